Context: an optimization exercise on an open-source flow, tuned for small area, a short achievable clock period and few clock cycles. The choices shown serve that exercise and are no tape-out recipe.
RTL that was checked went through simulation tests only; none was proved equivalent to the original.
The runs stand in the order in which they began. Some may have run side by side, so a run need not build on the results above it, and the first need not be the original design.
Some runs may be left out. An edit can pass the tests and still lose a function that they never use.
For runs 2 to 6, 8 to 10 and 24, only the layout was checked, not whether the RTL still works.
Power and IR drop assume default switching activity.

==> design.v <==
module CONVCOR(clk, rst_n, in_valid, in_a, in_b, in_mode, out_valid, out);
input clk, rst_n, in_valid, in_mode;
input [15:0] in_a, in_b;
output reg out_valid;
output reg signed [35:0] out;
reg [15:0] A1, A2, A3, B1, B2, B3;
always @(posedge clk) begin
  if (in_valid) begin
    A1 <= in_a; A2 <= A1; A3 <= A2;
    B1 <= in_b; B2 <= B1; B3 <= B2;
  end
end
reg m;
reg [3:0] cnt;
reg acc;
wire mm = (cnt == 4'd0) ? in_mode : m;
wire last = m ? (cnt == 4'd4) : (cnt == 4'd10);
wire [3:0] ncnt = (cnt == 4'd0) ? {3'd0, in_valid} : (last ? 4'd0 : cnt + 4'd1);
reg [1:0] sx, sy;
reg nacc, nvalid;
always @(*) begin
  sx = 2'd0; sy = 2'd0; nacc = 1'b0; nvalid = 1'b0;
  if (mm) begin
    nacc = (cnt == 4'd1) || (cnt == 4'd2);
    nvalid = (cnt == 4'd3);
  end else begin
    case (cnt)
      4'd1: begin sx = 2'd1; sy = 2'd0; end
      4'd2: begin sx = 2'd1; sy = 2'd2; nacc = 1'b1; end
      4'd3: begin sx = 2'd3; sy = 2'd1; end
      4'd4: begin sx = 2'd2; sy = 2'd2; nacc = 1'b1; end
      4'd5: begin sx = 2'd1; sy = 2'd3; nacc = 1'b1; end
      4'd6: begin sx = 2'd2; sy = 2'd1; end
      4'd7: begin sx = 2'd1; sy = 2'd2; nacc = 1'b1; end
      4'd8: begin sx = 2'd1; sy = 2'd1; end
      default: ;
    endcase
    nvalid = (cnt == 4'd1) || (cnt == 4'd3) || (cnt == 4'd6) || (cnt == 4'd8) || (cnt == 4'd9);
  end
end
wire [15:0] nx = (sx == 2'd0) ? in_a : (sx == 2'd1) ? A1 : (sx == 2'd2) ? A2 : A3;
wire [15:0] ny = (sy == 2'd0) ? in_b : (sy == 2'd1) ? B1 : (sy == 2'd2) ? B2 : B3;
reg [3:0] n_r_one, n_r_two, n_r_neg, n_i_one, n_i_two, n_i_neg;
integer k;
always @(*) begin
  for (k = 0; k < 4; k = k + 1) begin
    n_r_one[k] = ny[8+2*k] ^ ((k == 0) ? 1'b0 : ny[8+2*k-1]);
    n_r_two[k] = (ny[8+2*k+1] & ~ny[8+2*k] & ~((k == 0) ? 1'b0 : ny[8+2*k-1])) |
                 (~ny[8+2*k+1] & ny[8+2*k] & ((k == 0) ? 1'b0 : ny[8+2*k-1]));
    n_r_neg[k] = ny[8+2*k+1];
    n_i_one[k] = ny[2*k] ^ ((k == 0) ? 1'b0 : ny[2*k-1]);
    n_i_two[k] = (ny[2*k+1] & ~ny[2*k] & ~((k == 0) ? 1'b0 : ny[2*k-1])) |
                 (~ny[2*k+1] & ny[2*k] & ((k == 0) ? 1'b0 : ny[2*k-1]));
    n_i_neg[k] = ny[2*k+1];
  end
end
reg [7:0] xr, xi;
reg [3:0] r_one, r_two, r_neg, i_one, i_two, i_nre, i_nim;
always @(posedge clk) begin
  xr <= nx[15:8]; xi <= nx[7:0];
  r_one <= n_r_one; r_two <= n_r_two; r_neg <= n_r_neg;
  i_one <= n_i_one; i_two <= n_i_two;
  i_nre <= n_i_neg ^ {4{~mm}};
  i_nim <= n_i_neg ^ {4{mm}};
end
always @(posedge clk) begin
  if (!rst_n) begin
    cnt <= 4'd0;
    out_valid <= 1'b0;
    acc <= 1'b0;
  end else begin
    cnt <= ncnt;
    m <= mm;
    out_valid <= nvalid;
    acc <= nacc;
  end
end
wire [17:0] sre, sim;
wire prr_p0_0 = (r_one[0] & xr[0]) ^ r_neg[0];
wire prr_p0_1 = ((r_one[0] & xr[1]) | (r_two[0] & xr[0])) ^ r_neg[0];
wire prr_p0_2 = ((r_one[0] & xr[2]) | (r_two[0] & xr[1])) ^ r_neg[0];
wire prr_p0_3 = ((r_one[0] & xr[3]) | (r_two[0] & xr[2])) ^ r_neg[0];
wire prr_p0_4 = ((r_one[0] & xr[4]) | (r_two[0] & xr[3])) ^ r_neg[0];
wire prr_p0_5 = ((r_one[0] & xr[5]) | (r_two[0] & xr[4])) ^ r_neg[0];
wire prr_p0_6 = ((r_one[0] & xr[6]) | (r_two[0] & xr[5])) ^ r_neg[0];
wire prr_p0_7 = ((r_one[0] & xr[7]) | (r_two[0] & xr[6])) ^ r_neg[0];
wire prr_p0_8 = ((r_one[0] & xr[7]) | (r_two[0] & xr[7])) ^ r_neg[0];
wire prr_p1_0 = (r_one[1] & xr[0]) ^ r_neg[1];
wire prr_p1_1 = ((r_one[1] & xr[1]) | (r_two[1] & xr[0])) ^ r_neg[1];
wire prr_p1_2 = ((r_one[1] & xr[2]) | (r_two[1] & xr[1])) ^ r_neg[1];
wire prr_p1_3 = ((r_one[1] & xr[3]) | (r_two[1] & xr[2])) ^ r_neg[1];
wire prr_p1_4 = ((r_one[1] & xr[4]) | (r_two[1] & xr[3])) ^ r_neg[1];
wire prr_p1_5 = ((r_one[1] & xr[5]) | (r_two[1] & xr[4])) ^ r_neg[1];
wire prr_p1_6 = ((r_one[1] & xr[6]) | (r_two[1] & xr[5])) ^ r_neg[1];
wire prr_p1_7 = ((r_one[1] & xr[7]) | (r_two[1] & xr[6])) ^ r_neg[1];
wire prr_p1_8 = ((r_one[1] & xr[7]) | (r_two[1] & xr[7])) ^ r_neg[1];
wire prr_p2_0 = (r_one[2] & xr[0]) ^ r_neg[2];
wire prr_p2_1 = ((r_one[2] & xr[1]) | (r_two[2] & xr[0])) ^ r_neg[2];
wire prr_p2_2 = ((r_one[2] & xr[2]) | (r_two[2] & xr[1])) ^ r_neg[2];
wire prr_p2_3 = ((r_one[2] & xr[3]) | (r_two[2] & xr[2])) ^ r_neg[2];
wire prr_p2_4 = ((r_one[2] & xr[4]) | (r_two[2] & xr[3])) ^ r_neg[2];
wire prr_p2_5 = ((r_one[2] & xr[5]) | (r_two[2] & xr[4])) ^ r_neg[2];
wire prr_p2_6 = ((r_one[2] & xr[6]) | (r_two[2] & xr[5])) ^ r_neg[2];
wire prr_p2_7 = ((r_one[2] & xr[7]) | (r_two[2] & xr[6])) ^ r_neg[2];
wire prr_p2_8 = ((r_one[2] & xr[7]) | (r_two[2] & xr[7])) ^ r_neg[2];
wire prr_p3_0 = (r_one[3] & xr[0]) ^ r_neg[3];
wire prr_p3_1 = ((r_one[3] & xr[1]) | (r_two[3] & xr[0])) ^ r_neg[3];
wire prr_p3_2 = ((r_one[3] & xr[2]) | (r_two[3] & xr[1])) ^ r_neg[3];
wire prr_p3_3 = ((r_one[3] & xr[3]) | (r_two[3] & xr[2])) ^ r_neg[3];
wire prr_p3_4 = ((r_one[3] & xr[4]) | (r_two[3] & xr[3])) ^ r_neg[3];
wire prr_p3_5 = ((r_one[3] & xr[5]) | (r_two[3] & xr[4])) ^ r_neg[3];
wire prr_p3_6 = ((r_one[3] & xr[6]) | (r_two[3] & xr[5])) ^ r_neg[3];
wire prr_p3_7 = ((r_one[3] & xr[7]) | (r_two[3] & xr[6])) ^ r_neg[3];
wire prr_p3_8 = ((r_one[3] & xr[7]) | (r_two[3] & xr[7])) ^ r_neg[3];
wire pii_p0_0 = (i_one[0] & xi[0]) ^ i_nre[0];
wire pii_p0_1 = ((i_one[0] & xi[1]) | (i_two[0] & xi[0])) ^ i_nre[0];
wire pii_p0_2 = ((i_one[0] & xi[2]) | (i_two[0] & xi[1])) ^ i_nre[0];
wire pii_p0_3 = ((i_one[0] & xi[3]) | (i_two[0] & xi[2])) ^ i_nre[0];
wire pii_p0_4 = ((i_one[0] & xi[4]) | (i_two[0] & xi[3])) ^ i_nre[0];
wire pii_p0_5 = ((i_one[0] & xi[5]) | (i_two[0] & xi[4])) ^ i_nre[0];
wire pii_p0_6 = ((i_one[0] & xi[6]) | (i_two[0] & xi[5])) ^ i_nre[0];
wire pii_p0_7 = ((i_one[0] & xi[7]) | (i_two[0] & xi[6])) ^ i_nre[0];
wire pii_p0_8 = ((i_one[0] & xi[7]) | (i_two[0] & xi[7])) ^ i_nre[0];
wire pii_p1_0 = (i_one[1] & xi[0]) ^ i_nre[1];
wire pii_p1_1 = ((i_one[1] & xi[1]) | (i_two[1] & xi[0])) ^ i_nre[1];
wire pii_p1_2 = ((i_one[1] & xi[2]) | (i_two[1] & xi[1])) ^ i_nre[1];
wire pii_p1_3 = ((i_one[1] & xi[3]) | (i_two[1] & xi[2])) ^ i_nre[1];
wire pii_p1_4 = ((i_one[1] & xi[4]) | (i_two[1] & xi[3])) ^ i_nre[1];
wire pii_p1_5 = ((i_one[1] & xi[5]) | (i_two[1] & xi[4])) ^ i_nre[1];
wire pii_p1_6 = ((i_one[1] & xi[6]) | (i_two[1] & xi[5])) ^ i_nre[1];
wire pii_p1_7 = ((i_one[1] & xi[7]) | (i_two[1] & xi[6])) ^ i_nre[1];
wire pii_p1_8 = ((i_one[1] & xi[7]) | (i_two[1] & xi[7])) ^ i_nre[1];
wire pii_p2_0 = (i_one[2] & xi[0]) ^ i_nre[2];
wire pii_p2_1 = ((i_one[2] & xi[1]) | (i_two[2] & xi[0])) ^ i_nre[2];
wire pii_p2_2 = ((i_one[2] & xi[2]) | (i_two[2] & xi[1])) ^ i_nre[2];
wire pii_p2_3 = ((i_one[2] & xi[3]) | (i_two[2] & xi[2])) ^ i_nre[2];
wire pii_p2_4 = ((i_one[2] & xi[4]) | (i_two[2] & xi[3])) ^ i_nre[2];
wire pii_p2_5 = ((i_one[2] & xi[5]) | (i_two[2] & xi[4])) ^ i_nre[2];
wire pii_p2_6 = ((i_one[2] & xi[6]) | (i_two[2] & xi[5])) ^ i_nre[2];
wire pii_p2_7 = ((i_one[2] & xi[7]) | (i_two[2] & xi[6])) ^ i_nre[2];
wire pii_p2_8 = ((i_one[2] & xi[7]) | (i_two[2] & xi[7])) ^ i_nre[2];
wire pii_p3_0 = (i_one[3] & xi[0]) ^ i_nre[3];
wire pii_p3_1 = ((i_one[3] & xi[1]) | (i_two[3] & xi[0])) ^ i_nre[3];
wire pii_p3_2 = ((i_one[3] & xi[2]) | (i_two[3] & xi[1])) ^ i_nre[3];
wire pii_p3_3 = ((i_one[3] & xi[3]) | (i_two[3] & xi[2])) ^ i_nre[3];
wire pii_p3_4 = ((i_one[3] & xi[4]) | (i_two[3] & xi[3])) ^ i_nre[3];
wire pii_p3_5 = ((i_one[3] & xi[5]) | (i_two[3] & xi[4])) ^ i_nre[3];
wire pii_p3_6 = ((i_one[3] & xi[6]) | (i_two[3] & xi[5])) ^ i_nre[3];
wire pii_p3_7 = ((i_one[3] & xi[7]) | (i_two[3] & xi[6])) ^ i_nre[3];
wire pii_p3_8 = ((i_one[3] & xi[7]) | (i_two[3] & xi[7])) ^ i_nre[3];
wire pri_p0_0 = (i_one[0] & xr[0]) ^ i_nim[0];
wire pri_p0_1 = ((i_one[0] & xr[1]) | (i_two[0] & xr[0])) ^ i_nim[0];
wire pri_p0_2 = ((i_one[0] & xr[2]) | (i_two[0] & xr[1])) ^ i_nim[0];
wire pri_p0_3 = ((i_one[0] & xr[3]) | (i_two[0] & xr[2])) ^ i_nim[0];
wire pri_p0_4 = ((i_one[0] & xr[4]) | (i_two[0] & xr[3])) ^ i_nim[0];
wire pri_p0_5 = ((i_one[0] & xr[5]) | (i_two[0] & xr[4])) ^ i_nim[0];
wire pri_p0_6 = ((i_one[0] & xr[6]) | (i_two[0] & xr[5])) ^ i_nim[0];
wire pri_p0_7 = ((i_one[0] & xr[7]) | (i_two[0] & xr[6])) ^ i_nim[0];
wire pri_p0_8 = ((i_one[0] & xr[7]) | (i_two[0] & xr[7])) ^ i_nim[0];
wire pri_p1_0 = (i_one[1] & xr[0]) ^ i_nim[1];
wire pri_p1_1 = ((i_one[1] & xr[1]) | (i_two[1] & xr[0])) ^ i_nim[1];
wire pri_p1_2 = ((i_one[1] & xr[2]) | (i_two[1] & xr[1])) ^ i_nim[1];
wire pri_p1_3 = ((i_one[1] & xr[3]) | (i_two[1] & xr[2])) ^ i_nim[1];
wire pri_p1_4 = ((i_one[1] & xr[4]) | (i_two[1] & xr[3])) ^ i_nim[1];
wire pri_p1_5 = ((i_one[1] & xr[5]) | (i_two[1] & xr[4])) ^ i_nim[1];
wire pri_p1_6 = ((i_one[1] & xr[6]) | (i_two[1] & xr[5])) ^ i_nim[1];
wire pri_p1_7 = ((i_one[1] & xr[7]) | (i_two[1] & xr[6])) ^ i_nim[1];
wire pri_p1_8 = ((i_one[1] & xr[7]) | (i_two[1] & xr[7])) ^ i_nim[1];
wire pri_p2_0 = (i_one[2] & xr[0]) ^ i_nim[2];
wire pri_p2_1 = ((i_one[2] & xr[1]) | (i_two[2] & xr[0])) ^ i_nim[2];
wire pri_p2_2 = ((i_one[2] & xr[2]) | (i_two[2] & xr[1])) ^ i_nim[2];
wire pri_p2_3 = ((i_one[2] & xr[3]) | (i_two[2] & xr[2])) ^ i_nim[2];
wire pri_p2_4 = ((i_one[2] & xr[4]) | (i_two[2] & xr[3])) ^ i_nim[2];
wire pri_p2_5 = ((i_one[2] & xr[5]) | (i_two[2] & xr[4])) ^ i_nim[2];
wire pri_p2_6 = ((i_one[2] & xr[6]) | (i_two[2] & xr[5])) ^ i_nim[2];
wire pri_p2_7 = ((i_one[2] & xr[7]) | (i_two[2] & xr[6])) ^ i_nim[2];
wire pri_p2_8 = ((i_one[2] & xr[7]) | (i_two[2] & xr[7])) ^ i_nim[2];
wire pri_p3_0 = (i_one[3] & xr[0]) ^ i_nim[3];
wire pri_p3_1 = ((i_one[3] & xr[1]) | (i_two[3] & xr[0])) ^ i_nim[3];
wire pri_p3_2 = ((i_one[3] & xr[2]) | (i_two[3] & xr[1])) ^ i_nim[3];
wire pri_p3_3 = ((i_one[3] & xr[3]) | (i_two[3] & xr[2])) ^ i_nim[3];
wire pri_p3_4 = ((i_one[3] & xr[4]) | (i_two[3] & xr[3])) ^ i_nim[3];
wire pri_p3_5 = ((i_one[3] & xr[5]) | (i_two[3] & xr[4])) ^ i_nim[3];
wire pri_p3_6 = ((i_one[3] & xr[6]) | (i_two[3] & xr[5])) ^ i_nim[3];
wire pri_p3_7 = ((i_one[3] & xr[7]) | (i_two[3] & xr[6])) ^ i_nim[3];
wire pri_p3_8 = ((i_one[3] & xr[7]) | (i_two[3] & xr[7])) ^ i_nim[3];
wire pir_p0_0 = (r_one[0] & xi[0]) ^ r_neg[0];
wire pir_p0_1 = ((r_one[0] & xi[1]) | (r_two[0] & xi[0])) ^ r_neg[0];
wire pir_p0_2 = ((r_one[0] & xi[2]) | (r_two[0] & xi[1])) ^ r_neg[0];
wire pir_p0_3 = ((r_one[0] & xi[3]) | (r_two[0] & xi[2])) ^ r_neg[0];
wire pir_p0_4 = ((r_one[0] & xi[4]) | (r_two[0] & xi[3])) ^ r_neg[0];
wire pir_p0_5 = ((r_one[0] & xi[5]) | (r_two[0] & xi[4])) ^ r_neg[0];
wire pir_p0_6 = ((r_one[0] & xi[6]) | (r_two[0] & xi[5])) ^ r_neg[0];
wire pir_p0_7 = ((r_one[0] & xi[7]) | (r_two[0] & xi[6])) ^ r_neg[0];
wire pir_p0_8 = ((r_one[0] & xi[7]) | (r_two[0] & xi[7])) ^ r_neg[0];
wire pir_p1_0 = (r_one[1] & xi[0]) ^ r_neg[1];
wire pir_p1_1 = ((r_one[1] & xi[1]) | (r_two[1] & xi[0])) ^ r_neg[1];
wire pir_p1_2 = ((r_one[1] & xi[2]) | (r_two[1] & xi[1])) ^ r_neg[1];
wire pir_p1_3 = ((r_one[1] & xi[3]) | (r_two[1] & xi[2])) ^ r_neg[1];
wire pir_p1_4 = ((r_one[1] & xi[4]) | (r_two[1] & xi[3])) ^ r_neg[1];
wire pir_p1_5 = ((r_one[1] & xi[5]) | (r_two[1] & xi[4])) ^ r_neg[1];
wire pir_p1_6 = ((r_one[1] & xi[6]) | (r_two[1] & xi[5])) ^ r_neg[1];
wire pir_p1_7 = ((r_one[1] & xi[7]) | (r_two[1] & xi[6])) ^ r_neg[1];
wire pir_p1_8 = ((r_one[1] & xi[7]) | (r_two[1] & xi[7])) ^ r_neg[1];
wire pir_p2_0 = (r_one[2] & xi[0]) ^ r_neg[2];
wire pir_p2_1 = ((r_one[2] & xi[1]) | (r_two[2] & xi[0])) ^ r_neg[2];
wire pir_p2_2 = ((r_one[2] & xi[2]) | (r_two[2] & xi[1])) ^ r_neg[2];
wire pir_p2_3 = ((r_one[2] & xi[3]) | (r_two[2] & xi[2])) ^ r_neg[2];
wire pir_p2_4 = ((r_one[2] & xi[4]) | (r_two[2] & xi[3])) ^ r_neg[2];
wire pir_p2_5 = ((r_one[2] & xi[5]) | (r_two[2] & xi[4])) ^ r_neg[2];
wire pir_p2_6 = ((r_one[2] & xi[6]) | (r_two[2] & xi[5])) ^ r_neg[2];
wire pir_p2_7 = ((r_one[2] & xi[7]) | (r_two[2] & xi[6])) ^ r_neg[2];
wire pir_p2_8 = ((r_one[2] & xi[7]) | (r_two[2] & xi[7])) ^ r_neg[2];
wire pir_p3_0 = (r_one[3] & xi[0]) ^ r_neg[3];
wire pir_p3_1 = ((r_one[3] & xi[1]) | (r_two[3] & xi[0])) ^ r_neg[3];
wire pir_p3_2 = ((r_one[3] & xi[2]) | (r_two[3] & xi[1])) ^ r_neg[3];
wire pir_p3_3 = ((r_one[3] & xi[3]) | (r_two[3] & xi[2])) ^ r_neg[3];
wire pir_p3_4 = ((r_one[3] & xi[4]) | (r_two[3] & xi[3])) ^ r_neg[3];
wire pir_p3_5 = ((r_one[3] & xi[5]) | (r_two[3] & xi[4])) ^ r_neg[3];
wire pir_p3_6 = ((r_one[3] & xi[6]) | (r_two[3] & xi[5])) ^ r_neg[3];
wire pir_p3_7 = ((r_one[3] & xi[7]) | (r_two[3] & xi[6])) ^ r_neg[3];
wire pir_p3_8 = ((r_one[3] & xi[7]) | (r_two[3] & xi[7])) ^ r_neg[3];
wire tre_w1 = prr_p0_6 ^ prr_p1_4 ^ prr_p2_2;
wire tre_w2 = (prr_p0_6 & prr_p1_4) | (prr_p0_6 & prr_p2_2) | (prr_p1_4 & prr_p2_2);
wire tre_w3 = prr_p0_7 ^ prr_p1_5;
wire tre_w4 = prr_p0_7 & prr_p1_5;
wire tre_w5 = ~(prr_p0_8) ^ prr_p1_6;
wire tre_w6 = ~(prr_p0_8) & prr_p1_6;
wire tre_w7 = prr_p0_2 ^ prr_p1_0;
wire tre_w8 = prr_p0_2 & prr_p1_0;
wire tre_w9 = prr_p0_4 ^ prr_p1_2 ^ prr_p2_0;
wire tre_w10 = (prr_p0_4 & prr_p1_2) | (prr_p0_4 & prr_p2_0) | (prr_p1_2 & prr_p2_0);
wire tre_w11 = r_neg[2] ^ pii_p0_4;
wire tre_w12 = r_neg[2] & pii_p0_4;
wire tre_w13 = prr_p0_5 ^ prr_p1_3 ^ prr_p2_1;
wire tre_w14 = (prr_p0_5 & prr_p1_3) | (prr_p0_5 & prr_p2_1) | (prr_p1_3 & prr_p2_1);
wire tre_w15 = pii_p0_5 ^ pii_p1_3;
wire tre_w16 = pii_p0_5 & pii_p1_3;
wire tre_w17 = tre_w1 ^ prr_p3_0 ^ r_neg[3];
wire tre_w18 = (tre_w1 & prr_p3_0) | (tre_w1 & r_neg[3]) | (prr_p3_0 & r_neg[3]);
wire tre_w19 = pii_p0_6 ^ pii_p1_4 ^ pii_p2_2;
wire tre_w20 = (pii_p0_6 & pii_p1_4) | (pii_p0_6 & pii_p2_2) | (pii_p1_4 & pii_p2_2);
wire tre_w21 = pii_p3_0 ^ i_nre[3];
wire tre_w22 = pii_p3_0 & i_nre[3];
wire tre_w23 = tre_w2 ^ tre_w3 ^ prr_p2_3;
wire tre_w24 = (tre_w2 & tre_w3) | (tre_w2 & prr_p2_3) | (tre_w3 & prr_p2_3);
wire tre_w25 = prr_p3_1 ^ pii_p0_7 ^ pii_p1_5;
wire tre_w26 = (prr_p3_1 & pii_p0_7) | (prr_p3_1 & pii_p1_5) | (pii_p0_7 & pii_p1_5);
wire tre_w27 = pii_p2_3 ^ pii_p3_1 ^ out[25] & acc;
wire tre_w28 = (pii_p2_3 & pii_p3_1) | (pii_p2_3 & out[25] & acc) | (pii_p3_1 & out[25] & acc);
wire tre_w29 = tre_w4 ^ tre_w5 ^ prr_p2_4;
wire tre_w30 = (tre_w4 & tre_w5) | (tre_w4 & prr_p2_4) | (tre_w5 & prr_p2_4);
wire tre_w31 = prr_p3_2 ^ ~(pii_p0_8) ^ pii_p1_6;
wire tre_w32 = (prr_p3_2 & ~(pii_p0_8)) | (prr_p3_2 & pii_p1_6) | (~(pii_p0_8) & pii_p1_6);
wire tre_w33 = pii_p2_4 ^ pii_p3_2 ^ out[26] & acc;
wire tre_w34 = (pii_p2_4 & pii_p3_2) | (pii_p2_4 & out[26] & acc) | (pii_p3_2 & out[26] & acc);
wire tre_w35 = tre_w6 ^ prr_p1_7 ^ prr_p2_5;
wire tre_w36 = (tre_w6 & prr_p1_7) | (tre_w6 & prr_p2_5) | (prr_p1_7 & prr_p2_5);
wire tre_w37 = prr_p3_3 ^ pii_p1_7 ^ pii_p2_5;
wire tre_w38 = (prr_p3_3 & pii_p1_7) | (prr_p3_3 & pii_p2_5) | (pii_p1_7 & pii_p2_5);
wire tre_w39 = pii_p3_3 ^ out[27] & acc ^ 1'b1;
wire tre_w40 = (pii_p3_3 & out[27] & acc) | (pii_p3_3 & 1'b1) | (out[27] & acc & 1'b1);
wire tre_w41 = ~(prr_p1_8) ^ prr_p2_6 ^ prr_p3_4;
wire tre_w42 = (~(prr_p1_8) & prr_p2_6) | (~(prr_p1_8) & prr_p3_4) | (prr_p2_6 & prr_p3_4);
wire tre_w43 = ~(pii_p1_8) ^ pii_p2_6 ^ pii_p3_4;
wire tre_w44 = (~(pii_p1_8) & pii_p2_6) | (~(pii_p1_8) & pii_p3_4) | (pii_p2_6 & pii_p3_4);
wire tre_w45 = out[28] & acc ^ 1'b1;
wire tre_w46 = out[28] & acc & 1'b1;
wire tre_w47 = prr_p2_7 ^ prr_p3_5 ^ pii_p2_7;
wire tre_w48 = (prr_p2_7 & prr_p3_5) | (prr_p2_7 & pii_p2_7) | (prr_p3_5 & pii_p2_7);
wire tre_w49 = ~(prr_p2_8) ^ prr_p3_6;
wire tre_w50 = ~(prr_p2_8) & prr_p3_6;
wire tre_w51 = prr_p0_0 ^ r_neg[0];
wire tre_w52 = prr_p0_0 & r_neg[0];
wire tre_w53 = tre_w7 ^ r_neg[1] ^ pii_p0_2;
wire tre_w54 = (tre_w7 & r_neg[1]) | (tre_w7 & pii_p0_2) | (r_neg[1] & pii_p0_2);
wire tre_w55 = tre_w8 ^ prr_p0_3 ^ prr_p1_1;
wire tre_w56 = (tre_w8 & prr_p0_3) | (tre_w8 & prr_p1_1) | (prr_p0_3 & prr_p1_1);
wire tre_w57 = pii_p0_3 ^ pii_p1_1;
wire tre_w58 = pii_p0_3 & pii_p1_1;
wire tre_w59 = tre_w9 ^ tre_w11 ^ pii_p1_2;
wire tre_w60 = (tre_w9 & tre_w11) | (tre_w9 & pii_p1_2) | (tre_w11 & pii_p1_2);
wire tre_w61 = pii_p2_0 ^ i_nre[2] ^ out[22] & acc;
wire tre_w62 = (pii_p2_0 & i_nre[2]) | (pii_p2_0 & out[22] & acc) | (i_nre[2] & out[22] & acc);
wire tre_w63 = tre_w10 ^ tre_w12 ^ tre_w13;
wire tre_w64 = (tre_w10 & tre_w12) | (tre_w10 & tre_w13) | (tre_w12 & tre_w13);
wire tre_w65 = tre_w15 ^ pii_p2_1 ^ out[23] & acc;
wire tre_w66 = (tre_w15 & pii_p2_1) | (tre_w15 & out[23] & acc) | (pii_p2_1 & out[23] & acc);
wire tre_w67 = tre_w14 ^ tre_w16 ^ tre_w17;
wire tre_w68 = (tre_w14 & tre_w16) | (tre_w14 & tre_w17) | (tre_w16 & tre_w17);
wire tre_w69 = tre_w19 ^ tre_w21 ^ out[24] & acc;
wire tre_w70 = (tre_w19 & tre_w21) | (tre_w19 & out[24] & acc) | (tre_w21 & out[24] & acc);
wire tre_w71 = tre_w18 ^ tre_w20 ^ tre_w22;
wire tre_w72 = (tre_w18 & tre_w20) | (tre_w18 & tre_w22) | (tre_w20 & tre_w22);
wire tre_w73 = tre_w23 ^ tre_w25 ^ tre_w27;
wire tre_w74 = (tre_w23 & tre_w25) | (tre_w23 & tre_w27) | (tre_w25 & tre_w27);
wire tre_w75 = tre_w24 ^ tre_w26 ^ tre_w28;
wire tre_w76 = (tre_w24 & tre_w26) | (tre_w24 & tre_w28) | (tre_w26 & tre_w28);
wire tre_w77 = tre_w29 ^ tre_w31 ^ tre_w33;
wire tre_w78 = (tre_w29 & tre_w31) | (tre_w29 & tre_w33) | (tre_w31 & tre_w33);
wire tre_w79 = tre_w30 ^ tre_w32 ^ tre_w34;
wire tre_w80 = (tre_w30 & tre_w32) | (tre_w30 & tre_w34) | (tre_w32 & tre_w34);
wire tre_w81 = tre_w35 ^ tre_w37 ^ tre_w39;
wire tre_w82 = (tre_w35 & tre_w37) | (tre_w35 & tre_w39) | (tre_w37 & tre_w39);
wire tre_w83 = tre_w36 ^ tre_w38 ^ tre_w40;
wire tre_w84 = (tre_w36 & tre_w38) | (tre_w36 & tre_w40) | (tre_w38 & tre_w40);
wire tre_w85 = tre_w41 ^ tre_w43 ^ tre_w45;
wire tre_w86 = (tre_w41 & tre_w43) | (tre_w41 & tre_w45) | (tre_w43 & tre_w45);
wire tre_w87 = tre_w42 ^ tre_w44 ^ tre_w46;
wire tre_w88 = (tre_w42 & tre_w44) | (tre_w42 & tre_w46) | (tre_w44 & tre_w46);
wire tre_w89 = tre_w47 ^ pii_p3_5 ^ out[29] & acc;
wire tre_w90 = (tre_w47 & pii_p3_5) | (tre_w47 & out[29] & acc) | (pii_p3_5 & out[29] & acc);
wire tre_w91 = tre_w48 ^ tre_w49 ^ ~(pii_p2_8);
wire tre_w92 = (tre_w48 & tre_w49) | (tre_w48 & ~(pii_p2_8)) | (tre_w49 & ~(pii_p2_8));
wire tre_w93 = pii_p3_6 ^ out[30] & acc ^ 1'b1;
wire tre_w94 = (pii_p3_6 & out[30] & acc) | (pii_p3_6 & 1'b1) | (out[30] & acc & 1'b1);
wire tre_w95 = tre_w50 ^ prr_p3_7 ^ pii_p3_7;
wire tre_w96 = (tre_w50 & prr_p3_7) | (tre_w50 & pii_p3_7) | (prr_p3_7 & pii_p3_7);
wire tre_w97 = ~(prr_p3_8) ^ ~(pii_p3_8);
wire tre_w98 = ~(prr_p3_8) & ~(pii_p3_8);
wire tre_w99 = tre_w51 ^ pii_p0_0;
wire tre_w100 = tre_w51 & pii_p0_0;
wire tre_w101 = tre_w52 ^ prr_p0_1 ^ pii_p0_1;
wire tre_w102 = (tre_w52 & prr_p0_1) | (tre_w52 & pii_p0_1) | (prr_p0_1 & pii_p0_1);
wire tre_w103 = tre_w53 ^ pii_p1_0 ^ i_nre[1];
wire tre_w104 = (tre_w53 & pii_p1_0) | (tre_w53 & i_nre[1]) | (pii_p1_0 & i_nre[1]);
wire tre_w105 = tre_w54 ^ tre_w55 ^ tre_w57;
wire tre_w106 = (tre_w54 & tre_w55) | (tre_w54 & tre_w57) | (tre_w55 & tre_w57);
wire tre_w107 = tre_w56 ^ tre_w58 ^ tre_w59;
wire tre_w108 = (tre_w56 & tre_w58) | (tre_w56 & tre_w59) | (tre_w58 & tre_w59);
wire tre_w109 = tre_w60 ^ tre_w62 ^ tre_w63;
wire tre_w110 = (tre_w60 & tre_w62) | (tre_w60 & tre_w63) | (tre_w62 & tre_w63);
wire tre_w111 = tre_w64 ^ tre_w66 ^ tre_w67;
wire tre_w112 = (tre_w64 & tre_w66) | (tre_w64 & tre_w67) | (tre_w66 & tre_w67);
wire tre_w113 = tre_w68 ^ tre_w70 ^ tre_w71;
wire tre_w114 = (tre_w68 & tre_w70) | (tre_w68 & tre_w71) | (tre_w70 & tre_w71);
wire tre_w115 = tre_w72 ^ tre_w74 ^ tre_w75;
wire tre_w116 = (tre_w72 & tre_w74) | (tre_w72 & tre_w75) | (tre_w74 & tre_w75);
wire tre_w117 = tre_w76 ^ tre_w78 ^ tre_w79;
wire tre_w118 = (tre_w76 & tre_w78) | (tre_w76 & tre_w79) | (tre_w78 & tre_w79);
wire tre_w119 = tre_w80 ^ tre_w82 ^ tre_w83;
wire tre_w120 = (tre_w80 & tre_w82) | (tre_w80 & tre_w83) | (tre_w82 & tre_w83);
wire tre_w121 = tre_w84 ^ tre_w86 ^ tre_w87;
wire tre_w122 = (tre_w84 & tre_w86) | (tre_w84 & tre_w87) | (tre_w86 & tre_w87);
wire tre_w123 = tre_w88 ^ tre_w90 ^ tre_w91;
wire tre_w124 = (tre_w88 & tre_w90) | (tre_w88 & tre_w91) | (tre_w90 & tre_w91);
wire tre_w125 = tre_w92 ^ tre_w94 ^ tre_w95;
wire tre_w126 = (tre_w92 & tre_w94) | (tre_w92 & tre_w95) | (tre_w94 & tre_w95);
wire tre_w127 = tre_w96 ^ tre_w97 ^ out[32] & acc;
wire tre_w128 = (tre_w96 & tre_w97) | (tre_w96 & out[32] & acc) | (tre_w97 & out[32] & acc);
wire tre_w129 = tre_w99 ^ i_nre[0];
wire tre_w130 = tre_w99 & i_nre[0];
wire tre_w131 = tre_w100 ^ tre_w101 ^ out[19] & acc;
wire tre_w132 = (tre_w100 & tre_w101) | (tre_w100 & out[19] & acc) | (tre_w101 & out[19] & acc);
wire tre_w133 = tre_w102 ^ tre_w103 ^ out[20] & acc;
wire tre_w134 = (tre_w102 & tre_w103) | (tre_w102 & out[20] & acc) | (tre_w103 & out[20] & acc);
wire tre_w135 = tre_w104 ^ tre_w105 ^ out[21] & acc;
wire tre_w136 = (tre_w104 & tre_w105) | (tre_w104 & out[21] & acc) | (tre_w105 & out[21] & acc);
wire tre_w137 = tre_w106 ^ tre_w107 ^ tre_w61;
wire tre_w138 = (tre_w106 & tre_w107) | (tre_w106 & tre_w61) | (tre_w107 & tre_w61);
wire tre_w139 = tre_w108 ^ tre_w109 ^ tre_w65;
wire tre_w140 = (tre_w108 & tre_w109) | (tre_w108 & tre_w65) | (tre_w109 & tre_w65);
wire tre_w141 = tre_w110 ^ tre_w111 ^ tre_w69;
wire tre_w142 = (tre_w110 & tre_w111) | (tre_w110 & tre_w69) | (tre_w111 & tre_w69);
wire tre_w143 = tre_w112 ^ tre_w113 ^ tre_w73;
wire tre_w144 = (tre_w112 & tre_w113) | (tre_w112 & tre_w73) | (tre_w113 & tre_w73);
wire tre_w145 = tre_w114 ^ tre_w115 ^ tre_w77;
wire tre_w146 = (tre_w114 & tre_w115) | (tre_w114 & tre_w77) | (tre_w115 & tre_w77);
wire tre_w147 = tre_w116 ^ tre_w117 ^ tre_w81;
wire tre_w148 = (tre_w116 & tre_w117) | (tre_w116 & tre_w81) | (tre_w117 & tre_w81);
wire tre_w149 = tre_w118 ^ tre_w119 ^ tre_w85;
wire tre_w150 = (tre_w118 & tre_w119) | (tre_w118 & tre_w85) | (tre_w119 & tre_w85);
wire tre_w151 = tre_w120 ^ tre_w121 ^ tre_w89;
wire tre_w152 = (tre_w120 & tre_w121) | (tre_w120 & tre_w89) | (tre_w121 & tre_w89);
wire tre_w153 = tre_w122 ^ tre_w123 ^ tre_w93;
wire tre_w154 = (tre_w122 & tre_w123) | (tre_w122 & tre_w93) | (tre_w123 & tre_w93);
wire tre_w155 = tre_w124 ^ tre_w125 ^ out[31] & acc;
wire tre_w156 = (tre_w124 & tre_w125) | (tre_w124 & out[31] & acc) | (tre_w125 & out[31] & acc);
wire tre_w157 = tre_w126 ^ tre_w127 ^ 1'b1;
wire tre_w158 = (tre_w126 & tre_w127) | (tre_w126 & 1'b1) | (tre_w127 & 1'b1);
wire tre_w159 = tre_w128 ^ tre_w98 ^ out[33] & acc;
wire tre_w160 = (tre_w128 & tre_w98) | (tre_w128 & out[33] & acc) | (tre_w98 & out[33] & acc);
wire tre_w161 = out[34] & acc ^ 1'b1;
wire tre_w162 = out[34] & acc & 1'b1;
wire tre_w163 = out[35] & acc ^ 1'b1;
wire tre_w164 = out[35] & acc & 1'b1;
wire [17:0] tre_r0 = {tre_w162, tre_w160, tre_w158, tre_w156, tre_w154, tre_w152, tre_w150, tre_w148, tre_w146, tre_w144, tre_w142, tre_w140, tre_w138, tre_w136, tre_w134, tre_w132, tre_w130, tre_w129};
wire [17:0] tre_r1 = {tre_w163, tre_w161, tre_w159, tre_w157, tre_w155, tre_w153, tre_w151, tre_w149, tre_w147, tre_w145, tre_w143, tre_w141, tre_w139, tre_w137, tre_w135, tre_w133, tre_w131, out[18] & acc};
assign sre = tre_r0 + tre_r1;
wire tim_w1 = pri_p0_6 ^ pri_p1_4 ^ pri_p2_2;
wire tim_w2 = (pri_p0_6 & pri_p1_4) | (pri_p0_6 & pri_p2_2) | (pri_p1_4 & pri_p2_2);
wire tim_w3 = pri_p0_7 ^ pri_p1_5;
wire tim_w4 = pri_p0_7 & pri_p1_5;
wire tim_w5 = ~(pri_p0_8) ^ pri_p1_6;
wire tim_w6 = ~(pri_p0_8) & pri_p1_6;
wire tim_w7 = pri_p0_2 ^ pri_p1_0;
wire tim_w8 = pri_p0_2 & pri_p1_0;
wire tim_w9 = pri_p0_4 ^ pri_p1_2 ^ pri_p2_0;
wire tim_w10 = (pri_p0_4 & pri_p1_2) | (pri_p0_4 & pri_p2_0) | (pri_p1_2 & pri_p2_0);
wire tim_w11 = i_nim[2] ^ pir_p0_4;
wire tim_w12 = i_nim[2] & pir_p0_4;
wire tim_w13 = pri_p0_5 ^ pri_p1_3 ^ pri_p2_1;
wire tim_w14 = (pri_p0_5 & pri_p1_3) | (pri_p0_5 & pri_p2_1) | (pri_p1_3 & pri_p2_1);
wire tim_w15 = pir_p0_5 ^ pir_p1_3;
wire tim_w16 = pir_p0_5 & pir_p1_3;
wire tim_w17 = tim_w1 ^ pri_p3_0 ^ i_nim[3];
wire tim_w18 = (tim_w1 & pri_p3_0) | (tim_w1 & i_nim[3]) | (pri_p3_0 & i_nim[3]);
wire tim_w19 = pir_p0_6 ^ pir_p1_4 ^ pir_p2_2;
wire tim_w20 = (pir_p0_6 & pir_p1_4) | (pir_p0_6 & pir_p2_2) | (pir_p1_4 & pir_p2_2);
wire tim_w21 = pir_p3_0 ^ r_neg[3];
wire tim_w22 = pir_p3_0 & r_neg[3];
wire tim_w23 = tim_w2 ^ tim_w3 ^ pri_p2_3;
wire tim_w24 = (tim_w2 & tim_w3) | (tim_w2 & pri_p2_3) | (tim_w3 & pri_p2_3);
wire tim_w25 = pri_p3_1 ^ pir_p0_7 ^ pir_p1_5;
wire tim_w26 = (pri_p3_1 & pir_p0_7) | (pri_p3_1 & pir_p1_5) | (pir_p0_7 & pir_p1_5);
wire tim_w27 = pir_p2_3 ^ pir_p3_1 ^ out[7] & acc;
wire tim_w28 = (pir_p2_3 & pir_p3_1) | (pir_p2_3 & out[7] & acc) | (pir_p3_1 & out[7] & acc);
wire tim_w29 = tim_w4 ^ tim_w5 ^ pri_p2_4;
wire tim_w30 = (tim_w4 & tim_w5) | (tim_w4 & pri_p2_4) | (tim_w5 & pri_p2_4);
wire tim_w31 = pri_p3_2 ^ ~(pir_p0_8) ^ pir_p1_6;
wire tim_w32 = (pri_p3_2 & ~(pir_p0_8)) | (pri_p3_2 & pir_p1_6) | (~(pir_p0_8) & pir_p1_6);
wire tim_w33 = pir_p2_4 ^ pir_p3_2 ^ out[8] & acc;
wire tim_w34 = (pir_p2_4 & pir_p3_2) | (pir_p2_4 & out[8] & acc) | (pir_p3_2 & out[8] & acc);
wire tim_w35 = tim_w6 ^ pri_p1_7 ^ pri_p2_5;
wire tim_w36 = (tim_w6 & pri_p1_7) | (tim_w6 & pri_p2_5) | (pri_p1_7 & pri_p2_5);
wire tim_w37 = pri_p3_3 ^ pir_p1_7 ^ pir_p2_5;
wire tim_w38 = (pri_p3_3 & pir_p1_7) | (pri_p3_3 & pir_p2_5) | (pir_p1_7 & pir_p2_5);
wire tim_w39 = pir_p3_3 ^ out[9] & acc ^ 1'b1;
wire tim_w40 = (pir_p3_3 & out[9] & acc) | (pir_p3_3 & 1'b1) | (out[9] & acc & 1'b1);
wire tim_w41 = ~(pri_p1_8) ^ pri_p2_6 ^ pri_p3_4;
wire tim_w42 = (~(pri_p1_8) & pri_p2_6) | (~(pri_p1_8) & pri_p3_4) | (pri_p2_6 & pri_p3_4);
wire tim_w43 = ~(pir_p1_8) ^ pir_p2_6 ^ pir_p3_4;
wire tim_w44 = (~(pir_p1_8) & pir_p2_6) | (~(pir_p1_8) & pir_p3_4) | (pir_p2_6 & pir_p3_4);
wire tim_w45 = out[10] & acc ^ 1'b1;
wire tim_w46 = out[10] & acc & 1'b1;
wire tim_w47 = pri_p2_7 ^ pri_p3_5 ^ pir_p2_7;
wire tim_w48 = (pri_p2_7 & pri_p3_5) | (pri_p2_7 & pir_p2_7) | (pri_p3_5 & pir_p2_7);
wire tim_w49 = ~(pri_p2_8) ^ pri_p3_6;
wire tim_w50 = ~(pri_p2_8) & pri_p3_6;
wire tim_w51 = pri_p0_0 ^ i_nim[0];
wire tim_w52 = pri_p0_0 & i_nim[0];
wire tim_w53 = tim_w7 ^ i_nim[1] ^ pir_p0_2;
wire tim_w54 = (tim_w7 & i_nim[1]) | (tim_w7 & pir_p0_2) | (i_nim[1] & pir_p0_2);
wire tim_w55 = tim_w8 ^ pri_p0_3 ^ pri_p1_1;
wire tim_w56 = (tim_w8 & pri_p0_3) | (tim_w8 & pri_p1_1) | (pri_p0_3 & pri_p1_1);
wire tim_w57 = pir_p0_3 ^ pir_p1_1;
wire tim_w58 = pir_p0_3 & pir_p1_1;
wire tim_w59 = tim_w9 ^ tim_w11 ^ pir_p1_2;
wire tim_w60 = (tim_w9 & tim_w11) | (tim_w9 & pir_p1_2) | (tim_w11 & pir_p1_2);
wire tim_w61 = pir_p2_0 ^ r_neg[2] ^ out[4] & acc;
wire tim_w62 = (pir_p2_0 & r_neg[2]) | (pir_p2_0 & out[4] & acc) | (r_neg[2] & out[4] & acc);
wire tim_w63 = tim_w10 ^ tim_w12 ^ tim_w13;
wire tim_w64 = (tim_w10 & tim_w12) | (tim_w10 & tim_w13) | (tim_w12 & tim_w13);
wire tim_w65 = tim_w15 ^ pir_p2_1 ^ out[5] & acc;
wire tim_w66 = (tim_w15 & pir_p2_1) | (tim_w15 & out[5] & acc) | (pir_p2_1 & out[5] & acc);
wire tim_w67 = tim_w14 ^ tim_w16 ^ tim_w17;
wire tim_w68 = (tim_w14 & tim_w16) | (tim_w14 & tim_w17) | (tim_w16 & tim_w17);
wire tim_w69 = tim_w19 ^ tim_w21 ^ out[6] & acc;
wire tim_w70 = (tim_w19 & tim_w21) | (tim_w19 & out[6] & acc) | (tim_w21 & out[6] & acc);
wire tim_w71 = tim_w18 ^ tim_w20 ^ tim_w22;
wire tim_w72 = (tim_w18 & tim_w20) | (tim_w18 & tim_w22) | (tim_w20 & tim_w22);
wire tim_w73 = tim_w23 ^ tim_w25 ^ tim_w27;
wire tim_w74 = (tim_w23 & tim_w25) | (tim_w23 & tim_w27) | (tim_w25 & tim_w27);
wire tim_w75 = tim_w24 ^ tim_w26 ^ tim_w28;
wire tim_w76 = (tim_w24 & tim_w26) | (tim_w24 & tim_w28) | (tim_w26 & tim_w28);
wire tim_w77 = tim_w29 ^ tim_w31 ^ tim_w33;
wire tim_w78 = (tim_w29 & tim_w31) | (tim_w29 & tim_w33) | (tim_w31 & tim_w33);
wire tim_w79 = tim_w30 ^ tim_w32 ^ tim_w34;
wire tim_w80 = (tim_w30 & tim_w32) | (tim_w30 & tim_w34) | (tim_w32 & tim_w34);
wire tim_w81 = tim_w35 ^ tim_w37 ^ tim_w39;
wire tim_w82 = (tim_w35 & tim_w37) | (tim_w35 & tim_w39) | (tim_w37 & tim_w39);
wire tim_w83 = tim_w36 ^ tim_w38 ^ tim_w40;
wire tim_w84 = (tim_w36 & tim_w38) | (tim_w36 & tim_w40) | (tim_w38 & tim_w40);
wire tim_w85 = tim_w41 ^ tim_w43 ^ tim_w45;
wire tim_w86 = (tim_w41 & tim_w43) | (tim_w41 & tim_w45) | (tim_w43 & tim_w45);
wire tim_w87 = tim_w42 ^ tim_w44 ^ tim_w46;
wire tim_w88 = (tim_w42 & tim_w44) | (tim_w42 & tim_w46) | (tim_w44 & tim_w46);
wire tim_w89 = tim_w47 ^ pir_p3_5 ^ out[11] & acc;
wire tim_w90 = (tim_w47 & pir_p3_5) | (tim_w47 & out[11] & acc) | (pir_p3_5 & out[11] & acc);
wire tim_w91 = tim_w48 ^ tim_w49 ^ ~(pir_p2_8);
wire tim_w92 = (tim_w48 & tim_w49) | (tim_w48 & ~(pir_p2_8)) | (tim_w49 & ~(pir_p2_8));
wire tim_w93 = pir_p3_6 ^ out[12] & acc ^ 1'b1;
wire tim_w94 = (pir_p3_6 & out[12] & acc) | (pir_p3_6 & 1'b1) | (out[12] & acc & 1'b1);
wire tim_w95 = tim_w50 ^ pri_p3_7 ^ pir_p3_7;
wire tim_w96 = (tim_w50 & pri_p3_7) | (tim_w50 & pir_p3_7) | (pri_p3_7 & pir_p3_7);
wire tim_w97 = ~(pri_p3_8) ^ ~(pir_p3_8);
wire tim_w98 = ~(pri_p3_8) & ~(pir_p3_8);
wire tim_w99 = tim_w51 ^ pir_p0_0;
wire tim_w100 = tim_w51 & pir_p0_0;
wire tim_w101 = tim_w52 ^ pri_p0_1 ^ pir_p0_1;
wire tim_w102 = (tim_w52 & pri_p0_1) | (tim_w52 & pir_p0_1) | (pri_p0_1 & pir_p0_1);
wire tim_w103 = tim_w53 ^ pir_p1_0 ^ r_neg[1];
wire tim_w104 = (tim_w53 & pir_p1_0) | (tim_w53 & r_neg[1]) | (pir_p1_0 & r_neg[1]);
wire tim_w105 = tim_w54 ^ tim_w55 ^ tim_w57;
wire tim_w106 = (tim_w54 & tim_w55) | (tim_w54 & tim_w57) | (tim_w55 & tim_w57);
wire tim_w107 = tim_w56 ^ tim_w58 ^ tim_w59;
wire tim_w108 = (tim_w56 & tim_w58) | (tim_w56 & tim_w59) | (tim_w58 & tim_w59);
wire tim_w109 = tim_w60 ^ tim_w62 ^ tim_w63;
wire tim_w110 = (tim_w60 & tim_w62) | (tim_w60 & tim_w63) | (tim_w62 & tim_w63);
wire tim_w111 = tim_w64 ^ tim_w66 ^ tim_w67;
wire tim_w112 = (tim_w64 & tim_w66) | (tim_w64 & tim_w67) | (tim_w66 & tim_w67);
wire tim_w113 = tim_w68 ^ tim_w70 ^ tim_w71;
wire tim_w114 = (tim_w68 & tim_w70) | (tim_w68 & tim_w71) | (tim_w70 & tim_w71);
wire tim_w115 = tim_w72 ^ tim_w74 ^ tim_w75;
wire tim_w116 = (tim_w72 & tim_w74) | (tim_w72 & tim_w75) | (tim_w74 & tim_w75);
wire tim_w117 = tim_w76 ^ tim_w78 ^ tim_w79;
wire tim_w118 = (tim_w76 & tim_w78) | (tim_w76 & tim_w79) | (tim_w78 & tim_w79);
wire tim_w119 = tim_w80 ^ tim_w82 ^ tim_w83;
wire tim_w120 = (tim_w80 & tim_w82) | (tim_w80 & tim_w83) | (tim_w82 & tim_w83);
wire tim_w121 = tim_w84 ^ tim_w86 ^ tim_w87;
wire tim_w122 = (tim_w84 & tim_w86) | (tim_w84 & tim_w87) | (tim_w86 & tim_w87);
wire tim_w123 = tim_w88 ^ tim_w90 ^ tim_w91;
wire tim_w124 = (tim_w88 & tim_w90) | (tim_w88 & tim_w91) | (tim_w90 & tim_w91);
wire tim_w125 = tim_w92 ^ tim_w94 ^ tim_w95;
wire tim_w126 = (tim_w92 & tim_w94) | (tim_w92 & tim_w95) | (tim_w94 & tim_w95);
wire tim_w127 = tim_w96 ^ tim_w97 ^ out[14] & acc;
wire tim_w128 = (tim_w96 & tim_w97) | (tim_w96 & out[14] & acc) | (tim_w97 & out[14] & acc);
wire tim_w129 = tim_w99 ^ r_neg[0];
wire tim_w130 = tim_w99 & r_neg[0];
wire tim_w131 = tim_w100 ^ tim_w101 ^ out[1] & acc;
wire tim_w132 = (tim_w100 & tim_w101) | (tim_w100 & out[1] & acc) | (tim_w101 & out[1] & acc);
wire tim_w133 = tim_w102 ^ tim_w103 ^ out[2] & acc;
wire tim_w134 = (tim_w102 & tim_w103) | (tim_w102 & out[2] & acc) | (tim_w103 & out[2] & acc);
wire tim_w135 = tim_w104 ^ tim_w105 ^ out[3] & acc;
wire tim_w136 = (tim_w104 & tim_w105) | (tim_w104 & out[3] & acc) | (tim_w105 & out[3] & acc);
wire tim_w137 = tim_w106 ^ tim_w107 ^ tim_w61;
wire tim_w138 = (tim_w106 & tim_w107) | (tim_w106 & tim_w61) | (tim_w107 & tim_w61);
wire tim_w139 = tim_w108 ^ tim_w109 ^ tim_w65;
wire tim_w140 = (tim_w108 & tim_w109) | (tim_w108 & tim_w65) | (tim_w109 & tim_w65);
wire tim_w141 = tim_w110 ^ tim_w111 ^ tim_w69;
wire tim_w142 = (tim_w110 & tim_w111) | (tim_w110 & tim_w69) | (tim_w111 & tim_w69);
wire tim_w143 = tim_w112 ^ tim_w113 ^ tim_w73;
wire tim_w144 = (tim_w112 & tim_w113) | (tim_w112 & tim_w73) | (tim_w113 & tim_w73);
wire tim_w145 = tim_w114 ^ tim_w115 ^ tim_w77;
wire tim_w146 = (tim_w114 & tim_w115) | (tim_w114 & tim_w77) | (tim_w115 & tim_w77);
wire tim_w147 = tim_w116 ^ tim_w117 ^ tim_w81;
wire tim_w148 = (tim_w116 & tim_w117) | (tim_w116 & tim_w81) | (tim_w117 & tim_w81);
wire tim_w149 = tim_w118 ^ tim_w119 ^ tim_w85;
wire tim_w150 = (tim_w118 & tim_w119) | (tim_w118 & tim_w85) | (tim_w119 & tim_w85);
wire tim_w151 = tim_w120 ^ tim_w121 ^ tim_w89;
wire tim_w152 = (tim_w120 & tim_w121) | (tim_w120 & tim_w89) | (tim_w121 & tim_w89);
wire tim_w153 = tim_w122 ^ tim_w123 ^ tim_w93;
wire tim_w154 = (tim_w122 & tim_w123) | (tim_w122 & tim_w93) | (tim_w123 & tim_w93);
wire tim_w155 = tim_w124 ^ tim_w125 ^ out[13] & acc;
wire tim_w156 = (tim_w124 & tim_w125) | (tim_w124 & out[13] & acc) | (tim_w125 & out[13] & acc);
wire tim_w157 = tim_w126 ^ tim_w127 ^ 1'b1;
wire tim_w158 = (tim_w126 & tim_w127) | (tim_w126 & 1'b1) | (tim_w127 & 1'b1);
wire tim_w159 = tim_w128 ^ tim_w98 ^ out[15] & acc;
wire tim_w160 = (tim_w128 & tim_w98) | (tim_w128 & out[15] & acc) | (tim_w98 & out[15] & acc);
wire tim_w161 = out[16] & acc ^ 1'b1;
wire tim_w162 = out[16] & acc & 1'b1;
wire tim_w163 = out[17] & acc ^ 1'b1;
wire tim_w164 = out[17] & acc & 1'b1;
wire [17:0] tim_r0 = {tim_w162, tim_w160, tim_w158, tim_w156, tim_w154, tim_w152, tim_w150, tim_w148, tim_w146, tim_w144, tim_w142, tim_w140, tim_w138, tim_w136, tim_w134, tim_w132, tim_w130, tim_w129};
wire [17:0] tim_r1 = {tim_w163, tim_w161, tim_w159, tim_w157, tim_w155, tim_w153, tim_w151, tim_w149, tim_w147, tim_w145, tim_w143, tim_w141, tim_w139, tim_w137, tim_w135, tim_w133, tim_w131, out[0] & acc};
assign sim = tim_r0 + tim_r1;
always @(posedge clk) out <= {sre, sim};
endmodule
==> run.sh <==
#!/bin/bash
# synth_recipe.tcl (not shown) runs the flow's synth.tcl, then flattens the netlist and writes it again
# the make line also repeats each setting of config.mk as NAME=value (left out here)
make -C /OpenROAD-flow-scripts/flow DESIGN_CONFIG=/design/flow/config.mk WORK_HOME=/design/flow/orfs CLKGATE_MAP_FILE= SYNTH_SCRIPT=/design/flow/synth_recipe.tcl finish
==> config.mk <==
export PLATFORM = sky130hd
export DESIGN_NAME = CONVCOR
export DESIGN_NICKNAME = CONVCOR
export VERILOG_FILES = /design/flow/design.v
export SDC_FILE = /design/flow/constraint.sdc
export NUM_CORES = 4
export LEC_CHECK = 0
export CAP_MARGIN = 20
export CORE_MARGIN = 2
export CORE_UTILIZATION = 40
export SLEW_MARGIN = 20
==> constraint.sdc <==
create_clock -name core_clock -period 12.5 [get_ports {clk}]
set_input_delay 2.5000 -clock core_clock [delete_from_list [all_inputs] [get_ports {clk}]]
set_output_delay 2.5000 -clock core_clock [all_outputs]
set_load 0.01 [all_outputs]
==> results of run 1 <==
-- stage by stage --
stage                     hold WS, ns  cell area [µm²]  worst slack [ns]  instances  util [%]
after global placement         0.4246            14960             7.117       1749     43.41
after CTS                      0.4390            15590             7.014       1782     45.24
after floorplan                0.4166            13960             7.240       1301         -
final                          0.4375            15590             7.006       1782     45.25
after detailed placement       0.4291            14970             7.030       1750     43.44
after global routing           0.4507            15590             6.692       1782     45.25
-- worst paths after layout --
path	start	end	slack (ns)	depth (start not counted)
hold reg to reg	B2[1]	B3[1]	0.44	0
setup / recovery	i_one[2]	out[15]	7.01	15
setup reg to reg	i_one[2]	out[15]	7.01	15
hold / removal	B2[1]	B3[1]	0.44	0
-- routing by layer --
| metal | track usage (%) | share of wire, % | vias to the layer above |
|---|---|---|---|
| li1 | - | - | 4532 |
| met1 | 25.63 | 45 | 4798 |
| met2 | 29.91 | 47 | 313 |
| met3 | 3.239 | 6.5 | 28 |
| met4 | 4.353 | 1.3 | 0 |
| met5 | 0 | 0 | - |
-- worst reg2reg max path: stages, from the launching register on --
cell and delay, ns:
dfxtp_1 0.71, a22oi_1 0.21, xnor2_1 0.19, fa_1 0.54
xnor2_1 0.17, fa_1 0.54, inv_1 0.06, fa_1 0.53
inv_1 0.05, fa_1 0.45, ha_1 0.34, a2111oi_0 0.53
a21oi_1 0.21, o22ai_1 0.49, o21ai_0 0.16, a32o_1 0.22
-- registers in the layout, summed over array words and instances, names as in the netlist, 8 cells and up --
signal / cells
A1: 16
A2: 16
A3: 16
B1: 16
B2: 16
B3: 16
out: 36
xi: 8
xr: 8
-- layout make-up --
| type | count | area, µm² | share of cell area [%] |
|---|---|---|---|
| tap | 455 | 569.3 | 3.651 |
| sequential | 183 | 4637 | 29.74 |
| inverter | 124 | 465.4 | 2.985 |
| clock inverter | 11 | 127.6 | 0.8184 |
| multi-input combinational | 908 | 8516 | 54.61 |
| clock buffer | 21 | 493.0 | 3.161 |
| timing repair buffer | 80 | 785.8 | 5.039 |
-- cell usage in the layout (no fill, tap or decap), types with 4 or more instances in the layout --
cell type        synthesis  layout
a21oi_1                 42      42
clkdlybuf4s50_1          0      71
nor3_1                   6       6
buf_4                    0       7
mux4_2                  16      16
ha_1                    85      85
clkbuf_16                0      19
fa_1                   102     102
xnor2_1                146     146
a22oi_1                121     121
and2_1                   7       7
nand2b_1                17      17
nor2_1                  37      36
xor2_1                  61      61
mux2i_1                 15      15
a21o_1                  14      14
nand2_1                 67      67
o21ai_0                 38      38
nor2b_1                 10      10
o21a_1                   7       7
a211oi_1                 4       4
dfxtp_1                 86      84
edfxtp_1                97      97
mux2_2                  12      12
or2_2                   12      12
nor4_1                   4       4
a31oi_1                 11      11
o21bai_1                14      14
a222oi_1                 7       7
inv_1                  121     121
-- cells by family (layout without fill, tap and decap cells) --
logic type	after synthesis	count (layout)	synth area share [%]
multiplexers	43	43	4.625
AO/OA/AOI/OAI	287	287	14.48
adder cells (fa/ha/maj)	187	187	22.25
AND/OR/NAND/NOR	184	184	6.561
flip-flops	183	183	33.20
buffers and inverters	210	236	5.907
XOR/XNOR	207	207	12.99
==> impl_metrics.env, run 1 <==
export IMPL_outcome="timing/DRC/antenna clean"
export IMPL_syn_area_um2=13960
export IMPL_cts_htree_levels=4
export IMPL_num_antenna_cells=0
export IMPL_drv_slew=0
export IMPL_grt_max_degree=89
export IMPL_synth_seq_cells=183
export IMPL_cts_made_buffers=17
export IMPL_drt_iter0_markers=730
export IMPL_path_clk_slew_ns=0.08
export IMPL_vias=9671
export IMPL_startpoint_type="register"
export IMPL_place_gp_congestion=0.8254
export IMPL_maxCapViolCount=0
export IMPL_ys_flop_type="edfxtp_1"
export IMPL_worstPathMaxFanout=18
export IMPL_ctsResizeCount=0
export IMPL_synth_most_common_cell="xnor2_1"
export IMPL_synth_nets=1524
export IMPL_yosysSeqAreaShare_pct=33.20
export IMPL_fill_cells=3235
export IMPL_tightest_slew_ns=1.023
export IMPL_wl_per_cell_um=18.01
export IMPL_hold_viol=0
export IMPL_ctsHoldBuffers=0
export IMPL_grt_pass1_vias=9718
export IMPL_yosysWarnings=1
export IMPL_root_buffer="clkbuf_16"
export IMPL_clockBufferDepth=2
export IMPL_fin_crit_sh_pct=43.95
export IMPL_post_cts_buffers=0
export IMPL_viasPerCell=5.427
export IMPL_core_area_um2=34460
export IMPL_cp_top_family="adder cells"
export IMPL_ys_types=68
export IMPL_portBuffers=72
export IMPL_critPathMostFrequentCell="fa_1"
export IMPL_timing_setup_tns_ns=0
export IMPL_synth_common_cells="xnor2_1 (146), a22oi_1 (121), inv_1 (121)"
export IMPL_area_delta_synth_final_pct=11.71
export IMPL_worstSetupEndpointType="register"
export IMPL_finalWirelength_mm=32.10
export IMPL_die_area_um2=36410
export IMPL_antenna_found_initial=0
export IMPL_finalSetupViolations=0
export IMPL_clock_sinks=183
export IMPL_layout_drive_gt1_share_pct=7.234
export IMPL_grt_pass1_wl_mm=52.37
export IMPL_crit_path_max_incr_delay_ns=0.71
export IMPL_finalCriticalPeriod_ns=5.494
export IMPL_die_x_um=190.8
export IMPL_place_hpwl_mm=23.56
export IMPL_critPathSlowestCell="dfxtp_1"
export IMPL_worstPathArrival_ns=5.84
export IMPL_postSynthCellCount=1301
export IMPL_relSlewSlack_pct=31.79
export IMPL_synthArstFlopShare_pct=0
export IMPL_firstDrtPassIters=6
export IMPL_rsz0062_at_grt="false"
export IMPL_hp_class="register to register"
export IMPL_avgSynthCellArea_um2=10.73
export IMPL_fmax_mhz=182.0
export IMPL_overflow=0
export IMPL_synthTopCellsByArea="edfxtp_1 (21%), fa_1 (15%), dfxtp_1 (12%)"
export IMPL_required_ns=12.85
export IMPL_worst_skew_pair_late_latency_ns=0.45
export IMPL_crit_chain="a22oi_1, xnor2_1, fa_1, xnor2_1, fa_1, inv_1, fa_1, inv_1, fa_1, ha_1, a2111oi_0, a21oi_1, o22ai_1, o21ai_0, a32o_1"
export IMPL_nets=1537
export IMPL_rows=68
export IMPL_cts_tree="done"
export IMPL_ios=73
export IMPL_ant_nets=0
export IMPL_initial_core_util_pct=40.51
export IMPL_path_buf_inv=2
export IMPL_drcViolationCount=0
export IMPL_die_h_um=190.8
export IMPL_synth_edff_count=97
export IMPL_finClkSkew_ns=0.01242
export IMPL_yosys_area_top_type="edfxtp_1"
export IMPL_criticalPathCategory="register to register"
export IMPL_synth_top_area_share_pct=20.87
export IMPL_grt_usage_pct=18.44
Testbench counts, summed over its fixed seeds: cycles 12,944.
Power of run 1 is left out: the tool's default activity adds up to more than one toggle a clock period on the data nets, which glitch-free logic cannot reach.
==> run 2: changes to the inputs <==
--- a/design.v
+++ b/design.v
@@ -3,65 +3,86 @@
 input [15:0] in_a, in_b;
 output reg out_valid;
 output reg signed [35:0] out;
+reg m;
+reg [3:0] cnt;
+reg acc;
+wire idle = (cnt == 4'd0);
+wire mm = idle ? in_mode : m;
+wire last = m ? (cnt == 4'd4) : (cnt == 4'd10);
+wire [3:0] ncnt = idle ? {3'd0, in_valid} : (last ? 4'd0 : cnt + 4'd1);
 reg [15:0] A1, A2, A3, B1, B2, B3;
+wire shift = (cnt[3:2] == 2'b00) && (cnt[1:0] != 2'b11);
 always @(posedge clk) begin
-  if (in_valid) begin
+  if (shift) begin
     A1 <= in_a; A2 <= A1; A3 <= A2;
     B1 <= in_b; B2 <= B1; B3 <= B2;
   end
 end
-reg m;
-reg [3:0] cnt;
-reg acc;
-wire mm = (cnt == 4'd0) ? in_mode : m;
-wire last = m ? (cnt == 4'd4) : (cnt == 4'd10);
-wire [3:0] ncnt = (cnt == 4'd0) ? {3'd0, in_valid} : (last ? 4'd0 : cnt + 4'd1);
-reg [1:0] sx, sy;
-reg nacc, nvalid;
+reg [2:0] nax, nay;
+reg npx, npy, nacc, nvalid;
 always @(*) begin
-  sx = 2'd0; sy = 2'd0; nacc = 1'b0; nvalid = 1'b0;
-  if (mm) begin
+  nax = 3'b000; nay = 3'b000; npx = 1'b1; npy = 1'b1; nacc = 1'b0; nvalid = 1'b0;
+  if (m) begin
     nacc = (cnt == 4'd1) || (cnt == 4'd2);
     nvalid = (cnt == 4'd3);
   end else begin
     case (cnt)
-      4'd1: begin sx = 2'd1; sy = 2'd0; end
-      4'd2: begin sx = 2'd1; sy = 2'd2; nacc = 1'b1; end
-      4'd3: begin sx = 2'd3; sy = 2'd1; end
-      4'd4: begin sx = 2'd2; sy = 2'd2; nacc = 1'b1; end
-      4'd5: begin sx = 2'd1; sy = 2'd3; nacc = 1'b1; end
-      4'd6: begin sx = 2'd2; sy = 2'd1; end
-      4'd7: begin sx = 2'd1; sy = 2'd2; nacc = 1'b1; end
-      4'd8: begin sx = 2'd1; sy = 2'd1; end
+      4'd0: begin npx = 1'b0; nax = 3'b001; end
+      4'd1: begin npx = 1'b0; npy = 1'b0; nax = 3'b001; nay = 3'b010; end
+      4'd2: begin npx = 1'b0; npy = 1'b0; nax = 3'b100; nay = 3'b001; end
+      4'd3: begin npx = 1'b0; npy = 1'b0; nax = 3'b010; nay = 3'b010; end
+      4'd4: begin npx = 1'b0; npy = 1'b0; nax = 3'b001; nay = 3'b100; end
+      4'd5: begin npx = 1'b0; npy = 1'b0; nax = 3'b010; nay = 3'b001; end
+      4'd6: begin npx = 1'b0; npy = 1'b0; nax = 3'b001; nay = 3'b010; end
+      4'd7: begin npx = 1'b0; npy = 1'b0; nax = 3'b001; nay = 3'b001; end
       default: ;
     endcase
+    nacc = (cnt == 4'd2) || (cnt == 4'd4) || (cnt == 4'd5) || (cnt == 4'd7);
     nvalid = (cnt == 4'd1) || (cnt == 4'd3) || (cnt == 4'd6) || (cnt == 4'd8) || (cnt == 4'd9);
   end
+  if (idle) begin
+    nax = 3'b000; nay = 3'b000; npx = 1'b1; npy = 1'b1; nacc = 1'b0; nvalid = 1'b0;
+  end
 end
-wire [15:0] nx = (sx == 2'd0) ? in_a : (sx == 2'd1) ? A1 : (sx == 2'd2) ? A2 : A3;
-wire [15:0] ny = (sy == 2'd0) ? in_b : (sy == 2'd1) ? B1 : (sy == 2'd2) ? B2 : B3;
-reg [3:0] n_r_one, n_r_two, n_r_neg, n_i_one, n_i_two, n_i_neg;
-integer k;
-always @(*) begin
-  for (k = 0; k < 4; k = k + 1) begin
-    n_r_one[k] = ny[8+2*k] ^ ((k == 0) ? 1'b0 : ny[8+2*k-1]);
-    n_r_two[k] = (ny[8+2*k+1] & ~ny[8+2*k] & ~((k == 0) ? 1'b0 : ny[8+2*k-1])) |
-                 (~ny[8+2*k+1] & ny[8+2*k] & ((k == 0) ? 1'b0 : ny[8+2*k-1]));
-    n_r_neg[k] = ny[8+2*k+1];
-    n_i_one[k] = ny[2*k] ^ ((k == 0) ? 1'b0 : ny[2*k-1]);
-    n_i_two[k] = (ny[2*k+1] & ~ny[2*k] & ~((k == 0) ? 1'b0 : ny[2*k-1])) |
-                 (~ny[2*k+1] & ny[2*k] & ((k == 0) ? 1'b0 : ny[2*k-1]));
-    n_i_neg[k] = ny[2*k+1];
+reg [2:0] ax, ay;
+reg px, py;
+always @(posedge clk) begin
+  if (!rst_n) begin
+    px <= 1'b1; py <= 1'b1; ax <= 3'b000; ay <= 3'b000;
+  end else if (idle) begin
+    px <= 1'b1; py <= 1'b1; ax <= 3'b000; ay <= 3'b000;
+    if (in_valid && !in_mode) begin px <= 1'b0; ax <= 3'b001; end
+  end else begin
+    px <= npx; py <= npy; ax <= nax; ay <= nay;
   end
 end
+wire [15:0] sx = ({16{ax[0]}} & A1) | ({16{ax[1]}} & A2) | ({16{ax[2]}} & A3);
+wire [15:0] sy = ({16{ay[0]}} & B1) | ({16{ay[1]}} & B2) | ({16{ay[2]}} & B3);
+function [11:0] benc(input [7:0] y);    
+  integer k;
+  reg ym;
+  begin
+    for (k = 0; k < 4; k = k + 1) begin
+      ym = (k == 0) ? 1'b0 : y[2*k-1];
+      benc[k] = y[2*k] ^ ym;
+      benc[4+k] = (y[2*k+1] & ~y[2*k] & ~ym) | (~y[2*k+1] & y[2*k] & ym);
+      benc[8+k] = y[2*k+1];
+    end
+  end
+endfunction
+wire [11:0] er_pin = benc(in_b[15:8]), ei_pin = benc(in_b[7:0]);
+wire [11:0] er_st = benc(sy[15:8]), ei_st = benc(sy[7:0]);
+wire [11:0] ner = py ? er_pin : er_st;
+wire [11:0] nei = py ? ei_pin : ei_st;
+wire [15:0] nx = px ? in_a : sx;
 reg [7:0] xr, xi;
 reg [3:0] r_one, r_two, r_neg, i_one, i_two, i_nre, i_nim;
 always @(posedge clk) begin
   xr <= nx[15:8]; xi <= nx[7:0];
-  r_one <= n_r_one; r_two <= n_r_two; r_neg <= n_r_neg;
-  i_one <= n_i_one; i_two <= n_i_two;
-  i_nre <= n_i_neg ^ {4{~mm}};
-  i_nim <= n_i_neg ^ {4{mm}};
+  r_one <= ner[3:0]; r_two <= ner[7:4]; r_neg <= ner[11:8];
+  i_one <= nei[3:0]; i_two <= nei[7:4];
+  i_nre <= nei[11:8] ^ {4{~mm}};
+  i_nim <= nei[11:8] ^ {4{mm}};
 end
 always @(posedge clk) begin
   if (!rst_n) begin
==> flow/run.sh (new file) <==
#!/bin/bash
set -euo pipefail
bash standard.sh SETUP_SLACK_MARGIN=8.5 finish > standard_flow.log 2>&1
==> standard.sh (new file) <==
#!/bin/bash
# synth_recipe.tcl (not shown) runs the flow's synth.tcl, then flattens the netlist and writes it again
# the make line also repeats each setting of config.mk as NAME=value (left out here)
make -C /OpenROAD-flow-scripts/flow DESIGN_CONFIG=/design/flow/config.mk WORK_HOME=/design/flow/orfs CLKGATE_MAP_FILE= SYNTH_SCRIPT=/design/flow/synth_recipe.tcl "${@:-finish}"
removed: run.sh
==> run 2 against run 1 <==
Count of clock-buffer cells in the layout is 1 lower. Highest routed layer unchanged. Non-clock buffer count increased by 102. Hold slack better by 0.015 ns. Utilization up 4.7 points. Critical path type unchanged. Critical path depth increased by 2. Register-to-register slack gained 0.96 ns. Worst setup slack better by 0.96 ns. Synthesized area rose by 2.3%. Routed wire length is 17% higher. Cell area grew 13%.
==> impl_metrics.env, run 2 <==
export IMPL_relSlewSlack_pct=30.65
export IMPL_regMostFlops="out"
export IMPL_cp_depth=17
export IMPL_nets=1737
export IMPL_timing_setup_tns_ns=0
export IMPL_core_area_um2=35400
export IMPL_grt_pass1_vias=10770
export IMPL_critPathMostFrequentCell="fa_1"
export IMPL_synthArstFlopShare_pct=0
export IMPL_antenna_found_initial=0
export IMPL_cts_htree_levels=4
export IMPL_r2r_cells=17
export IMPL_initial_core_util_pct=40.36
export IMPL_worstPathArrival_ns=4.92
export IMPL_ys_flop_type="edfxtp_1"
export IMPL_tightest_slew_ns=1.039
export IMPL_die_area_um2=37250
export IMPL_synth_most_common_cell="inv_1"
export IMPL_yosysWarnings=1
export IMPL_startpoint_type="register"
export IMPL_synth_top_area_share_pct=20.39
export IMPL_finClkSkew_ns=0.01096
export IMPL_path_buf_inv=3
export IMPL_ctsHoldBuffers=0
export IMPL_required_ns=12.89
export IMPL_worst_skew_pair_late_latency_ns=0.45
export IMPL_largest_reg_flops=36
export IMPL_yosys_area_top_type="edfxtp_1"
export IMPL_syn_area_um2=14290
export IMPL_maxCapViolCount=0
export IMPL_layout_drive_gt1_share_pct=22.25
export IMPL_worstPathMaxFanout=8
export IMPL_wl_met3_mm=1.942
export IMPL_synth_edff_count=97
export IMPL_synth_seq_cells=191
export IMPL_vias=10900
export IMPL_crit_chain="buf_6, a22oi_2, xnor2_1, ha_1, fa_1, inv_1, fa_1, inv_1, fa_1, fa_1, ha_4, a21oi_2, nor2_1, nor2_1, a31oi_4, a41oi_2, a21boi_2"
export IMPL_path_clk_slew_ns=0.08
export IMPL_cts_made_buffers=17
export IMPL_area_delta_synth_final_pct=23.79
export IMPL_firstDrtPassIters=7
export IMPL_final_common_cell="inv_1"
export IMPL_crit_path_max_incr_delay_ns=0.58
export IMPL_grt_usage_pct=20.47
export IMPL_critPathSlowestCell="fa_1"
export IMPL_utilization_pct=49.97
export IMPL_viasPerCell=5.478
export IMPL_die_h_um=193.0
export IMPL_fmax_mhz=220.5
export IMPL_finalCriticalPeriod_ns=4.535
export IMPL_avgSynthCellArea_um2=10.08
export IMPL_place_gp_congestion=0.8228
export IMPL_drt_iter0_markers=958
export IMPL_worstHoldPathCells=0
export IMPL_portBuffers=72
export IMPL_instances_no_fill=1989
export IMPL_fin_crit_sh_pct=36.28
export IMPL_overflow=0
export IMPL_finalSetupViolations=0
export IMPL_rows=69
export IMPL_routed_wl_met2_mm=17.61
export IMPL_worstSetupEndpointType="register"
export IMPL_drv_slew=0
export IMPL_drcViolationCount=0
export IMPL_cts_tree="done"
export IMPL_place_hpwl_mm=25.02
export IMPL_postSynthCellCount=1417
export IMPL_rsz0062_at_grt="true"
export IMPL_topRoutingLayerUsed="met4"
export IMPL_clockBufferDepth=2
export IMPL_wl_per_cell_um=18.83
export IMPL_finalWirelength_mm=37.44
export IMPL_synth_common_cells="inv_1 (148), xnor2_1 (143), a22oi_1 (117)"
export IMPL_ys_types=59
export IMPL_synth_nets=1639
export IMPL_clock_sinks=191
export IMPL_hp_class="register to register"
export IMPL_die_x_um=193.0
export IMPL_yosysSeqAreaShare_pct=33.56
export IMPL_num_antenna_cells=0
export IMPL_outcome="timing/DRC/antenna clean"
export IMPL_ant_nets=0
export IMPL_met1Wirelength_mm=16.93
export IMPL_criticalPathCategory="register to register"
export IMPL_place_inst=1852
export IMPL_grt_pass1_wl_mm=58.94
export IMPL_ios=73
export IMPL_hold_ws_ns=0.4525
export IMPL_hold_viol=0
export IMPL_final_cell_mix="inv_1 (137), xnor2_1 (132), edfxtp_1 (97), nand2_1 (96), a22oi_1 (95)"
export IMPL_grt_max_degree=54
export IMPL_root_buffer="clkbuf_16"
export IMPL_cp_top_family="adder cells"
export IMPL_synthTopCellsByArea="edfxtp_1 (20%), fa_1 (14%), dfxtp_1 (13%)"
==> run 2: kinds of logic after synthesis <==
group | after synthesis | share of synthesized area, %
adders and majority gates | 186 | 21.65
buffers and inverters | 253 | 6.655
muxes | 30 | 2.137
DFF | 191 | 33.56
and+or+nand+nor | 223 | 6.901
AOI/OAI and AO/OA | 322 | 16.10
xor gates and xnor gates | 212 | 13.00
==> run 2: area by class of cell <==
type,count,area (µm²)
Multi-Input combinational cell,973,9346
Sequential cell,191,4933
Inverter,150,564.3
Fill cell,3151,17710
Tap cell,461,576.8
Timing Repair Buffer,182,1649
Clock buffer,20,478.0
Clock inverter,12,138.9
==> run 2: per-stage QoR <==
| stage | worst slack, ns | area, µm² |
|---|---|---|
| detailed placement | 7.204 | 15440 |
| global route | 7.833 | 17690 |
| CTS | 8.039 | 17190 |
| finish | 7.965 | 17690 |
| floorplan | 7.888 | 14700 |
| global placement | 7.311 | 15440 |
==> run 2: timing repair <==
action / in CTS / in global routing
gates resized for setup: 158 / 71
buffers inserted: 78 / 27
pin swaps: 63 / 47
setup endpoints to repair: 27 / 25
==> run 2: final timing paths <==
check             endpoint   from  slack, ns
setup reg to reg   out[35]  xr[5]       7.97
setup / recovery   out[35]  xr[5]       7.97
hold reg to reg      A2[2]  A1[2]       0.45
hold / removal       A2[2]  A1[2]       0.45
==> run 2: layer usage <==
layer / global-route usage [%] / up-vias
li1: - / 5076
met3: 3.204 / 65
met1: 28.61 / 5414
met2: 32.37 / 341
met4: 7.139 / 0
met5: 0 / -
Power of run 2 is left out for the same reason.
==> run 3: changes to the inputs <==
==> flow/run.sh (replaced) <==
#!/bin/bash
set -euo pipefail
bash standard.sh SETUP_SLACK_MARGIN=10 finish > standard_flow.log 2>&1
==> run 3 against run 2 <==
Hold slack got worse by 0.0023 ns. Register-to-register slack about the same. Worst setup slack improved by 0.0071 ns. Die area unchanged. Flip-flop and latch count unchanged. Routed wire length increased by 3.9%. Clock skew increased by 0.0029 ns. Synthesized area unchanged. Critical path depth decreased by 1. Cell count increased by 2.9%. Critical path type unchanged. Largest cell class unchanged.
==> impl_metrics.env, run 3 <==
export IMPL_clock_sinks=191
export IMPL_hp_class="register to register"
export IMPL_worstPathMaxFanout=13
export IMPL_yosysWarnings=1
export IMPL_drt_iter0_markers=1006
export IMPL_rsz0062_at_grt="true"
export IMPL_finalSetupViolations=0
export IMPL_maxCapViolCount=0
export IMPL_wl_per_cell_um=19.01
export IMPL_synthArstFlopShare_pct=0
export IMPL_num_antenna_cells=0
export IMPL_grt_pass1_vias=11160
export IMPL_ctsHoldBuffers=0
export IMPL_outcome="timing/DRC/antenna clean"
export IMPL_synth_most_common_cell="inv_1"
export IMPL_overflow=0
export IMPL_cp_top_family="adder cells"
export IMPL_rows=69
export IMPL_cts_made_buffers=17
export IMPL_avgSynthCellArea_um2=10.08
export IMPL_tightest_slew_ns=1.003
export IMPL_nets=1794
export IMPL_synth_nets=1639
export IMPL_startpoint_type="register"
export IMPL_finClkSkew_ns=0.01390
export IMPL_ys_types=59
export IMPL_fmax_mhz=220.9
export IMPL_crit_path_max_incr_delay_ns=0.52
export IMPL_syn_area_um2=14290
export IMPL_firstDrtPassIters=8
export IMPL_die_x_um=193.0
export IMPL_worstPathArrival_ns=4.88
export IMPL_portBuffers=72
export IMPL_root_buffer="clkbuf_16"
export IMPL_finalWirelength_mm=38.90
export IMPL_synth_seq_cells=191
export IMPL_criticalPathCategory="register to register"
export IMPL_hold_ws_ns=0.4503
export IMPL_core_area_um2=35400
export IMPL_worstSetupEndpointType="register"
export IMPL_finalCriticalPeriod_ns=4.528
export IMPL_relSlewSlack_pct=33.15
export IMPL_path_buf_inv=3
export IMPL_grt_usage_pct=20.77
export IMPL_drcViolationCount=0
export IMPL_regMostFlops="out"
export IMPL_drv_slew=0
export IMPL_cts_htree_levels=4
export IMPL_synth_common_cells="inv_1 (148), xnor2_1 (143), a22oi_1 (117)"
export IMPL_critPathMostFrequentCell="fa_1"
export IMPL_setup_slack_ns=7.972
export IMPL_place_inst=1851
export IMPL_yosys_area_top_type="edfxtp_1"
export IMPL_ys_flop_type="edfxtp_1"
export IMPL_initial_core_util_pct=40.36
export IMPL_die_h_um=193.0
export IMPL_final_cell_mix="xnor2_1 (126), buf_4 (126), inv_1 (111), edfxtp_1 (97), nand2_1 (90)"
export IMPL_place_hpwl_mm=25.39
export IMPL_yosysSeqAreaShare_pct=33.56
export IMPL_dpl_worst_slack_ns=7.216
export IMPL_die_area_um2=37250
export IMPL_layout_drive_gt1_share_pct=38.42
export IMPL_fin_crit_sh_pct=36.22
export IMPL_timing_setup_tns_ns=0
export IMPL_synth_top_area_share_pct=20.39
export IMPL_instances_no_fill=2046
export IMPL_required_ns=12.86
export IMPL_area_delta_synth_final_pct=33.71
export IMPL_cts_tree="done"
export IMPL_viasPerCell=5.532
export IMPL_grt_max_degree=79
export IMPL_worst_skew_pair_late_latency_ns=0.46
export IMPL_path_clk_slew_ns=0.08
export IMPL_critPathSlowestCell="fa_1"
export IMPL_synthTopCellsByArea="edfxtp_1 (20%), fa_1 (14%), dfxtp_1 (13%)"
export IMPL_clockBufferDepth=2
export IMPL_crit_chain="buf_4, a22oi_1, xnor2_1, fa_1, fa_1, inv_1, fa_1, fa_1, inv_1, ha_1, nand2_1, o2111ai_1, nand2_1, a31oi_4, a41oi_2, a21boi_2"
export IMPL_antenna_found_initial=0
export IMPL_largest_reg_flops=36
export IMPL_place_gp_congestion=0.8447
export IMPL_postSynthCellCount=1417
export IMPL_hold_viol=0
export IMPL_grt_pass1_wl_mm=60.06
export IMPL_ios=73
export IMPL_synth_edff_count=97
export IMPL_vias=11320
export IMPL_ant_nets=0
## run 3: layer usage
layer	track usage (%)	routed length, µm	up-vias
li1	-	-	5193
met1	28.40	16980	5609
met2	33.80	18410	428
met3	2.896	2333	88
met4	7.372	1174	0
met5	0	0	-
## run 3: metrics by stage
stage / cell area, µm² / utilization, %
2_1_floorplan: 15030 / -
3_3_place_gp: 15770 / 44.54
3_5_place_dp: 15770 / 44.54
4_1_cts: 18120 / 51.21
5_1_grt: 19100 / 53.97
6_report: 19100 / 53.97
## run 3: area by class of cell
type | instances | area, µm²
Fill cell | 3078 | 16290
Clock inverter | 15 | 187.7
Multi-Input combinational cell | 973 | 9962
Clock buffer | 17 | 425.4
Tap cell | 461 | 576.8
Sequential cell | 191 | 4994
Inverter | 150 | 716.9
Timing Repair Buffer | 239 | 2241
## run 3: cell families (layout without fill, tap and decap cells)
logic type | count (synthesis) | after routing | synth area share (%)
compound gates | 322 | 322 | 16.10
simple gates | 223 | 223 | 6.901
mux | 30 | 30 | 2.137
fa+ha+maj | 186 | 186 | 21.65
buf+inv | 253 | 421 | 6.655
flops | 191 | 191 | 33.56
xor+xnor | 212 | 212 | 13.00
## run 3: repair_timing
item / 4_1_cts / 5_1_grt
buffers inserted: 109 / 53
resized for setup: 614 / 126
gates cloned: 1 / 0
pin swaps: 84 / 125
endpoints found under the setup margin: 241 / 147
## run 3: path summary, 6_finish.rpt
path,from,endpoint,slack [ns],cells past startpoint
setup / recovery,r_one[2],out[35],7.97,16
hold / removal,B2[4],B3[4],0.45,0
setup reg to reg,r_one[2],out[35],7.97,16
hold reg to reg,B2[4],B3[4],0.45,0
Power of run 3 is left out for the same reason.
==> run 4: changes to the inputs <==
==> design.v (replaced) <==
module CONVCOR(clk, rst_n, in_valid, in_a, in_b, in_mode, out_valid, out);
input clk, rst_n, in_valid, in_mode;
input [15:0] in_a, in_b;
output reg out_valid;
output reg signed [35:0] out;
reg m;
reg [3:0] cnt;
reg acc;
wire idle = (cnt == 4'd0);
wire mm = idle ? in_mode : m;
wire last = m ? (cnt == 4'd4) : (cnt == 4'd10);
wire [3:0] ncnt = idle ? {3'd0, in_valid} : (last ? 4'd0 : cnt + 4'd1);
reg [15:0] A1, A2, A3, B1, B2, B3;
wire shift = (cnt[3:2] == 2'b00) && (cnt[1:0] != 2'b11);
always @(posedge clk) begin
  if (shift) begin
    A1 <= in_a; A2 <= A1; A3 <= A2;
    B1 <= in_b; B2 <= B1; B3 <= B2;
  end
end
reg [2:0] nax, nay;
reg npx, npy, nacc, nvalid;
always @(*) begin
  nax = 3'b000; nay = 3'b000; npx = 1'b1; npy = 1'b1; nacc = 1'b0; nvalid = 1'b0;
  if (m) begin
    nacc = (cnt == 4'd1) || (cnt == 4'd2);
    nvalid = (cnt == 4'd3);
  end else begin
    case (cnt)
      4'd0: begin npx = 1'b0; nax = 3'b001; end
      4'd1: begin npx = 1'b0; npy = 1'b0; nax = 3'b001; nay = 3'b010; end
      4'd2: begin npx = 1'b0; npy = 1'b0; nax = 3'b100; nay = 3'b001; end
      4'd3: begin npx = 1'b0; npy = 1'b0; nax = 3'b010; nay = 3'b010; end
      4'd4: begin npx = 1'b0; npy = 1'b0; nax = 3'b001; nay = 3'b100; end
      4'd5: begin npx = 1'b0; npy = 1'b0; nax = 3'b010; nay = 3'b001; end
      4'd6: begin npx = 1'b0; npy = 1'b0; nax = 3'b001; nay = 3'b010; end
      4'd7: begin npx = 1'b0; npy = 1'b0; nax = 3'b001; nay = 3'b001; end
      default: ;
    endcase
    nacc = (cnt == 4'd2) || (cnt == 4'd4) || (cnt == 4'd5) || (cnt == 4'd7);
    nvalid = (cnt == 4'd1) || (cnt == 4'd3) || (cnt == 4'd6) || (cnt == 4'd8) || (cnt == 4'd9);
  end
  if (idle) begin
    nax = 3'b000; nay = 3'b000; npx = 1'b1; npy = 1'b1; nacc = 1'b0; nvalid = 1'b0;
  end
end
reg [2:0] ax, ay;
reg px, py;
always @(posedge clk) begin
  if (!rst_n) begin
    px <= 1'b1; py <= 1'b1; ax <= 3'b000; ay <= 3'b000;
  end else if (idle) begin
    px <= 1'b1; py <= 1'b1; ax <= 3'b000; ay <= 3'b000;
    if (in_valid && !in_mode) begin px <= 1'b0; ax <= 3'b001; end
  end else begin
    px <= npx; py <= npy; ax <= nax; ay <= nay;
  end
end
wire [15:0] sx = ({16{ax[0]}} & A1) | ({16{ax[1]}} & A2) | ({16{ax[2]}} & A3);
wire [15:0] sy = ({16{ay[0]}} & B1) | ({16{ay[1]}} & B2) | ({16{ay[2]}} & B3);
function [16:0] benc(input [7:0] y);    
  integer k;
  reg ym, z;
  begin
    for (k = 0; k < 3; k = k + 1) begin
      ym = (k == 0) ? 1'b0 : y[2*k-1];
      benc[k] = y[2*k] ^ ym;
      benc[3+k] = (y[2*k+1] & ~y[2*k] & ~ym) | (~y[2*k+1] & y[2*k] & ym);
      benc[6+k] = y[2*k+1];
    end
    z = y[6] ^ y[5];
    benc[9]  = ~y[7] & z;                    
    benc[10] = y[7] & z;                     
    benc[11] = ~y[7] & y[6] & y[5];          
    benc[12] = y[7] & ~y[6] & ~y[5];         
    benc[16:13] = {benc[11], benc[12], benc[9], benc[10]};
  end
endfunction
wire [16:0] er_pin = benc(in_b[15:8]), ei_pin = benc(in_b[7:0]);
wire [16:0] er_st = benc(sy[15:8]), ei_st = benc(sy[7:0]);
wire [16:0] ner = py ? er_pin : er_st;
wire [16:0] nei = py ? ei_pin : ei_st;
wire [15:0] nx = px ? in_a : sx;
wire [8:0] nnxr = -{nx[15], nx[15:8]};
wire [8:0] nnxi = -{nx[7], nx[7:0]};
reg [7:0] xr, xi;
reg [8:0] nxr, nxi;
reg [2:0] r_one, r_two, r_neg, i_one, i_two, i_nre, i_nim;
reg [3:0] r_top, i_tre, i_tim;
always @(posedge clk) begin
  xr <= nx[15:8]; xi <= nx[7:0];
  nxr <= nnxr; nxi <= nnxi;
  r_one <= ner[2:0]; r_two <= ner[5:3]; r_neg <= ner[8:6]; r_top <= ner[12:9];
  i_one <= nei[2:0]; i_two <= nei[5:3];
  i_nre <= nei[8:6] ^ {3{~mm}};
  i_nim <= nei[8:6] ^ {3{mm}};
  i_tre <= mm ? nei[12:9] : nei[16:13];
  i_tim <= mm ? nei[16:13] : nei[12:9];
end
always @(posedge clk) begin
  if (!rst_n) begin
    cnt <= 4'd0;
    out_valid <= 1'b0;
    acc <= 1'b0;
  end else begin
    cnt <= ncnt;
    m <= mm;
    out_valid <= nvalid;
    acc <= nacc;
  end
end
wire [17:0] sre, sim;
wire prr_p0_0 = (r_one[0] & xr[0]) ^ r_neg[0];
wire prr_p0_1 = ((r_one[0] & xr[1]) | (r_two[0] & xr[0])) ^ r_neg[0];
wire prr_p0_2 = ((r_one[0] & xr[2]) | (r_two[0] & xr[1])) ^ r_neg[0];
wire prr_p0_3 = ((r_one[0] & xr[3]) | (r_two[0] & xr[2])) ^ r_neg[0];
wire prr_p0_4 = ((r_one[0] & xr[4]) | (r_two[0] & xr[3])) ^ r_neg[0];
wire prr_p0_5 = ((r_one[0] & xr[5]) | (r_two[0] & xr[4])) ^ r_neg[0];
wire prr_p0_6 = ((r_one[0] & xr[6]) | (r_two[0] & xr[5])) ^ r_neg[0];
wire prr_p0_7 = ((r_one[0] & xr[7]) | (r_two[0] & xr[6])) ^ r_neg[0];
wire prr_p0_8 = ((r_one[0] & xr[7]) | (r_two[0] & xr[7])) ^ r_neg[0];
wire prr_p1_0 = (r_one[1] & xr[0]) ^ r_neg[1];
wire prr_p1_1 = ((r_one[1] & xr[1]) | (r_two[1] & xr[0])) ^ r_neg[1];
wire prr_p1_2 = ((r_one[1] & xr[2]) | (r_two[1] & xr[1])) ^ r_neg[1];
wire prr_p1_3 = ((r_one[1] & xr[3]) | (r_two[1] & xr[2])) ^ r_neg[1];
wire prr_p1_4 = ((r_one[1] & xr[4]) | (r_two[1] & xr[3])) ^ r_neg[1];
wire prr_p1_5 = ((r_one[1] & xr[5]) | (r_two[1] & xr[4])) ^ r_neg[1];
wire prr_p1_6 = ((r_one[1] & xr[6]) | (r_two[1] & xr[5])) ^ r_neg[1];
wire prr_p1_7 = ((r_one[1] & xr[7]) | (r_two[1] & xr[6])) ^ r_neg[1];
wire prr_p1_8 = ((r_one[1] & xr[7]) | (r_two[1] & xr[7])) ^ r_neg[1];
wire prr_p2_0 = (r_one[2] & xr[0]) ^ r_neg[2];
wire prr_p2_1 = ((r_one[2] & xr[1]) | (r_two[2] & xr[0])) ^ r_neg[2];
wire prr_p2_2 = ((r_one[2] & xr[2]) | (r_two[2] & xr[1])) ^ r_neg[2];
wire prr_p2_3 = ((r_one[2] & xr[3]) | (r_two[2] & xr[2])) ^ r_neg[2];
wire prr_p2_4 = ((r_one[2] & xr[4]) | (r_two[2] & xr[3])) ^ r_neg[2];
wire prr_p2_5 = ((r_one[2] & xr[5]) | (r_two[2] & xr[4])) ^ r_neg[2];
wire prr_p2_6 = ((r_one[2] & xr[6]) | (r_two[2] & xr[5])) ^ r_neg[2];
wire prr_p2_7 = ((r_one[2] & xr[7]) | (r_two[2] & xr[6])) ^ r_neg[2];
wire prr_p2_8 = ((r_one[2] & xr[7]) | (r_two[2] & xr[7])) ^ r_neg[2];
wire prr_p3_0 = (r_top[0] & xr[0]) | (r_top[1] & nxr[0]);
wire prr_p3_1 = (r_top[0] & xr[1]) | (r_top[1] & nxr[1]) | (r_top[2] & xr[0]) | (r_top[3] & nxr[0]);
wire prr_p3_2 = (r_top[0] & xr[2]) | (r_top[1] & nxr[2]) | (r_top[2] & xr[1]) | (r_top[3] & nxr[1]);
wire prr_p3_3 = (r_top[0] & xr[3]) | (r_top[1] & nxr[3]) | (r_top[2] & xr[2]) | (r_top[3] & nxr[2]);
wire prr_p3_4 = (r_top[0] & xr[4]) | (r_top[1] & nxr[4]) | (r_top[2] & xr[3]) | (r_top[3] & nxr[3]);
wire prr_p3_5 = (r_top[0] & xr[5]) | (r_top[1] & nxr[5]) | (r_top[2] & xr[4]) | (r_top[3] & nxr[4]);
wire prr_p3_6 = (r_top[0] & xr[6]) | (r_top[1] & nxr[6]) | (r_top[2] & xr[5]) | (r_top[3] & nxr[5]);
wire prr_p3_7 = (r_top[0] & xr[7]) | (r_top[1] & nxr[7]) | (r_top[2] & xr[6]) | (r_top[3] & nxr[6]);
wire prr_p3_8 = (r_top[0] & xr[7]) | (r_top[1] & nxr[8]) | (r_top[2] & xr[7]) | (r_top[3] & nxr[7]);
wire prr_p3_9 = (r_top[0] & xr[7]) | (r_top[1] & nxr[8]) | (r_top[2] & xr[7]) | (r_top[3] & nxr[8]);
wire pii_p0_0 = (i_one[0] & xi[0]) ^ i_nre[0];
wire pii_p0_1 = ((i_one[0] & xi[1]) | (i_two[0] & xi[0])) ^ i_nre[0];
wire pii_p0_2 = ((i_one[0] & xi[2]) | (i_two[0] & xi[1])) ^ i_nre[0];
wire pii_p0_3 = ((i_one[0] & xi[3]) | (i_two[0] & xi[2])) ^ i_nre[0];
wire pii_p0_4 = ((i_one[0] & xi[4]) | (i_two[0] & xi[3])) ^ i_nre[0];
wire pii_p0_5 = ((i_one[0] & xi[5]) | (i_two[0] & xi[4])) ^ i_nre[0];
wire pii_p0_6 = ((i_one[0] & xi[6]) | (i_two[0] & xi[5])) ^ i_nre[0];
wire pii_p0_7 = ((i_one[0] & xi[7]) | (i_two[0] & xi[6])) ^ i_nre[0];
wire pii_p0_8 = ((i_one[0] & xi[7]) | (i_two[0] & xi[7])) ^ i_nre[0];
wire pii_p1_0 = (i_one[1] & xi[0]) ^ i_nre[1];
wire pii_p1_1 = ((i_one[1] & xi[1]) | (i_two[1] & xi[0])) ^ i_nre[1];
wire pii_p1_2 = ((i_one[1] & xi[2]) | (i_two[1] & xi[1])) ^ i_nre[1];
wire pii_p1_3 = ((i_one[1] & xi[3]) | (i_two[1] & xi[2])) ^ i_nre[1];
wire pii_p1_4 = ((i_one[1] & xi[4]) | (i_two[1] & xi[3])) ^ i_nre[1];
wire pii_p1_5 = ((i_one[1] & xi[5]) | (i_two[1] & xi[4])) ^ i_nre[1];
wire pii_p1_6 = ((i_one[1] & xi[6]) | (i_two[1] & xi[5])) ^ i_nre[1];
wire pii_p1_7 = ((i_one[1] & xi[7]) | (i_two[1] & xi[6])) ^ i_nre[1];
wire pii_p1_8 = ((i_one[1] & xi[7]) | (i_two[1] & xi[7])) ^ i_nre[1];
wire pii_p2_0 = (i_one[2] & xi[0]) ^ i_nre[2];
wire pii_p2_1 = ((i_one[2] & xi[1]) | (i_two[2] & xi[0])) ^ i_nre[2];
wire pii_p2_2 = ((i_one[2] & xi[2]) | (i_two[2] & xi[1])) ^ i_nre[2];
wire pii_p2_3 = ((i_one[2] & xi[3]) | (i_two[2] & xi[2])) ^ i_nre[2];
wire pii_p2_4 = ((i_one[2] & xi[4]) | (i_two[2] & xi[3])) ^ i_nre[2];
wire pii_p2_5 = ((i_one[2] & xi[5]) | (i_two[2] & xi[4])) ^ i_nre[2];
wire pii_p2_6 = ((i_one[2] & xi[6]) | (i_two[2] & xi[5])) ^ i_nre[2];
wire pii_p2_7 = ((i_one[2] & xi[7]) | (i_two[2] & xi[6])) ^ i_nre[2];
wire pii_p2_8 = ((i_one[2] & xi[7]) | (i_two[2] & xi[7])) ^ i_nre[2];
wire pii_p3_0 = (i_tre[0] & xi[0]) | (i_tre[1] & nxi[0]);
wire pii_p3_1 = (i_tre[0] & xi[1]) | (i_tre[1] & nxi[1]) | (i_tre[2] & xi[0]) | (i_tre[3] & nxi[0]);
wire pii_p3_2 = (i_tre[0] & xi[2]) | (i_tre[1] & nxi[2]) | (i_tre[2] & xi[1]) | (i_tre[3] & nxi[1]);
wire pii_p3_3 = (i_tre[0] & xi[3]) | (i_tre[1] & nxi[3]) | (i_tre[2] & xi[2]) | (i_tre[3] & nxi[2]);
wire pii_p3_4 = (i_tre[0] & xi[4]) | (i_tre[1] & nxi[4]) | (i_tre[2] & xi[3]) | (i_tre[3] & nxi[3]);
wire pii_p3_5 = (i_tre[0] & xi[5]) | (i_tre[1] & nxi[5]) | (i_tre[2] & xi[4]) | (i_tre[3] & nxi[4]);
wire pii_p3_6 = (i_tre[0] & xi[6]) | (i_tre[1] & nxi[6]) | (i_tre[2] & xi[5]) | (i_tre[3] & nxi[5]);
wire pii_p3_7 = (i_tre[0] & xi[7]) | (i_tre[1] & nxi[7]) | (i_tre[2] & xi[6]) | (i_tre[3] & nxi[6]);
wire pii_p3_8 = (i_tre[0] & xi[7]) | (i_tre[1] & nxi[8]) | (i_tre[2] & xi[7]) | (i_tre[3] & nxi[7]);
wire pii_p3_9 = (i_tre[0] & xi[7]) | (i_tre[1] & nxi[8]) | (i_tre[2] & xi[7]) | (i_tre[3] & nxi[8]);
wire pri_p0_0 = (i_one[0] & xr[0]) ^ i_nim[0];
wire pri_p0_1 = ((i_one[0] & xr[1]) | (i_two[0] & xr[0])) ^ i_nim[0];
wire pri_p0_2 = ((i_one[0] & xr[2]) | (i_two[0] & xr[1])) ^ i_nim[0];
wire pri_p0_3 = ((i_one[0] & xr[3]) | (i_two[0] & xr[2])) ^ i_nim[0];
wire pri_p0_4 = ((i_one[0] & xr[4]) | (i_two[0] & xr[3])) ^ i_nim[0];
wire pri_p0_5 = ((i_one[0] & xr[5]) | (i_two[0] & xr[4])) ^ i_nim[0];
wire pri_p0_6 = ((i_one[0] & xr[6]) | (i_two[0] & xr[5])) ^ i_nim[0];
wire pri_p0_7 = ((i_one[0] & xr[7]) | (i_two[0] & xr[6])) ^ i_nim[0];
wire pri_p0_8 = ((i_one[0] & xr[7]) | (i_two[0] & xr[7])) ^ i_nim[0];
wire pri_p1_0 = (i_one[1] & xr[0]) ^ i_nim[1];
wire pri_p1_1 = ((i_one[1] & xr[1]) | (i_two[1] & xr[0])) ^ i_nim[1];
wire pri_p1_2 = ((i_one[1] & xr[2]) | (i_two[1] & xr[1])) ^ i_nim[1];
wire pri_p1_3 = ((i_one[1] & xr[3]) | (i_two[1] & xr[2])) ^ i_nim[1];
wire pri_p1_4 = ((i_one[1] & xr[4]) | (i_two[1] & xr[3])) ^ i_nim[1];
wire pri_p1_5 = ((i_one[1] & xr[5]) | (i_two[1] & xr[4])) ^ i_nim[1];
wire pri_p1_6 = ((i_one[1] & xr[6]) | (i_two[1] & xr[5])) ^ i_nim[1];
wire pri_p1_7 = ((i_one[1] & xr[7]) | (i_two[1] & xr[6])) ^ i_nim[1];
wire pri_p1_8 = ((i_one[1] & xr[7]) | (i_two[1] & xr[7])) ^ i_nim[1];
wire pri_p2_0 = (i_one[2] & xr[0]) ^ i_nim[2];
wire pri_p2_1 = ((i_one[2] & xr[1]) | (i_two[2] & xr[0])) ^ i_nim[2];
wire pri_p2_2 = ((i_one[2] & xr[2]) | (i_two[2] & xr[1])) ^ i_nim[2];
wire pri_p2_3 = ((i_one[2] & xr[3]) | (i_two[2] & xr[2])) ^ i_nim[2];
wire pri_p2_4 = ((i_one[2] & xr[4]) | (i_two[2] & xr[3])) ^ i_nim[2];
wire pri_p2_5 = ((i_one[2] & xr[5]) | (i_two[2] & xr[4])) ^ i_nim[2];
wire pri_p2_6 = ((i_one[2] & xr[6]) | (i_two[2] & xr[5])) ^ i_nim[2];
wire pri_p2_7 = ((i_one[2] & xr[7]) | (i_two[2] & xr[6])) ^ i_nim[2];
wire pri_p2_8 = ((i_one[2] & xr[7]) | (i_two[2] & xr[7])) ^ i_nim[2];
wire pri_p3_0 = (i_tim[0] & xr[0]) | (i_tim[1] & nxr[0]);
wire pri_p3_1 = (i_tim[0] & xr[1]) | (i_tim[1] & nxr[1]) | (i_tim[2] & xr[0]) | (i_tim[3] & nxr[0]);
wire pri_p3_2 = (i_tim[0] & xr[2]) | (i_tim[1] & nxr[2]) | (i_tim[2] & xr[1]) | (i_tim[3] & nxr[1]);
wire pri_p3_3 = (i_tim[0] & xr[3]) | (i_tim[1] & nxr[3]) | (i_tim[2] & xr[2]) | (i_tim[3] & nxr[2]);
wire pri_p3_4 = (i_tim[0] & xr[4]) | (i_tim[1] & nxr[4]) | (i_tim[2] & xr[3]) | (i_tim[3] & nxr[3]);
wire pri_p3_5 = (i_tim[0] & xr[5]) | (i_tim[1] & nxr[5]) | (i_tim[2] & xr[4]) | (i_tim[3] & nxr[4]);
wire pri_p3_6 = (i_tim[0] & xr[6]) | (i_tim[1] & nxr[6]) | (i_tim[2] & xr[5]) | (i_tim[3] & nxr[5]);
wire pri_p3_7 = (i_tim[0] & xr[7]) | (i_tim[1] & nxr[7]) | (i_tim[2] & xr[6]) | (i_tim[3] & nxr[6]);
wire pri_p3_8 = (i_tim[0] & xr[7]) | (i_tim[1] & nxr[8]) | (i_tim[2] & xr[7]) | (i_tim[3] & nxr[7]);
wire pri_p3_9 = (i_tim[0] & xr[7]) | (i_tim[1] & nxr[8]) | (i_tim[2] & xr[7]) | (i_tim[3] & nxr[8]);
wire pir_p0_0 = (r_one[0] & xi[0]) ^ r_neg[0];
wire pir_p0_1 = ((r_one[0] & xi[1]) | (r_two[0] & xi[0])) ^ r_neg[0];
wire pir_p0_2 = ((r_one[0] & xi[2]) | (r_two[0] & xi[1])) ^ r_neg[0];
wire pir_p0_3 = ((r_one[0] & xi[3]) | (r_two[0] & xi[2])) ^ r_neg[0];
wire pir_p0_4 = ((r_one[0] & xi[4]) | (r_two[0] & xi[3])) ^ r_neg[0];
wire pir_p0_5 = ((r_one[0] & xi[5]) | (r_two[0] & xi[4])) ^ r_neg[0];
wire pir_p0_6 = ((r_one[0] & xi[6]) | (r_two[0] & xi[5])) ^ r_neg[0];
wire pir_p0_7 = ((r_one[0] & xi[7]) | (r_two[0] & xi[6])) ^ r_neg[0];
wire pir_p0_8 = ((r_one[0] & xi[7]) | (r_two[0] & xi[7])) ^ r_neg[0];
wire pir_p1_0 = (r_one[1] & xi[0]) ^ r_neg[1];
wire pir_p1_1 = ((r_one[1] & xi[1]) | (r_two[1] & xi[0])) ^ r_neg[1];
wire pir_p1_2 = ((r_one[1] & xi[2]) | (r_two[1] & xi[1])) ^ r_neg[1];
wire pir_p1_3 = ((r_one[1] & xi[3]) | (r_two[1] & xi[2])) ^ r_neg[1];
wire pir_p1_4 = ((r_one[1] & xi[4]) | (r_two[1] & xi[3])) ^ r_neg[1];
wire pir_p1_5 = ((r_one[1] & xi[5]) | (r_two[1] & xi[4])) ^ r_neg[1];
wire pir_p1_6 = ((r_one[1] & xi[6]) | (r_two[1] & xi[5])) ^ r_neg[1];
wire pir_p1_7 = ((r_one[1] & xi[7]) | (r_two[1] & xi[6])) ^ r_neg[1];
wire pir_p1_8 = ((r_one[1] & xi[7]) | (r_two[1] & xi[7])) ^ r_neg[1];
wire pir_p2_0 = (r_one[2] & xi[0]) ^ r_neg[2];
wire pir_p2_1 = ((r_one[2] & xi[1]) | (r_two[2] & xi[0])) ^ r_neg[2];
wire pir_p2_2 = ((r_one[2] & xi[2]) | (r_two[2] & xi[1])) ^ r_neg[2];
wire pir_p2_3 = ((r_one[2] & xi[3]) | (r_two[2] & xi[2])) ^ r_neg[2];
wire pir_p2_4 = ((r_one[2] & xi[4]) | (r_two[2] & xi[3])) ^ r_neg[2];
wire pir_p2_5 = ((r_one[2] & xi[5]) | (r_two[2] & xi[4])) ^ r_neg[2];
wire pir_p2_6 = ((r_one[2] & xi[6]) | (r_two[2] & xi[5])) ^ r_neg[2];
wire pir_p2_7 = ((r_one[2] & xi[7]) | (r_two[2] & xi[6])) ^ r_neg[2];
wire pir_p2_8 = ((r_one[2] & xi[7]) | (r_two[2] & xi[7])) ^ r_neg[2];
wire pir_p3_0 = (r_top[0] & xi[0]) | (r_top[1] & nxi[0]);
wire pir_p3_1 = (r_top[0] & xi[1]) | (r_top[1] & nxi[1]) | (r_top[2] & xi[0]) | (r_top[3] & nxi[0]);
wire pir_p3_2 = (r_top[0] & xi[2]) | (r_top[1] & nxi[2]) | (r_top[2] & xi[1]) | (r_top[3] & nxi[1]);
wire pir_p3_3 = (r_top[0] & xi[3]) | (r_top[1] & nxi[3]) | (r_top[2] & xi[2]) | (r_top[3] & nxi[2]);
wire pir_p3_4 = (r_top[0] & xi[4]) | (r_top[1] & nxi[4]) | (r_top[2] & xi[3]) | (r_top[3] & nxi[3]);
wire pir_p3_5 = (r_top[0] & xi[5]) | (r_top[1] & nxi[5]) | (r_top[2] & xi[4]) | (r_top[3] & nxi[4]);
wire pir_p3_6 = (r_top[0] & xi[6]) | (r_top[1] & nxi[6]) | (r_top[2] & xi[5]) | (r_top[3] & nxi[5]);
wire pir_p3_7 = (r_top[0] & xi[7]) | (r_top[1] & nxi[7]) | (r_top[2] & xi[6]) | (r_top[3] & nxi[6]);
wire pir_p3_8 = (r_top[0] & xi[7]) | (r_top[1] & nxi[8]) | (r_top[2] & xi[7]) | (r_top[3] & nxi[7]);
wire pir_p3_9 = (r_top[0] & xi[7]) | (r_top[1] & nxi[8]) | (r_top[2] & xi[7]) | (r_top[3] & nxi[8]);
wire tre_w1 = prr_p0_2 ^ prr_p1_0;
wire tre_w2 = prr_p0_2 & prr_p1_0;
wire tre_w3 = prr_p0_4 ^ prr_p1_2 ^ prr_p2_0;
wire tre_w4 = (prr_p0_4 & prr_p1_2) | (prr_p0_4 & prr_p2_0) | (prr_p1_2 & prr_p2_0);
wire tre_w5 = r_neg[2] ^ pii_p0_4;
wire tre_w6 = r_neg[2] & pii_p0_4;
wire tre_w7 = prr_p0_5 ^ prr_p1_3 ^ prr_p2_1;
wire tre_w8 = (prr_p0_5 & prr_p1_3) | (prr_p0_5 & prr_p2_1) | (prr_p1_3 & prr_p2_1);
wire tre_w9 = pii_p0_5 ^ pii_p1_3;
wire tre_w10 = pii_p0_5 & pii_p1_3;
wire tre_w11 = prr_p0_6 ^ prr_p1_4 ^ prr_p2_2;
wire tre_w12 = (prr_p0_6 & prr_p1_4) | (prr_p0_6 & prr_p2_2) | (prr_p1_4 & prr_p2_2);
wire tre_w13 = prr_p3_0 ^ pii_p0_6 ^ pii_p1_4;
wire tre_w14 = (prr_p3_0 & pii_p0_6) | (prr_p3_0 & pii_p1_4) | (pii_p0_6 & pii_p1_4);
wire tre_w15 = pii_p2_2 ^ pii_p3_0;
wire tre_w16 = pii_p2_2 & pii_p3_0;
wire tre_w17 = prr_p0_7 ^ prr_p1_5 ^ prr_p2_3;
wire tre_w18 = (prr_p0_7 & prr_p1_5) | (prr_p0_7 & prr_p2_3) | (prr_p1_5 & prr_p2_3);
wire tre_w19 = prr_p3_1 ^ pii_p0_7 ^ pii_p1_5;
wire tre_w20 = (prr_p3_1 & pii_p0_7) | (prr_p3_1 & pii_p1_5) | (pii_p0_7 & pii_p1_5);
wire tre_w21 = pii_p2_3 ^ pii_p3_1 ^ out[25] & acc;
wire tre_w22 = (pii_p2_3 & pii_p3_1) | (pii_p2_3 & out[25] & acc) | (pii_p3_1 & out[25] & acc);
wire tre_w23 = ~(prr_p0_8) ^ prr_p1_6 ^ prr_p2_4;
wire tre_w24 = (~(prr_p0_8) & prr_p1_6) | (~(prr_p0_8) & prr_p2_4) | (prr_p1_6 & prr_p2_4);
wire tre_w25 = prr_p3_2 ^ ~(pii_p0_8) ^ pii_p1_6;
wire tre_w26 = (prr_p3_2 & ~(pii_p0_8)) | (prr_p3_2 & pii_p1_6) | (~(pii_p0_8) & pii_p1_6);
wire tre_w27 = pii_p2_4 ^ pii_p3_2 ^ out[26] & acc;
wire tre_w28 = (pii_p2_4 & pii_p3_2) | (pii_p2_4 & out[26] & acc) | (pii_p3_2 & out[26] & acc);
wire tre_w29 = prr_p1_7 ^ prr_p2_5 ^ prr_p3_3;
wire tre_w30 = (prr_p1_7 & prr_p2_5) | (prr_p1_7 & prr_p3_3) | (prr_p2_5 & prr_p3_3);
wire tre_w31 = pii_p1_7 ^ pii_p2_5 ^ pii_p3_3;
wire tre_w32 = (pii_p1_7 & pii_p2_5) | (pii_p1_7 & pii_p3_3) | (pii_p2_5 & pii_p3_3);
wire tre_w33 = out[27] & acc ^ 1'b1;
wire tre_w34 = out[27] & acc & 1'b1;
wire tre_w35 = ~(prr_p1_8) ^ prr_p2_6 ^ prr_p3_4;
wire tre_w36 = (~(prr_p1_8) & prr_p2_6) | (~(prr_p1_8) & prr_p3_4) | (prr_p2_6 & prr_p3_4);
wire tre_w37 = ~(pii_p1_8) ^ pii_p2_6 ^ pii_p3_4;
wire tre_w38 = (~(pii_p1_8) & pii_p2_6) | (~(pii_p1_8) & pii_p3_4) | (pii_p2_6 & pii_p3_4);
wire tre_w39 = out[28] & acc ^ 1'b1;
wire tre_w40 = out[28] & acc & 1'b1;
wire tre_w41 = prr_p2_7 ^ prr_p3_5 ^ pii_p2_7;
wire tre_w42 = (prr_p2_7 & prr_p3_5) | (prr_p2_7 & pii_p2_7) | (prr_p3_5 & pii_p2_7);
wire tre_w43 = ~(prr_p2_8) ^ prr_p3_6;
wire tre_w44 = ~(prr_p2_8) & prr_p3_6;
wire tre_w45 = prr_p0_0 ^ r_neg[0];
wire tre_w46 = prr_p0_0 & r_neg[0];
wire tre_w47 = tre_w1 ^ r_neg[1] ^ pii_p0_2;
wire tre_w48 = (tre_w1 & r_neg[1]) | (tre_w1 & pii_p0_2) | (r_neg[1] & pii_p0_2);
wire tre_w49 = tre_w2 ^ prr_p0_3 ^ prr_p1_1;
wire tre_w50 = (tre_w2 & prr_p0_3) | (tre_w2 & prr_p1_1) | (prr_p0_3 & prr_p1_1);
wire tre_w51 = pii_p0_3 ^ pii_p1_1;
wire tre_w52 = pii_p0_3 & pii_p1_1;
wire tre_w53 = tre_w3 ^ tre_w5 ^ pii_p1_2;
wire tre_w54 = (tre_w3 & tre_w5) | (tre_w3 & pii_p1_2) | (tre_w5 & pii_p1_2);
wire tre_w55 = pii_p2_0 ^ i_nre[2] ^ out[22] & acc;
wire tre_w56 = (pii_p2_0 & i_nre[2]) | (pii_p2_0 & out[22] & acc) | (i_nre[2] & out[22] & acc);
wire tre_w57 = tre_w4 ^ tre_w6 ^ tre_w7;
wire tre_w58 = (tre_w4 & tre_w6) | (tre_w4 & tre_w7) | (tre_w6 & tre_w7);
wire tre_w59 = tre_w9 ^ pii_p2_1 ^ out[23] & acc;
wire tre_w60 = (tre_w9 & pii_p2_1) | (tre_w9 & out[23] & acc) | (pii_p2_1 & out[23] & acc);
wire tre_w61 = tre_w8 ^ tre_w10 ^ tre_w11;
wire tre_w62 = (tre_w8 & tre_w10) | (tre_w8 & tre_w11) | (tre_w10 & tre_w11);
wire tre_w63 = tre_w13 ^ tre_w15 ^ out[24] & acc;
wire tre_w64 = (tre_w13 & tre_w15) | (tre_w13 & out[24] & acc) | (tre_w15 & out[24] & acc);
wire tre_w65 = tre_w12 ^ tre_w14 ^ tre_w16;
wire tre_w66 = (tre_w12 & tre_w14) | (tre_w12 & tre_w16) | (tre_w14 & tre_w16);
wire tre_w67 = tre_w17 ^ tre_w19 ^ tre_w21;
wire tre_w68 = (tre_w17 & tre_w19) | (tre_w17 & tre_w21) | (tre_w19 & tre_w21);
wire tre_w69 = tre_w18 ^ tre_w20 ^ tre_w22;
wire tre_w70 = (tre_w18 & tre_w20) | (tre_w18 & tre_w22) | (tre_w20 & tre_w22);
wire tre_w71 = tre_w23 ^ tre_w25 ^ tre_w27;
wire tre_w72 = (tre_w23 & tre_w25) | (tre_w23 & tre_w27) | (tre_w25 & tre_w27);
wire tre_w73 = tre_w24 ^ tre_w26 ^ tre_w28;
wire tre_w74 = (tre_w24 & tre_w26) | (tre_w24 & tre_w28) | (tre_w26 & tre_w28);
wire tre_w75 = tre_w29 ^ tre_w31 ^ tre_w33;
wire tre_w76 = (tre_w29 & tre_w31) | (tre_w29 & tre_w33) | (tre_w31 & tre_w33);
wire tre_w77 = tre_w30 ^ tre_w32 ^ tre_w34;
wire tre_w78 = (tre_w30 & tre_w32) | (tre_w30 & tre_w34) | (tre_w32 & tre_w34);
wire tre_w79 = tre_w35 ^ tre_w37 ^ tre_w39;
wire tre_w80 = (tre_w35 & tre_w37) | (tre_w35 & tre_w39) | (tre_w37 & tre_w39);
wire tre_w81 = tre_w36 ^ tre_w38 ^ tre_w40;
wire tre_w82 = (tre_w36 & tre_w38) | (tre_w36 & tre_w40) | (tre_w38 & tre_w40);
wire tre_w83 = tre_w41 ^ pii_p3_5 ^ out[29] & acc;
wire tre_w84 = (tre_w41 & pii_p3_5) | (tre_w41 & out[29] & acc) | (pii_p3_5 & out[29] & acc);
wire tre_w85 = tre_w42 ^ tre_w43 ^ ~(pii_p2_8);
wire tre_w86 = (tre_w42 & tre_w43) | (tre_w42 & ~(pii_p2_8)) | (tre_w43 & ~(pii_p2_8));
wire tre_w87 = pii_p3_6 ^ out[30] & acc ^ 1'b1;
wire tre_w88 = (pii_p3_6 & out[30] & acc) | (pii_p3_6 & 1'b1) | (out[30] & acc & 1'b1);
wire tre_w89 = tre_w44 ^ prr_p3_7 ^ pii_p3_7;
wire tre_w90 = (tre_w44 & prr_p3_7) | (tre_w44 & pii_p3_7) | (prr_p3_7 & pii_p3_7);
wire tre_w91 = prr_p3_8 ^ pii_p3_8;
wire tre_w92 = prr_p3_8 & pii_p3_8;
wire tre_w93 = ~(prr_p3_9) ^ ~(pii_p3_9);
wire tre_w94 = ~(prr_p3_9) & ~(pii_p3_9);
wire tre_w95 = tre_w45 ^ pii_p0_0;
wire tre_w96 = tre_w45 & pii_p0_0;
wire tre_w97 = tre_w46 ^ prr_p0_1 ^ pii_p0_1;
wire tre_w98 = (tre_w46 & prr_p0_1) | (tre_w46 & pii_p0_1) | (prr_p0_1 & pii_p0_1);
wire tre_w99 = tre_w47 ^ pii_p1_0 ^ i_nre[1];
wire tre_w100 = (tre_w47 & pii_p1_0) | (tre_w47 & i_nre[1]) | (pii_p1_0 & i_nre[1]);
wire tre_w101 = tre_w48 ^ tre_w49 ^ tre_w51;
wire tre_w102 = (tre_w48 & tre_w49) | (tre_w48 & tre_w51) | (tre_w49 & tre_w51);
wire tre_w103 = tre_w50 ^ tre_w52 ^ tre_w53;
wire tre_w104 = (tre_w50 & tre_w52) | (tre_w50 & tre_w53) | (tre_w52 & tre_w53);
wire tre_w105 = tre_w54 ^ tre_w56 ^ tre_w57;
wire tre_w106 = (tre_w54 & tre_w56) | (tre_w54 & tre_w57) | (tre_w56 & tre_w57);
wire tre_w107 = tre_w58 ^ tre_w60 ^ tre_w61;
wire tre_w108 = (tre_w58 & tre_w60) | (tre_w58 & tre_w61) | (tre_w60 & tre_w61);
wire tre_w109 = tre_w62 ^ tre_w64 ^ tre_w65;
wire tre_w110 = (tre_w62 & tre_w64) | (tre_w62 & tre_w65) | (tre_w64 & tre_w65);
wire tre_w111 = tre_w66 ^ tre_w68 ^ tre_w69;
wire tre_w112 = (tre_w66 & tre_w68) | (tre_w66 & tre_w69) | (tre_w68 & tre_w69);
wire tre_w113 = tre_w70 ^ tre_w72 ^ tre_w73;
wire tre_w114 = (tre_w70 & tre_w72) | (tre_w70 & tre_w73) | (tre_w72 & tre_w73);
wire tre_w115 = tre_w74 ^ tre_w76 ^ tre_w77;
wire tre_w116 = (tre_w74 & tre_w76) | (tre_w74 & tre_w77) | (tre_w76 & tre_w77);
wire tre_w117 = tre_w78 ^ tre_w80 ^ tre_w81;
wire tre_w118 = (tre_w78 & tre_w80) | (tre_w78 & tre_w81) | (tre_w80 & tre_w81);
wire tre_w119 = tre_w82 ^ tre_w84 ^ tre_w85;
wire tre_w120 = (tre_w82 & tre_w84) | (tre_w82 & tre_w85) | (tre_w84 & tre_w85);
wire tre_w121 = tre_w86 ^ tre_w88 ^ tre_w89;
wire tre_w122 = (tre_w86 & tre_w88) | (tre_w86 & tre_w89) | (tre_w88 & tre_w89);
wire tre_w123 = tre_w90 ^ tre_w91 ^ out[32] & acc;
wire tre_w124 = (tre_w90 & tre_w91) | (tre_w90 & out[32] & acc) | (tre_w91 & out[32] & acc);
wire tre_w125 = tre_w92 ^ tre_w93 ^ out[33] & acc;
wire tre_w126 = (tre_w92 & tre_w93) | (tre_w92 & out[33] & acc) | (tre_w93 & out[33] & acc);
wire tre_w127 = tre_w95 ^ i_nre[0];
wire tre_w128 = tre_w95 & i_nre[0];
wire tre_w129 = tre_w96 ^ tre_w97 ^ out[19] & acc;
wire tre_w130 = (tre_w96 & tre_w97) | (tre_w96 & out[19] & acc) | (tre_w97 & out[19] & acc);
wire tre_w131 = tre_w98 ^ tre_w99 ^ out[20] & acc;
wire tre_w132 = (tre_w98 & tre_w99) | (tre_w98 & out[20] & acc) | (tre_w99 & out[20] & acc);
wire tre_w133 = tre_w100 ^ tre_w101 ^ out[21] & acc;
wire tre_w134 = (tre_w100 & tre_w101) | (tre_w100 & out[21] & acc) | (tre_w101 & out[21] & acc);
wire tre_w135 = tre_w102 ^ tre_w103 ^ tre_w55;
wire tre_w136 = (tre_w102 & tre_w103) | (tre_w102 & tre_w55) | (tre_w103 & tre_w55);
wire tre_w137 = tre_w104 ^ tre_w105 ^ tre_w59;
wire tre_w138 = (tre_w104 & tre_w105) | (tre_w104 & tre_w59) | (tre_w105 & tre_w59);
wire tre_w139 = tre_w106 ^ tre_w107 ^ tre_w63;
wire tre_w140 = (tre_w106 & tre_w107) | (tre_w106 & tre_w63) | (tre_w107 & tre_w63);
wire tre_w141 = tre_w108 ^ tre_w109 ^ tre_w67;
wire tre_w142 = (tre_w108 & tre_w109) | (tre_w108 & tre_w67) | (tre_w109 & tre_w67);
wire tre_w143 = tre_w110 ^ tre_w111 ^ tre_w71;
wire tre_w144 = (tre_w110 & tre_w111) | (tre_w110 & tre_w71) | (tre_w111 & tre_w71);
wire tre_w145 = tre_w112 ^ tre_w113 ^ tre_w75;
wire tre_w146 = (tre_w112 & tre_w113) | (tre_w112 & tre_w75) | (tre_w113 & tre_w75);
wire tre_w147 = tre_w114 ^ tre_w115 ^ tre_w79;
wire tre_w148 = (tre_w114 & tre_w115) | (tre_w114 & tre_w79) | (tre_w115 & tre_w79);
wire tre_w149 = tre_w116 ^ tre_w117 ^ tre_w83;
wire tre_w150 = (tre_w116 & tre_w117) | (tre_w116 & tre_w83) | (tre_w117 & tre_w83);
wire tre_w151 = tre_w118 ^ tre_w119 ^ tre_w87;
wire tre_w152 = (tre_w118 & tre_w119) | (tre_w118 & tre_w87) | (tre_w119 & tre_w87);
wire tre_w153 = tre_w120 ^ tre_w121 ^ out[31] & acc;
wire tre_w154 = (tre_w120 & tre_w121) | (tre_w120 & out[31] & acc) | (tre_w121 & out[31] & acc);
wire tre_w155 = tre_w122 ^ tre_w123 ^ 1'b1;
wire tre_w156 = (tre_w122 & tre_w123) | (tre_w122 & 1'b1) | (tre_w123 & 1'b1);
wire tre_w157 = tre_w124 ^ tre_w125 ^ 1'b1;
wire tre_w158 = (tre_w124 & tre_w125) | (tre_w124 & 1'b1) | (tre_w125 & 1'b1);
wire tre_w159 = tre_w126 ^ tre_w94 ^ out[34] & acc;
wire tre_w160 = (tre_w126 & tre_w94) | (tre_w126 & out[34] & acc) | (tre_w94 & out[34] & acc);
wire tre_w161 = out[35] & acc ^ 1'b1;
wire tre_w162 = out[35] & acc & 1'b1;
wire [17:0] tre_r0 = {tre_w160, tre_w158, tre_w156, tre_w154, tre_w152, tre_w150, tre_w148, tre_w146, tre_w144, tre_w142, tre_w140, tre_w138, tre_w136, tre_w134, tre_w132, tre_w130, tre_w128, tre_w127};
wire [17:0] tre_r1 = {tre_w161, tre_w159, tre_w157, tre_w155, tre_w153, tre_w151, tre_w149, tre_w147, tre_w145, tre_w143, tre_w141, tre_w139, tre_w137, tre_w135, tre_w133, tre_w131, tre_w129, out[18] & acc};
assign sre = tre_r0 + tre_r1;
wire tim_w1 = pri_p0_2 ^ pri_p1_0;
wire tim_w2 = pri_p0_2 & pri_p1_0;
wire tim_w3 = pri_p0_4 ^ pri_p1_2 ^ pri_p2_0;
wire tim_w4 = (pri_p0_4 & pri_p1_2) | (pri_p0_4 & pri_p2_0) | (pri_p1_2 & pri_p2_0);
wire tim_w5 = i_nim[2] ^ pir_p0_4;
wire tim_w6 = i_nim[2] & pir_p0_4;
wire tim_w7 = pri_p0_5 ^ pri_p1_3 ^ pri_p2_1;
wire tim_w8 = (pri_p0_5 & pri_p1_3) | (pri_p0_5 & pri_p2_1) | (pri_p1_3 & pri_p2_1);
wire tim_w9 = pir_p0_5 ^ pir_p1_3;
wire tim_w10 = pir_p0_5 & pir_p1_3;
wire tim_w11 = pri_p0_6 ^ pri_p1_4 ^ pri_p2_2;
wire tim_w12 = (pri_p0_6 & pri_p1_4) | (pri_p0_6 & pri_p2_2) | (pri_p1_4 & pri_p2_2);
wire tim_w13 = pri_p3_0 ^ pir_p0_6 ^ pir_p1_4;
wire tim_w14 = (pri_p3_0 & pir_p0_6) | (pri_p3_0 & pir_p1_4) | (pir_p0_6 & pir_p1_4);
wire tim_w15 = pir_p2_2 ^ pir_p3_0;
wire tim_w16 = pir_p2_2 & pir_p3_0;
wire tim_w17 = pri_p0_7 ^ pri_p1_5 ^ pri_p2_3;
wire tim_w18 = (pri_p0_7 & pri_p1_5) | (pri_p0_7 & pri_p2_3) | (pri_p1_5 & pri_p2_3);
wire tim_w19 = pri_p3_1 ^ pir_p0_7 ^ pir_p1_5;
wire tim_w20 = (pri_p3_1 & pir_p0_7) | (pri_p3_1 & pir_p1_5) | (pir_p0_7 & pir_p1_5);
wire tim_w21 = pir_p2_3 ^ pir_p3_1 ^ out[7] & acc;
wire tim_w22 = (pir_p2_3 & pir_p3_1) | (pir_p2_3 & out[7] & acc) | (pir_p3_1 & out[7] & acc);
wire tim_w23 = ~(pri_p0_8) ^ pri_p1_6 ^ pri_p2_4;
wire tim_w24 = (~(pri_p0_8) & pri_p1_6) | (~(pri_p0_8) & pri_p2_4) | (pri_p1_6 & pri_p2_4);
wire tim_w25 = pri_p3_2 ^ ~(pir_p0_8) ^ pir_p1_6;
wire tim_w26 = (pri_p3_2 & ~(pir_p0_8)) | (pri_p3_2 & pir_p1_6) | (~(pir_p0_8) & pir_p1_6);
wire tim_w27 = pir_p2_4 ^ pir_p3_2 ^ out[8] & acc;
wire tim_w28 = (pir_p2_4 & pir_p3_2) | (pir_p2_4 & out[8] & acc) | (pir_p3_2 & out[8] & acc);
wire tim_w29 = pri_p1_7 ^ pri_p2_5 ^ pri_p3_3;
wire tim_w30 = (pri_p1_7 & pri_p2_5) | (pri_p1_7 & pri_p3_3) | (pri_p2_5 & pri_p3_3);
wire tim_w31 = pir_p1_7 ^ pir_p2_5 ^ pir_p3_3;
wire tim_w32 = (pir_p1_7 & pir_p2_5) | (pir_p1_7 & pir_p3_3) | (pir_p2_5 & pir_p3_3);
wire tim_w33 = out[9] & acc ^ 1'b1;
wire tim_w34 = out[9] & acc & 1'b1;
wire tim_w35 = ~(pri_p1_8) ^ pri_p2_6 ^ pri_p3_4;
wire tim_w36 = (~(pri_p1_8) & pri_p2_6) | (~(pri_p1_8) & pri_p3_4) | (pri_p2_6 & pri_p3_4);
wire tim_w37 = ~(pir_p1_8) ^ pir_p2_6 ^ pir_p3_4;
wire tim_w38 = (~(pir_p1_8) & pir_p2_6) | (~(pir_p1_8) & pir_p3_4) | (pir_p2_6 & pir_p3_4);
wire tim_w39 = out[10] & acc ^ 1'b1;
wire tim_w40 = out[10] & acc & 1'b1;
wire tim_w41 = pri_p2_7 ^ pri_p3_5 ^ pir_p2_7;
wire tim_w42 = (pri_p2_7 & pri_p3_5) | (pri_p2_7 & pir_p2_7) | (pri_p3_5 & pir_p2_7);
wire tim_w43 = ~(pri_p2_8) ^ pri_p3_6;
wire tim_w44 = ~(pri_p2_8) & pri_p3_6;
wire tim_w45 = pri_p0_0 ^ i_nim[0];
wire tim_w46 = pri_p0_0 & i_nim[0];
wire tim_w47 = tim_w1 ^ i_nim[1] ^ pir_p0_2;
wire tim_w48 = (tim_w1 & i_nim[1]) | (tim_w1 & pir_p0_2) | (i_nim[1] & pir_p0_2);
wire tim_w49 = tim_w2 ^ pri_p0_3 ^ pri_p1_1;
wire tim_w50 = (tim_w2 & pri_p0_3) | (tim_w2 & pri_p1_1) | (pri_p0_3 & pri_p1_1);
wire tim_w51 = pir_p0_3 ^ pir_p1_1;
wire tim_w52 = pir_p0_3 & pir_p1_1;
wire tim_w53 = tim_w3 ^ tim_w5 ^ pir_p1_2;
wire tim_w54 = (tim_w3 & tim_w5) | (tim_w3 & pir_p1_2) | (tim_w5 & pir_p1_2);
wire tim_w55 = pir_p2_0 ^ r_neg[2] ^ out[4] & acc;
wire tim_w56 = (pir_p2_0 & r_neg[2]) | (pir_p2_0 & out[4] & acc) | (r_neg[2] & out[4] & acc);
wire tim_w57 = tim_w4 ^ tim_w6 ^ tim_w7;
wire tim_w58 = (tim_w4 & tim_w6) | (tim_w4 & tim_w7) | (tim_w6 & tim_w7);
wire tim_w59 = tim_w9 ^ pir_p2_1 ^ out[5] & acc;
wire tim_w60 = (tim_w9 & pir_p2_1) | (tim_w9 & out[5] & acc) | (pir_p2_1 & out[5] & acc);
wire tim_w61 = tim_w8 ^ tim_w10 ^ tim_w11;
wire tim_w62 = (tim_w8 & tim_w10) | (tim_w8 & tim_w11) | (tim_w10 & tim_w11);
wire tim_w63 = tim_w13 ^ tim_w15 ^ out[6] & acc;
wire tim_w64 = (tim_w13 & tim_w15) | (tim_w13 & out[6] & acc) | (tim_w15 & out[6] & acc);
wire tim_w65 = tim_w12 ^ tim_w14 ^ tim_w16;
wire tim_w66 = (tim_w12 & tim_w14) | (tim_w12 & tim_w16) | (tim_w14 & tim_w16);
wire tim_w67 = tim_w17 ^ tim_w19 ^ tim_w21;
wire tim_w68 = (tim_w17 & tim_w19) | (tim_w17 & tim_w21) | (tim_w19 & tim_w21);
wire tim_w69 = tim_w18 ^ tim_w20 ^ tim_w22;
wire tim_w70 = (tim_w18 & tim_w20) | (tim_w18 & tim_w22) | (tim_w20 & tim_w22);
wire tim_w71 = tim_w23 ^ tim_w25 ^ tim_w27;
wire tim_w72 = (tim_w23 & tim_w25) | (tim_w23 & tim_w27) | (tim_w25 & tim_w27);
wire tim_w73 = tim_w24 ^ tim_w26 ^ tim_w28;
wire tim_w74 = (tim_w24 & tim_w26) | (tim_w24 & tim_w28) | (tim_w26 & tim_w28);
wire tim_w75 = tim_w29 ^ tim_w31 ^ tim_w33;
wire tim_w76 = (tim_w29 & tim_w31) | (tim_w29 & tim_w33) | (tim_w31 & tim_w33);
wire tim_w77 = tim_w30 ^ tim_w32 ^ tim_w34;
wire tim_w78 = (tim_w30 & tim_w32) | (tim_w30 & tim_w34) | (tim_w32 & tim_w34);
wire tim_w79 = tim_w35 ^ tim_w37 ^ tim_w39;
wire tim_w80 = (tim_w35 & tim_w37) | (tim_w35 & tim_w39) | (tim_w37 & tim_w39);
wire tim_w81 = tim_w36 ^ tim_w38 ^ tim_w40;
wire tim_w82 = (tim_w36 & tim_w38) | (tim_w36 & tim_w40) | (tim_w38 & tim_w40);
wire tim_w83 = tim_w41 ^ pir_p3_5 ^ out[11] & acc;
wire tim_w84 = (tim_w41 & pir_p3_5) | (tim_w41 & out[11] & acc) | (pir_p3_5 & out[11] & acc);
wire tim_w85 = tim_w42 ^ tim_w43 ^ ~(pir_p2_8);
wire tim_w86 = (tim_w42 & tim_w43) | (tim_w42 & ~(pir_p2_8)) | (tim_w43 & ~(pir_p2_8));
wire tim_w87 = pir_p3_6 ^ out[12] & acc ^ 1'b1;
wire tim_w88 = (pir_p3_6 & out[12] & acc) | (pir_p3_6 & 1'b1) | (out[12] & acc & 1'b1);
wire tim_w89 = tim_w44 ^ pri_p3_7 ^ pir_p3_7;
wire tim_w90 = (tim_w44 & pri_p3_7) | (tim_w44 & pir_p3_7) | (pri_p3_7 & pir_p3_7);
wire tim_w91 = pri_p3_8 ^ pir_p3_8;
wire tim_w92 = pri_p3_8 & pir_p3_8;
wire tim_w93 = ~(pri_p3_9) ^ ~(pir_p3_9);
wire tim_w94 = ~(pri_p3_9) & ~(pir_p3_9);
wire tim_w95 = tim_w45 ^ pir_p0_0;
wire tim_w96 = tim_w45 & pir_p0_0;
wire tim_w97 = tim_w46 ^ pri_p0_1 ^ pir_p0_1;
wire tim_w98 = (tim_w46 & pri_p0_1) | (tim_w46 & pir_p0_1) | (pri_p0_1 & pir_p0_1);
wire tim_w99 = tim_w47 ^ pir_p1_0 ^ r_neg[1];
wire tim_w100 = (tim_w47 & pir_p1_0) | (tim_w47 & r_neg[1]) | (pir_p1_0 & r_neg[1]);
wire tim_w101 = tim_w48 ^ tim_w49 ^ tim_w51;
wire tim_w102 = (tim_w48 & tim_w49) | (tim_w48 & tim_w51) | (tim_w49 & tim_w51);
wire tim_w103 = tim_w50 ^ tim_w52 ^ tim_w53;
wire tim_w104 = (tim_w50 & tim_w52) | (tim_w50 & tim_w53) | (tim_w52 & tim_w53);
wire tim_w105 = tim_w54 ^ tim_w56 ^ tim_w57;
wire tim_w106 = (tim_w54 & tim_w56) | (tim_w54 & tim_w57) | (tim_w56 & tim_w57);
wire tim_w107 = tim_w58 ^ tim_w60 ^ tim_w61;
wire tim_w108 = (tim_w58 & tim_w60) | (tim_w58 & tim_w61) | (tim_w60 & tim_w61);
wire tim_w109 = tim_w62 ^ tim_w64 ^ tim_w65;
wire tim_w110 = (tim_w62 & tim_w64) | (tim_w62 & tim_w65) | (tim_w64 & tim_w65);
wire tim_w111 = tim_w66 ^ tim_w68 ^ tim_w69;
wire tim_w112 = (tim_w66 & tim_w68) | (tim_w66 & tim_w69) | (tim_w68 & tim_w69);
wire tim_w113 = tim_w70 ^ tim_w72 ^ tim_w73;
wire tim_w114 = (tim_w70 & tim_w72) | (tim_w70 & tim_w73) | (tim_w72 & tim_w73);
wire tim_w115 = tim_w74 ^ tim_w76 ^ tim_w77;
wire tim_w116 = (tim_w74 & tim_w76) | (tim_w74 & tim_w77) | (tim_w76 & tim_w77);
wire tim_w117 = tim_w78 ^ tim_w80 ^ tim_w81;
wire tim_w118 = (tim_w78 & tim_w80) | (tim_w78 & tim_w81) | (tim_w80 & tim_w81);
wire tim_w119 = tim_w82 ^ tim_w84 ^ tim_w85;
wire tim_w120 = (tim_w82 & tim_w84) | (tim_w82 & tim_w85) | (tim_w84 & tim_w85);
wire tim_w121 = tim_w86 ^ tim_w88 ^ tim_w89;
wire tim_w122 = (tim_w86 & tim_w88) | (tim_w86 & tim_w89) | (tim_w88 & tim_w89);
wire tim_w123 = tim_w90 ^ tim_w91 ^ out[14] & acc;
wire tim_w124 = (tim_w90 & tim_w91) | (tim_w90 & out[14] & acc) | (tim_w91 & out[14] & acc);
wire tim_w125 = tim_w92 ^ tim_w93 ^ out[15] & acc;
wire tim_w126 = (tim_w92 & tim_w93) | (tim_w92 & out[15] & acc) | (tim_w93 & out[15] & acc);
wire tim_w127 = tim_w95 ^ r_neg[0];
wire tim_w128 = tim_w95 & r_neg[0];
wire tim_w129 = tim_w96 ^ tim_w97 ^ out[1] & acc;
wire tim_w130 = (tim_w96 & tim_w97) | (tim_w96 & out[1] & acc) | (tim_w97 & out[1] & acc);
wire tim_w131 = tim_w98 ^ tim_w99 ^ out[2] & acc;
wire tim_w132 = (tim_w98 & tim_w99) | (tim_w98 & out[2] & acc) | (tim_w99 & out[2] & acc);
wire tim_w133 = tim_w100 ^ tim_w101 ^ out[3] & acc;
wire tim_w134 = (tim_w100 & tim_w101) | (tim_w100 & out[3] & acc) | (tim_w101 & out[3] & acc);
wire tim_w135 = tim_w102 ^ tim_w103 ^ tim_w55;
wire tim_w136 = (tim_w102 & tim_w103) | (tim_w102 & tim_w55) | (tim_w103 & tim_w55);
wire tim_w137 = tim_w104 ^ tim_w105 ^ tim_w59;
wire tim_w138 = (tim_w104 & tim_w105) | (tim_w104 & tim_w59) | (tim_w105 & tim_w59);
wire tim_w139 = tim_w106 ^ tim_w107 ^ tim_w63;
wire tim_w140 = (tim_w106 & tim_w107) | (tim_w106 & tim_w63) | (tim_w107 & tim_w63);
wire tim_w141 = tim_w108 ^ tim_w109 ^ tim_w67;
wire tim_w142 = (tim_w108 & tim_w109) | (tim_w108 & tim_w67) | (tim_w109 & tim_w67);
wire tim_w143 = tim_w110 ^ tim_w111 ^ tim_w71;
wire tim_w144 = (tim_w110 & tim_w111) | (tim_w110 & tim_w71) | (tim_w111 & tim_w71);
wire tim_w145 = tim_w112 ^ tim_w113 ^ tim_w75;
wire tim_w146 = (tim_w112 & tim_w113) | (tim_w112 & tim_w75) | (tim_w113 & tim_w75);
wire tim_w147 = tim_w114 ^ tim_w115 ^ tim_w79;
wire tim_w148 = (tim_w114 & tim_w115) | (tim_w114 & tim_w79) | (tim_w115 & tim_w79);
wire tim_w149 = tim_w116 ^ tim_w117 ^ tim_w83;
wire tim_w150 = (tim_w116 & tim_w117) | (tim_w116 & tim_w83) | (tim_w117 & tim_w83);
wire tim_w151 = tim_w118 ^ tim_w119 ^ tim_w87;
wire tim_w152 = (tim_w118 & tim_w119) | (tim_w118 & tim_w87) | (tim_w119 & tim_w87);
wire tim_w153 = tim_w120 ^ tim_w121 ^ out[13] & acc;
wire tim_w154 = (tim_w120 & tim_w121) | (tim_w120 & out[13] & acc) | (tim_w121 & out[13] & acc);
wire tim_w155 = tim_w122 ^ tim_w123 ^ 1'b1;
wire tim_w156 = (tim_w122 & tim_w123) | (tim_w122 & 1'b1) | (tim_w123 & 1'b1);
wire tim_w157 = tim_w124 ^ tim_w125 ^ 1'b1;
wire tim_w158 = (tim_w124 & tim_w125) | (tim_w124 & 1'b1) | (tim_w125 & 1'b1);
wire tim_w159 = tim_w126 ^ tim_w94 ^ out[16] & acc;
wire tim_w160 = (tim_w126 & tim_w94) | (tim_w126 & out[16] & acc) | (tim_w94 & out[16] & acc);
wire tim_w161 = out[17] & acc ^ 1'b1;
wire tim_w162 = out[17] & acc & 1'b1;
wire [17:0] tim_r0 = {tim_w160, tim_w158, tim_w156, tim_w154, tim_w152, tim_w150, tim_w148, tim_w146, tim_w144, tim_w142, tim_w140, tim_w138, tim_w136, tim_w134, tim_w132, tim_w130, tim_w128, tim_w127};
wire [17:0] tim_r1 = {tim_w161, tim_w159, tim_w157, tim_w155, tim_w153, tim_w151, tim_w149, tim_w147, tim_w145, tim_w143, tim_w141, tim_w139, tim_w137, tim_w135, tim_w133, tim_w131, tim_w129, out[0] & acc};
assign sim = tim_r0 + tim_r1;
always @(posedge clk) out <= {sre, sim};
endmodule
==> flow/run.sh (replaced) <==
#!/bin/bash
set -euo pipefail
bash standard.sh SETUP_SLACK_MARGIN=7 finish > standard_flow.log 2>&1
==> run 4 against run 3 <==
Count of clock-buffer cells in the layout up 14. Synthesized cell count grew 5.2%. Utilization shrank 8.3 points. First-iteration DRC count unchanged. Clock skew decreased by 0.0055 ns. Sequential share of layout area is 4.5 points higher. Cell count is 3.0% lower. Via count fell by 2.8%.
==> impl_metrics.env, run 4 <==
export IMPL_ys_flop_type="dfxtp_1"
export IMPL_required_ns=12.98
export IMPL_initial_core_util_pct=40.72
export IMPL_finClkSkew_ns=0.008441
export IMPL_place_gp_congestion=0.8635
export IMPL_synth_top_family_by_area="adder cells"
export IMPL_synth_compound_area_share_pct=17.36
export IMPL_synth_edff_count=97
export IMPL_largest_reg_flops=36
export IMPL_overflow=0
export IMPL_ctsHoldBuffers=0
export IMPL_yosysWarnings=1
export IMPL_ys_types=66
export IMPL_ant_nets=0
export IMPL_multi_input_area_um2=8925
export IMPL_worstPathMaxFanout=11
export IMPL_rsz0062_at_grt="false"
export IMPL_path_buf_inv=2
export IMPL_syn_area_um2=14940
export IMPL_drcViolationCount=0
export IMPL_grt_pass1_wl_mm=61.72
export IMPL_startpoint_type="register"
export IMPL_portBuffers=72
export IMPL_grt_max_degree=97
export IMPL_finalCriticalPeriod_ns=5.243
export IMPL_num_antenna_cells=0
export IMPL_clockBufferDepth=3
export IMPL_nets=1727
export IMPL_path_clk_slew_ns=0.06
export IMPL_clock_sinks=208
export IMPL_finalWirelength_mm=37.16
export IMPL_synthArstFlopShare_pct=0
export IMPL_synth_top_area_share_pct=19.49
export IMPL_synth_nets=1718
export IMPL_r2r_start="r_neg[2]"
export IMPL_r2r_end="out[34]"
export IMPL_core_area_um2=36700
export IMPL_layout_drive_gt1_share_pct=5.409
export IMPL_vias=11000
export IMPL_synth_common_cells="inv_1 (135), a22oi_1 (127), nand2_1 (126)"
export IMPL_cts_made_buffers=24
export IMPL_antenna_found_initial=0
export IMPL_wl_per_cell_um=18.73
export IMPL_viasPerCell=5.545
export IMPL_timing_setup_tns_ns=0
export IMPL_relSlewSlack_pct=40.74
export IMPL_die_area_um2=38920
export IMPL_dpl_worst_slack_ns=7.090
export IMPL_grt_usage_pct=19.90
export IMPL_area_delta_synth_final_pct=12.12
export IMPL_final_common_cell="inv_1"
export IMPL_root_buffer="clkbuf_16"
export IMPL_hold_viol=0
export IMPL_worst_skew_pair_late_latency_ns=0.55
export IMPL_fmax_mhz=190.7
export IMPL_place_hpwl_mm=26.82
export IMPL_cts_tree="done"
export IMPL_crit_path_max_incr_delay_ns=0.78
export IMPL_r2r_cells=14
export IMPL_rrSetupSlack_ns=7.26
export IMPL_avgSynthCellArea_um2=10.03
export IMPL_synthSimpleGateAreaFrac_pct=8.749
export IMPL_maxCapViolCount=0
export IMPL_firstDrtPassIters=5
export IMPL_critPathMostFrequentCell="fa_1"
export IMPL_criticalPathCategory="register to register"
export IMPL_cts_htree_levels=1
export IMPL_synthAdderAreaFrac_pct=21.20
export IMPL_worstSetupEndpointType="register"
export IMPL_die_x_um=197.3
export IMPL_synth_mux_area_share_pct=1.381
export IMPL_final_cell_mix="inv_1 (135), a22oi_1 (127), nand2_1 (126), xnor2_1 (120), dfxtp_1 (110)"
export IMPL_die_h_um=197.3
export IMPL_fin_crit_sh_pct=41.95
export IMPL_cp_top_family="adder cells"
export IMPL_outcome="timing/DRC/antenna clean"
export IMPL_min_to="A3[4]"
export IMPL_drv_slew=0
export IMPL_worstHoldPathCells=0
export IMPL_setup_slack_ns=7.257
export IMPL_tightest_slew_ns=0.8889
export IMPL_synthXorXnorAreaFrac_pct=10.96
export IMPL_yosysSeqAreaShare_pct=34.36
export IMPL_critPathSlowestCell="dfxtp_1"
export IMPL_crit_chain="inv_2, xnor2_1, fa_1, fa_1, fa_1, inv_1, fa_1, ha_1, a21o_1, a2111oi_2, a21oi_1, a221oi_1, o21ba_2, xnor2_1"
export IMPL_rows=70
export IMPL_drt_iter0_markers=1006
export IMPL_ios=73
export IMPL_postSynthCellCount=1490
export IMPL_hold_ws_ns=0.4458
export IMPL_synth_seq_cells=208
export IMPL_yosys_area_top_type="edfxtp_1"
export IMPL_fill_cells=3422
export IMPL_synth_most_common_cell="inv_1"
export IMPL_worstPathArrival_ns=5.72
export IMPL_hold_start="A2[4]"
export IMPL_finalSetupViolations=0
export IMPL_grt_pass1_vias=11220
export IMPL_regMostFlops="out"
export IMPL_regArea_um2=5136
export IMPL_synthTopCellsByArea="edfxtp_1 (19%), dfxtp_1 (15%), fa_1 (14%)"
export IMPL_hp_class="register to register"
run 4: cell types whose count changed after synthesis, sizes merged, moves of 13 or more:
cell / change
xnor2: -23
mux2i: -19
inv: -13
a22o: +13
dfxtp: +17
nand2: +27
run 4: worst max path at each step:
| stage | startpoint | slack [ns] | endpoint | depth (start not counted) |
|---|---|---|---|---|
| after global routing | r_neg[2] | 7.00 | out[17] | 15 |
| after detailed placement | r_neg[1] | 7.09 | out[34] | 14 |
| after CTS | r_neg[1] | 7.08 | out[34] | 14 |
| final | r_neg[2] | 7.26 | out[34] | 14 |
| after global placement | r_neg[1] | 7.25 | out[17] | 15 |
| after floorplan | cnt[2] | 7.68 | A1[0] | 2 |
run 4: cell families (layout without fill, tap and decap cells):
group | Yosys count | count (layout)
AO/OA/AOI/OAI | 360 | 360
XOR/XNOR | 187 | 187
adder cells (fa/ha/maj) | 192 | 192
buffers and inverters | 235 | 261
flip-flops | 208 | 208
multiplexers | 18 | 18
AND/OR/NAND/NOR | 290 | 290
run 4: layer usage:
| layer | track usage (%) | vias up | share of wire (%) | wire length (µm) |
|---|---|---|---|---|
| met5 | 0 | - | 0 | 0 |
| met4 | 5.124 | 0 | 2.3 | 856 |
| met3 | 2.783 | 55 | 8.0 | 2959 |
| met2 | 31.95 | 439 | 46 | 16940 |
| met1 | 28.27 | 5307 | 44 | 16410 |
| li1 | - | 5200 | - | - |
run 4: metrics by stage:
stage / instances / util [%] / area, µm²
floorplan: 1490 / - / 14950
global placement: 1937 / 43.37 / 15920
detailed placement: 1937 / 43.37 / 15920
CTS: 1980 / 45.56 / 16720
global route: 1984 / 45.66 / 16760
finish: 1984 / 45.66 / 16760
run 4: repair_timing:
item	in CTS	in global routing
endpoints found under the setup margin	0	6
resized for setup	0	1
buffers inserted	0	4
run 4: final cells by class:
cell class,count,share of cell area (%)
multi-input combinational,1047,53.26
sequential,208,30.65
clock inverter,12,0.9483
inverter,138,3.114
timing repair buffer,80,4.682
tap,468,3.495
clock buffer,31,3.846
Power of run 4 is left out for the same reason.
==> run 5: changes to the inputs <==
==> flow/run.sh (replaced) <==
#!/bin/bash
set -euo pipefail
bash standard.sh SETUP_SLACK_MARGIN=8 finish > standard_flow.log 2>&1
==> run 5 against run 4 <==
Still clean on timing, DRC and antenna. Sequential share of layout area fell by 1.2 points. Utilization grew 3.3 points. Clock skew up 0.0024 ns. Cell area rose by 7.2%. Synthesized area unchanged. First-iteration DRC count fell by 14%. Non-clock buffer count rose by 66. Critical path type unchanged. Critical endpoint unchanged.
==> impl_metrics.env, run 5 <==
export IMPL_rrSetupSlack_ns=7.92
export IMPL_synthTopCellsByArea="edfxtp_1 (19%), dfxtp_1 (15%), fa_1 (14%)"
export IMPL_r2r_end="out[34]"
export IMPL_grt_usage_pct=20.09
export IMPL_hold_viol=0
export IMPL_grt_met2_usage_pct=32.94
export IMPL_fin_crit_sh_pct=36.61
export IMPL_place_gp_congestion=0.9019
export IMPL_yosys_area_top_type="edfxtp_1"
export IMPL_tightest_slew_ns=0.8900
export IMPL_die_x_um=197.3
export IMPL_largest_reg_flops=36
export IMPL_crit_chain="or2_4, a222oi_1, fa_1, fa_2, fa_1, inv_2, fa_1, ha_4, a21o_4, a2111oi_4, a21oi_2, a221oi_2, o21ba_2, xnor2_1"
export IMPL_use_met3_pct=3.073
export IMPL_final_common_cell="inv_1"
export IMPL_worstSetupEndpointType="register"
export IMPL_die_area_um2=38920
export IMPL_nets=1793
export IMPL_ios=73
export IMPL_crit_path_max_incr_delay_ns=0.55
export IMPL_cp_top_family="adder cells"
export IMPL_fill_cells=3331
export IMPL_place_hpwl_mm=27.16
export IMPL_rows=70
export IMPL_synth_edff_count=97
export IMPL_wl_per_cell_um=18.90
export IMPL_worst_skew_pair_late_latency_ns=0.56
export IMPL_die_h_um=197.3
export IMPL_ant_nets=0
export IMPL_regMostFlops="out"
export IMPL_rsz0062_at_grt="true"
export IMPL_startpoint="r_top[2]"
export IMPL_yosysSeqAreaShare_pct=34.36
export IMPL_worstPathArrival_ns=5.06
export IMPL_required_ns=12.99
export IMPL_grt_use_met1_pct=27.39
export IMPL_cts_htree_levels=1
export IMPL_root_buffer="clkbuf_16"
export IMPL_synth_common_cells="inv_1 (135), a22oi_1 (127), nand2_1 (126)"
export IMPL_cp_depth=14
export IMPL_drcViolationCount=0
export IMPL_maxCapViolCount=0
export IMPL_relSlewSlack_pct=40.67
export IMPL_clock_sinks=208
export IMPL_synth_seq_cells=208
export IMPL_vias=11360
export IMPL_hp_class="register to register"
export IMPL_avgSynthCellArea_um2=10.03
export IMPL_initial_core_util_pct=40.72
export IMPL_grt_max_degree=49
export IMPL_num_antenna_cells=0
export IMPL_finalWirelength_mm=38.77
export IMPL_criticalPathCategory="register to register"
export IMPL_synth_top_area_share_pct=19.49
export IMPL_layout_drive_gt1_share_pct=16.93
export IMPL_syn_area_um2=14940
export IMPL_worstPathMaxFanout=3
export IMPL_ctsHoldBuffers=0
export IMPL_hold_start="A2[8]"
export IMPL_firstDrtPassIters=6
export IMPL_path_clk_slew_ns=0.06
export IMPL_drt_iter0_markers=864
export IMPL_fmax_mhz=218.5
export IMPL_r2r_cells=14
export IMPL_synth_most_common_cell="inv_1"
export IMPL_ys_types=66
export IMPL_grt_pass1_wl_mm=61.67
export IMPL_ys_flop_type="dfxtp_1"
export IMPL_overflow=0
export IMPL_yosysWarnings=1
export IMPL_cts_tree="done"
export IMPL_synth_nets=1718
export IMPL_critPathSlowestCell="fa_1"
export IMPL_postSynthCellCount=1490
export IMPL_top_usage_layer="met2"
export IMPL_grt_pass1_vias=11380
export IMPL_portBuffers=72
export IMPL_antenna_found_initial=1
export IMPL_timing_setup_tns_ns=0
export IMPL_finalSetupViolations=0
export IMPL_cts_made_buffers=24
export IMPL_startpoint_type="register"
export IMPL_clockBufferDepth=3
export IMPL_endpoint="out[34]"
export IMPL_path_buf_inv=1
export IMPL_final_cell_mix="inv_1 (133), nand2_1 (126), xnor2_1 (118), a22oi_1 (113), edfxtp_1 (97)"
export IMPL_area_delta_synth_final_pct=20.18
export IMPL_viasPerCell=5.539
export IMPL_critPathMostFrequentCell="fa_1"
export IMPL_drv_slew=0
export IMPL_finClkSkew_ns=0.01079
export IMPL_synthArstFlopShare_pct=0
export IMPL_core_area_um2=36700
export IMPL_r2r_start="r_top[2]"
export IMPL_finalCriticalPeriod_ns=4.576
export IMPL_outcome="timing/DRC/antenna clean"
[run 5: cell counts after synthesis]
No cell type changed its count.
[run 5: how the worst min path moves through the flow]
| stage | to | slack, ns | cells past startpoint |
|---|---|---|---|
| after global placement | B2[9] | 0.43 | 0 |
| after floorplan | A2[15] | 0.43 | 0 |
| final | A3[8] | 0.45 | 0 |
| after detailed placement | A3[12] | 0.43 | 0 |
| after global routing | A3[8] | 0.45 | 0 |
| after CTS | A3[8] | 0.44 | 0 |
[run 5: logic make-up (layout without fill, tap and decap cells)]
kind of cell	after synthesis	count (layout)	synth area share, %
xor+xnor	187	187	10.96
buf+inv	235	328	5.995
compound gates	360	360	17.36
flops	208	208	34.36
fa+ha+maj	192	192	21.20
simple gates	290	290	8.749
mux	18	18	1.381
[run 5: routing by layer]
metal  vias up  share of wire, %  wire (µm)
met1      5445                44      17020
met4         2               3.5       1338
met2       459                46      17650
met3        97               7.1       2744
met5         -             0.046         18
li1       5358                 -          -
[run 5: timing repair]
action                     4_1_cts  5_1_grt
buffers inserted                28       39
gates resized for setup        113       53
pin swaps                       21       33
setup endpoints to repair       22       14
gates cloned                     0        1
[run 5: metrics by stage]
step / util, % / cell area, µm² / setup slack [ns] / instances / hold slack [ns]
final: 48.94 / 17960 / 7.924 / 2051 / 0.4451
after global routing: 48.94 / 17960 / 7.801 / 2051 / 0.4519
after CTS: 47.40 / 17400 / 7.996 / 2011 / 0.4436
after detailed placement: 43.56 / 15980 / 7.152 / 1939 / 0.4324
after global placement: 43.56 / 15980 / 7.153 / 1939 / 0.4272
after floorplan: - / 15090 / 7.987 / 1490 / 0.4252
[run 5: cell type report]
type                    count  area (µm²)  share of cell area (%)
flip-flops and latches    208        5281                   29.41
inverters                 138       536.8                   2.989
well taps                 468       585.6                   3.260
clock inverters            12       116.4                  0.6479
clock buffers              32       734.5                   4.089
multi-input cells        1047        9385                   52.26
repair buffers            146        1320                   7.350
Power of run 5 is left out for the same reason.
--- run 6: outline of the changes from run 5 ---
design.v: 592 -> 748 lines; modules unchanged: 0
  CONVCOR: edited, 592 -> 748 lines, shown in part
==> module CONVCOR as of run 6, first 47 of 748 lines <==
module CONVCOR(clk, rst_n, in_valid, in_a, in_b, in_mode, out_valid, out);
input clk, rst_n, in_valid, in_mode;
input [15:0] in_a, in_b;
output reg out_valid;
output reg signed [35:0] out;
reg m;
reg [3:0] cnt;
reg acc;
wire idle = (cnt == 4'd0);
wire mm = idle ? in_mode : m;
wire last = m ? (cnt == 4'd4) : (cnt == 4'd10);
wire [3:0] ncnt = idle ? {3'd0, in_valid} : (last ? 4'd0 : cnt + 4'd1);
reg [15:0] A1, A2, A3, B1, B2, B3;
wire shift = (cnt[3:2] == 2'b00) && (cnt[1:0] != 2'b11);
always @(posedge clk) begin
  if (shift) begin
    A1 <= in_a; A2 <= A1; A3 <= A2;
    B1 <= in_b; B2 <= B1; B3 <= B2;
  end
end
reg [2:0] nax, nay;
reg npx, npy, nacc, nvalid;
always @(*) begin
  nax = 3'b000; nay = 3'b000; npx = 1'b1; npy = 1'b1; nacc = 1'b0; nvalid = 1'b0;
  if (m) begin
    nacc = (cnt == 4'd1) || (cnt == 4'd2);
    nvalid = (cnt == 4'd3);
  end else begin
    case (cnt)
      4'd0: begin npx = 1'b0; nax = 3'b001; end
      4'd1: begin npx = 1'b0; npy = 1'b0; nax = 3'b001; nay = 3'b010; end
      4'd2: begin npx = 1'b0; npy = 1'b0; nax = 3'b100; nay = 3'b001; end
      4'd3: begin npx = 1'b0; npy = 1'b0; nax = 3'b010; nay = 3'b010; end
      4'd4: begin npx = 1'b0; npy = 1'b0; nax = 3'b001; nay = 3'b100; end
      4'd5: begin npx = 1'b0; npy = 1'b0; nax = 3'b010; nay = 3'b001; end
      4'd6: begin npx = 1'b0; npy = 1'b0; nax = 3'b001; nay = 3'b010; end
      4'd7: begin npx = 1'b0; npy = 1'b0; nax = 3'b001; nay = 3'b001; end
      default: ;
    endcase
    nacc = (cnt == 4'd2) || (cnt == 4'd4) || (cnt == 4'd5) || (cnt == 4'd7);
    nvalid = (cnt == 4'd1) || (cnt == 4'd3) || (cnt == 4'd6) || (cnt == 4'd8) || (cnt == 4'd9);
  end
  if (idle) begin
    nax = 3'b000; nay = 3'b000; npx = 1'b1; npy = 1'b1; nacc = 1'b0; nvalid = 1'b0;
  end
end
reg [2:0] ax, ay;
==> run 6 against run 5 <==
Cell count grew 7.0%. Routed wire length grew 2.5%. Via count is 5.0% higher. Worst setup slack got worse by 0.53 ns. Critical path type unchanged. Highest routed layer is now met4.
==> impl_metrics.env, run 6 <==
export IMPL_grt_usage_pct=19.98
export IMPL_instances_no_fill=2194
export IMPL_rows=71
export IMPL_die_area_um2=39420
export IMPL_portBuffers=72
export IMPL_hold_viol=0
export IMPL_criticalPathCategory="register to register"
export IMPL_worstSetupEndpointType="register"
export IMPL_synth_seq_cells=208
export IMPL_drt_iter0_markers=1301
export IMPL_cts_htree_levels=1
export IMPL_synth_common_cells="xnor2_1 (265), nand2_1 (151), a22oi_1 (125)"
export IMPL_relSlewSlack_pct=31.66
export IMPL_path_buf_inv=3
export IMPL_die_h_um=198.6
export IMPL_place_gp_congestion=0.8999
export IMPL_firstDrtPassIters=9
export IMPL_synthTopCellsByArea="edfxtp_1 (19%), xnor2_1 (15%), dfxtp_1 (15%)"
export IMPL_fmax_mhz=195.9
export IMPL_hold_ws_ns=0.4469
export IMPL_required_ns=12.97
export IMPL_num_antenna_cells=0
export IMPL_cts_tree="done"
export IMPL_met1Wirelength_mm=18.37
export IMPL_clock_sinks=208
export IMPL_hp_class="register to register"
export IMPL_tightest_slew_ns=1.024
export IMPL_grt_pass1_vias=11360
export IMPL_root_buffer="clkbuf_16"
export IMPL_synth_edff_count=97
export IMPL_ys_flop_type="dfxtp_1"
export IMPL_postSynthCellCount=1587
export IMPL_finalSetupViolations=0
export IMPL_vias=11930
export IMPL_synthArstFlopShare_pct=0
export IMPL_critPathSlowestCell="xnor3_2"
export IMPL_final_cell_mix="xnor2_1 (237), nand2_1 (149), a22oi_1 (114), xor2_1 (102), edfxtp_1 (97)"
export IMPL_avgSynthCellArea_um2=9.540
export IMPL_yosysSeqAreaShare_pct=33.91
export IMPL_cts_made_buffers=24
export IMPL_wl_met3_mm=2.561
export IMPL_core_area_um2=37490
export IMPL_viasPerCell=5.436
export IMPL_timing_setup_tns_ns=0
export IMPL_path_clk_slew_ns=0.06
export IMPL_worst_skew_pair_late_latency_ns=0.55
export IMPL_worstPathMaxFanout=5
export IMPL_finClkSkew_ns=0.01575
export IMPL_yosys_area_top_type="edfxtp_1"
export IMPL_ys_types=66
export IMPL_cp_top_family="XOR/XNOR gates"
export IMPL_ant_nets=0
export IMPL_dpl_worst_slack_ns=6.770
export IMPL_overflow=0
export IMPL_largest_reg_flops=36
export IMPL_syn_area_um2=15140
export IMPL_place_hpwl_mm=28.14
export IMPL_finalWirelength_mm=39.75
export IMPL_rsz0062_at_grt="true"
export IMPL_maxCapViolCount=0
export IMPL_setup_slack_ns=7.396
export IMPL_initial_core_util_pct=40.39
export IMPL_ios=73
export IMPL_outcome="timing/DRC/antenna clean"
export IMPL_drv_slew=0
export IMPL_topRoutingLayerUsed="met4"
export IMPL_fin_crit_sh_pct=40.83
export IMPL_crit_path_max_incr_delay_ns=0.47
export IMPL_synth_top_area_share_pct=19.24
export IMPL_antenna_found_initial=0
export IMPL_synth_nets=1689
export IMPL_finalCriticalPeriod_ns=5.104
export IMPL_crit_chain="buf_6, buf_6, a22oi_2, xnor2_2, xnor2_1, xnor2_1, xor2_1, xnor2_1, xor2_1, buf_4, xnor3_2, nor2_4, xnor2_2, nor2b_4, fa_2, ha_4, o211a_1, o21a_1, o21a_1, o21ai_2, a21oi_2, o21a_1, o21ai_1, xnor2_1"
export IMPL_worstPathArrival_ns=5.57
export IMPL_layout_drive_gt1_share_pct=16.52
export IMPL_synth_most_common_cell="xnor2_1"
export IMPL_die_x_um=198.6
export IMPL_place_inst=2078
export IMPL_yosysWarnings=1
export IMPL_grt_max_degree=49
export IMPL_routed_wl_met2_mm=17.78
export IMPL_nets=1767
export IMPL_area_delta_synth_final_pct=20.17
export IMPL_clockBufferDepth=3
export IMPL_wl_per_cell_um=18.12
export IMPL_final_common_cell="xnor2_1"
export IMPL_drcViolationCount=0
export IMPL_critPathMostFrequentCell="xnor2_1"
export IMPL_regMostFlops="out"
export IMPL_grt_pass1_wl_mm=62.78
export IMPL_startpoint_type="register"
[run 6: routing by layer]
metal	vias up	GRT usage, %
met3	75	3.018
met5	-	0
met2	435	31.76
li1	5681	-
met4	0	5.141
met1	5736	28.39
[run 6: final cells by class]
cell class                 instances  area (µm²)
sequential                       208        5234
inverter                          89       335.3
tap                              511       639.4
clock buffer                      37       710.7
timing repair buffer             153        1366
clock inverter                     7       110.1
multi-input combinational       1189        9799
fill                            3515       19290
[run 6: metrics by stage]
stage | area [µm²] | util, %
final | 18200 | 48.53
after global routing | 18200 | 48.53
after CTS | 17730 | 47.29
after detailed placement | 16280 | 43.43
after global placement | 16280 | 43.43
after floorplan | 15300 | -
[run 6: timing repair]
item / 4_1_cts / 5_1_grt
hold buffers: 0 / 0
setup buffers: 45 / 27
pin swaps: 56 / 58
setup endpoints to repair: 22 / 16
gates resized for setup: 94 / 53
[run 6: kinds of logic after synthesis]
family	after synthesis	share of synthesized area, %
simple gates	298	8.503
compound gates	333	15.68
fa+ha+maj	138	11.23
xor+xnor	383	23.07
buf+inv	190	5.066
mux	37	2.537
flops	208	33.91
[run 6: path summary, 6_finish.rpt]
check                            from      end  slack (ns)  cells past startpoint
worst max-delay path            xr[3]  out[34]        7.40                     24
worst min-delay path            B2[5]    B3[5]        0.45                      0
worst max register to register  xr[3]  out[34]        7.40                     24
worst min register to register  B2[5]    B3[5]        0.45                      0
Power of run 6 is left out for the same reason.
==> run 7: changes to the inputs <==
==> design.v: back to that of run 1 <==
==> run 7 against run 6 <==
Cell area is 6.2% lower. Fmax grew 9.4%. Synthesized area fell by 7.8%. Sequential share of layout area decreased by 0.80 points. Critical endpoint is now out[35]. Hold slack worse by 0.0067 ns. Worst setup slack gained 0.44 ns.
==> impl_metrics.env, run 7 <==
export IMPL_drcViolationCount=0
export IMPL_ys_flop_type="edfxtp_1"
export IMPL_synth_most_common_cell="xnor2_1"
export IMPL_startpoint_type="register"
export IMPL_overflow=0
export IMPL_worstPathArrival_ns=5.03
export IMPL_die_h_um=190.8
export IMPL_yosysWarnings=1
export IMPL_hold_viol=0
export IMPL_required_ns=12.86
export IMPL_layout_drive_gt1_share_pct=23.09
export IMPL_timing_setup_tns_ns=0
export IMPL_postSynthCellCount=1301
export IMPL_worstPathMaxFanout=6
export IMPL_area_delta_synth_final_pct=22.26
export IMPL_fill_cells=3125
export IMPL_yosys_area_top_type="edfxtp_1"
export IMPL_die_x_um=190.8
export IMPL_path_buf_inv=2
export IMPL_critPathMostFrequentCell="fa_2"
export IMPL_worst_skew_pair_late_latency_ns=0.47
export IMPL_worstSetupEndpointType="register"
export IMPL_rsz0062_at_grt="true"
export IMPL_rows=68
export IMPL_critPathSlowestCell="fa_2"
export IMPL_grt_usage_pct=20.02
export IMPL_outcome="timing/DRC/antenna clean"
export IMPL_finClkSkew_ns=0.02035
export IMPL_fin_crit_sh_pct=37.33
export IMPL_viasPerCell=5.457
export IMPL_tightest_slew_ns=1.084
export IMPL_ys_types=68
export IMPL_cts_htree_levels=4
export IMPL_multi_input_area_um2=9146
export IMPL_final_cell_mix="xnor2_1 (134), inv_1 (112), a22oi_1 (100), edfxtp_1 (97), fa_1 (95)"
export IMPL_hp_class="register to register"
export IMPL_drv_slew=0
export IMPL_synth_top_area_share_pct=20.87
export IMPL_clock_sinks=183
export IMPL_yosysSeqAreaShare_pct=33.20
export IMPL_finalWirelength_mm=35.10
export IMPL_cts_made_buffers=17
export IMPL_synth_nets=1524
export IMPL_syn_area_um2=13960
export IMPL_drt_iter0_markers=866
export IMPL_crit_chain="a22oi_2, xnor2_2, fa_2, fa_2, inv_1, fa_2, fa_1, fa_1, inv_2, ha_4, or3_4, o21ba_4, o21ai_0, a21o_1, or4_1, and4_1"
export IMPL_grt_pass1_vias=10420
export IMPL_cp_top_family="adder cells"
export IMPL_clockBufferDepth=2
export IMPL_place_hpwl_mm=23.71
export IMPL_regMostFlops="out"
export IMPL_grt_max_degree=86
export IMPL_initial_core_util_pct=40.51
export IMPL_core_area_um2=34460
export IMPL_cts_tree="done"
export IMPL_num_antenna_cells=0
export IMPL_wl_per_cell_um=18.76
export IMPL_avgSynthCellArea_um2=10.73
export IMPL_finalSetupViolations=0
export IMPL_crit_path_max_incr_delay_ns=0.52
export IMPL_nets=1626
export IMPL_finalCriticalPeriod_ns=4.667
export IMPL_die_area_um2=36410
export IMPL_firstDrtPassIters=5
export IMPL_path_clk_slew_ns=0.09
export IMPL_synth_common_cells="xnor2_1 (146), a22oi_1 (121), inv_1 (121)"
export IMPL_fmax_mhz=214.3
export IMPL_place_gp_congestion=0.8035
export IMPL_regArea_um2=4772
export IMPL_grt_pass1_wl_mm=56.29
export IMPL_ctsHoldBuffers=0
export IMPL_ios=73
export IMPL_largest_reg_flops=36
export IMPL_final_common_cell="xnor2_1"
export IMPL_vias=10210
export IMPL_synthArstFlopShare_pct=0
export IMPL_criticalPathCategory="register to register"
export IMPL_ant_nets=0
export IMPL_synth_edff_count=97
export IMPL_relSlewSlack_pct=27.73
export IMPL_portBuffers=72
export IMPL_synth_seq_cells=183
export IMPL_maxCapViolCount=0
export IMPL_root_buffer="clkbuf_16"
export IMPL_antenna_found_initial=0
export IMPL_synthTopCellsByArea="edfxtp_1 (21%), fa_1 (15%), dfxtp_1 (12%)"
run 7: cell families (layout without fill, tap and decap cells):
family,count (synthesis),count (layout),share of synthesized area (%)
fa+ha+maj,187,187,22.25
simple gates,184,184,6.561
compound gates,287,287,14.48
mux,43,43,4.625
flops,183,183,33.20
buf+inv,210,325,5.907
xor+xnor,207,207,12.99
run 7: repair_timing:
action,CTS,global route
gates resized for setup,106,85
buffers inserted,65,25
setup endpoints to repair,23,23
cloned,0,0
pin swaps,13,74
run 7: layer usage:
layer / GRT usage, % / wire length [µm] / vias to the layer above
li1: - / - / 4722
met1: 27.16 / 15690 / 5096
met2: 32.07 / 16540 / 323
met3: 3.589 / 1975 / 69
met4: 7.096 / 904 / 0
met5: 0.4121 / 0 / -
run 7: worst paths after layout:
| kind | startpoint | end | slack [ns] | depth (start not counted) |
|---|---|---|---|---|
| worst max-delay path | xr[6] | out[35] | 7.83 | 16 |
| worst min-delay path | A2[6] | A3[6] | 0.44 | 0 |
| worst max register to register | xr[6] | out[35] | 7.83 | 16 |
| worst min register to register | A2[6] | A3[6] | 0.44 | 0 |
run 7: stage by stage:
step | setup slack [ns] | hold WS (ns) | cell area, µm² | util, % | instances
final | 7.833 | 0.4403 | 17070 | 49.53 | 1871
after detailed placement | 7.028 | 0.4274 | 15100 | 43.82 | 1749
after CTS | 7.836 | 0.4404 | 16500 | 47.87 | 1846
after global placement | 7.125 | 0.4227 | 15100 | 43.82 | 1749
after global routing | 7.639 | 0.4491 | 17070 | 49.53 | 1871
after floorplan | 7.780 | 0.4166 | 14240 | - | 1301
run 7: cell type report:
type,instances,area share (%)
clock buffer,18,2.639
clock inverter,14,0.8798
inverter,124,2.742
multi-input combinational,908,53.59
sequential,183,27.96
tap,455,3.336
timing repair buffer,169,8.849
Testbench counts for the RTL of run 7, summed over its fixed seeds: cycles 12,944.
Power of run 7 is left out for the same reason.
==> run 8: too many edits to list; what changed since run 7 <==
design.v: 558 -> 589 lines; modules unchanged: 0
  CONVCOR: edited, 558 -> 589 lines, shown in part
==> module CONVCOR, changes in run 8, first 49 of 902 lines <==
@@ -3,65 +3,96 @@
 input [15:0] in_a, in_b;
 output reg out_valid;
 output reg signed [35:0] out;
-reg [15:0] A1, A2, A3, B1, B2, B3;
-always @(posedge clk) begin
-  if (in_valid) begin
-    A1 <= in_a; A2 <= A1; A3 <= A2;
-    B1 <= in_b; B2 <= B1; B3 <= B2;
-  end
-end
 reg m;
 reg [3:0] cnt;
 reg acc;
-wire mm = (cnt == 4'd0) ? in_mode : m;
+wire idle = (cnt == 4'd0);
+wire mm = idle ? in_mode : m;
 wire last = m ? (cnt == 4'd4) : (cnt == 4'd10);
-wire [3:0] ncnt = (cnt == 4'd0) ? {3'd0, in_valid} : (last ? 4'd0 : cnt + 4'd1);
-reg [1:0] sx, sy;
-reg nacc, nvalid;
+wire [3:0] ncnt = idle ? {3'd0, in_valid} : (last ? 4'd0 : cnt + 4'd1);
+reg [15:0] A1, A2, A3, B1, B2, B3;
+wire shift = (cnt[3:2] == 2'b00) && (cnt[1:0] != 2'b11);
+always @(posedge clk) begin
+  A1 <= shift ? in_a : A3; A2 <= A1; A3 <= A2;
+  B1 <= shift ? in_b : B3; B2 <= B1; B3 <= B2;
+end
+reg [2:0] nax, nay;
+reg npx, npy, nacc, nvalid;
 always @(*) begin
-  sx = 2'd0; sy = 2'd0; nacc = 1'b0; nvalid = 1'b0;
-  if (mm) begin
+  nax = 3'b000; nay = 3'b000; npx = 1'b1; npy = 1'b1; nacc = 1'b0; nvalid = 1'b0;
+  if (m) begin
     nacc = (cnt == 4'd1) || (cnt == 4'd2);
     nvalid = (cnt == 4'd3);
   end else begin
     case (cnt)
-      4'd1: begin sx = 2'd1; sy = 2'd0; end
-      4'd2: begin sx = 2'd1; sy = 2'd2; nacc = 1'b1; end
-      4'd3: begin sx = 2'd3; sy = 2'd1; end
-      4'd4: begin sx = 2'd2; sy = 2'd2; nacc = 1'b1; end
-      4'd5: begin sx = 2'd1; sy = 2'd3; nacc = 1'b1; end
-      4'd6: begin sx = 2'd2; sy = 2'd1; end
-      4'd7: begin sx = 2'd1; sy = 2'd2; nacc = 1'b1; end
-      4'd8: begin sx = 2'd1; sy = 2'd1; end
+      4'd1: begin npx = 1'b0; npy = 1'b0; nax = 3'b001; nay = 3'b010; end
+      4'd2: begin npx = 1'b0; npy = 1'b0; nax = 3'b100; nay = 3'b001; end
==> run 8 against run 7 <==
Critical path type unchanged. Largest cell class unchanged. Highest routed layer unchanged. Count of clock-buffer cells in the layout increased by 11. Flip-flop and latch count grew 25. Cell count increased by 13%. Via count grew 11%. Still clean. Non-clock buffer count is 6 higher. Fmax is 3.0% higher. Routed wire length is 11% higher.
==> impl_metrics.env, run 8 <==
export IMPL_outcome="timing/DRC/antenna clean"
export IMPL_cp_top_family="adder cells"
export IMPL_syn_area_um2=14410
export IMPL_worstPathArrival_ns=4.97
export IMPL_worstSetupEndpointType="register"
export IMPL_wl_per_cell_um=18.53
export IMPL_synth_top_area_share_pct=28.76
export IMPL_postSynthCellCount=1530
export IMPL_yosys_area_top_type="dfxtp_1"
export IMPL_utilization_pct=49.84
export IMPL_critPathSlowestCell="fa_1"
export IMPL_overflow=0
export IMPL_tightest_slew_ns=0.8894
export IMPL_fmax_mhz=220.6
export IMPL_crit_path_max_incr_delay_ns=0.55
export IMPL_die_x_um=193.8
export IMPL_required_ns=12.94
export IMPL_ys_types=63
export IMPL_vias=11350
export IMPL_ios=73
export IMPL_synthArstFlopShare_pct=0
export IMPL_place_gp_congestion=0.8822
export IMPL_hp_class="register to register"
export IMPL_synth_common_cells="dfxtp_1 (207), inv_1 (148), a22oi_1 (125)"
export IMPL_worstHoldPathCells=0
export IMPL_antenna_found_initial=0
export IMPL_viasPerCell=5.390
export IMPL_synth_edff_count=1
export IMPL_hold_ws_ns=0.3383
export IMPL_drv_slew=0
export IMPL_clockBufferDepth=3
export IMPL_num_antenna_cells=0
export IMPL_area_delta_synth_final_pct=22.76
export IMPL_ys_flop_type="dfxtp_1"
export IMPL_grt_pass1_vias=11420
export IMPL_regMostFlops="out"
export IMPL_crit_chain="a22oi_1, xor2_1, fa_1, fa_1, fa_1, inv_1, fa_1, ha_4, a21o_1, nor2b_2, o21ai_2, a311oi_4, buf_6, o21bai_1, a21o_1, xor2_1"
export IMPL_maxCapViolCount=0
export IMPL_firstDrtPassIters=6
export IMPL_synth_nets=1758
export IMPL_rsz0062_at_grt="true"
export IMPL_finClkSkew_ns=0.01673
export IMPL_path_buf_inv=2
export IMPL_avgSynthCellArea_um2=9.416
export IMPL_relSlewSlack_pct=40.71
export IMPL_r2r_cells=16
export IMPL_die_h_um=193.8
export IMPL_core_area_um2=35480
export IMPL_synth_seq_cells=208
export IMPL_die_area_um2=37550
export IMPL_ant_nets=0
export IMPL_fin_area_um2=17680
export IMPL_clock_sinks=208
export IMPL_layout_drive_gt1_share_pct=20.61
export IMPL_final_common_cell="dfxtp_1"
export IMPL_finalSetupViolations=0
export IMPL_grt_pass1_wl_mm=61.56
export IMPL_root_buffer="clkbuf_16"
export IMPL_worst_skew_pair_late_latency_ns=0.55
export IMPL_criticalPathCategory="register to register"
export IMPL_hold_viol=0
export IMPL_drcViolationCount=0
export IMPL_synth_most_common_cell="dfxtp_1"
export IMPL_path_clk_slew_ns=0.06
export IMPL_cts_htree_levels=1
export IMPL_dpl_cell_area_um2=15370
export IMPL_portBuffers=72
export IMPL_drt_iter0_markers=896
export IMPL_timing_setup_tns_ns=0
export IMPL_worstPathMaxFanout=9
export IMPL_cp_depth=16
export IMPL_initial_core_util_pct=40.60
export IMPL_final_cell_mix="dfxtp_1 (162), inv_1 (146), nand2_1 (120), xnor2_1 (119), a22oi_1 (101)"
export IMPL_nets=1854
export IMPL_critPathMostFrequentCell="fa_1"
export IMPL_largest_reg_flops=36
export IMPL_fin_crit_sh_pct=36.26
export IMPL_rows=69
export IMPL_cts_tree="done"
export IMPL_finalWirelength_mm=39.02
export IMPL_synthTopCellsByArea="dfxtp_1 (29%), fa_1 (14%), ha_1 (7.8%)"
export IMPL_place_hpwl_mm=26.74
export IMPL_yosysSeqAreaShare_pct=28.97
export IMPL_grt_max_degree=51
export IMPL_grt_usage_pct=20.19
export IMPL_yosysWarnings=1
export IMPL_startpoint_type="register"
export IMPL_cts_made_buffers=25
export IMPL_finalCriticalPeriod_ns=4.532
==> run 8: changes by cell type after synthesis, moves of 16 or more <==
cell      before  now
clkbuf_1      71   88
dfxtp_1       86  207
edfxtp_1      97    1
inv_1        121  148
mux2_2        12   38
mux4_2        16    0
nand2_1       67  121
nor2_1        37   62
xnor2_1      146  121
==> run 8: layout make-up <==
| type | count | area (µm²) |
|---|---|---|
| clock buffers | 29 | 660.6 |
| repair buffers | 175 | 1549 |
| inverters | 150 | 570.5 |
| well taps | 461 | 576.8 |
| flip-flops and latches | 208 | 4318 |
| multi-input cells | 1066 | 9798 |
| clock inverters | 17 | 211.5 |
| fillers | 3193 | 17800 |
==> run 8: logic make-up (layout without fill, tap and decap cells) <==
kind of cell,after synthesis,after routing,share of synthesized area (%)
buf+inv,256,371,6.852
simple gates,268,268,8.424
mux,58,58,4.395
fa+ha+maj,192,192,21.99
xor+xnor,189,189,11.49
compound gates,359,359,17.87
flops,208,208,28.97
==> run 8: through the flow <==
| step | instances | setup WS [ns] |
|---|---|---|
| 6_report | 2106 | 7.968 |
| 4_1_cts | 2074 | 7.997 |
| 3_5_place_dp | 1963 | 7.122 |
| 5_1_grt | 2106 | 7.837 |
| 3_3_place_gp | 1963 | 7.171 |
| 2_1_floorplan | 1530 | 8.001 |
==> run 8: timing repair <==
action | 4_1_cts | 5_1_grt
endpoints found under the setup margin | 21 | 12
pin swaps | 16 | 40
resized for setup | 126 | 57
hold buffers | 0 | 0
buffers inserted | 65 | 32
==> run 8: path summary, 6_finish.rpt <==
path,startpoint,to,slack (ns)
max,xr[6],out[32],7.97
min reg2reg,A1[8],A2[8],0.34
max reg2reg,xr[6],out[32],7.97
min,A1[8],A2[8],0.34
==> run 8: routing by layer <==
layer	vias up	global-route usage, %	share of wire, %
li1	5434	-	-
met1	5494	27.15	44
met2	356	32.26	46
met3	67	4.053	7.0
met4	0	7.181	3.0
met5	-	0	0
Power of run 8 is left out for the same reason.
--- run 9: outline of the changes from run 8 ---
design.v: 589 -> 576 lines; modules unchanged: 0
  CONVCOR: edited, 589 -> 576 lines, shown in part
==> module CONVCOR, changes in run 9, first 46 of 824 lines <==
@@ -55,44 +55,31 @@
 end
 wire [15:0] sx = ({16{ax[0]}} & A1) | ({16{ax[1]}} & A2) | ({16{ax[2]}} & A3);
 wire [15:0] sy = ({16{ay[0]}} & B1) | ({16{ay[1]}} & B2) | ({16{ay[2]}} & B3);
-function [16:0] benc(input [7:0] y);    
+function [11:0] benc(input [7:0] y);    
   integer k;
-  reg ym, z;
+  reg ym;
   begin
-    for (k = 0; k < 3; k = k + 1) begin
+    for (k = 0; k < 4; k = k + 1) begin
       ym = (k == 0) ? 1'b0 : y[2*k-1];
       benc[k] = y[2*k] ^ ym;
-      benc[3+k] = (y[2*k+1] & ~y[2*k] & ~ym) | (~y[2*k+1] & y[2*k] & ym);
-      benc[6+k] = y[2*k+1];
+      benc[4+k] = (y[2*k+1] & ~y[2*k] & ~ym) | (~y[2*k+1] & y[2*k] & ym);
+      benc[8+k] = y[2*k+1];
     end
-    z = y[6] ^ y[5];
-    benc[9]  = ~y[7] & z;                    
-    benc[10] = y[7] & z;                     
-    benc[11] = ~y[7] & y[6] & y[5];          
-    benc[12] = y[7] & ~y[6] & ~y[5];         
-    benc[16:13] = {benc[11], benc[12], benc[9], benc[10]};
   end
 endfunction
-wire [16:0] er_pin = benc(in_b[15:8]), ei_pin = benc(in_b[7:0]);
-wire [16:0] er_st = benc(sy[15:8]), ei_st = benc(sy[7:0]);
-wire [16:0] ner = py ? er_pin : er_st;
-wire [16:0] nei = py ? ei_pin : ei_st;
+wire [11:0] er_pin = benc(in_b[15:8]), ei_pin = benc(in_b[7:0]);
+wire [11:0] er_st = benc(sy[15:8]), ei_st = benc(sy[7:0]);
+wire [11:0] ner = py ? er_pin : er_st;
+wire [11:0] nei = py ? ei_pin : ei_st;
 wire [15:0] nx = px ? in_a : sx;
-wire [8:0] nnxr = -{nx[15], nx[15:8]};
-wire [8:0] nnxi = -{nx[7], nx[7:0]};
 reg [7:0] xr, xi;
-reg [8:0] nxr, nxi;
-reg [2:0] r_one, r_two, r_neg, i_one, i_two, i_nre, i_nim;
-reg [3:0] r_top, i_tre, i_tim;
+reg [3:0] r_one, r_two, r_neg, i_one, i_two, i_nre, i_nim;
 always @(posedge clk) begin
   xr <= nx[15:8]; xi <= nx[7:0];
-  nxr <= nnxr; nxi <= nnxi;
==> run 9 against run 8 <==
Routed wire length is 9.6% lower. Worst setup slack worse by 0.0019 ns. Critical path depth stayed put. Cell count is 7.3% lower. Die area is 5.7% lower. Critical endpoint is now out[16]. Largest cell class unchanged.
==> impl_metrics.env, run 9 <==
export IMPL_drv_slew=0
export IMPL_critPathSlowestCell="fa_1"
export IMPL_root_buffer="clkbuf_16"
export IMPL_rrSetupSlack_ns=7.97
export IMPL_hp_class="register to register"
export IMPL_layout_drive_gt1_share_pct=20.28
export IMPL_ios=73
export IMPL_tightest_slew_ns=0.9834
export IMPL_largest_reg_flops=36
export IMPL_synthAdderAreaFrac_pct=22.80
export IMPL_synthTopCellsByArea="dfxtp_1 (28%), fa_1 (15%), xnor2_1 (9.3%)"
export IMPL_yosys_area_top_type="dfxtp_1"
export IMPL_synth_compound_area_share_pct=16.44
export IMPL_fmax_mhz=220.5
export IMPL_avgSynthCellArea_um2=9.560
export IMPL_crit_chain="o21ai_1, xor2_1, ha_1, fa_1, inv_1, fa_1, fa_1, inv_1, fa_1, ha_4, a21o_1, a21o_1, a21oi_2, o31ai_4, nor3b_2, a2111oi_2"
export IMPL_cts_made_buffers=17
export IMPL_synth_nets=1641
export IMPL_r2r_cells=16
export IMPL_fill_cells=3106
export IMPL_maxCapViolCount=0
export IMPL_postSynthCellCount=1419
export IMPL_finalSetupViolations=0
export IMPL_drt_iter0_markers=995
export IMPL_place_hpwl_mm=23.51
export IMPL_synthArstFlopShare_pct=0
export IMPL_dpl_cell_area_um2=14650
export IMPL_ys_types=58
export IMPL_worstPathArrival_ns=4.86
export IMPL_cts_htree_levels=4
export IMPL_nets=1713
export IMPL_crit_path_max_incr_delay_ns=0.55
export IMPL_critPathMostFrequentCell="fa_1"
export IMPL_place_gp_congestion=0.8125
export IMPL_final_cell_mix="dfxtp_1 (151), inv_1 (138), xnor2_1 (135), a22oi_1 (92), fa_1 (92)"
export IMPL_regArea_um2=3955
export IMPL_yosysWarnings=1
export IMPL_final_common_cell="dfxtp_1"
export IMPL_syn_area_um2=13570
export IMPL_wl_per_cell_um=18.08
export IMPL_min_to="B2[4]"
export IMPL_criticalPathCategory="register to register"
export IMPL_finalCriticalPeriod_ns=4.534
export IMPL_die_area_um2=35400
export IMPL_synth_seq_cells=191
export IMPL_drcViolationCount=0
export IMPL_ctsHoldBuffers=0
export IMPL_yosysSeqAreaShare_pct=28.26
export IMPL_clock_sinks=191
export IMPL_finalWirelength_mm=35.29
export IMPL_grt_pass1_vias=10770
export IMPL_ant_nets=0
export IMPL_cts_tree="done"
export IMPL_area_delta_synth_final_pct=21.60
export IMPL_worstHoldPathCells=0
export IMPL_core_area_um2=33450
export IMPL_grt_max_degree=48
export IMPL_hold_viol=0
export IMPL_overflow=0
export IMPL_rsz0062_at_grt="true"
export IMPL_antenna_found_initial=1
export IMPL_ys_flop_type="dfxtp_1"
export IMPL_synthXorXnorAreaFrac_pct=13.95
export IMPL_worst_skew_pair_late_latency_ns=0.46
export IMPL_fin_crit_sh_pct=36.27
export IMPL_grt_usage_pct=20.02
export IMPL_synth_top_family_by_area="adder cells"
export IMPL_fin_area_um2=16500
export IMPL_portBuffers=72
export IMPL_num_antenna_cells=0
export IMPL_path_clk_slew_ns=0.09
export IMPL_rows=67
export IMPL_multi_input_area_um2=9465
export IMPL_place_inst=1845
export IMPL_initial_core_util_pct=40.56
export IMPL_synth_common_cells="dfxtp_1 (190), inv_1 (145), xnor2_1 (144)"
export IMPL_clockBufferDepth=2
export IMPL_firstDrtPassIters=8
export IMPL_die_x_um=188.2
export IMPL_worstSetupEndpointType="register"
export IMPL_relSlewSlack_pct=34.35
export IMPL_regMostFlops="out"
export IMPL_timing_setup_tns_ns=0
export IMPL_r2r_start="i_two[0]"
export IMPL_finClkSkew_ns=0.01389
export IMPL_viasPerCell=5.419
export IMPL_synth_edff_count=1
export IMPL_synth_most_common_cell="dfxtp_1"
export IMPL_die_h_um=188.2
export IMPL_worstPathMaxFanout=8
export IMPL_instances_no_fill=1952
export IMPL_synth_mux_area_share_pct=4.907
export IMPL_vias=10580
export IMPL_r2r_end="out[16]"
export IMPL_grt_pass1_wl_mm=56.51
export IMPL_synth_top_area_share_pct=28.04
export IMPL_required_ns=12.83
export IMPL_hold_start="B1[4]"
export IMPL_startpoint_type="register"
export IMPL_synthSimpleGateAreaFrac_pct=6.779
export IMPL_outcome="timing/DRC/antenna clean"
[run 9: cells by family after synthesis]
family	count (synthesis)
AND/OR/NAND/NOR	208
flip-flops	191
AO/OA/AOI/OAI	309
adder cells (fa/ha/maj)	186
multiplexers	62
buffers and inverters	247
XOR/XNOR	216
[run 9: layout make-up]
class	count	share of cell area, %
Clock buffer	17	2.579
Clock inverter	15	1.100
Inverter	147	3.353
Multi-Input combinational cell	981	57.38
Sequential cell	191	23.98
Tap cell	448	3.398
Timing Repair Buffer	153	8.215
[run 9: repair_timing]
item | 4_1_cts | 5_1_grt
setup endpoints to repair | 24 | 15
setup buffers | 53 | 22
pin swaps | 25 | 58
resized for setup | 102 | 81
[run 9: how the worst max path moves through the flow]
stage / cells after the start / endpoint / start
after global placement: 14 / out[33] / r_neg[1]
after detailed placement: 14 / out[16] / r_neg[2]
final: 16 / out[16] / i_two[0]
after CTS: 16 / out[33] / xr[4]
after floorplan: 15 / out[17] / i_nim[2]
after global routing: 16 / out[16] / i_two[1]
[run 9: metrics by stage]
| step | setup slack [ns] | hold WS (ns) | utilization [%] |
|---|---|---|---|
| floorplan | 7.972 | 0.3298 | - |
| global placement | 7.245 | 0.3325 | 43.80 |
| detailed placement | 7.173 | 0.3353 | 43.80 |
| CTS | 7.988 | 0.3486 | 47.72 |
| global route | 7.802 | 0.3552 | 49.32 |
| finish | 7.966 | 0.3451 | 49.32 |
[run 9: metal layers]
metal | GRT usage (%) | share of wire (%) | wire (µm) | vias to the layer above
li1 | - | - | - | 4963
met1 | 26.76 | 43 | 15350 | 5220
met2 | 32.76 | 48 | 16890 | 322
met3 | 3.313 | 6.0 | 2132 | 70
met4 | 6.996 | 2.6 | 906 | 2
met5 | 0 | 0.031 | 11 | -
[run 9: critical path, delay by kind of cell (launching register included)]
| family | cells | cell delay [ns] |
|---|---|---|
| flip-flops | 1 | 0.39 |
| AND/OR/NAND/NOR | 1 | 0.24 |
| XOR/XNOR | 1 | 0.23 |
| AO/OA/AOI/OAI | 6 | 0.95 |
| adder cells (fa/ha/maj) | 6 | 2.47 |
| buffers and inverters | 2 | 0.13 |
Power of run 9 is left out for the same reason.
==> run 10: changes to the inputs <==
==> design.v (replaced) <==
module CONVCOR(clk, rst_n, in_valid, in_a, in_b, in_mode, out_valid, out);
input clk, rst_n, in_valid, in_mode;
input [15:0] in_a, in_b;
output reg out_valid;
output reg signed [35:0] out;
reg m;
reg [3:0] cnt;
reg acc;
wire idle = (cnt == 4'd0);
wire mm = idle ? in_mode : m;
wire last = m ? (cnt == 4'd5) : (cnt == 4'd11);
wire [3:0] ncnt = idle ? {3'd0, in_valid} : (last ? 4'd0 : cnt + 4'd1);
reg [15:0] A1, A2, A3, B1, B2, B3;
wire shift = (cnt[3:2] == 2'b00) && (cnt[1:0] != 2'b11);
always @(posedge clk) begin
  A1 <= shift ? in_a : A3; A2 <= A1; A3 <= A2;
  B1 <= shift ? in_b : B3; B2 <= B1; B3 <= B2;
end
reg [2:0] nax, nay;
reg npx, npy, nacc, nvalid;
always @(*) begin
  nax = 3'b000; nay = 3'b000; npx = 1'b1; npy = 1'b1; nacc = 1'b0; nvalid = 1'b0;
  if (m) begin
    nacc = (cnt == 4'd1) || (cnt == 4'd2);
    nvalid = (cnt == 4'd4);
  end else begin
    case (cnt)
      4'd1: begin npx = 1'b0; npy = 1'b0; nax = 3'b001; nay = 3'b010; end
      4'd2: begin npx = 1'b0; npy = 1'b0; nax = 3'b100; nay = 3'b001; end
      4'd3: begin npx = 1'b0; npy = 1'b0; nax = 3'b100; nay = 3'b100; end
      4'd4: begin npx = 1'b0; npy = 1'b0; nax = 3'b100; nay = 3'b010; end
      4'd5: begin npx = 1'b0; npy = 1'b0; nax = 3'b010; nay = 3'b001; end
      4'd6: begin npx = 1'b0; npy = 1'b0; nax = 3'b010; nay = 3'b100; end
      4'd7: begin npx = 1'b0; npy = 1'b0; nax = 3'b100; nay = 3'b100; end
      default: ;
    endcase
    nacc = (cnt == 4'd2) || (cnt == 4'd4) || (cnt == 4'd5) || (cnt == 4'd7);
    nvalid = (cnt == 4'd2) || (cnt == 4'd4) || (cnt == 4'd7) || (cnt == 4'd9) || (cnt == 4'd10);
  end
  if (idle) begin
    nax = 3'b000; nay = 3'b000; npx = 1'b1; npy = 1'b1; nacc = 1'b0; nvalid = 1'b0;
  end
end
reg [2:0] ax, ay;
reg px, py;
always @(posedge clk) begin
  if (!rst_n) begin
    px <= 1'b1; py <= 1'b1; ax <= 3'b000; ay <= 3'b000;
  end else if (idle) begin
    px <= 1'b1; py <= 1'b1; ax <= 3'b000; ay <= 3'b000;
    if (in_valid && !in_mode) begin px <= 1'b0; ax <= 3'b001; end
  end else begin
    px <= npx; py <= npy; ax <= nax; ay <= nay;
  end
end
wire [15:0] sx = ({16{ax[0]}} & A1) | ({16{ax[1]}} & A2) | ({16{ax[2]}} & A3);
wire [15:0] sy = ({16{ay[0]}} & B1) | ({16{ay[1]}} & B2) | ({16{ay[2]}} & B3);
function [16:0] benc(input [7:0] y);    
  integer k;
  reg ym, z;
  begin
    for (k = 0; k < 3; k = k + 1) begin
      ym = (k == 0) ? 1'b0 : y[2*k-1];
      benc[k] = y[2*k] ^ ym;
      benc[3+k] = (y[2*k+1] & ~y[2*k] & ~ym) | (~y[2*k+1] & y[2*k] & ym);
      benc[6+k] = y[2*k+1];
    end
    z = y[6] ^ y[5];
    benc[9]  = ~y[7] & z;                    
    benc[10] = y[7] & z;                     
    benc[11] = ~y[7] & y[6] & y[5];          
    benc[12] = y[7] & ~y[6] & ~y[5];         
    benc[16:13] = {benc[11], benc[12], benc[9], benc[10]};
  end
endfunction
wire [16:0] er_pin = benc(in_b[15:8]), ei_pin = benc(in_b[7:0]);
wire [16:0] er_st = benc(sy[15:8]), ei_st = benc(sy[7:0]);
wire [16:0] ner = py ? er_pin : er_st;
wire [16:0] nei = py ? ei_pin : ei_st;
wire [15:0] nx = px ? in_a : sx;
wire [8:0] nnxr = -{nx[15], nx[15:8]};
wire [8:0] nnxi = -{nx[7], nx[7:0]};
reg [7:0] xr, xi;
reg [8:0] nxr, nxi;
reg [2:0] r_one, r_two, r_neg, i_one, i_two, i_nre, i_nim;
reg [3:0] r_top, i_tre, i_tim;
always @(posedge clk) begin
  xr <= nx[15:8]; xi <= nx[7:0];
  nxr <= nnxr; nxi <= nnxi;
  r_one <= ner[2:0]; r_two <= ner[5:3]; r_neg <= ner[8:6]; r_top <= ner[12:9];
  i_one <= nei[2:0]; i_two <= nei[5:3];
  i_nre <= nei[8:6] ^ {3{~mm}};
  i_nim <= nei[8:6] ^ {3{mm}};
  i_tre <= mm ? nei[12:9] : nei[16:13];
  i_tim <= mm ? nei[16:13] : nei[12:9];
end
always @(posedge clk) begin
  if (!rst_n) begin
    cnt <= 4'd0;
    out_valid <= 1'b0;
    acc <= 1'b0;
  end else begin
    cnt <= ncnt;
    m <= mm;
    out_valid <= nvalid;
    acc <= nacc;
  end
end
reg [17:0] cre0, cre1, cim0, cim1;
reg acc2;
wire prr_p0_0 = (r_one[0] & xr[0]) ^ r_neg[0];
wire prr_p0_1 = ((r_one[0] & xr[1]) | (r_two[0] & xr[0])) ^ r_neg[0];
wire prr_p0_2 = ((r_one[0] & xr[2]) | (r_two[0] & xr[1])) ^ r_neg[0];
wire prr_p0_3 = ((r_one[0] & xr[3]) | (r_two[0] & xr[2])) ^ r_neg[0];
wire prr_p0_4 = ((r_one[0] & xr[4]) | (r_two[0] & xr[3])) ^ r_neg[0];
wire prr_p0_5 = ((r_one[0] & xr[5]) | (r_two[0] & xr[4])) ^ r_neg[0];
wire prr_p0_6 = ((r_one[0] & xr[6]) | (r_two[0] & xr[5])) ^ r_neg[0];
wire prr_p0_7 = ((r_one[0] & xr[7]) | (r_two[0] & xr[6])) ^ r_neg[0];
wire prr_p0_8 = ((r_one[0] & xr[7]) | (r_two[0] & xr[7])) ^ r_neg[0];
wire prr_p1_0 = (r_one[1] & xr[0]) ^ r_neg[1];
wire prr_p1_1 = ((r_one[1] & xr[1]) | (r_two[1] & xr[0])) ^ r_neg[1];
wire prr_p1_2 = ((r_one[1] & xr[2]) | (r_two[1] & xr[1])) ^ r_neg[1];
wire prr_p1_3 = ((r_one[1] & xr[3]) | (r_two[1] & xr[2])) ^ r_neg[1];
wire prr_p1_4 = ((r_one[1] & xr[4]) | (r_two[1] & xr[3])) ^ r_neg[1];
wire prr_p1_5 = ((r_one[1] & xr[5]) | (r_two[1] & xr[4])) ^ r_neg[1];
wire prr_p1_6 = ((r_one[1] & xr[6]) | (r_two[1] & xr[5])) ^ r_neg[1];
wire prr_p1_7 = ((r_one[1] & xr[7]) | (r_two[1] & xr[6])) ^ r_neg[1];
wire prr_p1_8 = ((r_one[1] & xr[7]) | (r_two[1] & xr[7])) ^ r_neg[1];
wire prr_p2_0 = (r_one[2] & xr[0]) ^ r_neg[2];
wire prr_p2_1 = ((r_one[2] & xr[1]) | (r_two[2] & xr[0])) ^ r_neg[2];
wire prr_p2_2 = ((r_one[2] & xr[2]) | (r_two[2] & xr[1])) ^ r_neg[2];
wire prr_p2_3 = ((r_one[2] & xr[3]) | (r_two[2] & xr[2])) ^ r_neg[2];
wire prr_p2_4 = ((r_one[2] & xr[4]) | (r_two[2] & xr[3])) ^ r_neg[2];
wire prr_p2_5 = ((r_one[2] & xr[5]) | (r_two[2] & xr[4])) ^ r_neg[2];
wire prr_p2_6 = ((r_one[2] & xr[6]) | (r_two[2] & xr[5])) ^ r_neg[2];
wire prr_p2_7 = ((r_one[2] & xr[7]) | (r_two[2] & xr[6])) ^ r_neg[2];
wire prr_p2_8 = ((r_one[2] & xr[7]) | (r_two[2] & xr[7])) ^ r_neg[2];
wire prr_p3_0 = (r_top[0] & xr[0]) | (r_top[1] & nxr[0]);
wire prr_p3_1 = (r_top[0] & xr[1]) | (r_top[1] & nxr[1]) | (r_top[2] & xr[0]) | (r_top[3] & nxr[0]);
wire prr_p3_2 = (r_top[0] & xr[2]) | (r_top[1] & nxr[2]) | (r_top[2] & xr[1]) | (r_top[3] & nxr[1]);
wire prr_p3_3 = (r_top[0] & xr[3]) | (r_top[1] & nxr[3]) | (r_top[2] & xr[2]) | (r_top[3] & nxr[2]);
wire prr_p3_4 = (r_top[0] & xr[4]) | (r_top[1] & nxr[4]) | (r_top[2] & xr[3]) | (r_top[3] & nxr[3]);
wire prr_p3_5 = (r_top[0] & xr[5]) | (r_top[1] & nxr[5]) | (r_top[2] & xr[4]) | (r_top[3] & nxr[4]);
wire prr_p3_6 = (r_top[0] & xr[6]) | (r_top[1] & nxr[6]) | (r_top[2] & xr[5]) | (r_top[3] & nxr[5]);
wire prr_p3_7 = (r_top[0] & xr[7]) | (r_top[1] & nxr[7]) | (r_top[2] & xr[6]) | (r_top[3] & nxr[6]);
wire prr_p3_8 = (r_top[0] & xr[7]) | (r_top[1] & nxr[8]) | (r_top[2] & xr[7]) | (r_top[3] & nxr[7]);
wire prr_p3_9 = (r_top[0] & xr[7]) | (r_top[1] & nxr[8]) | (r_top[2] & xr[7]) | (r_top[3] & nxr[8]);
wire pii_p0_0 = (i_one[0] & xi[0]) ^ i_nre[0];
wire pii_p0_1 = ((i_one[0] & xi[1]) | (i_two[0] & xi[0])) ^ i_nre[0];
wire pii_p0_2 = ((i_one[0] & xi[2]) | (i_two[0] & xi[1])) ^ i_nre[0];
wire pii_p0_3 = ((i_one[0] & xi[3]) | (i_two[0] & xi[2])) ^ i_nre[0];
wire pii_p0_4 = ((i_one[0] & xi[4]) | (i_two[0] & xi[3])) ^ i_nre[0];
wire pii_p0_5 = ((i_one[0] & xi[5]) | (i_two[0] & xi[4])) ^ i_nre[0];
wire pii_p0_6 = ((i_one[0] & xi[6]) | (i_two[0] & xi[5])) ^ i_nre[0];
wire pii_p0_7 = ((i_one[0] & xi[7]) | (i_two[0] & xi[6])) ^ i_nre[0];
wire pii_p0_8 = ((i_one[0] & xi[7]) | (i_two[0] & xi[7])) ^ i_nre[0];
wire pii_p1_0 = (i_one[1] & xi[0]) ^ i_nre[1];
wire pii_p1_1 = ((i_one[1] & xi[1]) | (i_two[1] & xi[0])) ^ i_nre[1];
wire pii_p1_2 = ((i_one[1] & xi[2]) | (i_two[1] & xi[1])) ^ i_nre[1];
wire pii_p1_3 = ((i_one[1] & xi[3]) | (i_two[1] & xi[2])) ^ i_nre[1];
wire pii_p1_4 = ((i_one[1] & xi[4]) | (i_two[1] & xi[3])) ^ i_nre[1];
wire pii_p1_5 = ((i_one[1] & xi[5]) | (i_two[1] & xi[4])) ^ i_nre[1];
wire pii_p1_6 = ((i_one[1] & xi[6]) | (i_two[1] & xi[5])) ^ i_nre[1];
wire pii_p1_7 = ((i_one[1] & xi[7]) | (i_two[1] & xi[6])) ^ i_nre[1];
wire pii_p1_8 = ((i_one[1] & xi[7]) | (i_two[1] & xi[7])) ^ i_nre[1];
wire pii_p2_0 = (i_one[2] & xi[0]) ^ i_nre[2];
wire pii_p2_1 = ((i_one[2] & xi[1]) | (i_two[2] & xi[0])) ^ i_nre[2];
wire pii_p2_2 = ((i_one[2] & xi[2]) | (i_two[2] & xi[1])) ^ i_nre[2];
wire pii_p2_3 = ((i_one[2] & xi[3]) | (i_two[2] & xi[2])) ^ i_nre[2];
wire pii_p2_4 = ((i_one[2] & xi[4]) | (i_two[2] & xi[3])) ^ i_nre[2];
wire pii_p2_5 = ((i_one[2] & xi[5]) | (i_two[2] & xi[4])) ^ i_nre[2];
wire pii_p2_6 = ((i_one[2] & xi[6]) | (i_two[2] & xi[5])) ^ i_nre[2];
wire pii_p2_7 = ((i_one[2] & xi[7]) | (i_two[2] & xi[6])) ^ i_nre[2];
wire pii_p2_8 = ((i_one[2] & xi[7]) | (i_two[2] & xi[7])) ^ i_nre[2];
wire pii_p3_0 = (i_tre[0] & xi[0]) | (i_tre[1] & nxi[0]);
wire pii_p3_1 = (i_tre[0] & xi[1]) | (i_tre[1] & nxi[1]) | (i_tre[2] & xi[0]) | (i_tre[3] & nxi[0]);
wire pii_p3_2 = (i_tre[0] & xi[2]) | (i_tre[1] & nxi[2]) | (i_tre[2] & xi[1]) | (i_tre[3] & nxi[1]);
wire pii_p3_3 = (i_tre[0] & xi[3]) | (i_tre[1] & nxi[3]) | (i_tre[2] & xi[2]) | (i_tre[3] & nxi[2]);
wire pii_p3_4 = (i_tre[0] & xi[4]) | (i_tre[1] & nxi[4]) | (i_tre[2] & xi[3]) | (i_tre[3] & nxi[3]);
wire pii_p3_5 = (i_tre[0] & xi[5]) | (i_tre[1] & nxi[5]) | (i_tre[2] & xi[4]) | (i_tre[3] & nxi[4]);
wire pii_p3_6 = (i_tre[0] & xi[6]) | (i_tre[1] & nxi[6]) | (i_tre[2] & xi[5]) | (i_tre[3] & nxi[5]);
wire pii_p3_7 = (i_tre[0] & xi[7]) | (i_tre[1] & nxi[7]) | (i_tre[2] & xi[6]) | (i_tre[3] & nxi[6]);
wire pii_p3_8 = (i_tre[0] & xi[7]) | (i_tre[1] & nxi[8]) | (i_tre[2] & xi[7]) | (i_tre[3] & nxi[7]);
wire pii_p3_9 = (i_tre[0] & xi[7]) | (i_tre[1] & nxi[8]) | (i_tre[2] & xi[7]) | (i_tre[3] & nxi[8]);
wire pri_p0_0 = (i_one[0] & xr[0]) ^ i_nim[0];
wire pri_p0_1 = ((i_one[0] & xr[1]) | (i_two[0] & xr[0])) ^ i_nim[0];
wire pri_p0_2 = ((i_one[0] & xr[2]) | (i_two[0] & xr[1])) ^ i_nim[0];
wire pri_p0_3 = ((i_one[0] & xr[3]) | (i_two[0] & xr[2])) ^ i_nim[0];
wire pri_p0_4 = ((i_one[0] & xr[4]) | (i_two[0] & xr[3])) ^ i_nim[0];
wire pri_p0_5 = ((i_one[0] & xr[5]) | (i_two[0] & xr[4])) ^ i_nim[0];
wire pri_p0_6 = ((i_one[0] & xr[6]) | (i_two[0] & xr[5])) ^ i_nim[0];
wire pri_p0_7 = ((i_one[0] & xr[7]) | (i_two[0] & xr[6])) ^ i_nim[0];
wire pri_p0_8 = ((i_one[0] & xr[7]) | (i_two[0] & xr[7])) ^ i_nim[0];
wire pri_p1_0 = (i_one[1] & xr[0]) ^ i_nim[1];
wire pri_p1_1 = ((i_one[1] & xr[1]) | (i_two[1] & xr[0])) ^ i_nim[1];
wire pri_p1_2 = ((i_one[1] & xr[2]) | (i_two[1] & xr[1])) ^ i_nim[1];
wire pri_p1_3 = ((i_one[1] & xr[3]) | (i_two[1] & xr[2])) ^ i_nim[1];
wire pri_p1_4 = ((i_one[1] & xr[4]) | (i_two[1] & xr[3])) ^ i_nim[1];
wire pri_p1_5 = ((i_one[1] & xr[5]) | (i_two[1] & xr[4])) ^ i_nim[1];
wire pri_p1_6 = ((i_one[1] & xr[6]) | (i_two[1] & xr[5])) ^ i_nim[1];
wire pri_p1_7 = ((i_one[1] & xr[7]) | (i_two[1] & xr[6])) ^ i_nim[1];
wire pri_p1_8 = ((i_one[1] & xr[7]) | (i_two[1] & xr[7])) ^ i_nim[1];
wire pri_p2_0 = (i_one[2] & xr[0]) ^ i_nim[2];
wire pri_p2_1 = ((i_one[2] & xr[1]) | (i_two[2] & xr[0])) ^ i_nim[2];
wire pri_p2_2 = ((i_one[2] & xr[2]) | (i_two[2] & xr[1])) ^ i_nim[2];
wire pri_p2_3 = ((i_one[2] & xr[3]) | (i_two[2] & xr[2])) ^ i_nim[2];
wire pri_p2_4 = ((i_one[2] & xr[4]) | (i_two[2] & xr[3])) ^ i_nim[2];
wire pri_p2_5 = ((i_one[2] & xr[5]) | (i_two[2] & xr[4])) ^ i_nim[2];
wire pri_p2_6 = ((i_one[2] & xr[6]) | (i_two[2] & xr[5])) ^ i_nim[2];
wire pri_p2_7 = ((i_one[2] & xr[7]) | (i_two[2] & xr[6])) ^ i_nim[2];
wire pri_p2_8 = ((i_one[2] & xr[7]) | (i_two[2] & xr[7])) ^ i_nim[2];
wire pri_p3_0 = (i_tim[0] & xr[0]) | (i_tim[1] & nxr[0]);
wire pri_p3_1 = (i_tim[0] & xr[1]) | (i_tim[1] & nxr[1]) | (i_tim[2] & xr[0]) | (i_tim[3] & nxr[0]);
wire pri_p3_2 = (i_tim[0] & xr[2]) | (i_tim[1] & nxr[2]) | (i_tim[2] & xr[1]) | (i_tim[3] & nxr[1]);
wire pri_p3_3 = (i_tim[0] & xr[3]) | (i_tim[1] & nxr[3]) | (i_tim[2] & xr[2]) | (i_tim[3] & nxr[2]);
wire pri_p3_4 = (i_tim[0] & xr[4]) | (i_tim[1] & nxr[4]) | (i_tim[2] & xr[3]) | (i_tim[3] & nxr[3]);
wire pri_p3_5 = (i_tim[0] & xr[5]) | (i_tim[1] & nxr[5]) | (i_tim[2] & xr[4]) | (i_tim[3] & nxr[4]);
wire pri_p3_6 = (i_tim[0] & xr[6]) | (i_tim[1] & nxr[6]) | (i_tim[2] & xr[5]) | (i_tim[3] & nxr[5]);
wire pri_p3_7 = (i_tim[0] & xr[7]) | (i_tim[1] & nxr[7]) | (i_tim[2] & xr[6]) | (i_tim[3] & nxr[6]);
wire pri_p3_8 = (i_tim[0] & xr[7]) | (i_tim[1] & nxr[8]) | (i_tim[2] & xr[7]) | (i_tim[3] & nxr[7]);
wire pri_p3_9 = (i_tim[0] & xr[7]) | (i_tim[1] & nxr[8]) | (i_tim[2] & xr[7]) | (i_tim[3] & nxr[8]);
wire pir_p0_0 = (r_one[0] & xi[0]) ^ r_neg[0];
wire pir_p0_1 = ((r_one[0] & xi[1]) | (r_two[0] & xi[0])) ^ r_neg[0];
wire pir_p0_2 = ((r_one[0] & xi[2]) | (r_two[0] & xi[1])) ^ r_neg[0];
wire pir_p0_3 = ((r_one[0] & xi[3]) | (r_two[0] & xi[2])) ^ r_neg[0];
wire pir_p0_4 = ((r_one[0] & xi[4]) | (r_two[0] & xi[3])) ^ r_neg[0];
wire pir_p0_5 = ((r_one[0] & xi[5]) | (r_two[0] & xi[4])) ^ r_neg[0];
wire pir_p0_6 = ((r_one[0] & xi[6]) | (r_two[0] & xi[5])) ^ r_neg[0];
wire pir_p0_7 = ((r_one[0] & xi[7]) | (r_two[0] & xi[6])) ^ r_neg[0];
wire pir_p0_8 = ((r_one[0] & xi[7]) | (r_two[0] & xi[7])) ^ r_neg[0];
wire pir_p1_0 = (r_one[1] & xi[0]) ^ r_neg[1];
wire pir_p1_1 = ((r_one[1] & xi[1]) | (r_two[1] & xi[0])) ^ r_neg[1];
wire pir_p1_2 = ((r_one[1] & xi[2]) | (r_two[1] & xi[1])) ^ r_neg[1];
wire pir_p1_3 = ((r_one[1] & xi[3]) | (r_two[1] & xi[2])) ^ r_neg[1];
wire pir_p1_4 = ((r_one[1] & xi[4]) | (r_two[1] & xi[3])) ^ r_neg[1];
wire pir_p1_5 = ((r_one[1] & xi[5]) | (r_two[1] & xi[4])) ^ r_neg[1];
wire pir_p1_6 = ((r_one[1] & xi[6]) | (r_two[1] & xi[5])) ^ r_neg[1];
wire pir_p1_7 = ((r_one[1] & xi[7]) | (r_two[1] & xi[6])) ^ r_neg[1];
wire pir_p1_8 = ((r_one[1] & xi[7]) | (r_two[1] & xi[7])) ^ r_neg[1];
wire pir_p2_0 = (r_one[2] & xi[0]) ^ r_neg[2];
wire pir_p2_1 = ((r_one[2] & xi[1]) | (r_two[2] & xi[0])) ^ r_neg[2];
wire pir_p2_2 = ((r_one[2] & xi[2]) | (r_two[2] & xi[1])) ^ r_neg[2];
wire pir_p2_3 = ((r_one[2] & xi[3]) | (r_two[2] & xi[2])) ^ r_neg[2];
wire pir_p2_4 = ((r_one[2] & xi[4]) | (r_two[2] & xi[3])) ^ r_neg[2];
wire pir_p2_5 = ((r_one[2] & xi[5]) | (r_two[2] & xi[4])) ^ r_neg[2];
wire pir_p2_6 = ((r_one[2] & xi[6]) | (r_two[2] & xi[5])) ^ r_neg[2];
wire pir_p2_7 = ((r_one[2] & xi[7]) | (r_two[2] & xi[6])) ^ r_neg[2];
wire pir_p2_8 = ((r_one[2] & xi[7]) | (r_two[2] & xi[7])) ^ r_neg[2];
wire pir_p3_0 = (r_top[0] & xi[0]) | (r_top[1] & nxi[0]);
wire pir_p3_1 = (r_top[0] & xi[1]) | (r_top[1] & nxi[1]) | (r_top[2] & xi[0]) | (r_top[3] & nxi[0]);
wire pir_p3_2 = (r_top[0] & xi[2]) | (r_top[1] & nxi[2]) | (r_top[2] & xi[1]) | (r_top[3] & nxi[1]);
wire pir_p3_3 = (r_top[0] & xi[3]) | (r_top[1] & nxi[3]) | (r_top[2] & xi[2]) | (r_top[3] & nxi[2]);
wire pir_p3_4 = (r_top[0] & xi[4]) | (r_top[1] & nxi[4]) | (r_top[2] & xi[3]) | (r_top[3] & nxi[3]);
wire pir_p3_5 = (r_top[0] & xi[5]) | (r_top[1] & nxi[5]) | (r_top[2] & xi[4]) | (r_top[3] & nxi[4]);
wire pir_p3_6 = (r_top[0] & xi[6]) | (r_top[1] & nxi[6]) | (r_top[2] & xi[5]) | (r_top[3] & nxi[5]);
wire pir_p3_7 = (r_top[0] & xi[7]) | (r_top[1] & nxi[7]) | (r_top[2] & xi[6]) | (r_top[3] & nxi[6]);
wire pir_p3_8 = (r_top[0] & xi[7]) | (r_top[1] & nxi[8]) | (r_top[2] & xi[7]) | (r_top[3] & nxi[7]);
wire pir_p3_9 = (r_top[0] & xi[7]) | (r_top[1] & nxi[8]) | (r_top[2] & xi[7]) | (r_top[3] & nxi[8]);
wire tre_w1 = prr_p0_4 ^ prr_p1_2 ^ prr_p2_0;
wire tre_w2 = (prr_p0_4 & prr_p1_2) | (prr_p0_4 & prr_p2_0) | (prr_p1_2 & prr_p2_0);
wire tre_w3 = prr_p0_5 ^ prr_p1_3;
wire tre_w4 = prr_p0_5 & prr_p1_3;
wire tre_w5 = prr_p0_6 ^ prr_p1_4 ^ prr_p2_2;
wire tre_w6 = (prr_p0_6 & prr_p1_4) | (prr_p0_6 & prr_p2_2) | (prr_p1_4 & prr_p2_2);
wire tre_w7 = prr_p3_0 ^ pii_p0_6;
wire tre_w8 = prr_p3_0 & pii_p0_6;
wire tre_w9 = prr_p0_7 ^ prr_p1_5 ^ prr_p2_3;
wire tre_w10 = (prr_p0_7 & prr_p1_5) | (prr_p0_7 & prr_p2_3) | (prr_p1_5 & prr_p2_3);
wire tre_w11 = prr_p3_1 ^ pii_p0_7 ^ pii_p1_5;
wire tre_w12 = (prr_p3_1 & pii_p0_7) | (prr_p3_1 & pii_p1_5) | (pii_p0_7 & pii_p1_5);
wire tre_w13 = ~(prr_p0_8) ^ prr_p1_6 ^ prr_p2_4;
wire tre_w14 = (~(prr_p0_8) & prr_p1_6) | (~(prr_p0_8) & prr_p2_4) | (prr_p1_6 & prr_p2_4);
wire tre_w15 = prr_p3_2 ^ ~(pii_p0_8) ^ pii_p1_6;
wire tre_w16 = (prr_p3_2 & ~(pii_p0_8)) | (prr_p3_2 & pii_p1_6) | (~(pii_p0_8) & pii_p1_6);
wire tre_w17 = prr_p1_7 ^ prr_p2_5 ^ prr_p3_3;
wire tre_w18 = (prr_p1_7 & prr_p2_5) | (prr_p1_7 & prr_p3_3) | (prr_p2_5 & prr_p3_3);
wire tre_w19 = pii_p1_7 ^ pii_p2_5;
wire tre_w20 = pii_p1_7 & pii_p2_5;
wire tre_w21 = ~(prr_p1_8) ^ prr_p2_6 ^ prr_p3_4;
wire tre_w22 = (~(prr_p1_8) & prr_p2_6) | (~(prr_p1_8) & prr_p3_4) | (prr_p2_6 & prr_p3_4);
wire tre_w23 = ~(pii_p1_8) ^ pii_p2_6;
wire tre_w24 = ~(pii_p1_8) & pii_p2_6;
wire tre_w25 = prr_p0_2 ^ prr_p1_0 ^ r_neg[1];
wire tre_w26 = (prr_p0_2 & prr_p1_0) | (prr_p0_2 & r_neg[1]) | (prr_p1_0 & r_neg[1]);
wire tre_w27 = prr_p0_3 ^ prr_p1_1;
wire tre_w28 = prr_p0_3 & prr_p1_1;
wire tre_w29 = tre_w1 ^ r_neg[2] ^ pii_p0_4;
wire tre_w30 = (tre_w1 & r_neg[2]) | (tre_w1 & pii_p0_4) | (r_neg[2] & pii_p0_4);
wire tre_w31 = pii_p1_2 ^ pii_p2_0;
wire tre_w32 = pii_p1_2 & pii_p2_0;
wire tre_w33 = tre_w2 ^ tre_w3 ^ prr_p2_1;
wire tre_w34 = (tre_w2 & tre_w3) | (tre_w2 & prr_p2_1) | (tre_w3 & prr_p2_1);
wire tre_w35 = pii_p0_5 ^ pii_p1_3 ^ pii_p2_1;
wire tre_w36 = (pii_p0_5 & pii_p1_3) | (pii_p0_5 & pii_p2_1) | (pii_p1_3 & pii_p2_1);
wire tre_w37 = tre_w4 ^ tre_w5 ^ tre_w7;
wire tre_w38 = (tre_w4 & tre_w5) | (tre_w4 & tre_w7) | (tre_w5 & tre_w7);
wire tre_w39 = pii_p1_4 ^ pii_p2_2 ^ pii_p3_0;
wire tre_w40 = (pii_p1_4 & pii_p2_2) | (pii_p1_4 & pii_p3_0) | (pii_p2_2 & pii_p3_0);
wire tre_w41 = tre_w6 ^ tre_w8 ^ tre_w9;
wire tre_w42 = (tre_w6 & tre_w8) | (tre_w6 & tre_w9) | (tre_w8 & tre_w9);
wire tre_w43 = tre_w11 ^ pii_p2_3 ^ pii_p3_1;
wire tre_w44 = (tre_w11 & pii_p2_3) | (tre_w11 & pii_p3_1) | (pii_p2_3 & pii_p3_1);
wire tre_w45 = tre_w10 ^ tre_w12 ^ tre_w13;
wire tre_w46 = (tre_w10 & tre_w12) | (tre_w10 & tre_w13) | (tre_w12 & tre_w13);
wire tre_w47 = tre_w15 ^ pii_p2_4 ^ pii_p3_2;
wire tre_w48 = (tre_w15 & pii_p2_4) | (tre_w15 & pii_p3_2) | (pii_p2_4 & pii_p3_2);
wire tre_w49 = tre_w14 ^ tre_w16 ^ tre_w17;
wire tre_w50 = (tre_w14 & tre_w16) | (tre_w14 & tre_w17) | (tre_w16 & tre_w17);
wire tre_w51 = tre_w19 ^ pii_p3_3 ^ 1'b1;
wire tre_w52 = (tre_w19 & pii_p3_3) | (tre_w19 & 1'b1) | (pii_p3_3 & 1'b1);
wire tre_w53 = tre_w18 ^ tre_w20 ^ tre_w21;
wire tre_w54 = (tre_w18 & tre_w20) | (tre_w18 & tre_w21) | (tre_w20 & tre_w21);
wire tre_w55 = tre_w23 ^ pii_p3_4 ^ 1'b1;
wire tre_w56 = (tre_w23 & pii_p3_4) | (tre_w23 & 1'b1) | (pii_p3_4 & 1'b1);
wire tre_w57 = tre_w22 ^ tre_w24 ^ prr_p2_7;
wire tre_w58 = (tre_w22 & tre_w24) | (tre_w22 & prr_p2_7) | (tre_w24 & prr_p2_7);
wire tre_w59 = prr_p3_5 ^ pii_p2_7 ^ pii_p3_5;
wire tre_w60 = (prr_p3_5 & pii_p2_7) | (prr_p3_5 & pii_p3_5) | (pii_p2_7 & pii_p3_5);
wire tre_w61 = ~(prr_p2_8) ^ prr_p3_6 ^ ~(pii_p2_8);
wire tre_w62 = (~(prr_p2_8) & prr_p3_6) | (~(prr_p2_8) & ~(pii_p2_8)) | (prr_p3_6 & ~(pii_p2_8));
wire tre_w63 = pii_p3_6 ^ 1'b1;
wire tre_w64 = pii_p3_6 & 1'b1;
wire tre_w65 = prr_p0_0 ^ r_neg[0];
wire tre_w66 = prr_p0_0 & r_neg[0];
wire tre_w67 = tre_w25 ^ pii_p0_2;
wire tre_w68 = tre_w25 & pii_p0_2;
wire tre_w69 = tre_w26 ^ tre_w27 ^ pii_p0_3;
wire tre_w70 = (tre_w26 & tre_w27) | (tre_w26 & pii_p0_3) | (tre_w27 & pii_p0_3);
wire tre_w71 = tre_w28 ^ tre_w29 ^ tre_w31;
wire tre_w72 = (tre_w28 & tre_w29) | (tre_w28 & tre_w31) | (tre_w29 & tre_w31);
wire tre_w73 = tre_w30 ^ tre_w32 ^ tre_w33;
wire tre_w74 = (tre_w30 & tre_w32) | (tre_w30 & tre_w33) | (tre_w32 & tre_w33);
wire tre_w75 = tre_w34 ^ tre_w36 ^ tre_w37;
wire tre_w76 = (tre_w34 & tre_w36) | (tre_w34 & tre_w37) | (tre_w36 & tre_w37);
wire tre_w77 = tre_w38 ^ tre_w40 ^ tre_w41;
wire tre_w78 = (tre_w38 & tre_w40) | (tre_w38 & tre_w41) | (tre_w40 & tre_w41);
wire tre_w79 = tre_w42 ^ tre_w44 ^ tre_w45;
wire tre_w80 = (tre_w42 & tre_w44) | (tre_w42 & tre_w45) | (tre_w44 & tre_w45);
wire tre_w81 = tre_w46 ^ tre_w48 ^ tre_w49;
wire tre_w82 = (tre_w46 & tre_w48) | (tre_w46 & tre_w49) | (tre_w48 & tre_w49);
wire tre_w83 = tre_w50 ^ tre_w52 ^ tre_w53;
wire tre_w84 = (tre_w50 & tre_w52) | (tre_w50 & tre_w53) | (tre_w52 & tre_w53);
wire tre_w85 = tre_w54 ^ tre_w56 ^ tre_w57;
wire tre_w86 = (tre_w54 & tre_w56) | (tre_w54 & tre_w57) | (tre_w56 & tre_w57);
wire tre_w87 = tre_w58 ^ tre_w60 ^ tre_w61;
wire tre_w88 = (tre_w58 & tre_w60) | (tre_w58 & tre_w61) | (tre_w60 & tre_w61);
wire tre_w89 = tre_w62 ^ tre_w64 ^ prr_p3_7;
wire tre_w90 = (tre_w62 & tre_w64) | (tre_w62 & prr_p3_7) | (tre_w64 & prr_p3_7);
wire tre_w91 = prr_p3_8 ^ pii_p3_8;
wire tre_w92 = prr_p3_8 & pii_p3_8;
wire tre_w93 = ~(prr_p3_9) ^ ~(pii_p3_9);
wire tre_w94 = ~(prr_p3_9) & ~(pii_p3_9);
wire tre_w95 = tre_w65 ^ pii_p0_0;
wire tre_w96 = tre_w65 & pii_p0_0;
wire tre_w97 = tre_w66 ^ prr_p0_1 ^ pii_p0_1;
wire tre_w98 = (tre_w66 & prr_p0_1) | (tre_w66 & pii_p0_1) | (prr_p0_1 & pii_p0_1);
wire tre_w99 = tre_w67 ^ pii_p1_0 ^ i_nre[1];
wire tre_w100 = (tre_w67 & pii_p1_0) | (tre_w67 & i_nre[1]) | (pii_p1_0 & i_nre[1]);
wire tre_w101 = tre_w68 ^ tre_w69 ^ pii_p1_1;
wire tre_w102 = (tre_w68 & tre_w69) | (tre_w68 & pii_p1_1) | (tre_w69 & pii_p1_1);
wire tre_w103 = tre_w70 ^ tre_w71 ^ i_nre[2];
wire tre_w104 = (tre_w70 & tre_w71) | (tre_w70 & i_nre[2]) | (tre_w71 & i_nre[2]);
wire tre_w105 = tre_w72 ^ tre_w73 ^ tre_w35;
wire tre_w106 = (tre_w72 & tre_w73) | (tre_w72 & tre_w35) | (tre_w73 & tre_w35);
wire tre_w107 = tre_w74 ^ tre_w75 ^ tre_w39;
wire tre_w108 = (tre_w74 & tre_w75) | (tre_w74 & tre_w39) | (tre_w75 & tre_w39);
wire tre_w109 = tre_w76 ^ tre_w77 ^ tre_w43;
wire tre_w110 = (tre_w76 & tre_w77) | (tre_w76 & tre_w43) | (tre_w77 & tre_w43);
wire tre_w111 = tre_w78 ^ tre_w79 ^ tre_w47;
wire tre_w112 = (tre_w78 & tre_w79) | (tre_w78 & tre_w47) | (tre_w79 & tre_w47);
wire tre_w113 = tre_w80 ^ tre_w81 ^ tre_w51;
wire tre_w114 = (tre_w80 & tre_w81) | (tre_w80 & tre_w51) | (tre_w81 & tre_w51);
wire tre_w115 = tre_w82 ^ tre_w83 ^ tre_w55;
wire tre_w116 = (tre_w82 & tre_w83) | (tre_w82 & tre_w55) | (tre_w83 & tre_w55);
wire tre_w117 = tre_w84 ^ tre_w85 ^ tre_w59;
wire tre_w118 = (tre_w84 & tre_w85) | (tre_w84 & tre_w59) | (tre_w85 & tre_w59);
wire tre_w119 = tre_w86 ^ tre_w87 ^ tre_w63;
wire tre_w120 = (tre_w86 & tre_w87) | (tre_w86 & tre_w63) | (tre_w87 & tre_w63);
wire tre_w121 = tre_w88 ^ tre_w89 ^ pii_p3_7;
wire tre_w122 = (tre_w88 & tre_w89) | (tre_w88 & pii_p3_7) | (tre_w89 & pii_p3_7);
wire tre_w123 = tre_w90 ^ tre_w91 ^ 1'b1;
wire tre_w124 = (tre_w90 & tre_w91) | (tre_w90 & 1'b1) | (tre_w91 & 1'b1);
wire tre_w125 = tre_w92 ^ tre_w93 ^ 1'b1;
wire tre_w126 = (tre_w92 & tre_w93) | (tre_w92 & 1'b1) | (tre_w93 & 1'b1);
wire [17:0] tre_r0 = {1'b1, tre_w126, tre_w124, tre_w122, tre_w120, tre_w118, tre_w116, tre_w114, tre_w112, tre_w110, tre_w108, tre_w106, tre_w104, tre_w102, tre_w100, tre_w98, tre_w96, tre_w95};
wire [17:0] tre_r1 = {1'b0, tre_w94, tre_w125, tre_w123, tre_w121, tre_w119, tre_w117, tre_w115, tre_w113, tre_w111, tre_w109, tre_w107, tre_w105, tre_w103, tre_w101, tre_w99, tre_w97, i_nre[0]};
wire tim_w1 = pri_p0_4 ^ pri_p1_2 ^ pri_p2_0;
wire tim_w2 = (pri_p0_4 & pri_p1_2) | (pri_p0_4 & pri_p2_0) | (pri_p1_2 & pri_p2_0);
wire tim_w3 = pri_p0_5 ^ pri_p1_3;
wire tim_w4 = pri_p0_5 & pri_p1_3;
wire tim_w5 = pri_p0_6 ^ pri_p1_4 ^ pri_p2_2;
wire tim_w6 = (pri_p0_6 & pri_p1_4) | (pri_p0_6 & pri_p2_2) | (pri_p1_4 & pri_p2_2);
wire tim_w7 = pri_p3_0 ^ pir_p0_6;
wire tim_w8 = pri_p3_0 & pir_p0_6;
wire tim_w9 = pri_p0_7 ^ pri_p1_5 ^ pri_p2_3;
wire tim_w10 = (pri_p0_7 & pri_p1_5) | (pri_p0_7 & pri_p2_3) | (pri_p1_5 & pri_p2_3);
wire tim_w11 = pri_p3_1 ^ pir_p0_7 ^ pir_p1_5;
wire tim_w12 = (pri_p3_1 & pir_p0_7) | (pri_p3_1 & pir_p1_5) | (pir_p0_7 & pir_p1_5);
wire tim_w13 = ~(pri_p0_8) ^ pri_p1_6 ^ pri_p2_4;
wire tim_w14 = (~(pri_p0_8) & pri_p1_6) | (~(pri_p0_8) & pri_p2_4) | (pri_p1_6 & pri_p2_4);
wire tim_w15 = pri_p3_2 ^ ~(pir_p0_8) ^ pir_p1_6;
wire tim_w16 = (pri_p3_2 & ~(pir_p0_8)) | (pri_p3_2 & pir_p1_6) | (~(pir_p0_8) & pir_p1_6);
wire tim_w17 = pri_p1_7 ^ pri_p2_5 ^ pri_p3_3;
wire tim_w18 = (pri_p1_7 & pri_p2_5) | (pri_p1_7 & pri_p3_3) | (pri_p2_5 & pri_p3_3);
wire tim_w19 = pir_p1_7 ^ pir_p2_5;
wire tim_w20 = pir_p1_7 & pir_p2_5;
wire tim_w21 = ~(pri_p1_8) ^ pri_p2_6 ^ pri_p3_4;
wire tim_w22 = (~(pri_p1_8) & pri_p2_6) | (~(pri_p1_8) & pri_p3_4) | (pri_p2_6 & pri_p3_4);
wire tim_w23 = ~(pir_p1_8) ^ pir_p2_6;
wire tim_w24 = ~(pir_p1_8) & pir_p2_6;
wire tim_w25 = pri_p0_2 ^ pri_p1_0 ^ i_nim[1];
wire tim_w26 = (pri_p0_2 & pri_p1_0) | (pri_p0_2 & i_nim[1]) | (pri_p1_0 & i_nim[1]);
wire tim_w27 = pri_p0_3 ^ pri_p1_1;
wire tim_w28 = pri_p0_3 & pri_p1_1;
wire tim_w29 = tim_w1 ^ i_nim[2] ^ pir_p0_4;
wire tim_w30 = (tim_w1 & i_nim[2]) | (tim_w1 & pir_p0_4) | (i_nim[2] & pir_p0_4);
wire tim_w31 = pir_p1_2 ^ pir_p2_0;
wire tim_w32 = pir_p1_2 & pir_p2_0;
wire tim_w33 = tim_w2 ^ tim_w3 ^ pri_p2_1;
wire tim_w34 = (tim_w2 & tim_w3) | (tim_w2 & pri_p2_1) | (tim_w3 & pri_p2_1);
wire tim_w35 = pir_p0_5 ^ pir_p1_3 ^ pir_p2_1;
wire tim_w36 = (pir_p0_5 & pir_p1_3) | (pir_p0_5 & pir_p2_1) | (pir_p1_3 & pir_p2_1);
wire tim_w37 = tim_w4 ^ tim_w5 ^ tim_w7;
wire tim_w38 = (tim_w4 & tim_w5) | (tim_w4 & tim_w7) | (tim_w5 & tim_w7);
wire tim_w39 = pir_p1_4 ^ pir_p2_2 ^ pir_p3_0;
wire tim_w40 = (pir_p1_4 & pir_p2_2) | (pir_p1_4 & pir_p3_0) | (pir_p2_2 & pir_p3_0);
wire tim_w41 = tim_w6 ^ tim_w8 ^ tim_w9;
wire tim_w42 = (tim_w6 & tim_w8) | (tim_w6 & tim_w9) | (tim_w8 & tim_w9);
wire tim_w43 = tim_w11 ^ pir_p2_3 ^ pir_p3_1;
wire tim_w44 = (tim_w11 & pir_p2_3) | (tim_w11 & pir_p3_1) | (pir_p2_3 & pir_p3_1);
wire tim_w45 = tim_w10 ^ tim_w12 ^ tim_w13;
wire tim_w46 = (tim_w10 & tim_w12) | (tim_w10 & tim_w13) | (tim_w12 & tim_w13);
wire tim_w47 = tim_w15 ^ pir_p2_4 ^ pir_p3_2;
wire tim_w48 = (tim_w15 & pir_p2_4) | (tim_w15 & pir_p3_2) | (pir_p2_4 & pir_p3_2);
wire tim_w49 = tim_w14 ^ tim_w16 ^ tim_w17;
wire tim_w50 = (tim_w14 & tim_w16) | (tim_w14 & tim_w17) | (tim_w16 & tim_w17);
wire tim_w51 = tim_w19 ^ pir_p3_3 ^ 1'b1;
wire tim_w52 = (tim_w19 & pir_p3_3) | (tim_w19 & 1'b1) | (pir_p3_3 & 1'b1);
wire tim_w53 = tim_w18 ^ tim_w20 ^ tim_w21;
wire tim_w54 = (tim_w18 & tim_w20) | (tim_w18 & tim_w21) | (tim_w20 & tim_w21);
wire tim_w55 = tim_w23 ^ pir_p3_4 ^ 1'b1;
wire tim_w56 = (tim_w23 & pir_p3_4) | (tim_w23 & 1'b1) | (pir_p3_4 & 1'b1);
wire tim_w57 = tim_w22 ^ tim_w24 ^ pri_p2_7;
wire tim_w58 = (tim_w22 & tim_w24) | (tim_w22 & pri_p2_7) | (tim_w24 & pri_p2_7);
wire tim_w59 = pri_p3_5 ^ pir_p2_7 ^ pir_p3_5;
wire tim_w60 = (pri_p3_5 & pir_p2_7) | (pri_p3_5 & pir_p3_5) | (pir_p2_7 & pir_p3_5);
wire tim_w61 = ~(pri_p2_8) ^ pri_p3_6 ^ ~(pir_p2_8);
wire tim_w62 = (~(pri_p2_8) & pri_p3_6) | (~(pri_p2_8) & ~(pir_p2_8)) | (pri_p3_6 & ~(pir_p2_8));
wire tim_w63 = pir_p3_6 ^ 1'b1;
wire tim_w64 = pir_p3_6 & 1'b1;
wire tim_w65 = pri_p0_0 ^ i_nim[0];
wire tim_w66 = pri_p0_0 & i_nim[0];
wire tim_w67 = tim_w25 ^ pir_p0_2;
wire tim_w68 = tim_w25 & pir_p0_2;
wire tim_w69 = tim_w26 ^ tim_w27 ^ pir_p0_3;
wire tim_w70 = (tim_w26 & tim_w27) | (tim_w26 & pir_p0_3) | (tim_w27 & pir_p0_3);
wire tim_w71 = tim_w28 ^ tim_w29 ^ tim_w31;
wire tim_w72 = (tim_w28 & tim_w29) | (tim_w28 & tim_w31) | (tim_w29 & tim_w31);
wire tim_w73 = tim_w30 ^ tim_w32 ^ tim_w33;
wire tim_w74 = (tim_w30 & tim_w32) | (tim_w30 & tim_w33) | (tim_w32 & tim_w33);
wire tim_w75 = tim_w34 ^ tim_w36 ^ tim_w37;
wire tim_w76 = (tim_w34 & tim_w36) | (tim_w34 & tim_w37) | (tim_w36 & tim_w37);
wire tim_w77 = tim_w38 ^ tim_w40 ^ tim_w41;
wire tim_w78 = (tim_w38 & tim_w40) | (tim_w38 & tim_w41) | (tim_w40 & tim_w41);
wire tim_w79 = tim_w42 ^ tim_w44 ^ tim_w45;
wire tim_w80 = (tim_w42 & tim_w44) | (tim_w42 & tim_w45) | (tim_w44 & tim_w45);
wire tim_w81 = tim_w46 ^ tim_w48 ^ tim_w49;
wire tim_w82 = (tim_w46 & tim_w48) | (tim_w46 & tim_w49) | (tim_w48 & tim_w49);
wire tim_w83 = tim_w50 ^ tim_w52 ^ tim_w53;
wire tim_w84 = (tim_w50 & tim_w52) | (tim_w50 & tim_w53) | (tim_w52 & tim_w53);
wire tim_w85 = tim_w54 ^ tim_w56 ^ tim_w57;
wire tim_w86 = (tim_w54 & tim_w56) | (tim_w54 & tim_w57) | (tim_w56 & tim_w57);
wire tim_w87 = tim_w58 ^ tim_w60 ^ tim_w61;
wire tim_w88 = (tim_w58 & tim_w60) | (tim_w58 & tim_w61) | (tim_w60 & tim_w61);
wire tim_w89 = tim_w62 ^ tim_w64 ^ pri_p3_7;
wire tim_w90 = (tim_w62 & tim_w64) | (tim_w62 & pri_p3_7) | (tim_w64 & pri_p3_7);
wire tim_w91 = pri_p3_8 ^ pir_p3_8;
wire tim_w92 = pri_p3_8 & pir_p3_8;
wire tim_w93 = ~(pri_p3_9) ^ ~(pir_p3_9);
wire tim_w94 = ~(pri_p3_9) & ~(pir_p3_9);
wire tim_w95 = tim_w65 ^ pir_p0_0;
wire tim_w96 = tim_w65 & pir_p0_0;
wire tim_w97 = tim_w66 ^ pri_p0_1 ^ pir_p0_1;
wire tim_w98 = (tim_w66 & pri_p0_1) | (tim_w66 & pir_p0_1) | (pri_p0_1 & pir_p0_1);
wire tim_w99 = tim_w67 ^ pir_p1_0 ^ r_neg[1];
wire tim_w100 = (tim_w67 & pir_p1_0) | (tim_w67 & r_neg[1]) | (pir_p1_0 & r_neg[1]);
wire tim_w101 = tim_w68 ^ tim_w69 ^ pir_p1_1;
wire tim_w102 = (tim_w68 & tim_w69) | (tim_w68 & pir_p1_1) | (tim_w69 & pir_p1_1);
wire tim_w103 = tim_w70 ^ tim_w71 ^ r_neg[2];
wire tim_w104 = (tim_w70 & tim_w71) | (tim_w70 & r_neg[2]) | (tim_w71 & r_neg[2]);
wire tim_w105 = tim_w72 ^ tim_w73 ^ tim_w35;
wire tim_w106 = (tim_w72 & tim_w73) | (tim_w72 & tim_w35) | (tim_w73 & tim_w35);
wire tim_w107 = tim_w74 ^ tim_w75 ^ tim_w39;
wire tim_w108 = (tim_w74 & tim_w75) | (tim_w74 & tim_w39) | (tim_w75 & tim_w39);
wire tim_w109 = tim_w76 ^ tim_w77 ^ tim_w43;
wire tim_w110 = (tim_w76 & tim_w77) | (tim_w76 & tim_w43) | (tim_w77 & tim_w43);
wire tim_w111 = tim_w78 ^ tim_w79 ^ tim_w47;
wire tim_w112 = (tim_w78 & tim_w79) | (tim_w78 & tim_w47) | (tim_w79 & tim_w47);
wire tim_w113 = tim_w80 ^ tim_w81 ^ tim_w51;
wire tim_w114 = (tim_w80 & tim_w81) | (tim_w80 & tim_w51) | (tim_w81 & tim_w51);
wire tim_w115 = tim_w82 ^ tim_w83 ^ tim_w55;
wire tim_w116 = (tim_w82 & tim_w83) | (tim_w82 & tim_w55) | (tim_w83 & tim_w55);
wire tim_w117 = tim_w84 ^ tim_w85 ^ tim_w59;
wire tim_w118 = (tim_w84 & tim_w85) | (tim_w84 & tim_w59) | (tim_w85 & tim_w59);
wire tim_w119 = tim_w86 ^ tim_w87 ^ tim_w63;
wire tim_w120 = (tim_w86 & tim_w87) | (tim_w86 & tim_w63) | (tim_w87 & tim_w63);
wire tim_w121 = tim_w88 ^ tim_w89 ^ pir_p3_7;
wire tim_w122 = (tim_w88 & tim_w89) | (tim_w88 & pir_p3_7) | (tim_w89 & pir_p3_7);
wire tim_w123 = tim_w90 ^ tim_w91 ^ 1'b1;
wire tim_w124 = (tim_w90 & tim_w91) | (tim_w90 & 1'b1) | (tim_w91 & 1'b1);
wire tim_w125 = tim_w92 ^ tim_w93 ^ 1'b1;
wire tim_w126 = (tim_w92 & tim_w93) | (tim_w92 & 1'b1) | (tim_w93 & 1'b1);
wire [17:0] tim_r0 = {1'b1, tim_w126, tim_w124, tim_w122, tim_w120, tim_w118, tim_w116, tim_w114, tim_w112, tim_w110, tim_w108, tim_w106, tim_w104, tim_w102, tim_w100, tim_w98, tim_w96, tim_w95};
wire [17:0] tim_r1 = {1'b0, tim_w94, tim_w125, tim_w123, tim_w121, tim_w119, tim_w117, tim_w115, tim_w113, tim_w111, tim_w109, tim_w107, tim_w105, tim_w103, tim_w101, tim_w99, tim_w97, r_neg[0]};
always @(posedge clk) begin
  cre0 <= tre_r0; cre1 <= tre_r1;
  cim0 <= tim_r0; cim1 <= tim_r1;
  acc2 <= acc;
end
wire [17:0] are = acc2 ? out[35:18] : 18'd0;
wire [17:0] aim = acc2 ? out[17:0] : 18'd0;
wire [17:0] sre = cre0 + cre1 + are;
wire [17:0] sim = cim0 + cim1 + aim;
always @(posedge clk) out <= {sre, sim};
endmodule
==> flow/run.sh (replaced) <==
#!/bin/bash
set -euo pipefail
bash standard.sh SETUP_SLACK_MARGIN=9 finish > standard_flow.log 2>&1
==> run 10 against run 9 <==
Synthesized cell count increased by 6.8%. Fmax increased by 29%. Critical path depth decreased by 15. Utilization decreased by 2.5 points. Cell count increased by 5.8%. Sequential share of layout area increased by 7.8 points. Cell area increased by 7.4%. Non-clock buffer count decreased by 61.
==> impl_metrics.env, run 10 <==
export IMPL_outcome="timing/DRC/antenna clean"
export IMPL_worstHoldPathCells=0
export IMPL_timing_setup_tns_ns=0
export IMPL_grt_max_degree=44
export IMPL_synth_top_area_share_pct=35.78
export IMPL_die_h_um=200.5
export IMPL_nets=1763
export IMPL_layout_drive_gt1_share_pct=14.41
export IMPL_cts_tree="done"
export IMPL_yosysWarnings=1
export IMPL_final_cell_mix="dfxtp_1 (215), inv_1 (129), a22oi_1 (126), fa_1 (126), xnor2_1 (107)"
export IMPL_grt_pass1_vias=11100
export IMPL_finalSetupViolations=0
export IMPL_yosysSeqAreaShare_pct=35.97
export IMPL_synth_seq_cells=277
export IMPL_worstPathArrival_ns=1.03
export IMPL_postSynthCellCount=1516
export IMPL_drt_iter0_markers=710
export IMPL_place_gp_congestion=0.8330
export IMPL_syn_area_um2=15440
export IMPL_maxCapViolCount=0
export IMPL_ant_nets=0
export IMPL_ys_types=64
export IMPL_r2r_start="i_tim[1]"
export IMPL_yosys_area_top_type="dfxtp_1"
export IMPL_vias=10920
export IMPL_clockBufferDepth=3
export IMPL_worst_skew_pair_late_latency_ns=0.56
export IMPL_cp_depth=1
export IMPL_utilization_pct=46.83
export IMPL_rsz0062_at_grt="true"
export IMPL_fin_crit_sh_pct=28.22
export IMPL_relSlewSlack_pct=37.24
export IMPL_startpoint="out[7]"
export IMPL_regMostFlops="out"
export IMPL_area_delta_synth_final_pct=14.76
export IMPL_hold_start="A2[10]"
export IMPL_synth_mux_area_share_pct=3.727
export IMPL_synthTopCellsByArea="dfxtp_1 (36%), fa_1 (16%), a22oi_1 (6.2%)"
export IMPL_firstDrtPassIters=5
export IMPL_avgSynthCellArea_um2=10.19
export IMPL_wl_per_cell_um=17.88
export IMPL_portBuffers=72
export IMPL_required_ns=10.00
export IMPL_synthXorXnorAreaFrac_pct=9.131
export IMPL_finalWirelength_mm=36.93
export IMPL_place_hpwl_mm=26.14
export IMPL_fill_cells=3575
export IMPL_ios=73
export IMPL_grt_usage_pct=18.01
export IMPL_antenna_found_initial=0
export IMPL_r2r_cells=7
export IMPL_worstSetupEndpointType="primary output"
export IMPL_crit_chain="buf_6"
export IMPL_ctsHoldBuffers=0
export IMPL_path_clk_slew_ns=0.06
export IMPL_regArea_um2=5637
export IMPL_worstPathMaxFanout=2
export IMPL_fmax_mhz=283.4
export IMPL_cts_made_buffers=30
export IMPL_multi_input_area_um2=9041
export IMPL_finClkSkew_ns=0.009900
export IMPL_cts_htree_levels=1
export IMPL_clock_sinks=277
export IMPL_cp_top_family="flip-flops"
export IMPL_ys_flop_type="dfxtp_1"
export IMPL_synth_top_family_by_area="adder cells"
export IMPL_die_area_um2=40200
export IMPL_finalCriticalPeriod_ns=3.528
export IMPL_startpoint_type="register"
export IMPL_synth_edff_count=1
export IMPL_vdd_drop_max_mv=0.1058
export IMPL_hold_viol=0
export IMPL_initial_core_util_pct=40.81
export IMPL_die_x_um=200.5
export IMPL_synthAdderAreaFrac_pct=21.68
export IMPL_critPathSlowestCell="dfxtp_4"
export IMPL_drv_slew=0
export IMPL_crit_path_max_incr_delay_ns=0.35
export IMPL_synthSimpleGateAreaFrac_pct=7.867
export IMPL_synth_common_cells="dfxtp_1 (276), inv_1 (129), a22oi_1 (127)"
export IMPL_criticalPathCategory="register to primary output"
export IMPL_final_common_cell="dfxtp_1"
export IMPL_core_area_um2=37840
export IMPL_drcViolationCount=0
export IMPL_rows=71
export IMPL_largest_reg_flops=36
export IMPL_power_density_nw_per_um2=259.5
export IMPL_grt_pass1_wl_mm=59.26
export IMPL_synthArstFlopShare_pct=0
export IMPL_root_buffer="clkbuf_16"
export IMPL_synth_most_common_cell="dfxtp_1"
export IMPL_hp_class="register to register"
export IMPL_viasPerCell=5.287
export IMPL_tightest_slew_ns=0.9403
export IMPL_path_buf_inv=1
export IMPL_num_antenna_cells=0
export IMPL_synth_nets=1744
export IMPL_synth_compound_area_share_pct=15.78
export IMPL_p_leak_nw=7.513
export IMPL_overflow=0
==> run 10: cell count changes in the layout (fill, tap and decap cells not counted), moves of 16 or more <==
cell,before,now
clkdlybuf4s50_1,72,35
xnor2_1,135,107
and2_1,5,40
fa_1,92,126
buf_4,74,18
a22oi_1,92,126
a22oi_2,24,1
mux2i_1,26,10
a21oi_1,40,61
dfxtp_1,151,215
xor2_1,71,54
buf_6,7,36
dfxtp_2,10,59
dfxtp_4,29,2
==> run 10: layer usage <==
metal | part of all wire (%) | wire (µm) | GRT usage, %
met5 | 0 | 0 | 0
met4 | 3.0 | 1097 | 6.058
met3 | 6.2 | 2273 | 3.117
met2 | 46 | 17000 | 29.45
met1 | 45 | 16570 | 24.19
==> run 10: final timing paths <==
kind / endpoint / slack (ns)
worst max-delay path: out[7] / 8.97
worst min-delay path: A3[10] / 0.34
worst max register to register: cim1[9] / 9.12
worst min register to register: A3[10] / 0.34
==> run 10: area by class of cell <==
cell class,count,area share [%]
Multi-Input combinational cell,1004,51.01
Sequential cell,277,31.80
Timing Repair Buffer,92,5.309
Clock buffer,44,4.991
Tap cell,511,3.607
Inverter,130,2.753
Clock inverter,8,0.5224
==> run 10: metrics by stage <==
| step | setup WS [ns] | cells | total power, mW | hold WS (ns) | instance area (µm²) |
|---|---|---|---|---|---|
| global route | 8.940 | 2066 | 5.051 | 0.3526 | 17720 |
| CTS | 8.930 | 2061 | 4.634 | 0.3475 | 17600 |
| detailed placement | 8.377 | 2002 | 3.679 | 0.3365 | 16450 |
| finish | 8.972 | 2066 | 4.599 | 0.3438 | 17720 |
| global placement | 8.373 | 2002 | 3.620 | 0.3256 | 16450 |
| floorplan | 9.014 | 1516 | 2.989 | 0.3096 | 15440 |
==> run 10: report_power, final <==
group / internal, mW / switching, mW
Clock: 0.525 / 0.345
Sequential: 1.17 / 0.214
Combinational: 1.10 / 1.24
Total: 2.80 / 1.80
==> run 10: kinds of logic after synthesis <==
family | Yosys count
AOI/OAI and AO/OA | 342
DFF | 277
and+or+nand+nor | 257
buffers and inverters | 235
adders and majority gates | 192
xor gates and xnor gates | 161
muxes | 52
==> run 10: what timing repair did <==
action                                  4_1_cts  5_1_grt
pin swaps                                     1        3
buffers inserted                              7        4
endpoints found under the setup margin       46       65
resized for setup                           237       33
cloned                                        0        1
==> run 11: changes to the inputs <==
==> design.v (replaced) <==
module CONVCOR(clk, rst_n, in_valid, in_a, in_b, in_mode, out_valid, out);
input clk, rst_n, in_valid, in_mode;
input [15:0] in_a, in_b;
output reg out_valid;
output reg signed [35:0] out;
reg m;
reg [3:0] cnt;
reg acc;
wire idle = (cnt == 4'd0);
wire mm = idle ? in_mode : m;
wire last = m ? (cnt == 4'd5) : (cnt == 4'd11);
wire [3:0] ncnt = idle ? {3'd0, in_valid} : (last ? 4'd0 : cnt + 4'd1);
reg [15:0] A1, A2, A3, B1, B2, B3;
wire shift = (cnt[3:2] == 2'b00) && (cnt[1:0] != 2'b11);
always @(posedge clk) begin
  A1 <= shift ? in_a : A3; A2 <= A1; A3 <= A2;
  B1 <= shift ? in_b : B3; B2 <= B1; B3 <= B2;
end
reg [2:0] nax, nay;
reg npx, npy, nacc, nvalid;
always @(*) begin
  nax = 3'b000; nay = 3'b000; npx = 1'b1; npy = 1'b1; nacc = 1'b0; nvalid = 1'b0;
  if (m) begin
    nacc = (cnt == 4'd1) || (cnt == 4'd2);
    nvalid = (cnt == 4'd4);
  end else begin
    case (cnt)
      4'd1: begin npx = 1'b0; npy = 1'b0; nax = 3'b001; nay = 3'b010; end
      4'd2: begin npx = 1'b0; npy = 1'b0; nax = 3'b100; nay = 3'b001; end
      4'd3: begin npx = 1'b0; npy = 1'b0; nax = 3'b100; nay = 3'b100; end
      4'd4: begin npx = 1'b0; npy = 1'b0; nax = 3'b100; nay = 3'b010; end
      4'd5: begin npx = 1'b0; npy = 1'b0; nax = 3'b010; nay = 3'b001; end
      4'd6: begin npx = 1'b0; npy = 1'b0; nax = 3'b010; nay = 3'b100; end
      4'd7: begin npx = 1'b0; npy = 1'b0; nax = 3'b100; nay = 3'b100; end
      default: ;
    endcase
    nacc = (cnt == 4'd2) || (cnt == 4'd4) || (cnt == 4'd5) || (cnt == 4'd7);
    nvalid = (cnt == 4'd2) || (cnt == 4'd4) || (cnt == 4'd7) || (cnt == 4'd9) || (cnt == 4'd10);
  end
  if (idle) begin
    nax = 3'b000; nay = 3'b000; npx = 1'b1; npy = 1'b1; nacc = 1'b0; nvalid = 1'b0;
  end
end
reg [2:0] ax, ay;
reg px, py;
always @(posedge clk) begin
  if (!rst_n) begin
    px <= 1'b1; py <= 1'b1; ax <= 3'b000; ay <= 3'b000;
  end else if (idle) begin
    px <= 1'b1; py <= 1'b1; ax <= 3'b000; ay <= 3'b000;
    if (in_valid && !in_mode) begin px <= 1'b0; ax <= 3'b001; end
  end else begin
    px <= npx; py <= npy; ax <= nax; ay <= nay;
  end
end
wire [15:0] sx = ({16{ax[0]}} & A1) | ({16{ax[1]}} & A2) | ({16{ax[2]}} & A3);
wire [15:0] sy = ({16{ay[0]}} & B1) | ({16{ay[1]}} & B2) | ({16{ay[2]}} & B3);
function [11:0] benc(input [7:0] y);    
  integer k;
  reg ym;
  begin
    for (k = 0; k < 4; k = k + 1) begin
      ym = (k == 0) ? 1'b0 : y[2*k-1];
      benc[k] = y[2*k] ^ ym;
      benc[4+k] = (y[2*k+1] & ~y[2*k] & ~ym) | (~y[2*k+1] & y[2*k] & ym);
      benc[8+k] = y[2*k+1];
    end
  end
endfunction
wire [11:0] er_pin = benc(in_b[15:8]), ei_pin = benc(in_b[7:0]);
wire [11:0] er_st = benc(sy[15:8]), ei_st = benc(sy[7:0]);
wire [11:0] ner = py ? er_pin : er_st;
wire [11:0] nei = py ? ei_pin : ei_st;
wire [15:0] nx = px ? in_a : sx;
reg [7:0] xr, xi;
reg [3:0] r_one, r_two, r_neg, i_one, i_two, i_nre, i_nim;
always @(posedge clk) begin
  xr <= nx[15:8]; xi <= nx[7:0];
  r_one <= ner[3:0]; r_two <= ner[7:4]; r_neg <= ner[11:8];
  i_one <= nei[3:0]; i_two <= nei[7:4];
  i_nre <= nei[11:8] ^ {4{~mm}};
  i_nim <= nei[11:8] ^ {4{mm}};
end
always @(posedge clk) begin
  if (!rst_n) begin
    cnt <= 4'd0;
    out_valid <= 1'b0;
    acc <= 1'b0;
  end else begin
    cnt <= ncnt;
    m <= mm;
    out_valid <= nvalid;
    acc <= nacc;
  end
end
reg [17:0] cre0, cre1, cim0, cim1;
reg acc2;
wire prr_p0_0 = (r_one[0] & xr[0]) ^ r_neg[0];
wire prr_p0_1 = ((r_one[0] & xr[1]) | (r_two[0] & xr[0])) ^ r_neg[0];
wire prr_p0_2 = ((r_one[0] & xr[2]) | (r_two[0] & xr[1])) ^ r_neg[0];
wire prr_p0_3 = ((r_one[0] & xr[3]) | (r_two[0] & xr[2])) ^ r_neg[0];
wire prr_p0_4 = ((r_one[0] & xr[4]) | (r_two[0] & xr[3])) ^ r_neg[0];
wire prr_p0_5 = ((r_one[0] & xr[5]) | (r_two[0] & xr[4])) ^ r_neg[0];
wire prr_p0_6 = ((r_one[0] & xr[6]) | (r_two[0] & xr[5])) ^ r_neg[0];
wire prr_p0_7 = ((r_one[0] & xr[7]) | (r_two[0] & xr[6])) ^ r_neg[0];
wire prr_p0_8 = ((r_one[0] & xr[7]) | (r_two[0] & xr[7])) ^ r_neg[0];
wire prr_p1_0 = (r_one[1] & xr[0]) ^ r_neg[1];
wire prr_p1_1 = ((r_one[1] & xr[1]) | (r_two[1] & xr[0])) ^ r_neg[1];
wire prr_p1_2 = ((r_one[1] & xr[2]) | (r_two[1] & xr[1])) ^ r_neg[1];
wire prr_p1_3 = ((r_one[1] & xr[3]) | (r_two[1] & xr[2])) ^ r_neg[1];
wire prr_p1_4 = ((r_one[1] & xr[4]) | (r_two[1] & xr[3])) ^ r_neg[1];
wire prr_p1_5 = ((r_one[1] & xr[5]) | (r_two[1] & xr[4])) ^ r_neg[1];
wire prr_p1_6 = ((r_one[1] & xr[6]) | (r_two[1] & xr[5])) ^ r_neg[1];
wire prr_p1_7 = ((r_one[1] & xr[7]) | (r_two[1] & xr[6])) ^ r_neg[1];
wire prr_p1_8 = ((r_one[1] & xr[7]) | (r_two[1] & xr[7])) ^ r_neg[1];
wire prr_p2_0 = (r_one[2] & xr[0]) ^ r_neg[2];
wire prr_p2_1 = ((r_one[2] & xr[1]) | (r_two[2] & xr[0])) ^ r_neg[2];
wire prr_p2_2 = ((r_one[2] & xr[2]) | (r_two[2] & xr[1])) ^ r_neg[2];
wire prr_p2_3 = ((r_one[2] & xr[3]) | (r_two[2] & xr[2])) ^ r_neg[2];
wire prr_p2_4 = ((r_one[2] & xr[4]) | (r_two[2] & xr[3])) ^ r_neg[2];
wire prr_p2_5 = ((r_one[2] & xr[5]) | (r_two[2] & xr[4])) ^ r_neg[2];
wire prr_p2_6 = ((r_one[2] & xr[6]) | (r_two[2] & xr[5])) ^ r_neg[2];
wire prr_p2_7 = ((r_one[2] & xr[7]) | (r_two[2] & xr[6])) ^ r_neg[2];
wire prr_p2_8 = ((r_one[2] & xr[7]) | (r_two[2] & xr[7])) ^ r_neg[2];
wire prr_p3_0 = (r_one[3] & xr[0]) ^ r_neg[3];
wire prr_p3_1 = ((r_one[3] & xr[1]) | (r_two[3] & xr[0])) ^ r_neg[3];
wire prr_p3_2 = ((r_one[3] & xr[2]) | (r_two[3] & xr[1])) ^ r_neg[3];
wire prr_p3_3 = ((r_one[3] & xr[3]) | (r_two[3] & xr[2])) ^ r_neg[3];
wire prr_p3_4 = ((r_one[3] & xr[4]) | (r_two[3] & xr[3])) ^ r_neg[3];
wire prr_p3_5 = ((r_one[3] & xr[5]) | (r_two[3] & xr[4])) ^ r_neg[3];
wire prr_p3_6 = ((r_one[3] & xr[6]) | (r_two[3] & xr[5])) ^ r_neg[3];
wire prr_p3_7 = ((r_one[3] & xr[7]) | (r_two[3] & xr[6])) ^ r_neg[3];
wire prr_p3_8 = ((r_one[3] & xr[7]) | (r_two[3] & xr[7])) ^ r_neg[3];
wire pii_p0_0 = (i_one[0] & xi[0]) ^ i_nre[0];
wire pii_p0_1 = ((i_one[0] & xi[1]) | (i_two[0] & xi[0])) ^ i_nre[0];
wire pii_p0_2 = ((i_one[0] & xi[2]) | (i_two[0] & xi[1])) ^ i_nre[0];
wire pii_p0_3 = ((i_one[0] & xi[3]) | (i_two[0] & xi[2])) ^ i_nre[0];
wire pii_p0_4 = ((i_one[0] & xi[4]) | (i_two[0] & xi[3])) ^ i_nre[0];
wire pii_p0_5 = ((i_one[0] & xi[5]) | (i_two[0] & xi[4])) ^ i_nre[0];
wire pii_p0_6 = ((i_one[0] & xi[6]) | (i_two[0] & xi[5])) ^ i_nre[0];
wire pii_p0_7 = ((i_one[0] & xi[7]) | (i_two[0] & xi[6])) ^ i_nre[0];
wire pii_p0_8 = ((i_one[0] & xi[7]) | (i_two[0] & xi[7])) ^ i_nre[0];
wire pii_p1_0 = (i_one[1] & xi[0]) ^ i_nre[1];
wire pii_p1_1 = ((i_one[1] & xi[1]) | (i_two[1] & xi[0])) ^ i_nre[1];
wire pii_p1_2 = ((i_one[1] & xi[2]) | (i_two[1] & xi[1])) ^ i_nre[1];
wire pii_p1_3 = ((i_one[1] & xi[3]) | (i_two[1] & xi[2])) ^ i_nre[1];
wire pii_p1_4 = ((i_one[1] & xi[4]) | (i_two[1] & xi[3])) ^ i_nre[1];
wire pii_p1_5 = ((i_one[1] & xi[5]) | (i_two[1] & xi[4])) ^ i_nre[1];
wire pii_p1_6 = ((i_one[1] & xi[6]) | (i_two[1] & xi[5])) ^ i_nre[1];
wire pii_p1_7 = ((i_one[1] & xi[7]) | (i_two[1] & xi[6])) ^ i_nre[1];
wire pii_p1_8 = ((i_one[1] & xi[7]) | (i_two[1] & xi[7])) ^ i_nre[1];
wire pii_p2_0 = (i_one[2] & xi[0]) ^ i_nre[2];
wire pii_p2_1 = ((i_one[2] & xi[1]) | (i_two[2] & xi[0])) ^ i_nre[2];
wire pii_p2_2 = ((i_one[2] & xi[2]) | (i_two[2] & xi[1])) ^ i_nre[2];
wire pii_p2_3 = ((i_one[2] & xi[3]) | (i_two[2] & xi[2])) ^ i_nre[2];
wire pii_p2_4 = ((i_one[2] & xi[4]) | (i_two[2] & xi[3])) ^ i_nre[2];
wire pii_p2_5 = ((i_one[2] & xi[5]) | (i_two[2] & xi[4])) ^ i_nre[2];
wire pii_p2_6 = ((i_one[2] & xi[6]) | (i_two[2] & xi[5])) ^ i_nre[2];
wire pii_p2_7 = ((i_one[2] & xi[7]) | (i_two[2] & xi[6])) ^ i_nre[2];
wire pii_p2_8 = ((i_one[2] & xi[7]) | (i_two[2] & xi[7])) ^ i_nre[2];
wire pii_p3_0 = (i_one[3] & xi[0]) ^ i_nre[3];
wire pii_p3_1 = ((i_one[3] & xi[1]) | (i_two[3] & xi[0])) ^ i_nre[3];
wire pii_p3_2 = ((i_one[3] & xi[2]) | (i_two[3] & xi[1])) ^ i_nre[3];
wire pii_p3_3 = ((i_one[3] & xi[3]) | (i_two[3] & xi[2])) ^ i_nre[3];
wire pii_p3_4 = ((i_one[3] & xi[4]) | (i_two[3] & xi[3])) ^ i_nre[3];
wire pii_p3_5 = ((i_one[3] & xi[5]) | (i_two[3] & xi[4])) ^ i_nre[3];
wire pii_p3_6 = ((i_one[3] & xi[6]) | (i_two[3] & xi[5])) ^ i_nre[3];
wire pii_p3_7 = ((i_one[3] & xi[7]) | (i_two[3] & xi[6])) ^ i_nre[3];
wire pii_p3_8 = ((i_one[3] & xi[7]) | (i_two[3] & xi[7])) ^ i_nre[3];
wire pri_p0_0 = (i_one[0] & xr[0]) ^ i_nim[0];
wire pri_p0_1 = ((i_one[0] & xr[1]) | (i_two[0] & xr[0])) ^ i_nim[0];
wire pri_p0_2 = ((i_one[0] & xr[2]) | (i_two[0] & xr[1])) ^ i_nim[0];
wire pri_p0_3 = ((i_one[0] & xr[3]) | (i_two[0] & xr[2])) ^ i_nim[0];
wire pri_p0_4 = ((i_one[0] & xr[4]) | (i_two[0] & xr[3])) ^ i_nim[0];
wire pri_p0_5 = ((i_one[0] & xr[5]) | (i_two[0] & xr[4])) ^ i_nim[0];
wire pri_p0_6 = ((i_one[0] & xr[6]) | (i_two[0] & xr[5])) ^ i_nim[0];
wire pri_p0_7 = ((i_one[0] & xr[7]) | (i_two[0] & xr[6])) ^ i_nim[0];
wire pri_p0_8 = ((i_one[0] & xr[7]) | (i_two[0] & xr[7])) ^ i_nim[0];
wire pri_p1_0 = (i_one[1] & xr[0]) ^ i_nim[1];
wire pri_p1_1 = ((i_one[1] & xr[1]) | (i_two[1] & xr[0])) ^ i_nim[1];
wire pri_p1_2 = ((i_one[1] & xr[2]) | (i_two[1] & xr[1])) ^ i_nim[1];
wire pri_p1_3 = ((i_one[1] & xr[3]) | (i_two[1] & xr[2])) ^ i_nim[1];
wire pri_p1_4 = ((i_one[1] & xr[4]) | (i_two[1] & xr[3])) ^ i_nim[1];
wire pri_p1_5 = ((i_one[1] & xr[5]) | (i_two[1] & xr[4])) ^ i_nim[1];
wire pri_p1_6 = ((i_one[1] & xr[6]) | (i_two[1] & xr[5])) ^ i_nim[1];
wire pri_p1_7 = ((i_one[1] & xr[7]) | (i_two[1] & xr[6])) ^ i_nim[1];
wire pri_p1_8 = ((i_one[1] & xr[7]) | (i_two[1] & xr[7])) ^ i_nim[1];
wire pri_p2_0 = (i_one[2] & xr[0]) ^ i_nim[2];
wire pri_p2_1 = ((i_one[2] & xr[1]) | (i_two[2] & xr[0])) ^ i_nim[2];
wire pri_p2_2 = ((i_one[2] & xr[2]) | (i_two[2] & xr[1])) ^ i_nim[2];
wire pri_p2_3 = ((i_one[2] & xr[3]) | (i_two[2] & xr[2])) ^ i_nim[2];
wire pri_p2_4 = ((i_one[2] & xr[4]) | (i_two[2] & xr[3])) ^ i_nim[2];
wire pri_p2_5 = ((i_one[2] & xr[5]) | (i_two[2] & xr[4])) ^ i_nim[2];
wire pri_p2_6 = ((i_one[2] & xr[6]) | (i_two[2] & xr[5])) ^ i_nim[2];
wire pri_p2_7 = ((i_one[2] & xr[7]) | (i_two[2] & xr[6])) ^ i_nim[2];
wire pri_p2_8 = ((i_one[2] & xr[7]) | (i_two[2] & xr[7])) ^ i_nim[2];
wire pri_p3_0 = (i_one[3] & xr[0]) ^ i_nim[3];
wire pri_p3_1 = ((i_one[3] & xr[1]) | (i_two[3] & xr[0])) ^ i_nim[3];
wire pri_p3_2 = ((i_one[3] & xr[2]) | (i_two[3] & xr[1])) ^ i_nim[3];
wire pri_p3_3 = ((i_one[3] & xr[3]) | (i_two[3] & xr[2])) ^ i_nim[3];
wire pri_p3_4 = ((i_one[3] & xr[4]) | (i_two[3] & xr[3])) ^ i_nim[3];
wire pri_p3_5 = ((i_one[3] & xr[5]) | (i_two[3] & xr[4])) ^ i_nim[3];
wire pri_p3_6 = ((i_one[3] & xr[6]) | (i_two[3] & xr[5])) ^ i_nim[3];
wire pri_p3_7 = ((i_one[3] & xr[7]) | (i_two[3] & xr[6])) ^ i_nim[3];
wire pri_p3_8 = ((i_one[3] & xr[7]) | (i_two[3] & xr[7])) ^ i_nim[3];
wire pir_p0_0 = (r_one[0] & xi[0]) ^ r_neg[0];
wire pir_p0_1 = ((r_one[0] & xi[1]) | (r_two[0] & xi[0])) ^ r_neg[0];
wire pir_p0_2 = ((r_one[0] & xi[2]) | (r_two[0] & xi[1])) ^ r_neg[0];
wire pir_p0_3 = ((r_one[0] & xi[3]) | (r_two[0] & xi[2])) ^ r_neg[0];
wire pir_p0_4 = ((r_one[0] & xi[4]) | (r_two[0] & xi[3])) ^ r_neg[0];
wire pir_p0_5 = ((r_one[0] & xi[5]) | (r_two[0] & xi[4])) ^ r_neg[0];
wire pir_p0_6 = ((r_one[0] & xi[6]) | (r_two[0] & xi[5])) ^ r_neg[0];
wire pir_p0_7 = ((r_one[0] & xi[7]) | (r_two[0] & xi[6])) ^ r_neg[0];
wire pir_p0_8 = ((r_one[0] & xi[7]) | (r_two[0] & xi[7])) ^ r_neg[0];
wire pir_p1_0 = (r_one[1] & xi[0]) ^ r_neg[1];
wire pir_p1_1 = ((r_one[1] & xi[1]) | (r_two[1] & xi[0])) ^ r_neg[1];
wire pir_p1_2 = ((r_one[1] & xi[2]) | (r_two[1] & xi[1])) ^ r_neg[1];
wire pir_p1_3 = ((r_one[1] & xi[3]) | (r_two[1] & xi[2])) ^ r_neg[1];
wire pir_p1_4 = ((r_one[1] & xi[4]) | (r_two[1] & xi[3])) ^ r_neg[1];
wire pir_p1_5 = ((r_one[1] & xi[5]) | (r_two[1] & xi[4])) ^ r_neg[1];
wire pir_p1_6 = ((r_one[1] & xi[6]) | (r_two[1] & xi[5])) ^ r_neg[1];
wire pir_p1_7 = ((r_one[1] & xi[7]) | (r_two[1] & xi[6])) ^ r_neg[1];
wire pir_p1_8 = ((r_one[1] & xi[7]) | (r_two[1] & xi[7])) ^ r_neg[1];
wire pir_p2_0 = (r_one[2] & xi[0]) ^ r_neg[2];
wire pir_p2_1 = ((r_one[2] & xi[1]) | (r_two[2] & xi[0])) ^ r_neg[2];
wire pir_p2_2 = ((r_one[2] & xi[2]) | (r_two[2] & xi[1])) ^ r_neg[2];
wire pir_p2_3 = ((r_one[2] & xi[3]) | (r_two[2] & xi[2])) ^ r_neg[2];
wire pir_p2_4 = ((r_one[2] & xi[4]) | (r_two[2] & xi[3])) ^ r_neg[2];
wire pir_p2_5 = ((r_one[2] & xi[5]) | (r_two[2] & xi[4])) ^ r_neg[2];
wire pir_p2_6 = ((r_one[2] & xi[6]) | (r_two[2] & xi[5])) ^ r_neg[2];
wire pir_p2_7 = ((r_one[2] & xi[7]) | (r_two[2] & xi[6])) ^ r_neg[2];
wire pir_p2_8 = ((r_one[2] & xi[7]) | (r_two[2] & xi[7])) ^ r_neg[2];
wire pir_p3_0 = (r_one[3] & xi[0]) ^ r_neg[3];
wire pir_p3_1 = ((r_one[3] & xi[1]) | (r_two[3] & xi[0])) ^ r_neg[3];
wire pir_p3_2 = ((r_one[3] & xi[2]) | (r_two[3] & xi[1])) ^ r_neg[3];
wire pir_p3_3 = ((r_one[3] & xi[3]) | (r_two[3] & xi[2])) ^ r_neg[3];
wire pir_p3_4 = ((r_one[3] & xi[4]) | (r_two[3] & xi[3])) ^ r_neg[3];
wire pir_p3_5 = ((r_one[3] & xi[5]) | (r_two[3] & xi[4])) ^ r_neg[3];
wire pir_p3_6 = ((r_one[3] & xi[6]) | (r_two[3] & xi[5])) ^ r_neg[3];
wire pir_p3_7 = ((r_one[3] & xi[7]) | (r_two[3] & xi[6])) ^ r_neg[3];
wire pir_p3_8 = ((r_one[3] & xi[7]) | (r_two[3] & xi[7])) ^ r_neg[3];
wire tre_w1 = prr_p0_6 ^ prr_p1_4;
wire tre_w2 = prr_p0_6 & prr_p1_4;
wire tre_w3 = prr_p0_4 ^ prr_p1_2 ^ prr_p2_0;
wire tre_w4 = (prr_p0_4 & prr_p1_2) | (prr_p0_4 & prr_p2_0) | (prr_p1_2 & prr_p2_0);
wire tre_w5 = prr_p0_5 ^ prr_p1_3;
wire tre_w6 = prr_p0_5 & prr_p1_3;
wire tre_w7 = tre_w1 ^ prr_p2_2 ^ prr_p3_0;
wire tre_w8 = (tre_w1 & prr_p2_2) | (tre_w1 & prr_p3_0) | (prr_p2_2 & prr_p3_0);
wire tre_w9 = r_neg[3] ^ pii_p0_6 ^ pii_p1_4;
wire tre_w10 = (r_neg[3] & pii_p0_6) | (r_neg[3] & pii_p1_4) | (pii_p0_6 & pii_p1_4);
wire tre_w11 = tre_w2 ^ prr_p0_7 ^ prr_p1_5;
wire tre_w12 = (tre_w2 & prr_p0_7) | (tre_w2 & prr_p1_5) | (prr_p0_7 & prr_p1_5);
wire tre_w13 = prr_p2_3 ^ prr_p3_1 ^ pii_p0_7;
wire tre_w14 = (prr_p2_3 & prr_p3_1) | (prr_p2_3 & pii_p0_7) | (prr_p3_1 & pii_p0_7);
wire tre_w15 = pii_p1_5 ^ pii_p2_3;
wire tre_w16 = pii_p1_5 & pii_p2_3;
wire tre_w17 = ~(prr_p0_8) ^ prr_p1_6 ^ prr_p2_4;
wire tre_w18 = (~(prr_p0_8) & prr_p1_6) | (~(prr_p0_8) & prr_p2_4) | (prr_p1_6 & prr_p2_4);
wire tre_w19 = prr_p3_2 ^ ~(pii_p0_8) ^ pii_p1_6;
wire tre_w20 = (prr_p3_2 & ~(pii_p0_8)) | (prr_p3_2 & pii_p1_6) | (~(pii_p0_8) & pii_p1_6);
wire tre_w21 = pii_p2_4 ^ pii_p3_2;
wire tre_w22 = pii_p2_4 & pii_p3_2;
wire tre_w23 = prr_p1_7 ^ prr_p2_5 ^ prr_p3_3;
wire tre_w24 = (prr_p1_7 & prr_p2_5) | (prr_p1_7 & prr_p3_3) | (prr_p2_5 & prr_p3_3);
wire tre_w25 = pii_p1_7 ^ pii_p2_5 ^ pii_p3_3;
wire tre_w26 = (pii_p1_7 & pii_p2_5) | (pii_p1_7 & pii_p3_3) | (pii_p2_5 & pii_p3_3);
wire tre_w27 = ~(prr_p1_8) ^ prr_p2_6 ^ prr_p3_4;
wire tre_w28 = (~(prr_p1_8) & prr_p2_6) | (~(prr_p1_8) & prr_p3_4) | (prr_p2_6 & prr_p3_4);
wire tre_w29 = ~(pii_p1_8) ^ pii_p2_6;
wire tre_w30 = ~(pii_p1_8) & pii_p2_6;
wire tre_w31 = prr_p0_2 ^ prr_p1_0 ^ r_neg[1];
wire tre_w32 = (prr_p0_2 & prr_p1_0) | (prr_p0_2 & r_neg[1]) | (prr_p1_0 & r_neg[1]);
wire tre_w33 = prr_p0_3 ^ prr_p1_1;
wire tre_w34 = prr_p0_3 & prr_p1_1;
wire tre_w35 = tre_w3 ^ r_neg[2] ^ pii_p0_4;
wire tre_w36 = (tre_w3 & r_neg[2]) | (tre_w3 & pii_p0_4) | (r_neg[2] & pii_p0_4);
wire tre_w37 = pii_p1_2 ^ pii_p2_0;
wire tre_w38 = pii_p1_2 & pii_p2_0;
wire tre_w39 = tre_w4 ^ tre_w5 ^ prr_p2_1;
wire tre_w40 = (tre_w4 & tre_w5) | (tre_w4 & prr_p2_1) | (tre_w5 & prr_p2_1);
wire tre_w41 = pii_p0_5 ^ pii_p1_3 ^ pii_p2_1;
wire tre_w42 = (pii_p0_5 & pii_p1_3) | (pii_p0_5 & pii_p2_1) | (pii_p1_3 & pii_p2_1);
wire tre_w43 = tre_w6 ^ tre_w7 ^ tre_w9;
wire tre_w44 = (tre_w6 & tre_w7) | (tre_w6 & tre_w9) | (tre_w7 & tre_w9);
wire tre_w45 = pii_p2_2 ^ pii_p3_0 ^ i_nre[3];
wire tre_w46 = (pii_p2_2 & pii_p3_0) | (pii_p2_2 & i_nre[3]) | (pii_p3_0 & i_nre[3]);
wire tre_w47 = tre_w8 ^ tre_w10 ^ tre_w11;
wire tre_w48 = (tre_w8 & tre_w10) | (tre_w8 & tre_w11) | (tre_w10 & tre_w11);
wire tre_w49 = tre_w13 ^ tre_w15 ^ pii_p3_1;
wire tre_w50 = (tre_w13 & tre_w15) | (tre_w13 & pii_p3_1) | (tre_w15 & pii_p3_1);
wire tre_w51 = tre_w12 ^ tre_w14 ^ tre_w16;
wire tre_w52 = (tre_w12 & tre_w14) | (tre_w12 & tre_w16) | (tre_w14 & tre_w16);
wire tre_w53 = tre_w17 ^ tre_w19 ^ tre_w21;
wire tre_w54 = (tre_w17 & tre_w19) | (tre_w17 & tre_w21) | (tre_w19 & tre_w21);
wire tre_w55 = tre_w18 ^ tre_w20 ^ tre_w22;
wire tre_w56 = (tre_w18 & tre_w20) | (tre_w18 & tre_w22) | (tre_w20 & tre_w22);
wire tre_w57 = tre_w23 ^ tre_w25 ^ 1'b1;
wire tre_w58 = (tre_w23 & tre_w25) | (tre_w23 & 1'b1) | (tre_w25 & 1'b1);
wire tre_w59 = tre_w24 ^ tre_w26 ^ tre_w27;
wire tre_w60 = (tre_w24 & tre_w26) | (tre_w24 & tre_w27) | (tre_w26 & tre_w27);
wire tre_w61 = tre_w29 ^ pii_p3_4 ^ 1'b1;
wire tre_w62 = (tre_w29 & pii_p3_4) | (tre_w29 & 1'b1) | (pii_p3_4 & 1'b1);
wire tre_w63 = tre_w28 ^ tre_w30 ^ prr_p2_7;
wire tre_w64 = (tre_w28 & tre_w30) | (tre_w28 & prr_p2_7) | (tre_w30 & prr_p2_7);
wire tre_w65 = prr_p3_5 ^ pii_p2_7 ^ pii_p3_5;
wire tre_w66 = (prr_p3_5 & pii_p2_7) | (prr_p3_5 & pii_p3_5) | (pii_p2_7 & pii_p3_5);
wire tre_w67 = ~(prr_p2_8) ^ prr_p3_6 ^ ~(pii_p2_8);
wire tre_w68 = (~(prr_p2_8) & prr_p3_6) | (~(prr_p2_8) & ~(pii_p2_8)) | (prr_p3_6 & ~(pii_p2_8));
wire tre_w69 = pii_p3_6 ^ 1'b1;
wire tre_w70 = pii_p3_6 & 1'b1;
wire tre_w71 = prr_p0_0 ^ r_neg[0];
wire tre_w72 = prr_p0_0 & r_neg[0];
wire tre_w73 = tre_w31 ^ pii_p0_2;
wire tre_w74 = tre_w31 & pii_p0_2;
wire tre_w75 = tre_w32 ^ tre_w33 ^ pii_p0_3;
wire tre_w76 = (tre_w32 & tre_w33) | (tre_w32 & pii_p0_3) | (tre_w33 & pii_p0_3);
wire tre_w77 = tre_w34 ^ tre_w35 ^ tre_w37;
wire tre_w78 = (tre_w34 & tre_w35) | (tre_w34 & tre_w37) | (tre_w35 & tre_w37);
wire tre_w79 = tre_w36 ^ tre_w38 ^ tre_w39;
wire tre_w80 = (tre_w36 & tre_w38) | (tre_w36 & tre_w39) | (tre_w38 & tre_w39);
wire tre_w81 = tre_w40 ^ tre_w42 ^ tre_w43;
wire tre_w82 = (tre_w40 & tre_w42) | (tre_w40 & tre_w43) | (tre_w42 & tre_w43);
wire tre_w83 = tre_w44 ^ tre_w46 ^ tre_w47;
wire tre_w84 = (tre_w44 & tre_w46) | (tre_w44 & tre_w47) | (tre_w46 & tre_w47);
wire tre_w85 = tre_w48 ^ tre_w50 ^ tre_w51;
wire tre_w86 = (tre_w48 & tre_w50) | (tre_w48 & tre_w51) | (tre_w50 & tre_w51);
wire tre_w87 = tre_w52 ^ tre_w54 ^ tre_w55;
wire tre_w88 = (tre_w52 & tre_w54) | (tre_w52 & tre_w55) | (tre_w54 & tre_w55);
wire tre_w89 = tre_w56 ^ tre_w58 ^ tre_w59;
wire tre_w90 = (tre_w56 & tre_w58) | (tre_w56 & tre_w59) | (tre_w58 & tre_w59);
wire tre_w91 = tre_w60 ^ tre_w62 ^ tre_w63;
wire tre_w92 = (tre_w60 & tre_w62) | (tre_w60 & tre_w63) | (tre_w62 & tre_w63);
wire tre_w93 = tre_w64 ^ tre_w66 ^ tre_w67;
wire tre_w94 = (tre_w64 & tre_w66) | (tre_w64 & tre_w67) | (tre_w66 & tre_w67);
wire tre_w95 = tre_w68 ^ tre_w70 ^ prr_p3_7;
wire tre_w96 = (tre_w68 & tre_w70) | (tre_w68 & prr_p3_7) | (tre_w70 & prr_p3_7);
wire tre_w97 = ~(prr_p3_8) ^ ~(pii_p3_8);
wire tre_w98 = ~(prr_p3_8) & ~(pii_p3_8);
wire tre_w99 = tre_w71 ^ pii_p0_0;
wire tre_w100 = tre_w71 & pii_p0_0;
wire tre_w101 = tre_w72 ^ prr_p0_1 ^ pii_p0_1;
wire tre_w102 = (tre_w72 & prr_p0_1) | (tre_w72 & pii_p0_1) | (prr_p0_1 & pii_p0_1);
wire tre_w103 = tre_w73 ^ pii_p1_0 ^ i_nre[1];
wire tre_w104 = (tre_w73 & pii_p1_0) | (tre_w73 & i_nre[1]) | (pii_p1_0 & i_nre[1]);
wire tre_w105 = tre_w74 ^ tre_w75 ^ pii_p1_1;
wire tre_w106 = (tre_w74 & tre_w75) | (tre_w74 & pii_p1_1) | (tre_w75 & pii_p1_1);
wire tre_w107 = tre_w76 ^ tre_w77 ^ i_nre[2];
wire tre_w108 = (tre_w76 & tre_w77) | (tre_w76 & i_nre[2]) | (tre_w77 & i_nre[2]);
wire tre_w109 = tre_w78 ^ tre_w79 ^ tre_w41;
wire tre_w110 = (tre_w78 & tre_w79) | (tre_w78 & tre_w41) | (tre_w79 & tre_w41);
wire tre_w111 = tre_w80 ^ tre_w81 ^ tre_w45;
wire tre_w112 = (tre_w80 & tre_w81) | (tre_w80 & tre_w45) | (tre_w81 & tre_w45);
wire tre_w113 = tre_w82 ^ tre_w83 ^ tre_w49;
wire tre_w114 = (tre_w82 & tre_w83) | (tre_w82 & tre_w49) | (tre_w83 & tre_w49);
wire tre_w115 = tre_w84 ^ tre_w85 ^ tre_w53;
wire tre_w116 = (tre_w84 & tre_w85) | (tre_w84 & tre_w53) | (tre_w85 & tre_w53);
wire tre_w117 = tre_w86 ^ tre_w87 ^ tre_w57;
wire tre_w118 = (tre_w86 & tre_w87) | (tre_w86 & tre_w57) | (tre_w87 & tre_w57);
wire tre_w119 = tre_w88 ^ tre_w89 ^ tre_w61;
wire tre_w120 = (tre_w88 & tre_w89) | (tre_w88 & tre_w61) | (tre_w89 & tre_w61);
wire tre_w121 = tre_w90 ^ tre_w91 ^ tre_w65;
wire tre_w122 = (tre_w90 & tre_w91) | (tre_w90 & tre_w65) | (tre_w91 & tre_w65);
wire tre_w123 = tre_w92 ^ tre_w93 ^ tre_w69;
wire tre_w124 = (tre_w92 & tre_w93) | (tre_w92 & tre_w69) | (tre_w93 & tre_w69);
wire tre_w125 = tre_w94 ^ tre_w95 ^ pii_p3_7;
wire tre_w126 = (tre_w94 & tre_w95) | (tre_w94 & pii_p3_7) | (tre_w95 & pii_p3_7);
wire tre_w127 = tre_w96 ^ tre_w97 ^ 1'b1;
wire tre_w128 = (tre_w96 & tre_w97) | (tre_w96 & 1'b1) | (tre_w97 & 1'b1);
wire [17:0] tre_r0 = {1'b1, 1'b1, tre_w128, tre_w126, tre_w124, tre_w122, tre_w120, tre_w118, tre_w116, tre_w114, tre_w112, tre_w110, tre_w108, tre_w106, tre_w104, tre_w102, tre_w100, tre_w99};
wire [17:0] tre_r1 = {1'b0, 1'b0, tre_w98, tre_w127, tre_w125, tre_w123, tre_w121, tre_w119, tre_w117, tre_w115, tre_w113, tre_w111, tre_w109, tre_w107, tre_w105, tre_w103, tre_w101, i_nre[0]};
wire tim_w1 = pri_p0_6 ^ pri_p1_4;
wire tim_w2 = pri_p0_6 & pri_p1_4;
wire tim_w3 = pri_p0_4 ^ pri_p1_2 ^ pri_p2_0;
wire tim_w4 = (pri_p0_4 & pri_p1_2) | (pri_p0_4 & pri_p2_0) | (pri_p1_2 & pri_p2_0);
wire tim_w5 = pri_p0_5 ^ pri_p1_3;
wire tim_w6 = pri_p0_5 & pri_p1_3;
wire tim_w7 = tim_w1 ^ pri_p2_2 ^ pri_p3_0;
wire tim_w8 = (tim_w1 & pri_p2_2) | (tim_w1 & pri_p3_0) | (pri_p2_2 & pri_p3_0);
wire tim_w9 = i_nim[3] ^ pir_p0_6 ^ pir_p1_4;
wire tim_w10 = (i_nim[3] & pir_p0_6) | (i_nim[3] & pir_p1_4) | (pir_p0_6 & pir_p1_4);
wire tim_w11 = tim_w2 ^ pri_p0_7 ^ pri_p1_5;
wire tim_w12 = (tim_w2 & pri_p0_7) | (tim_w2 & pri_p1_5) | (pri_p0_7 & pri_p1_5);
wire tim_w13 = pri_p2_3 ^ pri_p3_1 ^ pir_p0_7;
wire tim_w14 = (pri_p2_3 & pri_p3_1) | (pri_p2_3 & pir_p0_7) | (pri_p3_1 & pir_p0_7);
wire tim_w15 = pir_p1_5 ^ pir_p2_3;
wire tim_w16 = pir_p1_5 & pir_p2_3;
wire tim_w17 = ~(pri_p0_8) ^ pri_p1_6 ^ pri_p2_4;
wire tim_w18 = (~(pri_p0_8) & pri_p1_6) | (~(pri_p0_8) & pri_p2_4) | (pri_p1_6 & pri_p2_4);
wire tim_w19 = pri_p3_2 ^ ~(pir_p0_8) ^ pir_p1_6;
wire tim_w20 = (pri_p3_2 & ~(pir_p0_8)) | (pri_p3_2 & pir_p1_6) | (~(pir_p0_8) & pir_p1_6);
wire tim_w21 = pir_p2_4 ^ pir_p3_2;
wire tim_w22 = pir_p2_4 & pir_p3_2;
wire tim_w23 = pri_p1_7 ^ pri_p2_5 ^ pri_p3_3;
wire tim_w24 = (pri_p1_7 & pri_p2_5) | (pri_p1_7 & pri_p3_3) | (pri_p2_5 & pri_p3_3);
wire tim_w25 = pir_p1_7 ^ pir_p2_5 ^ pir_p3_3;
wire tim_w26 = (pir_p1_7 & pir_p2_5) | (pir_p1_7 & pir_p3_3) | (pir_p2_5 & pir_p3_3);
wire tim_w27 = ~(pri_p1_8) ^ pri_p2_6 ^ pri_p3_4;
wire tim_w28 = (~(pri_p1_8) & pri_p2_6) | (~(pri_p1_8) & pri_p3_4) | (pri_p2_6 & pri_p3_4);
wire tim_w29 = ~(pir_p1_8) ^ pir_p2_6;
wire tim_w30 = ~(pir_p1_8) & pir_p2_6;
wire tim_w31 = pri_p0_2 ^ pri_p1_0 ^ i_nim[1];
wire tim_w32 = (pri_p0_2 & pri_p1_0) | (pri_p0_2 & i_nim[1]) | (pri_p1_0 & i_nim[1]);
wire tim_w33 = pri_p0_3 ^ pri_p1_1;
wire tim_w34 = pri_p0_3 & pri_p1_1;
wire tim_w35 = tim_w3 ^ i_nim[2] ^ pir_p0_4;
wire tim_w36 = (tim_w3 & i_nim[2]) | (tim_w3 & pir_p0_4) | (i_nim[2] & pir_p0_4);
wire tim_w37 = pir_p1_2 ^ pir_p2_0;
wire tim_w38 = pir_p1_2 & pir_p2_0;
wire tim_w39 = tim_w4 ^ tim_w5 ^ pri_p2_1;
wire tim_w40 = (tim_w4 & tim_w5) | (tim_w4 & pri_p2_1) | (tim_w5 & pri_p2_1);
wire tim_w41 = pir_p0_5 ^ pir_p1_3 ^ pir_p2_1;
wire tim_w42 = (pir_p0_5 & pir_p1_3) | (pir_p0_5 & pir_p2_1) | (pir_p1_3 & pir_p2_1);
wire tim_w43 = tim_w6 ^ tim_w7 ^ tim_w9;
wire tim_w44 = (tim_w6 & tim_w7) | (tim_w6 & tim_w9) | (tim_w7 & tim_w9);
wire tim_w45 = pir_p2_2 ^ pir_p3_0 ^ r_neg[3];
wire tim_w46 = (pir_p2_2 & pir_p3_0) | (pir_p2_2 & r_neg[3]) | (pir_p3_0 & r_neg[3]);
wire tim_w47 = tim_w8 ^ tim_w10 ^ tim_w11;
wire tim_w48 = (tim_w8 & tim_w10) | (tim_w8 & tim_w11) | (tim_w10 & tim_w11);
wire tim_w49 = tim_w13 ^ tim_w15 ^ pir_p3_1;
wire tim_w50 = (tim_w13 & tim_w15) | (tim_w13 & pir_p3_1) | (tim_w15 & pir_p3_1);
wire tim_w51 = tim_w12 ^ tim_w14 ^ tim_w16;
wire tim_w52 = (tim_w12 & tim_w14) | (tim_w12 & tim_w16) | (tim_w14 & tim_w16);
wire tim_w53 = tim_w17 ^ tim_w19 ^ tim_w21;
wire tim_w54 = (tim_w17 & tim_w19) | (tim_w17 & tim_w21) | (tim_w19 & tim_w21);
wire tim_w55 = tim_w18 ^ tim_w20 ^ tim_w22;
wire tim_w56 = (tim_w18 & tim_w20) | (tim_w18 & tim_w22) | (tim_w20 & tim_w22);
wire tim_w57 = tim_w23 ^ tim_w25 ^ 1'b1;
wire tim_w58 = (tim_w23 & tim_w25) | (tim_w23 & 1'b1) | (tim_w25 & 1'b1);
wire tim_w59 = tim_w24 ^ tim_w26 ^ tim_w27;
wire tim_w60 = (tim_w24 & tim_w26) | (tim_w24 & tim_w27) | (tim_w26 & tim_w27);
wire tim_w61 = tim_w29 ^ pir_p3_4 ^ 1'b1;
wire tim_w62 = (tim_w29 & pir_p3_4) | (tim_w29 & 1'b1) | (pir_p3_4 & 1'b1);
wire tim_w63 = tim_w28 ^ tim_w30 ^ pri_p2_7;
wire tim_w64 = (tim_w28 & tim_w30) | (tim_w28 & pri_p2_7) | (tim_w30 & pri_p2_7);
wire tim_w65 = pri_p3_5 ^ pir_p2_7 ^ pir_p3_5;
wire tim_w66 = (pri_p3_5 & pir_p2_7) | (pri_p3_5 & pir_p3_5) | (pir_p2_7 & pir_p3_5);
wire tim_w67 = ~(pri_p2_8) ^ pri_p3_6 ^ ~(pir_p2_8);
wire tim_w68 = (~(pri_p2_8) & pri_p3_6) | (~(pri_p2_8) & ~(pir_p2_8)) | (pri_p3_6 & ~(pir_p2_8));
wire tim_w69 = pir_p3_6 ^ 1'b1;
wire tim_w70 = pir_p3_6 & 1'b1;
wire tim_w71 = pri_p0_0 ^ i_nim[0];
wire tim_w72 = pri_p0_0 & i_nim[0];
wire tim_w73 = tim_w31 ^ pir_p0_2;
wire tim_w74 = tim_w31 & pir_p0_2;
wire tim_w75 = tim_w32 ^ tim_w33 ^ pir_p0_3;
wire tim_w76 = (tim_w32 & tim_w33) | (tim_w32 & pir_p0_3) | (tim_w33 & pir_p0_3);
wire tim_w77 = tim_w34 ^ tim_w35 ^ tim_w37;
wire tim_w78 = (tim_w34 & tim_w35) | (tim_w34 & tim_w37) | (tim_w35 & tim_w37);
wire tim_w79 = tim_w36 ^ tim_w38 ^ tim_w39;
wire tim_w80 = (tim_w36 & tim_w38) | (tim_w36 & tim_w39) | (tim_w38 & tim_w39);
wire tim_w81 = tim_w40 ^ tim_w42 ^ tim_w43;
wire tim_w82 = (tim_w40 & tim_w42) | (tim_w40 & tim_w43) | (tim_w42 & tim_w43);
wire tim_w83 = tim_w44 ^ tim_w46 ^ tim_w47;
wire tim_w84 = (tim_w44 & tim_w46) | (tim_w44 & tim_w47) | (tim_w46 & tim_w47);
wire tim_w85 = tim_w48 ^ tim_w50 ^ tim_w51;
wire tim_w86 = (tim_w48 & tim_w50) | (tim_w48 & tim_w51) | (tim_w50 & tim_w51);
wire tim_w87 = tim_w52 ^ tim_w54 ^ tim_w55;
wire tim_w88 = (tim_w52 & tim_w54) | (tim_w52 & tim_w55) | (tim_w54 & tim_w55);
wire tim_w89 = tim_w56 ^ tim_w58 ^ tim_w59;
wire tim_w90 = (tim_w56 & tim_w58) | (tim_w56 & tim_w59) | (tim_w58 & tim_w59);
wire tim_w91 = tim_w60 ^ tim_w62 ^ tim_w63;
wire tim_w92 = (tim_w60 & tim_w62) | (tim_w60 & tim_w63) | (tim_w62 & tim_w63);
wire tim_w93 = tim_w64 ^ tim_w66 ^ tim_w67;
wire tim_w94 = (tim_w64 & tim_w66) | (tim_w64 & tim_w67) | (tim_w66 & tim_w67);
wire tim_w95 = tim_w68 ^ tim_w70 ^ pri_p3_7;
wire tim_w96 = (tim_w68 & tim_w70) | (tim_w68 & pri_p3_7) | (tim_w70 & pri_p3_7);
wire tim_w97 = ~(pri_p3_8) ^ ~(pir_p3_8);
wire tim_w98 = ~(pri_p3_8) & ~(pir_p3_8);
wire tim_w99 = tim_w71 ^ pir_p0_0;
wire tim_w100 = tim_w71 & pir_p0_0;
wire tim_w101 = tim_w72 ^ pri_p0_1 ^ pir_p0_1;
wire tim_w102 = (tim_w72 & pri_p0_1) | (tim_w72 & pir_p0_1) | (pri_p0_1 & pir_p0_1);
wire tim_w103 = tim_w73 ^ pir_p1_0 ^ r_neg[1];
wire tim_w104 = (tim_w73 & pir_p1_0) | (tim_w73 & r_neg[1]) | (pir_p1_0 & r_neg[1]);
wire tim_w105 = tim_w74 ^ tim_w75 ^ pir_p1_1;
wire tim_w106 = (tim_w74 & tim_w75) | (tim_w74 & pir_p1_1) | (tim_w75 & pir_p1_1);
wire tim_w107 = tim_w76 ^ tim_w77 ^ r_neg[2];
wire tim_w108 = (tim_w76 & tim_w77) | (tim_w76 & r_neg[2]) | (tim_w77 & r_neg[2]);
wire tim_w109 = tim_w78 ^ tim_w79 ^ tim_w41;
wire tim_w110 = (tim_w78 & tim_w79) | (tim_w78 & tim_w41) | (tim_w79 & tim_w41);
wire tim_w111 = tim_w80 ^ tim_w81 ^ tim_w45;
wire tim_w112 = (tim_w80 & tim_w81) | (tim_w80 & tim_w45) | (tim_w81 & tim_w45);
wire tim_w113 = tim_w82 ^ tim_w83 ^ tim_w49;
wire tim_w114 = (tim_w82 & tim_w83) | (tim_w82 & tim_w49) | (tim_w83 & tim_w49);
wire tim_w115 = tim_w84 ^ tim_w85 ^ tim_w53;
wire tim_w116 = (tim_w84 & tim_w85) | (tim_w84 & tim_w53) | (tim_w85 & tim_w53);
wire tim_w117 = tim_w86 ^ tim_w87 ^ tim_w57;
wire tim_w118 = (tim_w86 & tim_w87) | (tim_w86 & tim_w57) | (tim_w87 & tim_w57);
wire tim_w119 = tim_w88 ^ tim_w89 ^ tim_w61;
wire tim_w120 = (tim_w88 & tim_w89) | (tim_w88 & tim_w61) | (tim_w89 & tim_w61);
wire tim_w121 = tim_w90 ^ tim_w91 ^ tim_w65;
wire tim_w122 = (tim_w90 & tim_w91) | (tim_w90 & tim_w65) | (tim_w91 & tim_w65);
wire tim_w123 = tim_w92 ^ tim_w93 ^ tim_w69;
wire tim_w124 = (tim_w92 & tim_w93) | (tim_w92 & tim_w69) | (tim_w93 & tim_w69);
wire tim_w125 = tim_w94 ^ tim_w95 ^ pir_p3_7;
wire tim_w126 = (tim_w94 & tim_w95) | (tim_w94 & pir_p3_7) | (tim_w95 & pir_p3_7);
wire tim_w127 = tim_w96 ^ tim_w97 ^ 1'b1;
wire tim_w128 = (tim_w96 & tim_w97) | (tim_w96 & 1'b1) | (tim_w97 & 1'b1);
wire [17:0] tim_r0 = {1'b1, 1'b1, tim_w128, tim_w126, tim_w124, tim_w122, tim_w120, tim_w118, tim_w116, tim_w114, tim_w112, tim_w110, tim_w108, tim_w106, tim_w104, tim_w102, tim_w100, tim_w99};
wire [17:0] tim_r1 = {1'b0, 1'b0, tim_w98, tim_w127, tim_w125, tim_w123, tim_w121, tim_w119, tim_w117, tim_w115, tim_w113, tim_w111, tim_w109, tim_w107, tim_w105, tim_w103, tim_w101, r_neg[0]};
always @(posedge clk) begin
  cre0 <= tre_r0; cre1 <= tre_r1;
  cim0 <= tim_r0; cim1 <= tim_r1;
  acc2 <= acc;
end
wire [17:0] are = acc2 ? out[35:18] : 18'd0;
wire [17:0] aim = acc2 ? out[17:0] : 18'd0;
wire [17:0] sre = cre0 + cre1 + are;
wire [17:0] sim = cim0 + cim1 + aim;
always @(posedge clk) out <= {sre, sim};
endmodule
--- a/config.mk
+++ b/config.mk
@@ -8,4 +8,6 @@
 export CAP_MARGIN = 20
 export CORE_MARGIN = 2
 export CORE_UTILIZATION = 40
+export CTS_BUF_LIST = sky130_fd_sc_hd__clkbuf_8
+export CTS_CLUSTER_SIZE = 30
 export SLEW_MARGIN = 20
==> run 11 against run 10 <==
Critical path depth is the same. Cell area is 3.2% lower. Largest cell class unchanged. First-iteration DRC count fell by 2.5%. Fmax down 0.42%. Flip-flop and latch count fell by 21. Sequential share of layout area shrank 1.2 points. Count of clock-buffer cells in the layout up 15. Routed wire length fell by 9.5%. Hold slack worse by 0.020 ns. Register-to-register slack is essentially flat. Utilization grew 0.46 points. Clock skew is 0.033 ns higher.
==> impl_metrics.env, run 11 <==
export IMPL_r2r_start="acc2"
export IMPL_viasPerCell=5.152
export IMPL_root_buffer="clkbuf_8"
export IMPL_finalWirelength_mm=33.42
export IMPL_cp_depth=1
export IMPL_clockBufferDepth=3
export IMPL_rows=70
export IMPL_worstSetupEndpointType="primary output"
export IMPL_ys_types=58
export IMPL_avgSynthCellArea_um2=10.35
export IMPL_vdd_drop_max_mv=0.1067
export IMPL_num_antenna_cells=0
export IMPL_hold_viol=0
export IMPL_rsz0062_at_grt="true"
export IMPL_place_inst=1866
export IMPL_grt_pass1_vias=10480
export IMPL_swShare_pct=39.28
export IMPL_place_gp_congestion=0.8078
export IMPL_fmax_mhz=282.3
export IMPL_endpoint="out[16]"
export IMPL_core_area_um2=36260
export IMPL_grt_max_degree=39
export IMPL_r2r_cells=11
export IMPL_crit_chain="buf_6"
export IMPL_regMostFlops="out"
export IMPL_path_buf_inv=1
export IMPL_power_density_nw_per_um2=257.8
export IMPL_yosys_area_top_type="dfxtp_1"
export IMPL_power_frac_seq_pct=28.7
export IMPL_rrSetupSlack_ns=9.12
export IMPL_synthTopCellsByArea="dfxtp_1 (35%), fa_1 (17%), xnor2_1 (7.1%)"
export IMPL_instances_no_fill=1980
export IMPL_die_area_um2=38100
export IMPL_grt_usage_pct=17.95
export IMPL_final_common_cell="dfxtp_1"
export IMPL_initial_core_util_pct=40.32
export IMPL_outcome="timing/DRC/antenna clean"
export IMPL_drt_iter0_markers=692
export IMPL_synth_common_cells="dfxtp_1 (255), inv_1 (148), fa_1 (126)"
export IMPL_synth_top_area_share_pct=34.92
export IMPL_worstPathMaxFanout=3
export IMPL_startpoint_type="register"
export IMPL_clock_sinks=256
export IMPL_finClkSkew_ns=0.04273
export IMPL_drv_slew=0
export IMPL_yosysSeqAreaShare_pct=35.12
export IMPL_vias=10200
export IMPL_grt_pass1_wl_mm=55.08
export IMPL_syn_area_um2=14620
export IMPL_tightest_slew_ns=1.007
export IMPL_worst_skew_pair_late_latency_ns=0.59
export IMPL_cp_top_family="flip-flops"
export IMPL_path_clk_slew_ns=0.06
export IMPL_cts_htree_levels=2
export IMPL_cts_tree="done"
export IMPL_largest_reg_flops=36
export IMPL_worstPathArrival_ns=1.04
export IMPL_layout_drive_gt1_share_pct=17.72
export IMPL_p_leak_nw=7.503
export IMPL_die_x_um=195.2
export IMPL_ys_flop_type="dfxtp_1"
export IMPL_crit_path_max_incr_delay_ns=0.35
export IMPL_ios=73
export IMPL_die_h_um=195.2
export IMPL_pwr_share_comb_pct=51.4
export IMPL_final_cell_mix="dfxtp_1 (189), inv_1 (157), fa_1 (124), xnor2_1 (119), a22oi_1 (116)"
export IMPL_maxCapViolCount=0
export IMPL_portBuffers=72
export IMPL_synth_most_common_cell="dfxtp_1"
export IMPL_nets=1698
export IMPL_synth_edff_count=1
export IMPL_power_switching_mw=1.736
export IMPL_synth_seq_cells=256
export IMPL_required_ns=10.00
export IMPL_ant_nets=0
export IMPL_overflow=0
export IMPL_drcViolationCount=0
export IMPL_internal_power_mw=2.684
export IMPL_finalSetupViolations=0
export IMPL_p_clk_share_pct=20.0
export IMPL_synthArstFlopShare_pct=0
export IMPL_area_delta_synth_final_pct=17.29
export IMPL_relSlewSlack_pct=32.79
export IMPL_yosysWarnings=1
export IMPL_timing_setup_tns_ns=0
export IMPL_criticalPathCategory="register to primary output"
export IMPL_antenna_found_initial=0
export IMPL_fin_crit_sh_pct=28.34
export IMPL_hp_class="register to register"
export IMPL_synth_nets=1637
export IMPL_finalCriticalPeriod_ns=3.543
export IMPL_postSynthCellCount=1413
export IMPL_startpoint="out[16]"
export IMPL_critPathSlowestCell="dfxtp_2"
export IMPL_r2r_end="out[34]"
export IMPL_wl_per_cell_um=16.88
export IMPL_hold_start="acc"
export IMPL_place_hpwl_mm=22.97
export IMPL_firstDrtPassIters=5
export IMPL_hold_ws_ns=0.3233
export IMPL_cts_made_buffers=46
[run 11: cell count changes in the layout (fill, tap and decap cells not counted), sizes merged, moves of 13 or more]
cell	delta
mux2i	+16
clkbuf	+14
inv	+29
nand2	-30
nor2	-21
a21oi	-16
a221oi	-13
dfxtp	-21
buf	+18
[run 11: per-layer routing]
metal | share of wire (%) | track usage [%] | vias up | wire (µm)
met5 | 0 | 0 | - | 0
met4 | 2.5 | 6.079 | 0 | 820
met3 | 5.5 | 3.178 | 63 | 1845
met2 | 46 | 29.30 | 302 | 15370
met1 | 46 | 24.10 | 4958 | 15390
li1 | - | - | 4878 | -
[run 11: per-stage QoR]
step / cell area (µm²) / total power [mW] / worst slack, ns / utilization [%]
after floorplan: 14630 / 2.869 / 8.939 / -
after global placement: 15640 / 3.434 / 8.656 / 43.13
after detailed placement: 15640 / 3.481 / 8.607 / 43.13
after CTS: 17000 / 4.462 / 8.913 / 46.88
after global routing: 17150 / 4.906 / 8.907 / 47.29
final: 17150 / 4.420 / 8.957 / 47.29
[run 11: cell type report]
| type | instances | area (µm²) |
|---|---|---|
| fill | 3414 | 19110 |
| multi-input combinational | 912 | 8593 |
| sequential | 256 | 5250 |
| timing repair buffer | 110 | 1094 |
| clock buffer | 59 | 812.0 |
| tap | 468 | 585.6 |
| inverter | 148 | 555.5 |
| clock inverter | 27 | 257.7 |
[run 11: cells by family after synthesis]
group                    Yosys count  synth area share [%]
AO/OA/AOI/OAI                    281                 13.56
XOR/XNOR                         185                 11.08
adder cells (fa/ha/maj)          188                 22.56
buffers and inverters            245                 6.316
flip-flops                       256                 35.12
multiplexers                      65                 4.775
AND/OR/NAND/NOR                  193                 6.581
[run 11: power by group through the flow]
stage          Sequential [mW]  Combinational [mW]  Clock, mW
5_1_grt                   1.30                2.66      0.949
6_report                  1.27                2.27      0.882
4_1_cts                   1.27                2.28      0.907
2_1_floorplan             1.21                1.66          0
3_3_place_gp              1.26                2.17          0
3_5_place_dp              1.27                2.21          0
[run 11: worst min-delay path by stage]
stage | endpoint | slack [ns] | depth (start not counted)
5_1_grt | B2[0] | 0.33 | 0
6_report | acc2 | 0.32 | 0
2_1_floorplan | acc2 | 0.31 | 0
3_3_place_gp | acc2 | 0.31 | 0
3_5_place_dp | acc2 | 0.31 | 0
4_1_cts | acc2 | 0.32 | 0
[run 11: what timing repair did]
| item | CTS | global route |
|---|---|---|
| pin swaps | 4 | 6 |
| resized for setup | 249 | 27 |
| setup endpoints to repair | 52 | 55 |
| hold endpoints to repair | 0 | 0 |
| setup buffers | 17 | 10 |
| hold buffers | 0 | 0 |
| gates cloned | 1 | 0 |
Testbench counts for the RTL of run 11, summed over its fixed seeds: cycles 14,544.
==> run 12: changes to the inputs <==
--- a/config.mk
+++ b/config.mk
@@ -7,7 +7,7 @@
 export LEC_CHECK = 0
 export CAP_MARGIN = 20
 export CORE_MARGIN = 2
-export CORE_UTILIZATION = 40
+export CORE_UTILIZATION = 60
 export CTS_BUF_LIST = sky130_fd_sc_hd__clkbuf_8
 export CTS_CLUSTER_SIZE = 30
 export SLEW_MARGIN = 20
==> run 12 against run 11 <==
Clock skew shrank 0.016 ns. Synthesized cell count unchanged. Non-clock buffer count shrank 20. Routed wire length is 3.4% lower. Count of clock-buffer cells in the layout is 10 lower. Die area shrank 33%. Still clean. Fmax up 1.1%.
==> impl_metrics.env, run 12 <==
export IMPL_grt_max_degree=39
export IMPL_rows=57
export IMPL_clockBufferDepth=3
export IMPL_die_x_um=160.1
export IMPL_yosysSeqAreaShare_pct=35.12
export IMPL_ys_types=58
export IMPL_hp_class="register to register"
export IMPL_vias=10210
export IMPL_startpoint_type="register"
export IMPL_synthArstFlopShare_pct=0
export IMPL_grt_usage_pct=25.43
export IMPL_final_common_cell="dfxtp_1"
export IMPL_firstDrtPassIters=6
export IMPL_viasPerCell=5.680
export IMPL_worstSetupEndpointType="primary output"
export IMPL_avgSynthCellArea_um2=10.35
export IMPL_dpl_cell_area_um2=15440
export IMPL_finClkSkew_ns=0.02633
export IMPL_regMostFlops="out"
export IMPL_largest_reg_flops=36
export IMPL_outcome="timing/DRC/antenna clean"
export IMPL_area_delta_synth_final_pct=13.55
export IMPL_final_cell_mix="dfxtp_1 (189), inv_1 (158), fa_1 (125), xnor2_1 (119), a22oi_1 (117)"
export IMPL_place_hpwl_mm=22.40
export IMPL_fmax_mhz=285.2
export IMPL_cts_made_buffers=43
export IMPL_die_area_um2=25630
export IMPL_syn_area_um2=14620
export IMPL_worstPathMaxFanout=2
export IMPL_ctsHoldBuffers=0
export IMPL_maxCapViolCount=0
export IMPL_instances_no_fill=1798
export IMPL_path_buf_inv=1
export IMPL_num_antenna_cells=0
export IMPL_regArea_um2=5245
export IMPL_synth_top_area_share_pct=34.92
export IMPL_synthTopCellsByArea="dfxtp_1 (35%), fa_1 (17%), xnor2_1 (7.1%)"
export IMPL_crit_chain="buf_6"
export IMPL_fin_crit_sh_pct=28.05
export IMPL_core_area_um2=24110
export IMPL_r2r_cells=11
export IMPL_vdd_drop_max_mv=0.1566
export IMPL_postSynthCellCount=1413
export IMPL_crit_path_max_incr_delay_ns=0.33
export IMPL_grt_pass1_wl_mm=52.54
export IMPL_path_clk_slew_ns=0.06
export IMPL_drcViolationCount=0
export IMPL_layout_drive_gt1_share_pct=15.33
export IMPL_initial_core_util_pct=60.65
export IMPL_overflow=0
export IMPL_worstHoldPathCells=0
export IMPL_drt_iter0_markers=833
export IMPL_finalWirelength_mm=32.29
export IMPL_hold_start="acc"
export IMPL_rrSetupSlack_ns=9.14
export IMPL_synth_nets=1637
export IMPL_grt_pass1_vias=10480
export IMPL_worstPathArrival_ns=1.01
export IMPL_cp_top_family="flip-flops"
export IMPL_p_leak_nw=7.308
export IMPL_timing_setup_tns_ns=0
export IMPL_rsz0062_at_grt="true"
export IMPL_wl_per_cell_um=17.96
export IMPL_tightest_slew_ns=0.9752
export IMPL_min_to="acc2"
export IMPL_yosys_area_top_type="dfxtp_1"
export IMPL_criticalPathCategory="register to primary output"
export IMPL_hold_viol=0
export IMPL_synth_most_common_cell="dfxtp_1"
export IMPL_synth_edff_count=1
export IMPL_drv_slew=0
export IMPL_die_h_um=160.1
export IMPL_critPathSlowestCell="dfxtp_2"
export IMPL_worst_skew_pair_late_latency_ns=0.56
export IMPL_hold_ws_ns=0.3243
export IMPL_antenna_found_initial=0
export IMPL_yosysWarnings=1
export IMPL_root_buffer="clkbuf_8"
export IMPL_ant_nets=0
export IMPL_ios=73
export IMPL_r2r_end="cim1[6]"
export IMPL_place_inst=1720
export IMPL_fill_cells=1962
export IMPL_ys_flop_type="dfxtp_1"
export IMPL_power_density_nw_per_um2=258.0
export IMPL_finalSetupViolations=0
export IMPL_synth_common_cells="dfxtp_1 (255), inv_1 (148), fa_1 (126)"
export IMPL_required_ns=10.00
export IMPL_place_gp_congestion=0.8401
export IMPL_relSlewSlack_pct=34.90
export IMPL_portBuffers=72
export IMPL_synth_seq_cells=256
export IMPL_multi_input_area_um2=8573
export IMPL_cts_tree="done"
export IMPL_cts_htree_levels=2
export IMPL_r2r_start="i_two[1]"
export IMPL_finalCriticalPeriod_ns=3.506
export IMPL_nets=1675
export IMPL_fin_area_um2=16600
export IMPL_clock_sinks=256
## run 12: worst max-delay path by stage
stage	startpoint	end	slack, ns	cells after the start
6_report	out[12]	out[12]	8.99	1
4_1_cts	out[34]	out[34]	8.94	1
3_3_place_gp	in_mode	i_nim[0]	8.67	4
3_5_place_dp	in_mode	i_nim[2]	8.65	4
5_1_grt	acc2	out[17]	8.96	13
2_1_floorplan	r_neg[1]	cre1[6]	8.94	12
## run 12: cell type report
type / instances / share of cell area, %
timing repair buffer: 90 / 5.615
tap: 324 / 2.442
clock buffer: 49 / 4.062
multi-input combinational: 912 / 51.64
clock inverter: 19 / 1.296
sequential: 256 / 31.59
inverter: 148 / 3.346
## run 12: what timing repair did
item | 4_1_cts | 5_1_grt
cloned | 0 | 1
setup buffers | 6 | 3
endpoints found under the setup margin | 49 | 54
pin swaps | 0 | 1
gates resized for setup | 236 | 32
## run 12: metrics by stage
| stage | worst slack, ns | util (%) | power, mW |
|---|---|---|---|
| 6_report | 8.994 | 68.87 | 4.283 |
| 5_1_grt | 8.958 | 68.87 | 4.747 |
| 4_1_cts | 8.937 | 68.35 | 4.330 |
| 3_5_place_dp | 8.652 | 64.07 | 3.483 |
| 3_3_place_gp | 8.674 | 64.07 | 3.417 |
| 2_1_floorplan | 8.939 | - | 2.869 |
## run 12: per-layer routing
layer	global-route usage (%)	vias up	routed length, µm
met4	7.862	0	937
met5	0	-	0
met2	42.11	379	14930
met3	4.286	77	2297
li1	-	4822	-
met1	34.40	4935	14130
## run 12: kinds of logic (layout without fill, tap and decap cells)
family | count (synthesis) | after routing | share of synthesized area [%]
compound gates | 281 | 281 | 13.56
fa+ha+maj | 188 | 188 | 22.56
simple gates | 193 | 193 | 6.581
flops | 256 | 256 | 35.12
mux | 65 | 65 | 4.775
xor+xnor | 185 | 185 | 11.08
buf+inv | 245 | 306 | 6.316
## run 12: power by group
| part | switching (mW) | leakage (nW) | total, mW | internal (mW) |
|---|---|---|---|---|
| logic | 1.17 | 4.65 | 2.22 | 1.06 |
| clock network | 0.325 | 0.493 | 0.783 | 0.458 |
| registers | 0.189 | 2.16 | 1.28 | 1.09 |
| total | 1.68 | 7.31 | 4.28 | 2.60 |
==> run 13: changes to the inputs <==
--- a/config.mk
+++ b/config.mk
@@ -7,7 +7,5 @@
 export LEC_CHECK = 0
 export CAP_MARGIN = 20
 export CORE_MARGIN = 2
-export CORE_UTILIZATION = 60
-export CTS_BUF_LIST = sky130_fd_sc_hd__clkbuf_8
-export CTS_CLUSTER_SIZE = 30
+export CORE_UTILIZATION = 40
 export SLEW_MARGIN = 20
==> run 13 against run 12 <==
Still clean on timing, DRC and antenna. Cell count is 8.1% higher. Flip-flop and latch count unchanged. Synthesized area unchanged. Clock power up 11%. Sequential share of layout area is 0.81 points lower. Sequential power about the same. Register-to-register slack barely moved. Critical path depth unchanged. Total power is 2.8% higher. Synthesized cell count unchanged. Highest routed layer unchanged.
==> impl_metrics.env, run 13 <==
export IMPL_outcome="timing/DRC/antenna clean"
export IMPL_grt_max_degree=39
export IMPL_final_cell_mix="dfxtp_1 (189), inv_1 (148), fa_1 (124), xnor2_1 (119), a22oi_1 (117)"
export IMPL_cts_made_buffers=28
export IMPL_rows=70
export IMPL_finalWirelength_mm=33.13
export IMPL_required_ns=10.00
export IMPL_wl_met3_mm=1.706
export IMPL_final_common_cell="dfxtp_1"
export IMPL_core_area_um2=36260
export IMPL_topRoutingLayerUsed="met4"
export IMPL_synth_seq_cells=256
export IMPL_finalCriticalPeriod_ns=3.522
export IMPL_internal_power_mw=2.687
export IMPL_rsz0062_at_grt="true"
export IMPL_grt_pass1_wl_mm=54.86
export IMPL_drcViolationCount=0
export IMPL_yosys_area_top_type="dfxtp_1"
export IMPL_ctsHoldBuffers=0
export IMPL_setup_slack_ns=8.978
export IMPL_tightest_slew_ns=1.012
export IMPL_path_clk_slew_ns=0.06
export IMPL_fin_area_um2=17050
export IMPL_num_antenna_cells=0
export IMPL_worstPathMaxFanout=3
export IMPL_finClkSkew_ns=0.009547
export IMPL_drv_slew=0
export IMPL_cts_tree="done"
export IMPL_hold_viol=0
export IMPL_root_buffer="clkbuf_16"
export IMPL_synthTopCellsByArea="dfxtp_1 (35%), fa_1 (17%), xnor2_1 (7.1%)"
export IMPL_hp_class="register to register"
export IMPL_cts_htree_levels=1
export IMPL_cp_top_family="flip-flops"
export IMPL_power_switching_mw=1.717
export IMPL_antenna_found_initial=0
export IMPL_ios=73
export IMPL_dpl_cell_area_um2=15640
export IMPL_yosysWarnings=1
export IMPL_nets=1678
export IMPL_clock_sinks=256
export IMPL_wl_per_cell_um=17.04
export IMPL_synth_top_area_share_pct=34.92
export IMPL_vias=10080
export IMPL_routed_wl_met2_mm=15.31
export IMPL_die_h_um=195.2
export IMPL_worst_skew_pair_late_latency_ns=0.56
export IMPL_synthArstFlopShare_pct=0
export IMPL_worstPathArrival_ns=1.02
export IMPL_relSlewSlack_pct=32.45
export IMPL_die_area_um2=38100
export IMPL_startpoint_type="register"
export IMPL_viasPerCell=5.184
export IMPL_clockBufferDepth=3
export IMPL_p_leak_nw=7.382
export IMPL_vdd_drop_max_mv=0.1271
export IMPL_yosysSeqAreaShare_pct=35.12
export IMPL_p_clk_share_pct=19.8
export IMPL_die_x_um=195.2
export IMPL_fin_crit_sh_pct=28.17
export IMPL_place_gp_congestion=0.8078
export IMPL_timing_setup_tns_ns=0
export IMPL_layout_drive_gt1_share_pct=16.19
export IMPL_postSynthCellCount=1413
export IMPL_synth_edff_count=1
export IMPL_pwr_share_comb_pct=51.4
export IMPL_criticalPathCategory="register to primary output"
export IMPL_crit_path_max_incr_delay_ns=0.35
export IMPL_power_frac_seq_pct=28.8
export IMPL_ys_flop_type="dfxtp_1"
export IMPL_fmax_mhz=284.0
export IMPL_regMostFlops="out"
export IMPL_area_delta_synth_final_pct=16.65
export IMPL_synth_most_common_cell="dfxtp_1"
export IMPL_path_buf_inv=1
export IMPL_portBuffers=72
export IMPL_avgSynthCellArea_um2=10.35
export IMPL_ys_types=58
export IMPL_overflow=0
export IMPL_place_hpwl_mm=22.97
export IMPL_drt_iter0_markers=648
export IMPL_initial_core_util_pct=40.32
export IMPL_dpl_worst_slack_ns=8.607
export IMPL_synth_nets=1637
export IMPL_ant_nets=0
export IMPL_maxCapViolCount=0
export IMPL_power_density_nw_per_um2=258.3
export IMPL_largest_reg_flops=36
export IMPL_swShare_pct=38.98
export IMPL_firstDrtPassIters=5
export IMPL_synth_common_cells="dfxtp_1 (255), inv_1 (148), fa_1 (126)"
export IMPL_grt_pass1_vias=10360
export IMPL_critPathSlowestCell="dfxtp_2"
export IMPL_met1Wirelength_mm=15.22
export IMPL_finalSetupViolations=0
export IMPL_grt_usage_pct=17.79
export IMPL_crit_chain="buf_6"
export IMPL_syn_area_um2=14620
export IMPL_worstSetupEndpointType="primary output"
==> run 13: cell count changes in the layout (fill, tap and decap cells not counted), sizes merged <==
cell / before / now
clkbuf: 50 / 33
clkinv: 2 / 8
inv: 160 / 149
bufinv: 5 / 4
bufbuf: 0 / 1
clkinvlp: 0 / 6
buf: 54 / 72
==> run 13: power by group through the flow <==
stage               sequential [mW]  clock, mW  combinational, mW
finish                         1.27      0.872               2.27
floorplan                      1.21          0               1.66
CTS                            1.27      0.895               2.28
global route                   1.30      0.928               2.66
global placement               1.26          0               2.17
detailed placement             1.27          0               2.21
==> run 13: cell type report <==
cell class	instances	area, µm²
Multi-Input combinational cell	912	8588
Inverter	148	555.5
Tap cell	468	585.6
Sequential cell	256	5250
Clock inverter	19	240.2
Fill cell	3410	19210
Timing Repair Buffer	108	1075
Clock buffer	33	759.5
==> run 13: cell families (layout without fill, tap and decap cells) <==
family / after synthesis / count (layout) / share of synthesized area (%)
xor+xnor: 185 / 185 / 11.08
fa+ha+maj: 188 / 188 / 22.56
compound gates: 281 / 281 / 13.56
simple gates: 193 / 193 / 6.581
mux: 65 / 65 / 4.775
flops: 256 / 256 / 35.12
buf+inv: 245 / 308 / 6.316
==> run 13: path summary, 6_finish.rpt <==
kind,start,slack [ns],endpoint,depth (start not counted)
max,out[16],8.98,out[16],1
min,acc,0.32,acc2,0
max reg2reg,acc2,9.13,out[35],12
min reg2reg,acc,0.32,acc2,0
==> run 13: repair_timing <==
item | 4_1_cts | 5_1_grt
pin swaps | 2 | 5
setup endpoints to repair | 46 | 51
cloned | 1 | 0
setup buffers | 16 | 9
gates resized for setup | 247 | 27
==> run 13: per-stage QoR <==
step,hold slack (ns),utilization [%],instances,power (mW)
final,0.3246,47.03,1944,4.404
after global routing,0.3391,47.03,1944,4.883
after CTS,0.3308,46.66,1935,4.445
after detailed placement,0.3136,43.13,1866,3.481
after global placement,0.3124,43.13,1866,3.434
after floorplan,0.3096,-,1413,2.869
==> run 13: layer usage <==
metal  track usage (%)  up-vias
li1                  -     4827
met1             24.12     4930
met2             29.55      257
met3             2.366       63
met4             5.626        0
met5                 0        -
==> run 14: changes to the inputs <==
--- a/config.mk
+++ b/config.mk
@@ -7,5 +7,6 @@
 export LEC_CHECK = 0
 export CAP_MARGIN = 20
 export CORE_MARGIN = 2
-export CORE_UTILIZATION = 40
+export CORE_UTILIZATION = 70
+export CTS_CLUSTER_SIZE = 30
 export SLEW_MARGIN = 20
==> run 14 against run 13 <==
Total power shrank 2.5%. Utilization grew 34 points. Hold slack gained 0.012 ns. Cell count shrank 12%. Worst setup slack gained 0.037 ns. Critical path depth is the same. Via count grew 3.2%. Critical path type unchanged.
==> impl_metrics.env, run 14 <==
export IMPL_postSynthCellCount=1413
export IMPL_avgSynthCellArea_um2=10.35
export IMPL_portBuffers=72
export IMPL_synth_seq_cells=256
export IMPL_cts_htree_levels=1
export IMPL_final_cell_mix="dfxtp_1 (190), inv_1 (148), fa_1 (125), xnor2_1 (119), a22oi_1 (117)"
export IMPL_startpoint_type="register"
export IMPL_synthTopCellsByArea="dfxtp_1 (35%), fa_1 (17%), xnor2_1 (7.1%)"
export IMPL_min_to="acc2"
export IMPL_crit_chain="buf_6"
export IMPL_grt_usage_pct=29.86
export IMPL_drcViolationCount=0
export IMPL_vdd_drop_max_mv=0.1200
export IMPL_rows=52
export IMPL_synth_common_cells="dfxtp_1 (255), inv_1 (148), fa_1 (126)"
export IMPL_criticalPathCategory="register to primary output"
export IMPL_initial_core_util_pct=71.79
export IMPL_worstHoldPathCells=0
export IMPL_nets=1652
export IMPL_hold_start="acc"
export IMPL_ios=73
export IMPL_die_x_um=148.5
export IMPL_ys_flop_type="dfxtp_1"
export IMPL_regMostFlops="out"
export IMPL_required_ns=10.00
export IMPL_num_antenna_cells=0
export IMPL_area_delta_synth_final_pct=12.42
export IMPL_yosys_area_top_type="dfxtp_1"
export IMPL_finalSetupViolations=0
export IMPL_cts_tree="done"
export IMPL_synth_most_common_cell="dfxtp_1"
export IMPL_finClkSkew_ns=0.02028
export IMPL_layout_drive_gt1_share_pct=14.03
export IMPL_place_hpwl_mm=21.85
export IMPL_grt_pass1_vias=10570
export IMPL_clockBufferDepth=3
export IMPL_worstSetupEndpointType="primary output"
export IMPL_tightest_slew_ns=0.9893
export IMPL_finalWirelength_mm=32.76
export IMPL_place_gp_congestion=0.8711
export IMPL_utilization_pct=80.71
export IMPL_relSlewSlack_pct=33.96
export IMPL_rsz0062_at_grt="true"
export IMPL_worst_skew_pair_late_latency_ns=0.54
export IMPL_power_density_nw_per_um2=261.3
export IMPL_ant_nets=0
export IMPL_p_leak_nw=7.202
export IMPL_dpl_worst_slack_ns=8.644
export IMPL_core_area_um2=20360
export IMPL_yosysWarnings=1
export IMPL_setup_slack_ns=9.015
export IMPL_largest_reg_flops=36
export IMPL_grt_max_degree=39
export IMPL_synth_edff_count=1
export IMPL_die_h_um=148.5
export IMPL_root_buffer="clkbuf_16"
export IMPL_antenna_found_initial=1
export IMPL_r2r_end="cim1[6]"
export IMPL_drt_iter0_markers=881
export IMPL_r2r_cells=11
export IMPL_grt_pass1_wl_mm=53.19
export IMPL_ys_types=58
export IMPL_fin_crit_sh_pct=27.88
export IMPL_clock_sinks=256
export IMPL_overflow=0
export IMPL_synthArstFlopShare_pct=0
export IMPL_syn_area_um2=14620
export IMPL_path_clk_slew_ns=0.06
export IMPL_vias=10400
export IMPL_r2r_start="i_two[0]"
export IMPL_worstPathMaxFanout=2
export IMPL_wl_per_cell_um=19.08
export IMPL_synth_nets=1637
export IMPL_maxCapViolCount=0
export IMPL_hold_viol=0
export IMPL_finalCriticalPeriod_ns=3.485
export IMPL_viasPerCell=6.054
export IMPL_yosysSeqAreaShare_pct=35.12
export IMPL_die_area_um2=22060
export IMPL_path_buf_inv=1
export IMPL_critPathSlowestCell="dfxtp_2"
export IMPL_final_common_cell="dfxtp_1"
export IMPL_worstPathArrival_ns=0.98
export IMPL_rrSetupSlack_ns=9.09
export IMPL_hp_class="register to register"
export IMPL_timing_setup_tns_ns=0
export IMPL_cts_made_buffers=25
export IMPL_drv_slew=0
export IMPL_cp_top_family="flip-flops"
export IMPL_crit_path_max_incr_delay_ns=0.33
export IMPL_fmax_mhz=287.0
export IMPL_outcome="timing/DRC/antenna clean"
export IMPL_synth_top_area_share_pct=34.92
export IMPL_firstDrtPassIters=7
[run 14: cell count changes in the layout (fill, tap and decap cells not counted), moves of 2 or more]
| cell | previous run | this run |
|---|---|---|
| buf_2 | 0 | 2 |
| buf_4 | 34 | 11 |
| buf_6 | 37 | 35 |
| bufinv_16 | 4 | 2 |
| clkbuf_1 | 1 | 5 |
| clkbuf_16 | 28 | 26 |
| clkbuf_8 | 4 | 6 |
| clkinv_2 | 6 | 4 |
| clkinvlp_4 | 6 | 2 |
| dfxtp_2 | 53 | 57 |
| dfxtp_4 | 13 | 8 |
[run 14: timing repair]
item,in CTS,in global routing
hold buffers,0,0
cloned,0,1
pin swaps,0,2
setup endpoints to repair,49,50
setup buffers,1,3
resized for setup,196,65
[run 14: worst max-delay path by stage]
stage / from / endpoint / depth (start not counted)
after global placement: in_mode / i_nim[2] / 4
after CTS: out[34] / out[34] / 1
after global routing: i_nim[0] / cim1[6] / 10
after detailed placement: in_mode / i_nim[2] / 4
final: out[28] / out[28] / 1
after floorplan: r_neg[1] / cre1[6] / 12
[run 14: cells by family (layout without fill, tap and decap cells)]
logic type	after synthesis	count (layout)	synth area share (%)
AO/OA/AOI/OAI	281	281	13.56
adder cells (fa/ha/maj)	188	188	22.56
multiplexers	65	65	4.775
XOR/XNOR	185	185	11.08
buffers and inverters	245	279	6.316
AND/OR/NAND/NOR	193	193	6.581
flip-flops	256	256	35.12
[run 14: through the flow]
stage	cells	power (mW)	cell area (µm²)	hold slack [ns]
after floorplan	1413	2.869	14630	0.3096
after global placement	1666	3.380	15380	0.3106
after detailed placement	1666	3.468	15380	0.3121
after CTS	1713	4.242	16160	0.3485
after global routing	1717	4.701	16440	0.3448
final	1717	4.295	16440	0.3368
[run 14: layer usage]
| metal | vias to the layer above | track usage [%] | share of wire [%] |
|---|---|---|---|
| met5 | - | 0 | 0.046 |
| met4 | 2 | 9.190 | 2.9 |
| met3 | 78 | 4.540 | 7.6 |
| met2 | 454 | 49.75 | 48 |
| met1 | 5081 | 40.63 | 42 |
| li1 | 4780 | - | - |
[run 14: cell type report]
class | instances | area, µm²
clock buffer | 36 | 726.9
clock inverter | 10 | 123.9
fill | 1253 | 3929
inverter | 148 | 555.5
multi-input combinational | 912 | 8573
sequential | 256 | 5236
tap | 270 | 337.8
timing repair buffer | 85 | 882.1
[run 14: report_power, final]
part | total (mW) | switching [mW] | leakage, nW | internal (mW)
logic | 2.25 | 1.20 | 4.63 | 1.05
registers | 1.28 | 0.195 | 2.16 | 1.09
clock network | 0.767 | 0.319 | 0.415 | 0.449
total | 4.30 | 1.71 | 7.20 | 2.58
==> run 15: changes to the inputs <==
--- a/config.mk
+++ b/config.mk
@@ -7,6 +7,8 @@
 export LEC_CHECK = 0
 export CAP_MARGIN = 20
 export CORE_MARGIN = 2
-export CORE_UTILIZATION = 70
+export CORE_UTILIZATION = 75
+export CTS_BUF_LIST = sky130_fd_sc_hd__clkbuf_16
+export CTS_CLUSTER_DIAMETER = 100
 export CTS_CLUSTER_SIZE = 30
 export SLEW_MARGIN = 20
==> run 15 against run 14 <==
Sequential share of layout area up 1.6 points. Routed wire length down 2.4%. Hold slack better by 0.0068 ns. Largest cell class unchanged. Utilization up 0.88 points. Cell count down 1.9%. Die area down 6.5%. Synthesized area unchanged.
==> impl_metrics.env, run 15 <==
export IMPL_power_density_nw_per_um2=247.9
export IMPL_required_ns=10.00
export IMPL_portBuffers=72
export IMPL_setup_slack_ns=9.029
export IMPL_path_buf_inv=1
export IMPL_synth_most_common_cell="dfxtp_1"
export IMPL_synth_edff_count=1
export IMPL_postSynthCellCount=1413
export IMPL_finClkSkew_ns=0.02744
export IMPL_grt_usage_pct=31.27
export IMPL_rsz0062_at_grt="true"
export IMPL_place_gp_congestion=0.9060
export IMPL_synth_top_area_share_pct=34.92
export IMPL_worstSetupEndpointType="primary output"
export IMPL_p_leak_nw=6.889
export IMPL_tightest_slew_ns=1.024
export IMPL_synthTopCellsByArea="dfxtp_1 (35%), fa_1 (17%), xnor2_1 (7.1%)"
export IMPL_final_common_cell="dfxtp_1"
export IMPL_finalWirelength_mm=31.99
export IMPL_place_hpwl_mm=22.31
export IMPL_grt_max_degree=39
export IMPL_ys_flop_type="dfxtp_1"
export IMPL_fin_area_um2=15720
export IMPL_die_h_um=143.6
export IMPL_worst_skew_pair_late_latency_ns=0.50
export IMPL_syn_area_um2=14620
export IMPL_finalCriticalPeriod_ns=3.471
export IMPL_grt_pass1_wl_mm=50.94
export IMPL_power_frac_seq_pct=32.5
export IMPL_firstDrtPassIters=6
export IMPL_grt_pass1_vias=10370
export IMPL_cts_tree="done"
export IMPL_core_area_um2=19270
export IMPL_fmax_mhz=288.1
export IMPL_yosys_area_top_type="dfxtp_1"
export IMPL_nets=1640
export IMPL_ios=73
export IMPL_rows=51
export IMPL_crit_path_max_incr_delay_ns=0.35
export IMPL_finalSetupViolations=0
export IMPL_worstPathMaxFanout=2
export IMPL_relSlewSlack_pct=31.66
export IMPL_critPathSlowestCell="dfxtp_2"
export IMPL_synthArstFlopShare_pct=0
export IMPL_fill_cells=1231
export IMPL_clock_sinks=256
export IMPL_synth_common_cells="dfxtp_1 (255), inv_1 (148), fa_1 (126)"
export IMPL_pwr_share_comb_pct=56.5
export IMPL_outcome="timing/DRC/antenna clean"
export IMPL_r2r_start="xi[7]"
export IMPL_maxCapViolCount=0
export IMPL_p_clk_share_pct=11.1
export IMPL_final_cell_mix="dfxtp_1 (186), inv_1 (149), fa_1 (126), xnor2_1 (119), a22oi_1 (117)"
export IMPL_swShare_pct=41.94
export IMPL_startpoint_type="register"
export IMPL_root_buffer="clkbuf_16"
export IMPL_initial_core_util_pct=75.87
export IMPL_largest_reg_flops=36
export IMPL_criticalPathCategory="register to primary output"
export IMPL_layout_drive_gt1_share_pct=12.68
export IMPL_synth_nets=1637
export IMPL_num_antenna_cells=0
export IMPL_fin_crit_sh_pct=27.77
export IMPL_dpl_worst_slack_ns=8.655
export IMPL_drcViolationCount=0
export IMPL_synth_seq_cells=256
export IMPL_hp_class="register to register"
export IMPL_worstPathArrival_ns=0.97
export IMPL_vdd_drop_max_mv=0.1447
export IMPL_cp_top_family="flip-flops"
export IMPL_die_area_um2=20630
export IMPL_vias=10280
export IMPL_crit_chain="buf_2"
export IMPL_cts_htree_levels=1
export IMPL_dpl_cell_area_um2=15360
export IMPL_regMostFlops="out"
export IMPL_viasPerCell=6.107
export IMPL_hold_viol=0
export IMPL_hold_start="acc"
export IMPL_timing_setup_tns_ns=0
export IMPL_die_x_um=143.6
export IMPL_drv_slew=0
export IMPL_drt_iter0_markers=931
export IMPL_overflow=0
export IMPL_avgSynthCellArea_um2=10.35
export IMPL_path_clk_slew_ns=0.11
export IMPL_wl_per_cell_um=18.99
export IMPL_cts_made_buffers=12
export IMPL_ant_nets=0
export IMPL_clockBufferDepth=3
export IMPL_startpoint="out[16]"
export IMPL_yosysSeqAreaShare_pct=35.12
export IMPL_antenna_found_initial=0
export IMPL_area_delta_synth_final_pct=7.540
export IMPL_power_switching_mw=1.634
export IMPL_yosysWarnings=1
export IMPL_total_power_mw=3.897
export IMPL_ys_types=58
export IMPL_internal_power_mw=2.263
[run 15: repair_timing]
action	in CTS	in global routing
cloned	0	1
buffers inserted	5	1
gates resized for setup	206	29
pin swaps	0	2
hold buffers	0	0
endpoints found under the setup margin	50	17
[run 15: power groups by stage]
stage | clock network [mW] | registers, mW | logic, mW
global placement | 0 | 1.26 | 2.11
global route | 0.466 | 1.29 | 2.52
CTS | 0.441 | 1.26 | 2.21
floorplan | 0 | 1.21 | 1.66
detailed placement | 0 | 1.27 | 2.24
finish | 0.432 | 1.26 | 2.20
[run 15: worst paths after layout]
kind                                end  slack [ns]  cells after the start
worst min-delay path               acc2        0.34                      0
worst max register to register  cim1[9]        9.08                      7
worst min register to register     acc2        0.34                      0
worst max-delay path            out[16]        9.03                      1
[run 15: kinds of logic after synthesis]
logic type                 count (synthesis)  synth area share, %
xor gates and xnor gates                 185                11.08
AOI/OAI and AO/OA                        281                13.56
muxes                                     65                4.775
adders and majority gates                188                22.56
DFF                                      256                35.12
buffers and inverters                    245                6.316
and+or+nand+nor                          193                6.581
[run 15: cell type report]
cell class	instances	area, µm²	area share [%]
Tap cell	265	331.6	2.109
Clock buffer	12	300.3	1.910
Clock inverter	5	37.54	0.2387
Multi-Input combinational cell	912	8567	54.49
Sequential cell	256	5254	33.42
Inverter	148	555.5	3.533
Timing Repair Buffer	86	676.9	4.305
[run 15: stage by stage]
step                instances  hold WS, ns  utilization, %
floorplan                1413       0.3096               -
global placement         1660       0.3102           79.72
detailed placement       1660       0.3185           79.72
CTS                      1682       0.3502           81.09
global route             1684       0.3502           81.59
finish                   1684       0.3436           81.59
[run 15: metal layers]
metal | up-vias | track usage [%] | wire, µm
met2 | 466 | 53.88 | 15620
met4 | 0 | 9.288 | 922
met5 | - | 0 | 0
met3 | 84 | 4.565 | 2432
li1 | 4726 | - | -
met1 | 5008 | 41.25 | 13010
==> run 16: changes to the inputs <==
--- a/config.mk
+++ b/config.mk
@@ -7,8 +7,8 @@
 export LEC_CHECK = 0
 export CAP_MARGIN = 20
 export CORE_MARGIN = 2
-export CORE_UTILIZATION = 75
+export CORE_UTILIZATION = 70
 export CTS_BUF_LIST = sky130_fd_sc_hd__clkbuf_16
-export CTS_CLUSTER_DIAMETER = 100
-export CTS_CLUSTER_SIZE = 30
+export CTS_CLUSTER_DIAMETER = 120
+export CTS_CLUSTER_SIZE = 25
 export SLEW_MARGIN = 20
==> run 16 against run 15 <==
Still clean on timing, DRC and antenna. Count of clock-buffer cells in the layout up 2. Cell count is 0.53% higher. Fmax shrank 0.19%. Worst setup slack lost 0.0066 ns. Utilization is 4.0 points lower. Sequential share of layout area shrank 0.33 points. Cell area rose by 0.51%. Routed wire length decreased by 0.89%. Global-route usage shrank 2.2 points. Largest cell class unchanged. Highest routed layer is now met5.
==> impl_metrics.env, run 16 <==
export IMPL_rsz0062_at_grt="true"
export IMPL_finalSetupViolations=0
export IMPL_worstSetupEndpointType="primary output"
export IMPL_wl_per_cell_um=18.72
export IMPL_finalCriticalPeriod_ns=3.478
export IMPL_rows=52
export IMPL_crit_path_max_incr_delay_ns=0.33
export IMPL_yosys_area_top_type="dfxtp_1"
export IMPL_power_density_nw_per_um2=247.5
export IMPL_hold_viol=0
export IMPL_clock_sinks=256
export IMPL_vias=10150
export IMPL_path_buf_inv=1
export IMPL_place_gp_congestion=0.8711
export IMPL_timing_setup_tns_ns=0
export IMPL_hold_ws_ns=0.3324
export IMPL_final_cell_mix="dfxtp_1 (190), inv_1 (149), fa_1 (126), xnor2_1 (119), a22oi_1 (117)"
export IMPL_synth_top_area_share_pct=34.92
export IMPL_drt_iter0_markers=834
export IMPL_hp_class="register to register"
export IMPL_ant_nets=0
export IMPL_grt_pass1_wl_mm=51.83
export IMPL_core_area_um2=20360
export IMPL_ys_types=58
export IMPL_vdd_drop_max_mv=0.1326
export IMPL_fmax_mhz=287.5
export IMPL_critPathSlowestCell="dfxtp_2"
export IMPL_drv_slew=0
export IMPL_fin_crit_sh_pct=27.82
export IMPL_overflow=0
export IMPL_cts_made_buffers=14
export IMPL_num_antenna_cells=0
export IMPL_synthTopCellsByArea="dfxtp_1 (35%), fa_1 (17%), xnor2_1 (7.1%)"
export IMPL_initial_core_util_pct=71.79
export IMPL_criticalPathCategory="register to primary output"
export IMPL_required_ns=10.00
export IMPL_grt_max_degree=39
export IMPL_worst_skew_pair_late_latency_ns=0.51
export IMPL_min_to="acc2"
export IMPL_die_x_um=148.5
export IMPL_ios=73
export IMPL_worstPathArrival_ns=0.98
export IMPL_rrSetupSlack_ns=9.07
export IMPL_finClkSkew_ns=0.02002
export IMPL_yosysSeqAreaShare_pct=35.12
export IMPL_r2r_cells=10
export IMPL_die_h_um=148.5
export IMPL_portBuffers=72
export IMPL_worstHoldPathCells=0
export IMPL_r2r_start="i_nim[1]"
export IMPL_viasPerCell=5.994
export IMPL_yosysWarnings=1
export IMPL_firstDrtPassIters=8
export IMPL_synth_nets=1637
export IMPL_syn_area_um2=14620
export IMPL_synthArstFlopShare_pct=0
export IMPL_nets=1646
export IMPL_root_buffer="clkbuf_16"
export IMPL_r2r_end="cim1[6]"
export IMPL_layout_drive_gt1_share_pct=12.79
export IMPL_fill_cells=1390
export IMPL_startpoint_type="register"
export IMPL_antenna_found_initial=1
export IMPL_worstPathMaxFanout=2
export IMPL_synth_edff_count=1
export IMPL_maxCapViolCount=0
export IMPL_cts_tree="done"
export IMPL_avgSynthCellArea_um2=10.35
export IMPL_crit_chain="buf_2"
export IMPL_cp_top_family="flip-flops"
export IMPL_regMostFlops="out"
export IMPL_grt_pass1_vias=10300
export IMPL_cts_htree_levels=1
export IMPL_area_delta_synth_final_pct=8.088
export IMPL_synth_most_common_cell="dfxtp_1"
export IMPL_drcViolationCount=0
export IMPL_relSlewSlack_pct=35.84
export IMPL_final_common_cell="dfxtp_1"
export IMPL_clockBufferDepth=3
export IMPL_grt_usage_pct=29.12
export IMPL_outcome="timing/DRC/antenna clean"
export IMPL_tightest_slew_ns=0.9610
export IMPL_largest_reg_flops=36
export IMPL_finalWirelength_mm=31.70
export IMPL_place_hpwl_mm=21.85
export IMPL_die_area_um2=22060
export IMPL_hold_start="acc"
export IMPL_postSynthCellCount=1413
export IMPL_synth_seq_cells=256
export IMPL_path_clk_slew_ns=0.11
export IMPL_ys_flop_type="dfxtp_1"
export IMPL_synth_common_cells="dfxtp_1 (255), inv_1 (148), fa_1 (126)"
export IMPL_p_leak_nw=6.935
## run 16: cell counts after synthesis
Identical to the previous run, type by type.
## run 16: worst max path at each step
| stage | end | slack [ns] | cells past startpoint | from |
|---|---|---|---|---|
| global placement | i_nim[2] | 8.69 | 4 | in_mode |
| global route | cim1[6] | 8.93 | 11 | i_one[0] |
| floorplan | cre1[6] | 8.94 | 12 | r_neg[1] |
| finish | out[34] | 9.02 | 1 | out[34] |
| detailed placement | i_nim[2] | 8.64 | 4 | in_mode |
| CTS | out[34] | 8.93 | 1 | out[34] |
## run 16: report_power, final
group	total [mW]	switching, mW	leakage (nW)	internal, mW
combinational	2.17	1.18	4.58	0.995
sequential	1.26	0.179	2.16	1.08
clock	0.477	0.267	0.195	0.209
total	3.91	1.62	6.93	2.29
## run 16: stage by stage
step / utilization, % / cell area [µm²] / std cells / total power, mW / worst slack, ns
2_1_floorplan: - / 14630 / 1413 / 2.869 / 8.939
6_report: 77.60 / 15800 / 1693 / 3.911 / 9.022
5_1_grt: 77.60 / 15800 / 1693 / 4.323 / 8.932
4_1_cts: 77.09 / 15700 / 1688 / 3.918 / 8.931
3_3_place_gp: 75.50 / 15380 / 1666 / 3.380 / 8.693
3_5_place_dp: 75.50 / 15380 / 1666 / 3.468 / 8.644
## run 16: logic make-up (layout without fill, tap and decap cells)
group / after synthesis / in the layout / share of synthesized area [%]
AOI/OAI and AO/OA: 281 / 281 / 13.56
xor gates and xnor gates: 185 / 185 / 11.08
adders and majority gates: 188 / 188 / 22.56
buffers and inverters: 245 / 255 / 6.316
DFF: 256 / 256 / 35.12
muxes: 65 / 65 / 4.775
and+or+nand+nor: 193 / 193 / 6.581
## run 16: metal layers
layer  share of wire, %  track usage, %  vias to the layer above  wire [µm]
met5              0.044               0                        -         14
met4                3.1           9.476                        2        992
met3                7.6           4.018                       76       2415
met2                 47           48.29                      442      14990
met1                 42           39.90                     4885      13290
li1                   -               -                     4743          -
## run 16: cell type report
type	count	area, µm²	share of cell area, %
multi-input cells	912	8571	54.24
repair buffers	90	719.4	4.553
inverters	148	555.5	3.515
well taps	270	337.8	2.138
clock buffers	14	350.3	2.217
flip-flops and latches	256	5229	33.09
clock inverters	3	40.04	0.2534
## run 16: timing repair
action | 4_1_cts | 5_1_grt
gates cloned | 0 | 1
buffers inserted | 5 | 4
pin swaps | 0 | 2
gates resized for setup | 202 | 23
endpoints found under the setup margin | 47 | 21
hold buffers | 0 | 0
==> run 17: changes to the inputs <==
==> flow/run.sh (replaced) <==
#!/bin/bash
set -euo pipefail
bash standard.sh SETUP_SLACK_MARGIN=9.2 finish > standard_flow.log 2>&1
--- a/config.mk
+++ b/config.mk
@@ -7,7 +7,7 @@
 export LEC_CHECK = 0
 export CAP_MARGIN = 20
 export CORE_MARGIN = 2
-export CORE_UTILIZATION = 70
+export CORE_UTILIZATION = 60
 export CTS_BUF_LIST = sky130_fd_sc_hd__clkbuf_16
 export CTS_CLUSTER_DIAMETER = 120
 export CTS_CLUSTER_SIZE = 25
==> run 17 against run 16 <==
Critical path depth unchanged. Global-route usage is 3.8 points lower. Clock power is 0.8% lower. Largest power group unchanged. Combinational power is 6% higher. Largest cell class unchanged.
==> impl_metrics.env, run 17 <==
export IMPL_fmax_mhz=289.2
export IMPL_utilization_pct=68.43
export IMPL_viasPerCell=5.703
export IMPL_synth_edff_count=1
export IMPL_power_switching_mw=1.651
export IMPL_power_density_nw_per_um2=245.2
export IMPL_place_gp_congestion=0.8105
export IMPL_power_frac_seq_pct=31.3
export IMPL_synthArstFlopShare_pct=0
export IMPL_cts_made_buffers=14
export IMPL_hold_ws_ns=0.3298
export IMPL_required_ns=10.00
export IMPL_cts_htree_levels=1
export IMPL_cp_depth=1
export IMPL_synth_top_area_share_pct=34.92
export IMPL_synth_nets=1637
export IMPL_regMostFlops="out"
export IMPL_avgSynthCellArea_um2=10.35
export IMPL_place_hpwl_mm=21.90
export IMPL_synthTopCellsByArea="dfxtp_1 (35%), fa_1 (17%), xnor2_1 (7.1%)"
export IMPL_root_buffer="clkbuf_16"
export IMPL_cts_tree="done"
export IMPL_largest_reg_flops=36
export IMPL_vias=10150
export IMPL_firstDrtPassIters=6
export IMPL_final_cell_mix="dfxtp_1 (185), inv_1 (148), fa_1 (124), xnor2_1 (119), a22oi_1 (113)"
export IMPL_yosysWarnings=1
export IMPL_final_common_cell="dfxtp_1"
export IMPL_maxCapViolCount=0
export IMPL_crit_chain="buf_6"
export IMPL_die_h_um=160.1
export IMPL_postSynthCellCount=1413
export IMPL_timing_setup_tns_ns=0
export IMPL_grt_max_degree=39
export IMPL_swShare_pct=40.83
export IMPL_nets=1678
export IMPL_yosys_area_top_type="dfxtp_1"
export IMPL_synth_most_common_cell="dfxtp_1"
export IMPL_die_area_um2=25630
export IMPL_r2r_cells=11
export IMPL_ios=73
export IMPL_overflow=0
export IMPL_yosysSeqAreaShare_pct=35.12
export IMPL_ant_nets=0
export IMPL_rows=57
export IMPL_num_antenna_cells=0
export IMPL_p_leak_nw=7.205
export IMPL_worstPathMaxFanout=2
export IMPL_internal_power_mw=2.393
export IMPL_worst_skew_pair_late_latency_ns=0.50
export IMPL_fin_crit_sh_pct=27.66
export IMPL_drt_iter0_markers=841
export IMPL_die_x_um=160.1
export IMPL_place_inst=1720
export IMPL_path_buf_inv=1
export IMPL_antenna_found_initial=0
export IMPL_instances_no_fill=1779
export IMPL_tightest_slew_ns=1.028
export IMPL_critPathSlowestCell="dfxtp_2"
export IMPL_fill_cells=1969
export IMPL_worstPathArrival_ns=0.96
export IMPL_grt_pass1_vias=10230
export IMPL_relSlewSlack_pct=31.39
export IMPL_core_area_um2=24110
export IMPL_clock_sinks=256
export IMPL_cp_top_family="flip-flops"
export IMPL_path_clk_slew_ns=0.09
export IMPL_grt_pass1_wl_mm=52.85
export IMPL_vdd_drop_max_mv=0.1314
export IMPL_pwr_share_comb_pct=57.0
export IMPL_ys_types=58
export IMPL_crit_path_max_incr_delay_ns=0.34
export IMPL_initial_core_util_pct=60.65
export IMPL_wl_per_cell_um=18.02
export IMPL_startpoint_type="register"
export IMPL_worstHoldPathCells=0
export IMPL_finalCriticalPeriod_ns=3.458
export IMPL_finalSetupViolations=0
export IMPL_drcViolationCount=0
export IMPL_area_delta_synth_final_pct=12.82
export IMPL_drv_slew=0
export IMPL_p_clk_share_pct=11.7
export IMPL_hp_class="register to register"
export IMPL_finalWirelength_mm=32.05
export IMPL_synth_seq_cells=256
export IMPL_rsz0062_at_grt="true"
export IMPL_syn_area_um2=14620
export IMPL_portBuffers=72
export IMPL_ys_flop_type="dfxtp_1"
export IMPL_clockBufferDepth=3
export IMPL_ctsHoldBuffers=0
export IMPL_outcome="timing/DRC/antenna clean"
export IMPL_grt_usage_pct=25.34
export IMPL_criticalPathCategory="register to primary output"
export IMPL_hold_viol=0
export IMPL_finClkSkew_ns=0.02081
export IMPL_layout_drive_gt1_share_pct=15.95
export IMPL_worstSetupEndpointType="primary output"
export IMPL_synth_common_cells="dfxtp_1 (255), inv_1 (148), fa_1 (126)"
==> run 17: cell counts after synthesis <==
Identical to the previous run, type by type.
==> run 17: through the flow <==
step           instance area [µm²]  worst slack (ns)  power (mW)
2_1_floorplan                14730             9.168       2.873
3_3_place_gp                 15460             8.637       3.422
3_5_place_dp                 15460             8.605       3.482
4_1_cts                      16140             9.028       4.041
6_report                     16490             9.042       4.044
5_1_grt                      16490             9.003       4.498
==> run 17: power by group through the flow <==
stage / Clock [mW] / Combinational, mW / Sequential (mW)
after floorplan: 0 / 1.67 / 1.21
after global placement: 0 / 2.16 / 1.26
after detailed placement: 0 / 2.22 / 1.27
after CTS: 0.491 / 2.28 / 1.27
after global routing: 0.522 / 2.68 / 1.30
final: 0.473 / 2.30 / 1.27
==> run 17: layout make-up <==
class	instances	area (µm²)	share of cell area [%]
Inverter	148	555.5	3.368
Multi-Input combinational cell	912	8653	52.46
Clock inverter	3	40.04	0.2427
Timing Repair Buffer	122	1217	7.381
Tap cell	324	405.4	2.458
Sequential cell	256	5273	31.97
Clock buffer	14	350.3	2.124
==> run 17: what timing repair did <==
action | 4_1_cts | 5_1_grt
pin swaps | 5 | 16
gates resized for setup | 274 | 26
setup buffers | 8 | 33
endpoints found under the setup margin | 74 | 52
endpoints found under the hold margin | 0 | 0
gates cloned | 1 | 0
==> run 17: worst register-to-register path, stage by stage, from the launching register on <==
cell and delay (ns):
dfxtp_4 0.50, a22oi_2 0.10, xnor2_1 0.14, ha_1 0.29, inv_1 0.05, fa_1 0.48
inv_1 0.05, fa_1 0.48, inv_1 0.05, fa_1 0.47, inv_1 0.05, fa_1 0.43
==> run 17: logic make-up after synthesis <==
kind of cell	share of synthesized area [%]
AOI/OAI and AO/OA	13.56
xor gates and xnor gates	11.08
adders and majority gates	22.56
buffers and inverters	6.316
DFF	35.12
muxes	4.775
and+or+nand+nor	6.581
==> run 17: worst paths after layout <==
kind	endpoint	startpoint	slack [ns]
worst min-delay path	acc2	acc	0.33
worst max-delay path	out[16]	out[16]	9.04
worst min register to register	acc2	acc	0.33
worst max register to register	cim1[6]	i_one[1]	9.30
==> run 17: metal layers <==
metal  vias up  wire length [µm]  global-route usage (%)
met5         -                55                   1.705
met4         2               618                   5.938
met3        41              1979                   3.013
met2       348             15310                   42.50
met1      4951             14090                   35.28
li1       4804                 -                       -
==> run 18: changes to the inputs <==
==> flow/run.sh (replaced) <==
#!/bin/bash
set -euo pipefail
bash standard.sh SETUP_SLACK_MARGIN=8.9 finish > standard_flow.log 2>&1
==> run 18 against run 17 <==
Still clean on timing, DRC and antenna. Hold slack better by 0.0032 ns. Die area unchanged. Utilization decreased by 3.1 points. Register-to-register slack got worse by 0.28 ns. Clock power is essentially flat. Non-clock buffer count shrank 40. Critical path depth is the same. First-iteration DRC count shrank 3.6%. Global-route usage down 0.52 points. Cell count decreased by 2.2%. Cell area is 4.5% lower. Via count decreased by 1.5%. Critical path type unchanged. Critical endpoint is now out[13]. Highest routed layer is now met4.
==> impl_metrics.env, run 18 <==
export IMPL_total_power_mw=3.873
export IMPL_startpoint_type="register"
export IMPL_syn_area_um2=14620
export IMPL_initial_core_util_pct=60.65
export IMPL_grt_pass1_wl_mm=51.68
export IMPL_fin_crit_sh_pct=28.44
export IMPL_required_ns=10.00
export IMPL_avgSynthCellArea_um2=10.35
export IMPL_finalWirelength_mm=31.25
export IMPL_synth_common_cells="dfxtp_1 (255), inv_1 (148), fa_1 (126)"
export IMPL_cts_made_buffers=14
export IMPL_timing_setup_tns_ns=0
export IMPL_place_gp_congestion=0.8519
export IMPL_vdd_drop_max_mv=0.1248
export IMPL_synthArstFlopShare_pct=0
export IMPL_cp_top_family="flip-flops"
export IMPL_rows=57
export IMPL_final_cell_mix="dfxtp_1 (220), inv_1 (149), fa_1 (126), xnor2_1 (119), a22oi_1 (117)"
export IMPL_root_buffer="clkbuf_16"
export IMPL_worstSetupEndpointType="primary output"
export IMPL_p_leak_nw=6.895
export IMPL_maxCapViolCount=0
export IMPL_tightest_slew_ns=1.021
export IMPL_path_buf_inv=1
export IMPL_synth_seq_cells=256
export IMPL_ys_types=58
export IMPL_ctsHoldBuffers=0
export IMPL_viasPerCell=5.747
export IMPL_hold_ws_ns=0.3331
export IMPL_layout_drive_gt1_share_pct=10.11
export IMPL_yosys_area_top_type="dfxtp_1"
export IMPL_worstPathArrival_ns=1.05
export IMPL_die_area_um2=25630
export IMPL_synth_top_area_share_pct=34.92
export IMPL_ant_nets=0
export IMPL_worst_skew_pair_late_latency_ns=0.50
export IMPL_antenna_found_initial=0
export IMPL_synth_nets=1637
export IMPL_nets=1638
export IMPL_synthTopCellsByArea="dfxtp_1 (35%), fa_1 (17%), xnor2_1 (7.1%)"
export IMPL_drv_slew=0
export IMPL_grt_usage_pct=24.83
export IMPL_drcViolationCount=0
export IMPL_finalSetupViolations=0
export IMPL_power_density_nw_per_um2=245.8
export IMPL_dpl_cell_area_um2=15440
export IMPL_crit_chain="clkdlybuf4s15_2"
export IMPL_postSynthCellCount=1413
export IMPL_critPathSlowestCell="dfxtp_2"
export IMPL_synth_most_common_cell="dfxtp_1"
export IMPL_criticalPathCategory="register to primary output"
export IMPL_rsz0062_at_grt="true"
export IMPL_core_area_um2=24110
export IMPL_outcome="timing/DRC/antenna clean"
export IMPL_path_clk_slew_ns=0.09
export IMPL_wl_per_cell_um=17.97
export IMPL_ios=73
export IMPL_final_common_cell="dfxtp_1"
export IMPL_firstDrtPassIters=6
export IMPL_fin_area_um2=15760
export IMPL_clockBufferDepth=3
export IMPL_yosysSeqAreaShare_pct=35.12
export IMPL_num_antenna_cells=0
export IMPL_cts_htree_levels=1
export IMPL_die_h_um=160.1
export IMPL_finClkSkew_ns=0.01974
export IMPL_vias=9994
export IMPL_largest_reg_flops=36
export IMPL_regMostFlops="out"
export IMPL_yosysWarnings=1
export IMPL_finalCriticalPeriod_ns=3.555
export IMPL_hold_viol=0
export IMPL_grt_pass1_vias=10060
export IMPL_synth_edff_count=1
export IMPL_worstPathMaxFanout=2
export IMPL_ys_flop_type="dfxtp_1"
export IMPL_drt_iter0_markers=811
export IMPL_grt_max_degree=39
export IMPL_cts_tree="done"
export IMPL_crit_path_max_incr_delay_ns=0.35
export IMPL_area_delta_synth_final_pct=7.762
export IMPL_portBuffers=72
export IMPL_clock_sinks=256
export IMPL_overflow=0
export IMPL_die_x_um=160.1
export IMPL_relSlewSlack_pct=31.83
export IMPL_fmax_mhz=281.3
export IMPL_place_hpwl_mm=22.23
export IMPL_utilization_pct=65.36
export IMPL_hp_class="register to register"
[run 18: report_power, final]
part	switching [mW]	leakage [nW]	internal, mW
Combinational	1.16	4.54	0.987
Clock	0.264	0.195	0.209
Sequential	0.179	2.16	1.07
Total	1.60	6.89	2.27
[run 18: kinds of logic after synthesis]
kind of cell	Yosys count	share of synthesized area (%)
buf+inv	245	6.316
simple gates	193	6.581
flops	256	35.12
fa+ha+maj	188	22.56
mux	65	4.775
compound gates	281	13.56
xor+xnor	185	11.08
[run 18: final cells by class]
class | count | area, µm²
multi-input combinational | 912 | 8567
clock inverter | 3 | 40.04
inverter | 148 | 555.5
timing repair buffer | 82 | 655.6
sequential | 256 | 5181
clock buffer | 14 | 350.3
fill | 2036 | 8351
tap | 324 | 405.4
[run 18: stage by stage]
| step | instances | setup WS, ns |
|---|---|---|
| after floorplan | 1413 | 8.919 |
| after global placement | 1720 | 8.668 |
| after detailed placement | 1720 | 8.667 |
| after CTS | 1737 | 8.886 |
| after global routing | 1739 | 8.899 |
| final | 1739 | 8.945 |
[run 18: path summary, 6_finish.rpt]
check,slack [ns],from,depth (start not counted),to
max,8.95,out[13],1,out[13]
min,0.33,acc,0,acc2
max reg2reg,9.02,xr[6],11,cre1[6]
min reg2reg,0.33,acc,0,acc2
[run 18: metal layers]
metal	vias to the layer above	share of wire (%)	global-route usage (%)
met5	-	0	0
met4	0	2.7	6.020
met3	56	6.7	3.662
met2	361	46	41.34
met1	4846	44	34.43
li1	4731	-	-
[run 18: what timing repair did]
item	CTS	global route
buffers inserted	0	2
setup endpoints to repair	42	46
resized for setup	102	50
cloned	0	0
==> run 19: changes to the inputs <==
==> flow/run.sh (replaced) <==
#!/bin/bash
set -euo pipefail
bash standard.sh SETUP_SLACK_MARGIN=9 finish > standard_flow.log 2>&1
--- a/config.mk
+++ b/config.mk
@@ -5,6 +5,7 @@
 export SDC_FILE = /design/flow/constraint.sdc
 export NUM_CORES = 4
 export LEC_CHECK = 0
+export ABC_AREA = 1
 export CAP_MARGIN = 20
 export CORE_MARGIN = 2
 export CORE_UTILIZATION = 60
==> run 19 against run 18 <==
Global-route usage is 2.3 points higher. Utilization increased by 2.6 points. Synthesized cell count grew 31%. Largest cell class unchanged. Still clean on timing, DRC and antenna.
==> impl_metrics.env, run 19 <==
export IMPL_outcome="timing/DRC/antenna clean"
export IMPL_num_antenna_cells=0
export IMPL_overflow=0
export IMPL_rows=58
export IMPL_grt_max_degree=65
export IMPL_cp_top_family="flip-flops"
export IMPL_nets=2157
export IMPL_ctsHoldBuffers=0
export IMPL_timing_setup_tns_ns=0
export IMPL_cts_made_buffers=14
export IMPL_path_buf_inv=1
export IMPL_maxCapViolCount=0
export IMPL_finalCriticalPeriod_ns=3.469
export IMPL_final_common_cell="nand2_1"
export IMPL_syn_area_um2=15310
export IMPL_ios=73
export IMPL_ys_types=40
export IMPL_die_h_um=163.7
export IMPL_crit_path_max_incr_delay_ns=0.35
export IMPL_clockBufferDepth=3
export IMPL_synthTopCellsByArea="dfxtp_1 (33%), fa_1 (16%), nand2_1 (11%)"
export IMPL_area_delta_synth_final_pct=11.51
export IMPL_criticalPathCategory="register to primary output"
export IMPL_clock_sinks=256
export IMPL_root_buffer="clkbuf_16"
export IMPL_yosysWarnings=1
export IMPL_initial_core_util_pct=60.98
export IMPL_portBuffers=72
export IMPL_crit_chain="buf_2"
export IMPL_tightest_slew_ns=0.7074
export IMPL_synth_most_common_cell="nand2_1"
export IMPL_vias=11990
export IMPL_worst_skew_pair_late_latency_ns=0.49
export IMPL_yosysSeqAreaShare_pct=33.54
export IMPL_synthArstFlopShare_pct=0
export IMPL_largest_reg_flops=36
export IMPL_required_ns=10.00
export IMPL_worstPathMaxFanout=3
export IMPL_ys_flop_type="dfxtp_1"
export IMPL_regMostFlops="out"
export IMPL_relSlewSlack_pct=52.78
export IMPL_path_clk_slew_ns=0.09
export IMPL_postSynthCellCount=1844
export IMPL_cts_htree_levels=1
export IMPL_worstSetupEndpointType="primary output"
export IMPL_die_area_um2=26810
export IMPL_hp_class="register to register"
export IMPL_avgSynthCellArea_um2=8.303
export IMPL_critPathSlowestCell="dfxtp_2"
export IMPL_finalWirelength_mm=36.25
export IMPL_fin_crit_sh_pct=27.75
export IMPL_viasPerCell=5.292
export IMPL_synth_nets=2068
export IMPL_die_x_um=163.7
export IMPL_synth_edff_count=1
export IMPL_rsz0062_at_grt="true"
export IMPL_place_hpwl_mm=26.61
export IMPL_ant_nets=0
export IMPL_grt_usage_pct=27.16
export IMPL_drv_slew=0
export IMPL_worstPathArrival_ns=0.97
export IMPL_wl_per_cell_um=16.00
export IMPL_hold_viol=0
export IMPL_finClkSkew_ns=0.01507
export IMPL_finalSetupViolations=0
export IMPL_startpoint_type="register"
export IMPL_synth_top_area_share_pct=33.34
export IMPL_synth_seq_cells=256
export IMPL_antenna_found_initial=0
export IMPL_yosys_area_top_type="dfxtp_1"
export IMPL_place_gp_congestion=1.005
export IMPL_cts_tree="done"
export IMPL_drt_iter0_markers=1159
export IMPL_fmax_mhz=288.3
export IMPL_final_cell_mix="nand2_1 (429), inv_1 (323), dfxtp_1 (202), xor2_1 (147), fa_1 (126)"
export IMPL_grt_pass1_vias=11460
export IMPL_firstDrtPassIters=9
export IMPL_drcViolationCount=0
export IMPL_synth_common_cells="nand2_1 (429), inv_1 (347), dfxtp_1 (255)"
export IMPL_layout_drive_gt1_share_pct=11.94
export IMPL_core_area_um2=25110
export IMPL_grt_pass1_wl_mm=57.82
-- run 19: kinds of logic (layout without fill, tap and decap cells) --
family | after synthesis | in the layout | share of synthesized area (%)
AO/OA/AOI/OAI | 259 | 259 | 9.962
XOR/XNOR | 155 | 155 | 8.965
adder cells (fa/ha/maj) | 188 | 188 | 21.54
buffers and inverters | 426 | 517 | 10.95
flip-flops | 256 | 256 | 33.54
multiplexers | 1 | 1 | 0.07354
AND/OR/NAND/NOR | 559 | 559 | 14.97
-- run 19: path summary, 6_finish.rpt --
| path | from | to | slack, ns | cells after the start |
|---|---|---|---|---|
| setup / recovery | out[16] | out[16] | 9.03 | 1 |
| setup reg to reg | xi[4] | cre1[6] | 9.06 | 9 |
| hold / removal | acc | acc2 | 0.33 | 0 |
| hold reg to reg | acc | acc2 | 0.33 | 0 |
-- run 19: final cells by class --
| type | count | area [µm²] |
|---|---|---|
| repair buffers | 145 | 1109 |
| multi-input cells | 1162 | 8517 |
| clock inverters | 3 | 28.78 |
| clock buffers | 15 | 375.4 |
| inverters | 352 | 1414 |
| fillers | 2156 | 8036 |
| well taps | 330 | 412.9 |
| flip-flops and latches | 256 | 5206 |
| repair inverters | 2 | 10.01 |
-- run 19: through the flow --
step	utilization, %	cell area (µm²)	worst slack (ns)	cells	hold WS, ns
2_1_floorplan	-	15310	9.053	1844	0.3096
4_1_cts	66.42	16680	8.880	2225	0.3276
3_3_place_gp	64.25	16130	8.804	2177	0.3122
5_1_grt	67.99	17070	8.990	2265	0.3578
3_5_place_dp	64.25	16130	8.769	2177	0.3158
6_report	67.99	17070	9.031	2265	0.3278
-- run 19: repair_timing --
action,in CTS,in global routing
resized for setup,200,35
pin swaps,0,3
endpoints found under the setup margin,50,27
gates cloned,0,2
setup buffers,30,38
-- run 19: routing by layer --
layer	vias up	wire, µm	global-route usage (%)
met5	-	0	0
met4	0	1058	7.057
met3	114	2956	4.773
met2	492	16380	44.71
met1	5507	15850	37.28
li1	5873	-	-
Power of run 19 is not shown: the default activity estimate is doubtful for this run.
==> run 20: changes to the inputs <==
--- a/config.mk
+++ b/config.mk
@@ -5,7 +5,6 @@
 export SDC_FILE = /design/flow/constraint.sdc
 export NUM_CORES = 4
 export LEC_CHECK = 0
-export ABC_AREA = 1
 export CAP_MARGIN = 20
 export CORE_MARGIN = 2
 export CORE_UTILIZATION = 60
==> run 20 against run 19 <==
Count of clock-buffer cells in the layout shrank 1. Critical endpoint is now out[13]. Critical path type unchanged. Hold slack gained 0.00072 ns. Still clean on timing, DRC and antenna. Non-clock buffer count shrank 55. Via count shrank 16%. Sequential share of layout area grew 2.5 points. Flip-flop and latch count is the same. First-iteration DRC count shrank 18%. Synthesized area shrank 4.5%.
==> impl_metrics.env, run 20 <==
export IMPL_outcome="timing/DRC/antenna clean"
export IMPL_required_ns=10.00
export IMPL_yosysSeqAreaShare_pct=35.12
export IMPL_syn_area_um2=14620
export IMPL_firstDrtPassIters=6
export IMPL_synth_most_common_cell="dfxtp_1"
export IMPL_r2r_start="xr[5]"
export IMPL_num_antenna_cells=0
export IMPL_overflow=0
export IMPL_synth_edff_count=1
export IMPL_criticalPathCategory="register to primary output"
export IMPL_dpl_worst_slack_ns=8.652
export IMPL_path_buf_inv=1
export IMPL_fill_cells=2029
export IMPL_crit_path_max_incr_delay_ns=0.34
export IMPL_critPathSlowestCell="dfxtp_2"
export IMPL_portBuffers=72
export IMPL_grt_max_degree=39
export IMPL_grt_pass1_vias=10140
export IMPL_timing_setup_tns_ns=0
export IMPL_r2r_end="cre1[6]"
export IMPL_fin_crit_sh_pct=27.73
export IMPL_min_to="acc2"
export IMPL_postSynthCellCount=1413
export IMPL_cp_top_family="flip-flops"
export IMPL_drv_slew=0
export IMPL_worstPathArrival_ns=0.97
export IMPL_path_clk_slew_ns=0.10
export IMPL_drcViolationCount=0
export IMPL_r2r_cells=11
export IMPL_hold_viol=0
export IMPL_rsz0062_at_grt="false"
export IMPL_ys_types=58
export IMPL_relSlewSlack_pct=33.69
export IMPL_die_area_um2=25630
export IMPL_regMostFlops="out"
export IMPL_tightest_slew_ns=0.9933
export IMPL_ios=73
export IMPL_worstPathMaxFanout=2
export IMPL_area_delta_synth_final_pct=8.832
export IMPL_synth_common_cells="dfxtp_1 (255), inv_1 (148), fa_1 (126)"
export IMPL_grt_usage_pct=24.86
export IMPL_ys_flop_type="dfxtp_1"
export IMPL_worstHoldPathCells=0
export IMPL_avgSynthCellArea_um2=10.35
export IMPL_finClkSkew_ns=0.02253
export IMPL_cts_htree_levels=1
export IMPL_antenna_found_initial=0
export IMPL_p_leak_nw=6.945
export IMPL_root_buffer="clkbuf_16"
export IMPL_final_common_cell="dfxtp_1"
export IMPL_final_cell_mix="dfxtp_1 (189), inv_1 (149), fa_1 (125), xnor2_1 (119), a22oi_1 (117)"
export IMPL_synthArstFlopShare_pct=0
export IMPL_wl_per_cell_um=18.18
export IMPL_cts_tree="done"
export IMPL_maxCapViolCount=0
export IMPL_place_gp_congestion=0.8401
export IMPL_yosys_area_top_type="dfxtp_1"
export IMPL_initial_core_util_pct=60.65
export IMPL_fmax_mhz=288.5
export IMPL_crit_chain="buf_2"
export IMPL_largest_reg_flops=36
export IMPL_ant_nets=0
export IMPL_finalCriticalPeriod_ns=3.466
export IMPL_vias=10020
export IMPL_hp_class="register to register"
export IMPL_die_h_um=160.1
export IMPL_clock_sinks=256
export IMPL_viasPerCell=5.734
export IMPL_synth_top_area_share_pct=34.92
export IMPL_finalSetupViolations=0
export IMPL_nets=1646
export IMPL_rows=57
export IMPL_worstSetupEndpointType="primary output"
export IMPL_synth_seq_cells=256
export IMPL_finalWirelength_mm=31.76
export IMPL_startpoint_type="register"
export IMPL_layout_drive_gt1_share_pct=12.93
export IMPL_die_x_um=160.1
export IMPL_grt_pass1_wl_mm=51.54
export IMPL_hold_start="acc"
export IMPL_drt_iter0_markers=946
export IMPL_place_hpwl_mm=22.40
export IMPL_rrSetupSlack_ns=9.11
export IMPL_setup_slack_ns=9.034
export IMPL_cts_made_buffers=14
export IMPL_yosysWarnings=1
export IMPL_worst_skew_pair_late_latency_ns=0.50
export IMPL_clockBufferDepth=3
export IMPL_synth_nets=1637
export IMPL_power_density_nw_per_um2=245.8
export IMPL_hold_ws_ns=0.3285
export IMPL_core_area_um2=24110
export IMPL_vdd_drop_max_mv=0.1260
export IMPL_synthTopCellsByArea="dfxtp_1 (35%), fa_1 (17%), xnor2_1 (7.1%)"
==> run 20: report_power, final <==
group	internal, mW	total (mW)	leakage (nW)	switching (mW)
Sequential	1.08	1.26	2.16	0.179
Clock	0.209	0.475	0.195	0.265
Combinational	1.01	2.17	4.59	1.17
==> run 20: routing by layer <==
layer  GRT usage [%]  share of wire (%)
met1           34.87                 45
met2           41.36                 47
met3           3.195                6.3
met4           5.856                2.4
met5               0                  0
==> run 20: per-stage QoR <==
stage	total power, mW	area [µm²]	cells	utilization (%)
6_report	3.910	15910	1747	66.01
4_1_cts	3.938	15770	1743	65.41
3_5_place_dp	3.483	15440	1720	64.07
2_1_floorplan	2.869	14630	1413	-
3_3_place_gp	3.417	15440	1720	64.07
5_1_grt	4.359	15910	1747	66.01
==> run 20: cell type report <==
| type | instances | area (µm²) | area share, % |
|---|---|---|---|
| Multi-Input combinational cell | 912 | 8573 | 53.88 |
| Sequential cell | 256 | 5243 | 32.95 |
| Timing Repair Buffer | 90 | 744.5 | 4.679 |
| Inverter | 148 | 555.5 | 3.491 |
| Tap cell | 324 | 405.4 | 2.548 |
| Clock buffer | 14 | 350.3 | 2.202 |
| Clock inverter | 3 | 40.04 | 0.2516 |
==> run 20: what timing repair did <==
item | 4_1_cts | 5_1_grt
cloned | 0 | 1
pin swaps | 0 | 1
setup endpoints to repair | 50 | 25
hold buffers | 0 | 0
resized for setup | 204 | 33
buffers inserted | 6 | 3
==> run 20: cells by family after synthesis <==
| group | count (synthesis) | share of synthesized area (%) |
|---|---|---|
| compound gates | 281 | 13.56 |
| buf+inv | 245 | 6.316 |
| mux | 65 | 4.775 |
| fa+ha+maj | 188 | 22.56 |
| simple gates | 193 | 6.581 |
| xor+xnor | 185 | 11.08 |
| flops | 256 | 35.12 |
==> run 20: worst max path at each step <==
stage / startpoint / endpoint / slack [ns] / depth (start not counted)
after floorplan: r_neg[1] / cre1[6] / 8.94 / 12
after global placement: in_mode / i_nim[0] / 8.67 / 4
final: out[13] / out[13] / 9.03 / 1
after CTS: xi[5] / cim1[6] / 9.02 / 8
after global routing: acc2 / out[17] / 8.99 / 13
after detailed placement: in_mode / i_nim[2] / 8.65 / 4
==> run 21: changes to the inputs <==
==> flow/run.sh (replaced) <==
#!/bin/bash
set -euo pipefail
bash standard.sh SETUP_SLACK_MARGIN=9 "BUFFER_PORTS_ARGS=-buffer_cell sky130_fd_sc_hd__buf_1" finish > standard_flow.log 2>&1
==> run 21 against run 20 <==
Still clean on timing, DRC and antenna. Non-clock buffer count is 5 lower. Highest routed layer unchanged. Clock skew is 0.0028 ns lower. Total power is 1.4% lower. Utilization is 1.3 points lower. Synthesized cell count stayed put. Sequential share of layout area is 0.56 points higher. Cell area is 1.9% lower. Combinational power is 2% lower. Flip-flop and latch count stayed put. Via count is 1.1% lower.
==> impl_metrics.env, run 21 <==
export IMPL_outcome="timing/DRC/antenna clean"
export IMPL_root_buffer="clkbuf_16"
export IMPL_syn_area_um2=14620
export IMPL_vdd_drop_max_mv=0.1468
export IMPL_maxCapViolCount=0
export IMPL_criticalPathCategory="register to primary output"
export IMPL_die_h_um=160.1
export IMPL_fin_crit_sh_pct=27.72
export IMPL_finalCriticalPeriod_ns=3.465
export IMPL_ys_types=58
export IMPL_yosysWarnings=1
export IMPL_viasPerCell=5.688
export IMPL_synth_nets=1637
export IMPL_finalSetupViolations=0
export IMPL_fmax_mhz=288.6
export IMPL_regArea_um2=5229
export IMPL_grt_max_degree=39
export IMPL_place_hpwl_mm=22.42
export IMPL_startpoint="out[11]"
export IMPL_path_clk_slew_ns=0.10
export IMPL_drv_slew=0
export IMPL_ios=73
export IMPL_drcViolationCount=0
export IMPL_synth_seq_cells=256
export IMPL_overflow=0
export IMPL_nets=1641
export IMPL_grt_pass1_wl_mm=51.10
export IMPL_worstHoldPathCells=0
export IMPL_cts_made_buffers=14
export IMPL_layout_drive_gt1_share_pct=11.71
export IMPL_multi_input_area_um2=8574
export IMPL_clockBufferDepth=3
export IMPL_startpoint_type="register"
export IMPL_portBuffers=72
export IMPL_die_x_um=160.1
export IMPL_synth_common_cells="dfxtp_1 (255), inv_1 (148), fa_1 (126)"
export IMPL_area_delta_synth_final_pct=6.744
export IMPL_antenna_found_initial=0
export IMPL_die_area_um2=25630
export IMPL_synth_edff_count=1
export IMPL_path_buf_inv=1
export IMPL_grt_pass1_vias=9931
export IMPL_r2r_cells=10
export IMPL_vias=9908
export IMPL_hold_ws_ns=0.3406
export IMPL_worstPathMaxFanout=2
export IMPL_ys_flop_type="dfxtp_1"
export IMPL_avgSynthCellArea_um2=10.35
export IMPL_hp_class="register to register"
export IMPL_fill_cells=2007
export IMPL_synth_most_common_cell="dfxtp_1"
export IMPL_cts_htree_levels=1
export IMPL_drt_iter0_markers=887
export IMPL_crit_path_max_incr_delay_ns=0.34
export IMPL_regMostFlops="out"
export IMPL_hold_start="acc"
export IMPL_ant_nets=0
export IMPL_cts_tree="done"
export IMPL_wl_per_cell_um=17.78
export IMPL_required_ns=10.00
export IMPL_dpl_cell_area_um2=14990
export IMPL_timing_setup_tns_ns=0
export IMPL_worstSetupEndpointType="primary output"
export IMPL_initial_core_util_pct=60.65
export IMPL_firstDrtPassIters=6
export IMPL_fin_area_um2=15610
export IMPL_largest_reg_flops=36
export IMPL_worst_skew_pair_late_latency_ns=0.50
export IMPL_synth_top_area_share_pct=34.92
export IMPL_final_cell_mix="dfxtp_1 (202), inv_1 (149), fa_1 (126), xnor2_1 (119), a22oi_1 (117)"
export IMPL_finalWirelength_mm=30.97
export IMPL_yosysSeqAreaShare_pct=35.12
export IMPL_critPathSlowestCell="dfxtp_1"
export IMPL_yosys_area_top_type="dfxtp_1"
export IMPL_cp_top_family="flip-flops"
export IMPL_r2r_start="i_nim[0]"
export IMPL_synthTopCellsByArea="dfxtp_1 (35%), fa_1 (17%), xnor2_1 (7.1%)"
export IMPL_clock_sinks=256
export IMPL_utilization_pct=64.74
export IMPL_num_antenna_cells=0
export IMPL_p_leak_nw=6.817
export IMPL_crit_chain="buf_2"
export IMPL_synthArstFlopShare_pct=0
export IMPL_rsz0062_at_grt="true"
export IMPL_cp_depth=1
export IMPL_worstPathArrival_ns=0.96
export IMPL_postSynthCellCount=1413
export IMPL_grt_usage_pct=24.72
export IMPL_tightest_slew_ns=0.9666
export IMPL_core_area_um2=24110
export IMPL_power_density_nw_per_um2=247.2
export IMPL_relSlewSlack_pct=35.47
export IMPL_place_gp_congestion=0.8608
export IMPL_rows=57
export IMPL_hold_viol=0
export IMPL_final_common_cell="dfxtp_1"
export IMPL_finClkSkew_ns=0.01973
[run 21: area by class of cell]
class	count	area share, %
Clock inverter	3	0.2566
Multi-Input combinational cell	912	54.94
Timing Repair Buffer	85	2.894
Tap cell	324	2.598
Inverter	148	3.560
Clock buffer	14	2.245
Sequential cell	256	33.50
[run 21: final timing paths]
check        endpoint  slack [ns]
max           out[11]        9.04
min              acc2        0.34
max reg2reg   cim1[6]        9.09
min reg2reg      acc2        0.34
[run 21: through the flow]
step           total power, mW  cells  worst slack [ns]
2_1_floorplan            2.869   1413             8.939
3_3_place_gp             3.336   1719             8.800
3_5_place_dp             3.375   1719             8.774
4_1_cts                  3.879   1738             8.998
5_1_grt                  4.306   1742             8.927
6_report                 3.857   1742             9.035
[run 21: what timing repair did]
action,CTS,global route
pin swaps,0,1
resized for setup,40,71
setup buffers,2,4
hold buffers,0,0
endpoints found under the setup margin,32,48
[run 21: cell families (layout without fill, tap and decap cells)]
kind of cell    Yosys count  after routing  synth area share [%]
simple gates            193            193                 6.581
flops                   256            256                 35.12
buf+inv                 245            250                 6.316
xor+xnor                185            185                 11.08
fa+ha+maj               188            188                 22.56
compound gates          281            281                 13.56
mux                      65             65                 4.775
[run 21: where the power goes]
part | internal, mW | switching (mW)
combinational | 0.972 | 1.16
sequential | 1.08 | 0.175
clock | 0.209 | 0.263
[run 21: per-layer routing]
layer	global-route usage (%)	vias to the layer above	wire length, µm
li1	-	4738	-
met1	34.93	4833	13980
met2	39.83	282	14310
met3	3.299	55	1694
met4	7.658	0	975
met5	0	-	0
==> run 22: changes to the inputs <==
--- a/config.mk
+++ b/config.mk
@@ -9,6 +9,6 @@
 export CORE_MARGIN = 2
 export CORE_UTILIZATION = 60
 export CTS_BUF_LIST = sky130_fd_sc_hd__clkbuf_16
-export CTS_CLUSTER_DIAMETER = 120
-export CTS_CLUSTER_SIZE = 25
+export CTS_CLUSTER_DIAMETER = 90
+export CTS_CLUSTER_SIZE = 30
 export SLEW_MARGIN = 20
==> run 22 against run 21 <==
First-iteration DRC count is 6.5% lower. Flip-flop and latch count unchanged. Die area unchanged. Count of clock-buffer cells in the layout decreased by 2. Synthesized area unchanged. Cell area decreased by 0.26%. Register-to-register slack improved by 0.02 ns. Non-clock buffer count did not move. Utilization fell by 0.17 points. Clock skew rose by 0.011 ns. Clock power down 9.1%. Largest cell class unchanged. Largest power group unchanged.
==> impl_metrics.env, run 22 <==
export IMPL_die_x_um=160.1
export IMPL_cts_htree_levels=1
export IMPL_yosysSeqAreaShare_pct=35.12
export IMPL_synth_top_area_share_pct=34.92
export IMPL_overflow=0
export IMPL_yosys_area_top_type="dfxtp_1"
export IMPL_synth_mux_area_share_pct=4.775
export IMPL_path_clk_slew_ns=0.11
export IMPL_total_power_mw=3.816
export IMPL_ys_flop_type="dfxtp_1"
export IMPL_cts_tree="done"
export IMPL_p_clk_share_pct=11.2
export IMPL_worstPathMaxFanout=2
export IMPL_initial_core_util_pct=60.65
export IMPL_place_inst=1719
export IMPL_endpoint="out[17]"
export IMPL_synth_seq_cells=256
export IMPL_cp_depth=1
export IMPL_clockBufferDepth=3
export IMPL_fin_area_um2=15560
export IMPL_worstSetupEndpointType="primary output"
export IMPL_regMostFlops="out"
export IMPL_final_common_cell="dfxtp_1"
export IMPL_synth_most_common_cell="dfxtp_1"
export IMPL_synth_top_family_by_area="adder cells"
export IMPL_wl_per_cell_um=18.03
export IMPL_grt_pass1_wl_mm=50.80
export IMPL_num_antenna_cells=0
export IMPL_power_density_nw_per_um2=245.2
export IMPL_crit_chain="buf_6"
export IMPL_core_area_um2=24110
export IMPL_yosysWarnings=1
export IMPL_firstDrtPassIters=6
export IMPL_r2r_cells=12
export IMPL_synth_compound_area_share_pct=13.56
export IMPL_ios=73
export IMPL_fmax_mhz=288.6
export IMPL_power_switching_mw=1.588
export IMPL_antenna_found_initial=0
export IMPL_maxCapViolCount=0
export IMPL_top_usage_layer="met2"
export IMPL_pwr_share_comb_pct=55.9
export IMPL_dpl_worst_slack_ns=8.774
export IMPL_drv_slew=0
export IMPL_r2r_end="out[35]"
export IMPL_synth_nets=1637
export IMPL_layout_drive_gt1_share_pct=10.87
export IMPL_cts_made_buffers=12
export IMPL_worstPathArrival_ns=0.96
export IMPL_setup_slack_ns=9.035
export IMPL_place_gp_congestion=0.8608
export IMPL_grt_usage_pct=24.58
export IMPL_finalWirelength_mm=31.39
export IMPL_drcViolationCount=0
export IMPL_drt_iter0_markers=829
export IMPL_synthAdderAreaFrac_pct=22.56
export IMPL_timing_setup_tns_ns=0
export IMPL_synthTopCellsByArea="dfxtp_1 (35%), fa_1 (17%), xnor2_1 (7.1%)"
export IMPL_vdd_drop_max_mv=0.1405
export IMPL_hp_class="register to register"
export IMPL_postSynthCellCount=1413
export IMPL_hold_start="acc"
export IMPL_final_cell_mix="dfxtp_1 (205), inv_1 (151), fa_1 (126), xnor2_1 (119), a22oi_1 (117)"
export IMPL_ys_types=58
export IMPL_swShare_pct=41.61
export IMPL_crit_path_max_incr_delay_ns=0.34
export IMPL_grt_pass1_vias=9870
export IMPL_power_frac_seq_pct=32.9
export IMPL_finalCriticalPeriod_ns=3.465
export IMPL_synth_edff_count=1
export IMPL_cp_top_family="flip-flops"
export IMPL_rrSetupSlack_ns=9.11
export IMPL_finClkSkew_ns=0.03038
export IMPL_grt_met2_usage_pct=39.49
export IMPL_utilization_pct=64.57
export IMPL_finalSetupViolations=0
export IMPL_ctsHoldBuffers=0
export IMPL_relSlewSlack_pct=34.74
export IMPL_required_ns=10.00
export IMPL_outcome="timing/DRC/antenna clean"
export IMPL_syn_area_um2=14620
export IMPL_dpl_cell_area_um2=14990
export IMPL_grt_max_degree=39
export IMPL_grt_use_met1_pct=34.91
export IMPL_criticalPathCategory="register to primary output"
export IMPL_instances_no_fill=1741
export IMPL_avgSynthCellArea_um2=10.35
export IMPL_synthSimpleGateAreaFrac_pct=6.581
export IMPL_use_met3_pct=3.351
export IMPL_die_area_um2=25630
export IMPL_die_h_um=160.1
export IMPL_largest_reg_flops=36
export IMPL_internal_power_mw=2.228
export IMPL_path_buf_inv=1
export IMPL_ant_nets=0
export IMPL_portBuffers=72
export IMPL_root_buffer="clkbuf_16"
export IMPL_rows=57
export IMPL_startpoint="out[17]"
export IMPL_vias=9894
export IMPL_p_leak_nw=6.791
export IMPL_viasPerCell=5.683
export IMPL_synthXorXnorAreaFrac_pct=11.08
export IMPL_tightest_slew_ns=0.9776
export IMPL_hold_viol=0
export IMPL_clock_sinks=256
export IMPL_place_hpwl_mm=22.42
export IMPL_synth_common_cells="dfxtp_1 (255), inv_1 (148), fa_1 (126)"
export IMPL_startpoint_type="register"
export IMPL_critPathSlowestCell="dfxtp_2"
export IMPL_r2r_start="acc2"
export IMPL_nets=1639
export IMPL_fin_crit_sh_pct=27.72
export IMPL_hold_ws_ns=0.3324
export IMPL_area_delta_synth_final_pct=6.461
export IMPL_rsz0062_at_grt="true"
export IMPL_worst_skew_pair_late_latency_ns=0.51
export IMPL_synthArstFlopShare_pct=0
==> run 22: timing repair <==
item,CTS,global route
pin swaps,0,2
cloned,0,1
gates resized for setup,37,69
setup endpoints to repair,26,52
setup buffers,1,4
==> run 22: how the worst min path moves through the flow <==
stage,depth (start not counted),endpoint
global placement,0,acc2
floorplan,0,acc2
detailed placement,0,acc2
CTS,0,acc2
finish,0,acc2
global route,0,acc2
==> run 22: metal layers <==
layer	vias to the layer above	routed length, µm
met2	329	14390
met3	55	2006
met4	0	939
met5	-	0
li1	4726	-
met1	4784	14050
==> run 22: kinds of logic after synthesis <==
family                   Yosys count
AO/OA/AOI/OAI                    281
XOR/XNOR                         185
adder cells (fa/ha/maj)          188
buffers and inverters            245
flip-flops                       256
multiplexers                      65
AND/OR/NAND/NOR                  193
==> run 22: layout make-up <==
class	count	area, µm²
Tap cell	324	405.4
Sequential cell	256	5230
Timing Repair Buffer	85	475.5
Inverter	148	555.5
Clock inverter	4	27.53
Clock buffer	12	300.3
Multi-Input combinational cell	912	8571
Fill cell	1997	8541
==> run 22: power groups by stage <==
stage | clock network, mW | registers, mW | logic [mW]
6_report | 0.429 | 1.25 | 2.13
5_1_grt | 0.468 | 1.28 | 2.50
4_1_cts | 0.442 | 1.25 | 2.14
3_5_place_dp | 0 | 1.27 | 2.11
3_3_place_gp | 0 | 1.26 | 2.08
2_1_floorplan | 0 | 1.21 | 1.66
==> run 23: changes to the inputs <==
--- a/config.mk
+++ b/config.mk
@@ -9,6 +9,6 @@
 export CORE_MARGIN = 2
 export CORE_UTILIZATION = 60
 export CTS_BUF_LIST = sky130_fd_sc_hd__clkbuf_16
-export CTS_CLUSTER_DIAMETER = 90
-export CTS_CLUSTER_SIZE = 30
+export CTS_CLUSTER_DIAMETER = 150
+export CTS_CLUSTER_SIZE = 20
 export SLEW_MARGIN = 20
==> run 23 against run 22 <==
Synthesized cell count unchanged. Worst setup slack worse by 0.0047 ns. Cell count unchanged. First-iteration DRC count up 4.9%. Die area unchanged. Critical path depth unchanged. Hold slack better by 0.0016 ns. Sequential share of layout area down 0.19 points. Synthesized area unchanged. Cell area up 0.31%. Via count down 0.33%. Largest cell class unchanged.
==> impl_metrics.env, run 23 <==
export IMPL_outcome="timing/DRC/antenna clean"
export IMPL_ys_types=58
export IMPL_synth_common_cells="dfxtp_1 (255), inv_1 (148), fa_1 (126)"
export IMPL_maxCapViolCount=0
export IMPL_worstSetupEndpointType="primary output"
export IMPL_path_clk_slew_ns=0.08
export IMPL_worstPathMaxFanout=2
export IMPL_finalCriticalPeriod_ns=3.469
export IMPL_place_gp_congestion=0.8608
export IMPL_clock_sinks=256
export IMPL_swShare_pct=40.93
export IMPL_area_delta_synth_final_pct=6.795
export IMPL_grt_pass1_wl_mm=51.16
export IMPL_regMostFlops="out"
export IMPL_antenna_found_initial=0
export IMPL_initial_core_util_pct=60.65
export IMPL_hp_class="register to register"
export IMPL_crit_path_max_incr_delay_ns=0.35
export IMPL_internal_power_mw=2.299
export IMPL_yosys_area_top_type="dfxtp_1"
export IMPL_root_buffer="clkbuf_16"
export IMPL_worst_skew_pair_late_latency_ns=0.49
export IMPL_setup_slack_ns=9.031
export IMPL_ant_nets=0
export IMPL_worstPathArrival_ns=0.97
export IMPL_synthXorXnorAreaFrac_pct=11.08
export IMPL_dpl_cell_area_um2=14990
export IMPL_synthAdderAreaFrac_pct=22.56
export IMPL_wl_per_cell_um=17.86
export IMPL_cts_htree_levels=1
export IMPL_synthSimpleGateAreaFrac_pct=6.581
export IMPL_grt_max_degree=39
export IMPL_die_x_um=160.1
export IMPL_postSynthCellCount=1413
export IMPL_clockBufferDepth=3
export IMPL_rsz0062_at_grt="true"
export IMPL_die_h_um=160.1
export IMPL_tightest_slew_ns=0.9815
export IMPL_fin_area_um2=15610
export IMPL_power_density_nw_per_um2=249.3
export IMPL_hold_viol=0
export IMPL_portBuffers=72
export IMPL_cp_top_family="flip-flops"
export IMPL_finClkSkew_ns=0.01390
export IMPL_nets=1640
export IMPL_finalWirelength_mm=31.10
export IMPL_die_area_um2=25630
export IMPL_place_hpwl_mm=22.42
export IMPL_drt_iter0_markers=870
export IMPL_synth_nets=1637
export IMPL_syn_area_um2=14620
export IMPL_power_frac_seq_pct=32.2
export IMPL_startpoint_type="register"
export IMPL_vias=9861
export IMPL_synth_compound_area_share_pct=13.56
export IMPL_yosysSeqAreaShare_pct=35.12
export IMPL_ys_flop_type="dfxtp_1"
export IMPL_relSlewSlack_pct=34.48
export IMPL_instances_no_fill=1741
export IMPL_synth_most_common_cell="dfxtp_1"
export IMPL_place_inst=1719
export IMPL_criticalPathCategory="register to primary output"
export IMPL_largest_reg_flops=36
export IMPL_synth_edff_count=1
export IMPL_grt_pass1_vias=9934
export IMPL_final_common_cell="dfxtp_1"
export IMPL_power_switching_mw=1.593
export IMPL_synthArstFlopShare_pct=0
export IMPL_overflow=0
export IMPL_fmax_mhz=288.2
export IMPL_ios=73
export IMPL_synth_mux_area_share_pct=4.775
export IMPL_finalSetupViolations=0
export IMPL_viasPerCell=5.664
export IMPL_required_ns=10.00
export IMPL_synth_top_area_share_pct=34.92
export IMPL_yosysWarnings=1
export IMPL_dpl_worst_slack_ns=8.774
export IMPL_cts_made_buffers=16
export IMPL_synth_top_family_by_area="adder cells"
export IMPL_path_buf_inv=1
export IMPL_layout_drive_gt1_share_pct=10.66
export IMPL_p_leak_nw=6.825
export IMPL_core_area_um2=24110
export IMPL_avgSynthCellArea_um2=10.35
export IMPL_drv_slew=0
export IMPL_hold_ws_ns=0.3340
export IMPL_utilization_pct=64.77
export IMPL_timing_setup_tns_ns=0
export IMPL_pwr_share_comb_pct=54.4
export IMPL_drcViolationCount=0
export IMPL_grt_usage_pct=24.71
export IMPL_fin_crit_sh_pct=27.75
export IMPL_synthTopCellsByArea="dfxtp_1 (35%), fa_1 (17%), xnor2_1 (7.1%)"
export IMPL_p_clk_share_pct=13.4
export IMPL_critPathSlowestCell="dfxtp_2"
export IMPL_synth_seq_cells=256
export IMPL_vdd_drop_max_mv=0.1390
export IMPL_final_cell_mix="dfxtp_1 (212), inv_1 (149), fa_1 (126), xnor2_1 (119), a22oi_1 (117)"
export IMPL_crit_chain="buf_2"
export IMPL_total_power_mw=3.892
export IMPL_num_antenna_cells=0
export IMPL_rows=57
export IMPL_firstDrtPassIters=6
export IMPL_cts_tree="done"
## run 23: routing by layer
layer	part of all wire, %	up-vias	global-route usage (%)
met4	1.9	0	5.938
met2	47	273	40.26
li1	-	4735	-
met5	0	-	0
met3	5.5	37	3.455
met1	46	4816	35.15
## run 23: path summary, 6_finish.rpt
path                               start  cells past startpoint  slack [ns]      end
worst max-delay path             out[28]                      1        9.03  out[28]
worst min-delay path                 acc                      0        0.33     acc2
worst max register to register  i_nim[0]                     10        9.10  cim1[6]
worst min register to register       acc                      0        0.33     acc2
## run 23: cell type report
type                            instances  area, µm²
Multi-Input combinational cell        912       8571
Fill cell                            2003       8492
Sequential cell                       256       5216
Inverter                              148      555.5
Clock buffer                           17      425.4
Timing Repair Buffer                   82      406.6
Tap cell                              324      405.4
Clock inverter                          2      33.78
## run 23: cells by family after synthesis
family	after synthesis
adder cells (fa/ha/maj)	188
XOR/XNOR	185
AND/OR/NAND/NOR	193
multiplexers	65
buffers and inverters	245
AO/OA/AOI/OAI	281
flip-flops	256
## run 23: power groups by stage
stage | clock network, mW | registers, mW | logic [mW]
2_1_floorplan | 0 | 1.21 | 1.66
3_3_place_gp | 0 | 1.26 | 2.08
3_5_place_dp | 0 | 1.27 | 2.11
4_1_cts | 0.537 | 1.25 | 2.13
5_1_grt | 0.567 | 1.28 | 2.48
6_report | 0.523 | 1.25 | 2.12
## run 23: worst register-to-register path, cell delays in order (launching register included)
cell     delay [ns]
dfxtp_1        0.69
xnor2_1        0.16
ha_1           0.31
inv_1          0.05
fa_1           0.47
inv_1          0.05
fa_1           0.50
inv_1          0.05
fa_1           0.52
inv_1          0.05
fa_1           0.43
## run 23: what timing repair did
| action | CTS | global route |
|---|---|---|
| hold buffers | 0 | 0 |
| setup endpoints to repair | 18 | 52 |
| pin swaps | 0 | 1 |
| cloned | 0 | 0 |
| gates resized for setup | 24 | 70 |
| buffers inserted | 0 | 3 |
==> run 24: changes to the inputs <==
==> design.v: back to that of run 10 <==
==> run 24 against run 23 <==
Still clean on timing, DRC and antenna. Non-clock buffer count up 7. Hold slack better by 0.016 ns. Combinational power increased by 7%. Critical path depth unchanged. Total power grew 6.9%. Cell count increased by 6.3%. Largest power group unchanged. Highest routed layer unchanged.
==> impl_metrics.env, run 24 <==
export IMPL_outcome="timing/DRC/antenna clean"
export IMPL_synthArstFlopShare_pct=0
export IMPL_portBuffers=72
export IMPL_utilization_pct=65.49
export IMPL_synth_seq_cells=277
export IMPL_rsz0062_at_grt="true"
export IMPL_p_leak_nw=7.099
export IMPL_fin_area_um2=16540
export IMPL_avgSynthCellArea_um2=10.19
export IMPL_power_density_nw_per_um2=251.6
export IMPL_root_buffer="clkbuf_16"
export IMPL_fin_crit_sh_pct=27.74
export IMPL_synthTopCellsByArea="dfxtp_1 (36%), fa_1 (16%), a22oi_1 (6.2%)"
export IMPL_dpl_cell_area_um2=15780
export IMPL_swShare_pct=41.04
export IMPL_ys_flop_type="dfxtp_1"
export IMPL_setup_slack_ns=9.033
export IMPL_maxCapViolCount=0
export IMPL_postSynthCellCount=1516
export IMPL_initial_core_util_pct=61.15
export IMPL_rows=58
export IMPL_layout_drive_gt1_share_pct=12.24
export IMPL_path_buf_inv=1
export IMPL_power_switching_mw=1.708
export IMPL_die_x_um=164.4
export IMPL_finalWirelength_mm=34.71
export IMPL_crit_path_max_incr_delay_ns=0.34
export IMPL_required_ns=10.00
export IMPL_place_gp_congestion=0.8828
export IMPL_crit_chain="buf_2"
export IMPL_ctsHoldBuffers=0
export IMPL_criticalPathCategory="register to primary output"
export IMPL_finalSetupViolations=0
export IMPL_synth_top_area_share_pct=35.78
export IMPL_antenna_found_initial=1
export IMPL_hp_class="register to register"
export IMPL_hold_viol=0
export IMPL_firstDrtPassIters=8
export IMPL_relSlewSlack_pct=38.15
export IMPL_yosysWarnings=1
export IMPL_grt_pass1_vias=10850
export IMPL_finalCriticalPeriod_ns=3.467
export IMPL_cts_htree_levels=1
export IMPL_overflow=0
export IMPL_drv_slew=0
export IMPL_cts_tree="done"
export IMPL_core_area_um2=25250
export IMPL_synth_common_cells="dfxtp_1 (276), inv_1 (129), a22oi_1 (127)"
export IMPL_final_cell_mix="dfxtp_1 (217), inv_1 (130), a22oi_1 (127), fa_1 (126), xnor2_1 (107)"
export IMPL_p_clk_share_pct=12.6
export IMPL_die_h_um=164.4
export IMPL_vdd_drop_max_mv=0.1737
export IMPL_drt_iter0_markers=928
export IMPL_hold_ws_ns=0.3498
export IMPL_yosysSeqAreaShare_pct=35.97
export IMPL_path_clk_slew_ns=0.08
export IMPL_syn_area_um2=15440
export IMPL_internal_power_mw=2.453
export IMPL_synth_edff_count=1
export IMPL_critPathSlowestCell="dfxtp_2"
export IMPL_timing_setup_tns_ns=0
export IMPL_vias=10900
export IMPL_cp_top_family="flip-flops"
export IMPL_synth_nets=1744
export IMPL_synth_most_common_cell="dfxtp_1"
export IMPL_clockBufferDepth=3
export IMPL_grt_max_degree=44
export IMPL_rrSetupSlack_ns=9.08
export IMPL_worstSetupEndpointType="primary output"
export IMPL_startpoint_type="register"
export IMPL_regMostFlops="out"
export IMPL_final_common_cell="dfxtp_1"
export IMPL_grt_usage_pct=26.66
export IMPL_ys_types=64
export IMPL_clock_sinks=277
export IMPL_largest_reg_flops=36
export IMPL_place_hpwl_mm=24.38
export IMPL_power_frac_seq_pct=32.9
export IMPL_finClkSkew_ns=0.01128
export IMPL_fmax_mhz=288.4
export IMPL_worstPathArrival_ns=0.97
export IMPL_drcViolationCount=0
export IMPL_fill_cells=2067
export IMPL_ant_nets=0
export IMPL_cts_made_buffers=17
export IMPL_area_delta_synth_final_pct=7.097
export IMPL_grt_pass1_wl_mm=57.10
export IMPL_die_area_um2=27040
export IMPL_wl_per_cell_um=18.75
export IMPL_viasPerCell=5.889
export IMPL_ios=73
export IMPL_worst_skew_pair_late_latency_ns=0.51
export IMPL_pwr_share_comb_pct=54.4
export IMPL_worstPathMaxFanout=2
export IMPL_nets=1747
export IMPL_dpl_worst_slack_ns=8.620
export IMPL_yosys_area_top_type="dfxtp_1"
export IMPL_tightest_slew_ns=0.9264
-- run 24: cell count changes in the layout (fill, tap and decap cells not counted), sizes merged, moves of 7 or more --
cell / change
a222oi: -7
dfxtp: +21
nor2: +21
xnor2: -12
a22oi: +9
a22o: +12
xor2: -12
a21oi: +16
inv: -17
a221oi: +13
mux2i: -16
clkbuf: -20
buf: +27
nand2: +30
-- run 24: path summary, 6_finish.rpt --
path	start	to	cells past startpoint
setup / recovery	out[33]	out[33]	1
hold / removal	B2[6]	B3[6]	0
setup reg to reg	i_tim[0]	cim1[9]	7
hold reg to reg	B2[6]	B3[6]	0
-- run 24: metrics by stage --
stage          instances  total power, mW
5_1_grt             1850            4.620
3_5_place_dp        1821            3.561
2_1_floorplan       1516            2.989
6_report            1851            4.161
3_3_place_gp        1821            3.518
4_1_cts             1841            4.117
-- run 24: per-layer routing --
layer,global-route usage (%),up-vias,part of all wire (%)
met4,7.194,0,2.8
met1,38.27,5314,46
li1,-,5157,-
met2,42.49,358,45
met5,0,-,0
met3,3.842,72,6.0
-- run 24: area by class of cell --
| type | instances | area (µm²) | area share [%] |
|---|---|---|---|
| antenna | 1 | 2.502 | 0.01513 |
| sequential | 277 | 5632 | 34.05 |
| inverter | 130 | 488.0 | 2.950 |
| clock inverter | 3 | 17.52 | 0.1059 |
| clock buffer | 17 | 425.4 | 2.572 |
| timing repair buffer | 89 | 551.8 | 3.336 |
| tap | 330 | 412.9 | 2.496 |
| multi-input combinational | 1004 | 9010 | 54.47 |
-- run 24: logic make-up (layout without fill, tap and decap cells) --
group | after synthesis | in the layout | synth area share (%)
compound gates | 342 | 342 | 15.78
xor+xnor | 161 | 161 | 9.131
fa+ha+maj | 192 | 192 | 21.68
buf+inv | 235 | 239 | 5.841
flops | 277 | 277 | 35.97
mux | 52 | 52 | 3.727
other cells | 0 | 1 | 0
simple gates | 257 | 257 | 7.867
-- run 24: what timing repair did --
action / in CTS / in global routing
buffers inserted: 0 / 9
gates resized for setup: 52 / 71
pin swaps: 0 / 2
setup endpoints to repair: 45 / 61
-- run 24: power groups by stage --
| stage | sequential [mW] | clock, mW | combinational [mW] |
|---|---|---|---|
| 5_1_grt | 1.40 | 0.578 | 2.64 |
| 2_1_floorplan | 1.29 | 0 | 1.70 |
| 6_report | 1.37 | 0.525 | 2.26 |
| 3_3_place_gp | 1.37 | 0 | 2.15 |
| 3_5_place_dp | 1.37 | 0 | 2.19 |
| 4_1_cts | 1.36 | 0.546 | 2.21 |
==> run 25: changes to the inputs <==
==> design.v (replaced) <==
module CONVCOR(clk, rst_n, in_valid, in_a, in_b, in_mode, out_valid, out);
input clk, rst_n, in_valid, in_mode;
input [15:0] in_a, in_b;
output reg out_valid;
output reg signed [35:0] out;
reg m;
reg [3:0] cnt;
reg acc;
wire idle = (cnt == 4'd0);
wire mm = idle ? in_mode : m;
wire last = m ? (cnt == 4'd5) : (cnt == 4'd11);
wire [3:0] ncnt = idle ? {3'd0, in_valid} : (last ? 4'd0 : cnt + 4'd1);
reg [15:0] A1, A2, A3, B1, B2, B3;
wire shift = (cnt[3:2] == 2'b00) && (cnt[1:0] != 2'b11);
always @(posedge clk) begin
  A1 <= shift ? in_a : A3; A2 <= A1; A3 <= A2;
  B1 <= shift ? in_b : B3; B2 <= B1; B3 <= B2;
end
reg [2:0] nax, nay;
reg npx, npy, nacc, nvalid;
always @(*) begin
  nax = 3'b000; nay = 3'b000; npx = 1'b1; npy = 1'b1; nacc = 1'b0; nvalid = 1'b0;
  if (m) begin
    nacc = (cnt == 4'd1) || (cnt == 4'd2);
    nvalid = (cnt == 4'd4);
  end else begin
    case (cnt)
      4'd1: begin npx = 1'b0; npy = 1'b0; nax = 3'b001; nay = 3'b010; end
      4'd2: begin npx = 1'b0; npy = 1'b0; nax = 3'b100; nay = 3'b001; end
      4'd3: begin npx = 1'b0; npy = 1'b0; nax = 3'b100; nay = 3'b100; end
      4'd4: begin npx = 1'b0; npy = 1'b0; nax = 3'b100; nay = 3'b010; end
      4'd5: begin npx = 1'b0; npy = 1'b0; nax = 3'b010; nay = 3'b001; end
      4'd6: begin npx = 1'b0; npy = 1'b0; nax = 3'b010; nay = 3'b100; end
      4'd7: begin npx = 1'b0; npy = 1'b0; nax = 3'b100; nay = 3'b100; end
      default: ;
    endcase
    nacc = (cnt == 4'd2) || (cnt == 4'd4) || (cnt == 4'd5) || (cnt == 4'd7);
    nvalid = (cnt == 4'd2) || (cnt == 4'd4) || (cnt == 4'd7) || (cnt == 4'd9) || (cnt == 4'd10);
  end
  if (idle) begin
    nax = 3'b000; nay = 3'b000; npx = 1'b1; npy = 1'b1; nacc = 1'b0; nvalid = 1'b0;
  end
end
reg [2:0] ax, ay;
reg px, py;
always @(posedge clk) begin
  if (!rst_n) begin
    px <= 1'b1; py <= 1'b1; ax <= 3'b000; ay <= 3'b000;
  end else if (idle) begin
    px <= 1'b1; py <= 1'b1; ax <= 3'b000; ay <= 3'b000;
    if (in_valid && !in_mode) begin px <= 1'b0; ax <= 3'b001; end
  end else begin
    px <= npx; py <= npy; ax <= nax; ay <= nay;
  end
end
wire [15:0] sx = ({16{ax[0]}} & A1) | ({16{ax[1]}} & A2) | ({16{ax[2]}} & A3);
wire [15:0] sy = ({16{ay[0]}} & B1) | ({16{ay[1]}} & B2) | ({16{ay[2]}} & B3);
function [11:0] benc(input [7:0] y);    
  integer k;
  reg ym;
  begin
    for (k = 0; k < 4; k = k + 1) begin
      ym = (k == 0) ? 1'b0 : y[2*k-1];
      benc[k] = y[2*k] ^ ym;
      benc[4+k] = (y[2*k+1] & ~y[2*k] & ~ym) | (~y[2*k+1] & y[2*k] & ym);
      benc[8+k] = y[2*k+1];
    end
  end
endfunction
wire [15:0] ny = py ? in_b : sy;
wire [11:0] ner = benc(ny[15:8]);
wire [11:0] nei = benc(ny[7:0]);
wire [15:0] nx = px ? in_a : sx;
reg [7:0] xr, xi;
reg [3:0] r_one, r_two, r_neg, i_one, i_two, i_nre, i_nim;
always @(posedge clk) begin
  xr <= nx[15:8]; xi <= nx[7:0];
  r_one <= ner[3:0]; r_two <= ner[7:4]; r_neg <= ner[11:8];
  i_one <= nei[3:0]; i_two <= nei[7:4];
  i_nre <= nei[11:8] ^ {4{~mm}};
  i_nim <= nei[11:8] ^ {4{mm}};
end
always @(posedge clk) begin
  if (!rst_n) begin
    cnt <= 4'd0;
    out_valid <= 1'b0;
    acc <= 1'b0;
  end else begin
    cnt <= ncnt;
    m <= mm;
    out_valid <= nvalid;
    acc <= nacc;
  end
end
reg [17:0] cre0, cre1, cim0, cim1;
reg acc2;
wire prr_p0_0 = (r_one[0] & xr[0]) ^ r_neg[0];
wire prr_p0_1 = ((r_one[0] & xr[1]) | (r_two[0] & xr[0])) ^ r_neg[0];
wire prr_p0_2 = ((r_one[0] & xr[2]) | (r_two[0] & xr[1])) ^ r_neg[0];
wire prr_p0_3 = ((r_one[0] & xr[3]) | (r_two[0] & xr[2])) ^ r_neg[0];
wire prr_p0_4 = ((r_one[0] & xr[4]) | (r_two[0] & xr[3])) ^ r_neg[0];
wire prr_p0_5 = ((r_one[0] & xr[5]) | (r_two[0] & xr[4])) ^ r_neg[0];
wire prr_p0_6 = ((r_one[0] & xr[6]) | (r_two[0] & xr[5])) ^ r_neg[0];
wire prr_p0_7 = ((r_one[0] & xr[7]) | (r_two[0] & xr[6])) ^ r_neg[0];
wire prr_p0_8 = ((r_one[0] & xr[7]) | (r_two[0] & xr[7])) ^ r_neg[0];
wire prr_p1_0 = (r_one[1] & xr[0]) ^ r_neg[1];
wire prr_p1_1 = ((r_one[1] & xr[1]) | (r_two[1] & xr[0])) ^ r_neg[1];
wire prr_p1_2 = ((r_one[1] & xr[2]) | (r_two[1] & xr[1])) ^ r_neg[1];
wire prr_p1_3 = ((r_one[1] & xr[3]) | (r_two[1] & xr[2])) ^ r_neg[1];
wire prr_p1_4 = ((r_one[1] & xr[4]) | (r_two[1] & xr[3])) ^ r_neg[1];
wire prr_p1_5 = ((r_one[1] & xr[5]) | (r_two[1] & xr[4])) ^ r_neg[1];
wire prr_p1_6 = ((r_one[1] & xr[6]) | (r_two[1] & xr[5])) ^ r_neg[1];
wire prr_p1_7 = ((r_one[1] & xr[7]) | (r_two[1] & xr[6])) ^ r_neg[1];
wire prr_p1_8 = ((r_one[1] & xr[7]) | (r_two[1] & xr[7])) ^ r_neg[1];
wire prr_p2_0 = (r_one[2] & xr[0]) ^ r_neg[2];
wire prr_p2_1 = ((r_one[2] & xr[1]) | (r_two[2] & xr[0])) ^ r_neg[2];
wire prr_p2_2 = ((r_one[2] & xr[2]) | (r_two[2] & xr[1])) ^ r_neg[2];
wire prr_p2_3 = ((r_one[2] & xr[3]) | (r_two[2] & xr[2])) ^ r_neg[2];
wire prr_p2_4 = ((r_one[2] & xr[4]) | (r_two[2] & xr[3])) ^ r_neg[2];
wire prr_p2_5 = ((r_one[2] & xr[5]) | (r_two[2] & xr[4])) ^ r_neg[2];
wire prr_p2_6 = ((r_one[2] & xr[6]) | (r_two[2] & xr[5])) ^ r_neg[2];
wire prr_p2_7 = ((r_one[2] & xr[7]) | (r_two[2] & xr[6])) ^ r_neg[2];
wire prr_p2_8 = ((r_one[2] & xr[7]) | (r_two[2] & xr[7])) ^ r_neg[2];
wire prr_p3_0 = (r_one[3] & xr[0]) ^ r_neg[3];
wire prr_p3_1 = ((r_one[3] & xr[1]) | (r_two[3] & xr[0])) ^ r_neg[3];
wire prr_p3_2 = ((r_one[3] & xr[2]) | (r_two[3] & xr[1])) ^ r_neg[3];
wire prr_p3_3 = ((r_one[3] & xr[3]) | (r_two[3] & xr[2])) ^ r_neg[3];
wire prr_p3_4 = ((r_one[3] & xr[4]) | (r_two[3] & xr[3])) ^ r_neg[3];
wire prr_p3_5 = ((r_one[3] & xr[5]) | (r_two[3] & xr[4])) ^ r_neg[3];
wire prr_p3_6 = ((r_one[3] & xr[6]) | (r_two[3] & xr[5])) ^ r_neg[3];
wire prr_p3_7 = ((r_one[3] & xr[7]) | (r_two[3] & xr[6])) ^ r_neg[3];
wire prr_p3_8 = ((r_one[3] & xr[7]) | (r_two[3] & xr[7])) ^ r_neg[3];
wire pii_p0_0 = (i_one[0] & xi[0]) ^ i_nre[0];
wire pii_p0_1 = ((i_one[0] & xi[1]) | (i_two[0] & xi[0])) ^ i_nre[0];
wire pii_p0_2 = ((i_one[0] & xi[2]) | (i_two[0] & xi[1])) ^ i_nre[0];
wire pii_p0_3 = ((i_one[0] & xi[3]) | (i_two[0] & xi[2])) ^ i_nre[0];
wire pii_p0_4 = ((i_one[0] & xi[4]) | (i_two[0] & xi[3])) ^ i_nre[0];
wire pii_p0_5 = ((i_one[0] & xi[5]) | (i_two[0] & xi[4])) ^ i_nre[0];
wire pii_p0_6 = ((i_one[0] & xi[6]) | (i_two[0] & xi[5])) ^ i_nre[0];
wire pii_p0_7 = ((i_one[0] & xi[7]) | (i_two[0] & xi[6])) ^ i_nre[0];
wire pii_p0_8 = ((i_one[0] & xi[7]) | (i_two[0] & xi[7])) ^ i_nre[0];
wire pii_p1_0 = (i_one[1] & xi[0]) ^ i_nre[1];
wire pii_p1_1 = ((i_one[1] & xi[1]) | (i_two[1] & xi[0])) ^ i_nre[1];
wire pii_p1_2 = ((i_one[1] & xi[2]) | (i_two[1] & xi[1])) ^ i_nre[1];
wire pii_p1_3 = ((i_one[1] & xi[3]) | (i_two[1] & xi[2])) ^ i_nre[1];
wire pii_p1_4 = ((i_one[1] & xi[4]) | (i_two[1] & xi[3])) ^ i_nre[1];
wire pii_p1_5 = ((i_one[1] & xi[5]) | (i_two[1] & xi[4])) ^ i_nre[1];
wire pii_p1_6 = ((i_one[1] & xi[6]) | (i_two[1] & xi[5])) ^ i_nre[1];
wire pii_p1_7 = ((i_one[1] & xi[7]) | (i_two[1] & xi[6])) ^ i_nre[1];
wire pii_p1_8 = ((i_one[1] & xi[7]) | (i_two[1] & xi[7])) ^ i_nre[1];
wire pii_p2_0 = (i_one[2] & xi[0]) ^ i_nre[2];
wire pii_p2_1 = ((i_one[2] & xi[1]) | (i_two[2] & xi[0])) ^ i_nre[2];
wire pii_p2_2 = ((i_one[2] & xi[2]) | (i_two[2] & xi[1])) ^ i_nre[2];
wire pii_p2_3 = ((i_one[2] & xi[3]) | (i_two[2] & xi[2])) ^ i_nre[2];
wire pii_p2_4 = ((i_one[2] & xi[4]) | (i_two[2] & xi[3])) ^ i_nre[2];
wire pii_p2_5 = ((i_one[2] & xi[5]) | (i_two[2] & xi[4])) ^ i_nre[2];
wire pii_p2_6 = ((i_one[2] & xi[6]) | (i_two[2] & xi[5])) ^ i_nre[2];
wire pii_p2_7 = ((i_one[2] & xi[7]) | (i_two[2] & xi[6])) ^ i_nre[2];
wire pii_p2_8 = ((i_one[2] & xi[7]) | (i_two[2] & xi[7])) ^ i_nre[2];
wire pii_p3_0 = (i_one[3] & xi[0]) ^ i_nre[3];
wire pii_p3_1 = ((i_one[3] & xi[1]) | (i_two[3] & xi[0])) ^ i_nre[3];
wire pii_p3_2 = ((i_one[3] & xi[2]) | (i_two[3] & xi[1])) ^ i_nre[3];
wire pii_p3_3 = ((i_one[3] & xi[3]) | (i_two[3] & xi[2])) ^ i_nre[3];
wire pii_p3_4 = ((i_one[3] & xi[4]) | (i_two[3] & xi[3])) ^ i_nre[3];
wire pii_p3_5 = ((i_one[3] & xi[5]) | (i_two[3] & xi[4])) ^ i_nre[3];
wire pii_p3_6 = ((i_one[3] & xi[6]) | (i_two[3] & xi[5])) ^ i_nre[3];
wire pii_p3_7 = ((i_one[3] & xi[7]) | (i_two[3] & xi[6])) ^ i_nre[3];
wire pii_p3_8 = ((i_one[3] & xi[7]) | (i_two[3] & xi[7])) ^ i_nre[3];
wire pri_p0_0 = (i_one[0] & xr[0]) ^ i_nim[0];
wire pri_p0_1 = ((i_one[0] & xr[1]) | (i_two[0] & xr[0])) ^ i_nim[0];
wire pri_p0_2 = ((i_one[0] & xr[2]) | (i_two[0] & xr[1])) ^ i_nim[0];
wire pri_p0_3 = ((i_one[0] & xr[3]) | (i_two[0] & xr[2])) ^ i_nim[0];
wire pri_p0_4 = ((i_one[0] & xr[4]) | (i_two[0] & xr[3])) ^ i_nim[0];
wire pri_p0_5 = ((i_one[0] & xr[5]) | (i_two[0] & xr[4])) ^ i_nim[0];
wire pri_p0_6 = ((i_one[0] & xr[6]) | (i_two[0] & xr[5])) ^ i_nim[0];
wire pri_p0_7 = ((i_one[0] & xr[7]) | (i_two[0] & xr[6])) ^ i_nim[0];
wire pri_p0_8 = ((i_one[0] & xr[7]) | (i_two[0] & xr[7])) ^ i_nim[0];
wire pri_p1_0 = (i_one[1] & xr[0]) ^ i_nim[1];
wire pri_p1_1 = ((i_one[1] & xr[1]) | (i_two[1] & xr[0])) ^ i_nim[1];
wire pri_p1_2 = ((i_one[1] & xr[2]) | (i_two[1] & xr[1])) ^ i_nim[1];
wire pri_p1_3 = ((i_one[1] & xr[3]) | (i_two[1] & xr[2])) ^ i_nim[1];
wire pri_p1_4 = ((i_one[1] & xr[4]) | (i_two[1] & xr[3])) ^ i_nim[1];
wire pri_p1_5 = ((i_one[1] & xr[5]) | (i_two[1] & xr[4])) ^ i_nim[1];
wire pri_p1_6 = ((i_one[1] & xr[6]) | (i_two[1] & xr[5])) ^ i_nim[1];
wire pri_p1_7 = ((i_one[1] & xr[7]) | (i_two[1] & xr[6])) ^ i_nim[1];
wire pri_p1_8 = ((i_one[1] & xr[7]) | (i_two[1] & xr[7])) ^ i_nim[1];
wire pri_p2_0 = (i_one[2] & xr[0]) ^ i_nim[2];
wire pri_p2_1 = ((i_one[2] & xr[1]) | (i_two[2] & xr[0])) ^ i_nim[2];
wire pri_p2_2 = ((i_one[2] & xr[2]) | (i_two[2] & xr[1])) ^ i_nim[2];
wire pri_p2_3 = ((i_one[2] & xr[3]) | (i_two[2] & xr[2])) ^ i_nim[2];
wire pri_p2_4 = ((i_one[2] & xr[4]) | (i_two[2] & xr[3])) ^ i_nim[2];
wire pri_p2_5 = ((i_one[2] & xr[5]) | (i_two[2] & xr[4])) ^ i_nim[2];
wire pri_p2_6 = ((i_one[2] & xr[6]) | (i_two[2] & xr[5])) ^ i_nim[2];
wire pri_p2_7 = ((i_one[2] & xr[7]) | (i_two[2] & xr[6])) ^ i_nim[2];
wire pri_p2_8 = ((i_one[2] & xr[7]) | (i_two[2] & xr[7])) ^ i_nim[2];
wire pri_p3_0 = (i_one[3] & xr[0]) ^ i_nim[3];
wire pri_p3_1 = ((i_one[3] & xr[1]) | (i_two[3] & xr[0])) ^ i_nim[3];
wire pri_p3_2 = ((i_one[3] & xr[2]) | (i_two[3] & xr[1])) ^ i_nim[3];
wire pri_p3_3 = ((i_one[3] & xr[3]) | (i_two[3] & xr[2])) ^ i_nim[3];
wire pri_p3_4 = ((i_one[3] & xr[4]) | (i_two[3] & xr[3])) ^ i_nim[3];
wire pri_p3_5 = ((i_one[3] & xr[5]) | (i_two[3] & xr[4])) ^ i_nim[3];
wire pri_p3_6 = ((i_one[3] & xr[6]) | (i_two[3] & xr[5])) ^ i_nim[3];
wire pri_p3_7 = ((i_one[3] & xr[7]) | (i_two[3] & xr[6])) ^ i_nim[3];
wire pri_p3_8 = ((i_one[3] & xr[7]) | (i_two[3] & xr[7])) ^ i_nim[3];
wire pir_p0_0 = (r_one[0] & xi[0]) ^ r_neg[0];
wire pir_p0_1 = ((r_one[0] & xi[1]) | (r_two[0] & xi[0])) ^ r_neg[0];
wire pir_p0_2 = ((r_one[0] & xi[2]) | (r_two[0] & xi[1])) ^ r_neg[0];
wire pir_p0_3 = ((r_one[0] & xi[3]) | (r_two[0] & xi[2])) ^ r_neg[0];
wire pir_p0_4 = ((r_one[0] & xi[4]) | (r_two[0] & xi[3])) ^ r_neg[0];
wire pir_p0_5 = ((r_one[0] & xi[5]) | (r_two[0] & xi[4])) ^ r_neg[0];
wire pir_p0_6 = ((r_one[0] & xi[6]) | (r_two[0] & xi[5])) ^ r_neg[0];
wire pir_p0_7 = ((r_one[0] & xi[7]) | (r_two[0] & xi[6])) ^ r_neg[0];
wire pir_p0_8 = ((r_one[0] & xi[7]) | (r_two[0] & xi[7])) ^ r_neg[0];
wire pir_p1_0 = (r_one[1] & xi[0]) ^ r_neg[1];
wire pir_p1_1 = ((r_one[1] & xi[1]) | (r_two[1] & xi[0])) ^ r_neg[1];
wire pir_p1_2 = ((r_one[1] & xi[2]) | (r_two[1] & xi[1])) ^ r_neg[1];
wire pir_p1_3 = ((r_one[1] & xi[3]) | (r_two[1] & xi[2])) ^ r_neg[1];
wire pir_p1_4 = ((r_one[1] & xi[4]) | (r_two[1] & xi[3])) ^ r_neg[1];
wire pir_p1_5 = ((r_one[1] & xi[5]) | (r_two[1] & xi[4])) ^ r_neg[1];
wire pir_p1_6 = ((r_one[1] & xi[6]) | (r_two[1] & xi[5])) ^ r_neg[1];
wire pir_p1_7 = ((r_one[1] & xi[7]) | (r_two[1] & xi[6])) ^ r_neg[1];
wire pir_p1_8 = ((r_one[1] & xi[7]) | (r_two[1] & xi[7])) ^ r_neg[1];
wire pir_p2_0 = (r_one[2] & xi[0]) ^ r_neg[2];
wire pir_p2_1 = ((r_one[2] & xi[1]) | (r_two[2] & xi[0])) ^ r_neg[2];
wire pir_p2_2 = ((r_one[2] & xi[2]) | (r_two[2] & xi[1])) ^ r_neg[2];
wire pir_p2_3 = ((r_one[2] & xi[3]) | (r_two[2] & xi[2])) ^ r_neg[2];
wire pir_p2_4 = ((r_one[2] & xi[4]) | (r_two[2] & xi[3])) ^ r_neg[2];
wire pir_p2_5 = ((r_one[2] & xi[5]) | (r_two[2] & xi[4])) ^ r_neg[2];
wire pir_p2_6 = ((r_one[2] & xi[6]) | (r_two[2] & xi[5])) ^ r_neg[2];
wire pir_p2_7 = ((r_one[2] & xi[7]) | (r_two[2] & xi[6])) ^ r_neg[2];
wire pir_p2_8 = ((r_one[2] & xi[7]) | (r_two[2] & xi[7])) ^ r_neg[2];
wire pir_p3_0 = (r_one[3] & xi[0]) ^ r_neg[3];
wire pir_p3_1 = ((r_one[3] & xi[1]) | (r_two[3] & xi[0])) ^ r_neg[3];
wire pir_p3_2 = ((r_one[3] & xi[2]) | (r_two[3] & xi[1])) ^ r_neg[3];
wire pir_p3_3 = ((r_one[3] & xi[3]) | (r_two[3] & xi[2])) ^ r_neg[3];
wire pir_p3_4 = ((r_one[3] & xi[4]) | (r_two[3] & xi[3])) ^ r_neg[3];
wire pir_p3_5 = ((r_one[3] & xi[5]) | (r_two[3] & xi[4])) ^ r_neg[3];
wire pir_p3_6 = ((r_one[3] & xi[6]) | (r_two[3] & xi[5])) ^ r_neg[3];
wire pir_p3_7 = ((r_one[3] & xi[7]) | (r_two[3] & xi[6])) ^ r_neg[3];
wire pir_p3_8 = ((r_one[3] & xi[7]) | (r_two[3] & xi[7])) ^ r_neg[3];
wire tre_w1 = prr_p0_6 ^ prr_p1_4;
wire tre_w2 = prr_p0_6 & prr_p1_4;
wire tre_w3 = prr_p0_4 ^ prr_p1_2 ^ prr_p2_0;
wire tre_w4 = (prr_p0_4 & prr_p1_2) | (prr_p0_4 & prr_p2_0) | (prr_p1_2 & prr_p2_0);
wire tre_w5 = prr_p0_5 ^ prr_p1_3;
wire tre_w6 = prr_p0_5 & prr_p1_3;
wire tre_w7 = tre_w1 ^ prr_p2_2 ^ prr_p3_0;
wire tre_w8 = (tre_w1 & prr_p2_2) | (tre_w1 & prr_p3_0) | (prr_p2_2 & prr_p3_0);
wire tre_w9 = r_neg[3] ^ pii_p0_6 ^ pii_p1_4;
wire tre_w10 = (r_neg[3] & pii_p0_6) | (r_neg[3] & pii_p1_4) | (pii_p0_6 & pii_p1_4);
wire tre_w11 = tre_w2 ^ prr_p0_7 ^ prr_p1_5;
wire tre_w12 = (tre_w2 & prr_p0_7) | (tre_w2 & prr_p1_5) | (prr_p0_7 & prr_p1_5);
wire tre_w13 = prr_p2_3 ^ prr_p3_1 ^ pii_p0_7;
wire tre_w14 = (prr_p2_3 & prr_p3_1) | (prr_p2_3 & pii_p0_7) | (prr_p3_1 & pii_p0_7);
wire tre_w15 = pii_p1_5 ^ pii_p2_3;
wire tre_w16 = pii_p1_5 & pii_p2_3;
wire tre_w17 = ~(prr_p0_8) ^ prr_p1_6 ^ prr_p2_4;
wire tre_w18 = (~(prr_p0_8) & prr_p1_6) | (~(prr_p0_8) & prr_p2_4) | (prr_p1_6 & prr_p2_4);
wire tre_w19 = prr_p3_2 ^ ~(pii_p0_8) ^ pii_p1_6;
wire tre_w20 = (prr_p3_2 & ~(pii_p0_8)) | (prr_p3_2 & pii_p1_6) | (~(pii_p0_8) & pii_p1_6);
wire tre_w21 = pii_p2_4 ^ pii_p3_2;
wire tre_w22 = pii_p2_4 & pii_p3_2;
wire tre_w23 = prr_p1_7 ^ prr_p2_5 ^ prr_p3_3;
wire tre_w24 = (prr_p1_7 & prr_p2_5) | (prr_p1_7 & prr_p3_3) | (prr_p2_5 & prr_p3_3);
wire tre_w25 = pii_p1_7 ^ pii_p2_5 ^ pii_p3_3;
wire tre_w26 = (pii_p1_7 & pii_p2_5) | (pii_p1_7 & pii_p3_3) | (pii_p2_5 & pii_p3_3);
wire tre_w27 = ~(prr_p1_8) ^ prr_p2_6 ^ prr_p3_4;
wire tre_w28 = (~(prr_p1_8) & prr_p2_6) | (~(prr_p1_8) & prr_p3_4) | (prr_p2_6 & prr_p3_4);
wire tre_w29 = ~(pii_p1_8) ^ pii_p2_6;
wire tre_w30 = ~(pii_p1_8) & pii_p2_6;
wire tre_w31 = prr_p0_2 ^ prr_p1_0 ^ r_neg[1];
wire tre_w32 = (prr_p0_2 & prr_p1_0) | (prr_p0_2 & r_neg[1]) | (prr_p1_0 & r_neg[1]);
wire tre_w33 = prr_p0_3 ^ prr_p1_1;
wire tre_w34 = prr_p0_3 & prr_p1_1;
wire tre_w35 = tre_w3 ^ r_neg[2] ^ pii_p0_4;
wire tre_w36 = (tre_w3 & r_neg[2]) | (tre_w3 & pii_p0_4) | (r_neg[2] & pii_p0_4);
wire tre_w37 = pii_p1_2 ^ pii_p2_0;
wire tre_w38 = pii_p1_2 & pii_p2_0;
wire tre_w39 = tre_w4 ^ tre_w5 ^ prr_p2_1;
wire tre_w40 = (tre_w4 & tre_w5) | (tre_w4 & prr_p2_1) | (tre_w5 & prr_p2_1);
wire tre_w41 = pii_p0_5 ^ pii_p1_3 ^ pii_p2_1;
wire tre_w42 = (pii_p0_5 & pii_p1_3) | (pii_p0_5 & pii_p2_1) | (pii_p1_3 & pii_p2_1);
wire tre_w43 = tre_w6 ^ tre_w7 ^ tre_w9;
wire tre_w44 = (tre_w6 & tre_w7) | (tre_w6 & tre_w9) | (tre_w7 & tre_w9);
wire tre_w45 = pii_p2_2 ^ pii_p3_0 ^ i_nre[3];
wire tre_w46 = (pii_p2_2 & pii_p3_0) | (pii_p2_2 & i_nre[3]) | (pii_p3_0 & i_nre[3]);
wire tre_w47 = tre_w8 ^ tre_w10 ^ tre_w11;
wire tre_w48 = (tre_w8 & tre_w10) | (tre_w8 & tre_w11) | (tre_w10 & tre_w11);
wire tre_w49 = tre_w13 ^ tre_w15 ^ pii_p3_1;
wire tre_w50 = (tre_w13 & tre_w15) | (tre_w13 & pii_p3_1) | (tre_w15 & pii_p3_1);
wire tre_w51 = tre_w12 ^ tre_w14 ^ tre_w16;
wire tre_w52 = (tre_w12 & tre_w14) | (tre_w12 & tre_w16) | (tre_w14 & tre_w16);
wire tre_w53 = tre_w17 ^ tre_w19 ^ tre_w21;
wire tre_w54 = (tre_w17 & tre_w19) | (tre_w17 & tre_w21) | (tre_w19 & tre_w21);
wire tre_w55 = tre_w18 ^ tre_w20 ^ tre_w22;
wire tre_w56 = (tre_w18 & tre_w20) | (tre_w18 & tre_w22) | (tre_w20 & tre_w22);
wire tre_w57 = tre_w23 ^ tre_w25 ^ 1'b1;
wire tre_w58 = (tre_w23 & tre_w25) | (tre_w23 & 1'b1) | (tre_w25 & 1'b1);
wire tre_w59 = tre_w24 ^ tre_w26 ^ tre_w27;
wire tre_w60 = (tre_w24 & tre_w26) | (tre_w24 & tre_w27) | (tre_w26 & tre_w27);
wire tre_w61 = tre_w29 ^ pii_p3_4 ^ 1'b1;
wire tre_w62 = (tre_w29 & pii_p3_4) | (tre_w29 & 1'b1) | (pii_p3_4 & 1'b1);
wire tre_w63 = tre_w28 ^ tre_w30 ^ prr_p2_7;
wire tre_w64 = (tre_w28 & tre_w30) | (tre_w28 & prr_p2_7) | (tre_w30 & prr_p2_7);
wire tre_w65 = prr_p3_5 ^ pii_p2_7 ^ pii_p3_5;
wire tre_w66 = (prr_p3_5 & pii_p2_7) | (prr_p3_5 & pii_p3_5) | (pii_p2_7 & pii_p3_5);
wire tre_w67 = ~(prr_p2_8) ^ prr_p3_6 ^ ~(pii_p2_8);
wire tre_w68 = (~(prr_p2_8) & prr_p3_6) | (~(prr_p2_8) & ~(pii_p2_8)) | (prr_p3_6 & ~(pii_p2_8));
wire tre_w69 = pii_p3_6 ^ 1'b1;
wire tre_w70 = pii_p3_6 & 1'b1;
wire tre_w71 = prr_p0_0 ^ r_neg[0];
wire tre_w72 = prr_p0_0 & r_neg[0];
wire tre_w73 = tre_w31 ^ pii_p0_2;
wire tre_w74 = tre_w31 & pii_p0_2;
wire tre_w75 = tre_w32 ^ tre_w33 ^ pii_p0_3;
wire tre_w76 = (tre_w32 & tre_w33) | (tre_w32 & pii_p0_3) | (tre_w33 & pii_p0_3);
wire tre_w77 = tre_w34 ^ tre_w35 ^ tre_w37;
wire tre_w78 = (tre_w34 & tre_w35) | (tre_w34 & tre_w37) | (tre_w35 & tre_w37);
wire tre_w79 = tre_w36 ^ tre_w38 ^ tre_w39;
wire tre_w80 = (tre_w36 & tre_w38) | (tre_w36 & tre_w39) | (tre_w38 & tre_w39);
wire tre_w81 = tre_w40 ^ tre_w42 ^ tre_w43;
wire tre_w82 = (tre_w40 & tre_w42) | (tre_w40 & tre_w43) | (tre_w42 & tre_w43);
wire tre_w83 = tre_w44 ^ tre_w46 ^ tre_w47;
wire tre_w84 = (tre_w44 & tre_w46) | (tre_w44 & tre_w47) | (tre_w46 & tre_w47);
wire tre_w85 = tre_w48 ^ tre_w50 ^ tre_w51;
wire tre_w86 = (tre_w48 & tre_w50) | (tre_w48 & tre_w51) | (tre_w50 & tre_w51);
wire tre_w87 = tre_w52 ^ tre_w54 ^ tre_w55;
wire tre_w88 = (tre_w52 & tre_w54) | (tre_w52 & tre_w55) | (tre_w54 & tre_w55);
wire tre_w89 = tre_w56 ^ tre_w58 ^ tre_w59;
wire tre_w90 = (tre_w56 & tre_w58) | (tre_w56 & tre_w59) | (tre_w58 & tre_w59);
wire tre_w91 = tre_w60 ^ tre_w62 ^ tre_w63;
wire tre_w92 = (tre_w60 & tre_w62) | (tre_w60 & tre_w63) | (tre_w62 & tre_w63);
wire tre_w93 = tre_w64 ^ tre_w66 ^ tre_w67;
wire tre_w94 = (tre_w64 & tre_w66) | (tre_w64 & tre_w67) | (tre_w66 & tre_w67);
wire tre_w95 = tre_w68 ^ tre_w70 ^ prr_p3_7;
wire tre_w96 = (tre_w68 & tre_w70) | (tre_w68 & prr_p3_7) | (tre_w70 & prr_p3_7);
wire tre_w97 = ~(prr_p3_8) ^ ~(pii_p3_8);
wire tre_w98 = ~(prr_p3_8) & ~(pii_p3_8);
wire tre_w99 = tre_w71 ^ pii_p0_0;
wire tre_w100 = tre_w71 & pii_p0_0;
wire tre_w101 = tre_w72 ^ prr_p0_1 ^ pii_p0_1;
wire tre_w102 = (tre_w72 & prr_p0_1) | (tre_w72 & pii_p0_1) | (prr_p0_1 & pii_p0_1);
wire tre_w103 = tre_w73 ^ pii_p1_0 ^ i_nre[1];
wire tre_w104 = (tre_w73 & pii_p1_0) | (tre_w73 & i_nre[1]) | (pii_p1_0 & i_nre[1]);
wire tre_w105 = tre_w74 ^ tre_w75 ^ pii_p1_1;
wire tre_w106 = (tre_w74 & tre_w75) | (tre_w74 & pii_p1_1) | (tre_w75 & pii_p1_1);
wire tre_w107 = tre_w76 ^ tre_w77 ^ i_nre[2];
wire tre_w108 = (tre_w76 & tre_w77) | (tre_w76 & i_nre[2]) | (tre_w77 & i_nre[2]);
wire tre_w109 = tre_w78 ^ tre_w79 ^ tre_w41;
wire tre_w110 = (tre_w78 & tre_w79) | (tre_w78 & tre_w41) | (tre_w79 & tre_w41);
wire tre_w111 = tre_w80 ^ tre_w81 ^ tre_w45;
wire tre_w112 = (tre_w80 & tre_w81) | (tre_w80 & tre_w45) | (tre_w81 & tre_w45);
wire tre_w113 = tre_w82 ^ tre_w83 ^ tre_w49;
wire tre_w114 = (tre_w82 & tre_w83) | (tre_w82 & tre_w49) | (tre_w83 & tre_w49);
wire tre_w115 = tre_w84 ^ tre_w85 ^ tre_w53;
wire tre_w116 = (tre_w84 & tre_w85) | (tre_w84 & tre_w53) | (tre_w85 & tre_w53);
wire tre_w117 = tre_w86 ^ tre_w87 ^ tre_w57;
wire tre_w118 = (tre_w86 & tre_w87) | (tre_w86 & tre_w57) | (tre_w87 & tre_w57);
wire tre_w119 = tre_w88 ^ tre_w89 ^ tre_w61;
wire tre_w120 = (tre_w88 & tre_w89) | (tre_w88 & tre_w61) | (tre_w89 & tre_w61);
wire tre_w121 = tre_w90 ^ tre_w91 ^ tre_w65;
wire tre_w122 = (tre_w90 & tre_w91) | (tre_w90 & tre_w65) | (tre_w91 & tre_w65);
wire tre_w123 = tre_w92 ^ tre_w93 ^ tre_w69;
wire tre_w124 = (tre_w92 & tre_w93) | (tre_w92 & tre_w69) | (tre_w93 & tre_w69);
wire tre_w125 = tre_w94 ^ tre_w95 ^ pii_p3_7;
wire tre_w126 = (tre_w94 & tre_w95) | (tre_w94 & pii_p3_7) | (tre_w95 & pii_p3_7);
wire tre_w127 = tre_w96 ^ tre_w97 ^ 1'b1;
wire tre_w128 = (tre_w96 & tre_w97) | (tre_w96 & 1'b1) | (tre_w97 & 1'b1);
wire [17:0] tre_r0 = {1'b1, 1'b1, tre_w128, tre_w126, tre_w124, tre_w122, tre_w120, tre_w118, tre_w116, tre_w114, tre_w112, tre_w110, tre_w108, tre_w106, tre_w104, tre_w102, tre_w100, tre_w99};
wire [17:0] tre_r1 = {1'b0, 1'b0, tre_w98, tre_w127, tre_w125, tre_w123, tre_w121, tre_w119, tre_w117, tre_w115, tre_w113, tre_w111, tre_w109, tre_w107, tre_w105, tre_w103, tre_w101, i_nre[0]};
wire tim_w1 = pri_p0_6 ^ pri_p1_4;
wire tim_w2 = pri_p0_6 & pri_p1_4;
wire tim_w3 = pri_p0_4 ^ pri_p1_2 ^ pri_p2_0;
wire tim_w4 = (pri_p0_4 & pri_p1_2) | (pri_p0_4 & pri_p2_0) | (pri_p1_2 & pri_p2_0);
wire tim_w5 = pri_p0_5 ^ pri_p1_3;
wire tim_w6 = pri_p0_5 & pri_p1_3;
wire tim_w7 = tim_w1 ^ pri_p2_2 ^ pri_p3_0;
wire tim_w8 = (tim_w1 & pri_p2_2) | (tim_w1 & pri_p3_0) | (pri_p2_2 & pri_p3_0);
wire tim_w9 = i_nim[3] ^ pir_p0_6 ^ pir_p1_4;
wire tim_w10 = (i_nim[3] & pir_p0_6) | (i_nim[3] & pir_p1_4) | (pir_p0_6 & pir_p1_4);
wire tim_w11 = tim_w2 ^ pri_p0_7 ^ pri_p1_5;
wire tim_w12 = (tim_w2 & pri_p0_7) | (tim_w2 & pri_p1_5) | (pri_p0_7 & pri_p1_5);
wire tim_w13 = pri_p2_3 ^ pri_p3_1 ^ pir_p0_7;
wire tim_w14 = (pri_p2_3 & pri_p3_1) | (pri_p2_3 & pir_p0_7) | (pri_p3_1 & pir_p0_7);
wire tim_w15 = pir_p1_5 ^ pir_p2_3;
wire tim_w16 = pir_p1_5 & pir_p2_3;
wire tim_w17 = ~(pri_p0_8) ^ pri_p1_6 ^ pri_p2_4;
wire tim_w18 = (~(pri_p0_8) & pri_p1_6) | (~(pri_p0_8) & pri_p2_4) | (pri_p1_6 & pri_p2_4);
wire tim_w19 = pri_p3_2 ^ ~(pir_p0_8) ^ pir_p1_6;
wire tim_w20 = (pri_p3_2 & ~(pir_p0_8)) | (pri_p3_2 & pir_p1_6) | (~(pir_p0_8) & pir_p1_6);
wire tim_w21 = pir_p2_4 ^ pir_p3_2;
wire tim_w22 = pir_p2_4 & pir_p3_2;
wire tim_w23 = pri_p1_7 ^ pri_p2_5 ^ pri_p3_3;
wire tim_w24 = (pri_p1_7 & pri_p2_5) | (pri_p1_7 & pri_p3_3) | (pri_p2_5 & pri_p3_3);
wire tim_w25 = pir_p1_7 ^ pir_p2_5 ^ pir_p3_3;
wire tim_w26 = (pir_p1_7 & pir_p2_5) | (pir_p1_7 & pir_p3_3) | (pir_p2_5 & pir_p3_3);
wire tim_w27 = ~(pri_p1_8) ^ pri_p2_6 ^ pri_p3_4;
wire tim_w28 = (~(pri_p1_8) & pri_p2_6) | (~(pri_p1_8) & pri_p3_4) | (pri_p2_6 & pri_p3_4);
wire tim_w29 = ~(pir_p1_8) ^ pir_p2_6;
wire tim_w30 = ~(pir_p1_8) & pir_p2_6;
wire tim_w31 = pri_p0_2 ^ pri_p1_0 ^ i_nim[1];
wire tim_w32 = (pri_p0_2 & pri_p1_0) | (pri_p0_2 & i_nim[1]) | (pri_p1_0 & i_nim[1]);
wire tim_w33 = pri_p0_3 ^ pri_p1_1;
wire tim_w34 = pri_p0_3 & pri_p1_1;
wire tim_w35 = tim_w3 ^ i_nim[2] ^ pir_p0_4;
wire tim_w36 = (tim_w3 & i_nim[2]) | (tim_w3 & pir_p0_4) | (i_nim[2] & pir_p0_4);
wire tim_w37 = pir_p1_2 ^ pir_p2_0;
wire tim_w38 = pir_p1_2 & pir_p2_0;
wire tim_w39 = tim_w4 ^ tim_w5 ^ pri_p2_1;
wire tim_w40 = (tim_w4 & tim_w5) | (tim_w4 & pri_p2_1) | (tim_w5 & pri_p2_1);
wire tim_w41 = pir_p0_5 ^ pir_p1_3 ^ pir_p2_1;
wire tim_w42 = (pir_p0_5 & pir_p1_3) | (pir_p0_5 & pir_p2_1) | (pir_p1_3 & pir_p2_1);
wire tim_w43 = tim_w6 ^ tim_w7 ^ tim_w9;
wire tim_w44 = (tim_w6 & tim_w7) | (tim_w6 & tim_w9) | (tim_w7 & tim_w9);
wire tim_w45 = pir_p2_2 ^ pir_p3_0 ^ r_neg[3];
wire tim_w46 = (pir_p2_2 & pir_p3_0) | (pir_p2_2 & r_neg[3]) | (pir_p3_0 & r_neg[3]);
wire tim_w47 = tim_w8 ^ tim_w10 ^ tim_w11;
wire tim_w48 = (tim_w8 & tim_w10) | (tim_w8 & tim_w11) | (tim_w10 & tim_w11);
wire tim_w49 = tim_w13 ^ tim_w15 ^ pir_p3_1;
wire tim_w50 = (tim_w13 & tim_w15) | (tim_w13 & pir_p3_1) | (tim_w15 & pir_p3_1);
wire tim_w51 = tim_w12 ^ tim_w14 ^ tim_w16;
wire tim_w52 = (tim_w12 & tim_w14) | (tim_w12 & tim_w16) | (tim_w14 & tim_w16);
wire tim_w53 = tim_w17 ^ tim_w19 ^ tim_w21;
wire tim_w54 = (tim_w17 & tim_w19) | (tim_w17 & tim_w21) | (tim_w19 & tim_w21);
wire tim_w55 = tim_w18 ^ tim_w20 ^ tim_w22;
wire tim_w56 = (tim_w18 & tim_w20) | (tim_w18 & tim_w22) | (tim_w20 & tim_w22);
wire tim_w57 = tim_w23 ^ tim_w25 ^ 1'b1;
wire tim_w58 = (tim_w23 & tim_w25) | (tim_w23 & 1'b1) | (tim_w25 & 1'b1);
wire tim_w59 = tim_w24 ^ tim_w26 ^ tim_w27;
wire tim_w60 = (tim_w24 & tim_w26) | (tim_w24 & tim_w27) | (tim_w26 & tim_w27);
wire tim_w61 = tim_w29 ^ pir_p3_4 ^ 1'b1;
wire tim_w62 = (tim_w29 & pir_p3_4) | (tim_w29 & 1'b1) | (pir_p3_4 & 1'b1);
wire tim_w63 = tim_w28 ^ tim_w30 ^ pri_p2_7;
wire tim_w64 = (tim_w28 & tim_w30) | (tim_w28 & pri_p2_7) | (tim_w30 & pri_p2_7);
wire tim_w65 = pri_p3_5 ^ pir_p2_7 ^ pir_p3_5;
wire tim_w66 = (pri_p3_5 & pir_p2_7) | (pri_p3_5 & pir_p3_5) | (pir_p2_7 & pir_p3_5);
wire tim_w67 = ~(pri_p2_8) ^ pri_p3_6 ^ ~(pir_p2_8);
wire tim_w68 = (~(pri_p2_8) & pri_p3_6) | (~(pri_p2_8) & ~(pir_p2_8)) | (pri_p3_6 & ~(pir_p2_8));
wire tim_w69 = pir_p3_6 ^ 1'b1;
wire tim_w70 = pir_p3_6 & 1'b1;
wire tim_w71 = pri_p0_0 ^ i_nim[0];
wire tim_w72 = pri_p0_0 & i_nim[0];
wire tim_w73 = tim_w31 ^ pir_p0_2;
wire tim_w74 = tim_w31 & pir_p0_2;
wire tim_w75 = tim_w32 ^ tim_w33 ^ pir_p0_3;
wire tim_w76 = (tim_w32 & tim_w33) | (tim_w32 & pir_p0_3) | (tim_w33 & pir_p0_3);
wire tim_w77 = tim_w34 ^ tim_w35 ^ tim_w37;
wire tim_w78 = (tim_w34 & tim_w35) | (tim_w34 & tim_w37) | (tim_w35 & tim_w37);
wire tim_w79 = tim_w36 ^ tim_w38 ^ tim_w39;
wire tim_w80 = (tim_w36 & tim_w38) | (tim_w36 & tim_w39) | (tim_w38 & tim_w39);
wire tim_w81 = tim_w40 ^ tim_w42 ^ tim_w43;
wire tim_w82 = (tim_w40 & tim_w42) | (tim_w40 & tim_w43) | (tim_w42 & tim_w43);
wire tim_w83 = tim_w44 ^ tim_w46 ^ tim_w47;
wire tim_w84 = (tim_w44 & tim_w46) | (tim_w44 & tim_w47) | (tim_w46 & tim_w47);
wire tim_w85 = tim_w48 ^ tim_w50 ^ tim_w51;
wire tim_w86 = (tim_w48 & tim_w50) | (tim_w48 & tim_w51) | (tim_w50 & tim_w51);
wire tim_w87 = tim_w52 ^ tim_w54 ^ tim_w55;
wire tim_w88 = (tim_w52 & tim_w54) | (tim_w52 & tim_w55) | (tim_w54 & tim_w55);
wire tim_w89 = tim_w56 ^ tim_w58 ^ tim_w59;
wire tim_w90 = (tim_w56 & tim_w58) | (tim_w56 & tim_w59) | (tim_w58 & tim_w59);
wire tim_w91 = tim_w60 ^ tim_w62 ^ tim_w63;
wire tim_w92 = (tim_w60 & tim_w62) | (tim_w60 & tim_w63) | (tim_w62 & tim_w63);
wire tim_w93 = tim_w64 ^ tim_w66 ^ tim_w67;
wire tim_w94 = (tim_w64 & tim_w66) | (tim_w64 & tim_w67) | (tim_w66 & tim_w67);
wire tim_w95 = tim_w68 ^ tim_w70 ^ pri_p3_7;
wire tim_w96 = (tim_w68 & tim_w70) | (tim_w68 & pri_p3_7) | (tim_w70 & pri_p3_7);
wire tim_w97 = ~(pri_p3_8) ^ ~(pir_p3_8);
wire tim_w98 = ~(pri_p3_8) & ~(pir_p3_8);
wire tim_w99 = tim_w71 ^ pir_p0_0;
wire tim_w100 = tim_w71 & pir_p0_0;
wire tim_w101 = tim_w72 ^ pri_p0_1 ^ pir_p0_1;
wire tim_w102 = (tim_w72 & pri_p0_1) | (tim_w72 & pir_p0_1) | (pri_p0_1 & pir_p0_1);
wire tim_w103 = tim_w73 ^ pir_p1_0 ^ r_neg[1];
wire tim_w104 = (tim_w73 & pir_p1_0) | (tim_w73 & r_neg[1]) | (pir_p1_0 & r_neg[1]);
wire tim_w105 = tim_w74 ^ tim_w75 ^ pir_p1_1;
wire tim_w106 = (tim_w74 & tim_w75) | (tim_w74 & pir_p1_1) | (tim_w75 & pir_p1_1);
wire tim_w107 = tim_w76 ^ tim_w77 ^ r_neg[2];
wire tim_w108 = (tim_w76 & tim_w77) | (tim_w76 & r_neg[2]) | (tim_w77 & r_neg[2]);
wire tim_w109 = tim_w78 ^ tim_w79 ^ tim_w41;
wire tim_w110 = (tim_w78 & tim_w79) | (tim_w78 & tim_w41) | (tim_w79 & tim_w41);
wire tim_w111 = tim_w80 ^ tim_w81 ^ tim_w45;
wire tim_w112 = (tim_w80 & tim_w81) | (tim_w80 & tim_w45) | (tim_w81 & tim_w45);
wire tim_w113 = tim_w82 ^ tim_w83 ^ tim_w49;
wire tim_w114 = (tim_w82 & tim_w83) | (tim_w82 & tim_w49) | (tim_w83 & tim_w49);
wire tim_w115 = tim_w84 ^ tim_w85 ^ tim_w53;
wire tim_w116 = (tim_w84 & tim_w85) | (tim_w84 & tim_w53) | (tim_w85 & tim_w53);
wire tim_w117 = tim_w86 ^ tim_w87 ^ tim_w57;
wire tim_w118 = (tim_w86 & tim_w87) | (tim_w86 & tim_w57) | (tim_w87 & tim_w57);
wire tim_w119 = tim_w88 ^ tim_w89 ^ tim_w61;
wire tim_w120 = (tim_w88 & tim_w89) | (tim_w88 & tim_w61) | (tim_w89 & tim_w61);
wire tim_w121 = tim_w90 ^ tim_w91 ^ tim_w65;
wire tim_w122 = (tim_w90 & tim_w91) | (tim_w90 & tim_w65) | (tim_w91 & tim_w65);
wire tim_w123 = tim_w92 ^ tim_w93 ^ tim_w69;
wire tim_w124 = (tim_w92 & tim_w93) | (tim_w92 & tim_w69) | (tim_w93 & tim_w69);
wire tim_w125 = tim_w94 ^ tim_w95 ^ pir_p3_7;
wire tim_w126 = (tim_w94 & tim_w95) | (tim_w94 & pir_p3_7) | (tim_w95 & pir_p3_7);
wire tim_w127 = tim_w96 ^ tim_w97 ^ 1'b1;
wire tim_w128 = (tim_w96 & tim_w97) | (tim_w96 & 1'b1) | (tim_w97 & 1'b1);
wire [17:0] tim_r0 = {1'b1, 1'b1, tim_w128, tim_w126, tim_w124, tim_w122, tim_w120, tim_w118, tim_w116, tim_w114, tim_w112, tim_w110, tim_w108, tim_w106, tim_w104, tim_w102, tim_w100, tim_w99};
wire [17:0] tim_r1 = {1'b0, 1'b0, tim_w98, tim_w127, tim_w125, tim_w123, tim_w121, tim_w119, tim_w117, tim_w115, tim_w113, tim_w111, tim_w109, tim_w107, tim_w105, tim_w103, tim_w101, r_neg[0]};
always @(posedge clk) begin
  cre0 <= tre_r0; cre1 <= tre_r1;
  cim0 <= tim_r0; cim1 <= tim_r1;
  acc2 <= acc;
end
wire [17:0] are = acc2 ? out[35:18] : 18'd0;
wire [17:0] aim = acc2 ? out[17:0] : 18'd0;
wire [17:0] sre = cre0 + cre1 + are;
wire [17:0] sim = cim0 + cim1 + aim;
always @(posedge clk) out <= {sre, sim};
endmodule
==> run 25 against run 24 <==
Worst setup slack improved by 0.0017 ns. Routed wire length down 14%. Clock power decreased by 1%. Sequential share of layout area hardly changed. Flip-flop and latch count fell by 21. Count of clock-buffer cells in the layout is 1 lower. Largest power group unchanged. Largest cell class unchanged. Utilization fell by 0.17 points. Synthesized area down 6.9%. Combinational power about the same.
==> impl_metrics.env, run 25 <==
export IMPL_outcome="timing/DRC/antenna clean"
export IMPL_ios=73
export IMPL_synth_common_cells="dfxtp_1 (255), inv_1 (159), fa_1 (126)"
export IMPL_dpl_worst_slack_ns=8.758
export IMPL_crit_chain="buf_2"
export IMPL_p_clk_share_pct=12.7
export IMPL_area_delta_synth_final_pct=6.649
export IMPL_cts_htree_levels=1
export IMPL_fill_cells=1921
export IMPL_criticalPathCategory="register to primary output"
export IMPL_worst_skew_pair_late_latency_ns=0.50
export IMPL_firstDrtPassIters=9
export IMPL_avgSynthCellArea_um2=10.56
export IMPL_ant_nets=0
export IMPL_p_leak_nw=6.766
export IMPL_vias=9595
export IMPL_antenna_found_initial=0
export IMPL_layout_drive_gt1_share_pct=11.35
export IMPL_synthTopCellsByArea="dfxtp_1 (36%), fa_1 (18%), xnor2_1 (6.9%)"
export IMPL_min_to="A2[15]"
export IMPL_overflow=0
export IMPL_worstPathArrival_ns=0.97
export IMPL_r2r_end="cre1[6]"
export IMPL_path_clk_slew_ns=0.08
export IMPL_finClkSkew_ns=0.01294
export IMPL_syn_area_um2=14380
export IMPL_drv_slew=0
export IMPL_internal_power_mw=2.368
export IMPL_r2r_start="r_neg[0]"
export IMPL_swShare_pct=41.90
export IMPL_yosysSeqAreaShare_pct=35.72
export IMPL_total_power_mw=4.075
export IMPL_viasPerCell=5.694
export IMPL_die_h_um=158.8
export IMPL_core_area_um2=23470
export IMPL_post_cts_buffers=0
export IMPL_power_density_nw_per_um2=265.8
export IMPL_power_switching_mw=1.708
export IMPL_tightest_slew_ns=1.028
export IMPL_die_area_um2=25210
export IMPL_path_buf_inv=1
export IMPL_root_buffer="clkbuf_16"
export IMPL_power_frac_seq_pct=31.2
export IMPL_grt_max_degree=25
export IMPL_place_hpwl_mm=21.59
export IMPL_startpoint_type="register"
export IMPL_finalCriticalPeriod_ns=3.465
export IMPL_rsz0062_at_grt="true"
export IMPL_final_cell_mix="dfxtp_1 (204), inv_1 (160), fa_1 (126), xnor2_1 (113), a22oi_1 (113)"
export IMPL_drcViolationCount=0
export IMPL_worstPathMaxFanout=3
export IMPL_setup_slack_ns=9.035
export IMPL_postSynthCellCount=1362
export IMPL_hp_class="register to register"
export IMPL_wl_per_cell_um=17.75
export IMPL_grt_pass1_vias=9593
export IMPL_cts_tree="done"
export IMPL_rows=56
export IMPL_critPathSlowestCell="dfxtp_2"
export IMPL_yosysWarnings=1
export IMPL_drt_iter0_markers=779
export IMPL_rrSetupSlack_ns=9.10
export IMPL_finalSetupViolations=0
export IMPL_place_inst=1666
export IMPL_ys_types=52
export IMPL_timing_setup_tns_ns=0
export IMPL_clock_sinks=256
export IMPL_largest_reg_flops=36
export IMPL_instances_no_fill=1685
export IMPL_num_antenna_cells=0
export IMPL_required_ns=10.00
export IMPL_synth_nets=1586
export IMPL_portBuffers=72
export IMPL_worstSetupEndpointType="primary output"
export IMPL_initial_core_util_pct=61.25
export IMPL_regMostFlops="out"
export IMPL_hold_ws_ns=0.3403
export IMPL_synth_most_common_cell="dfxtp_1"
export IMPL_synth_seq_cells=256
export IMPL_grt_usage_pct=23.93
export IMPL_worstHoldPathCells=0
export IMPL_maxCapViolCount=0
export IMPL_r2r_cells=10
export IMPL_synthArstFlopShare_pct=0
export IMPL_place_gp_congestion=0.8974
export IMPL_cts_made_buffers=16
export IMPL_crit_path_max_incr_delay_ns=0.34
export IMPL_final_common_cell="dfxtp_1"
export IMPL_hold_viol=0
export IMPL_hold_start="A1[15]"
export IMPL_ctsHoldBuffers=0
export IMPL_grt_pass1_wl_mm=49.06
export IMPL_synth_top_area_share_pct=35.51
export IMPL_yosys_area_top_type="dfxtp_1"
export IMPL_nets=1589
export IMPL_fmax_mhz=288.6
export IMPL_die_x_um=158.8
export IMPL_clockBufferDepth=3
export IMPL_fin_crit_sh_pct=27.72
export IMPL_finalWirelength_mm=29.90
export IMPL_relSlewSlack_pct=31.38
export IMPL_synth_edff_count=1
export IMPL_vdd_drop_max_mv=0.1344
export IMPL_pwr_share_comb_pct=56.1
export IMPL_ys_flop_type="dfxtp_1"
export IMPL_cp_top_family="flip-flops"
## run 25: changes by cell type in the layout (fill, tap and decap cells not counted), sizes merged, moves of 9 or more
cell,delta
a21oi,-27
a221oi,-12
a222oi,+10
a22o,-12
a22oi,-14
buf,-14
dfxtp,-21
inv,+28
mux2i,+26
nand2,-40
nor2,-33
nor3,-9
xor2,+16
## run 25: worst max-delay path by stage
stage                     cells after the start  endpoint  slack, ns      from
after global routing                         10   cre1[6]       8.95  r_neg[0]
final                                         1   out[16]       9.03   out[16]
after detailed placement                     10   cre1[6]       8.76  r_neg[0]
after CTS                                    11   cre1[6]       8.94  r_two[0]
after floorplan                              13   cim1[6]       9.03  i_one[0]
after global placement                       10   cre1[6]       8.77  r_neg[0]
## run 25: power by group through the flow
stage | registers [mW] | clock network (mW) | logic [mW]
3_3_place_gp | 1.28 | 0 | 2.25
2_1_floorplan | 1.22 | 0 | 1.80
3_5_place_dp | 1.29 | 0 | 2.31
6_report | 1.27 | 0.518 | 2.28
5_1_grt | 1.30 | 0.560 | 2.68
4_1_cts | 1.27 | 0.534 | 2.33
## run 25: routing by layer
layer	vias to the layer above	GRT usage, %	part of all wire [%]	wire, µm
li1	4526	-	-	-
met1	4736	32.48	45	13400
met2	272	40.10	47	14000
met3	61	3.344	5.7	1693
met4	0	7.006	2.7	818
met5	-	0	0	0
## run 25: layout make-up
class	instances	area, µm²	share of cell area, %
multi-input combinational	852	8282	54.02
clock buffer	16	400.4	2.611
timing repair buffer	80	380.4	2.481
inverter	159	596.8	3.893
clock inverter	3	50.05	0.3264
sequential	256	5224	34.07
tap	319	399.1	2.603
## run 25: kinds of logic (layout without fill, tap and decap cells)
group                      after synthesis  in the layout  synth area share (%)
and+or+nand+nor                        151            151                 5.170
xor gates and xnor gates               183            183                 11.15
AOI/OAI and AO/OA                      259            259                 13.00
buffers and inverters                  254            258                 6.754
muxes                                   71             71                 5.265
adders and majority gates              188            188                 22.94
DFF                                    256            256                 35.72
## run 25: through the flow
step | utilization [%] | instance area, µm²
floorplan | - | 14390
global placement | 62.81 | 14740
detailed placement | 62.81 | 14740
CTS | 64.96 | 15250
global route | 65.32 | 15330
finish | 65.32 | 15330
## run 25: what timing repair did
item	4_1_cts	5_1_grt
cloned	0	0
gates resized for setup	43	56
setup endpoints to repair	35	41
Testbench counts for the RTL of run 25, summed over its fixed seeds: cycles 14,544.
==> run 26: changes to the inputs <==
--- a/config.mk
+++ b/config.mk
@@ -7,7 +7,7 @@
 export LEC_CHECK = 0
 export CAP_MARGIN = 20
 export CORE_MARGIN = 2
-export CORE_UTILIZATION = 60
+export CORE_UTILIZATION = 70
 export CTS_BUF_LIST = sky130_fd_sc_hd__clkbuf_16
 export CTS_CLUSTER_DIAMETER = 150
 export CTS_CLUSTER_SIZE = 20
==> run 26 against run 25 <==
Sequential power about the same. Highest routed layer unchanged. Cell count decreased by 2.8%. Die area decreased by 14%. Routed wire length decreased by 0.99%. Synthesized cell count unchanged. Via count increased by 0.51%. Combinational power increased by 2%. Register-to-register slack about the same. Synthesized area unchanged. Still clean. Critical path depth unchanged.
==> impl_metrics.env, run 26 <==
export IMPL_synthAdderAreaFrac_pct=22.94
export IMPL_synth_seq_cells=256
export IMPL_finalSetupViolations=0
export IMPL_place_hpwl_mm=21.14
export IMPL_timing_setup_tns_ns=0
export IMPL_yosys_area_top_type="dfxtp_1"
export IMPL_die_h_um=147.3
export IMPL_worst_skew_pair_late_latency_ns=0.51
export IMPL_clock_sinks=256
export IMPL_yosysSeqAreaShare_pct=35.72
export IMPL_criticalPathCategory="register to primary output"
export IMPL_hold_viol=0
export IMPL_cts_made_buffers=16
export IMPL_grt_pass1_vias=9597
export IMPL_regMostFlops="out"
export IMPL_rows=52
export IMPL_core_area_um2=20170
export IMPL_grt_usage_pct=27.78
export IMPL_maxCapViolCount=0
export IMPL_overflow=0
export IMPL_viasPerCell=5.888
export IMPL_antenna_found_initial=0
export IMPL_grt_max_degree=37
export IMPL_portBuffers=72
export IMPL_place_gp_congestion=0.8838
export IMPL_initial_core_util_pct=71.28
export IMPL_synthSimpleGateAreaFrac_pct=5.170
export IMPL_synth_edff_count=1
export IMPL_cts_htree_levels=1
export IMPL_final_common_cell="dfxtp_1"
export IMPL_place_inst=1617
export IMPL_postSynthCellCount=1362
export IMPL_synth_top_family_by_area="adder cells"
export IMPL_ios=73
export IMPL_nets=1591
export IMPL_die_x_um=147.3
export IMPL_cp_top_family="flip-flops"
export IMPL_area_delta_synth_final_pct=6.406
export IMPL_worstSetupEndpointType="primary output"
export IMPL_drcViolationCount=0
export IMPL_num_antenna_cells=0
export IMPL_synth_top_area_share_pct=35.51
export IMPL_layout_drive_gt1_share_pct=11.18
export IMPL_path_clk_slew_ns=0.08
export IMPL_path_buf_inv=1
export IMPL_synth_nets=1586
export IMPL_syn_area_um2=14380
export IMPL_firstDrtPassIters=8
export IMPL_synth_mux_area_share_pct=5.265
export IMPL_drt_iter0_markers=889
export IMPL_finalWirelength_mm=29.61
export IMPL_wl_per_cell_um=18.08
export IMPL_relSlewSlack_pct=33.16
export IMPL_cts_tree="done"
export IMPL_yosysWarnings=1
export IMPL_outcome="timing/DRC/antenna clean"
export IMPL_hold_ws_ns=0.3327
export IMPL_largest_reg_flops=36
export IMPL_setup_slack_ns=9.030
export IMPL_avgSynthCellArea_um2=10.56
export IMPL_worstPathArrival_ns=0.97
export IMPL_clockBufferDepth=3
export IMPL_ys_types=52
export IMPL_finClkSkew_ns=0.02196
export IMPL_ant_nets=0
export IMPL_synth_most_common_cell="dfxtp_1"
export IMPL_ys_flop_type="dfxtp_1"
export IMPL_synth_common_cells="dfxtp_1 (255), inv_1 (159), fa_1 (126)"
export IMPL_vias=9644
export IMPL_instances_no_fill=1638
export IMPL_synthXorXnorAreaFrac_pct=11.15
export IMPL_synthArstFlopShare_pct=0
export IMPL_root_buffer="clkbuf_16"
export IMPL_dpl_worst_slack_ns=8.705
export IMPL_rsz0062_at_grt="true"
export IMPL_synthTopCellsByArea="dfxtp_1 (36%), fa_1 (18%), xnor2_1 (6.9%)"
export IMPL_hp_class="register to register"
export IMPL_fin_crit_sh_pct=27.76
export IMPL_synth_compound_area_share_pct=13.00
export IMPL_crit_chain="buf_2"
export IMPL_ctsHoldBuffers=0
export IMPL_die_area_um2=21700
export IMPL_tightest_slew_ns=1.001
export IMPL_power_density_nw_per_um2=268.7
export IMPL_p_leak_nw=6.782
export IMPL_crit_path_max_incr_delay_ns=0.34
export IMPL_grt_pass1_wl_mm=48.13
export IMPL_critPathSlowestCell="dfxtp_2"
export IMPL_startpoint_type="register"
export IMPL_drv_slew=0
export IMPL_required_ns=10.00
export IMPL_final_cell_mix="dfxtp_1 (208), inv_1 (160), fa_1 (126), xnor2_1 (113), a22oi_1 (113)"
export IMPL_finalCriticalPeriod_ns=3.470
export IMPL_worstPathMaxFanout=2
export IMPL_fmax_mhz=288.2
export IMPL_vdd_drop_max_mv=0.1432
==> run 26: worst paths after layout <==
| path | start | depth (start not counted) | endpoint | slack (ns) |
|---|---|---|---|---|
| setup / recovery | out[17] | 1 | out[17] | 9.03 |
| hold / removal | acc | 0 | acc2 | 0.33 |
| setup reg to reg | i_nim[1] | 10 | cim1[6] | 9.10 |
| hold reg to reg | acc | 0 | acc2 | 0.33 |
==> run 26: area by class of cell <==
class | instances | area [µm²]
repair buffers | 82 | 401.6
well taps | 270 | 337.8
fillers | 1468 | 4872
clock inverters | 3 | 50.05
flip-flops and latches | 256 | 5229
clock buffers | 16 | 400.4
multi-input cells | 852 | 8282
inverters | 159 | 596.8
==> run 26: cell families (layout without fill, tap and decap cells) <==
family	count (synthesis)	count (layout)
fa+ha+maj	188	188
buf+inv	254	260
flops	256	256
compound gates	259	259
simple gates	151	151
xor+xnor	183	183
mux	71	71
==> run 26: what timing repair did <==
item	4_1_cts	5_1_grt
hold endpoints to repair	0	0
gates resized for setup	31	69
setup endpoints to repair	21	49
setup buffers	1	1
==> run 26: layer usage <==
metal / wire length (µm) / GRT usage, % / part of all wire, %
met5: 0 / 0 / 0
met4: 838 / 9.279 / 2.8
met1: 12730 / 37.42 / 43
met2: 14420 / 46.96 / 49
met3: 1622 / 3.478 / 5.5
==> run 26: where the power goes <==
part	switching [mW]	total [mW]	internal [mW]	leakage, nW
clock network	0.262	0.514	0.253	0.224
logic	1.28	2.32	1.04	4.40
registers	0.183	1.27	1.09	2.16
total	1.73	4.11	2.38	6.78
==> run 26: per-stage QoR <==
stage	power (mW)	instance area (µm²)	utilization, %
finish	4.111	15300	75.84
global route	4.568	15300	75.84
CTS	4.116	15170	75.22
detailed placement	3.583	14680	72.76
global placement	3.485	14680	72.76
floorplan	3.015	14390	-
==> run 27: changes to the inputs <==
--- a/config.mk
+++ b/config.mk
@@ -7,8 +7,9 @@
 export LEC_CHECK = 0
 export CAP_MARGIN = 20
 export CORE_MARGIN = 2
-export CORE_UTILIZATION = 70
+export CORE_UTILIZATION = 60
 export CTS_BUF_LIST = sky130_fd_sc_hd__clkbuf_16
 export CTS_CLUSTER_DIAMETER = 150
 export CTS_CLUSTER_SIZE = 20
+export GPL_TIMING_DRIVEN = 0
 export SLEW_MARGIN = 20
==> run 27 against run 26 <==
Still clean on timing, DRC and antenna. Largest cell class unchanged. Worst setup slack better by 0.0030 ns. Die area is 16% higher. Clock skew is 0.0095 ns lower. Cell count increased by 8.4%.
==> impl_metrics.env, run 27 <==
export IMPL_synthArstFlopShare_pct=0
export IMPL_ios=73
export IMPL_clockBufferDepth=3
export IMPL_cp_top_family="flip-flops"
export IMPL_final_cell_mix="dfxtp_1 (230), inv_1 (160), fa_1 (126), xnor2_1 (113), a22oi_1 (109)"
export IMPL_ctsHoldBuffers=0
export IMPL_synth_seq_cells=256
export IMPL_yosysWarnings=1
export IMPL_cts_made_buffers=16
export IMPL_grt_max_degree=22
export IMPL_worstPathMaxFanout=2
export IMPL_synth_nets=1586
export IMPL_die_x_um=158.8
export IMPL_yosys_area_top_type="dfxtp_1"
export IMPL_firstDrtPassIters=6
export IMPL_hold_viol=0
export IMPL_criticalPathCategory="register to primary output"
export IMPL_area_delta_synth_final_pct=10.76
export IMPL_vdd_drop_max_mv=0.1551
export IMPL_timing_setup_tns_ns=0
export IMPL_relSlewSlack_pct=47.59
export IMPL_num_antenna_cells=0
export IMPL_fmax_mhz=288.4
export IMPL_path_buf_inv=1
export IMPL_fin_crit_sh_pct=27.74
export IMPL_grt_usage_pct=27.27
export IMPL_critPathSlowestCell="dfxtp_1"
export IMPL_core_area_um2=23470
export IMPL_tightest_slew_ns=0.7862
export IMPL_ys_flop_type="dfxtp_1"
export IMPL_die_area_um2=25210
export IMPL_synthTopCellsByArea="dfxtp_1 (36%), fa_1 (18%), xnor2_1 (6.9%)"
export IMPL_avgSynthCellArea_um2=10.56
export IMPL_path_clk_slew_ns=0.08
export IMPL_postSynthCellCount=1362
export IMPL_overflow=0
export IMPL_cts_htree_levels=1
export IMPL_synth_common_cells="dfxtp_1 (255), inv_1 (159), fa_1 (126)"
export IMPL_finalCriticalPeriod_ns=3.467
export IMPL_drv_slew=0
export IMPL_ant_nets=0
export IMPL_fill_cells=1887
export IMPL_startpoint_type="register"
export IMPL_synth_most_common_cell="dfxtp_1"
export IMPL_finClkSkew_ns=0.01248
export IMPL_crit_path_max_incr_delay_ns=0.33
export IMPL_grt_pass1_wl_mm=54.95
export IMPL_rsz0062_at_grt="true"
export IMPL_vias=10220
export IMPL_ys_types=52
export IMPL_worstSetupEndpointType="primary output"
export IMPL_final_common_cell="dfxtp_1"
export IMPL_drcViolationCount=0
export IMPL_cts_tree="done"
export IMPL_root_buffer="clkbuf_16"
export IMPL_portBuffers=72
export IMPL_outcome="timing/DRC/antenna clean"
export IMPL_largest_reg_flops=36
export IMPL_layout_drive_gt1_share_pct=13.18
export IMPL_crit_chain="buf_1"
export IMPL_drt_iter0_markers=934
export IMPL_syn_area_um2=14380
export IMPL_yosysSeqAreaShare_pct=35.72
export IMPL_place_hpwl_mm=25.64
export IMPL_antenna_found_initial=0
export IMPL_viasPerCell=5.756
export IMPL_synth_edff_count=1
export IMPL_clock_sinks=256
export IMPL_regMostFlops="out"
export IMPL_p_leak_nw=7.116
export IMPL_initial_core_util_pct=61.25
export IMPL_finalSetupViolations=0
export IMPL_total_power_mw=4.158
export IMPL_die_h_um=158.8
export IMPL_rows=56
export IMPL_place_gp_congestion=1.042
export IMPL_hp_class="register to register"
export IMPL_nets=1680
export IMPL_synth_top_area_share_pct=35.51
export IMPL_power_density_nw_per_um2=261.1
export IMPL_wl_per_cell_um=19.11
export IMPL_worstPathArrival_ns=0.97
export IMPL_worst_skew_pair_late_latency_ns=0.49
export IMPL_maxCapViolCount=0
export IMPL_required_ns=10.00
export IMPL_finalWirelength_mm=33.93
export IMPL_grt_pass1_vias=10440
run 27: report_power, final:
part	switching [mW]	total (mW)	leakage, nW	internal, mW
clock network	0.259	0.523	0.229	0.263
logic	1.37	2.44	4.73	1.06
registers	0.113	1.20	2.16	1.09
total	1.75	4.16	7.12	2.41
run 27: what timing repair did:
item / 4_1_cts / 5_1_grt
resized for setup: 106 / 89
pin swaps: 0 / 8
endpoints found under the setup margin: 62 / 54
cloned: 0 / 0
setup buffers: 0 / 4
run 27: final timing paths:
path / startpoint / to / slack [ns] / cells after the start
max reg2reg: i_one[1] / cim1[6] / 9.07 / 13
max: out[24] / out[24] / 9.03 / 1
min: acc / acc2 / 0.33 / 0
min reg2reg: acc / acc2 / 0.33 / 0
run 27: layer usage:
metal / part of all wire, % / vias to the layer above / track usage (%)
met5: 0 / - / 0
met4: 4.6 / 0 / 10.05
met3: 8.5 / 110 / 5.904
met2: 45 / 472 / 44.18
met1: 42 / 4922 / 36.08
li1: - / 4718 / -
run 27: logic make-up (layout without fill, tap and decap cells):
family | after synthesis | in the layout | synth area share, %
simple gates | 151 | 151 | 5.170
compound gates | 259 | 259 | 13.00
xor+xnor | 183 | 183 | 11.15
fa+ha+maj | 188 | 188 | 22.94
flops | 256 | 256 | 35.72
mux | 71 | 71 | 5.265
buf+inv | 254 | 349 | 6.754
run 27: final cells by class:
class	instances	area, µm²	area share, %
clock inverter	2	33.78	0.2122
sequential	256	5176	32.51
buffer	95	653.1	4.102
tap	319	399.1	2.507
inverter	159	596.8	3.748
timing repair buffer	76	336.6	2.114
multi-input combinational	852	8302	52.14
clock buffer	17	425.4	2.672
run 27: stage by stage:
stage / util [%] / cells / hold WS, ns / setup WS [ns] / area (µm²)
final: 67.84 / 1776 / 0.3305 / 9.033 / 15920
after global routing: 67.84 / 1776 / 0.3486 / 8.927 / 15920
after global placement: 64.15 / 1753 / 0.3133 / 8.356 / 15060
after floorplan: - / 1362 / 0.3096 / 9.026 / 14390
after CTS: 67.24 / 1772 / 0.3346 / 8.942 / 15780
after detailed placement: 64.15 / 1753 / 0.3205 / 8.353 / 15060

==> separate check: timing with driven ports <==
The results above use ideal ports. As a check the final layouts listed here were re-extracted and re-timed, cells and wires unchanged. Step 1: set_driving_cell puts a clkbuf_16 on clk and a buf_2 on each other input, an assumption about the parent block. Step 2 moves the port delays by t, midway between the first and last clock arrival at a register: inputs arrive t later, outputs are due t later. That takes back most of the time a late clock gives input paths. Slacks: ideal / step 1 / step 2; pairs: ideal / step 1.
run	shift t [ns]	setup WS [ns]	hold slack, ns	worst register clock-pin slew, ns	pins driven straight from the clock port
run 1	0.497	7.006 / 7.006 / 7.006	0.438 / 0.438 / 0.438	0.08 / 0.08	1
run 2	0.496	7.965 / 7.965 / 7.965	0.453 / 0.453 / 0.453	0.08 / 0.08	1
run 3	0.503	7.972 / 7.972 / 7.972	0.450 / 0.450 / 0.450	0.09 / 0.09	1
run 4	0.597	7.257 / 7.257 / 7.257	0.446 / 0.446 / 0.446	0.06 / 0.06	1
run 5	0.602	7.924 / 7.924 / 7.924	0.445 / 0.445 / 0.445	0.07 / 0.07	1
run 6	0.598	7.396 / 7.396 / 7.396	0.447 / 0.447 / 0.447	0.07 / 0.07	1
run 7	0.508	7.833 / 7.833 / 7.681	0.440 / 0.440 / 0.440	0.09 / 0.09	1
run 8	0.597	7.968 / 7.968 / 7.968	0.338 / 0.338 / 0.338	0.07 / 0.07	1
run 9	0.500	7.966 / 7.966 / 7.966	0.345 / 0.345 / 0.345	0.09 / 0.09	1
run 10	0.610	8.972 / 8.918 / 8.455	0.344 / 0.344 / 0.344	0.06 / 0.06	1
run 11	0.615	8.957 / 8.911 / 8.620	0.323 / 0.323 / 0.323	0.06 / 0.06	1
run 12	0.593	8.994 / 8.948 / 8.666	0.324 / 0.324 / 0.324	0.06 / 0.06	1
run 13	0.612	8.978 / 8.925 / 8.621	0.325 / 0.325 / 0.325	0.06 / 0.06	1
run 14	0.582	9.015 / 8.966 / 8.629	0.337 / 0.337 / 0.337	0.07 / 0.07	1
run 15	0.538	9.029 / 8.981 / 8.617	0.344 / 0.344 / 0.344	0.11 / 0.11	1
run 16	0.552	9.022 / 8.974 / 8.635	0.332 / 0.332 / 0.332	0.11 / 0.11	1
run 17	0.542	9.042 / 8.994 / 8.785	0.330 / 0.330 / 0.330	0.10 / 0.10	1
run 18	0.540	8.945 / 8.898 / 8.648	0.333 / 0.333 / 0.333	0.10 / 0.10	1
run 19	0.536	9.031 / 8.982 / 8.776	0.328 / 0.328 / 0.328	0.10 / 0.10	1
run 20	0.542	9.034 / 8.984 / 8.674	0.329 / 0.329 / 0.329	0.10 / 0.10	1
run 21	0.540	9.035 / 8.988 / 8.954	0.341 / 0.341 / 0.341	0.10 / 0.10	1
run 22	0.540	9.035 / 8.987 / 9.007	0.332 / 0.332 / 0.332	0.11 / 0.11	1
run 23	0.534	9.031 / 8.984 / 9.004	0.334 / 0.334 / 0.334	0.09 / 0.09	1
run 24	0.549	9.033 / 8.985 / 8.713	0.350 / 0.350 / 0.350	0.08 / 0.08	1
run 25	0.542	9.035 / 8.987 / 8.951	0.340 / 0.340 / 0.340	0.09 / 0.09	1
run 26	0.550	9.030 / 8.978 / 8.916	0.333 / 0.333 / 0.333	0.09 / 0.09	1
run 27	0.538	9.033 / 8.983 / 8.792	0.331 / 0.331 / 0.331	0.09 / 0.09	1
After both steps every run listed still meets setup and hold. For run 10, which loses most, drivers alone change the setup slack by -0.054 ns; drivers and shift together by -0.517 ns.
